Background: an optimization exercise with open tools, aiming at small area and a short achievable clock period. Do not read the settings as production practice. Where RTL was checked, it was by simulation tests only, not by an equivalence proof against the original. Order is by start time. A run may have started before the one above it ended, and the first run may already hold edits. The series may have gaps, and a smaller design here may also do less where the tests do not look. For runs 2 to 6, 10 to 12, 21, 26, 27 and 40 to 42, only the layout was checked, not whether the RTL still works. The clock cells of runs 16 to 42 come from the design's own scripts or RTL, not from TritonCTS. No driver is modelled on the clock port, so clock power and skew are understated where the tree is cut down; a real chip needs a root buffer or a tree. No activity file was given, so power comes from the tool's default toggle rates.

**config.mk**
```make
export PLATFORM = sky130hd
export DESIGN_NAME = pipelined_multiplier
export DESIGN_NICKNAME = pipelined_multiplier
export VERILOG_FILES = /design/flow/design.v
export SDC_FILE = /design/flow/constraint.sdc
export NUM_CORES = 4
export LEC_CHECK = 0
export CAP_MARGIN = 20
export CORE_MARGIN = 2
export CORE_UTILIZATION = 40
export SLEW_MARGIN = 20
```
**constraint.sdc**
```tcl
create_clock -name core_clock -period 4.5 [get_ports {clk}]
set_input_delay 0.9000 -clock core_clock [delete_from_list [all_inputs] [get_ports {clk}]]
set_output_delay 0.9000 -clock core_clock [all_outputs]
set_load 0.01 [all_outputs]
```
**design.v**
```verilog
module pipelined_multiplier (
    input clk,                 
    input rst,                 
    input [10:0] n1,           
    input [7:0] n2,        
    output reg [18:0] product  
);
    reg [10:0] reg_n1_stage1;
    reg [7:0] reg_n2_stage1;
    reg [18:0] partial_product_stage2;
    reg [18:0] final_product_stage3;
    always @(posedge clk or posedge rst) begin
        if (rst) begin
            reg_n1_stage1 <= 11'b0;
            reg_n2_stage1 <= 8'b0;
        end else begin
            reg_n1_stage1 <= n1;
            reg_n2_stage1 <= n2;
        end
    end
    always @(posedge clk or posedge rst) begin
        if (rst) begin
            partial_product_stage2 <= 19'b0;
        end else begin
            partial_product_stage2 <= reg_n1_stage1 * reg_n2_stage1; 
        end
    end
    always @(posedge clk or posedge rst) begin
        if (rst) begin
            final_product_stage3 <= 19'b0;
        end else begin
            final_product_stage3 <= {3'b000, partial_product_stage2};     
        end
    end
    always @(posedge clk or posedge rst) begin
        if (rst) begin
            product <= 19'b0;
        end else begin
            product <= final_product_stage3;
        end
    end
endmodule
```
**run.sh**
```bash
#!/bin/bash
# synth_recipe.tcl (not shown) runs the flow's synth.tcl, then flattens the netlist and writes it again
# the make line also repeats each setting of config.mk as NAME=value (left out here)
make -C /OpenROAD-flow-scripts/flow DESIGN_CONFIG=/design/flow/config.mk WORK_HOME=/design/flow/orfs CLKGATE_MAP_FILE= SYNTH_SCRIPT=/design/flow/synth_recipe.tcl finish
```
==> key figures, run 1 <==
Worst setup path
  – Worst Path Max Fanout: 8
  – Crit path kind: flop to flop
  – Largest delay contributor family on the critical path: adder cells
  – Crit path required time: 4.73 ns
  – Critical Path End Type: flop
  – Maximum cell stage delay along the critical path: 0.53 ns
  – Crit-path most repeated cell: fa_1
  – Startpoint types: flop
  – Critical path's slowest cell: fa_1
  – Worst-path cell chain: and2_1, fa_1, fa_1, fa_1, inv_1, fa_1, inv_1, ha_1, a211oi_2, nor2_1, a311oi_2, o21bai_1, xnor2_1
  – Data arrival, critical path: 4.57 ns
  – CP bufs+invs: 2

Timing
  – Rel. slew slack: 47.96%
  – RSZ-0062 raised after global routing: false
  – Final hold viol count: 0
  – Fin crit share: 96.50%
  – F_max: 0.2303 GHz
  – Setup TNS: 0 ns
  – Setup Skew: 0.004940 ns
  – WHS: 0.3442 ns
  – Clock period minus worst slack: 4.343 ns
  – Final Max Tran Viols: 0
  – Pin slew with the least headroom to its limit: 0.7797 ns
  – Final setup violation count: 0

Drt
  – Initial DRT Pass Iterations: 4
  – Initial DRC Count: 132
  – Total number of vias: 3006
  – Routed wire per std cell: 13.49 um
  – Vias per cell: 4.864
  – Post-Route WL: 8335 um
  – DRT antenna net count: 0
  – DRC viols: 0

Cells and area
  – Ant diodes: 0
  – Area delta synth->final: 18.81%
  – Sequential Area: 1913 um2
  – Final Cell Area: 5786 um2
  – Final core utilization: 48.37%
  – Layout cells sized above 1: 9.342%
  – Multi-input gate area: 2645 um2
  – Final nets: 580
  – Filler cell count: 1076

Synthesis
  – Synth top area share: 39.05%
  – Post-synthesis sequential area ratio: 39.05%
  – Synth Instances: 422
  – Most area-consuming cells after synthesis: dfrtp_1 39%, fa_1 22%, ha_1 10%, and2_1 9.4%, inv_1 5.7%
  – Synth Warn #: 1
  – Net Count, Synth: 536
  – Post-synth cell types: 37
  – Syn Area/Cell: 11.54 um2
  – Synth Cell Area: 4870 um2
  – Synth area leader: dfrtp_1
  – Register bit count reported by yosys: 76

Floorplan
  – Full die area: 13070 um2
  – Row cnt: 40
  – Initial core utilization: 40.71%
  – Die Ht: 114.3 um
  – I/O pin cnt: 40
  – Core Box Area: 11960 um2
  – Die width: 114.3 um

Global routing
  – Initial antenna violation count: 0
  – Vias in the first global route: 3067
  – GRT overflow: 0
  – First-pass GRT wire length: 14280 um
  – Largest net degree at the start of global routing: 48
  – GR Util All Layers: 14.36%

Power and ir drop
  – PwrDens: 564.5 nW/um2
  – Maximum vdd drop: 0.0002862 V
  – Static leakage: 2.784 nW
  – Total Power: 3.266 mW

Clocking
  – Post-CTS Hold Buffers: 0
  – Num Clock Sinks: 76
  – Clk pin slew, worst setup/hold paths: 0.06 ns
  – Root Driver: clkbuf_16
  – CTS Buffer Depth: 2
  – Worst skew pair latency: 0.34 ns
  – H-tree levels: 3
  – CTS tree: built
  – Num CTS Buffers: 9

Run
  – Number of max-cap violations: 0

Place
  – Placed instance area: 5413 um2
  – HPWL after DPL: 6547 um
  – Final Wtd Congestion: 0.9016
  – IO buf count: 39

Hold path
  – Hold Crit Class: flop to flop

Status
  – Status: finished clean
-- final timing paths --
check,start,slack (ns),cells past startpoint,end
max in group asynchronous,rst,2.62,3,reg_n1_stage1[3]
hold reg to reg,partial_product_stage2[2],0.34,0,final_product_stage3[2]
setup reg to reg,reg_n1_stage1[9],0.16,13,partial_product_stage2[18]
setup / recovery,reg_n1_stage1[9],0.16,13,partial_product_stage2[18]
hold / removal,partial_product_stage2[2],0.34,0,final_product_stage3[2]
min in group asynchronous,rst,1.01,2,product[10]
-- kinds of logic after synthesis --
group	after synthesis	share of synthesized area, %
AOI/OAI and AO/OA	37	6.038
xor gates and xnor gates	14	2.518
adders and majority gates	93	32.22
buffers and inverters	86	6.835
DFF	76	39.05
muxes	1	0.2056
and+or+nand+nor	115	13.13
-- cells in the final DEF, fill, tap and decap left out, types with 2 or more instances in the layout --
master	n
clkdlybuf4s50_1	39
a21oi_1	7
a21o_1	2
bufinv_16	2
clkbuf_8	2
and2_1	73
clkbuf_1	2
o21ai_0	5
nand4_1	3
clkbuf_16	9
fa_1	54
a211oi_2	3
nand3b_1	2
dfrtp_1	67
xnor2_1	10
ha_1	38
nor2_1	5
o211ai_2	2
nand2_1	27
inv_1	73
a21oi_2	3
xor2_1	4
nand2b_1	2
dfrtp_2	9
buf_4	6
o21ai_1	3
-- power by group --
group	switching [mW]	total (mW)	internal [mW]
clock	0.264	0.781	0.517
sequential	0.0695	0.987	0.918
combinational	0.809	1.50	0.689
-- metal layers --
metal | routed length (um) | GRT usage, %
met1 | 3424 | 17.73
met2 | 4358 | 23.49
met3 | 366 | 4.182
met4 | 185 | 6.423
met5 | 0 | 0
-- Yosys cell counts, drive strengths merged --
cell    instances
a211oi          3
a21o            3
a21oi          11
a311oi          1
a31oi           1
a41o            1
and2           73
buf             3
clkbuf          9
dfrtp          76
fa             54
ha             39
inv            74
mux2i           1
nand2          27
nand2b          2
nand3           1
nand3b          2
nand4           3
nor2            5
nor2b           1
nor3            1
o211ai          3
o21a            1
o21ai           8
o21bai          2
o221a           1
o31a            1
o31ai           1
xnor2          10
xor2            4
-- state kept, by name, summed over array words and instances (netlist names) --
register and flops:
reg_n2_stage1 8, final_product_stage3 19, product 19, reg_n1_stage1 11
partial_product_stage2 19
-- cell type report --
cell class / instances / area share (%)
tap: 147 / 3.179
timing repair buffer: 45 / 7.526
sequential: 76 / 33.07
clock buffer: 13 / 4.498
clock inverter: 3 / 1.189
inverter: 74 / 4.823
multi-input combinational: 260 / 45.72
-- what timing repair did --
item / in CTS / in global routing
endpoints found under the hold margin: 0 / 0
endpoints found under the setup margin: 0 / 2
gates resized for setup: 0 / 11
buffers inserted: 0 / 3
-- per-stage QoR --
step	cells	setup WS, ns
floorplan	422	0.3771
global placement	599	0.1520
detailed placement	599	0.07908
CTS	615	0.04894
global route	618	0.0002562
finish	618	0.1573
-- worst reg2reg max path, delay by kind of cell (launching register included) --
| family | cells | cell delay (ns) |
|---|---|---|
| adder cells (fa/ha/maj) | 5 | 2.45 |
| AO/OA/AOI/OAI | 3 | 0.77 |
| flip-flops | 1 | 0.46 |
| AND/OR/NAND/NOR | 2 | 0.31 |
| XOR/XNOR | 1 | 0.14 |
| buffers and inverters | 2 | 0.09 |
==> inputs of run 2 (changes only) <==
==> design.v (replaced) <==
module pipelined_multiplier (
    input clk,
    input rst,
    input [10:0] n1,
    input [7:0] n2,
    output reg [18:0] product
);
    reg [10:0] a1, a2, a3;
    reg [7:0]  b1;
    reg [4:0]  b2;
    reg [1:0]  b3;
    reg [13:0] p2;
    reg [16:0] p3;
    reg        v1, v2, v3;
    always @(posedge clk) begin
        a1 <= n1; b1 <= n2;
        a2 <= a1; b2 <= b1[7:3]; p2 <= a1 * b1[2:0];
        a3 <= a2; b3 <= b2[4:3]; p3 <= p2 + ((a2 * b2[2:0]) << 3);
    end
    always @(posedge clk or posedge rst) begin
        if (rst) begin
            v1 <= 1'b0;
            v2 <= 1'b0;
            v3 <= 1'b0;
        end else begin
            v1 <= 1'b1;
            v2 <= v1;
            v3 <= v2;
        end
    end
    always @(posedge clk or posedge rst) begin
        if (rst)
            product <= 19'b0;
        else if (v3)
            product <= p3 + ((a3 * b3) << 6);
        else
            product <= 19'b0;
    end
endmodule
==> run 2 against run 1 <==
  * Die area rose by 15%
  * Count of clock-buffer cells in the layout shrank 3
  * Cell count is 33% higher
  * Power shrank 4.7%
  * Setup slack better by 0.32 ns
  * Clock power rose by 1%
  * Clock skew hardly changed
  * Cell area grew 13%
  * Area after synthesis up 16%
  * Sequential power grew 18%
  * Critical path type unchanged
==> key figures, run 2 <==
Timing
  – Fin crit share: 89.35%
  – Setup Skew: 0.005032 ns
  – Final Max Tran Viols: 0
  – F_max: 0.2487 GHz
  – Clock period minus worst slack: 4.021 ns
  – Setup TNS: 0 ns
  – Final setup violation count: 0
  – Final hold viol count: 0
  – Pin slew with the least headroom to its limit: 0.8309 ns
  – RSZ-0062 raised after global routing: false
  – Rel. slew slack: 44.54%

Worst setup path
  – Largest delay contributor family on the critical path: adder cells
  – Critical Path End Type: flop
  – Crit path kind: flop to flop
  – Crit path required time: 4.73 ns
  – CP bufs+invs: 1
  – Worst-path cell chain: nand2_1, fa_1, inv_1, ha_1, fa_1, a211oi_2, o21ai_0, a21oi_1, xnor2_1, ha_1, nand3_1, nor2_1, a21oi_1, a21oi_1, nand3_1, nand2b_1, o211ai_1
  – Critical path's slowest cell: fa_1
  – Worst Path Max Fanout: 11
  – Crit-path most repeated cell: a21oi_1
  – Startpoint types: flop
  – Maximum cell stage delay along the critical path: 0.56 ns
  – Data arrival, critical path: 4.25 ns

Clocking
  – Post-CTS setup buffers: 0
  – Worst skew pair latency: 0.35 ns
  – CTS Buffer Depth: 2
  – Post-cts sizing count: 0
  – Root Driver: clkbuf_16
  – H-tree levels: 3
  – Post-CTS Hold Buffers: 0
  – Num Clock Sinks: 101
  – CTS tree: built
  – Clk pin slew, worst setup/hold paths: 0.07 ns
  – Num CTS Buffers: 9

Synthesis
  – Synth Warn #: 1
  – Async SR Flop Fraction: 21.78%
  – Syn Area/Cell: 9.420 um2
  – Synth top area share: 28.08%
  – Synth Instances: 598
  – Synth area leader: dfxtp_1
  – Ys flop type: dfxtp_1
  – Most area-consuming cells after synthesis: dfxtp_1 28%, ha_1 14%, dfrtp_1 9.8%, fa_1 8.2%, nand2_1 4.8%
  – Top cells by count, synth: 79 x dfxtp_1, 72 x nand2_1, 61 x ha_1
  – Post-synth cell types: 53
  – Most frequent cell after synthesis: dfxtp_1
  – Post-synthesis sequential area ratio: 37.85%
  – Register bit count reported by yosys: 101
  – EDFF count, synth: 0
  – Net Count, Synth: 703
  – Synth Cell Area: 5633 um2

Power and ir drop
  – Maximum vdd drop: 0.0001917 V
  – Clock power frac: 25.4%
  – Static leakage: 3.076 nW
  – Flop pwr share: 37.2%
  – Power Internal: 2.082 mW
  – Sw Ratio: 33.12%
  – Gate power share: 37.5%
  – PwrDens: 477.5 nW/um2
  – Net Sw Power: 1.031 mW
  – Total Power: 3.113 mW

Cells and area
  – Final core utilization: 47.15%
  – Max reg flops: 19
  – Filler-free cell count of the finished design: 823
  – Final nets: 743
  – Biggest regs: product (19), p3 (17), p2 (14)
  – Largest Register: product
  – Ant diodes: 0
  – Final Cell Area: 6519 um2
  – Most frequent cells in the layout: 79 x dfxtp_1, 72 x nand2_1, 61 x ha_1, 51 x inv_1, 44 x nor2_1
  – Most common cell after layout, fill and taps aside: dfxtp_1
  – Area delta synth->final: 15.73%
  – Layout cells sized above 1: 3.888%

Drt
  – Post-Route WL: 10030 um
  – Initial DRC Count: 124
  – DRC viols: 0
  – Total number of vias: 4057
  – Routed wire per std cell: 12.19 um
  – Vias per cell: 4.930
  – Initial DRT Pass Iterations: 4
  – DRT antenna net count: 0

Floorplan
  – Row cnt: 43
  – Die width: 122.7 um
  – Die Ht: 122.7 um
  – Full die area: 15050 um2
  – I/O pin cnt: 40
  – Core Box Area: 13830 um2
  – Initial core utilization: 40.74%

Global routing
  – Vias in the first global route: 4066
  – First-pass GRT wire length: 17660 um
  – GR Util All Layers: 15.08%
  – GRT overflow: 0
  – Largest net degree at the start of global routing: 23
  – Initial antenna violation count: 0

Place
  – HPWL after DPL: 8233 um
  – Final Wtd Congestion: 0.8563
  – IO buf count: 39
  – Placed instance area: 6211 um2
  – Cell count after placement: 807

Hold path
  – Hold Crit Class: flop to flop

Run
  – Number of max-cap violations: 0

Status
  – Status: finished clean
[run 2: layout make-up]
cell class	count	area, um2
Clock buffer	10	229.0
Clock inverter	6	78.83
Fill cell	1312	7308
Inverter	52	195.2
Multi-Input combinational cell	435	3268
Sequential cell	101	2132
Tap cell	180	225.2
Timing Repair Buffer	39	390.4
[run 2: power by group through the flow]
stage          Sequential [mW]  Combinational, mW  Clock [mW]
2_1_floorplan             1.17              0.864           0
3_3_place_gp              1.18               1.14           0
3_5_place_dp              1.18               1.16           0
4_1_cts                   1.16               1.17       0.825
5_1_grt                   1.17               1.34       0.866
6_report                  1.16               1.17       0.789
[run 2: worst register-to-register path, cell delays in order, from the launching register on]
cell,delay (ns)
dfxtp_1,0.54
nand2_1,0.15
fa_1,0.56
inv_1,0.05
ha_1,0.22
fa_1,0.44
a211oi_2,0.23
o21ai_0,0.12
a21oi_1,0.23
xnor2_1,0.12
ha_1,0.36
nand3_1,0.08
nor2_1,0.10
a21oi_1,0.11
a21oi_1,0.26
nand3_1,0.13
nand2b_1,0.10
o211ai_1,0.09
[run 2: logic make-up (layout without fill, tap and decap cells)]
family / count (synthesis) / after routing / synth area share (%)
simple gates: 206 / 206 / 17.55
compound gates: 104 / 104 / 12.44
flops: 101 / 101 / 37.85
fa+ha+maj: 84 / 84 / 21.72
buf+inv: 62 / 107 / 4.131
xor+xnor: 39 / 39 / 6.064
other cells: 1 / 1 / 0.06657
mux: 1 / 1 / 0.1777
[run 2: path summary, 6_finish.rpt]
path / start / endpoint / slack [ns] / cells after the start
max in group asynchronous: rst / product[4] / 2.98 / 2
max reg2reg: b2[2] / p3[16] / 0.48 / 17
min reg2reg: b2[4] / b3[1] / 0.33 / 0
min in group asynchronous: rst / product[6] / 1.01 / 2
min: b2[4] / b3[1] / 0.33 / 0
max: b2[2] / p3[16] / 0.48 / 17
[run 2: through the flow]
stage                     setup slack [ns]  hold slack (ns)
after global placement              0.6237           0.3121
final                               0.4794           0.3266
after detailed placement            0.4971           0.3128
after CTS                           0.4691           0.3290
after floorplan                     0.8191           0.3096
after global routing                0.1174           0.3403
[run 2: metal layers]
layer  vias up  global-route usage [%]  part of all wire (%)
met5         -                       0                     0
met2        70                   26.35                    50
li1       2076                       -                     -
met1      1893                   17.23                    44
met3        18                   4.600                   4.0
met4         0                   5.675                   1.6
==> inputs of run 3 (changes only) <==
--- a/design.v
+++ b/design.v
@@ -8,7 +8,3 @@
     reg [10:0] a1, a2, a3;
-    reg [7:0]  b1;
-    reg [4:0]  b2;
-    reg [1:0]  b3;
-    reg [13:0] p2;
-    reg [16:0] p3;
+    reg [7:0]  b1, b2, b3;
     reg        v1, v2, v3;
@@ -16,4 +12,4 @@
         a1 <= n1; b1 <= n2;
-        a2 <= a1; b2 <= b1[7:3]; p2 <= a1 * b1[2:0];
-        a3 <= a2; b3 <= b2[4:3]; p3 <= p2 + ((a2 * b2[2:0]) << 3);
+        a2 <= a1; b2 <= b1;
+        a3 <= a2; b3 <= b2;
     end
@@ -30,2 +26,3 @@
     end
+    wire [7:0] b3g = b3 & {8{v3}};
     always @(posedge clk or posedge rst) begin
@@ -33,6 +30,4 @@
             product <= 19'b0;
-        else if (v3)
-            product <= p3 + ((a3 * b3) << 6);
         else
-            product <= 19'b0;
+            product <= a3 * b3g;
     end
==> run 3 against run 2 <==
  * Non-clock buffer count rose by 16
  * Setup slack got worse by 0.34 ns
  * Sequential power fell by 29%
  * Clock power fell by 8.7%
  * Combinational power fell by 28%
  * Global-route usage fell by 1.0 points
  * Still clean
  * Critical path type unchanged
  * Routed wire length fell by 15%
  * Synthesized cell count fell by 26%
  * Cell area fell by 11%
  * Critical endpoint is now product[17]
==> key figures, run 3 <==
Status
  – Status: finished clean

Timing
  – Rel. slew slack: 41.61%
  – Final setup violation count: 0
  – Final hold viol count: 0
  – Clock period minus worst slack: 4.357 ns
  – Setup Skew: 0.01205 ns
  – WHS: 0.3193 ns
  – Pin slew with the least headroom to its limit: 0.8749 ns
  – Final Max Tran Viols: 0
  – F_max: 0.2295 GHz
  – Fin crit share: 96.83%
  – PnR worst setup slack: 0.1427 ns

Floorplan
  – Initial core utilization: 41.30%
  – Die Ht: 112.8 um
  – Core Box Area: 11470 um2
  – Full die area: 12730 um2
  – Die width: 112.8 um
  – I/O pin cnt: 40
  – Row cnt: 39

Synthesis
  – Syn Area/Cell: 10.74 um2
  – Post-synth cell types: 39
  – Ys flop type: dfxtp_1
  – Post-synthesis sequential area ratio: 35.72%
  – Most area-consuming cells after synthesis: dfxtp_1 24%, fa_1 23%, dfrtp_1 12%, ha_1 10%, and3_1 9.6%
  – Synth area leader: dfxtp_1
  – Top cells by count, synth: 80 x inv_1, 73 x and3_1, 57 x dfxtp_1
  – Synth Cell Area: 4736 um2
  – Register bit count reported by yosys: 79
  – Net Count, Synth: 555
  – EDFF count, synth: 0
  – Synth Instances: 441
  – Synth Warn #: 1
  – Most frequent cell after synthesis: inv_1
  – Async SR Flop Fraction: 27.85%
  – Synth top area share: 24.10%

Clocking
  – H-tree levels: 3
  – Post-CTS Hold Buffers: 0
  – Num Clock Sinks: 79
  – Num CTS Buffers: 9
  – Worst skew pair latency: 0.34 ns
  – CTS Buffer Depth: 2
  – CTS tree: built
  – Root Driver: clkbuf_16
  – Clk pin slew, worst setup/hold paths: 0.08 ns

Place
  – Placed instance area: 5323 um2
  – Final Wtd Congestion: 0.8621
  – Cell count after placement: 613
  – HPWL after DPL: 6327 um
  – IO buf count: 39
  – Place WS: -0.001732 ns

Cells and area
  – Max reg flops: 19
  – Most frequent cells in the layout: 79 x inv_1, 73 x and3_1, 56 x dfxtp_1, 53 x fa_1, 39 x clkdlybuf4s50_1
  – Final Cell Area: 5801 um2
  – Layout cells sized above 1: 12.42%
  – Area delta synth->final: 22.48%
  – Final nets: 600
  – Largest Register: product
  – Ant diodes: 0
  – Filler-free cell count of the finished design: 634
  – Final core utilization: 50.58%
  – Most common cell after layout, fill and taps aside: inv_1

Worst setup path
  – Crit path kind: flop to flop
  – Critical Path End Type: flop
  – Worst Path Max Fanout: 23
  – Crit path required time: 4.76 ns
  – Setup crit start: v3
  – Data arrival, critical path: 4.62 ns
  – Startpoint types: flop
  – Critical R2R Launch: v3

Drt
  – Routed wire per std cell: 13.38 um
  – Total number of vias: 3059
  – Initial DRC Count: 182
  – Post-Route WL: 8483 um
  – DRC viols: 0
  – DRT antenna net count: 0
  – Vias per cell: 4.825
  – Initial DRT Pass Iterations: 4

Power and ir drop
  – PwrDens: 411.7 nW/um2
  – Maximum vdd drop: 0.0002280 V
  – Static leakage: 2.941 nW

Hold path
  – Hold path startpoint: b2[0]
  – Hold Crit Class: flop to flop

Global routing
  – Initial antenna violation count: 0
  – Largest net degree at the start of global routing: 47
  – GRT overflow: 0
  – GR Util All Layers: 14.09%
  – Vias in the first global route: 3077
  – First-pass GRT wire length: 14420 um

Run
  – Number of max-cap violations: 0
-- run 3: changes by cell type after synthesis, moves of 29 or more --
| cell | before | now |
|---|---|---|
| nand2_1 | 72 | 11 |
| inv_1 | 51 | 80 |
| and2_1 | 42 | 0 |
| and3_1 | 3 | 73 |
| fa_1 | 23 | 54 |
| nor2_1 | 44 | 5 |
-- run 3: repair_timing --
action,CTS,global route
endpoints found under the setup margin,1,7
gates cloned,0,1
gates resized for setup,1,21
pin swaps,0,19
setup buffers,0,4
-- run 3: cell families after synthesis --
group,after synthesis,synth area share [%]
flops,79,35.72
mux,1,0.2114
buf+inv,101,8.243
other cells,1,0.07918
simple gates,123,15.03
xor+xnor,13,2.404
fa+ha+maj,93,33.13
compound gates,30,5.178
-- run 3: path summary, 6_finish.rpt --
check	end	slack (ns)	depth (start not counted)
max	product[17]	0.14	16
min	b3[0]	0.32	0
max reg2reg	product[17]	0.14	16
min reg2reg	b3[0]	0.32	0
max in group asynchronous	v3	2.86	2
min in group asynchronous	product[6]	1.04	2
-- run 3: worst max-delay path: stages (launching register included) --
cell and delay (ns):
dfrtp_2 0.44, buf_6 0.15, buf_12 0.14, and3_1 0.16, fa_1 0.45, fa_1 0.53, fa_1 0.55, inv_1 0.05
fa_1 0.53, inv_1 0.07, ha_4 0.28, buf_4 0.13, o211ai_1 0.10, a31oi_2 0.28, o21ai_4 0.10, o221ai_2 0.17
xor2_1 0.15
-- run 3: metal layers --
layer / GRT usage, % / wire length, um / up-vias
met5: 0 / 0 / -
met4: 5.203 / 178 / 0
met3: 3.428 / 379 / 15
met2: 22.44 / 4068 / 69
met1: 18.78 / 3856 / 1464
li1: - / - / 1511
-- run 3: cell type report --
class                   count  area, um2
fillers                  1002       5667
flip-flops and latches     79       1694
multi-input cells         261       2771
clock buffers               9      225.2
inverters                  80      300.3
well taps                 143      178.9
clock inverters             7      73.82
repair buffers             55      556.8
-- run 3: through the flow --
step / TNS [ns] / total power [mW]
final: 0 / 2.388
after floorplan: 0 / 1.351
after detailed placement: -0.001732 / 1.607
after CTS: 0 / 2.338
after global placement: 0 / 1.593
after global routing: -0.03517 / 2.566
-- run 3: power by group --
part | internal, mW | total [mW] | leakage, nW | switching [mW]
Combinational | 0.425 | 0.843 | 2.05 | 0.419
Sequential | 0.788 | 0.825 | 0.751 | 0.0373
Clock | 0.392 | 0.720 | 0.141 | 0.328
==> inputs of run 4 (changes only) <==
==> design.v (replaced) <==
module pipelined_multiplier (
    input clk,
    input rst,
    input [10:0] n1,
    input [7:0] n2,
    output reg [18:0] product
);
    reg [10:0] a1;
    reg [7:0] b1;
    reg [18:0] x2, y2;
    reg [18:0] p3;
    reg v1, v2, v3;
    wire pp1;
    wire pp2;
    wire pp3;
    wire pp4;
    wire pp5;
    wire pp6;
    wire pp7;
    wire pp8;
    wire pp9;
    wire pp10;
    wire pp11;
    wire pp12;
    wire pp13;
    wire pp14;
    wire pp15;
    wire pp16;
    wire pp17;
    wire pp18;
    wire pp19;
    wire pp20;
    wire pp21;
    wire pp22;
    wire pp23;
    wire pp24;
    wire pp25;
    wire pp26;
    wire pp27;
    wire pp28;
    wire pp29;
    wire pp30;
    wire pp31;
    wire pp32;
    wire pp33;
    wire pp34;
    wire pp35;
    wire pp36;
    wire pp37;
    wire pp38;
    wire pp39;
    wire pp40;
    wire pp41;
    wire pp42;
    wire pp43;
    wire pp44;
    wire pp45;
    wire pp46;
    wire pp47;
    wire pp48;
    wire pp49;
    wire pp50;
    wire pp51;
    wire pp52;
    wire pp53;
    wire pp54;
    wire pp55;
    wire pp56;
    wire pp57;
    wire pp58;
    wire pp59;
    wire pp60;
    wire pp61;
    wire pp62;
    wire pp63;
    wire pp64;
    wire pp65;
    wire pp66;
    wire pp67;
    wire pp68;
    wire pp69;
    wire pp70;
    wire pp71;
    wire pp72;
    wire pp73;
    wire pp74;
    wire pp75;
    wire pp76;
    wire pp77;
    wire pp78;
    wire pp79;
    wire pp80;
    wire pp81;
    wire pp82;
    wire pp83;
    wire pp84;
    wire pp85;
    wire pp86;
    wire pp87;
    wire pp88;
    wire s89;
    wire c90;
    wire s91;
    wire c92;
    wire s93;
    wire c94;
    wire s95;
    wire c96;
    wire s97;
    wire c98;
    wire s99;
    wire c100;
    wire s101;
    wire c102;
    wire s103;
    wire c104;
    wire s105;
    wire c106;
    wire s107;
    wire c108;
    wire s109;
    wire c110;
    wire s111;
    wire c112;
    wire s113;
    wire c114;
    wire s115;
    wire c116;
    wire s117;
    wire c118;
    wire s119;
    wire c120;
    wire s121;
    wire c122;
    wire s123;
    wire c124;
    wire s125;
    wire c126;
    wire s127;
    wire c128;
    wire s129;
    wire c130;
    wire s131;
    wire c132;
    wire s133;
    wire c134;
    wire s135;
    wire c136;
    wire s137;
    wire c138;
    wire s139;
    wire c140;
    wire s141;
    wire c142;
    wire s143;
    wire c144;
    wire s145;
    wire c146;
    wire s147;
    wire c148;
    wire s149;
    wire c150;
    wire s151;
    wire c152;
    wire s153;
    wire c154;
    wire s155;
    wire c156;
    wire s157;
    wire c158;
    wire s159;
    wire c160;
    wire s161;
    wire c162;
    wire s163;
    wire c164;
    wire s165;
    wire c166;
    wire s167;
    wire c168;
    wire s169;
    wire c170;
    wire s171;
    wire c172;
    wire s173;
    wire c174;
    wire s175;
    wire c176;
    wire s177;
    wire c178;
    wire s179;
    wire c180;
    wire s181;
    wire c182;
    wire s183;
    wire c184;
    wire s185;
    wire c186;
    wire s187;
    wire c188;
    wire s189;
    wire c190;
    wire s191;
    wire c192;
    wire s193;
    wire c194;
    wire s195;
    wire c196;
    wire s197;
    wire c198;
    wire s199;
    wire c200;
    wire s201;
    wire c202;
    wire s203;
    wire c204;
    wire s205;
    wire c206;
    wire s207;
    wire c208;
    assign pp1 = a1[0] & b1[0];
    assign pp2 = a1[0] & b1[1];
    assign pp3 = a1[0] & b1[2];
    assign pp4 = a1[0] & b1[3];
    assign pp5 = a1[0] & b1[4];
    assign pp6 = a1[0] & b1[5];
    assign pp7 = a1[0] & b1[6];
    assign pp8 = a1[0] & b1[7];
    assign pp9 = a1[1] & b1[0];
    assign pp10 = a1[1] & b1[1];
    assign pp11 = a1[1] & b1[2];
    assign pp12 = a1[1] & b1[3];
    assign pp13 = a1[1] & b1[4];
    assign pp14 = a1[1] & b1[5];
    assign pp15 = a1[1] & b1[6];
    assign pp16 = a1[1] & b1[7];
    assign pp17 = a1[2] & b1[0];
    assign pp18 = a1[2] & b1[1];
    assign pp19 = a1[2] & b1[2];
    assign pp20 = a1[2] & b1[3];
    assign pp21 = a1[2] & b1[4];
    assign pp22 = a1[2] & b1[5];
    assign pp23 = a1[2] & b1[6];
    assign pp24 = a1[2] & b1[7];
    assign pp25 = a1[3] & b1[0];
    assign pp26 = a1[3] & b1[1];
    assign pp27 = a1[3] & b1[2];
    assign pp28 = a1[3] & b1[3];
    assign pp29 = a1[3] & b1[4];
    assign pp30 = a1[3] & b1[5];
    assign pp31 = a1[3] & b1[6];
    assign pp32 = a1[3] & b1[7];
    assign pp33 = a1[4] & b1[0];
    assign pp34 = a1[4] & b1[1];
    assign pp35 = a1[4] & b1[2];
    assign pp36 = a1[4] & b1[3];
    assign pp37 = a1[4] & b1[4];
    assign pp38 = a1[4] & b1[5];
    assign pp39 = a1[4] & b1[6];
    assign pp40 = a1[4] & b1[7];
    assign pp41 = a1[5] & b1[0];
    assign pp42 = a1[5] & b1[1];
    assign pp43 = a1[5] & b1[2];
    assign pp44 = a1[5] & b1[3];
    assign pp45 = a1[5] & b1[4];
    assign pp46 = a1[5] & b1[5];
    assign pp47 = a1[5] & b1[6];
    assign pp48 = a1[5] & b1[7];
    assign pp49 = a1[6] & b1[0];
    assign pp50 = a1[6] & b1[1];
    assign pp51 = a1[6] & b1[2];
    assign pp52 = a1[6] & b1[3];
    assign pp53 = a1[6] & b1[4];
    assign pp54 = a1[6] & b1[5];
    assign pp55 = a1[6] & b1[6];
    assign pp56 = a1[6] & b1[7];
    assign pp57 = a1[7] & b1[0];
    assign pp58 = a1[7] & b1[1];
    assign pp59 = a1[7] & b1[2];
    assign pp60 = a1[7] & b1[3];
    assign pp61 = a1[7] & b1[4];
    assign pp62 = a1[7] & b1[5];
    assign pp63 = a1[7] & b1[6];
    assign pp64 = a1[7] & b1[7];
    assign pp65 = a1[8] & b1[0];
    assign pp66 = a1[8] & b1[1];
    assign pp67 = a1[8] & b1[2];
    assign pp68 = a1[8] & b1[3];
    assign pp69 = a1[8] & b1[4];
    assign pp70 = a1[8] & b1[5];
    assign pp71 = a1[8] & b1[6];
    assign pp72 = a1[8] & b1[7];
    assign pp73 = a1[9] & b1[0];
    assign pp74 = a1[9] & b1[1];
    assign pp75 = a1[9] & b1[2];
    assign pp76 = a1[9] & b1[3];
    assign pp77 = a1[9] & b1[4];
    assign pp78 = a1[9] & b1[5];
    assign pp79 = a1[9] & b1[6];
    assign pp80 = a1[9] & b1[7];
    assign pp81 = a1[10] & b1[0];
    assign pp82 = a1[10] & b1[1];
    assign pp83 = a1[10] & b1[2];
    assign pp84 = a1[10] & b1[3];
    assign pp85 = a1[10] & b1[4];
    assign pp86 = a1[10] & b1[5];
    assign pp87 = a1[10] & b1[6];
    assign pp88 = a1[10] & b1[7];
    assign s89 = pp10 ^ pp17 ^ pp3;
    assign c90 = (pp10 & pp17) | (pp10 & pp3) | (pp17 & pp3);
    assign s91 = pp11 ^ pp18 ^ pp25;
    assign c92 = (pp11 & pp18) | (pp11 & pp25) | (pp18 & pp25);
    assign s93 = pp4 ^ c90 ^ s91;
    assign c94 = (pp4 & c90) | (pp4 & s91) | (c90 & s91);
    assign s95 = pp12 ^ pp19 ^ pp26;
    assign c96 = (pp12 & pp19) | (pp12 & pp26) | (pp19 & pp26);
    assign s97 = pp33 ^ pp5 ^ c92;
    assign c98 = (pp33 & pp5) | (pp33 & c92) | (pp5 & c92);
    assign s99 = s95 ^ c94 ^ s97;
    assign c100 = (s95 & c94) | (s95 & s97) | (c94 & s97);
    assign s101 = pp13 ^ pp20 ^ pp27;
    assign c102 = (pp13 & pp20) | (pp13 & pp27) | (pp20 & pp27);
    assign s103 = pp34 ^ pp41 ^ pp6;
    assign c104 = (pp34 & pp41) | (pp34 & pp6) | (pp41 & pp6);
    assign s105 = c96 ^ s101 ^ s103;
    assign c106 = (c96 & s101) | (c96 & s103) | (s101 & s103);
    assign s107 = c98 ^ s105 ^ c100;
    assign c108 = (c98 & s105) | (c98 & c100) | (s105 & c100);
    assign s109 = pp14 ^ pp21 ^ pp28;
    assign c110 = (pp14 & pp21) | (pp14 & pp28) | (pp21 & pp28);
    assign s111 = pp35 ^ pp42 ^ pp49;
    assign c112 = (pp35 & pp42) | (pp35 & pp49) | (pp42 & pp49);
    assign s113 = pp7 ^ c102 ^ c104;
    assign c114 = (pp7 & c102) | (pp7 & c104) | (c102 & c104);
    assign s115 = s109 ^ s111 ^ c106;
    assign c116 = (s109 & s111) | (s109 & c106) | (s111 & c106);
    assign s117 = s113 ^ s115 ^ c108;
    assign c118 = (s113 & s115) | (s113 & c108) | (s115 & c108);
    assign s119 = pp15 ^ pp22 ^ pp29;
    assign c120 = (pp15 & pp22) | (pp15 & pp29) | (pp22 & pp29);
    assign s121 = pp36 ^ pp43 ^ pp50;
    assign c122 = (pp36 & pp43) | (pp36 & pp50) | (pp43 & pp50);
    assign s123 = pp57 ^ pp8 ^ c110;
    assign c124 = (pp57 & pp8) | (pp57 & c110) | (pp8 & c110);
    assign s125 = c112 ^ s119 ^ s121;
    assign c126 = (c112 & s119) | (c112 & s121) | (s119 & s121);
    assign s127 = c114 ^ s123 ^ s125;
    assign c128 = (c114 & s123) | (c114 & s125) | (s123 & s125);
    assign s129 = c116 ^ s127 ^ c118;
    assign c130 = (c116 & s127) | (c116 & c118) | (s127 & c118);
    assign s131 = pp16 ^ pp23 ^ pp30;
    assign c132 = (pp16 & pp23) | (pp16 & pp30) | (pp23 & pp30);
    assign s133 = pp37 ^ pp44 ^ pp51;
    assign c134 = (pp37 & pp44) | (pp37 & pp51) | (pp44 & pp51);
    assign s135 = pp58 ^ pp65 ^ c120;
    assign c136 = (pp58 & pp65) | (pp58 & c120) | (pp65 & c120);
    assign s137 = c122 ^ s131 ^ s133;
    assign c138 = (c122 & s131) | (c122 & s133) | (s131 & s133);
    assign s139 = c124 ^ c126 ^ s135;
    assign c140 = (c124 & c126) | (c124 & s135) | (c126 & s135);
    assign s141 = s137 ^ c128 ^ s139;
    assign c142 = (s137 & c128) | (s137 & s139) | (c128 & s139);
    assign s143 = pp24 ^ pp31 ^ pp38;
    assign c144 = (pp24 & pp31) | (pp24 & pp38) | (pp31 & pp38);
    assign s145 = pp45 ^ pp52 ^ pp59;
    assign c146 = (pp45 & pp52) | (pp45 & pp59) | (pp52 & pp59);
    assign s147 = pp66 ^ pp73 ^ c132;
    assign c148 = (pp66 & pp73) | (pp66 & c132) | (pp73 & c132);
    assign s149 = c134 ^ s143 ^ s145;
    assign c150 = (c134 & s143) | (c134 & s145) | (s143 & s145);
    assign s151 = c136 ^ c138 ^ s147;
    assign c152 = (c136 & c138) | (c136 & s147) | (c138 & s147);
    assign s153 = s149 ^ c140 ^ s151;
    assign c154 = (s149 & c140) | (s149 & s151) | (c140 & s151);
    assign s155 = pp32 ^ pp39 ^ pp46;
    assign c156 = (pp32 & pp39) | (pp32 & pp46) | (pp39 & pp46);
    assign s157 = pp53 ^ pp60 ^ pp67;
    assign c158 = (pp53 & pp60) | (pp53 & pp67) | (pp60 & pp67);
    assign s159 = pp74 ^ pp81 ^ c144;
    assign c160 = (pp74 & pp81) | (pp74 & c144) | (pp81 & c144);
    assign s161 = c146 ^ s155 ^ s157;
    assign c162 = (c146 & s155) | (c146 & s157) | (s155 & s157);
    assign s163 = c148 ^ c150 ^ s159;
    assign c164 = (c148 & c150) | (c148 & s159) | (c150 & s159);
    assign s165 = s161 ^ c152 ^ s163;
    assign c166 = (s161 & c152) | (s161 & s163) | (c152 & s163);
    assign s167 = pp40 ^ pp47 ^ pp54;
    assign c168 = (pp40 & pp47) | (pp40 & pp54) | (pp47 & pp54);
    assign s169 = pp61 ^ pp68 ^ pp75;
    assign c170 = (pp61 & pp68) | (pp61 & pp75) | (pp68 & pp75);
    assign s171 = pp82 ^ c156 ^ c158;
    assign c172 = (pp82 & c156) | (pp82 & c158) | (c156 & c158);
    assign s173 = s167 ^ s169 ^ c160;
    assign c174 = (s167 & s169) | (s167 & c160) | (s169 & c160);
    assign s175 = c162 ^ s171 ^ c164;
    assign c176 = (c162 & s171) | (c162 & c164) | (s171 & c164);
    assign s177 = s173 ^ s175 ^ c166;
    assign c178 = (s173 & s175) | (s173 & c166) | (s175 & c166);
    assign s179 = pp48 ^ pp55 ^ pp62;
    assign c180 = (pp48 & pp55) | (pp48 & pp62) | (pp55 & pp62);
    assign s181 = pp69 ^ pp76 ^ pp83;
    assign c182 = (pp69 & pp76) | (pp69 & pp83) | (pp76 & pp83);
    assign s183 = c168 ^ c170 ^ s179;
    assign c184 = (c168 & c170) | (c168 & s179) | (c170 & s179);
    assign s185 = s181 ^ c172 ^ s183;
    assign c186 = (s181 & c172) | (s181 & s183) | (c172 & s183);
    assign s187 = c174 ^ s185 ^ c176;
    assign c188 = (c174 & s185) | (c174 & c176) | (s185 & c176);
    assign s189 = pp56 ^ pp63 ^ pp70;
    assign c190 = (pp56 & pp63) | (pp56 & pp70) | (pp63 & pp70);
    assign s191 = pp77 ^ pp84 ^ c180;
    assign c192 = (pp77 & pp84) | (pp77 & c180) | (pp84 & c180);
    assign s193 = c182 ^ s189 ^ c184;
    assign c194 = (c182 & s189) | (c182 & c184) | (s189 & c184);
    assign s195 = s191 ^ c186 ^ s193;
    assign c196 = (s191 & c186) | (s191 & s193) | (c186 & s193);
    assign s197 = pp64 ^ pp71 ^ pp78;
    assign c198 = (pp64 & pp71) | (pp64 & pp78) | (pp71 & pp78);
    assign s199 = pp85 ^ c190 ^ s197;
    assign c200 = (pp85 & c190) | (pp85 & s197) | (c190 & s197);
    assign s201 = c192 ^ s199 ^ c194;
    assign c202 = (c192 & s199) | (c192 & c194) | (s199 & c194);
    assign s203 = pp72 ^ pp79 ^ pp86;
    assign c204 = (pp72 & pp79) | (pp72 & pp86) | (pp79 & pp86);
    assign s205 = c198 ^ s203 ^ c200;
    assign c206 = (c198 & s203) | (c198 & c200) | (s203 & c200);
    assign s207 = pp80 ^ pp87 ^ c204;
    assign c208 = (pp80 & pp87) | (pp80 & c204) | (pp87 & c204);
    wire [18:0] xa = {1'b0, pp88, c206, c202, c196, c188, c178, s177, c154, c142, c130, s129, s117, s107, s99, s93, s89, pp2, pp1};
    wire [18:0] xb = {1'b0, c208, s207, s205, s201, s195, s187, 1'b0, s165, s153, s141, 1'b0, 1'b0, 1'b0, 1'b0, 1'b0, 1'b0, pp9, 1'b0};
    always @(posedge clk) begin
        a1 <= n1;
        b1 <= n2;
        x2 <= xa;
        y2 <= xb;
        p3 <= x2 + y2;
    end
    always @(posedge clk or posedge rst) begin
        if (rst) begin
            v1 <= 1'b0;
            v2 <= 1'b0;
            v3 <= 1'b0;
        end else begin
            v1 <= 1'b1;
            v2 <= v1;
            v3 <= v2;
        end
    end
    always @(posedge clk or posedge rst) begin
        if (rst)
            product <= 19'b0;
        else
            product <= p3 & {19{v3}};
    end
endmodule
==> run 4 against run 3 <==
  * Global-route usage fell by 0.076 points
  * Still clean
  * Critical endpoint is now x2[7]
  * Clock skew fell by 0.0054 ns
  * First-iteration DRC count fell by 64%
  * Count of clock-buffer cells in the layout did not move
  * Highest routed layer unchanged
==> key figures, run 4 <==
Cells and area
  – Filler cell count: 1042
  – Layout cells sized above 1: 4.167%
  – Final nets: 543
  – Filler-free cell count of the finished design: 599
  – Sequential Area: 1872 um2
  – Final core utilization: 47.92%
  – Most frequent cells in the layout: 82 x and2_1, 66 x dfxtp_1, 61 x inv_1, 60 x fa_1, 39 x clkdlybuf4s50_1
  – Final Cell Area: 5401 um2
  – Most common cell after layout, fill and taps aside: and2_1
  – Area delta synth->final: 18.05%
  – Multi-input gate area: 2430 um2
  – Biggest regs: p3 (19), product (19), x2 (18)
  – Ant diodes: 0

Floorplan
  – Die width: 111.0 um
  – Core Box Area: 11270 um2
  – Row cnt: 39
  – Full die area: 12310 um2
  – I/O pin cnt: 40
  – Die Ht: 111.0 um
  – Initial core utilization: 40.59%

Worst setup path
  – Critical Path End Type: flop
  – Startpoint types: flop
  – Worst Path Max Fanout: 11
  – Data arrival, critical path: 3.44 ns
  – Crit path required time: 4.72 ns
  – Crit path kind: flop to flop

Synthesis
  – Synth area leader: dfxtp_1
  – Net Count, Synth: 504
  – Most frequent cell after synthesis: and2_1
  – Post-synthesis sequential area ratio: 40.91%
  – EDFF count, synth: 0
  – Synth Warn #: 1
  – Post-synth cell types: 36
  – Ys flop type: dfxtp_1
  – Most area-consuming cells after synthesis: dfxtp_1 29%, fa_1 26%, dfrtp_1 12%, and2_1 11%, inv_1 5.0%
  – Synth Cell Area: 4576 um2
  – Syn Area/Cell: 11.11 um2
  – Register bit count reported by yosys: 88
  – Synth top area share: 28.88%
  – Top cells by count, synth: 82 x and2_1, 66 x dfxtp_1, 61 x inv_1
  – Async SR Flop Fraction: 25.00%
  – Synth Instances: 412

Drt
  – Post-Route WL: 7809 um
  – Total number of vias: 2658
  – Routed wire per std cell: 13.04 um
  – DRC viols: 0
  – Vias per cell: 4.437
  – Initial DRC Count: 66
  – DRT antenna net count: 0
  – Initial DRT Pass Iterations: 4

Power and ir drop
  – Static leakage: 2.465 nW
  – Total Power: 2.730 mW
  – Net Sw Power: 860.5 uW
  – PwrDens: 505.4 nW/um2
  – Gate power share: 32.5%
  – Power Internal: 1.869 mW
  – Flop pwr share: 39.9%
  – Clock power frac: 27.5%
  – Maximum vdd drop: 0.0001777 V
  – Sw Ratio: 31.52%

Status
  – Status: finished clean

Global routing
  – GRT overflow: 0
  – First-pass GRT wire length: 13530 um
  – Largest net degree at the start of global routing: 23
  – Vias in the first global route: 2783
  – Initial antenna violation count: 0
  – GR Util All Layers: 14.01%

Timing
  – F_max: 0.3105 GHz
  – Final Max Tran Viols: 0
  – Pin slew with the least headroom to its limit: 0.7780 ns
  – Final hold viol count: 0
  – WHS: 0.3390 ns
  – Setup Skew: 0.006674 ns
  – Fin crit share: 71.56%
  – Final setup violation count: 0
  – Clock period minus worst slack: 3.220 ns
  – Setup TNS: 0 ns
  – Rel. slew slack: 48.07%
  – RSZ-0062 raised after global routing: false
  – PnR worst setup slack: 1.280 ns

Place
  – IO buf count: 39
  – HPWL after DPL: 6068 um
  – Cell count after placement: 583
  – Placed instance area: 5100 um2
  – Place WS: 1.298 ns
  – Final Wtd Congestion: 0.8502

Clocking
  – Num Clock Sinks: 88
  – Post-CTS Hold Buffers: 0
  – Clk pin slew, worst setup/hold paths: 0.06 ns
  – Num CTS Buffers: 9
  – H-tree levels: 3
  – CTS Buffer Depth: 2
  – Post-cts sizing count: 0
  – Worst skew pair latency: 0.35 ns
  – CTS tree: built
  – Post-CTS setup buffers: 0
  – Root Driver: clkbuf_16

Run
  – Number of max-cap violations: 0

Hold path
  – Hold Crit Class: flop to flop
[run 4: changes by cell type in the layout (fill, tap and decap cells not counted), moves of 7 or more]
cell     previous run  this run
and2_1              0        82
inv_1              79        61
and3_1             73         1
ha_1               33        11
buf_4              12         0
nand3_1            18         9
nand2_1            10        32
dfxtp_1            56        66
fa_1               53        60
[run 4: cell families (layout without fill, tap and decap cells)]
group,after synthesis,in the layout,synth area share (%)
AND/OR/NAND/NOR,139,139,16.95
flip-flops,88,88,40.91
buffers and inverters,72,116,5.989
adder cells (fa/ha/maj),71,71,29.26
AO/OA/AOI/OAI,28,28,4.293
XOR/XNOR,12,12,2.297
other,1,1,0.08196
multiplexers,1,1,0.2188
[run 4: power groups by stage]
stage | Clock [mW] | Combinational, mW | Sequential (mW)
after floorplan | 0 | 0.645 | 1.10
after global placement | 0 | 0.863 | 1.10
after detailed placement | 0 | 0.896 | 1.11
after CTS | 0.777 | 0.902 | 1.09
after global routing | 0.819 | 1.01 | 1.12
final | 0.752 | 0.888 | 1.09
[run 4: worst paths after layout]
check	from	end	slack, ns	cells past startpoint
worst max register to register	b1[1]	x2[7]	1.28	9
worst min-delay path	x2[0]	p3[0]	0.34	0
worst max-delay path	b1[1]	x2[7]	1.28	9
max in group asynchronous	rst	product[16]	3.00	2
worst min register to register	x2[0]	p3[0]	0.34	0
min in group asynchronous	rst	product[7]	1.01	2
[run 4: critical path: stages (launching register included)]
cell	delay [ns]
dfxtp_1	0.52
and2_1	0.21
fa_1	0.45
fa_1	0.41
fa_1	0.41
inv_1	0.08
fa_1	0.16
inv_1	0.05
fa_1	0.38
fa_1	0.43
[run 4: layout make-up]
cell class	count	share of cell area, %
clock buffer	9	4.170
clock inverter	7	1.413
inverter	61	4.239
multi-input combinational	252	44.98
sequential	88	34.65
tap	143	3.312
timing repair buffer	39	7.227
[run 4: per-layer routing]
layer  global-route usage, %  wire length (um)
met4                   6.583               149
met5                       0                 0
met3                   3.116               263
met1                   18.09              3679
met2                   22.54              3717
==> inputs of run 5 (changes only) <==
--- a/design.v
+++ b/design.v
@@ -7,7 +7,6 @@
 );
-    reg [10:0] a1;
-    reg [7:0] b1;
-    reg [18:0] x2, y2;
-    reg [18:0] p3;
+    reg [10:0] a1, a2, a3;
+    reg [7:0] b1, b2, b3;
     reg v1, v2, v3;
+    wire [7:0] b3g = b3 & {8{v3}};
     wire pp1;
@@ -220,90 +219,90 @@
     wire c208;
-    assign pp1 = a1[0] & b1[0];
-    assign pp2 = a1[0] & b1[1];
-    assign pp3 = a1[0] & b1[2];
-    assign pp4 = a1[0] & b1[3];
-    assign pp5 = a1[0] & b1[4];
-    assign pp6 = a1[0] & b1[5];
-    assign pp7 = a1[0] & b1[6];
-    assign pp8 = a1[0] & b1[7];
-    assign pp9 = a1[1] & b1[0];
-    assign pp10 = a1[1] & b1[1];
-    assign pp11 = a1[1] & b1[2];
-    assign pp12 = a1[1] & b1[3];
-    assign pp13 = a1[1] & b1[4];
-    assign pp14 = a1[1] & b1[5];
-    assign pp15 = a1[1] & b1[6];
-    assign pp16 = a1[1] & b1[7];
-    assign pp17 = a1[2] & b1[0];
-    assign pp18 = a1[2] & b1[1];
-    assign pp19 = a1[2] & b1[2];
-    assign pp20 = a1[2] & b1[3];
-    assign pp21 = a1[2] & b1[4];
-    assign pp22 = a1[2] & b1[5];
-    assign pp23 = a1[2] & b1[6];
-    assign pp24 = a1[2] & b1[7];
-    assign pp25 = a1[3] & b1[0];
-    assign pp26 = a1[3] & b1[1];
-    assign pp27 = a1[3] & b1[2];
-    assign pp28 = a1[3] & b1[3];
-    assign pp29 = a1[3] & b1[4];
-    assign pp30 = a1[3] & b1[5];
-    assign pp31 = a1[3] & b1[6];
-    assign pp32 = a1[3] & b1[7];
-    assign pp33 = a1[4] & b1[0];
-    assign pp34 = a1[4] & b1[1];
-    assign pp35 = a1[4] & b1[2];
-    assign pp36 = a1[4] & b1[3];
-    assign pp37 = a1[4] & b1[4];
-    assign pp38 = a1[4] & b1[5];
-    assign pp39 = a1[4] & b1[6];
-    assign pp40 = a1[4] & b1[7];
-    assign pp41 = a1[5] & b1[0];
-    assign pp42 = a1[5] & b1[1];
-    assign pp43 = a1[5] & b1[2];
-    assign pp44 = a1[5] & b1[3];
-    assign pp45 = a1[5] & b1[4];
-    assign pp46 = a1[5] & b1[5];
-    assign pp47 = a1[5] & b1[6];
-    assign pp48 = a1[5] & b1[7];
-    assign pp49 = a1[6] & b1[0];
-    assign pp50 = a1[6] & b1[1];
-    assign pp51 = a1[6] & b1[2];
-    assign pp52 = a1[6] & b1[3];
-    assign pp53 = a1[6] & b1[4];
-    assign pp54 = a1[6] & b1[5];
-    assign pp55 = a1[6] & b1[6];
-    assign pp56 = a1[6] & b1[7];
-    assign pp57 = a1[7] & b1[0];
-    assign pp58 = a1[7] & b1[1];
-    assign pp59 = a1[7] & b1[2];
-    assign pp60 = a1[7] & b1[3];
-    assign pp61 = a1[7] & b1[4];
-    assign pp62 = a1[7] & b1[5];
-    assign pp63 = a1[7] & b1[6];
-    assign pp64 = a1[7] & b1[7];
-    assign pp65 = a1[8] & b1[0];
-    assign pp66 = a1[8] & b1[1];
-    assign pp67 = a1[8] & b1[2];
-    assign pp68 = a1[8] & b1[3];
-    assign pp69 = a1[8] & b1[4];
-    assign pp70 = a1[8] & b1[5];
-    assign pp71 = a1[8] & b1[6];
-    assign pp72 = a1[8] & b1[7];
-    assign pp73 = a1[9] & b1[0];
-    assign pp74 = a1[9] & b1[1];
-    assign pp75 = a1[9] & b1[2];
-    assign pp76 = a1[9] & b1[3];
-    assign pp77 = a1[9] & b1[4];
-    assign pp78 = a1[9] & b1[5];
-    assign pp79 = a1[9] & b1[6];
-    assign pp80 = a1[9] & b1[7];
-    assign pp81 = a1[10] & b1[0];
-    assign pp82 = a1[10] & b1[1];
-    assign pp83 = a1[10] & b1[2];
-    assign pp84 = a1[10] & b1[3];
-    assign pp85 = a1[10] & b1[4];
-    assign pp86 = a1[10] & b1[5];
-    assign pp87 = a1[10] & b1[6];
-    assign pp88 = a1[10] & b1[7];
+    assign pp1 = a3[0] & b3g[0];
+    assign pp2 = a3[0] & b3g[1];
+    assign pp3 = a3[0] & b3g[2];
+    assign pp4 = a3[0] & b3g[3];
+    assign pp5 = a3[0] & b3g[4];
+    assign pp6 = a3[0] & b3g[5];
+    assign pp7 = a3[0] & b3g[6];
+    assign pp8 = a3[0] & b3g[7];
+    assign pp9 = a3[1] & b3g[0];
+    assign pp10 = a3[1] & b3g[1];
+    assign pp11 = a3[1] & b3g[2];
+    assign pp12 = a3[1] & b3g[3];
+    assign pp13 = a3[1] & b3g[4];
+    assign pp14 = a3[1] & b3g[5];
+    assign pp15 = a3[1] & b3g[6];
+    assign pp16 = a3[1] & b3g[7];
+    assign pp17 = a3[2] & b3g[0];
+    assign pp18 = a3[2] & b3g[1];
+    assign pp19 = a3[2] & b3g[2];
+    assign pp20 = a3[2] & b3g[3];
+    assign pp21 = a3[2] & b3g[4];
+    assign pp22 = a3[2] & b3g[5];
+    assign pp23 = a3[2] & b3g[6];
+    assign pp24 = a3[2] & b3g[7];
+    assign pp25 = a3[3] & b3g[0];
+    assign pp26 = a3[3] & b3g[1];
+    assign pp27 = a3[3] & b3g[2];
+    assign pp28 = a3[3] & b3g[3];
+    assign pp29 = a3[3] & b3g[4];
+    assign pp30 = a3[3] & b3g[5];
+    assign pp31 = a3[3] & b3g[6];
+    assign pp32 = a3[3] & b3g[7];
+    assign pp33 = a3[4] & b3g[0];
+    assign pp34 = a3[4] & b3g[1];
+    assign pp35 = a3[4] & b3g[2];
+    assign pp36 = a3[4] & b3g[3];
+    assign pp37 = a3[4] & b3g[4];
+    assign pp38 = a3[4] & b3g[5];
+    assign pp39 = a3[4] & b3g[6];
+    assign pp40 = a3[4] & b3g[7];
+    assign pp41 = a3[5] & b3g[0];
+    assign pp42 = a3[5] & b3g[1];
+    assign pp43 = a3[5] & b3g[2];
+    assign pp44 = a3[5] & b3g[3];
+    assign pp45 = a3[5] & b3g[4];
+    assign pp46 = a3[5] & b3g[5];
+    assign pp47 = a3[5] & b3g[6];
+    assign pp48 = a3[5] & b3g[7];
+    assign pp49 = a3[6] & b3g[0];
+    assign pp50 = a3[6] & b3g[1];
+    assign pp51 = a3[6] & b3g[2];
+    assign pp52 = a3[6] & b3g[3];
+    assign pp53 = a3[6] & b3g[4];
+    assign pp54 = a3[6] & b3g[5];
+    assign pp55 = a3[6] & b3g[6];
+    assign pp56 = a3[6] & b3g[7];
+    assign pp57 = a3[7] & b3g[0];
+    assign pp58 = a3[7] & b3g[1];
+    assign pp59 = a3[7] & b3g[2];
+    assign pp60 = a3[7] & b3g[3];
+    assign pp61 = a3[7] & b3g[4];
+    assign pp62 = a3[7] & b3g[5];
+    assign pp63 = a3[7] & b3g[6];
+    assign pp64 = a3[7] & b3g[7];
+    assign pp65 = a3[8] & b3g[0];
+    assign pp66 = a3[8] & b3g[1];
+    assign pp67 = a3[8] & b3g[2];
+    assign pp68 = a3[8] & b3g[3];
+    assign pp69 = a3[8] & b3g[4];
+    assign pp70 = a3[8] & b3g[5];
+    assign pp71 = a3[8] & b3g[6];
+    assign pp72 = a3[8] & b3g[7];
+    assign pp73 = a3[9] & b3g[0];
+    assign pp74 = a3[9] & b3g[1];
+    assign pp75 = a3[9] & b3g[2];
+    assign pp76 = a3[9] & b3g[3];
+    assign pp77 = a3[9] & b3g[4];
+    assign pp78 = a3[9] & b3g[5];
+    assign pp79 = a3[9] & b3g[6];
+    assign pp80 = a3[9] & b3g[7];
+    assign pp81 = a3[10] & b3g[0];
+    assign pp82 = a3[10] & b3g[1];
+    assign pp83 = a3[10] & b3g[2];
+    assign pp84 = a3[10] & b3g[3];
+    assign pp85 = a3[10] & b3g[4];
+    assign pp86 = a3[10] & b3g[5];
+    assign pp87 = a3[10] & b3g[6];
+    assign pp88 = a3[10] & b3g[7];
     assign s89 = pp10 ^ pp17 ^ pp3;
@@ -431,7 +430,5 @@
     always @(posedge clk) begin
-        a1 <= n1;
-        b1 <= n2;
-        x2 <= xa;
-        y2 <= xb;
-        p3 <= x2 + y2;
+        a1 <= n1; b1 <= n2;
+        a2 <= a1; b2 <= b1;
+        a3 <= a2; b3 <= b2;
     end
@@ -452,3 +449,3 @@
         else
-            product <= p3 & {19{v3}};
+            product <= xa + xb;
     end
==> run 5 against run 4 <==
  * Largest power group unchanged
  * Still clean
  * Combinational power decreased by about 10%
  * Cell area increased by 3.9%
  * Sequential power fell by 24%
  * Power fell by 22%
  * Critical path type unchanged
  * Routed wire length is 13% higher
==> key figures, run 5 <==
Worst setup path
  – Data arrival, critical path: 4.69 ns
  – Critical R2R Capture: product[12]
  – Worst-path cell chain: buf_6, clkbuf_16, and3_4, fa_1, fa_2, inv_2, fa_1, fa_2, fa_1, or3b_4, or3_4, a311o_1, xnor2_1
  – Startpoint types: flop
  – Crit path kind: flop to flop
  – FF-to-FF setup slack: 0.08 ns
  – Critical path's slowest cell: dfrtp_2
  – Worst Path Max Fanout: 5
  – Critical path destination: product[12]
  – Critical Path End Type: flop
  – Setup crit start: v3
  – Critical R2R Launch: v3
  – Crit path required time: 4.77 ns
  – Maximum cell stage delay along the critical path: 0.49 ns
  – Worst r2r path cells: 13
  – Crit-path most repeated cell: fa_1

Synthesis
  – Post-synthesis sequential area ratio: 38.82%
  – Syn Area/Cell: 10.87 um2
  – Adder-cell share of the synthesized area: 30.72%
  – Async SR Flop Fraction: 27.85%
  – XOR/XNOR Fraction of Synth Area: 2.412%
  – Synth top area share: 27.56%
  – Post-synthesis mux area share: 0.4881%
  – Synth Warn #: 1
  – Simple-Gate Fraction of Synth Area: 16.51%
  – EDFF count, synth: 0
  – Most area-consuming cells after synthesis: fa_1 28%, dfxtp_1 26%, dfrtp_1 13%, and3_1 8.2%, inv_1 5.9%
  – Complex-gate fraction of the synthesized area: 3.618%
  – Largest family of logic cells by synthesized area: adder cells
  – Most frequent cell after synthesis: inv_1
  – Net Count, Synth: 493
  – Post-synth cell types: 39
  – Synth area leader: fa_1
  – Synth Instances: 401
  – Ys flop type: dfxtp_1
  – Top cells by count, synth: 69 x inv_1, 60 x fa_1, 57 x and3_1, 57 x dfxtp_1, 22 x dfrtp_1
  – Synth Cell Area: 4358 um2
  – Register bit count reported by yosys: 79

Cells and area
  – Layout cells sized above 1: 20.75%
  – Filler cell count: 985
  – Sequential Area: 1693 um2
  – Area delta synth->final: 28.77%
  – Multi-input gate area: 2492 um2
  – Final nets: 569
  – Ant diodes: 0
  – Most frequent cells in the layout: 63 x inv_1, 57 x dfxtp_1, 52 x and3_1, 45 x fa_1, 39 x clkdlybuf4s50_1
  – Largest Register: product
  – Max reg flops: 19
  – Most common cell after layout, fill and taps aside: inv_1

Drt
  – DRT antenna net count: 0
  – Routed wire per std cell: 14.17 um
  – DRC viols: 0
  – Initial DRC Count: 210
  – Vias per cell: 4.847
  – Total number of vias: 3015
  – Post-Route WL: 8812 um
  – Initial DRT Pass Iterations: 4

Clocking
  – CTS Buffer Depth: 2
  – Clk pin slew, worst setup/hold paths: 0.10 ns
  – H-tree levels: 3
  – CTS tree: built
  – Post-CTS Hold Buffers: 0
  – Num Clock Sinks: 79
  – Worst skew pair latency: 0.37 ns
  – Num CTS Buffers: 9
  – Root Driver: clkbuf_8

Timing
  – Final setup violation count: 0
  – WHS: 0.3157 ns
  – Final hold viol count: 0
  – Fin crit share: 98.19%
  – F_max: 0.2263 GHz
  – PnR worst setup slack: 0.08167 ns
  – RSZ-0062 raised after global routing: true
  – Final Max Tran Viols: 0
  – Rel. slew slack: 45.72%
  – Setup Skew: 0.01365 ns
  – Clock period minus worst slack: 4.418 ns
  – Pin slew with the least headroom to its limit: 0.8133 ns

Floorplan
  – Die width: 108.4 um
  – Die Ht: 108.4 um
  – Row cnt: 38
  – Initial core utilization: 40.56%
  – Core Box Area: 10750 um2
  – I/O pin cnt: 40
  – Full die area: 11750 um2

Global routing
  – First-pass GRT wire length: 13940 um
  – Initial antenna violation count: 0
  – Largest net degree at the start of global routing: 40
  – GRT overflow: 0
  – Vias in the first global route: 3027
  – GR Util All Layers: 15.70%

Place
  – Final Wtd Congestion: 0.9136
  – HPWL after DPL: 6293 um
  – Place WS: -0.1052 ns
  – IO buf count: 39

Hold path
  – Hold Crit Class: flop to flop

Status
  – Status: finished clean

Power and ir drop
  – Static leakage: 2.668 nW
  – Maximum vdd drop: 0.0001551 V
  – PwrDens: 377.7 nW/um2

Run
  – Number of max-cap violations: 0
==> run 5: cell count changes in the layout (fill, tap and decap cells not counted), sizes merged, moves of 4 or more <==
| cell | delta |
|---|---|
| and2 | -80 |
| and3 | +56 |
| buf | +38 |
| clkbuf | +4 |
| dfxtp | -9 |
| inv | +9 |
| nand2 | -13 |
| nand3 | +12 |
| nor2 | +5 |
==> run 5: cell families (layout without fill, tap and decap cells) <==
logic type	after synthesis	count (layout)
XOR/XNOR	12	12
adder cells (fa/ha/maj)	71	71
other	1	1
multiplexers	2	2
flip-flops	79	79
AND/OR/NAND/NOR	128	128
buffers and inverters	85	166
AO/OA/AOI/OAI	23	23
==> run 5: worst min path at each step <==
| stage | start | endpoint | slack, ns | cells after the start |
|---|---|---|---|---|
| 3_3_place_gp | a2[6] | a3[6] | 0.31 | 0 |
| 4_1_cts | b2[7] | b3[7] | 0.32 | 0 |
| 2_1_floorplan | a1[0] | a2[0] | 0.31 | 0 |
| 6_report | b2[7] | b3[7] | 0.32 | 0 |
| 3_5_place_dp | a1[8] | a2[8] | 0.31 | 0 |
| 5_1_grt | b2[7] | b3[7] | 0.33 | 0 |
==> run 5: timing repair <==
action,CTS,global route
cloned,0,5
resized for setup,3,45
pin swaps,0,30
setup endpoints to repair,1,7
buffers inserted,0,7
==> run 5: routing by layer <==
| layer | routed length [um] | vias to the layer above | GRT usage (%) | part of all wire [%] |
|---|---|---|---|---|
| li1 | - | 1441 | - | - |
| met4 | 204 | 0 | 7.509 | 2.3 |
| met1 | 3800 | 1453 | 19.82 | 43 |
| met2 | 4328 | 106 | 25.34 | 49 |
| met5 | 0 | - | 0 | 0 |
| met3 | 479 | 15 | 3.858 | 5.4 |
==> run 5: stage by stage <==
stage	std cells	utilization (%)	cell area [um2]	total power, mW	setup TNS, ns
5_1_grt	622	52.22	5612	2.275	-0.2111
3_5_place_dp	594	47.48	5102	1.538	-0.1052
6_report	622	52.22	5612	2.120	0
3_3_place_gp	594	47.48	5102	1.526	0
4_1_cts	610	49.21	5288	2.042	0
2_1_floorplan	401	-	4363	1.252	0
==> run 5: report_power, final <==
| part | switching [mW] | internal (mW) |
|---|---|---|
| clock | 0.288 | 0.207 |
| sequential | 0.0349 | 0.791 |
| combinational | 0.376 | 0.424 |
| total | 0.698 | 1.42 |
==> run 5: critical path, delay by kind of cell, from the launching register on <==
kind / cells / cell delay [ns]
AND/OR/NAND/NOR: 3 / 0.96
AO/OA/AOI/OAI: 1 / 0.28
flip-flops: 1 / 0.49
buffers and inverters: 3 / 0.35
adder cells (fa/ha/maj): 5 / 2.12
XOR/XNOR: 1 / 0.12
==> run 5: layout make-up <==
class / count / share of cell area [%]
sequential: 79 / 30.17
clock buffer: 9 / 2.207
multi-input combinational: 237 / 44.41
timing repair buffer: 81 / 14.54
tap: 140 / 3.122
inverter: 69 / 4.615
clock inverter: 7 / 0.9365
==> inputs of run 6 (changes only) <==
==> design.v (replaced) <==
module pipelined_multiplier (
    input clk,
    input rst,
    input [10:0] n1,
    input [7:0] n2,
    output reg [18:0] product
);
    reg [10:0] a1;
    reg [7:0] b1;
    reg [31:0] r2;
    reg [18:0] r3;
    reg v1, v2, v3;
    wire pp1;
    wire pp2;
    wire pp3;
    wire pp4;
    wire pp5;
    wire pp6;
    wire pp7;
    wire pp8;
    wire pp9;
    wire pp10;
    wire pp11;
    wire pp12;
    wire pp13;
    wire pp14;
    wire pp15;
    wire pp16;
    wire pp17;
    wire pp18;
    wire pp19;
    wire pp20;
    wire pp21;
    wire pp22;
    wire pp23;
    wire pp24;
    wire pp25;
    wire pp26;
    wire pp27;
    wire pp28;
    wire pp29;
    wire pp30;
    wire pp31;
    wire pp32;
    wire pp33;
    wire pp34;
    wire pp35;
    wire pp36;
    wire pp37;
    wire pp38;
    wire pp39;
    wire pp40;
    wire pp41;
    wire pp42;
    wire pp43;
    wire pp44;
    wire pp45;
    wire pp46;
    wire pp47;
    wire pp48;
    wire pp49;
    wire pp50;
    wire pp51;
    wire pp52;
    wire pp53;
    wire pp54;
    wire pp55;
    wire pp56;
    wire pp57;
    wire pp58;
    wire pp59;
    wire pp60;
    wire pp61;
    wire pp62;
    wire pp63;
    wire pp64;
    wire pp65;
    wire pp66;
    wire pp67;
    wire pp68;
    wire pp69;
    wire pp70;
    wire pp71;
    wire pp72;
    wire pp73;
    wire pp74;
    wire pp75;
    wire pp76;
    wire pp77;
    wire pp78;
    wire pp79;
    wire pp80;
    wire pp81;
    wire pp82;
    wire pp83;
    wire pp84;
    wire pp85;
    wire pp86;
    wire pp87;
    wire pp88;
    wire s89;
    wire c90;
    wire s91;
    wire c92;
    wire s93;
    wire c94;
    wire s95;
    wire c96;
    wire s97;
    wire c98;
    wire s99;
    wire c100;
    wire s101;
    wire c102;
    wire s103;
    wire c104;
    wire s105;
    wire c106;
    wire s107;
    wire c108;
    wire s109;
    wire c110;
    wire s111;
    wire c112;
    wire s113;
    wire c114;
    wire s115;
    wire c116;
    wire s117;
    wire c118;
    wire s119;
    wire c120;
    wire s121;
    wire c122;
    wire s123;
    wire c124;
    wire s125;
    wire c126;
    wire s127;
    wire c128;
    wire s129;
    wire c130;
    wire s131;
    wire c132;
    wire s133;
    wire c134;
    wire s135;
    wire c136;
    wire s137;
    wire c138;
    wire s139;
    wire c140;
    wire s141;
    wire c142;
    wire s143;
    wire c144;
    wire s145;
    wire c146;
    wire s147;
    wire c148;
    wire s149;
    wire c150;
    wire s151;
    wire c152;
    wire s153;
    wire c154;
    wire s155;
    wire c156;
    wire s157;
    wire c158;
    wire s159;
    wire c160;
    wire s161;
    wire c162;
    wire s163;
    wire c164;
    wire s165;
    wire c166;
    wire s167;
    wire c168;
    wire s169;
    wire c170;
    wire s171;
    wire c172;
    wire s173;
    wire c174;
    wire s175;
    wire c176;
    wire s177;
    wire c178;
    wire s179;
    wire c180;
    wire s181;
    wire c182;
    wire s183;
    wire c184;
    wire s185;
    wire c186;
    wire s187;
    wire c188;
    wire s189;
    wire c190;
    wire s191;
    wire c192;
    wire s193;
    wire c194;
    wire s195;
    wire c196;
    wire s197;
    wire c198;
    wire s199;
    wire c200;
    wire s201;
    wire c202;
    wire s203;
    wire c204;
    wire s205;
    wire c206;
    wire s207;
    wire c208;
    assign pp1 = a1[0] & b1[0];
    assign pp2 = a1[0] & b1[1];
    assign pp3 = a1[0] & b1[2];
    assign pp4 = a1[0] & b1[3];
    assign pp5 = a1[0] & b1[4];
    assign pp6 = a1[0] & b1[5];
    assign pp7 = a1[0] & b1[6];
    assign pp8 = a1[0] & b1[7];
    assign pp9 = a1[1] & b1[0];
    assign pp10 = a1[1] & b1[1];
    assign pp11 = a1[1] & b1[2];
    assign pp12 = a1[1] & b1[3];
    assign pp13 = a1[1] & b1[4];
    assign pp14 = a1[1] & b1[5];
    assign pp15 = a1[1] & b1[6];
    assign pp16 = a1[1] & b1[7];
    assign pp17 = a1[2] & b1[0];
    assign pp18 = a1[2] & b1[1];
    assign pp19 = a1[2] & b1[2];
    assign pp20 = a1[2] & b1[3];
    assign pp21 = a1[2] & b1[4];
    assign pp22 = a1[2] & b1[5];
    assign pp23 = a1[2] & b1[6];
    assign pp24 = a1[2] & b1[7];
    assign pp25 = a1[3] & b1[0];
    assign pp26 = a1[3] & b1[1];
    assign pp27 = a1[3] & b1[2];
    assign pp28 = a1[3] & b1[3];
    assign pp29 = a1[3] & b1[4];
    assign pp30 = a1[3] & b1[5];
    assign pp31 = a1[3] & b1[6];
    assign pp32 = a1[3] & b1[7];
    assign pp33 = a1[4] & b1[0];
    assign pp34 = a1[4] & b1[1];
    assign pp35 = a1[4] & b1[2];
    assign pp36 = a1[4] & b1[3];
    assign pp37 = a1[4] & b1[4];
    assign pp38 = a1[4] & b1[5];
    assign pp39 = a1[4] & b1[6];
    assign pp40 = a1[4] & b1[7];
    assign pp41 = a1[5] & b1[0];
    assign pp42 = a1[5] & b1[1];
    assign pp43 = a1[5] & b1[2];
    assign pp44 = a1[5] & b1[3];
    assign pp45 = a1[5] & b1[4];
    assign pp46 = a1[5] & b1[5];
    assign pp47 = a1[5] & b1[6];
    assign pp48 = a1[5] & b1[7];
    assign pp49 = a1[6] & b1[0];
    assign pp50 = a1[6] & b1[1];
    assign pp51 = a1[6] & b1[2];
    assign pp52 = a1[6] & b1[3];
    assign pp53 = a1[6] & b1[4];
    assign pp54 = a1[6] & b1[5];
    assign pp55 = a1[6] & b1[6];
    assign pp56 = a1[6] & b1[7];
    assign pp57 = a1[7] & b1[0];
    assign pp58 = a1[7] & b1[1];
    assign pp59 = a1[7] & b1[2];
    assign pp60 = a1[7] & b1[3];
    assign pp61 = a1[7] & b1[4];
    assign pp62 = a1[7] & b1[5];
    assign pp63 = a1[7] & b1[6];
    assign pp64 = a1[7] & b1[7];
    assign pp65 = a1[8] & b1[0];
    assign pp66 = a1[8] & b1[1];
    assign pp67 = a1[8] & b1[2];
    assign pp68 = a1[8] & b1[3];
    assign pp69 = a1[8] & b1[4];
    assign pp70 = a1[8] & b1[5];
    assign pp71 = a1[8] & b1[6];
    assign pp72 = a1[8] & b1[7];
    assign pp73 = a1[9] & b1[0];
    assign pp74 = a1[9] & b1[1];
    assign pp75 = a1[9] & b1[2];
    assign pp76 = a1[9] & b1[3];
    assign pp77 = a1[9] & b1[4];
    assign pp78 = a1[9] & b1[5];
    assign pp79 = a1[9] & b1[6];
    assign pp80 = a1[9] & b1[7];
    assign pp81 = a1[10] & b1[0];
    assign pp82 = a1[10] & b1[1];
    assign pp83 = a1[10] & b1[2];
    assign pp84 = a1[10] & b1[3];
    assign pp85 = a1[10] & b1[4];
    assign pp86 = a1[10] & b1[5];
    assign pp87 = a1[10] & b1[6];
    assign pp88 = a1[10] & b1[7];
    assign s89 = pp10 ^ pp17 ^ pp3;
    assign c90 = (pp10 & pp17) | (pp10 & pp3) | (pp17 & pp3);
    assign s91 = pp11 ^ pp18 ^ pp25;
    assign c92 = (pp11 & pp18) | (pp11 & pp25) | (pp18 & pp25);
    assign s93 = pp4 ^ c90 ^ s91;
    assign c94 = (pp4 & c90) | (pp4 & s91) | (c90 & s91);
    assign s95 = pp12 ^ pp19 ^ pp26;
    assign c96 = (pp12 & pp19) | (pp12 & pp26) | (pp19 & pp26);
    assign s97 = pp33 ^ pp5 ^ c92;
    assign c98 = (pp33 & pp5) | (pp33 & c92) | (pp5 & c92);
    assign s99 = s95 ^ c94 ^ s97;
    assign c100 = (s95 & c94) | (s95 & s97) | (c94 & s97);
    assign s101 = pp13 ^ pp20 ^ pp27;
    assign c102 = (pp13 & pp20) | (pp13 & pp27) | (pp20 & pp27);
    assign s103 = pp34 ^ pp41 ^ pp6;
    assign c104 = (pp34 & pp41) | (pp34 & pp6) | (pp41 & pp6);
    assign s105 = c96 ^ s101 ^ s103;
    assign c106 = (c96 & s101) | (c96 & s103) | (s101 & s103);
    assign s107 = c98 ^ s105 ^ c100;
    assign c108 = (c98 & s105) | (c98 & c100) | (s105 & c100);
    assign s109 = pp14 ^ pp21 ^ pp28;
    assign c110 = (pp14 & pp21) | (pp14 & pp28) | (pp21 & pp28);
    assign s111 = pp35 ^ pp42 ^ pp49;
    assign c112 = (pp35 & pp42) | (pp35 & pp49) | (pp42 & pp49);
    assign s113 = pp7 ^ c102 ^ c104;
    assign c114 = (pp7 & c102) | (pp7 & c104) | (c102 & c104);
    assign s115 = s109 ^ s111 ^ c106;
    assign c116 = (s109 & s111) | (s109 & c106) | (s111 & c106);
    assign s117 = pp15 ^ pp22 ^ pp29;
    assign c118 = (pp15 & pp22) | (pp15 & pp29) | (pp22 & pp29);
    assign s119 = pp36 ^ pp43 ^ pp50;
    assign c120 = (pp36 & pp43) | (pp36 & pp50) | (pp43 & pp50);
    assign s121 = pp57 ^ pp8 ^ c110;
    assign c122 = (pp57 & pp8) | (pp57 & c110) | (pp8 & c110);
    assign s123 = c112 ^ s117 ^ s119;
    assign c124 = (c112 & s117) | (c112 & s119) | (s117 & s119);
    assign s125 = c114 ^ s121 ^ s123;
    assign c126 = (c114 & s121) | (c114 & s123) | (s121 & s123);
    assign s127 = pp16 ^ pp23 ^ pp30;
    assign c128 = (pp16 & pp23) | (pp16 & pp30) | (pp23 & pp30);
    assign s129 = pp37 ^ pp44 ^ pp51;
    assign c130 = (pp37 & pp44) | (pp37 & pp51) | (pp44 & pp51);
    assign s131 = pp58 ^ pp65 ^ c118;
    assign c132 = (pp58 & pp65) | (pp58 & c118) | (pp65 & c118);
    assign s133 = c120 ^ s127 ^ s129;
    assign c134 = (c120 & s127) | (c120 & s129) | (s127 & s129);
    assign s135 = c122 ^ c124 ^ s131;
    assign c136 = (c122 & c124) | (c122 & s131) | (c124 & s131);
    assign s137 = s133 ^ c126 ^ s135;
    assign c138 = (s133 & c126) | (s133 & s135) | (c126 & s135);
    assign s139 = pp24 ^ pp31 ^ pp38;
    assign c140 = (pp24 & pp31) | (pp24 & pp38) | (pp31 & pp38);
    assign s141 = pp45 ^ pp52 ^ pp59;
    assign c142 = (pp45 & pp52) | (pp45 & pp59) | (pp52 & pp59);
    assign s143 = pp66 ^ pp73 ^ c128;
    assign c144 = (pp66 & pp73) | (pp66 & c128) | (pp73 & c128);
    assign s145 = c130 ^ s139 ^ s141;
    assign c146 = (c130 & s139) | (c130 & s141) | (s139 & s141);
    assign s147 = c132 ^ c134 ^ s143;
    assign c148 = (c132 & c134) | (c132 & s143) | (c134 & s143);
    assign s149 = s145 ^ c136 ^ s147;
    assign c150 = (s145 & c136) | (s145 & s147) | (c136 & s147);
    assign s151 = pp32 ^ pp39 ^ pp46;
    assign c152 = (pp32 & pp39) | (pp32 & pp46) | (pp39 & pp46);
    assign s153 = pp53 ^ pp60 ^ pp67;
    assign c154 = (pp53 & pp60) | (pp53 & pp67) | (pp60 & pp67);
    assign s155 = pp74 ^ pp81 ^ c140;
    assign c156 = (pp74 & pp81) | (pp74 & c140) | (pp81 & c140);
    assign s157 = c142 ^ s151 ^ s153;
    assign c158 = (c142 & s151) | (c142 & s153) | (s151 & s153);
    assign s159 = c144 ^ c146 ^ s155;
    assign c160 = (c144 & c146) | (c144 & s155) | (c146 & s155);
    assign s161 = s157 ^ c148 ^ s159;
    assign c162 = (s157 & c148) | (s157 & s159) | (c148 & s159);
    assign s163 = pp40 ^ pp47 ^ pp54;
    assign c164 = (pp40 & pp47) | (pp40 & pp54) | (pp47 & pp54);
    assign s165 = pp61 ^ pp68 ^ pp75;
    assign c166 = (pp61 & pp68) | (pp61 & pp75) | (pp68 & pp75);
    assign s167 = pp82 ^ c152 ^ c154;
    assign c168 = (pp82 & c152) | (pp82 & c154) | (c152 & c154);
    assign s169 = s163 ^ s165 ^ c156;
    assign c170 = (s163 & s165) | (s163 & c156) | (s165 & c156);
    assign s171 = c158 ^ s167 ^ c160;
    assign c172 = (c158 & s167) | (c158 & c160) | (s167 & c160);
    assign s173 = pp48 ^ pp55 ^ pp62;
    assign c174 = (pp48 & pp55) | (pp48 & pp62) | (pp55 & pp62);
    assign s175 = pp69 ^ pp76 ^ pp83;
    assign c176 = (pp69 & pp76) | (pp69 & pp83) | (pp76 & pp83);
    assign s177 = c164 ^ c166 ^ s173;
    assign c178 = (c164 & c166) | (c164 & s173) | (c166 & s173);
    assign s179 = s175 ^ c168 ^ s177;
    assign c180 = (s175 & c168) | (s175 & s177) | (c168 & s177);
    assign s181 = pp56 ^ pp63 ^ pp70;
    assign c182 = (pp56 & pp63) | (pp56 & pp70) | (pp63 & pp70);
    assign s183 = pp77 ^ pp84 ^ c174;
    assign c184 = (pp77 & pp84) | (pp77 & c174) | (pp84 & c174);
    assign s185 = c176 ^ s181 ^ c178;
    assign c186 = (c176 & s181) | (c176 & c178) | (s181 & c178);
    assign s187 = s183 ^ c180 ^ s185;
    assign c188 = (s183 & c180) | (s183 & s185) | (c180 & s185);
    assign s189 = pp64 ^ pp71 ^ pp78;
    assign c190 = (pp64 & pp71) | (pp64 & pp78) | (pp71 & pp78);
    assign s191 = pp85 ^ c182 ^ s189;
    assign c192 = (pp85 & c182) | (pp85 & s189) | (c182 & s189);
    assign s193 = c184 ^ s191 ^ c186;
    assign c194 = (c184 & s191) | (c184 & c186) | (s191 & c186);
    assign s195 = pp72 ^ pp79 ^ pp86;
    assign c196 = (pp72 & pp79) | (pp72 & pp86) | (pp79 & pp86);
    assign s197 = c190 ^ s195 ^ c192;
    assign c198 = (c190 & s195) | (c190 & c192) | (s195 & c192);
    assign s199 = pp80 ^ pp87 ^ c196;
    assign c200 = (pp80 & pp87) | (pp80 & c196) | (pp87 & c196);
    assign s201 = r2[7] ^ r2[8] ^ r2[9];
    assign c202 = (r2[7] & r2[8]) | (r2[7] & r2[9]) | (r2[8] & r2[9]);
    assign s203 = r2[10] ^ r2[11] ^ c202;
    assign c204 = (r2[10] & r2[11]) | (r2[10] & c202) | (r2[11] & c202);
    assign s205 = r2[17] ^ r2[18] ^ r2[19];
    assign c206 = (r2[17] & r2[18]) | (r2[17] & r2[19]) | (r2[18] & r2[19]);
    assign s207 = r2[20] ^ r2[21] ^ r2[22];
    assign c208 = (r2[20] & r2[21]) | (r2[20] & r2[22]) | (r2[21] & r2[22]);
    wire [18:0] sum2 = {1'b0, r2[30], r2[28], r2[26], r2[24], r2[23], c206, s205, r2[15], r2[13], r2[12], s203, s201, r2[6], r2[5], r2[4], r2[3], r2[1], r2[0]} + {1'b0, r2[31], r2[29], r2[27], r2[25], c208, s207, 1'b0, r2[16], r2[14], c204, 1'b0, 1'b0, 1'b0, 1'b0, 1'b0, 1'b0, r2[2], 1'b0};
    always @(posedge clk) begin
        a1 <= n1;
        b1 <= n2;
        r2[0] <= pp1;
        r2[1] <= pp2;
        r2[2] <= pp9;
        r2[3] <= s89;
        r2[4] <= s93;
        r2[5] <= s99;
        r2[6] <= s107;
        r2[7] <= s113;
        r2[8] <= s115;
        r2[9] <= c108;
        r2[10] <= c116;
        r2[11] <= s125;
        r2[12] <= s137;
        r2[13] <= c138;
        r2[14] <= s149;
        r2[15] <= c150;
        r2[16] <= s161;
        r2[17] <= s169;
        r2[18] <= s171;
        r2[19] <= c162;
        r2[20] <= c170;
        r2[21] <= s179;
        r2[22] <= c172;
        r2[23] <= s187;
        r2[24] <= c188;
        r2[25] <= s193;
        r2[26] <= c194;
        r2[27] <= s197;
        r2[28] <= c198;
        r2[29] <= s199;
        r2[30] <= pp88;
        r2[31] <= c200;
        r3 <= sum2;
    end
    always @(posedge clk or posedge rst) begin
        if (rst) begin
            v1 <= 1'b0;
            v2 <= 1'b0;
            v3 <= 1'b0;
        end else begin
            v1 <= 1'b1;
            v2 <= v1;
            v3 <= v2;
        end
    end
    always @(posedge clk or posedge rst) begin
        if (rst)
            product <= 19'b0;
        else
            product <= r3 & {19{v3}};
    end
endmodule
==> run 6 against run 5 <==
  * Still clean
  * Die area rose by 5.4%
  * Area after synthesis increased by 5.6%
  * Fmax increased by 60%
  * Register-to-register slack better by 1.7 ns
  * Routed wire length down 16%
  * Power increased by 30%
  * Worst hold slack improved by 0.024 ns
  * Combinational power is 18% higher
  * Cell area down 3.7%
==> key figures, run 6 <==
Cells and area
  – Max reg flops: 32
  – Filler cell count: 1100
  – Ant diodes: 0
  – Layout cells sized above 1: 4.846%
  – Most common cell after layout, fill and taps aside: dfxtp_1
  – Largest Register: r2
  – Filler-free cell count of the finished design: 597
  – Area delta synth->final: 17.43%
  – Biggest regs: r2 (32), product (19), r3 (19)
  – Final nets: 541
  – Final core utilization: 47.73%
  – Most frequent cells in the layout: 70 x dfxtp_1, 62 x inv_1, 62 x and2_1, 60 x fa_1, 49 x nand2_1

Timing
  – RSZ-0062 raised after global routing: false
  – Final hold viol count: 0
  – Pin slew with the least headroom to its limit: 0.7740 ns
  – Clock period minus worst slack: 2.765 ns
  – Setup TNS: 0 ns
  – Final Max Tran Viols: 0
  – Rel. slew slack: 48.34%
  – Fin crit share: 61.44%
  – Final setup violation count: 0
  – WHS: 0.3397 ns
  – Setup Skew: 0.006690 ns
  – F_max: 0.3617 GHz

Global routing
  – GRT overflow: 0
  – First-pass GRT wire length: 13190 um
  – Largest net degree at the start of global routing: 23
  – Initial antenna violation count: 0
  – GR Util All Layers: 13.37%
  – Vias in the first global route: 2776

Worst setup path
  – Startpoint types: flop
  – Data arrival, critical path: 2.97 ns
  – FF-to-FF setup slack: 1.74 ns
  – Crit path required time: 4.71 ns
  – Critical Path End Type: flop
  – Worst r2r path cells: 7
  – Critical R2R Launch: b1[6]
  – Critical R2R Capture: r2[12]
  – Critical path destination: r2[12]
  – Crit path kind: flop to flop
  – Worst Path Max Fanout: 11
  – Setup crit start: b1[6]

Drt
  – DRC viols: 0
  – Routed wire per std cell: 12.38 um
  – Total number of vias: 2685
  – Post-Route WL: 7393 um
  – Initial DRT Pass Iterations: 4
  – Initial DRC Count: 60
  – Vias per cell: 4.497
  – DRT antenna net count: 0

Synthesis
  – Largest family of logic cells by synthesized area: adder cells
  – Post-synthesis mux area share: 0.4622%
  – Post-synthesis sequential area ratio: 42.41%
  – Synth Cell Area: 4602 um2
  – Simple-Gate Fraction of Synth Area: 16.56%
  – Adder-cell share of the synthesized area: 29.09%
  – Most frequent cell after synthesis: dfxtp_1
  – Top cells by count, synth: 70 x dfxtp_1, 62 x and2_1, 62 x inv_1
  – Async SR Flop Fraction: 23.91%
  – Register bit count reported by yosys: 92
  – Synth Warn #: 1
  – Synth area leader: dfxtp_1
  – Most area-consuming cells after synthesis: dfxtp_1 30%, fa_1 26%, dfrtp_1 12%, and2_1 8.4%, inv_1 5.1%
  – EDFF count, synth: 0
  – Net Count, Synth: 503
  – Synth top area share: 30.45%
  – Syn Area/Cell: 11.20 um2
  – Synth Instances: 411
  – XOR/XNOR Fraction of Synth Area: 2.284%
  – Complex-gate fraction of the synthesized area: 3.072%
  – Post-synth cell types: 41
  – Ys flop type: dfxtp_1

Place
  – Final Wtd Congestion: 0.8421
  – Cell count after placement: 581
  – IO buf count: 39
  – HPWL after DPL: 5874 um

Clocking
  – Post-CTS Hold Buffers: 0
  – Post-cts sizing count: 0
  – CTS tree: built
  – Root Driver: clkbuf_16
  – Clk pin slew, worst setup/hold paths: 0.06 ns
  – Post-CTS setup buffers: 0
  – Num CTS Buffers: 9
  – H-tree levels: 3
  – Worst skew pair latency: 0.33 ns
  – Num Clock Sinks: 92
  – CTS Buffer Depth: 2

Power and ir drop
  – PwrDens: 511.7 nW/um2
  – Maximum vdd drop: 0.0002014 V
  – Total Power: 2.765 mW
  – Static leakage: 2.465 nW

Hold path
  – Hold Crit Class: flop to flop
  – Hold path startpoint: r2[0]
  – Hold Path Stages: 0

Floorplan
  – I/O pin cnt: 40
  – Initial core utilization: 40.65%
  – Full die area: 12380 um2
  – Row cnt: 39
  – Core Box Area: 11320 um2
  – Die width: 111.3 um
  – Die Ht: 111.3 um

Run
  – Number of max-cap violations: 0

Status
  – Status: finished clean
-- run 6: final cells by class --
type	instances	area, um2	share of cell area, %
multi-input cells	245	2372	43.90
flip-flops and latches	92	1952	36.12
repair buffers	39	390.4	7.224
clock buffers	11	242.7	4.492
inverters	62	232.7	4.307
well taps	143	178.9	3.311
clock inverters	5	35.03	0.6483
-- run 6: worst min-delay path by stage --
| stage | to |
|---|---|
| 2_1_floorplan | r3[0] |
| 3_3_place_gp | r3[0] |
| 3_5_place_dp | r3[0] |
| 4_1_cts | r3[0] |
| 5_1_grt | r3[0] |
| 6_report | r3[0] |
-- run 6: logic make-up after synthesis --
kind of cell,count (synthesis)
XOR/XNOR,12
multiplexers,2
AND/OR/NAND/NOR,139
other,1
buffers and inverters,74
adder cells (fa/ha/maj),71
flip-flops,92
AO/OA/AOI/OAI,20
-- run 6: metal layers --
layer	track usage (%)	share of wire, %
met4	5.185	0.64
met2	21.79	48
met1	17.23	47
met5	0	0
met3	3.335	4.5
-- run 6: power by group --
part | switching (mW) | total (mW) | internal, mW
Sequential | 0.0862 | 1.13 | 1.04
Combinational | 0.466 | 0.943 | 0.477
Clock | 0.301 | 0.692 | 0.391
Total | 0.854 | 2.77 | 1.91
-- run 6: per-stage QoR --
| step | setup WS, ns | instance area (um2) |
|---|---|---|
| detailed placement | 1.745 | 5126 |
| global placement | 1.768 | 5126 |
| CTS | 1.736 | 5404 |
| global route | 1.602 | 5404 |
| floorplan | 1.813 | 4602 |
| finish | 1.735 | 5404 |
-- run 6: critical path: stages (launching register included) --
cell and delay (ns):
dfxtp_1 0.40, and2_1 0.22, fa_1 0.53, inv_1 0.06
fa_1 0.43, fa_1 0.51, inv_1 0.05, fa_1 0.43
==> inputs of run 7 (changes only) <==
==> design.v (replaced) <==
module pipelined_multiplier (
    input clk,
    input rst,
    input [10:0] n1,
    input [7:0] n2,
    output reg [18:0] product
);
    reg [10:0] a1;
    reg [7:0] b1;
    reg [48:0] r2;
    reg [28:0] r3;
    reg v1, v2, v3;
    wire pp1;
    wire pp2;
    wire pp3;
    wire pp4;
    wire pp5;
    wire pp6;
    wire pp7;
    wire pp8;
    wire pp9;
    wire pp10;
    wire pp11;
    wire pp12;
    wire pp13;
    wire pp14;
    wire pp15;
    wire pp16;
    wire pp17;
    wire pp18;
    wire pp19;
    wire pp20;
    wire pp21;
    wire pp22;
    wire pp23;
    wire pp24;
    wire pp25;
    wire pp26;
    wire pp27;
    wire pp28;
    wire pp29;
    wire pp30;
    wire pp31;
    wire pp32;
    wire pp33;
    wire pp34;
    wire pp35;
    wire pp36;
    wire pp37;
    wire pp38;
    wire pp39;
    wire pp40;
    wire pp41;
    wire pp42;
    wire pp43;
    wire pp44;
    wire pp45;
    wire pp46;
    wire pp47;
    wire pp48;
    wire pp49;
    wire pp50;
    wire pp51;
    wire pp52;
    wire pp53;
    wire pp54;
    wire pp55;
    wire pp56;
    wire pp57;
    wire pp58;
    wire pp59;
    wire pp60;
    wire pp61;
    wire pp62;
    wire pp63;
    wire pp64;
    wire pp65;
    wire pp66;
    wire pp67;
    wire pp68;
    wire pp69;
    wire pp70;
    wire pp71;
    wire pp72;
    wire pp73;
    wire pp74;
    wire pp75;
    wire pp76;
    wire pp77;
    wire pp78;
    wire pp79;
    wire pp80;
    wire pp81;
    wire pp82;
    wire pp83;
    wire pp84;
    wire pp85;
    wire pp86;
    wire pp87;
    wire pp88;
    wire s89;
    wire c90;
    wire s91;
    wire c92;
    wire s93;
    wire c94;
    wire s95;
    wire c96;
    wire s97;
    wire c98;
    wire s99;
    wire c100;
    wire s101;
    wire c102;
    wire s103;
    wire c104;
    wire s105;
    wire c106;
    wire s107;
    wire c108;
    wire s109;
    wire c110;
    wire s111;
    wire c112;
    wire s113;
    wire c114;
    wire s115;
    wire c116;
    wire s117;
    wire c118;
    wire s119;
    wire c120;
    wire s121;
    wire c122;
    wire s123;
    wire c124;
    wire s125;
    wire c126;
    wire s127;
    wire c128;
    wire s129;
    wire c130;
    wire s131;
    wire c132;
    wire s133;
    wire c134;
    wire s135;
    wire c136;
    wire s137;
    wire c138;
    wire s139;
    wire c140;
    wire s141;
    wire c142;
    wire s143;
    wire c144;
    wire s145;
    wire c146;
    wire s147;
    wire c148;
    wire s149;
    wire c150;
    wire s151;
    wire c152;
    wire s153;
    wire c154;
    wire s155;
    wire c156;
    wire s157;
    wire c158;
    wire s159;
    wire c160;
    wire s161;
    wire c162;
    wire s163;
    wire c164;
    wire s165;
    wire c166;
    wire s167;
    wire c168;
    wire s169;
    wire c170;
    wire s171;
    wire c172;
    wire s173;
    wire c174;
    wire s175;
    wire c176;
    wire s177;
    wire c178;
    wire s179;
    wire c180;
    wire s181;
    wire c182;
    wire s183;
    wire c184;
    wire s185;
    wire c186;
    wire s187;
    wire c188;
    wire s189;
    wire c190;
    wire s191;
    wire c192;
    wire s193;
    wire c194;
    wire s195;
    wire c196;
    wire s197;
    wire c198;
    wire s199;
    wire c200;
    wire s201;
    wire c202;
    wire s203;
    wire c204;
    wire s205;
    wire c206;
    wire s207;
    wire c208;
    assign pp1 = a1[0] & b1[0];
    assign pp2 = a1[0] & b1[1];
    assign pp3 = a1[0] & b1[2];
    assign pp4 = a1[0] & b1[3];
    assign pp5 = a1[0] & b1[4];
    assign pp6 = a1[0] & b1[5];
    assign pp7 = a1[0] & b1[6];
    assign pp8 = a1[0] & b1[7];
    assign pp9 = a1[1] & b1[0];
    assign pp10 = a1[1] & b1[1];
    assign pp11 = a1[1] & b1[2];
    assign pp12 = a1[1] & b1[3];
    assign pp13 = a1[1] & b1[4];
    assign pp14 = a1[1] & b1[5];
    assign pp15 = a1[1] & b1[6];
    assign pp16 = a1[1] & b1[7];
    assign pp17 = a1[2] & b1[0];
    assign pp18 = a1[2] & b1[1];
    assign pp19 = a1[2] & b1[2];
    assign pp20 = a1[2] & b1[3];
    assign pp21 = a1[2] & b1[4];
    assign pp22 = a1[2] & b1[5];
    assign pp23 = a1[2] & b1[6];
    assign pp24 = a1[2] & b1[7];
    assign pp25 = a1[3] & b1[0];
    assign pp26 = a1[3] & b1[1];
    assign pp27 = a1[3] & b1[2];
    assign pp28 = a1[3] & b1[3];
    assign pp29 = a1[3] & b1[4];
    assign pp30 = a1[3] & b1[5];
    assign pp31 = a1[3] & b1[6];
    assign pp32 = a1[3] & b1[7];
    assign pp33 = a1[4] & b1[0];
    assign pp34 = a1[4] & b1[1];
    assign pp35 = a1[4] & b1[2];
    assign pp36 = a1[4] & b1[3];
    assign pp37 = a1[4] & b1[4];
    assign pp38 = a1[4] & b1[5];
    assign pp39 = a1[4] & b1[6];
    assign pp40 = a1[4] & b1[7];
    assign pp41 = a1[5] & b1[0];
    assign pp42 = a1[5] & b1[1];
    assign pp43 = a1[5] & b1[2];
    assign pp44 = a1[5] & b1[3];
    assign pp45 = a1[5] & b1[4];
    assign pp46 = a1[5] & b1[5];
    assign pp47 = a1[5] & b1[6];
    assign pp48 = a1[5] & b1[7];
    assign pp49 = a1[6] & b1[0];
    assign pp50 = a1[6] & b1[1];
    assign pp51 = a1[6] & b1[2];
    assign pp52 = a1[6] & b1[3];
    assign pp53 = a1[6] & b1[4];
    assign pp54 = a1[6] & b1[5];
    assign pp55 = a1[6] & b1[6];
    assign pp56 = a1[6] & b1[7];
    assign pp57 = a1[7] & b1[0];
    assign pp58 = a1[7] & b1[1];
    assign pp59 = a1[7] & b1[2];
    assign pp60 = a1[7] & b1[3];
    assign pp61 = a1[7] & b1[4];
    assign pp62 = a1[7] & b1[5];
    assign pp63 = a1[7] & b1[6];
    assign pp64 = a1[7] & b1[7];
    assign pp65 = a1[8] & b1[0];
    assign pp66 = a1[8] & b1[1];
    assign pp67 = a1[8] & b1[2];
    assign pp68 = a1[8] & b1[3];
    assign pp69 = a1[8] & b1[4];
    assign pp70 = a1[8] & b1[5];
    assign pp71 = a1[8] & b1[6];
    assign pp72 = a1[8] & b1[7];
    assign pp73 = a1[9] & b1[0];
    assign pp74 = a1[9] & b1[1];
    assign pp75 = a1[9] & b1[2];
    assign pp76 = a1[9] & b1[3];
    assign pp77 = a1[9] & b1[4];
    assign pp78 = a1[9] & b1[5];
    assign pp79 = a1[9] & b1[6];
    assign pp80 = a1[9] & b1[7];
    assign pp81 = a1[10] & b1[0];
    assign pp82 = a1[10] & b1[1];
    assign pp83 = a1[10] & b1[2];
    assign pp84 = a1[10] & b1[3];
    assign pp85 = a1[10] & b1[4];
    assign pp86 = a1[10] & b1[5];
    assign pp87 = a1[10] & b1[6];
    assign pp88 = a1[10] & b1[7];
    assign s89 = pp10 ^ pp17 ^ pp3;
    assign c90 = (pp10 & pp17) | (pp10 & pp3) | (pp17 & pp3);
    assign s91 = pp11 ^ pp18 ^ pp25;
    assign c92 = (pp11 & pp18) | (pp11 & pp25) | (pp18 & pp25);
    assign s93 = pp4 ^ c90 ^ s91;
    assign c94 = (pp4 & c90) | (pp4 & s91) | (c90 & s91);
    assign s95 = pp12 ^ pp19 ^ pp26;
    assign c96 = (pp12 & pp19) | (pp12 & pp26) | (pp19 & pp26);
    assign s97 = pp33 ^ pp5 ^ c92;
    assign c98 = (pp33 & pp5) | (pp33 & c92) | (pp5 & c92);
    assign s99 = pp13 ^ pp20 ^ pp27;
    assign c100 = (pp13 & pp20) | (pp13 & pp27) | (pp20 & pp27);
    assign s101 = pp34 ^ pp41 ^ pp6;
    assign c102 = (pp34 & pp41) | (pp34 & pp6) | (pp41 & pp6);
    assign s103 = c96 ^ s101 ^ s99;
    assign c104 = (c96 & s101) | (c96 & s99) | (s101 & s99);
    assign s105 = pp14 ^ pp21 ^ pp28;
    assign c106 = (pp14 & pp21) | (pp14 & pp28) | (pp21 & pp28);
    assign s107 = pp35 ^ pp42 ^ pp49;
    assign c108 = (pp35 & pp42) | (pp35 & pp49) | (pp42 & pp49);
    assign s109 = pp7 ^ c100 ^ c102;
    assign c110 = (pp7 & c100) | (pp7 & c102) | (c100 & c102);
    assign s111 = pp15 ^ pp22 ^ pp29;
    assign c112 = (pp15 & pp22) | (pp15 & pp29) | (pp22 & pp29);
    assign s113 = pp36 ^ pp43 ^ pp50;
    assign c114 = (pp36 & pp43) | (pp36 & pp50) | (pp43 & pp50);
    assign s115 = pp57 ^ pp8 ^ c106;
    assign c116 = (pp57 & pp8) | (pp57 & c106) | (pp8 & c106);
    assign s117 = c108 ^ s111 ^ s113;
    assign c118 = (c108 & s111) | (c108 & s113) | (s111 & s113);
    assign s119 = pp16 ^ pp23 ^ pp30;
    assign c120 = (pp16 & pp23) | (pp16 & pp30) | (pp23 & pp30);
    assign s121 = pp37 ^ pp44 ^ pp51;
    assign c122 = (pp37 & pp44) | (pp37 & pp51) | (pp44 & pp51);
    assign s123 = pp58 ^ pp65 ^ c112;
    assign c124 = (pp58 & pp65) | (pp58 & c112) | (pp65 & c112);
    assign s125 = c114 ^ s119 ^ s121;
    assign c126 = (c114 & s119) | (c114 & s121) | (s119 & s121);
    assign s127 = pp24 ^ pp31 ^ pp38;
    assign c128 = (pp24 & pp31) | (pp24 & pp38) | (pp31 & pp38);
    assign s129 = pp45 ^ pp52 ^ pp59;
    assign c130 = (pp45 & pp52) | (pp45 & pp59) | (pp52 & pp59);
    assign s131 = pp66 ^ pp73 ^ c120;
    assign c132 = (pp66 & pp73) | (pp66 & c120) | (pp73 & c120);
    assign s133 = c122 ^ s127 ^ s129;
    assign c134 = (c122 & s127) | (c122 & s129) | (s127 & s129);
    assign s135 = pp32 ^ pp39 ^ pp46;
    assign c136 = (pp32 & pp39) | (pp32 & pp46) | (pp39 & pp46);
    assign s137 = pp53 ^ pp60 ^ pp67;
    assign c138 = (pp53 & pp60) | (pp53 & pp67) | (pp60 & pp67);
    assign s139 = pp74 ^ pp81 ^ c128;
    assign c140 = (pp74 & pp81) | (pp74 & c128) | (pp81 & c128);
    assign s141 = c130 ^ s135 ^ s137;
    assign c142 = (c130 & s135) | (c130 & s137) | (s135 & s137);
    assign s143 = pp40 ^ pp47 ^ pp54;
    assign c144 = (pp40 & pp47) | (pp40 & pp54) | (pp47 & pp54);
    assign s145 = pp61 ^ pp68 ^ pp75;
    assign c146 = (pp61 & pp68) | (pp61 & pp75) | (pp68 & pp75);
    assign s147 = pp82 ^ c136 ^ c138;
    assign c148 = (pp82 & c136) | (pp82 & c138) | (c136 & c138);
    assign s149 = pp48 ^ pp55 ^ pp62;
    assign c150 = (pp48 & pp55) | (pp48 & pp62) | (pp55 & pp62);
    assign s151 = pp69 ^ pp76 ^ pp83;
    assign c152 = (pp69 & pp76) | (pp69 & pp83) | (pp76 & pp83);
    assign s153 = c144 ^ c146 ^ s149;
    assign c154 = (c144 & c146) | (c144 & s149) | (c146 & s149);
    assign s155 = pp56 ^ pp63 ^ pp70;
    assign c156 = (pp56 & pp63) | (pp56 & pp70) | (pp63 & pp70);
    assign s157 = pp77 ^ pp84 ^ c150;
    assign c158 = (pp77 & pp84) | (pp77 & c150) | (pp84 & c150);
    assign s159 = pp64 ^ pp71 ^ pp78;
    assign c160 = (pp64 & pp71) | (pp64 & pp78) | (pp71 & pp78);
    assign s161 = pp85 ^ c156 ^ s159;
    assign c162 = (pp85 & c156) | (pp85 & s159) | (c156 & s159);
    assign s163 = pp72 ^ pp79 ^ pp86;
    assign c164 = (pp72 & pp79) | (pp72 & pp86) | (pp79 & pp86);
    assign s165 = pp80 ^ pp87 ^ c164;
    assign c166 = (pp80 & pp87) | (pp80 & c164) | (pp87 & c164);
    assign s167 = r2[5] ^ r2[6] ^ r2[7];
    assign c168 = (r2[5] & r2[6]) | (r2[5] & r2[7]) | (r2[6] & r2[7]);
    assign s169 = r2[8] ^ r2[9] ^ c168;
    assign c170 = (r2[8] & r2[9]) | (r2[8] & c168) | (r2[9] & c168);
    assign s171 = r2[10] ^ r2[11] ^ r2[12];
    assign c172 = (r2[10] & r2[11]) | (r2[10] & r2[12]) | (r2[11] & r2[12]);
    assign s173 = r2[13] ^ s171 ^ c170;
    assign c174 = (r2[13] & s171) | (r2[13] & c170) | (s171 & c170);
    assign s175 = r2[14] ^ r2[15] ^ r2[16];
    assign c176 = (r2[14] & r2[15]) | (r2[14] & r2[16]) | (r2[15] & r2[16]);
    assign s177 = r2[17] ^ r2[18] ^ r2[19];
    assign c178 = (r2[17] & r2[18]) | (r2[17] & r2[19]) | (r2[18] & r2[19]);
    assign s179 = r2[20] ^ c176 ^ s177;
    assign c180 = (r2[20] & c176) | (r2[20] & s177) | (c176 & s177);
    assign s181 = r2[21] ^ r2[22] ^ r2[23];
    assign c182 = (r2[21] & r2[22]) | (r2[21] & r2[23]) | (r2[22] & r2[23]);
    assign s183 = r2[24] ^ c178 ^ s181;
    assign c184 = (r2[24] & c178) | (r2[24] & s181) | (c178 & s181);
    assign s185 = r2[25] ^ r2[26] ^ r2[27];
    assign c186 = (r2[25] & r2[26]) | (r2[25] & r2[27]) | (r2[26] & r2[27]);
    assign s187 = r2[28] ^ c182 ^ s185;
    assign c188 = (r2[28] & c182) | (r2[28] & s185) | (c182 & s185);
    assign s189 = r2[29] ^ r2[30] ^ r2[31];
    assign c190 = (r2[29] & r2[30]) | (r2[29] & r2[31]) | (r2[30] & r2[31]);
    assign s191 = r2[32] ^ r2[33] ^ c186;
    assign c192 = (r2[32] & r2[33]) | (r2[32] & c186) | (r2[33] & c186);
    assign s193 = s189 ^ c188 ^ s191;
    assign c194 = (s189 & c188) | (s189 & s191) | (c188 & s191);
    assign s195 = r2[34] ^ r2[35] ^ r2[36];
    assign c196 = (r2[34] & r2[35]) | (r2[34] & r2[36]) | (r2[35] & r2[36]);
    assign s197 = c190 ^ s195 ^ c192;
    assign c198 = (c190 & s195) | (c190 & c192) | (s195 & c192);
    assign s199 = r2[37] ^ r2[38] ^ r2[39];
    assign c200 = (r2[37] & r2[38]) | (r2[37] & r2[39]) | (r2[38] & r2[39]);
    assign s201 = r2[40] ^ c196 ^ s199;
    assign c202 = (r2[40] & c196) | (r2[40] & s199) | (c196 & s199);
    assign s203 = r2[41] ^ r2[42] ^ c200;
    assign c204 = (r2[41] & r2[42]) | (r2[41] & c200) | (r2[42] & c200);
    assign s205 = r2[43] ^ r2[44] ^ r2[45];
    assign c206 = (r2[43] & r2[44]) | (r2[43] & r2[45]) | (r2[44] & r2[45]);
    assign s207 = r3[10] ^ r3[8] ^ r3[9];
    assign c208 = (r3[10] & r3[8]) | (r3[10] & r3[9]) | (r3[8] & r3[9]);
    wire [18:0] sum3 = {1'b0, r3[27], r3[25], r3[23], r3[21], r3[19], r3[17], r3[16], r3[14], r3[12], r3[11], s207, r3[7], r3[6], r3[5], r3[4], r3[3], r3[1], r3[0]} + {1'b0, r3[28], r3[26], r3[24], r3[22], r3[20], r3[18], 1'b0, r3[15], r3[13], c208, 1'b0, 1'b0, 1'b0, 1'b0, 1'b0, 1'b0, r3[2], 1'b0};
    always @(posedge clk) begin
        a1 <= n1;
        b1 <= n2;
        r2[0] <= pp1;
        r2[1] <= pp2;
        r2[2] <= pp9;
        r2[3] <= s89;
        r2[4] <= s93;
        r2[5] <= s95;
        r2[6] <= c94;
        r2[7] <= s97;
        r2[8] <= c98;
        r2[9] <= s103;
        r2[10] <= s105;
        r2[11] <= s107;
        r2[12] <= c104;
        r2[13] <= s109;
        r2[14] <= c110;
        r2[15] <= s115;
        r2[16] <= s117;
        r2[17] <= c116;
        r2[18] <= c118;
        r2[19] <= s123;
        r2[20] <= s125;
        r2[21] <= c124;
        r2[22] <= c126;
        r2[23] <= s131;
        r2[24] <= s133;
        r2[25] <= c132;
        r2[26] <= c134;
        r2[27] <= s139;
        r2[28] <= s141;
        r2[29] <= s143;
        r2[30] <= s145;
        r2[31] <= c140;
        r2[32] <= c142;
        r2[33] <= s147;
        r2[34] <= s151;
        r2[35] <= c148;
        r2[36] <= s153;
        r2[37] <= c152;
        r2[38] <= s155;
        r2[39] <= c154;
        r2[40] <= s157;
        r2[41] <= c158;
        r2[42] <= s161;
        r2[43] <= c160;
        r2[44] <= s163;
        r2[45] <= c162;
        r2[46] <= s165;
        r2[47] <= pp88;
        r2[48] <= c166;
        r3[0] <= r2[0];
        r3[1] <= r2[1];
        r3[2] <= r2[2];
        r3[3] <= r2[3];
        r3[4] <= r2[4];
        r3[5] <= s167;
        r3[6] <= s169;
        r3[7] <= s173;
        r3[8] <= c172;
        r3[9] <= s175;
        r3[10] <= c174;
        r3[11] <= s179;
        r3[12] <= c180;
        r3[13] <= s183;
        r3[14] <= c184;
        r3[15] <= s187;
        r3[16] <= s193;
        r3[17] <= c194;
        r3[18] <= s197;
        r3[19] <= c198;
        r3[20] <= s201;
        r3[21] <= c202;
        r3[22] <= s203;
        r3[23] <= c204;
        r3[24] <= s205;
        r3[25] <= r2[46];
        r3[26] <= c206;
        r3[27] <= r2[47];
        r3[28] <= r2[48];
    end
    always @(posedge clk or posedge rst) begin
        if (rst) begin
            v1 <= 1'b0;
            v2 <= 1'b0;
            v3 <= 1'b0;
        end else begin
            v1 <= 1'b1;
            v2 <= v1;
            v3 <= v2;
        end
    end
    always @(posedge clk or posedge rst) begin
        if (rst)
            product <= 19'b0;
        else
            product <= sum3 & {19{v3}};
    end
endmodule
==> run 7 against run 6 <==
  * Still clean
  * Flip-flop and latch count rose by 27
  * Setup slack improved by 0.58 ns
  * Routed wire length rose by 17%
  * Combinational power fell by 4.6%
  * Clock skew rose by 0.0013 ns
  * Power rose by 29%
  * Die area rose by 12%
  * Sequential share of layout area rose by 3.5 points
  * Worst hold slack got worse by 0.020 ns
  * Register-to-register slack improved by 0.70 ns
  * Area after synthesis rose by 12%
  * Critical path type is now flop to output pin
  * Critical endpoint is now product[17]
  * Largest power group unchanged
==> key figures, run 7 <==
Clocking
  – Num Clock Sinks: 119
  – Worst skew pair latency: 0.41 ns
  – H-tree levels: 4
  – CTS tree: built
  – Post-cts sizing count: 0
  – CTS Buffer Depth: 2
  – Post-CTS setup buffers: 0
  – Post-CTS Hold Buffers: 0
  – Num CTS Buffers: 17
  – Root Driver: clkbuf_16
  – Clk pin slew, worst setup/hold paths: 0.05 ns

Timing
  – Rel. slew slack: 48.48%
  – PnR worst setup slack: 2.319 ns
  – F_max: 0.4585 GHz
  – Final setup violation count: 0
  – Fin crit share: 48.47%
  – RSZ-0062 raised after global routing: false
  – Clock period minus worst slack: 2.181 ns
  – Setup TNS: 0 ns
  – Final hold viol count: 0
  – Setup Skew: 0.008023 ns
  – Final Max Tran Viols: 0
  – Pin slew with the least headroom to its limit: 0.7719 ns

Worst setup path
  – CP bufs+invs: 1
  – Worst-path cell chain: clkdlybuf4s50_1
  – Setup crit start: product[17]
  – Crit path required time: 3.60 ns
  – Startpoint types: flop
  – Data arrival, critical path: 1.28 ns
  – Critical R2R Launch: r3[8]
  – Worst Path Max Fanout: 1
  – Maximum cell stage delay along the critical path: 0.53 ns
  – Critical path's slowest cell: clkdlybuf4s50_1
  – Critical R2R Capture: product[17]
  – FF-to-FF setup slack: 2.44 ns
  – Largest delay contributor family on the critical path: buffers and inverters
  – Worst r2r path cells: 6
  – Crit path kind: flop to output pin
  – Critical Path End Type: output pin

Synthesis
  – Ys flop type: dfxtp_1
  – Synth area leader: dfxtp_1
  – Post-synthesis sequential area ratio: 48.30%
  – Synth top area share: 37.63%
  – Top cells by count, synth: 97 x dfxtp_1, 70 x inv_1, 64 x and2_1
  – Async SR Flop Fraction: 18.49%
  – Most frequent cell after synthesis: dfxtp_1
  – Net Count, Synth: 538
  – Register bit count reported by yosys: 119
  – Largest family of logic cells by synthesized area: adder cells
  – Complex-gate fraction of the synthesized area: 3.395%
  – Post-synthesis mux area share: 0.5820%
  – XOR/XNOR Fraction of Synth Area: 1.697%
  – Post-synth cell types: 39
  – Syn Area/Cell: 11.57 um2
  – Adder-cell share of the synthesized area: 25.95%
  – Simple-Gate Fraction of Synth Area: 14.11%
  – Synth Instances: 446
  – Most area-consuming cells after synthesis: dfxtp_1 38%, fa_1 23%, dfrtp_1 11%, and2_1 7.8%, inv_1 5.1%
  – Synth Warn #: 1
  – EDFF count, synth: 0
  – Synth Cell Area: 5160 um2

Power and ir drop
  – PwrDens: 566.6 nW/um2
  – Total Power: 3.569 mW
  – Maximum vdd drop: 0.0002468 V
  – Static leakage: 2.869 nW

Cells and area
  – Most frequent cells in the layout: 97 x dfxtp_1, 70 x inv_1, 64 x and2_1, 60 x fa_1, 46 x nand2_1
  – Area delta synth->final: 22.07%
  – Biggest regs: r2 (49), r3 (29), product (19)
  – Final Cell Area: 6299 um2
  – Layout cells sized above 1: 6.917%
  – Ant diodes: 0
  – Filler cell count: 1142
  – Most common cell after layout, fill and taps aside: dfxtp_1
  – Max reg flops: 49
  – Final nets: 585
  – Largest Register: r2

Place
  – Placed instance area: 5724 um2
  – IO buf count: 39
  – Place WS: 2.438 ns
  – HPWL after DPL: 6471 um
  – Final Wtd Congestion: 0.8793

Hold path
  – Hold Crit Class: flop to flop
  – Hold path startpoint: r2[2]
  – Hold Path Stages: 0
  – Hold Crit Endpoint: r3[2]

Status
  – Status: finished clean

Global routing
  – Initial antenna violation count: 0
  – GR Util All Layers: 14.30%
  – GRT overflow: 0
  – First-pass GRT wire length: 15470 um
  – Vias in the first global route: 3270
  – Largest net degree at the start of global routing: 23

Drt
  – Initial DRT Pass Iterations: 4
  – Initial DRC Count: 120
  – DRT antenna net count: 0
  – Routed wire per std cell: 12.80 um
  – Post-Route WL: 8681 um
  – Vias per cell: 4.398
  – Total number of vias: 2982
  – DRC viols: 0

Run
  – Number of max-cap violations: 0

Floorplan
  – Core Box Area: 12620 um2
  – I/O pin cnt: 40
  – Initial core utilization: 40.89%
  – Full die area: 13820 um2
  – Die width: 117.6 um
  – Die Ht: 117.6 um
  – Row cnt: 41
[run 7: through the flow]
step	util, %	cells	hold slack, ns
2_1_floorplan	-	446	0.3096
3_5_place_dp	45.36	646	0.3121
3_3_place_gp	45.36	646	0.3169
5_1_grt	49.91	678	0.3318
4_1_cts	49.91	678	0.3210
6_report	49.91	678	0.3198
[run 7: cell families (layout without fill, tap and decap cells)]
| group | after synthesis | count (layout) |
|---|---|---|
| and+or+nand+nor | 136 | 136 |
| DFF | 119 | 119 |
| AOI/OAI and AO/OA | 25 | 25 |
| buffers and inverters | 81 | 141 |
| other | 1 | 1 |
| muxes | 3 | 3 |
| xor gates and xnor gates | 10 | 10 |
| adders and majority gates | 71 | 71 |
[run 7: power breakdown]
part / leakage (nW) / switching (mW) / internal, mW
combinational: 1.50 / 0.453 / 0.447
clock: 0.274 / 0.435 / 0.831
sequential: 1.10 / 0.120 / 1.28
[run 7: layout make-up]
class / instances / area [um2] / share of cell area, %
tap: 172 / 215.2 / 3.417
timing repair buffer: 39 / 390.4 / 6.198
sequential: 119 / 2492 / 39.57
inverter: 70 / 262.8 / 4.172
multi-input combinational: 246 / 2364 / 37.52
clock inverter: 7 / 67.56 / 1.073
clock buffer: 25 / 506.7 / 8.045
[run 7: worst register-to-register path: cells and delay by family, from the launching register on]
kind / cells / cell delay [ns]
adders and majority gates: 2 / 0.75
AOI/OAI and AO/OA: 2 / 0.62
DFF: 1 / 0.31
muxes: 1 / 0.21
and+or+nand+nor: 1 / 0.09
[run 7: worst max path at each step]
stage	end	cells past startpoint	slack (ns)
2_1_floorplan	product[17]	6	2.55
6_report	product[17]	1	2.32
5_1_grt	product[17]	1	2.25
3_3_place_gp	product[15]	7	2.49
3_5_place_dp	product[15]	7	2.44
4_1_cts	product[17]	1	2.28
[run 7: routing by layer]
layer | vias to the layer above | global-route usage (%) | part of all wire [%]
li1 | 1442 | - | -
met1 | 1452 | 17.23 | 45
met2 | 69 | 23.25 | 48
met3 | 19 | 4.264 | 4.7
met4 | 0 | 7.455 | 2.7
met5 | - | 0 | 0
==> inputs of run 8 (changes only) <==
==> flow/run.sh (new file) <==
#!/bin/bash
# Own layout flow: the standard ORFS flow (standard.sh) with two changes:
#  - synthesis: the same script as synth_recipe.tcl, except that the second
#    part of Yosys's synth (fine:) runs with -noabc, so the bit-level adders
#    of the design reach extract_fa as written and map onto full-adder cells
#    without inverters between them (the final ABC mapping still runs);
#  - port buffers: buffer_ports uses sky130_fd_sc_hd__buf_2 instead of the
#    cell it picks by itself (clkdlybuf4s50_1).
# Each tool's output goes to its own log file in the work folder.
set -euo pipefail
work=$(pwd)
first='proc synth {args} { yosys synth -nofsm -noshare {*}$args }'
if [[ "$(head -1 synth_recipe.tcl)" == "$first" ]]; then
  {
    echo 'proc synth {args} { if {[lsearch $args "fine:"] >= 0} { yosys synth -nofsm -noshare -noabc {*}$args } else { yosys synth -nofsm -noshare {*}$args } }'
    tail -n +2 synth_recipe.tcl
  } > "$work/own_synth.tcl"
else
  cp synth_recipe.tcl "$work/own_synth.tcl"
fi
extra=()
if [[ -f flow/extra.mk ]]; then
  while IFS= read -r line; do
    [[ -n "$line" && "$line" != \#* ]] && extra+=("$line")
  done < flow/extra.mk
fi
bash standard.sh SYNTH_SCRIPT="$work/own_synth.tcl" \
  "BUFFER_PORTS_ARGS=-buffer_cell sky130_fd_sc_hd__buf_2" ${extra[@]+"${extra[@]}"} finish \
  > "$work/orfs_make.log" 2>&1
==> standard.sh (new file) <==
#!/bin/bash
# synth_recipe.tcl (not shown) runs the flow's synth.tcl, then flattens the netlist and writes it again
# the make line also repeats each setting of config.mk as NAME=value (left out here)
make -C /OpenROAD-flow-scripts/flow DESIGN_CONFIG=/design/flow/config.mk WORK_HOME=/design/flow/orfs CLKGATE_MAP_FILE= SYNTH_SCRIPT=/design/flow/synth_recipe.tcl "${@:-finish}"
removed: run.sh
==> run 8 against run 7 <==
  * Global-route usage shrank 0.20 points
  * Still clean on timing, DRC and antenna
  * Cell area shrank 4.3%
  * Clock skew about the same
  * Via count down 8.7%
  * Register-to-register slack hardly changed
  * Power rose by 5.0%
  * First-iteration DRC count is 30% lower
  * Non-clock buffer count is the same
  * Critical path type is now flop to flop
  * Synthesized cell count is 15% lower
  * Flip-flop and latch count unchanged
  * Critical path depth rose by 6
==> key figures, run 8 <==
Status
  – Status: finished clean

Synthesis
  – Post-synth cell types: 33
  – Most area-consuming cells after synthesis: dfxtp_1 39%, fa_1 24%, and2_1 13%, dfrtp_1 11%, ha_1 2.7%
  – Top cells by count, synth: 105 x and2_1, 97 x dfxtp_1, 60 x fa_1
  – EDFF count, synth: 0
  – Synth Warn #: 1
  – Async SR Flop Fraction: 18.49%
  – Syn Area/Cell: 13.26 um2
  – Synth top area share: 38.65%
  – Net Count, Synth: 471
  – Synth Cell Area: 5025 um2
  – Post-synthesis sequential area ratio: 49.60%
  – Most frequent cell after synthesis: and2_1
  – Ys flop type: dfxtp_1
  – Synth area leader: dfxtp_1
  – Synth Instances: 379
  – Register bit count reported by yosys: 119

Worst setup path
  – Data arrival, critical path: 2.36 ns
  – Startpoint types: flop
  – CP Depth: 7
  – Critical Path End Type: flop
  – Largest delay contributor family on the critical path: adder cells
  – Critical path's slowest cell: fa_1
  – Maximum cell stage delay along the critical path: 0.42 ns
  – Worst-path cell chain: fa_1, ha_1, nand4_1, o21ai_1, a31oi_1, xnor2_1, and2_1
  – CP bufs+invs: 0
  – Worst Path Max Fanout: 4
  – Worst r2r path cells: 7
  – Crit path kind: flop to flop
  – Crit path required time: 4.79 ns

Timing
  – PnR worst setup slack: 2.435 ns
  – WHS: 0.3270 ns
  – Fin crit share: 45.90%
  – RSZ-0062 raised after global routing: false
  – Clock period minus worst slack: 2.065 ns
  – Setup Skew: 0.007897 ns
  – Final hold viol count: 0
  – Setup TNS: 0 ns
  – Rel. slew slack: 48.69%
  – Pin slew with the least headroom to its limit: 0.7689 ns
  – F_max: 0.4842 GHz
  – Final setup violation count: 0
  – Final Max Tran Viols: 0

Global routing
  – Largest net degree at the start of global routing: 23
  – Vias in the first global route: 2989
  – GR Util All Layers: 14.11%
  – Initial antenna violation count: 0
  – First-pass GRT wire length: 14300 um
  – GRT overflow: 0

Place
  – Place WS: 2.451 ns
  – Final Wtd Congestion: 0.8337
  – IO buf count: 39
  – Placed instance area: 5389 um2
  – HPWL after DPL: 5970 um
  – Cell count after placement: 575

Drt
  – Vias per cell: 4.488
  – DRT antenna net count: 0
  – Initial DRT Pass Iterations: 4
  – Initial DRC Count: 84
  – Routed wire per std cell: 13.69 um
  – Post-Route WL: 8311 um
  – Total number of vias: 2724
  – DRC viols: 0

Clocking
  – Post-cts sizing count: 0
  – Num Clock Sinks: 119
  – Post-CTS setup buffers: 0
  – Worst skew pair latency: 0.40 ns
  – H-tree levels: 4
  – CTS tree: built
  – Clk pin slew, worst setup/hold paths: 0.05 ns
  – Root Driver: clkbuf_16
  – Post-CTS Hold Buffers: 0
  – Num CTS Buffers: 17
  – CTS Buffer Depth: 2

Floorplan
  – Initial core utilization: 41.32%
  – I/O pin cnt: 40
  – Core Box Area: 12160 um2
  – Die width: 116.1 um
  – Full die area: 13470 um2
  – Row cnt: 40
  – Die Ht: 116.1 um

Cells and area
  – Filler-free cell count of the finished design: 607
  – Largest Register: r2
  – Biggest regs: r2 (49), r3 (29), product (19)
  – Ant diodes: 0
  – Most frequent cells in the layout: 105 x and2_1, 97 x dfxtp_1, 60 x fa_1, 39 x buf_2, 22 x dfrtp_1
  – Final core utilization: 49.58%
  – Max reg flops: 49
  – Layout cells sized above 1: 16.86%
  – Final nets: 518
  – Sequential Area: 2492 um2
  – Multi-input gate area: 2480 um2
  – Area delta synth->final: 19.99%
  – Most common cell after layout, fill and taps aside: and2_1
  – Final Cell Area: 6030 um2
  – Filler cell count: 1080

Power and ir drop
  – Static leakage: 2.673 nW
  – Sw Ratio: 27.99%
  – Gate power share: 24.3%
  – Clock power frac: 38.3%
  – Net Sw Power: 1.049 mW
  – PwrDens: 621.2 nW/um2
  – Total Power: 3.746 mW
  – Flop pwr share: 37.4%
  – Power Internal: 2.697 mW
  – Maximum vdd drop: 0.0002369 V

Run
  – Number of max-cap violations: 0

Hold path
  – Hold Crit Class: flop to flop
  – Hold Path Stages: 0
run 8: worst reg2reg max path: cells and delay by family, from the launching register on:
| family | cells | cell delay, ns |
|---|---|---|
| AND/OR/NAND/NOR | 2 | 0.28 |
| adder cells (fa/ha/maj) | 2 | 0.76 |
| XOR/XNOR | 1 | 0.14 |
| flip-flops | 1 | 0.31 |
| AO/OA/AOI/OAI | 2 | 0.47 |
run 8: logic make-up (layout without fill, tap and decap cells):
family / after synthesis / after routing / synth area share, %
AOI/OAI and AO/OA: 25 / 25 / 4.108
DFF: 119 / 119 / 49.60
adders and majority gates: 71 / 71 / 26.64
xor gates and xnor gates: 14 / 14 / 2.440
other: 1 / 1 / 0.07463
and+or+nand+nor: 135 / 135 / 16.09
buffers and inverters: 14 / 74 / 1.046
run 8: cell type report:
class,instances,share of cell area (%)
Timing Repair Buffer,39,3.237
Inverter,3,0.1868
Multi-Input combinational cell,246,41.13
Clock buffer,20,7.761
Clock inverter,12,2.864
Tap cell,168,3.486
Sequential cell,119,41.34
run 8: layer usage:
layer	track usage, %	wire [um]
met1	17.84	3921
met4	6.984	189
met5	0	0
met2	22.22	3863
met3	4.184	337
run 8: path summary, 6_finish.rpt:
| kind | end | start | slack [ns] |
|---|---|---|---|
| min | r3[2] | r2[2] | 0.33 |
| min reg2reg | r3[2] | r2[2] | 0.33 |
| max reg2reg | product[16] | r3[8] | 2.43 |
| min in group asynchronous | product[12] | rst | 0.64 |
| max | product[16] | r3[8] | 2.43 |
| max in group asynchronous | v1 | rst | 3.38 |
run 8: power groups by stage:
stage | combinational, mW | clock, mW | sequential [mW]
final | 0.910 | 1.43 | 1.40
after global routing | 1.04 | 1.52 | 1.43
after CTS | 0.918 | 1.46 | 1.40
after detailed placement | 0.904 | 0 | 1.42
after global placement | 0.878 | 0 | 1.42
after floorplan | 0.674 | 0 | 1.42
==> inputs of run 9 (changes only) <==
--- a/config.mk
+++ b/config.mk
@@ -9,3 +9,5 @@
 export CORE_MARGIN = 2
-export CORE_UTILIZATION = 40
+export CORE_UTILIZATION = 60
+export CTS_BUF_LIST = sky130_fd_sc_hd__clkbuf_8
+export CTS_CLUSTER_SIZE = 30
 export SLEW_MARGIN = 20
==> run 9 against run 8 <==
  * Area after synthesis is the same
  * Highest routed layer unchanged
  * Via count shrank 0.95%
  * First-iteration DRC count is the same
  * Clock skew grew 0.0018 ns
  * Critical path depth is the same
  * Sequential power is essentially flat
  * Routed wire length shrank 5.6%
  * Non-clock buffer count is the same
  * Critical path type unchanged
  * Largest cell class unchanged
  * Worst hold slack lost 0.0050 ns
  * Clock power shrank 27%
  * Core utilization grew 21 points
==> key figures, run 9 <==
Worst setup path
  – Startpoint types: flop
  – Critical R2R Launch: r3[8]
  – Largest delay contributor family on the critical path: adder cells
  – Crit path required time: 4.81 ns
  – CP Depth: 7
  – CP bufs+invs: 0
  – Maximum cell stage delay along the critical path: 0.42 ns
  – Critical R2R Capture: product[14]
  – Worst Path Max Fanout: 4
  – Critical path's slowest cell: fa_1
  – Crit path kind: flop to flop
  – Critical Path End Type: flop
  – Worst r2r path cells: 7
  – FF-to-FF setup slack: 2.43 ns
  – Data arrival, critical path: 2.38 ns
  – Worst-path cell chain: fa_1, ha_1, nand4_1, o21ai_1, a31oi_1, xnor2_1, and2_1

Synthesis
  – Synth Cell Area: 5025 um2
  – Syn Area/Cell: 13.26 um2
  – Synth top area share: 38.65%
  – Post-synthesis mux area share: 0%
  – Async SR Flop Fraction: 18.49%
  – Adder-cell share of the synthesized area: 26.64%
  – Largest family of logic cells by synthesized area: adder cells
  – Complex-gate fraction of the synthesized area: 4.109%
  – Top cells by count, synth: 105 x and2_1, 97 x dfxtp_1, 60 x fa_1
  – Net Count, Synth: 471
  – Post-synth cell types: 33
  – Ys flop type: dfxtp_1
  – Synth Warn #: 1
  – Synth area leader: dfxtp_1
  – EDFF count, synth: 0
  – Register bit count reported by yosys: 119
  – XOR/XNOR Fraction of Synth Area: 2.440%
  – Most area-consuming cells after synthesis: dfxtp_1 39%, fa_1 24%, and2_1 13%, dfrtp_1 11%, ha_1 2.7%
  – Synth Instances: 379
  – Simple-Gate Fraction of Synth Area: 16.09%
  – Most frequent cell after synthesis: and2_1
  – Post-synthesis sequential area ratio: 49.60%

Hold path
  – Hold Path Stages: 0
  – Hold path startpoint: r2[47]
  – Hold Crit Class: flop to flop
  – Hold Crit Endpoint: r3[27]

Power and ir drop
  – Clock power frac: 31.4%
  – PwrDens: 582.7 nW/um2
  – Power Internal: 2.345 mW
  – Flop pwr share: 41.8%
  – Maximum vdd drop: 0.0002399 V
  – Gate power share: 26.8%
  – Total Power: 3.351 mW
  – Static leakage: 2.584 nW
  – Net Sw Power: 1.006 mW
  – Sw Ratio: 30.03%

Clocking
  – Root Driver: clkbuf_8
  – Num CTS Buffers: 17
  – Num Clock Sinks: 119
  – Worst skew pair latency: 0.42 ns
  – Post-CTS setup buffers: 0
  – Clk pin slew, worst setup/hold paths: 0.07 ns
  – H-tree levels: 4
  – Post-CTS Hold Buffers: 0
  – CTS Buffer Depth: 2
  – Post-cts sizing count: 0
  – CTS tree: built

Floorplan
  – Core Box Area: 8175 um2
  – I/O pin cnt: 40
  – Row cnt: 33
  – Full die area: 9123 um2
  – Die Ht: 95.52 um
  – Initial core utilization: 61.46%
  – Die width: 95.52 um

Place
  – Placed instance area: 5310 um2
  – HPWL after DPL: 5740 um
  – Final Wtd Congestion: 0.8348
  – IO buf count: 39

Drt
  – Post-Route WL: 7848 um
  – Initial DRT Pass Iterations: 4
  – Initial DRC Count: 84
  – DRC viols: 0
  – DRT antenna net count: 0
  – Vias per cell: 4.960
  – Routed wire per std cell: 14.43 um
  – Total number of vias: 2698

Global routing
  – GRT overflow: 0
  – Vias in the first global route: 2854
  – Largest net degree at the start of global routing: 23
  – Initial antenna violation count: 0
  – GR Util All Layers: 20.25%
  – First-pass GRT wire length: 13570 um

Timing
  – Clock period minus worst slack: 2.066 ns
  – Final setup violation count: 0
  – Fin crit share: 45.92%
  – Setup Skew: 0.009659 ns
  – RSZ-0062 raised after global routing: false
  – Final hold viol count: 0
  – F_max: 0.4840 GHz
  – Rel. slew slack: 48.78%
  – Pin slew with the least headroom to its limit: 0.7675 ns
  – Setup TNS: 0 ns
  – Final Max Tran Viols: 0

Cells and area
  – Ant diodes: 0
  – Most common cell after layout, fill and taps aside: and2_1
  – Final Cell Area: 5752 um2
  – Final nets: 518
  – Biggest regs: r2 (49), r3 (29), product (19)
  – Area delta synth->final: 14.47%
  – Most frequent cells in the layout: 105 x and2_1, 97 x dfxtp_1, 60 x fa_1, 39 x buf_2, 22 x dfrtp_1
  – Max reg flops: 49
  – Largest Register: r2
  – Layout cells sized above 1: 16.86%

Run
  – Number of max-cap violations: 0

Status
  – Status: finished clean
[run 9: stage by stage]
step                util [%]  setup slack (ns)  instances  hold WS (ns)
floorplan                  -             2.621        379        0.3096
global placement       64.95             2.473        512        0.3142
detailed placement     64.95             2.450        512        0.3135
CTS                    70.36             2.439        544        0.3220
global route           70.36             2.329        544        0.3252
finish                 70.36             2.434        544        0.3220
[run 9: routing by layer]
metal  part of all wire (%)  vias up  track usage, %
met5                      0        -               0
met4                   0.97        0           7.024
met3                    4.7        8           6.640
met2                     46       68           30.63
met1                     48     1313           27.68
li1                       -     1309               -
[run 9: final cells by class]
| cell class | instances | area [um2] |
|---|---|---|
| Fill cell | 585 | 2424 |
| Timing Repair Buffer | 39 | 195.2 |
| Sequential cell | 119 | 2492 |
| Clock inverter | 14 | 193.9 |
| Multi-Input combinational cell | 246 | 2480 |
| Inverter | 3 | 11.26 |
| Tap cell | 105 | 131.4 |
| Clock buffer | 18 | 247.7 |
[run 9: cells by family after synthesis]
| logic type | Yosys count |
|---|---|
| flip-flops | 119 |
| buffers and inverters | 14 |
| AND/OR/NAND/NOR | 135 |
| other | 1 |
| adder cells (fa/ha/maj) | 71 |
| AO/OA/AOI/OAI | 25 |
| XOR/XNOR | 14 |
[run 9: worst max-delay path by stage]
stage                      from           to  slack, ns
final                     r3[8]  product[14]       2.43
after global routing      r3[8]  product[16]       2.33
after CTS                 r3[8]  product[14]       2.44
after detailed placement  r3[8]  product[16]       2.45
after global placement    r3[8]  product[14]       2.47
after floorplan           r3[8]  product[14]       2.62
[run 9: power by group through the flow]
| stage | logic (mW) | clock network, mW | registers (mW) |
|---|---|---|---|
| after floorplan | 0.674 | 0 | 1.42 |
| after global placement | 0.876 | 0 | 1.42 |
| after detailed placement | 0.899 | 0 | 1.43 |
| after CTS | 0.908 | 1.07 | 1.40 |
| after global routing | 1.02 | 1.12 | 1.43 |
| final | 0.899 | 1.05 | 1.40 |
==> inputs of run 10 (changes only) <==
==> design.v (replaced) <==
module pipelined_multiplier (
    input clk,
    input rst,
    input [10:0] n1,
    input [7:0] n2,
    output reg [18:0] product
);
    reg [10:0] a1;
    reg [7:0] b1;
    reg [48:0] r2;
    reg [32:0] r3;
    reg v1, v2, v3;
    wire pp1;
    wire pp2;
    wire pp3;
    wire pp4;
    wire pp5;
    wire pp6;
    wire pp7;
    wire pp8;
    wire pp9;
    wire pp10;
    wire pp11;
    wire pp12;
    wire pp13;
    wire pp14;
    wire pp15;
    wire pp16;
    wire pp17;
    wire pp18;
    wire pp19;
    wire pp20;
    wire pp21;
    wire pp22;
    wire pp23;
    wire pp24;
    wire pp25;
    wire pp26;
    wire pp27;
    wire pp28;
    wire pp29;
    wire pp30;
    wire pp31;
    wire pp32;
    wire pp33;
    wire pp34;
    wire pp35;
    wire pp36;
    wire pp37;
    wire pp38;
    wire pp39;
    wire pp40;
    wire pp41;
    wire pp42;
    wire pp43;
    wire pp44;
    wire pp45;
    wire pp46;
    wire pp47;
    wire pp48;
    wire pp49;
    wire pp50;
    wire pp51;
    wire pp52;
    wire pp53;
    wire pp54;
    wire pp55;
    wire pp56;
    wire pp57;
    wire pp58;
    wire pp59;
    wire pp60;
    wire pp61;
    wire pp62;
    wire pp63;
    wire pp64;
    wire pp65;
    wire pp66;
    wire pp67;
    wire pp68;
    wire pp69;
    wire pp70;
    wire pp71;
    wire pp72;
    wire pp73;
    wire pp74;
    wire pp75;
    wire pp76;
    wire pp77;
    wire pp78;
    wire pp79;
    wire pp80;
    wire pp81;
    wire pp82;
    wire pp83;
    wire pp84;
    wire pp85;
    wire pp86;
    wire pp87;
    wire pp88;
    wire s89;
    wire c90;
    wire s91;
    wire c92;
    wire s93;
    wire c94;
    wire s95;
    wire c96;
    wire s97;
    wire c98;
    wire s99;
    wire c100;
    wire s101;
    wire c102;
    wire s103;
    wire c104;
    wire s105;
    wire c106;
    wire s107;
    wire c108;
    wire s109;
    wire c110;
    wire s111;
    wire c112;
    wire s113;
    wire c114;
    wire s115;
    wire c116;
    wire s117;
    wire c118;
    wire s119;
    wire c120;
    wire s121;
    wire c122;
    wire s123;
    wire c124;
    wire s125;
    wire c126;
    wire s127;
    wire c128;
    wire s129;
    wire c130;
    wire s131;
    wire c132;
    wire s133;
    wire c134;
    wire s135;
    wire c136;
    wire s137;
    wire c138;
    wire s139;
    wire c140;
    wire s141;
    wire c142;
    wire s143;
    wire c144;
    wire s145;
    wire c146;
    wire s147;
    wire c148;
    wire s149;
    wire c150;
    wire s151;
    wire c152;
    wire s153;
    wire c154;
    wire s155;
    wire c156;
    wire s157;
    wire c158;
    wire s159;
    wire c160;
    wire s161;
    wire c162;
    wire s163;
    wire c164;
    wire s165;
    wire c166;
    wire s167;
    wire c168;
    wire s169;
    wire c170;
    wire s171;
    wire c172;
    wire s173;
    wire c174;
    wire s175;
    wire c176;
    wire s177;
    wire c178;
    wire s179;
    wire c180;
    wire s181;
    wire c182;
    wire s183;
    wire c184;
    wire s185;
    wire c186;
    wire s187;
    wire c188;
    wire s189;
    wire c190;
    wire s191;
    wire c192;
    wire s193;
    wire c194;
    wire s195;
    wire c196;
    wire s197;
    wire c198;
    wire s199;
    wire c200;
    wire s201;
    wire c202;
    wire s203;
    wire c204;
    wire s205;
    wire c206;
    wire s207;
    wire c208;
    assign pp1 = a1[0] & b1[0];
    assign pp2 = a1[0] & b1[1];
    assign pp3 = a1[0] & b1[2];
    assign pp4 = a1[0] & b1[3];
    assign pp5 = a1[0] & b1[4];
    assign pp6 = a1[0] & b1[5];
    assign pp7 = a1[0] & b1[6];
    assign pp8 = a1[0] & b1[7];
    assign pp9 = a1[1] & b1[0];
    assign pp10 = a1[1] & b1[1];
    assign pp11 = a1[1] & b1[2];
    assign pp12 = a1[1] & b1[3];
    assign pp13 = a1[1] & b1[4];
    assign pp14 = a1[1] & b1[5];
    assign pp15 = a1[1] & b1[6];
    assign pp16 = a1[1] & b1[7];
    assign pp17 = a1[2] & b1[0];
    assign pp18 = a1[2] & b1[1];
    assign pp19 = a1[2] & b1[2];
    assign pp20 = a1[2] & b1[3];
    assign pp21 = a1[2] & b1[4];
    assign pp22 = a1[2] & b1[5];
    assign pp23 = a1[2] & b1[6];
    assign pp24 = a1[2] & b1[7];
    assign pp25 = a1[3] & b1[0];
    assign pp26 = a1[3] & b1[1];
    assign pp27 = a1[3] & b1[2];
    assign pp28 = a1[3] & b1[3];
    assign pp29 = a1[3] & b1[4];
    assign pp30 = a1[3] & b1[5];
    assign pp31 = a1[3] & b1[6];
    assign pp32 = a1[3] & b1[7];
    assign pp33 = a1[4] & b1[0];
    assign pp34 = a1[4] & b1[1];
    assign pp35 = a1[4] & b1[2];
    assign pp36 = a1[4] & b1[3];
    assign pp37 = a1[4] & b1[4];
    assign pp38 = a1[4] & b1[5];
    assign pp39 = a1[4] & b1[6];
    assign pp40 = a1[4] & b1[7];
    assign pp41 = a1[5] & b1[0];
    assign pp42 = a1[5] & b1[1];
    assign pp43 = a1[5] & b1[2];
    assign pp44 = a1[5] & b1[3];
    assign pp45 = a1[5] & b1[4];
    assign pp46 = a1[5] & b1[5];
    assign pp47 = a1[5] & b1[6];
    assign pp48 = a1[5] & b1[7];
    assign pp49 = a1[6] & b1[0];
    assign pp50 = a1[6] & b1[1];
    assign pp51 = a1[6] & b1[2];
    assign pp52 = a1[6] & b1[3];
    assign pp53 = a1[6] & b1[4];
    assign pp54 = a1[6] & b1[5];
    assign pp55 = a1[6] & b1[6];
    assign pp56 = a1[6] & b1[7];
    assign pp57 = a1[7] & b1[0];
    assign pp58 = a1[7] & b1[1];
    assign pp59 = a1[7] & b1[2];
    assign pp60 = a1[7] & b1[3];
    assign pp61 = a1[7] & b1[4];
    assign pp62 = a1[7] & b1[5];
    assign pp63 = a1[7] & b1[6];
    assign pp64 = a1[7] & b1[7];
    assign pp65 = a1[8] & b1[0];
    assign pp66 = a1[8] & b1[1];
    assign pp67 = a1[8] & b1[2];
    assign pp68 = a1[8] & b1[3];
    assign pp69 = a1[8] & b1[4];
    assign pp70 = a1[8] & b1[5];
    assign pp71 = a1[8] & b1[6];
    assign pp72 = a1[8] & b1[7];
    assign pp73 = a1[9] & b1[0];
    assign pp74 = a1[9] & b1[1];
    assign pp75 = a1[9] & b1[2];
    assign pp76 = a1[9] & b1[3];
    assign pp77 = a1[9] & b1[4];
    assign pp78 = a1[9] & b1[5];
    assign pp79 = a1[9] & b1[6];
    assign pp80 = a1[9] & b1[7];
    assign pp81 = a1[10] & b1[0];
    assign pp82 = a1[10] & b1[1];
    assign pp83 = a1[10] & b1[2];
    assign pp84 = a1[10] & b1[3];
    assign pp85 = a1[10] & b1[4];
    assign pp86 = a1[10] & b1[5];
    assign pp87 = a1[10] & b1[6];
    assign pp88 = a1[10] & b1[7];
    assign s89 = pp3 ^ pp10 ^ pp17;
    assign c90 = (pp3 & pp10) | (pp3 & pp17) | (pp10 & pp17);
    assign s91 = pp4 ^ pp11 ^ pp18;
    assign c92 = (pp4 & pp11) | (pp4 & pp18) | (pp11 & pp18);
    assign s93 = pp5 ^ pp12 ^ pp19;
    assign c94 = (pp5 & pp12) | (pp5 & pp19) | (pp12 & pp19);
    assign s95 = pp6 ^ pp13 ^ pp20;
    assign c96 = (pp6 & pp13) | (pp6 & pp20) | (pp13 & pp20);
    assign s97 = pp27 ^ pp34 ^ pp41;
    assign c98 = (pp27 & pp34) | (pp27 & pp41) | (pp34 & pp41);
    assign s99 = pp7 ^ pp14 ^ pp21;
    assign c100 = (pp7 & pp14) | (pp7 & pp21) | (pp14 & pp21);
    assign s101 = pp28 ^ pp35 ^ pp42;
    assign c102 = (pp28 & pp35) | (pp28 & pp42) | (pp35 & pp42);
    assign s103 = pp8 ^ pp15 ^ pp22;
    assign c104 = (pp8 & pp15) | (pp8 & pp22) | (pp15 & pp22);
    assign s105 = pp29 ^ pp36 ^ pp43;
    assign c106 = (pp29 & pp36) | (pp29 & pp43) | (pp36 & pp43);
    assign s107 = pp16 ^ pp23 ^ pp30;
    assign c108 = (pp16 & pp23) | (pp16 & pp30) | (pp23 & pp30);
    assign s109 = pp37 ^ pp44 ^ pp51;
    assign c110 = (pp37 & pp44) | (pp37 & pp51) | (pp44 & pp51);
    assign s111 = pp24 ^ pp31 ^ pp38;
    assign c112 = (pp24 & pp31) | (pp24 & pp38) | (pp31 & pp38);
    assign s113 = pp45 ^ pp52 ^ pp59;
    assign c114 = (pp45 & pp52) | (pp45 & pp59) | (pp52 & pp59);
    assign s115 = pp32 ^ pp39 ^ pp46;
    assign c116 = (pp32 & pp39) | (pp32 & pp46) | (pp39 & pp46);
    assign s117 = pp53 ^ pp60 ^ pp67;
    assign c118 = (pp53 & pp60) | (pp53 & pp67) | (pp60 & pp67);
    assign s119 = pp40 ^ pp47 ^ pp54;
    assign c120 = (pp40 & pp47) | (pp40 & pp54) | (pp47 & pp54);
    assign s121 = pp61 ^ pp68 ^ pp75;
    assign c122 = (pp61 & pp68) | (pp61 & pp75) | (pp68 & pp75);
    assign s123 = pp48 ^ pp55 ^ pp62;
    assign c124 = (pp48 & pp55) | (pp48 & pp62) | (pp55 & pp62);
    assign s125 = pp69 ^ pp76 ^ pp83;
    assign c126 = (pp69 & pp76) | (pp69 & pp83) | (pp76 & pp83);
    assign s127 = pp56 ^ pp63 ^ pp70;
    assign c128 = (pp56 & pp63) | (pp56 & pp70) | (pp63 & pp70);
    assign s129 = pp64 ^ pp71 ^ pp78;
    assign c130 = (pp64 & pp71) | (pp64 & pp78) | (pp71 & pp78);
    assign s131 = pp72 ^ pp79 ^ pp86;
    assign c132 = (pp72 & pp79) | (pp72 & pp86) | (pp79 & pp86);
    assign s133 = pp25 ^ c90 ^ s91;
    assign c134 = (pp25 & c90) | (pp25 & s91) | (c90 & s91);
    assign s135 = pp26 ^ pp33 ^ c92;
    assign c136 = (pp26 & pp33) | (pp26 & c92) | (pp33 & c92);
    assign s137 = c94 ^ s95 ^ s97;
    assign c138 = (c94 & s95) | (c94 & s97) | (s95 & s97);
    assign s139 = pp49 ^ c96 ^ c98;
    assign c140 = (pp49 & c96) | (pp49 & c98) | (c96 & c98);
    assign s141 = pp50 ^ pp57 ^ c100;
    assign c142 = (pp50 & pp57) | (pp50 & c100) | (pp57 & c100);
    assign s143 = c102 ^ s103 ^ s105;
    assign c144 = (c102 & s103) | (c102 & s105) | (s103 & s105);
    assign s145 = pp58 ^ pp65 ^ c104;
    assign c146 = (pp58 & pp65) | (pp58 & c104) | (pp65 & c104);
    assign s147 = c106 ^ s107 ^ s109;
    assign c148 = (c106 & s107) | (c106 & s109) | (s107 & s109);
    assign s149 = pp66 ^ pp73 ^ c108;
    assign c150 = (pp66 & pp73) | (pp66 & c108) | (pp73 & c108);
    assign s151 = c110 ^ s111 ^ s113;
    assign c152 = (c110 & s111) | (c110 & s113) | (s111 & s113);
    assign s153 = pp74 ^ pp81 ^ c112;
    assign c154 = (pp74 & pp81) | (pp74 & c112) | (pp81 & c112);
    assign s155 = c114 ^ s115 ^ s117;
    assign c156 = (c114 & s115) | (c114 & s117) | (s115 & s117);
    assign s157 = pp82 ^ c116 ^ c118;
    assign c158 = (pp82 & c116) | (pp82 & c118) | (c116 & c118);
    assign s159 = c120 ^ c122 ^ s123;
    assign c160 = (c120 & c122) | (c120 & s123) | (c122 & s123);
    assign s161 = pp77 ^ pp84 ^ c124;
    assign c162 = (pp77 & pp84) | (pp77 & c124) | (pp84 & c124);
    assign s163 = pp85 ^ c128 ^ s129;
    assign c164 = (pp85 & c128) | (pp85 & s129) | (c128 & s129);
    assign s165 = pp80 ^ pp87 ^ c132;
    assign c166 = (pp80 & pp87) | (pp80 & c132) | (pp87 & c132);
    assign s167 = r2[29] ^ r2[30];
    assign c168 = r2[29] & r2[30];
    assign s169 = r2[10] ^ r2[11];
    assign c170 = r2[10] & r2[11];
    assign s171 = r2[14] ^ r2[15];
    assign c172 = r2[14] & r2[15];
    assign s173 = r2[17] ^ r2[18] ^ r2[19];
    assign c174 = (r2[17] & r2[18]) | (r2[17] & r2[19]) | (r2[18] & r2[19]);
    assign s175 = r2[21] ^ r2[22] ^ r2[23];
    assign c176 = (r2[21] & r2[22]) | (r2[21] & r2[23]) | (r2[22] & r2[23]);
    assign s177 = r2[25] ^ r2[26] ^ r2[27];
    assign c178 = (r2[25] & r2[26]) | (r2[25] & r2[27]) | (r2[26] & r2[27]);
    assign s179 = r2[31] ^ r2[32] ^ r2[33];
    assign c180 = (r2[31] & r2[32]) | (r2[31] & r2[33]) | (r2[32] & r2[33]);
    assign s181 = r2[34] ^ r2[35] ^ r2[36];
    assign c182 = (r2[34] & r2[35]) | (r2[34] & r2[36]) | (r2[35] & r2[36]);
    assign s183 = r2[37] ^ r2[38] ^ r2[39];
    assign c184 = (r2[37] & r2[38]) | (r2[37] & r2[39]) | (r2[38] & r2[39]);
    assign s185 = r2[5] ^ r2[6];
    assign c186 = r2[5] & r2[6];
    assign s187 = r2[8] ^ r2[9];
    assign c188 = r2[8] & r2[9];
    assign s189 = r2[12] ^ r2[13] ^ s169;
    assign c190 = (r2[12] & r2[13]) | (r2[12] & s169) | (r2[13] & s169);
    assign s191 = r2[16] ^ c170 ^ s171;
    assign c192 = (r2[16] & c170) | (r2[16] & s171) | (c170 & s171);
    assign s193 = r2[20] ^ c172 ^ s173;
    assign c194 = (r2[20] & c172) | (r2[20] & s173) | (c172 & s173);
    assign s195 = r2[24] ^ c174 ^ s175;
    assign c196 = (r2[24] & c174) | (r2[24] & s175) | (c174 & s175);
    assign s197 = r2[28] ^ c176 ^ s177;
    assign c198 = (r2[28] & c176) | (r2[28] & s177) | (c176 & s177);
    assign s199 = s167 ^ c178 ^ s179;
    assign c200 = (s167 & c178) | (s167 & s179) | (c178 & s179);
    assign s201 = c168 ^ c180 ^ s181;
    assign c202 = (c168 & c180) | (c168 & s181) | (c180 & s181);
    assign s203 = r2[40] ^ c182 ^ s183;
    assign c204 = (r2[40] & c182) | (r2[40] & s183) | (c182 & s183);
    assign s205 = r2[41] ^ r2[42] ^ c184;
    assign c206 = (r2[41] & r2[42]) | (r2[41] & c184) | (r2[42] & c184);
    assign s207 = r2[43] ^ r2[44] ^ r2[45];
    assign c208 = (r2[43] & r2[44]) | (r2[43] & r2[45]) | (r2[44] & r2[45]);
    wire [18:0] sum3 = {1'b0, r3[31], r3[29], r3[27], r3[25], r3[23], r3[21], r3[19], r3[17], r3[15], r3[13], r3[11], r3[9], r3[7], r3[5], r3[4], r3[3], r3[1], r3[0]}
                     + {1'b0, r3[32], r3[30], r3[28], r3[26], r3[24], r3[22], r3[20], r3[18], r3[16], r3[14], r3[12], r3[10], r3[8], r3[6], 1'b0, 1'b0, r3[2], 1'b0};
    always @(posedge clk) begin
        a1 <= n1;
        b1 <= n2;
        r2[0] <= pp1;
        r2[1] <= pp2;
        r2[2] <= pp9;
        r2[3] <= s89;
        r2[4] <= s133;
        r2[5] <= s93;
        r2[6] <= c134;
        r2[7] <= s135;
        r2[8] <= c136;
        r2[9] <= s137;
        r2[10] <= s99;
        r2[11] <= s101;
        r2[12] <= c138;
        r2[13] <= s139;
        r2[14] <= c140;
        r2[15] <= s141;
        r2[16] <= s143;
        r2[17] <= c142;
        r2[18] <= c144;
        r2[19] <= s145;
        r2[20] <= s147;
        r2[21] <= c146;
        r2[22] <= c148;
        r2[23] <= s149;
        r2[24] <= s151;
        r2[25] <= c150;
        r2[26] <= c152;
        r2[27] <= s153;
        r2[28] <= s155;
        r2[29] <= s119;
        r2[30] <= s121;
        r2[31] <= c154;
        r2[32] <= c156;
        r2[33] <= s157;
        r2[34] <= s125;
        r2[35] <= c158;
        r2[36] <= s159;
        r2[37] <= c126;
        r2[38] <= s127;
        r2[39] <= c160;
        r2[40] <= s161;
        r2[41] <= c162;
        r2[42] <= s163;
        r2[43] <= c130;
        r2[44] <= s131;
        r2[45] <= c164;
        r2[46] <= s165;
        r2[47] <= pp88;
        r2[48] <= c166;
        r3[0] <= r2[0];
        r3[1] <= r2[1];
        r3[2] <= r2[2];
        r3[3] <= r2[3];
        r3[4] <= r2[4];
        r3[5] <= r2[7];
        r3[6] <= s185;
        r3[7] <= c186;
        r3[8] <= s187;
        r3[9] <= c188;
        r3[10] <= s189;
        r3[11] <= c190;
        r3[12] <= s191;
        r3[13] <= c192;
        r3[14] <= s193;
        r3[15] <= c194;
        r3[16] <= s195;
        r3[17] <= c196;
        r3[18] <= s197;
        r3[19] <= c198;
        r3[20] <= s199;
        r3[21] <= c200;
        r3[22] <= s201;
        r3[23] <= c202;
        r3[24] <= s203;
        r3[25] <= c204;
        r3[26] <= s205;
        r3[27] <= c206;
        r3[28] <= s207;
        r3[29] <= r2[46];
        r3[30] <= c208;
        r3[31] <= r2[47];
        r3[32] <= r2[48];
    end
    always @(posedge clk or posedge rst) begin
        if (rst) begin
            v1 <= 1'b0;
            v2 <= 1'b0;
            v3 <= 1'b0;
        end else begin
            v1 <= 1'b1;
            v2 <= v1;
            v3 <= v2;
        end
    end
    always @(posedge clk or posedge rst) begin
        if (rst)
            product <= 19'b0;
        else
            product <= sum3 & {19{v3}};
    end
endmodule
==> run 10 against run 9 <==
  * Flip-flop and latch count grew 4
  * Register-to-register slack gained 0.13 ns
  * Via count grew 6.7%
  * Critical path depth shrank 1
  * Clock power is essentially flat
  * First-iteration DRC count is the same
  * Die area grew 3.8%
  * Fmax grew 7.0%
  * Critical endpoint is now product[17]
  * Highest routed layer unchanged
==> key figures, run 10 <==
Global routing
  – Vias in the first global route: 3192
  – First-pass GRT wire length: 15240 um
  – Largest net degree at the start of global routing: 23
  – GR Util All Layers: 20.57%
  – GRT overflow: 0
  – Initial antenna violation count: 0

Timing
  – F_max: 0.5176 GHz
  – Final hold viol count: 0
  – Fin crit share: 42.93%
  – Setup TNS: 0 ns
  – Setup Skew: 0.01196 ns
  – Final Max Tran Viols: 0
  – WHS: 0.3279 ns
  – Rel. slew slack: 47.51%
  – RSZ-0062 raised after global routing: false
  – Clock period minus worst slack: 1.932 ns
  – Final setup violation count: 0
  – Pin slew with the least headroom to its limit: 0.7865 ns

Cells and area
  – Filler cell count: 646
  – Final nets: 545
  – Biggest regs: r2 (49), r3 (33), product (19)
  – Sequential Area: 2572 um2
  – Largest Register: r2
  – Final Cell Area: 5953 um2
  – Max reg flops: 49
  – Ant diodes: 0
  – Most frequent cells in the layout: 101 x dfxtp_1, 91 x and2_1, 55 x fa_1, 39 x buf_2, 22 x dfrtp_1
  – Multi-input gate area: 2589 um2
  – Most common cell after layout, fill and taps aside: dfxtp_1
  – Layout cells sized above 1: 17.79%
  – Filler-free cell count of the finished design: 569
  – Area delta synth->final: 13.99%

Worst setup path
  – Critical R2R Launch: r3[21]
  – FF-to-FF setup slack: 2.57 ns
  – Startpoint types: flop
  – Worst r2r path cells: 6
  – Worst Path Max Fanout: 5
  – Crit path kind: flop to flop
  – Critical Path End Type: flop
  – Crit path required time: 4.85 ns
  – Data arrival, critical path: 2.29 ns
  – Critical R2R Capture: product[17]

Drt
  – Vias per cell: 5.062
  – Initial DRT Pass Iterations: 4
  – Total number of vias: 2880
  – DRT antenna net count: 0
  – Post-Route WL: 8603 um
  – DRC viols: 0
  – Initial DRC Count: 84
  – Routed wire per std cell: 15.12 um

Synthesis
  – Synth Cell Area: 5223 um2
  – Synth top area share: 38.72%
  – Most frequent cell after synthesis: dfxtp_1
  – Register bit count reported by yosys: 123
  – Async SR Flop Fraction: 17.89%
  – Synth Warn #: 1
  – EDFF count, synth: 0
  – Most area-consuming cells after synthesis: dfxtp_1 39%, fa_1 21%, and2_1 11%, dfrtp_1 11%, ha_1 5.0%
  – Synth area leader: dfxtp_1
  – Top cells by count, synth: 101 x dfxtp_1, 91 x and2_1, 55 x fa_1
  – Net Count, Synth: 498
  – Syn Area/Cell: 13.02 um2
  – Post-synth cell types: 43
  – Synth Instances: 401
  – Ys flop type: dfxtp_1
  – Post-synthesis sequential area ratio: 49.26%

Clocking
  – Num Clock Sinks: 123
  – Num CTS Buffers: 17
  – Post-CTS setup buffers: 0
  – Worst skew pair latency: 0.42 ns
  – CTS tree: built
  – Root Driver: clkbuf_8
  – Post-CTS Hold Buffers: 0
  – CTS Buffer Depth: 2
  – Clk pin slew, worst setup/hold paths: 0.08 ns
  – H-tree levels: 4
  – Post-cts sizing count: 0

Hold path
  – Hold Crit Endpoint: r3[2]
  – Hold path startpoint: r2[2]
  – Hold Path Stages: 0
  – Hold Crit Class: flop to flop

Power and ir drop
  – PwrDens: 583.0 nW/um2
  – Static leakage: 2.747 nW
  – Total Power: 3.471 mW
  – Maximum vdd drop: 0.0002858 V

Floorplan
  – Row cnt: 34
  – Core Box Area: 8593 um2
  – I/O pin cnt: 40
  – Die Ht: 97.30 um
  – Initial core utilization: 60.77%
  – Full die area: 9466 um2
  – Die width: 97.30 um

Run
  – Number of max-cap violations: 0

Place
  – Final Wtd Congestion: 0.8589
  – IO buf count: 39
  – Placed instance area: 5510 um2
  – HPWL after DPL: 6281 um
  – Cell count after placement: 537

Status
  – Status: finished clean
## run 10: cell types whose count changed after synthesis, sizes merged, moves of 8 or more
| cell | change |
|---|---|
| and2 | -14 |
| xnor2 | -9 |
| a21oi | +9 |
| ha | +10 |
| nor2 | +8 |
## run 10: worst max-delay path by stage
stage,start,to
3_5_place_dp,r3[11],product[15]
2_1_floorplan,r3[17],product[14]
6_report,r3[21],product[17]
4_1_cts,r3[21],product[17]
3_3_place_gp,r3[17],product[14]
5_1_grt,r3[21],product[17]
## run 10: layout make-up
class                   count  share of cell area, %
clock buffers              17                  3.930
clock inverters            15                  3.510
well taps                 108                  2.270
inverters                   5                 0.3153
repair buffers             39                  3.279
multi-input cells         262                  43.48
flip-flops and latches    123                  43.21
## run 10: cell families (layout without fill, tap and decap cells)
| group | after synthesis | after routing | share of synthesized area [%] |
|---|---|---|---|
| AND/OR/NAND/NOR | 129 | 129 | 14.28 |
| flip-flops | 123 | 123 | 49.26 |
| adder cells (fa/ha/maj) | 76 | 76 | 26.11 |
| AO/OA/AOI/OAI | 44 | 44 | 6.996 |
| buffers and inverters | 16 | 76 | 1.174 |
| XOR/XNOR | 8 | 8 | 1.342 |
| multiplexers | 4 | 4 | 0.7667 |
| other | 1 | 1 | 0.07180 |
## run 10: metrics by stage
step	setup slack (ns)	util, %
global route	2.420	69.28
global placement	2.685	64.12
finish	2.568	69.28
CTS	2.585	69.28
detailed placement	2.626	64.12
floorplan	2.762	-
## run 10: metal layers
layer  GRT usage, %  share of wire, %  vias to the layer above
li1               -                 -                     1403
met1          28.26                48                     1390
met2          31.57                46                       71
met3          4.964               4.1                       16
met4          9.081               1.9                        0
met5              0                 0                        -
## run 10: power breakdown
group          total (mW)  switching [mW]  internal, mW
Sequential           1.42          0.0963          1.32
Clock                1.07           0.454         0.614
Combinational       0.987           0.554         0.433
## run 10: critical path, stage by stage (launching register included)
cell     delay, ns
dfxtp_1       0.32
ha_1          0.37
a21oi_1       0.26
o21ai_0       0.21
a221o_1       0.35
a21oi_1       0.17
mux2i_1       0.19
==> inputs of run 11 (changes only) <==
--- a/config.mk
+++ b/config.mk
@@ -11,3 +11,5 @@
 export CTS_BUF_LIST = sky130_fd_sc_hd__clkbuf_8
-export CTS_CLUSTER_SIZE = 30
+export CTS_CLUSTER_DIAMETER = 150
+export CTS_CLUSTER_SIZE = 40
+export SETUP_SLACK_MARGIN = 2.8
 export SLEW_MARGIN = 20
==> run 11 against run 10 <==
  * Global-route usage down 0.076 points
  * Count of clock-buffer cells in the layout grew 1
  * Power increased by 3.5%
  * Highest routed layer unchanged
==> key figures, run 11 <==
Cells and area
  – Ant diodes: 0
  – Biggest regs: r2 (49), r3 (33), product (19)
  – Final core utilization: 74.17%
  – Most frequent cells in the layout: 81 x and2_1, 80 x dfxtp_1, 50 x fa_1, 40 x buf_2, 22 x dfrtp_1
  – Sequential Area: 2636 um2
  – Area delta synth->final: 22.04%
  – Layout cells sized above 1: 32.29%
  – Most common cell after layout, fill and taps aside: and2_1
  – Final nets: 564
  – Multi-input gate area: 2820 um2
  – Largest Register: r2
  – Final Cell Area: 6374 um2
  – Max reg flops: 49
  – Filler cell count: 575

Global routing
  – Largest net degree at the start of global routing: 23
  – Vias in the first global route: 3195
  – GRT overflow: 0
  – GR Util All Layers: 20.50%
  – First-pass GRT wire length: 15220 um
  – Initial antenna violation count: 0

Drt
  – Routed wire per std cell: 15.71 um
  – DRT antenna net count: 0
  – Initial DRC Count: 61
  – DRC viols: 0
  – Total number of vias: 2986
  – Initial DRT Pass Iterations: 4
  – Vias per cell: 5.078
  – Post-Route WL: 9237 um

Timing
  – Pin slew with the least headroom to its limit: 0.7900 ns
  – Setup Skew: 0.01695 ns
  – WHS: 0.3219 ns
  – Final hold viol count: 0
  – F_max: 0.5469 GHz
  – RSZ-0062 raised after global routing: true
  – Rel. slew slack: 47.27%
  – Clock period minus worst slack: 1.829 ns
  – Setup TNS: 0 ns
  – Fin crit share: 40.64%
  – Final Max Tran Viols: 0
  – Final setup violation count: 0

Place
  – HPWL after DPL: 6240 um
  – Placed instance area: 5560 um2
  – IO buf count: 39
  – Final Wtd Congestion: 0.8424

Synthesis
  – Async SR Flop Fraction: 17.89%
  – Synth Instances: 401
  – Synth top area share: 38.72%
  – Synth area leader: dfxtp_1
  – Post-synthesis sequential area ratio: 49.26%
  – Most frequent cell after synthesis: dfxtp_1
  – Syn Area/Cell: 13.02 um2
  – Post-synth cell types: 43
  – Net Count, Synth: 498
  – Most area-consuming cells after synthesis: dfxtp_1 39%, fa_1 21%, and2_1 11%, dfrtp_1 11%, ha_1 5.0%
  – EDFF count, synth: 0
  – Synth Warn #: 1
  – Synth Cell Area: 5223 um2
  – Register bit count reported by yosys: 123
  – Ys flop type: dfxtp_1
  – Top cells by count, synth: 101 x dfxtp_1, 91 x and2_1, 55 x fa_1

Clocking
  – Num CTS Buffers: 17
  – Worst skew pair latency: 0.41 ns
  – Clk pin slew, worst setup/hold paths: 0.08 ns
  – H-tree levels: 4
  – Root Driver: clkbuf_8
  – CTS tree: built
  – Num Clock Sinks: 123
  – CTS Buffer Depth: 2

Floorplan
  – Die width: 97.30 um
  – Die Ht: 97.30 um
  – I/O pin cnt: 40
  – Row cnt: 34
  – Core Box Area: 8593 um2
  – Initial core utilization: 60.77%
  – Full die area: 9466 um2

Worst setup path
  – Critical R2R Launch: r3[8]
  – Worst-path cell chain: buf_2
  – Crit path required time: 3.60 ns
  – Startpoint types: flop
  – Setup crit start: product[17]
  – Data arrival, critical path: 0.93 ns
  – Critical Path End Type: output pin
  – Critical path's slowest cell: dfrtp_1
  – CP Depth: 1
  – Maximum cell stage delay along the critical path: 0.38 ns
  – Critical R2R Capture: product[14]
  – Critical path destination: product[17]
  – Largest delay contributor family on the critical path: flip-flops
  – FF-to-FF setup slack: 2.74 ns
  – Worst Path Max Fanout: 1
  – Worst r2r path cells: 6
  – Crit path kind: flop to output pin
  – CP bufs+invs: 1

Run
  – Number of max-cap violations: 0

Power and ir drop
  – Maximum vdd drop: 0.0002505 V
  – Static leakage: 2.838 nW
  – PwrDens: 563.5 nW/um2

Status
  – Status: finished clean

Hold path
  – Hold Crit Class: flop to flop
## run 11: changes by cell type in the layout (fill, tap and decap cells not counted), sizes merged
| cell | previous run | this run |
|---|---|---|
| buf | 39 | 58 |
| bufinv | 4 | 2 |
| clkbuf | 17 | 18 |
| clkinv | 6 | 5 |
| clkinvlp | 0 | 3 |
| inv | 10 | 9 |
## run 11: final cells by class
| type | count | share of cell area, % |
|---|---|---|
| clock inverter | 14 | 2.277 |
| clock buffer | 18 | 3.887 |
| sequential | 123 | 41.36 |
| multi-input combinational | 262 | 44.25 |
| inverter | 5 | 0.2945 |
| timing repair buffer | 58 | 5.811 |
| tap | 108 | 2.120 |
## run 11: stage by stage
stage	worst slack [ns]	power, mW	cells
floorplan	2.807	2.211	401
global placement	2.711	2.442	537
detailed placement	2.666	2.459	537
CTS	2.652	3.496	573
global route	2.610	3.819	588
finish	2.671	3.591	588
## run 11: how the worst min path moves through the flow
stage | start | endpoint | slack (ns) | depth (start not counted)
6_report | r2[0] | r3[0] | 0.32 | 0
5_1_grt | r2[0] | r3[0] | 0.34 | 0
4_1_cts | r2[2] | r3[2] | 0.32 | 0
3_5_place_dp | r2[1] | r3[1] | 0.32 | 0
3_3_place_gp | r2[48] | r3[32] | 0.31 | 0
2_1_floorplan | r2[0] | r3[0] | 0.31 | 0
## run 11: power by group
group / internal, mW / total, mW / switching (mW)
logic: 0.577 / 1.21 / 0.637
clock network: 0.508 / 0.939 / 0.431
registers: 1.32 / 1.44 / 0.119
## run 11: kinds of logic after synthesis
| group | after synthesis | share of synthesized area (%) |
|---|---|---|
| muxes | 4 | 0.7667 |
| AOI/OAI and AO/OA | 44 | 6.996 |
| and+or+nand+nor | 129 | 14.28 |
| DFF | 123 | 49.26 |
| adders and majority gates | 76 | 26.11 |
| xor gates and xnor gates | 8 | 1.342 |
| other | 1 | 0.07180 |
| buffers and inverters | 16 | 1.174 |
## run 11: worst register-to-register path: cells and delay by family, from the launching register on
| family | cells | cell delay [ns] |
|---|---|---|
| mux | 1 | 0.11 |
| fa+ha+maj | 1 | 0.27 |
| compound gates | 4 | 0.94 |
| flops | 1 | 0.33 |
## run 11: routing by layer
metal | GRT usage, % | share of wire [%] | vias up
met2 | 33.44 | 49 | 75
met1 | 26.65 | 46 | 1459
li1 | - | - | 1436
met3 | 5.683 | 3.6 | 16
met5 | 0 | 0 | -
met4 | 7.158 | 1.6 | 0
## run 11: what timing repair did
item / CTS / global route
pin swaps: 9 / 31
setup buffers: 4 / 15
hold buffers: 0 / 0
endpoints found under the setup margin: 41 / 36
resized for setup: 35 / 58
==> inputs of run 12 (changes only) <==
--- a/config.mk
+++ b/config.mk
@@ -11,4 +11,3 @@
 export CTS_BUF_LIST = sky130_fd_sc_hd__clkbuf_8
-export CTS_CLUSTER_DIAMETER = 150
-export CTS_CLUSTER_SIZE = 40
+export CTS_CLUSTER_SIZE = 30
 export SETUP_SLACK_MARGIN = 2.8
==> run 12 against run 11 <==
  * Routed wire length did not move
  * Worst hold slack did not move
  * Combinational power about the same
  * Global-route usage unchanged
  * Flip-flop and latch count stayed put
  * Core utilization unchanged
  * Power unchanged
  * Fmax unchanged
  * Clock skew stayed put
  * Via count is the same
  * Cell area unchanged
  * Die area unchanged
==> key figures, run 12 <==
Clocking
  – Clk pin slew, worst setup/hold paths: 0.08 ns
  – Root Driver: clkbuf_8
  – CTS tree: built
  – H-tree levels: 4
  – Num Clock Sinks: 123
  – Num CTS Buffers: 17
  – Post-CTS Hold Buffers: 0
  – CTS Buffer Depth: 2
  – Worst skew pair latency: 0.41 ns

Synthesis
  – Simple-Gate Fraction of Synth Area: 14.28%
  – Async SR Flop Fraction: 17.89%
  – Adder-cell share of the synthesized area: 26.11%
  – Syn Area/Cell: 13.02 um2
  – Largest family of logic cells by synthesized area: adder cells
  – Synth area leader: dfxtp_1
  – Synth Cell Area: 5223 um2
  – Net Count, Synth: 498
  – Ys flop type: dfxtp_1
  – Complex-gate fraction of the synthesized area: 6.996%
  – EDFF count, synth: 0
  – Most area-consuming cells after synthesis: dfxtp_1 39%, fa_1 21%, and2_1 11%, dfrtp_1 11%, ha_1 5.0%
  – Post-synthesis sequential area ratio: 49.26%
  – Synth top area share: 38.72%
  – Top cells by count, synth: 101 x dfxtp_1, 91 x and2_1, 55 x fa_1
  – Most frequent cell after synthesis: dfxtp_1
  – Register bit count reported by yosys: 123
  – Synth Instances: 401
  – Post-synthesis mux area share: 0.7667%
  – XOR/XNOR Fraction of Synth Area: 1.342%
  – Post-synth cell types: 43
  – Synth Warn #: 1

Timing
  – Rel. slew slack: 47.27%
  – Final hold viol count: 0
  – Pin slew with the least headroom to its limit: 0.7900 ns
  – Fin crit share: 40.64%
  – F_max: 0.5469 GHz
  – Final setup violation count: 0
  – Setup TNS: 0 ns
  – RSZ-0062 raised after global routing: true
  – Clock period minus worst slack: 1.829 ns
  – Setup Skew: 0.01695 ns
  – Final Max Tran Viols: 0

Hold path
  – Hold path startpoint: r2[0]
  – Hold Crit Endpoint: r3[0]
  – Hold Crit Class: flop to flop
  – Hold Path Stages: 0

Status
  – Status: finished clean

Floorplan
  – Core Box Area: 8593 um2
  – I/O pin cnt: 40
  – Die width: 97.30 um
  – Initial core utilization: 60.77%
  – Die Ht: 97.30 um
  – Full die area: 9466 um2
  – Row cnt: 34

Cells and area
  – Final Cell Area: 6374 um2
  – Most frequent cells in the layout: 81 x and2_1, 80 x dfxtp_1, 50 x fa_1, 40 x buf_2, 22 x dfrtp_1
  – Final nets: 564
  – Most common cell after layout, fill and taps aside: and2_1
  – Largest Register: r2
  – Layout cells sized above 1: 32.29%
  – Filler cell count: 575
  – Multi-input gate area: 2820 um2
  – Biggest regs: r2 (49), r3 (33), product (19)
  – Sequential Area: 2636 um2
  – Max reg flops: 49
  – Ant diodes: 0
  – Area delta synth->final: 22.04%

Drt
  – DRT antenna net count: 0
  – Vias per cell: 5.078
  – Post-Route WL: 9237 um
  – Routed wire per std cell: 15.71 um
  – Initial DRC Count: 61
  – Total number of vias: 2986
  – DRC viols: 0
  – Initial DRT Pass Iterations: 4

Worst setup path
  – Data arrival, critical path: 0.93 ns
  – Maximum cell stage delay along the critical path: 0.38 ns
  – Crit path required time: 3.60 ns
  – Critical R2R Capture: product[14]
  – Crit path kind: flop to output pin
  – Critical Path End Type: output pin
  – Critical R2R Launch: r3[8]
  – Largest delay contributor family on the critical path: flip-flops
  – FF-to-FF setup slack: 2.74 ns
  – Worst-path cell chain: buf_2
  – Critical path's slowest cell: dfrtp_1
  – CP bufs+invs: 1
  – Worst r2r path cells: 6
  – Worst Path Max Fanout: 1
  – Startpoint types: flop

Place
  – Final Wtd Congestion: 0.8424
  – IO buf count: 39
  – HPWL after DPL: 6240 um
  – Placed instance area: 5560 um2

Power and ir drop
  – Flop pwr share: 40.0%
  – Net Sw Power: 1.188 mW
  – Gate power share: 33.8%
  – Total Power: 3.591 mW
  – Sw Ratio: 33.07%
  – Clock power frac: 26.1%
  – Power Internal: 2.404 mW
  – Maximum vdd drop: 0.0002505 V
  – PwrDens: 563.5 nW/um2
  – Static leakage: 2.838 nW

Global routing
  – First-pass GRT wire length: 15220 um
  – Initial antenna violation count: 0
  – Vias in the first global route: 3195
  – Largest net degree at the start of global routing: 23
  – GRT overflow: 0
  – GR Util All Layers: 20.50%

Run
  – Number of max-cap violations: 0
-- run 12: cell counts in the layout (fill, tap and decap cells not counted) --
No cell type changed its count.
-- run 12: what timing repair did --
action | 4_1_cts | 5_1_grt
buffers inserted | 4 | 15
hold endpoints to repair | 0 | 0
resized for setup | 35 | 58
pin swaps | 9 | 31
setup endpoints to repair | 41 | 36
cloned | 0 | 0
-- run 12: layout make-up --
type / count / area share, %
multi-input combinational: 262 / 44.25
clock inverter: 14 / 2.277
inverter: 5 / 0.2945
timing repair buffer: 58 / 5.811
sequential: 123 / 41.36
clock buffer: 18 / 3.887
tap: 108 / 2.120
-- run 12: worst max path at each step --
stage           startpoint          end  cells past startpoint
3_3_place_gp        r3[21]  product[17]                      6
5_1_grt              r3[1]  product[17]                      8
6_report       product[17]  product[17]                      1
3_5_place_dp        r3[21]  product[17]                      6
4_1_cts         product[2]   product[2]                      1
2_1_floorplan       r3[13]  product[14]                      6
-- run 12: through the flow --
step | util [%] | instances | hold slack [ns] | worst slack, ns
4_1_cts | 70.97 | 573 | 0.3243 | 2.652
3_5_place_dp | 64.71 | 537 | 0.3157 | 2.666
5_1_grt | 74.17 | 588 | 0.3390 | 2.610
3_3_place_gp | 64.71 | 537 | 0.3140 | 2.711
6_report | 74.17 | 588 | 0.3219 | 2.671
2_1_floorplan | - | 401 | 0.3096 | 2.807
-- run 12: power by group through the flow --
stage                     clock network (mW)  logic [mW]  registers, mW
after floorplan                            0       0.760           1.45
after global placement                     0       0.994           1.45
after detailed placement                   0        1.00           1.46
after CTS                              0.959        1.10           1.44
after global routing                    1.01        1.34           1.46
final                                  0.939        1.21           1.44
-- run 12: routing by layer --
metal  global-route usage, %  part of all wire (%)  vias to the layer above
met1                   26.65                    46                     1459
met5                       0                     0                        -
li1                        -                     -                     1436
met2                   33.44                    49                       75
met4                   7.158                   1.6                        0
met3                   5.683                   3.6                       16
-- run 12: cell families (layout without fill, tap and decap cells) --
logic type,count (synthesis),in the layout
xor gates and xnor gates,8,8
DFF,123,123
muxes,4,4
buffers and inverters,16,95
other,1,1
adders and majority gates,76,76
AOI/OAI and AO/OA,44,44
and+or+nand+nor,129,129
==> inputs of run 13 (changes only) <==
==> design.v: back to that of run 7 <==
==> run 13 against run 12 <==
  * Still clean on timing, DRC and antenna
  * First-iteration DRC count up 49%
  * Area after synthesis down 3.8%
  * Combinational power fell by 18%
  * Cell count shrank 6.5%
  * Synthesized cell count fell by 5.5%
  * Flip-flop and latch count is 4 lower
  * Routed wire length fell by 13%
  * Critical endpoint is now product[16]
  * Highest routed layer unchanged
==> key figures, run 13 <==
Worst setup path
  – Crit path required time: 4.80 ns
  – Worst-path cell chain: fa_2, ha_4, nand4_1, o21ai_2, a31oi_1, xnor2_1, and2_1
  – Critical R2R Launch: r3[10]
  – Critical path's slowest cell: fa_2
  – FF-to-FF setup slack: 2.59 ns
  – Critical R2R Capture: product[16]
  – Critical Path End Type: flop
  – Maximum cell stage delay along the critical path: 0.41 ns
  – Worst r2r path cells: 7
  – Largest delay contributor family on the critical path: adder cells
  – Worst Path Max Fanout: 4
  – Startpoint types: flop
  – Data arrival, critical path: 2.21 ns
  – CP bufs+invs: 0
  – Crit path kind: flop to flop

Timing
  – Final Max Tran Viols: 0
  – Final hold viol count: 0
  – RSZ-0062 raised after global routing: true
  – F_max: 0.5241 GHz
  – Final setup violation count: 0
  – Setup TNS: 0 ns
  – Rel. slew slack: 48.55%
  – Clock period minus worst slack: 1.908 ns
  – Setup Skew: 0.009015 ns
  – Pin slew with the least headroom to its limit: 0.7709 ns
  – Fin crit share: 42.40%

Floorplan
  – Row cnt: 33
  – I/O pin cnt: 40
  – Core Box Area: 8175 um2
  – Die width: 95.52 um
  – Full die area: 9123 um2
  – Initial core utilization: 61.46%
  – Die Ht: 95.52 um

Synthesis
  – Most frequent cell after synthesis: and2_1
  – Async SR Flop Fraction: 18.49%
  – EDFF count, synth: 0
  – Synth area leader: dfxtp_1
  – Ys flop type: dfxtp_1
  – Synth Warn #: 1
  – Synth top area share: 38.65%
  – Top cells by count, synth: 105 x and2_1, 97 x dfxtp_1, 60 x fa_1
  – Syn Area/Cell: 13.26 um2
  – Synth Instances: 379
  – Register bit count reported by yosys: 119
  – Post-synth cell types: 33
  – Synth Cell Area: 5025 um2
  – Most area-consuming cells after synthesis: dfxtp_1 39%, fa_1 24%, and2_1 13%, dfrtp_1 11%, ha_1 2.7%
  – Net Count, Synth: 471
  – Post-synthesis sequential area ratio: 49.60%

Drt
  – Total number of vias: 2742
  – Post-Route WL: 8066 um
  – Routed wire per std cell: 14.67 um
  – Vias per cell: 4.985
  – DRC viols: 0
  – DRT antenna net count: 0
  – Initial DRT Pass Iterations: 4
  – Initial DRC Count: 91

Clocking
  – Worst skew pair latency: 0.41 ns
  – Num CTS Buffers: 17
  – Clk pin slew, worst setup/hold paths: 0.08 ns
  – Post-CTS Hold Buffers: 0
  – CTS tree: built
  – H-tree levels: 4
  – Root Driver: clkbuf_8
  – CTS Buffer Depth: 2
  – Num Clock Sinks: 119

Global routing
  – First-pass GRT wire length: 13920 um
  – Vias in the first global route: 2941
  – GRT overflow: 0
  – GR Util All Layers: 20.73%
  – Initial antenna violation count: 0
  – Largest net degree at the start of global routing: 23

Place
  – HPWL after DPL: 5645 um
  – Final Wtd Congestion: 0.8220
  – Cell count after placement: 512
  – IO buf count: 39

Power and ir drop
  – PwrDens: 567.2 nW/um2
  – Maximum vdd drop: 0.0002706 V
  – Static leakage: 2.601 nW

Run
  – Number of max-cap violations: 0

Cells and area
  – Largest Register: r2
  – Most frequent cells in the layout: 102 x and2_1, 78 x dfxtp_1, 52 x fa_1, 36 x buf_2, 22 x dfrtp_1
  – Biggest regs: r2 (49), r3 (29), product (19)
  – Max reg flops: 49
  – Layout cells sized above 1: 26.29%
  – Most common cell after layout, fill and taps aside: and2_1
  – Filler-free cell count of the finished design: 550
  – Final nets: 524
  – Ant diodes: 0
  – Area delta synth->final: 17.28%

Hold path
  – Hold Crit Class: flop to flop
  – Hold Crit Endpoint: r3[4]
  – Hold Path Stages: 0
  – Hold path startpoint: r2[4]

Status
  – Status: finished clean
run 13: cell count changes in the layout (fill, tap and decap cells not counted), moves of 5 or more:
cell     change
and2_4       -7
buf_4        -7
ha_4         -8
nor2_1       -8
nand4_1      +5
and2_1      +21
xnor2_1      +9
run 13: where the power goes:
part	internal (mW)	switching, mW
logic	0.501	0.495
registers	1.28	0.125
clock network	0.510	0.429
run 13: per-layer routing:
| metal | part of all wire, % | global-route usage (%) |
|---|---|---|
| met5 | 0 | 0 |
| met4 | 2.6 | 7.857 |
| met3 | 3.8 | 6.403 |
| met2 | 46 | 31.75 |
| met1 | 47 | 27.98 |
run 13: worst max-delay path by stage:
stage,start,to,slack [ns],cells after the start
final,r3[10],product[16],2.59,7
after global routing,r3[10],product[16],2.50,7
after CTS,r3[10],product[16],2.58,7
after detailed placement,r3[10],product[16],2.59,7
after global placement,r3[10],product[16],2.65,7
after floorplan,r3[10],product[11],2.73,7
run 13: cells by family (layout without fill, tap and decap cells):
kind of cell	count (synthesis)	in the layout	share of synthesized area, %
AND/OR/NAND/NOR	135	135	16.09
flip-flops	119	119	49.60
adder cells (fa/ha/maj)	71	71	26.64
AO/OA/AOI/OAI	25	25	4.108
XOR/XNOR	14	14	2.440
buffers and inverters	14	80	1.046
other	1	1	0.07463
run 13: what timing repair did:
action / in CTS / in global routing
buffers inserted: 2 / 4
pin swaps: 5 / 10
endpoints found under the setup margin: 45 / 42
gates resized for setup: 18 / 30
run 13: metrics by stage:
stage	power (mW)	setup WS (ns)	hold slack [ns]	utilization (%)	cell area [um2]
CTS	3.339	2.578	0.3293	70.77	5786
global route	3.581	2.497	0.3366	72.08	5893
detailed placement	2.360	2.591	0.3164	65.37	5344
global placement	2.341	2.651	0.3136	65.37	5344
floorplan	2.131	2.734	0.3096	-	5059
finish	3.343	2.592	0.3243	72.08	5893
run 13: final cells by class:
cell class	count	area [um2]
Clock buffer	18	247.7
Multi-Input combinational cell	246	2549
Sequential cell	119	2546
Fill cell	567	2282
Clock inverter	14	147.6
Tap cell	105	131.4
Inverter	3	11.26
Timing Repair Buffer	45	260.3
--- run 14: outline of the changes from run 13 ---
design.v: 529 -> 811 lines; modules unchanged: 0
  pipelined_multiplier: edited, 529 -> 811 lines, shown in part
==> module pipelined_multiplier, changes in run 14, first 102 of 679 lines <==
@@ -10,3 +10,3 @@
     reg [48:0] r2;
-    reg [28:0] r3;
+    reg [32:0] r3;
     reg v1, v2, v3;
@@ -220,2 +220,141 @@
     wire c208;
+    wire g209;
+    wire p210;
+    wire g211;
+    wire p212;
+    wire g213;
+    wire p214;
+    wire g215;
+    wire p216;
+    wire g217;
+    wire p218;
+    wire g219;
+    wire p220;
+    wire g221;
+    wire p222;
+    wire g223;
+    wire p224;
+    wire g225;
+    wire p226;
+    wire g227;
+    wire p228;
+    wire g229;
+    wire p230;
+    wire g231;
+    wire p232;
+    wire g233;
+    wire p234;
+    wire g235;
+    wire p236;
+    wire g237;
+    wire p238;
+    wire G1_239;
+    wire P1_240;
+    wire P1_241;
+    wire P1_242;
+    wire G1_243;
+    wire P1_244;
+    wire G1_245;
+    wire P1_246;
+    wire G1_247;
+    wire P1_248;
+    wire G1_249;
+    wire P1_250;
+    wire G1_251;
+    wire P1_252;
+    wire G1_253;
+    wire P1_254;
+    wire G1_255;
+    wire P1_256;
+    wire G1_257;
+    wire P1_258;
+    wire G1_259;
+    wire P1_260;
+    wire G1_261;
+    wire P1_262;
+    wire G1_263;
+    wire P1_264;
+    wire G1_265;
+    wire P1_266;
+    wire G1_267;
+    wire P1_268;
+    wire G2_269;
+    wire G2_270;
+    wire P2_271;
+    wire P2_272;
+    wire G2_273;
+    wire P2_274;
+    wire G2_275;
+    wire P2_276;
+    wire G2_277;
+    wire P2_278;
+    wire G2_279;
+    wire P2_280;
+    wire G2_281;
+    wire P2_282;
+    wire G2_283;
+    wire P2_284;
+    wire G2_285;
+    wire P2_286;
+    wire G2_287;
+    wire P2_288;
+    wire G2_289;
+    wire P2_290;
+    wire G2_291;
+    wire P2_292;
+    wire G2_293;
+    wire P2_294;
+    wire G2_295;
+    wire P2_296;
+    wire G3_297;
+    wire G3_298;
+    wire G3_299;
+    wire G3_300;
+    wire P3_301;
+    wire G3_302;
+    wire P3_303;
--- a/config.mk
+++ b/config.mk
@@ -11,4 +11,2 @@
 export CTS_BUF_LIST = sky130_fd_sc_hd__clkbuf_8
-export CTS_CLUSTER_SIZE = 30
-export SETUP_SLACK_MARGIN = 2.8
 export SLEW_MARGIN = 20
==> run 14 against run 13 <==
  * Register-to-register slack better by 0.03 ns
  * Critical path depth decreased by 1
  * Via count grew 7.4%
  * Area after synthesis is 3.9% higher
  * Core utilization shrank 3.2 points
  * Flip-flop and latch count rose by 4
  * Global-route usage fell by 0.34 points
  * Count of clock-buffer cells in the layout shrank 1
==> key figures, run 14 <==
Drt
  – Vias per cell: 5.086
  – Total number of vias: 2945
  – Initial DRC Count: 52
  – Routed wire per std cell: 14.83 um
  – Post-Route WL: 8588 um
  – Initial DRT Pass Iterations: 4
  – DRT antenna net count: 0
  – DRC viols: 0

Synthesis
  – Register bit count reported by yosys: 123
  – Synth Cell Area: 5220 um2
  – Adder-cell share of the synthesized area: 26.13%
  – Complex-gate fraction of the synthesized area: 5.441%
  – Most area-consuming cells after synthesis: dfxtp_1 39%, fa_1 21%, and2_1 12%, dfrtp_1 11%, ha_1 5.0%
  – Post-synthesis sequential area ratio: 49.28%
  – Synth Warn #: 1
  – Post-synthesis mux area share: 0.1918%
  – Post-synth cell types: 43
  – Async SR Flop Fraction: 17.89%
  – Synth top area share: 38.73%
  – Synth Instances: 412
  – XOR/XNOR Fraction of Synth Area: 1.342%
  – Ys flop type: dfxtp_1
  – Net Count, Synth: 509
  – Synth area leader: dfxtp_1
  – Top cells by count, synth: 101 x dfxtp_1, 98 x and2_1, 55 x fa_1
  – Simple-Gate Fraction of Synth Area: 16.08%
  – EDFF count, synth: 0
  – Syn Area/Cell: 12.67 um2
  – Most frequent cell after synthesis: dfxtp_1
  – Largest family of logic cells by synthesized area: adder cells

Place
  – Place WS: 2.701 ns
  – Final Wtd Congestion: 0.8073
  – IO buf count: 39
  – HPWL after DPL: 6322 um

Global routing
  – GR Util All Layers: 20.39%
  – GRT overflow: 0
  – Vias in the first global route: 3146
  – Largest net degree at the start of global routing: 23
  – First-pass GRT wire length: 15030 um
  – Initial antenna violation count: 0

Cells and area
  – Area delta synth->final: 13.37%
  – Final nets: 555
  – Most frequent cells in the layout: 101 x dfxtp_1, 98 x and2_1, 55 x fa_1, 39 x buf_2, 22 x dfrtp_1
  – Ant diodes: 0
  – Biggest regs: r2 (49), r3 (33), product (19)
  – Largest Register: r2
  – Filler cell count: 625
  – Layout cells sized above 1: 15.71%
  – Most common cell after layout, fill and taps aside: dfxtp_1
  – Max reg flops: 49

Timing
  – PnR worst setup slack: 2.620 ns
  – Final hold viol count: 0
  – Fin crit share: 41.78%
  – Clock period minus worst slack: 1.880 ns
  – Setup TNS: 0 ns
  – Pin slew with the least headroom to its limit: 0.7670 ns
  – RSZ-0062 raised after global routing: false
  – F_max: 0.5319 GHz
  – Rel. slew slack: 48.81%
  – Final setup violation count: 0
  – Final Max Tran Viols: 0
  – Setup Skew: 0.01167 ns

Floorplan
  – Die Ht: 97.28 um
  – Initial core utilization: 60.75%
  – Core Box Area: 8593 um2
  – Die width: 97.28 um
  – I/O pin cnt: 40
  – Full die area: 9462 um2
  – Row cnt: 34

Clocking
  – CTS tree: built
  – Post-cts sizing count: 0
  – Worst skew pair latency: 0.42 ns
  – Post-CTS Hold Buffers: 0
  – Num Clock Sinks: 123
  – Clk pin slew, worst setup/hold paths: 0.08 ns
  – H-tree levels: 4
  – Num CTS Buffers: 17
  – Root Driver: clkbuf_8
  – CTS Buffer Depth: 2
  – Post-CTS setup buffers: 0

Power and ir drop
  – Flop pwr share: 46.8%
  – PwrDens: 550.3 nW/um2
  – Net Sw Power: 1.016 mW
  – Sw Ratio: 31.18%
  – Maximum vdd drop: 0.0002514 V
  – Power Internal: 2.241 mW
  – Clock power frac: 31.2%
  – Gate power share: 22.0%
  – Total Power: 3.257 mW
  – Static leakage: 2.697 nW

Run
  – Number of max-cap violations: 0

Worst setup path
  – Data arrival, critical path: 2.21 ns
  – FF-to-FF setup slack: 2.62 ns
  – Startpoint types: flop
  – Worst Path Max Fanout: 3
  – Crit path kind: flop to flop
  – Crit path required time: 4.83 ns
  – Critical Path End Type: flop

Status
  – Status: finished clean

Hold path
  – Hold Crit Class: flop to flop
==> run 14: path summary, 6_finish.rpt <==
path                       startpoint  cells past startpoint     endpoint
max                             r3[2]                      6  product[17]
min                             r2[3]                      0        r3[3]
max reg2reg                     r3[2]                      6  product[17]
min reg2reg                     r2[3]                      0        r3[3]
max in group asynchronous         rst                      2  product[16]
min in group asynchronous         rst                      2   product[1]
==> run 14: kinds of logic (layout without fill, tap and decap cells) <==
family / count (synthesis) / in the layout
multiplexers: 1 / 1
AO/OA/AOI/OAI: 43 / 43
other: 1 / 1
XOR/XNOR: 8 / 8
flip-flops: 123 / 123
AND/OR/NAND/NOR: 142 / 142
buffers and inverters: 18 / 77
adder cells (fa/ha/maj): 76 / 76
==> run 14: per-stage QoR <==
stage / std cells / hold WS (ns) / instance area [um2] / util (%)
4_1_cts: 579 / 0.3181 / 5918 / 68.87
6_report: 579 / 0.3162 / 5918 / 68.87
2_1_floorplan: 412 / 0.3096 / 5220 / -
3_3_place_gp: 547 / 0.3147 / 5497 / 63.96
3_5_place_dp: 547 / 0.3135 / 5497 / 63.96
5_1_grt: 579 / 0.3298 / 5918 / 68.87
==> run 14: worst max-delay path: stages, from the launching register on <==
cell and delay, ns:
dfxtp_1 0.32, ha_1 0.22, a31oi_1 0.35, a22oi_1 0.25
a221oi_1 0.35, a21oi_1 0.11, nor3b_1 0.18
==> run 14: area by class of cell <==
type	instances	area (um2)	share of cell area, %
sequential	123	2572	43.47
tap	108	135.1	2.283
timing repair buffer	39	195.2	3.298
clock inverter	15	187.7	3.171
clock buffer	17	234.0	3.953
inverter	6	22.52	0.3805
multi-input combinational	271	2571	43.45
==> run 14: power by group through the flow <==
stage	clock network (mW)	registers [mW]	logic, mW
after floorplan	0	1.50	0.538
after global placement	0	1.55	0.695
after detailed placement	0	1.55	0.714
after CTS	1.04	1.52	0.729
after global routing	1.09	1.55	0.841
final	1.02	1.52	0.718
==> run 14: metal layers <==
| metal | global-route usage, % | wire length (um) |
|---|---|---|
| met1 | 26.55 | 4126 |
| met2 | 33.17 | 3992 |
| met3 | 5.612 | 321 |
| met4 | 7.265 | 147 |
| met5 | 0 | 0 |
==> inputs of run 15 (changes only) <==
--- a/config.mk
+++ b/config.mk
@@ -11,2 +11,3 @@
 export CTS_BUF_LIST = sky130_fd_sc_hd__clkbuf_8
+export SETUP_SLACK_MARGIN = 2.65
 export SLEW_MARGIN = 20
==> run 15 against run 14 <==
  * Flip-flop and latch count unchanged
  * Cell count unchanged
  * Non-clock buffer count did not move
  * Combinational power is 1% higher
  * Via count is 0.14% higher
  * Power grew 0.35%
  * Worst hold slack barely moved
  * Clock power hardly changed
  * Critical path type is now flop to output pin
  * Largest cell class is now multi-input combinational cells
  * Largest power group unchanged
==> key figures, run 15 <==
Worst setup path
  – Critical Path End Type: output pin
  – Setup crit start: product[0]
  – Worst Path Max Fanout: 1
  – CP Depth: 1
  – Crit path kind: flop to output pin
  – FF-to-FF setup slack: 2.72 ns
  – Critical R2R Capture: r2[24]
  – Largest delay contributor family on the critical path: flip-flops
  – Critical path's slowest cell: dfrtp_1
  – Worst r2r path cells: 3
  – Crit path required time: 3.60 ns
  – Worst-path cell chain: buf_2
  – Critical R2R Launch: b1[3]
  – Maximum cell stage delay along the critical path: 0.37 ns
  – Data arrival, critical path: 0.93 ns
  – Critical path destination: product[0]
  – CP bufs+invs: 1
  – Startpoint types: flop

Drt
  – Post-Route WL: 8608 um
  – DRC viols: 0
  – Initial DRT Pass Iterations: 4
  – DRT antenna net count: 0
  – Total number of vias: 2949
  – Routed wire per std cell: 14.87 um
  – Vias per cell: 5.093
  – Initial DRC Count: 47

Timing
  – Setup TNS: 0 ns
  – Final Max Tran Viols: 0
  – Final setup violation count: 0
  – PnR worst setup slack: 2.673 ns
  – Rel. slew slack: 48.81%
  – Clock period minus worst slack: 1.827 ns
  – Fin crit share: 40.59%
  – Final hold viol count: 0
  – F_max: 0.5474 GHz
  – Pin slew with the least headroom to its limit: 0.7671 ns
  – RSZ-0062 raised after global routing: true
  – Setup Skew: 0.01204 ns

Cells and area
  – Final core utilization: 69.22%
  – Area delta synth->final: 13.95%
  – Max reg flops: 49
  – Most frequent cells in the layout: 99 x dfxtp_1, 98 x and2_1, 55 x fa_1, 39 x buf_2, 22 x dfrtp_1
  – Ant diodes: 0
  – Final Cell Area: 5948 um2
  – Layout cells sized above 1: 17.20%
  – Largest Register: r2
  – Most common cell after layout, fill and taps aside: dfxtp_1
  – Biggest regs: r2 (49), r3 (33), product (19)
  – Final nets: 555

Synthesis
  – Synth area leader: dfxtp_1
  – Synth Instances: 412
  – Syn Area/Cell: 12.67 um2
  – Synth Cell Area: 5220 um2
  – Post-synth cell types: 43
  – Ys flop type: dfxtp_1
  – Register bit count reported by yosys: 123
  – Most area-consuming cells after synthesis: dfxtp_1 39%, fa_1 21%, and2_1 12%, dfrtp_1 11%, ha_1 5.0%
  – Top cells by count, synth: 101 x dfxtp_1, 98 x and2_1, 55 x fa_1
  – Post-synthesis sequential area ratio: 49.28%
  – EDFF count, synth: 0
  – Async SR Flop Fraction: 17.89%
  – Synth Warn #: 1
  – Most frequent cell after synthesis: dfxtp_1
  – Synth top area share: 38.73%
  – Net Count, Synth: 509

Global routing
  – M2 GR Usage: 33.17%
  – Met1 usage: 26.55%
  – Met3 Usage GRT: 5.612%
  – Largest net degree at the start of global routing: 23
  – First-pass GRT wire length: 15030 um
  – Vias in the first global route: 3146
  – GRT overflow: 0
  – Busiest layer in global routing: met2
  – GR Util All Layers: 20.39%
  – Initial antenna violation count: 0

Clocking
  – H-tree levels: 4
  – Root Driver: clkbuf_8
  – Post-CTS Hold Buffers: 0
  – Clk pin slew, worst setup/hold paths: 0.08 ns
  – CTS tree: built
  – Num CTS Buffers: 17
  – Num Clock Sinks: 123
  – Worst skew pair latency: 0.42 ns
  – CTS Buffer Depth: 2

Floorplan
  – Die width: 97.28 um
  – Full die area: 9462 um2
  – Row cnt: 34
  – Core Box Area: 8593 um2
  – I/O pin cnt: 40
  – Die Ht: 97.28 um
  – Initial core utilization: 60.75%

Run
  – Number of max-cap violations: 0

Power and ir drop
  – Total Power: 3.269 mW
  – PwrDens: 549.5 nW/um2
  – Maximum vdd drop: 0.0002515 V
  – Static leakage: 2.698 nW

Place
  – Placed instance area: 5497 um2
  – IO buf count: 39
  – Final Wtd Congestion: 0.8073
  – Place WS: 2.701 ns
  – HPWL after DPL: 6322 um

Status
  – Status: finished clean

Hold path
  – Hold Crit Class: flop to flop
==> run 15: cell counts after synthesis <==
No cell type changed its count.
==> run 15: final cells by class <==
type                            instances  area (um2)
Clock buffer                           17       234.0
Inverter                                6       26.28
Multi-Input combinational cell        271        2595
Tap cell                              108       135.1
Fill cell                             626        2645
Timing Repair Buffer                   39       195.2
Sequential cell                       123        2575
Clock inverter                         15       187.7
==> run 15: where the power goes <==
part	internal [mW]	leakage, nW	total, mW	switching, mW
Clock	0.560	0.210	1.02	0.457
Combinational	0.355	1.36	0.726	0.371
Sequential	1.33	1.13	1.53	0.196
Total	2.24	2.70	3.27	1.02
==> run 15: repair_timing <==
action,CTS,global route
setup endpoints to repair,1,17
gates resized for setup,0,8
buffers inserted,0,0
==> run 15: per-stage QoR <==
step | std cells | hold slack, ns
2_1_floorplan | 412 | 0.3096
3_3_place_gp | 547 | 0.3147
3_5_place_dp | 547 | 0.3135
4_1_cts | 579 | 0.3181
5_1_grt | 579 | 0.3298
6_report | 579 | 0.3160
==> run 15: worst min path at each step <==
| stage | startpoint | depth (start not counted) | end |
|---|---|---|---|
| 6_report | r2[3] | 0 | r3[3] |
| 5_1_grt | r2[3] | 0 | r3[3] |
| 4_1_cts | r2[0] | 0 | r3[0] |
| 3_5_place_dp | r2[0] | 0 | r3[0] |
| 3_3_place_gp | r2[0] | 0 | r3[0] |
| 2_1_floorplan | r2[0] | 0 | r3[0] |
==> run 15: cell families after synthesis <==
group	after synthesis	synth area share, %
flops	123	49.28
fa+ha+maj	76	26.13
compound gates	43	5.441
buf+inv	18	1.462
other cells	1	0.07184
xor+xnor	8	1.342
simple gates	142	16.08
mux	1	0.1918
==> run 15: per-layer routing <==
layer  vias up  share of wire, %  routed length, um
met5         -                 0                  0
met4         0               1.7                147
met1      1434                48               4143
met2        66                47               4011
li1       1435                 -                  -
met3        14               3.5                305
==> inputs of run 16 (changes only) <==
--- a/flow/run.sh
+++ b/flow/run.sh
@@ -1,3 +1,3 @@
 #!/bin/bash
-# Own layout flow: the standard ORFS flow (standard.sh) with two changes:
+# Own layout flow: the standard ORFS flow (standard.sh) with three changes:
 #  - synthesis: the same script as synth_recipe.tcl, except that the second
@@ -7,3 +7,5 @@
 #  - port buffers: buffer_ports uses sky130_fd_sc_hd__buf_2 instead of the
-#    cell it picks by itself (clkdlybuf4s50_1).
+#    cell it picks by itself (clkdlybuf4s50_1);
+#  - clock tree: flow/mycts.tcl (sourced before CTS) replaces
+#    clock_tree_synthesis with a two-level tree (root and 9 leaf buffers).
 # Each tool's output goes to its own log file in the work folder.
@@ -27,3 +29,3 @@
 bash standard.sh SYNTH_SCRIPT="$work/own_synth.tcl" \
-  "BUFFER_PORTS_ARGS=-buffer_cell sky130_fd_sc_hd__buf_2" ${extra[@]+"${extra[@]}"} finish \
+  "BUFFER_PORTS_ARGS=-buffer_cell sky130_fd_sc_hd__buf_2" "PRE_CTS_TCL=$work/flow/mycts.tcl" ${extra[@]+"${extra[@]}"} finish \
   > "$work/orfs_make.log" 2>&1
==> flow/mycts.tcl (new file) <==
# Clock tree for a small design: the clock port drives one root buffer,
# which drives NLEAF leaf buffers, each driving one group of flip-flops
# (groups formed by position so each leaf is near its flip-flops).
# Replaces clock_tree_synthesis, whose H-tree makes 17 buffers here.
rename clock_tree_synthesis orig_clock_tree_synthesis
proc clock_tree_synthesis {args} {
  set leaf_cell sky130_fd_sc_hd__clkbuf_8
  set root_cell sky130_fd_sc_hd__clkbuf_16
  set nleaf 9
  if {[info exists ::env(OWN_CTS_LEAVES)]} { set nleaf $::env(OWN_CTS_LEAVES) }
  if {[info exists ::env(OWN_CTS_LEAF_CELL)]} { set leaf_cell $::env(OWN_CTS_LEAF_CELL) }
  if {[info exists ::env(OWN_CTS_ROOT_CELL)]} { set root_cell $::env(OWN_CTS_ROOT_CELL) }
  set block [ord::get_db_block]
  set clk_port [lindex [all_clocks] 0]
  set clk_net [[$block findBTerm clk] getNet]
  set sinks {}
  foreach pin [get_pins -of_objects [get_nets clk]] {
    if {[get_property $pin direction] ne "input"} { continue }
    set it [sta::sta_to_db_pin $pin]
    set bb [[$it getInst] getBBox]
    lappend sinks [list [expr {([$bb xMin] + [$bb xMax]) / 2}] [expr {([$bb yMin] + [$bb yMax]) / 2}] $pin]
  }
  set n [llength $sinks]
  puts "own cts: $n sinks, $nleaf leaf buffers"
  # split into nleaf groups: sort by y into rows of groups, then by x
  set ny [expr {int(sqrt($nleaf))}]
  if {$ny < 1} { set ny 1 }
  set nx [expr {($nleaf + $ny - 1) / $ny}]
  set groups {}
  set byy [lsort -integer -index 1 $sinks]
  set per_row [expr {($n + $ny - 1) / $ny}]
  for {set r 0} {$r < $ny} {incr r} {
    set row [lrange $byy [expr {$r * $per_row}] [expr {($r + 1) * $per_row - 1}]]
    set byx [lsort -integer -index 0 $row]
    set m [llength $byx]
    set per [expr {($m + $nx - 1) / $nx}]
    for {set c 0} {$c < $nx} {incr c} {
      set g [lrange $byx [expr {$c * $per}] [expr {($c + 1) * $per - 1}]]
      if {[llength $g]} { lappend groups $g }
    }
  }
  set dbu [$block getDbUnitsPerMicron]
  set leaves {}
  set k 0
  foreach g $groups {
    set sx 0; set sy 0; set pins {}
    foreach s $g { set sx [expr {$sx + [lindex $s 0]}]; set sy [expr {$sy + [lindex $s 1]}]; lappend pins [lindex $s 2] }
    set cx [expr {double($sx) / [llength $g] / $dbu}]
    set cy [expr {double($sy) / [llength $g] / $dbu}]
    set name "clkleaf_$k"
    set r [insert_buffer -buffer_cell $leaf_cell -net [get_nets clk] -load_pins $pins -location [list $cx $cy] -buffer_name $name -net_name "clknet_leaf_$k"]
    set name [get_full_name $r]
    lappend leaves $name
    incr k
  }
  # root buffer at the centre of the leaves
  set sx 0; set sy 0; set pins {}
  foreach l $leaves {
    set bb [[$block findInst $l] getBBox]
    set sx [expr {$sx + ([$bb xMin] + [$bb xMax]) / 2}]
    set sy [expr {$sy + ([$bb yMin] + [$bb yMax]) / 2}]
    lappend pins [get_pins $l/A]
  }
  set cx [expr {double($sx) / [llength $leaves] / $dbu}]
  set cy [expr {double($sy) / [llength $leaves] / $dbu}]
  insert_buffer -buffer_cell $root_cell -net [get_nets clk] -load_pins $pins -location [list $cx $cy] -buffer_name clkroot -net_name clknet_root
  foreach net [$block getNets] {
    set nm [$net getName]
    if {[string match clknet_* $nm] || $net eq $clk_net} { $net setSigType CLOCK }
  }
  set_propagated_clock [all_clocks]
}
--- a/config.mk
+++ b/config.mk
@@ -9,4 +9,3 @@
 export CORE_MARGIN = 2
-export CORE_UTILIZATION = 60
-export CTS_BUF_LIST = sky130_fd_sc_hd__clkbuf_8
+export CORE_UTILIZATION = 75
 export SETUP_SLACK_MARGIN = 2.65
==> run 16 against run 15 <==
  * Worst hold slack improved by 0.017 ns
  * Cell count down 8.6%
  * Largest power group unchanged
  * Register-to-register slack about the same
  * Flip-flop and latch count stayed put
  * Setup slack better by 0.038 ns
  * Combinational power rose by 3.3%
  * Critical path depth up 2
  * Clock skew increased by 0.0020 ns
==> key figures, run 16 <==
Worst setup path
  – Crit path required time: 4.71 ns
  – Maximum cell stage delay along the critical path: 0.56 ns
  – Critical path's slowest cell: fa_1
  – Crit-path most repeated cell: fa_1
  – CP bufs+invs: 0
  – Startpoint types: flop
  – Critical Path End Type: flop
  – Largest delay contributor family on the critical path: adder cells
  – Data arrival, critical path: 2.00 ns
  – Worst-path cell chain: and2_1, fa_1, fa_1
  – Worst Path Max Fanout: 11
  – Crit path kind: flop to flop

Power and ir drop
  – Gate power share: 26.8%
  – Static leakage: 2.565 nW
  – Flop pwr share: 54.6%
  – Maximum vdd drop: 0.0002838 V
  – Power Internal: 1.912 mW
  – Net Sw Power: 890.7 uW
  – Sw Ratio: 31.78%
  – PwrDens: 499.0 nW/um2
  – Total Power: 2.803 mW
  – Clock power frac: 18.7%

Synthesis
  – Post-synth cell types: 43
  – Synth Cell Area: 5220 um2
  – Register bit count reported by yosys: 123
  – Net Count, Synth: 509
  – Post-synthesis sequential area ratio: 49.28%
  – Most frequent cell after synthesis: dfxtp_1
  – Syn Area/Cell: 12.67 um2
  – Top cells by count, synth: 101 x dfxtp_1, 98 x and2_1, 55 x fa_1
  – Ys flop type: dfxtp_1
  – Synth area leader: dfxtp_1
  – Synth Instances: 412
  – EDFF count, synth: 0
  – Async SR Flop Fraction: 17.89%
  – Synth top area share: 38.73%
  – Most area-consuming cells after synthesis: dfxtp_1 39%, fa_1 21%, and2_1 12%, dfrtp_1 11%, ha_1 5.0%
  – Synth Warn #: 1

Timing
  – F_max: 0.5591 GHz
  – RSZ-0062 raised after global routing: true
  – Setup Skew: 0.01403 ns
  – Setup TNS: 0 ns
  – WHS: 0.3327 ns
  – Final hold viol count: 0
  – Final setup violation count: 0
  – Fin crit share: 39.75%
  – Final Max Tran Viols: 0
  – Clock period minus worst slack: 1.789 ns
  – Rel. slew slack: 49.92%
  – Pin slew with the least headroom to its limit: 0.7503 ns
  – PnR worst setup slack: 2.711 ns

Clocking
  – Post-CTS setup buffers: 0
  – Worst skew pair latency: 0.34 ns
  – Post-CTS Hold Buffers: 0
  – Clk pin slew, worst setup/hold paths: 0.09 ns

Drt
  – Initial DRT Pass Iterations: 4
  – Post-Route WL: 9117 um
  – Routed wire per std cell: 17.23 um
  – Initial DRC Count: 82
  – DRC viols: 0
  – DRT antenna net count: 0
  – Total number of vias: 2986
  – Vias per cell: 5.645

Floorplan
  – Row cnt: 30
  – Die width: 87.43 um
  – Full die area: 7643 um2
  – I/O pin cnt: 40
  – Initial core utilization: 77.26%
  – Core Box Area: 6756 um2
  – Die Ht: 87.43 um

Cells and area
  – Final core utilization: 83.13%
  – Final nets: 548
  – Max reg flops: 49
  – Area delta synth->final: 7.598%
  – Final Cell Area: 5617 um2
  – Filler-free cell count of the finished design: 529
  – Biggest regs: r2 (49), r3 (33), product (19)
  – Most frequent cells in the layout: 101 x dfxtp_1, 98 x and2_1, 55 x fa_1, 39 x buf_2, 22 x dfrtp_1
  – Most common cell after layout, fill and taps aside: dfxtp_1
  – Ant diodes: 0
  – Layout cells sized above 1: 11.80%
  – Largest Register: r2

Global routing
  – Initial antenna violation count: 0
  – Largest net degree at the start of global routing: 23
  – First-pass GRT wire length: 14810 um
  – Vias in the first global route: 3194
  – GR Util All Layers: 25.19%
  – GRT overflow: 0

Place
  – Cell count after placement: 519
  – IO buf count: 39
  – Placed instance area: 5461 um2
  – HPWL after DPL: 7004 um
  – Final Wtd Congestion: 0.8117
  – Place WS: 2.704 ns

Run
  – Number of max-cap violations: 0

Status
  – Status: finished clean

Hold path
  – Hold Crit Class: flop to flop
run 16: cell count changes in the layout (fill, tap and decap cells not counted), moves of 3 or more:
cell	delta
inv_6	-5
bufinv_16	-3
clkinvlp_4	-3
clkbuf_8	-8
run 16: cell families after synthesis:
family / Yosys count / synth area share, %
and+or+nand+nor: 142 / 16.08
DFF: 123 / 49.28
adders and majority gates: 76 / 26.13
AOI/OAI and AO/OA: 43 / 5.441
buffers and inverters: 18 / 1.462
xor gates and xnor gates: 8 / 1.342
other: 1 / 0.07184
muxes: 1 / 0.1918
run 16: power groups by stage:
| stage | clock, mW | sequential (mW) | combinational (mW) |
|---|---|---|---|
| floorplan | 0 | 1.50 | 0.538 |
| global placement | 0 | 1.54 | 0.679 |
| detailed placement | 0 | 1.55 | 0.738 |
| CTS | 0.542 | 1.53 | 0.758 |
| global route | 0.577 | 1.56 | 0.863 |
| finish | 0.523 | 1.53 | 0.750 |
run 16: area by class of cell, without the clock buffers:
cell class              instances  area (um2)
inverters                       6       22.52
fillers                       383        1140
multi-input cells             271        2577
repair buffers                 39       195.2
well taps                      80       100.1
flip-flops and latches        123        2572
run 16: timing repair:
item,4_1_cts,5_1_grt
hold endpoints to repair,0,0
gates resized for setup,0,1
setup endpoints to repair,0,3
run 16: path summary, 6_finish.rpt:
check / from / to / slack (ns) / depth (start not counted)
max in group asynchronous: rst / product[11] / 3.34 / 2
min in group asynchronous: rst / product[17] / 0.69 / 2
max: b1[2] / r2[9] / 2.71 / 3
min: r2[4] / r3[4] / 0.33 / 0
min reg2reg: r2[4] / r3[4] / 0.33 / 0
max reg2reg: b1[2] / r2[9] / 2.71 / 3
run 16: routing by layer:
metal | global-route usage, % | vias up | part of all wire, %
met2 | 46.90 | 92 | 52
met4 | 7.413 | 0 | 3.1
li1 | - | 1409 | -
met5 | 0 | - | 0
met1 | 30.51 | 1462 | 41
met3 | 3.033 | 23 | 4.3
==> inputs of run 17 (changes only) <==
--- a/config.mk
+++ b/config.mk
@@ -9,3 +9,3 @@
 export CORE_MARGIN = 2
-export CORE_UTILIZATION = 75
+export CORE_UTILIZATION = 60
 export SETUP_SLACK_MARGIN = 2.65
==> run 17 against run 16 <==
  * Still clean on timing, DRC and antenna
  * Cell count is 5.3% higher
  * Sequential power about the same
  * Critical path depth is the same
  * Area after synthesis is the same
  * Clock skew is 0.0013 ns lower
  * Global-route usage shrank 6.9 points
  * Fmax rose by 1.2%
  * Die area up 24%
  * Power decreased by 1.2%
  * Synthesized cell count did not move
  * Critical path type unchanged
  * Largest cell class unchanged
  * Largest power group unchanged
  * Highest routed layer unchanged
==> key figures, run 17 <==
Worst setup path
  – Crit path required time: 4.71 ns
  – Worst r2r path cells: 3
  – Data arrival, critical path: 1.98 ns
  – Crit path kind: flop to flop
  – Worst Path Max Fanout: 11
  – Critical R2R Capture: r2[20]
  – Setup crit start: b1[3]
  – Critical R2R Launch: b1[3]
  – Critical Path End Type: flop
  – FF-to-FF setup slack: 2.73 ns
  – Startpoint types: flop

Timing
  – Setup Skew: 0.01269 ns
  – Final setup violation count: 0
  – Final Max Tran Viols: 0
  – Setup TNS: 0 ns
  – Pin slew with the least headroom to its limit: 0.7647 ns
  – Clock period minus worst slack: 1.768 ns
  – Final hold viol count: 0
  – F_max: 0.5657 GHz
  – Fin crit share: 39.29%
  – RSZ-0062 raised after global routing: true
  – Rel. slew slack: 48.96%

Hold path
  – Hold Crit Endpoint: r3[4]
  – Hold Crit Class: flop to flop
  – Hold Path Stages: 0
  – Hold path startpoint: r2[4]

Run
  – Number of max-cap violations: 0

Synthesis
  – Most area-consuming cells after synthesis: dfxtp_1 39%, fa_1 21%, and2_1 12%, dfrtp_1 11%, ha_1 5.0%
  – Top cells by count, synth: 101 x dfxtp_1, 98 x and2_1, 55 x fa_1
  – Synth Instances: 412
  – Async SR Flop Fraction: 17.89%
  – Syn Area/Cell: 12.67 um2
  – Post-synthesis sequential area ratio: 49.28%
  – Most frequent cell after synthesis: dfxtp_1
  – Synth area leader: dfxtp_1
  – Synth Warn #: 1
  – Synth Cell Area: 5220 um2
  – Ys flop type: dfxtp_1
  – EDFF count, synth: 0
  – Post-synth cell types: 43
  – Register bit count reported by yosys: 123
  – Net Count, Synth: 509
  – Synth top area share: 38.73%

Cells and area
  – Max reg flops: 49
  – Final Cell Area: 5662 um2
  – Filler cell count: 646
  – Layout cells sized above 1: 12.69%
  – Final nets: 548
  – Multi-input gate area: 2584 um2
  – Biggest regs: r2 (49), r3 (33), product (19)
  – Most frequent cells in the layout: 98 x and2_1, 98 x dfxtp_1, 55 x fa_1, 39 x buf_2, 22 x dfrtp_1
  – Area delta synth->final: 8.461%
  – Largest Register: r2
  – Final core utilization: 65.89%
  – Sequential Area: 2576 um2
  – Ant diodes: 0

Drt
  – DRC viols: 0
  – DRT antenna net count: 0
  – Routed wire per std cell: 14.92 um
  – Initial DRC Count: 51
  – Initial DRT Pass Iterations: 4
  – Post-Route WL: 8309 um
  – Total number of vias: 2874
  – Vias per cell: 5.160

Floorplan
  – Initial core utilization: 60.75%
  – Full die area: 9462 um2
  – Die width: 97.28 um
  – Core Box Area: 8593 um2
  – Die Ht: 97.28 um
  – I/O pin cnt: 40
  – Row cnt: 34

Power and ir drop
  – Total Power: 2.768 mW
  – Maximum vdd drop: 0.0002220 V
  – Static leakage: 2.567 nW
  – PwrDens: 488.9 nW/um2

Place
  – Final Wtd Congestion: 0.8073
  – IO buf count: 39
  – Placed instance area: 5497 um2
  – HPWL after DPL: 6322 um

Global routing
  – Vias in the first global route: 3035
  – M2 GR Usage: 31.46%
  – Busiest layer in global routing: met2
  – First-pass GRT wire length: 14480 um
  – Met3 Usage GRT: 1.655%
  – Initial antenna violation count: 0
  – Largest net degree at the start of global routing: 23
  – GRT overflow: 0
  – Met1 usage: 25.81%
  – GR Util All Layers: 18.32%

Clocking
  – Post-CTS setup buffers: 0
  – Clk pin slew, worst setup/hold paths: 0.09 ns
  – Worst skew pair latency: 0.33 ns
  – Post-CTS Hold Buffers: 0

Status
  – Status: finished clean
run 17: worst max-delay path by stage:
stage / cells after the start / slack [ns] / endpoint
3_5_place_dp: 6 / 2.70 / product[17]
6_report: 3 / 2.73 / r2[20]
4_1_cts: 6 / 2.69 / product[17]
5_1_grt: 6 / 2.65 / product[17]
3_3_place_gp: 6 / 2.75 / product[17]
2_1_floorplan: 4 / 2.83 / r2[16]
run 17: metal layers:
layer / vias to the layer above / wire length, um
met2: 79 / 3742
met1: 1376 / 3990
met5: - / 0
met4: 0 / 212
met3: 16 / 364
li1: 1403 / -
run 17: cell type report, without the clock buffers:
cell class,count,share of cell area (%)
repair buffers,39,3.448
inverters,6,0.3978
well taps,108,2.387
flip-flops and latches,123,45.50
multi-input cells,271,45.64
run 17: worst max-delay path: stages (launching register included):
cell and delay [ns]:
dfxtp_1 0.53, and2_1 0.22, fa_1 0.44, fa_1 0.45
run 17: power by group:
part | internal (mW) | leakage [nW] | total [mW] | switching (mW)
Clock | 0.221 | 0.0770 | 0.530 | 0.310
Sequential | 1.33 | 1.13 | 1.52 | 0.194
Combinational | 0.352 | 1.36 | 0.714 | 0.363
run 17: cell families (layout without fill, tap and decap cells):
logic type      Yosys count  after routing  synth area share (%)
other cells               1              1               0.07184
fa+ha+maj                76             76                 26.13
mux                       1              1                0.1918
buf+inv                  18             55                 1.462
flops                   123            123                 49.28
compound gates           43             43                 5.441
simple gates            142            142                 16.08
xor+xnor                  8              8                 1.342
run 17: per-stage QoR:
step / hold slack [ns] / setup WS [ns] / cells
5_1_grt: 0.3517 / 2.649 / 557
3_5_place_dp: 0.3135 / 2.701 / 547
6_report: 0.3312 / 2.732 / 557
4_1_cts: 0.3331 / 2.688 / 557
3_3_place_gp: 0.3147 / 2.753 / 547
2_1_floorplan: 0.3096 / 2.830 / 412
run 17: what timing repair did:
item,in CTS,in global routing
endpoints found under the hold margin,0,0
resized for setup,0,6
setup endpoints to repair,0,6
==> inputs of run 18 (changes only) <==
--- a/config.mk
+++ b/config.mk
@@ -10,3 +10,3 @@
 export CORE_UTILIZATION = 60
-export SETUP_SLACK_MARGIN = 2.65
+export SETUP_SLACK_MARGIN = 2.75
 export SLEW_MARGIN = 20
==> run 18 against run 17 <==
  * Routed wire length increased by 0.45%
  * Largest power group unchanged
  * Global-route usage unchanged
  * Cell count unchanged
  * Cell area increased by 0.80%
  * Critical path type is now flop to output pin
  * Register-to-register slack improved by 0.08 ns
  * First-iteration DRC count increased by 12%
  * Flip-flop and latch count unchanged
  * Die area unchanged
==> key figures, run 18 <==
Status
  – Status: finished clean

Global routing
  – Vias in the first global route: 3043
  – Initial antenna violation count: 0
  – First-pass GRT wire length: 14500 um
  – GR Util All Layers: 18.32%
  – Largest net degree at the start of global routing: 23
  – GRT overflow: 0

Clocking
  – Clk pin slew, worst setup/hold paths: 0.08 ns
  – Worst skew pair latency: 0.33 ns

Synthesis
  – Post-synthesis sequential area ratio: 49.28%
  – Syn Area/Cell: 12.67 um2
  – Ys flop type: dfxtp_1
  – Most area-consuming cells after synthesis: dfxtp_1 39%, fa_1 21%, and2_1 12%, dfrtp_1 11%, ha_1 5.0%
  – Synth Cell Area: 5220 um2
  – EDFF count, synth: 0
  – Synth Instances: 412
  – Synth area leader: dfxtp_1
  – Async SR Flop Fraction: 17.89%
  – Net Count, Synth: 509
  – Register bit count reported by yosys: 123
  – Top cells by count, synth: 101 x dfxtp_1, 98 x and2_1, 55 x fa_1
  – Synth top area share: 38.73%
  – Post-synth cell types: 43
  – Synth Warn #: 1
  – Most frequent cell after synthesis: dfxtp_1

Worst setup path
  – Data arrival, critical path: 0.83 ns
  – Crit path required time: 3.60 ns
  – Worst Path Max Fanout: 1
  – Critical Path End Type: output pin
  – Critical path's slowest cell: dfrtp_1
  – Worst-path cell chain: buf_2
  – Startpoint types: flop
  – Maximum cell stage delay along the critical path: 0.37 ns
  – CP bufs+invs: 1
  – Critical R2R Capture: r2[24]
  – Crit path kind: flop to output pin
  – FF-to-FF setup slack: 2.81 ns
  – Worst r2r path cells: 3
  – Largest delay contributor family on the critical path: flip-flops
  – Critical R2R Launch: a1[6]

Cells and area
  – Max reg flops: 49
  – Most frequent cells in the layout: 98 x and2_1, 84 x dfxtp_1, 55 x fa_1, 39 x buf_2
  – Largest Register: r2
  – Biggest regs: r2 (49), r3 (33), product (19)
  – Layout cells sized above 1: 16.70%
  – Final nets: 548
  – Filler cell count: 646
  – Multi-input gate area: 2604 um2
  – Area delta synth->final: 9.324%
  – Ant diodes: 0
  – Filler-free cell count of the finished design: 557
  – Sequential Area: 2597 um2
  – Most common cell after layout, fill and taps aside: and2_1
  – Final core utilization: 66.41%

Timing
  – Setup Skew: 0.01363 ns
  – RSZ-0062 raised after global routing: true
  – F_max: 0.5784 GHz
  – Rel. slew slack: 48.85%
  – Setup TNS: 0 ns
  – Final hold viol count: 0
  – Clock period minus worst slack: 1.729 ns
  – Final setup violation count: 0
  – PnR worst setup slack: 2.771 ns
  – Fin crit share: 38.42%
  – Final Max Tran Viols: 0
  – Pin slew with the least headroom to its limit: 0.7665 ns

Floorplan
  – Initial core utilization: 60.75%
  – Full die area: 9462 um2
  – Die Ht: 97.28 um
  – Core Box Area: 8593 um2
  – Row cnt: 34
  – Die width: 97.28 um
  – I/O pin cnt: 40

Drt
  – Vias per cell: 5.156
  – Post-Route WL: 8346 um
  – DRC viols: 0
  – Initial DRT Pass Iterations: 4
  – Routed wire per std cell: 14.98 um
  – Total number of vias: 2872
  – DRT antenna net count: 0
  – Initial DRC Count: 57

Power and ir drop
  – Total Power: 2.781 mW
  – PwrDens: 487.3 nW/um2
  – Static leakage: 2.566 nW
  – Maximum vdd drop: 0.0002175 V

Place
  – Cell count after placement: 547
  – Final Wtd Congestion: 0.8073
  – IO buf count: 39
  – Place WS: 2.701 ns
  – HPWL after DPL: 6322 um

Hold path
  – Hold path startpoint: r2[4]
  – Hold Crit Endpoint: r3[4]
  – Hold Crit Class: flop to flop
  – Hold Path Stages: 0

Run
  – Number of max-cap violations: 0
## run 18: cell counts after synthesis
Identical to the previous run, type by type.
## run 18: worst max path at each step
| stage | start | end | slack, ns | cells after the start |
|---|---|---|---|---|
| final | product[18] | product[18] | 2.77 | 1 |
| after global routing | product[18] | product[18] | 2.73 | 1 |
| after CTS | product[18] | product[18] | 2.75 | 1 |
| after detailed placement | r3[2] | product[17] | 2.70 | 6 |
| after global placement | r3[2] | product[17] | 2.75 | 6 |
| after floorplan | b1[7] | r2[16] | 2.83 | 4 |
## run 18: area by class of cell, without the clock buffers
cell class,count,area share [%]
inverter,6,0.4604
sequential,123,45.52
timing repair buffer,39,3.420
multi-input combinational,271,45.63
tap,108,2.368
## run 18: where the power goes
group	switching (mW)	total, mW	internal, mW
clock network	0.308	0.529	0.221
logic	0.367	0.721	0.354
registers	0.198	1.53	1.33
## run 18: kinds of logic after synthesis
group	after synthesis	synth area share (%)
mux	1	0.1918
compound gates	43	5.441
other cells	1	0.07184
simple gates	142	16.08
buf+inv	18	1.462
flops	123	49.28
fa+ha+maj	76	26.13
xor+xnor	8	1.342
## run 18: stage by stage
step / area (um2) / hold WS [ns]
after global routing: 5707 / 0.3517
after floorplan: 5220 / 0.3096
after global placement: 5497 / 0.3147
final: 5707 / 0.3312
after detailed placement: 5497 / 0.3135
after CTS: 5655 / 0.3331
## run 18: repair_timing
item | in CTS | in global routing
gates cloned | 0 | 0
endpoints found under the setup margin | 5 | 32
gates resized for setup | 4 | 22
pin swaps | 0 | 1
endpoints found under the hold margin | 0 | 0
hold buffers | 0 | 0
buffers inserted | 0 | 0
## run 18: metal layers
metal	up-vias	track usage [%]	part of all wire, %
li1	1407	-	-
met1	1383	25.71	48
met3	16	1.655	3.9
met5	-	0	0
met2	66	31.57	46
met4	0	3.953	2.5
==> inputs of run 19 (changes only) <==
--- a/config.mk
+++ b/config.mk
@@ -10,3 +10,3 @@
 export CORE_UTILIZATION = 60
-export SETUP_SLACK_MARGIN = 2.75
+export SETUP_SLACK_MARGIN = 2.55
 export SLEW_MARGIN = 20
==> run 19 against run 18 <==
  * Critical path depth grew 2
  * Critical endpoint is now r2[20]
  * Still clean
  * Clock power is essentially flat
  * Flip-flop and latch count stayed put
==> key figures, run 19 <==
Timing
  – F_max: 0.5634 GHz
  – Setup Skew: 0.01279 ns
  – Final Max Tran Viols: 0
  – Fin crit share: 39.45%
  – Rel. slew slack: 48.96%
  – Final setup violation count: 0
  – Setup TNS: 0 ns
  – Pin slew with the least headroom to its limit: 0.7647 ns
  – Final hold viol count: 0
  – Clock period minus worst slack: 1.775 ns
  – RSZ-0062 raised after global routing: false

Cells and area
  – Layout cells sized above 1: 11.80%
  – Ant diodes: 0
  – Biggest regs: r2 (49), r3 (33), product (19)
  – Max reg flops: 49
  – Largest Register: r2
  – Most common cell after layout, fill and taps aside: dfxtp_1
  – Most frequent cells in the layout: 101 x dfxtp_1, 98 x and2_1, 55 x fa_1, 39 x buf_2, 22 x dfrtp_1
  – Final nets: 548
  – Area delta synth->final: 8.269%
  – Final Cell Area: 5652 um2

Synthesis
  – Most area-consuming cells after synthesis: dfxtp_1 39%, fa_1 21%, and2_1 12%, dfrtp_1 11%, ha_1 5.0%
  – Post-synthesis sequential area ratio: 49.28%
  – Net Count, Synth: 509
  – Post-synth cell types: 43
  – Register bit count reported by yosys: 123
  – Syn Area/Cell: 12.67 um2
  – EDFF count, synth: 0
  – Synth Warn #: 1
  – Most frequent cell after synthesis: dfxtp_1
  – Top cells by count, synth: 101 x dfxtp_1, 98 x and2_1, 55 x fa_1
  – Synth area leader: dfxtp_1
  – Synth Instances: 412
  – Synth top area share: 38.73%
  – Async SR Flop Fraction: 17.89%
  – Synth Cell Area: 5220 um2
  – Ys flop type: dfxtp_1

Worst setup path
  – FF-to-FF setup slack: 2.72 ns
  – Data arrival, critical path: 1.99 ns
  – Critical Path End Type: flop
  – Critical path destination: r2[20]
  – Setup crit start: b1[2]
  – Worst r2r path cells: 3
  – Startpoint types: flop
  – Worst Path Max Fanout: 11
  – Crit path required time: 4.71 ns
  – Critical R2R Capture: r2[20]
  – Critical R2R Launch: b1[2]
  – Crit path kind: flop to flop

Hold path
  – Hold Crit Class: flop to flop
  – Hold Path Stages: 0
  – Hold path startpoint: r2[4]

Clocking
  – Worst skew pair latency: 0.33 ns
  – Post-CTS setup buffers: 0
  – Post-CTS Hold Buffers: 0
  – Clk pin slew, worst setup/hold paths: 0.09 ns

Floorplan
  – Initial core utilization: 60.75%
  – Die Ht: 97.28 um
  – Die width: 97.28 um
  – Full die area: 9462 um2
  – I/O pin cnt: 40
  – Core Box Area: 8593 um2
  – Row cnt: 34

Place
  – Final Wtd Congestion: 0.8073
  – IO buf count: 39
  – HPWL after DPL: 6322 um
  – Placed instance area: 5497 um2

Global routing
  – Largest net degree at the start of global routing: 23
  – GR Util All Layers: 18.32%
  – Initial antenna violation count: 0
  – GRT overflow: 0
  – First-pass GRT wire length: 14480 um
  – Vias in the first global route: 3035

Drt
  – Initial DRT Pass Iterations: 4
  – Vias per cell: 5.145
  – DRC viols: 0
  – Post-Route WL: 8261 um
  – Total number of vias: 2866
  – Initial DRC Count: 56
  – Routed wire per std cell: 14.83 um
  – DRT antenna net count: 0

Power and ir drop
  – Static leakage: 2.565 nW
  – Maximum vdd drop: 0.0002221 V
  – PwrDens: 489.2 nW/um2

Status
  – Status: finished clean

Run
  – Number of max-cap violations: 0
==> run 19: changes by cell type in the layout (fill, tap and decap cells not counted), moves of 2 or more <==
cell / change
a221oi_2: -2
dfxtp_1: +17
a221oi_1: +2
dfxtp_2: -16
==> run 19: where the power goes <==
group / internal (mW) / leakage (nW) / switching (mW)
clock: 0.221 / 0.0770 / 0.311
sequential: 1.33 / 1.13 / 0.192
combinational: 0.351 / 1.36 / 0.361
==> run 19: cells by family (layout without fill, tap and decap cells) <==
| logic type | after synthesis | after routing | synth area share (%) |
|---|---|---|---|
| xor+xnor | 8 | 8 | 1.342 |
| flops | 123 | 123 | 49.28 |
| mux | 1 | 1 | 0.1918 |
| buf+inv | 18 | 55 | 1.462 |
| simple gates | 142 | 142 | 16.08 |
| other cells | 1 | 1 | 0.07184 |
| compound gates | 43 | 43 | 5.441 |
| fa+ha+maj | 76 | 76 | 26.13 |
==> run 19: layout make-up, without the clock buffers <==
cell class	instances	area, um2
Timing Repair Buffer	39	195.2
Inverter	6	22.52
Sequential cell	123	2572
Multi-Input combinational cell	271	2577
Tap cell	108	135.1
Fill cell	645	2942
==> run 19: worst min path at each step <==
stage	end	slack, ns
detailed placement	r3[0]	0.31
global placement	r3[0]	0.31
global route	r3[4]	0.35
finish	r3[4]	0.33
floorplan	r3[0]	0.31
CTS	r3[4]	0.33
==> run 19: per-layer routing <==
| layer | wire length (um) | global-route usage, % | vias to the layer above |
|---|---|---|---|
| met2 | 3708 | 31.46 | 72 |
| li1 | - | - | 1405 |
| met1 | 4002 | 25.81 | 1373 |
| met3 | 337 | 1.655 | 16 |
| met4 | 212 | 3.953 | 0 |
| met5 | 0 | 0 | - |
==> run 19: what timing repair did <==
item,in CTS,in global routing
resized for setup,0,1
setup endpoints to repair,0,1
hold endpoints to repair,0,0
==> run 19: critical path, cell delays in order (launching register included) <==
cell     delay [ns]
dfxtp_1        0.56
and2_1         0.21
fa_1           0.43
fa_1           0.45
==> run 19: metrics by stage <==
stage	hold WS (ns)	cells	total power, mW	util (%)	worst slack, ns
after detailed placement	0.3135	547	2.262	63.96	2.701
final	0.3312	557	2.765	65.77	2.725
after CTS	0.3331	557	2.801	65.70	2.688
after global routing	0.3517	557	2.980	65.77	2.575
after global placement	0.3147	547	2.243	63.96	2.753
after floorplan	0.3096	412	2.038	-	2.830
==> inputs of run 20 (changes only) <==
--- a/config.mk
+++ b/config.mk
@@ -10,3 +10,3 @@
 export CORE_UTILIZATION = 60
-export SETUP_SLACK_MARGIN = 2.55
+export SETUP_SLACK_MARGIN = 2.85
 export SLEW_MARGIN = 20
==> run 20 against run 19 <==
  * Routed wire length is 6.9% higher
  * Synthesized cell count did not move
  * Setup slack gained 0.038 ns
  * Fmax grew 2.2%
  * Global-route usage grew 0.41 points
  * Largest power group unchanged
  * Sequential power is essentially flat
  * Core utilization increased by 3.6 points
  * Combinational power grew 9.6%
  * Clock skew grew 0.0032 ns
  * Clock power about the same
  * Still clean on timing, DRC and antenna
==> key figures, run 20 <==
Drt
  – Routed wire per std cell: 15.46 um
  – Total number of vias: 3010
  – DRC viols: 0
  – DRT antenna net count: 0
  – Post-Route WL: 8827 um
  – Initial DRT Pass Iterations: 4
  – Initial DRC Count: 86
  – Vias per cell: 5.271

Place
  – Place WS: 2.723 ns
  – Placed instance area: 5502 um2
  – Final Wtd Congestion: 0.8021
  – IO buf count: 39
  – Cell count after placement: 547
  – HPWL after DPL: 6557 um

Worst setup path
  – Worst r2r path cells: 4
  – Worst-path cell chain: buf_6
  – Critical R2R Capture: r2[24]
  – Worst Path Max Fanout: 1
  – Critical R2R Launch: b1[4]
  – Critical Path End Type: output pin
  – Critical path destination: product[14]
  – Critical path's slowest cell: dfrtp_1
  – Setup crit start: product[14]
  – Largest delay contributor family on the critical path: flip-flops
  – FF-to-FF setup slack: 2.80 ns
  – CP bufs+invs: 1
  – Crit path kind: flop to output pin
  – Maximum cell stage delay along the critical path: 0.38 ns
  – CP Depth: 1
  – Startpoint types: flop
  – Data arrival, critical path: 0.84 ns
  – Crit path required time: 3.60 ns

Synthesis
  – Most frequent cell after synthesis: dfxtp_1
  – Top cells by count, synth: 101 x dfxtp_1, 98 x and2_1, 55 x fa_1
  – Complex-gate fraction of the synthesized area: 5.441%
  – XOR/XNOR Fraction of Synth Area: 1.342%
  – Most area-consuming cells after synthesis: dfxtp_1 39%, fa_1 21%, and2_1 12%, dfrtp_1 11%, ha_1 5.0%
  – Synth Instances: 412
  – Largest family of logic cells by synthesized area: adder cells
  – Post-synth cell types: 43
  – Simple-Gate Fraction of Synth Area: 16.08%
  – Ys flop type: dfxtp_1
  – Register bit count reported by yosys: 123
  – Synth Warn #: 1
  – Post-synthesis mux area share: 0.1918%
  – Syn Area/Cell: 12.67 um2
  – Adder-cell share of the synthesized area: 26.13%
  – Post-synthesis sequential area ratio: 49.28%
  – EDFF count, synth: 0
  – Synth top area share: 38.73%
  – Net Count, Synth: 509
  – Async SR Flop Fraction: 17.89%
  – Synth Cell Area: 5220 um2
  – Synth area leader: dfxtp_1

Floorplan
  – Full die area: 9462 um2
  – Die width: 97.28 um
  – Initial core utilization: 60.75%
  – Die Ht: 97.28 um
  – Core Box Area: 8593 um2
  – I/O pin cnt: 40
  – Row cnt: 34

Clocking
  – Worst skew pair latency: 0.34 ns
  – Clk pin slew, worst setup/hold paths: 0.09 ns

Cells and area
  – Most frequent cells in the layout: 88 x and2_1, 71 x dfxtp_1, 50 x fa_1, 37 x buf_2
  – Layout cells sized above 1: 26.35%
  – Biggest regs: r2 (49), r3 (33), product (19)
  – Area delta synth->final: 14.26%
  – Final Cell Area: 5964 um2
  – Max reg flops: 49
  – Most common cell after layout, fill and taps aside: and2_1
  – Filler-free cell count of the finished design: 571
  – Ant diodes: 0
  – Final nets: 562
  – Largest Register: r2

Status
  – Status: finished clean

Timing
  – Clock period minus worst slack: 1.737 ns
  – Final setup violation count: 0
  – Fin crit share: 38.60%
  – Final Max Tran Viols: 0
  – RSZ-0062 raised after global routing: true
  – PnR worst setup slack: 2.763 ns
  – F_max: 0.5757 GHz
  – Pin slew with the least headroom to its limit: 0.7633 ns
  – Setup TNS: 0 ns
  – Rel. slew slack: 49.06%
  – Final hold viol count: 0
  – Setup Skew: 0.01601 ns

Power and ir drop
  – Total Power: 2.857 mW
  – Maximum vdd drop: 0.0002689 V
  – Static leakage: 2.689 nW
  – PwrDens: 479.0 nW/um2

Global routing
  – Vias in the first global route: 3062
  – GRT overflow: 0
  – Largest net degree at the start of global routing: 23
  – Initial antenna violation count: 0
  – GR Util All Layers: 18.73%
  – First-pass GRT wire length: 14870 um

Hold path
  – Hold Crit Class: flop to flop
  – Hold path startpoint: r2[3]

Run
  – Number of max-cap violations: 0
-- run 20: through the flow --
stage | util [%] | hold WS, ns
after global placement | 64.02 | 0.3135
final | 69.41 | 0.3322
after global routing | 69.41 | 0.3404
after detailed placement | 64.02 | 0.3136
after CTS | 66.60 | 0.3327
after floorplan | - | 0.3096
-- run 20: layer usage --
metal	up-vias	GRT usage, %	wire (um)
met3	23	2.086	467
met2	90	32.00	4190
met4	0	3.632	229
met1	1454	26.46	3938
met5	-	0	0
li1	1443	-	-
-- run 20: how the worst min path moves through the flow --
stage,end,cells past startpoint
6_report,r3[3],0
5_1_grt,r3[3],0
4_1_cts,r3[3],0
3_5_place_dp,r3[3],0
3_3_place_gp,r3[0],0
2_1_floorplan,r3[0],0
-- run 20: cell families (layout without fill, tap and decap cells) --
kind of cell / count (synthesis) / count (layout)
muxes: 1 / 1
xor gates and xnor gates: 8 / 8
other: 1 / 1
buffers and inverters: 18 / 69
and+or+nand+nor: 142 / 142
adders and majority gates: 76 / 76
DFF: 123 / 123
AOI/OAI and AO/OA: 43 / 43
-- run 20: what timing repair did --
item,in CTS,in global routing
pin swaps,4,19
resized for setup,30,60
buffers inserted,2,12
hold buffers,0,0
endpoints found under the setup margin,47,47
endpoints found under the hold margin,0,0
gates cloned,0,0
-- run 20: power breakdown --
group / leakage, nW / switching [mW] / internal [mW] / total, mW
clock network: 0.0770 / 0.312 / 0.221 / 0.532
registers: 1.13 / 0.209 / 1.34 / 1.55
logic: 1.48 / 0.382 / 0.397 / 0.780
total: 2.69 / 0.903 / 1.95 / 2.86
-- run 20: worst reg2reg max path, stage by stage (launching register included) --
cell and delay [ns]:
dfxtp_4 0.38, buf_6 0.13, and2_1 0.14, fa_1 0.52, fa_2 0.43
-- run 20: area by class of cell, without the clock buffers --
cell class                 count  area (um2)
multi-input combinational    271        2678
inverter                       6       23.77
timing repair buffer          53       327.8
fill                         649        2629
sequential                   123        2651
tap                          108       135.1
==> inputs of run 21 (changes only) <==
--- a/design.v
+++ b/design.v
@@ -250,111 +250,69 @@
     wire p238;
-    wire G1_239;
-    wire P1_240;
+    wire P1_239;
+    wire G1_240;
     wire P1_241;
-    wire P1_242;
-    wire G1_243;
-    wire P1_244;
-    wire G1_245;
-    wire P1_246;
-    wire G1_247;
-    wire P1_248;
-    wire G1_249;
-    wire P1_250;
-    wire G1_251;
-    wire P1_252;
-    wire G1_253;
-    wire P1_254;
-    wire G1_255;
-    wire P1_256;
-    wire G1_257;
-    wire P1_258;
-    wire G1_259;
-    wire P1_260;
-    wire G1_261;
-    wire P1_262;
-    wire G1_263;
-    wire P1_264;
-    wire G1_265;
-    wire P1_266;
-    wire G1_267;
-    wire P1_268;
-    wire G2_269;
-    wire G2_270;
-    wire P2_271;
-    wire P2_272;
-    wire G2_273;
-    wire P2_274;
-    wire G2_275;
-    wire P2_276;
-    wire G2_277;
-    wire P2_278;
-    wire G2_279;
-    wire P2_280;
-    wire G2_281;
-    wire P2_282;
-    wire G2_283;
-    wire P2_284;
-    wire G2_285;
-    wire P2_286;
-    wire G2_287;
-    wire P2_288;
-    wire G2_289;
-    wire P2_290;
-    wire G2_291;
-    wire P2_292;
-    wire G2_293;
-    wire P2_294;
-    wire G2_295;
-    wire P2_296;
-    wire G3_297;
-    wire G3_298;
-    wire G3_299;
-    wire G3_300;
-    wire P3_301;
-    wire G3_302;
-    wire P3_303;
-    wire G3_304;
-    wire P3_305;
-    wire G3_306;
-    wire P3_307;
-    wire G3_308;
-    wire P3_309;
-    wire G3_310;
-    wire P3_311;
-    wire G3_312;
-    wire P3_313;
-    wire G3_314;
-    wire P3_315;
-    wire G3_316;
-    wire P3_317;
-    wire G3_318;
-    wire P3_319;
-    wire G4_320;
-    wire G4_321;
-    wire G4_322;
-    wire G4_323;
-    wire G4_324;
-    wire G4_325;
-    wire G4_326;
-    wire G4_327;
-    wire P4_328;
-    wire G4_329;
-    wire P4_330;
-    wire G5_331;
-    wire sum332;
-    wire sum333;
-    wire sum334;
-    wire sum335;
-    wire sum336;
-    wire sum337;
-    wire sum338;
-    wire sum339;
-    wire sum340;
-    wire sum341;
-    wire sum342;
-    wire sum343;
-    wire sum344;
-    wire sum345;
-    wire sum346;
-    wire sum347;
+    wire G1_242;
+    wire P1_243;
+    wire G1_244;
+    wire P1_245;
+    wire G1_246;
+    wire P1_247;
+    wire G1_248;
+    wire P1_249;
+    wire G1_250;
+    wire P1_251;
+    wire G1_252;
+    wire P1_253;
+    wire G2_254;
+    wire G2_255;
+    wire G2_256;
+    wire P2_257;
+    wire G2_258;
+    wire P2_259;
+    wire G2_260;
+    wire P2_261;
+    wire G2_262;
+    wire P2_263;
+    wire G2_264;
+    wire P2_265;
+    wire G2_266;
+    wire P2_267;
+    wire G3_268;
+    wire G3_269;
+    wire G3_270;
+    wire G3_271;
+    wire G3_272;
+    wire P3_273;
+    wire G3_274;
+    wire P3_275;
+    wire G3_276;
+    wire P3_277;
+    wire G3_278;
+    wire P3_279;
+    wire G4_280;
+    wire G4_281;
+    wire G4_282;
+    wire G4_283;
+    wire G4_284;
+    wire G4_285;
+    wire G4_286;
+    wire G4_287;
+    wire G5_288;
+    wire G5_289;
+    wire sum290;
+    wire sum291;
+    wire sum292;
+    wire sum293;
+    wire sum294;
+    wire sum295;
+    wire sum296;
+    wire sum297;
+    wire sum298;
+    wire sum299;
+    wire sum300;
+    wire sum301;
+    wire sum302;
+    wire sum303;
+    wire sum304;
+    wire sum305;
     assign pp1 = a1[0] & b1[0];
@@ -597,112 +555,70 @@
     assign g237 = r2[47] & r2[48];
-    assign G1_239 = r3[3] & r3[2];
-    assign P1_240 = r3[3] & r3[1];
-    assign P1_241 = r3[4] & r3[3];
-    assign P1_242 = r3[5] & r3[4];
-    assign G1_243 = r3[8] | (r3[7] & r3[6]);
-    assign P1_244 = r3[7] & r3[5];
-    assign G1_245 = r3[10] | (r3[9] & r3[8]);
-    assign P1_246 = r3[9] & r3[7];
-    assign G1_247 = r3[12] | (r3[11] & r3[10]);
-    assign P1_248 = r3[11] & r3[9];
-    assign G1_249 = r3[14] | (r3[13] & r3[12]);
-    assign P1_250 = r3[13] & r3[11];
-    assign G1_251 = r3[16] | (r3[15] & r3[14]);
-    assign P1_252 = r3[15] & r3[13];
-    assign G1_253 = r3[18] | (r3[17] & r3[16]);
-    assign P1_254 = r3[17] & r3[15];
-    assign G1_255 = r3[20] | (r3[19] & r3[18]);
-    assign P1_256 = r3[19] & r3[17];
-    assign G1_257 = r3[22] | (r3[21] & r3[20]);
-    assign P1_258 = r3[21] & r3[19];
-    assign G1_259 = r3[24] | (r3[23] & r3[22]);
-    assign P1_260 = r3[23] & r3[21];
-    assign G1_261 = r3[26] | (r3[25] & r3[24]);
-    assign P1_262 = r3[25] & r3[23];
-    assign G1_263 = r3[28] | (r3[27] & r3[26]);
-    assign P1_264 = r3[27] & r3[25];
-    assign G1_265 = r3[30] | (r3[29] & r3[28]);
-    assign P1_266 = r3[29] & r3[27];
-    assign G1_267 = r3[32] | (r3[31] & r3[30]);
-    assign P1_268 = r3[31] & r3[29];
-    assign G2_269 = P1_241 & r3[2];
-    assign G2_270 = r3[6] | (P1_242 & G1_239);
-    assign P2_271 = P1_242 & P1_240;
-    assign P2_272 = P1_244 & P1_241;
-    assign G2_273 = G1_245 | (P1_246 & r3[6]);
-    assign P2_274 = P1_246 & P1_242;
-    assign G2_275 = G1_247 | (P1_248 & G1_243);
-    assign P2_276 = P1_248 & P1_244;
-    assign G2_277 = G1_249 | (P1_250 & G1_245);
-    assign P2_278 = P1_250 & P1_246;
-    assign G2_279 = G1_251 | (P1_252 & G1_247);
-    assign P2_280 = P1_252 & P1_248;
-    assign G2_281 = G1_253 | (P1_254 & G1_249);
-    assign P2_282 = P1_254 & P1_250;
-    assign G2_283 = G1_255 | (P1_256 & G1_251);
-    assign P2_284 = P1_256 & P1_252;
-    assign G2_285 = G1_257 | (P1_258 & G1_253);
-    assign P2_286 = P1_258 & P1_254;
-    assign G2_287 = G1_259 | (P1_260 & G1_255);
-    assign P2_288 = P1_260 & P1_256;
-    assign G2_289 = G1_261 | (P1_262 & G1_257);
-    assign P2_290 = P1_262 & P1_258;
-    assign G2_291 = G1_263 | (P1_264 & G1_259);
-    assign P2_292 = P1_264 & P1_260;
-    assign G2_293 = G1_265 | (P1_266 & G1_261);
-    assign P2_294 = P1_266 & P1_262;
-    assign G2_295 = G1_267 | (P1_268 & G1_263);
-    assign P2_296 = P1_268 & P1_264;
-    assign G3_297 = G1_243 | (P2_272 & r3[2]);
-    assign G3_298 = G2_273 | (P2_274 & G1_239);
-    assign G3_299 = G2_275 | (P2_276 & G2_269);
-    assign G3_300 = G2_277 | (P2_278 & G2_270);
-    assign P3_301 = P2_278 & P2_271;
-    assign G3_302 = G2_279 | (P2_280 & G1_243);
-    assign P3_303 = P2_280 & P2_272;
-    assign G3_304 = G2_281 | (P2_282 & G2_273);
-    assign P3_305 = P2_282 & P2_274;
-    assign G3_306 = G2_283 | (P2_284 & G2_275);
-    assign P3_307 = P2_284 & P2_276;
-    assign G3_308 = G2_285 | (P2_286 & G2_277);
-    assign P3_309 = P2_286 & P2_278;
-    assign G3_310 = G2_287 | (P2_288 & G2_279);
-    assign P3_311 = P2_288 & P2_280;
-    assign G3_312 = G2_289 | (P2_290 & G2_281);
-    assign P3_313 = P2_290 & P2_282;
-    assign G3_314 = G2_291 | (P2_292 & G2_283);
-    assign P3_315 = P2_292 & P2_284;
-    assign G3_316 = G2_293 | (P2_294 & G2_285);
-    assign P3_317 = P2_294 & P2_286;
-    assign G3_318 = G2_295 | (P2_296 & G2_287);
-    assign P3_319 = P2_296 & P2_288;
-    assign G4_320 = G3_302 | (P3_303 & r3[2]);
-    assign G4_321 = G3_304 | (P3_305 & G1_239);
-    assign G4_322 = G3_306 | (P3_307 & G2_269);
-    assign G4_323 = G3_308 | (P3_309 & G2_270);
-    assign G4_324 = G3_310 | (P3_311 & G3_297);
-    assign G4_325 = G3_312 | (P3_313 & G3_298);
-    assign G4_326 = G3_314 | (P3_315 & G3_299);
-    assign G4_327 = G3_316 | (P3_317 & G3_300);
-    assign P4_328 = P3_317 & P3_301;
-    assign G4_329 = G3_318 | (P3_319 & G3_302);
-    assign P4_330 = P3_319 & P3_303;
-    assign G5_331 = G4_329 | (P4_330 & r3[2]);
-    assign sum332 = r3[3] ^ r3[2];
-    assign sum333 = r3[4] ^ G1_239;
-    assign sum334 = r3[5] ^ G2_269;
-    assign sum335 = r3[7] ^ G2_270;
-    assign sum336 = r3[9] ^ G3_297;
-    assign sum337 = r3[11] ^ G3_298;
-    assign sum338 = r3[13] ^ G3_299;
-    assign sum339 = r3[15] ^ G3_300;
-    assign sum340 = r3[17] ^ G4_320;
-    assign sum341 = r3[19] ^ G4_321;
-    assign sum342 = r3[21] ^ G4_322;
-    assign sum343 = r3[23] ^ G4_323;
-    assign sum344 = r3[25] ^ G4_324;
-    assign sum345 = r3[27] ^ G4_325;
-    assign sum346 = r3[29] ^ G4_326;
-    assign sum347 = r3[31] ^ G4_327;
-    wire [18:0] sum3 = {G5_331, sum347, sum346, sum345, sum344, sum343, sum342, sum341, sum340, sum339, sum338, sum337, sum336, sum335, sum334, sum333, sum332, r3[1], r3[0]};
+    assign P1_239 = r3[4] & r3[3];
+    assign G1_240 = r3[8] | (r3[7] & r3[6]);
+    assign P1_241 = r3[7] & r3[5];
+    assign G1_242 = r3[12] | (r3[11] & r3[10]);
+    assign P1_243 = r3[11] & r3[9];
+    assign G1_244 = r3[16] | (r3[15] & r3[14]);
+    assign P1_245 = r3[15] & r3[13];
+    assign G1_246 = r3[20] | (r3[19] & r3[18]);
+    assign P1_247 = r3[19] & r3[17];
+    assign G1_248 = r3[24] | (r3[23] & r3[22]);
+    assign P1_249 = r3[23] & r3[21];
+    assign G1_250 = r3[28] | (r3[27] & r3[26]);
+    assign P1_251 = r3[27] & r3[25];
+    assign G1_252 = r3[32] | (r3[31] & r3[30]);
+    assign P1_253 = r3[31] & r3[29];
+    assign G2_254 = r3[3] & r3[2];
+    assign G2_255 = P1_239 & r3[2];
+    assign G2_256 = r3[10] | (r3[9] & G1_240);
+    assign P2_257 = r3[9] & P1_241;
+    assign G2_258 = G1_242 | (P1_243 & G1_240);
+    assign P2_259 = P1_243 & P1_241;
+    assign G2_260 = r3[18] | (r3[17] & G1_244);
+    assign P2_261 = r3[17] & P1_245;
+    assign G2_262 = G1_246 | (P1_247 & G1_244);
+    assign P2_263 = P1_247 & P1_245;
+    assign G2_264 = r3[26] | (r3[25] & G1_248);
+    assign P2_265 = r3[25] & P1_249;
+    assign G2_266 = G1_250 | (P1_251 & G1_248);
+    assign P2_267 = P1_251 & P1_249;
+    assign G3_268 = r3[6] | (r3[5] & G2_255);
+    assign G3_269 = G1_240 | (P1_241 & G2_255);
+    assign G3_270 = G2_256 | (P2_257 & G2_255);
+    assign G3_271 = G2_258 | (P2_259 & G2_255);
+    assign G3_272 = r3[22] | (r3[21] & G2_262);
+    assign P3_273 = r3[21] & P2_263;
+    assign G3_274 = G1_248 | (P1_249 & G2_262);
+    assign P3_275 = P1_249 & P2_263;
+    assign G3_276 = G2_264 | (P2_265 & G2_262);
+    assign P3_277 = P2_265 & P2_263;
+    assign G3_278 = G2_266 | (P2_267 & G2_262);
+    assign P3_279 = P2_267 & P2_263;
+    assign G4_280 = r3[14] | (r3[13] & G3_271);
+    assign G4_281 = G1_244 | (P1_245 & G3_271);
+    assign G4_282 = G2_260 | (P2_261 & G3_271);
+    assign G4_283 = G2_262 | (P2_263 & G3_271);
+    assign G4_284 = G3_272 | (P3_273 & G3_271);
+    assign G4_285 = G3_274 | (P3_275 & G3_271);
+    assign G4_286 = G3_276 | (P3_277 & G3_271);
+    assign G4_287 = G3_278 | (P3_279 & G3_271);
+    assign G5_288 = r3[30] | (r3[29] & G4_287);
+    assign G5_289 = G1_252 | (P1_253 & G4_287);
+    assign sum290 = r3[3] ^ r3[2];
+    assign sum291 = r3[4] ^ G2_254;
+    assign sum292 = r3[5] ^ G2_255;
+    assign sum293 = r3[7] ^ G3_268;
+    assign sum294 = r3[9] ^ G3_269;
+    assign sum295 = r3[11] ^ G3_270;
+    assign sum296 = r3[13] ^ G3_271;
+    assign sum297 = r3[15] ^ G4_280;
+    assign sum298 = r3[17] ^ G4_281;
+    assign sum299 = r3[19] ^ G4_282;
+    assign sum300 = r3[21] ^ G4_283;
+    assign sum301 = r3[23] ^ G4_284;
+    assign sum302 = r3[25] ^ G4_285;
+    assign sum303 = r3[27] ^ G4_286;
+    assign sum304 = r3[29] ^ G4_287;
+    assign sum305 = r3[31] ^ G5_288;
+    wire [18:0] sum3 = {G5_289, sum305, sum304, sum303, sum302, sum301, sum300, sum299, sum298, sum297, sum296, sum295, sum294, sum293, sum292, sum291, sum290, r3[1], r3[0]};
     always @(posedge clk) begin
--- a/config.mk
+++ b/config.mk
@@ -10,3 +10,3 @@
 export CORE_UTILIZATION = 60
-export SETUP_SLACK_MARGIN = 2.85
+export SETUP_SLACK_MARGIN = 2.75
 export SLEW_MARGIN = 20
==> run 21 against run 20 <==
  * Largest power group unchanged
  * Routed wire length is 4.3% lower
  * Flip-flop and latch count stayed put
  * Die area is 1.8% lower
  * Largest cell class is now registers
  * Synthesized cell count is 8.0% lower
  * Highest routed layer unchanged
  * Critical path type is now flop to flop
  * Still clean
==> key figures, run 21 <==
Status
  – Status: finished clean

Timing
  – Final setup violation count: 0
  – F_max: 0.5212 GHz
  – Rel. slew slack: 49.04%
  – Setup TNS: 0 ns
  – Fin crit share: 42.64%
  – Clock period minus worst slack: 1.919 ns
  – Setup Skew: 0.01918 ns
  – Final hold viol count: 0
  – Final Max Tran Viols: 0
  – Pin slew with the least headroom to its limit: 0.7636 ns
  – RSZ-0062 raised after global routing: true

Worst setup path
  – Crit path kind: flop to flop
  – Critical Path End Type: flop
  – Critical R2R Launch: r3[14]
  – Largest delay contributor family on the critical path: simple AND/OR/NAND/NOR gates
  – CP Depth: 8
  – Startpoint types: flop
  – Worst Path Max Fanout: 3
  – Critical path destination: product[17]
  – Worst r2r path cells: 8
  – Worst-path cell chain: a21o_1, and3_4, nor3b_4, o221ai_2, a21o_1, ha_2, or3_1, and3_4
  – Setup crit start: r3[14]
  – Critical R2R Capture: product[17]
  – Critical path's slowest cell: dfxtp_2
  – Crit path required time: 4.74 ns
  – CP bufs+invs: 0
  – Maximum cell stage delay along the critical path: 0.33 ns
  – Data arrival, critical path: 2.16 ns
  – FF-to-FF setup slack: 2.58 ns

Floorplan
  – Full die area: 9288 um2
  – I/O pin cnt: 40
  – Core Box Area: 8258 um2
  – Row cnt: 33
  – Initial core utilization: 62.00%
  – Die width: 96.38 um
  – Die Ht: 96.38 um

Cells and area
  – Layout cells sized above 1: 25.17%
  – Filler-free cell count of the finished design: 538
  – Area delta synth->final: 13.47%
  – Most frequent cells in the layout: 98 x and2_1, 72 x dfxtp_1, 53 x fa_1, 32 x buf_2, 25 x dfxtp_2
  – Final Cell Area: 5809 um2
  – Final nets: 535
  – Most common cell after layout, fill and taps aside: and2_1
  – Biggest regs: r2 (49), r3 (33), product (19)
  – Max reg flops: 49
  – Filler cell count: 593
  – Ant diodes: 0
  – Largest Register: r2

Drt
  – Routed wire per std cell: 15.70 um
  – Initial DRC Count: 55
  – DRC viols: 0
  – DRT antenna net count: 0
  – Total number of vias: 2775
  – Vias per cell: 5.158
  – Post-Route WL: 8445 um
  – Initial DRT Pass Iterations: 4

Global routing
  – First-pass GRT wire length: 14790 um
  – GRT overflow: 0
  – Largest net degree at the start of global routing: 27
  – GR Util All Layers: 20.35%
  – Vias in the first global route: 2986
  – Initial antenna violation count: 0

Synthesis
  – Top cells by count, synth: 101 x dfxtp_1, 98 x and2_1, 55 x fa_1
  – Post-synthesis sequential area ratio: 50.24%
  – Synth top area share: 39.49%
  – Most frequent cell after synthesis: dfxtp_1
  – Ys flop type: dfxtp_1
  – Post-synth cell types: 41
  – Async SR Flop Fraction: 17.89%
  – Synth Warn #: 1
  – Syn Area/Cell: 13.51 um2
  – Register bit count reported by yosys: 123
  – EDFF count, synth: 0
  – Synth area leader: dfxtp_1
  – Synth Cell Area: 5120 um2
  – Synth Instances: 379
  – Most area-consuming cells after synthesis: dfxtp_1 39%, fa_1 22%, and2_1 12%, dfrtp_1 11%, ha_1 5.9%
  – Net Count, Synth: 479

Power and ir drop
  – Maximum vdd drop: 0.0002928 V
  – PwrDens: 492.8 nW/um2
  – Static leakage: 2.675 nW
  – Total Power: 2.863 mW

Run
  – Number of max-cap violations: 0

Place
  – Final Wtd Congestion: 0.8697
  – HPWL after DPL: 5831 um
  – Cell count after placement: 513
  – Placed instance area: 5445 um2
  – IO buf count: 39

Clocking
  – Post-CTS Hold Buffers: 0
  – Clk pin slew, worst setup/hold paths: 0.09 ns
  – Worst skew pair latency: 0.34 ns

Hold path
  – Hold path startpoint: r2[4]
  – Hold Crit Class: flop to flop
run 21: changes by cell type after synthesis, sizes merged, moves of 3 or more:
cell and change:
ha +3, a21boi -3, nand2 -8, a21oi -11, and3 +5, nand3 -6
nor2 -4
run 21: final cells by class, without the clock buffers:
cell class	count	area [um2]	area share, %
timing repair buffer	54	349.1	6.009
sequential	123	2619	45.08
multi-input combinational	240	2539	43.70
inverter	6	22.52	0.3877
tap	105	131.4	2.261
run 21: power breakdown:
group	switching [mW]	internal [mW]	total [mW]
logic	0.371	0.441	0.812
registers	0.168	1.34	1.51
clock network	0.322	0.221	0.542
total	0.861	2.00	2.86
run 21: worst min path at each step:
stage / to / slack (ns) / cells after the start
floorplan: r3[3] / 0.31 / 0
global placement: r3[3] / 0.32 / 0
detailed placement: r3[4] / 0.31 / 0
CTS: r3[4] / 0.33 / 0
global route: r3[3] / 0.34 / 0
finish: r3[4] / 0.33 / 0
run 21: repair_timing:
action | in CTS | in global routing
endpoints found under the setup margin | 18 | 32
gates cloned | 0 | 0
pin swaps | 8 | 7
gates resized for setup | 14 | 24
setup buffers | 10 | 5
run 21: cells by family after synthesis:
family | count (synthesis) | share of synthesized area, %
AOI/OAI and AO/OA | 25 | 4.277
xor gates and xnor gates | 4 | 0.6844
adders and majority gates | 79 | 27.37
buffers and inverters | 16 | 1.173
DFF | 123 | 50.24
muxes | 1 | 0.1955
other | 1 | 0.07324
and+or+nand+nor | 130 | 15.98
run 21: per-layer routing:
| metal | up-vias | GRT usage [%] | wire [um] |
|---|---|---|---|
| li1 | 1330 | - | - |
| met1 | 1354 | 29.14 | 3929 |
| met2 | 75 | 34.66 | 3980 |
| met3 | 16 | 1.707 | 347 |
| met4 | 0 | 3.756 | 188 |
| met5 | - | 0 | 0 |
run 21: per-stage QoR:
stage          util [%]  setup slack (ns)  hold slack [ns]
2_1_floorplan         -             2.646           0.3095
3_3_place_gp      65.94             2.575           0.3159
3_5_place_dp      65.94             2.501           0.3120
4_1_cts           68.95             2.524           0.3286
5_1_grt           70.35             2.516           0.3384
6_report          70.35             2.581           0.3286
run 21: worst register-to-register path, stage by stage (launching register included):
cell and delay [ns]:
dfxtp_2 0.33, a21o_1 0.19, and3_4 0.19, nor3b_4 0.18, o221ai_2 0.13, a21o_1 0.18, ha_2 0.16, or3_1 0.30
and3_4 0.17
==> inputs of run 22 (changes only) <==
==> design.v: back to that of run 14 <==
--- a/flow/run.sh
+++ b/flow/run.sh
@@ -9,3 +9,4 @@
 #  - clock tree: flow/mycts.tcl (sourced before CTS) replaces
-#    clock_tree_synthesis with a two-level tree (root and 9 leaf buffers).
+#    clock_tree_synthesis with a one-level tree (4 clkbuf_16 buffers fed by
+#    the clock port, each driving a quarter of the flip-flops).
 # Each tool's output goes to its own log file in the work folder.
--- a/flow/mycts.tcl
+++ b/flow/mycts.tcl
@@ -1,10 +1,6 @@
-# Clock tree for a small design: the clock port drives one root buffer,
-# which drives NLEAF leaf buffers, each driving one group of flip-flops
-# (groups formed by position so each leaf is near its flip-flops).
-# Replaces clock_tree_synthesis, whose H-tree makes 17 buffers here.
 rename clock_tree_synthesis orig_clock_tree_synthesis
 proc clock_tree_synthesis {args} {
-  set leaf_cell sky130_fd_sc_hd__clkbuf_8
-  set root_cell sky130_fd_sc_hd__clkbuf_16
-  set nleaf 9
+  set leaf_cell sky130_fd_sc_hd__clkbuf_16
+  set root_cell none
+  set nleaf 4
   if {[info exists ::env(OWN_CTS_LEAVES)]} { set nleaf $::env(OWN_CTS_LEAVES) }
@@ -55,2 +51,10 @@
   }
+  if {$root_cell eq "none"} {
+    foreach net [$block getNets] {
+      set nm [$net getName]
+      if {[string match clknet_* $nm] || $net eq $clk_net} { $net setSigType CLOCK }
+    }
+    set_propagated_clock [all_clocks]
+    return
+  }
   # root buffer at the centre of the leaves
--- a/config.mk
+++ b/config.mk
@@ -10,3 +10,3 @@
 export CORE_UTILIZATION = 60
-export SETUP_SLACK_MARGIN = 2.75
+export SETUP_SLACK_MARGIN = 2.85
 export SLEW_MARGIN = 20
==> run 22 against run 21 <==
  * Via count grew 5.4%
  * Routed wire length up 1.1%
  * Register-to-register slack gained 0.22 ns
  * Global-route usage down 1.8 points
  * Die area is 1.9% higher
  * Worst hold slack better by 0.0085 ns
  * Largest cell class unchanged
  * Clock skew down 0.0099 ns
==> key figures, run 22 <==
Drt
  – Total number of vias: 2926
  – DRT antenna net count: 0
  – Initial DRT Pass Iterations: 4
  – DRC viols: 0
  – Vias per cell: 5.216
  – Initial DRC Count: 66
  – Routed wire per std cell: 15.21 um
  – Post-Route WL: 8534 um

Cells and area
  – Most common cell after layout, fill and taps aside: and2_1
  – Ant diodes: 0
  – Final core utilization: 67.92%
  – Layout cells sized above 1: 23.62%
  – Filler-free cell count of the finished design: 561
  – Largest Register: r2
  – Final nets: 552
  – Most frequent cells in the layout: 92 x and2_1, 70 x dfxtp_1, 52 x fa_1, 39 x buf_2
  – Area delta synth->final: 11.82%
  – Max reg flops: 49
  – Biggest regs: r2 (49), r3 (33), product (19)

Worst setup path
  – Crit path kind: flop to flop
  – Worst r2r path cells: 4
  – Crit path required time: 4.56 ns
  – CP Depth: 4
  – Data arrival, critical path: 1.76 ns
  – Largest delay contributor family on the critical path: adder cells
  – Critical R2R Capture: r2[24]
  – Critical R2R Launch: b1[5]
  – CP bufs+invs: 1
  – Critical path's slowest cell: fa_1
  – Maximum cell stage delay along the critical path: 0.52 ns
  – Startpoint types: flop
  – Worst Path Max Fanout: 5
  – Critical Path End Type: flop
  – FF-to-FF setup slack: 2.80 ns
  – Worst-path cell chain: buf_4, and2_4, fa_1, fa_2

Floorplan
  – Die width: 97.28 um
  – I/O pin cnt: 40
  – Initial core utilization: 60.75%
  – Row cnt: 34
  – Die Ht: 97.28 um
  – Full die area: 9462 um2
  – Core Box Area: 8593 um2

Synthesis
  – Post-synthesis sequential area ratio: 49.28%
  – Synth Instances: 412
  – Syn Area/Cell: 12.67 um2
  – Synth area leader: dfxtp_1
  – Register bit count reported by yosys: 123
  – Post-synth cell types: 43
  – Top cells by count, synth: 101 x dfxtp_1, 98 x and2_1, 55 x fa_1
  – Async SR Flop Fraction: 17.89%
  – Synth top area share: 38.73%
  – EDFF count, synth: 0
  – Synth Cell Area: 5220 um2
  – Most area-consuming cells after synthesis: dfxtp_1 39%, fa_1 21%, and2_1 12%, dfrtp_1 11%, ha_1 5.0%
  – Synth Warn #: 1
  – Most frequent cell after synthesis: dfxtp_1
  – Net Count, Synth: 509
  – Ys flop type: dfxtp_1

Timing
  – Pin slew with the least headroom to its limit: 0.7630 ns
  – Setup Skew: 0.009328 ns
  – Fin crit share: 37.73%
  – Setup TNS: 0 ns
  – RSZ-0062 raised after global routing: true
  – Final Max Tran Viols: 0
  – WHS: 0.3372 ns
  – Final hold viol count: 0
  – Rel. slew slack: 49.08%
  – Clock period minus worst slack: 1.698 ns
  – Final setup violation count: 0
  – F_max: 0.5890 GHz

Hold path
  – Hold Crit Endpoint: r3[3]
  – Hold Path Stages: 0
  – Hold path startpoint: r2[3]
  – Hold Crit Class: flop to flop

Status
  – Status: finished clean

Power and ir drop
  – Static leakage: 2.616 nW
  – Total Power: 2.715 mW
  – PwrDens: 465.1 nW/um2
  – Maximum vdd drop: 0.0002220 V

Global routing
  – Vias in the first global route: 3014
  – Initial antenna violation count: 0
  – GR Util All Layers: 18.54%
  – GRT overflow: 0
  – First-pass GRT wire length: 14760 um
  – Largest net degree at the start of global routing: 32

Place
  – Cell count after placement: 547
  – IO buf count: 39
  – Final Wtd Congestion: 0.8021
  – HPWL after DPL: 6557 um

Clocking
  – Worst skew pair latency: 0.17 ns
  – Clk pin slew, worst setup/hold paths: 0.11 ns
  – Post-CTS Hold Buffers: 0

Run
  – Number of max-cap violations: 0
-- run 22: cell types whose count changed after synthesis, sizes merged, moves of 3 or more --
cell	change
ha	-3
nand3	+6
a21boi	+3
nor2	+4
a21oi	+11
nand2	+8
and3	-5
-- run 22: power breakdown --
part	switching [mW]	internal, mW	total, mW	leakage (nW)
combinational	0.371	0.383	0.754	1.43
sequential	0.212	1.34	1.55	1.13
clock	0.248	0.165	0.413	0.0493
-- run 22: what timing repair did --
item,in CTS,in global routing
setup buffers,4,6
setup endpoints to repair,29,28
cloned,0,0
pin swaps,9,14
gates resized for setup,34,38
-- run 22: how the worst max path moves through the flow --
stage / start / slack [ns] / to
after floorplan: b1[7] / 2.85 / r2[16]
after global placement: r3[2] / 2.75 / product[17]
after detailed placement: r3[2] / 2.72 / product[17]
after CTS: r3[2] / 2.80 / product[17]
after global routing: r3[2] / 2.78 / product[17]
final: b1[5] / 2.80 / r2[24]
-- run 22: worst register-to-register path, delay by kind of cell, from the launching register on --
| kind | cells | cell delay (ns) |
|---|---|---|
| simple gates | 1 | 0.13 |
| buf+inv | 1 | 0.14 |
| flops | 1 | 0.37 |
| fa+ha+maj | 2 | 0.95 |
-- run 22: routing by layer --
| metal | wire, um | global-route usage [%] | share of wire [%] |
|---|---|---|---|
| met1 | 4002 | 27.00 | 47 |
| met2 | 4072 | 31.89 | 48 |
| met3 | 279 | 0.9353 | 3.3 |
| met4 | 179 | 3.098 | 2.1 |
| met5 | 0 | 0 | 0 |
-- run 22: final cells by class, without the clock buffers --
cell class	instances	area (um2)
Multi-Input combinational cell	271	2651
Tap cell	108	135.1
Fill cell	663	2756
Inverter	6	23.77
Timing Repair Buffer	49	274.0
Sequential cell	123	2653
-- run 22: cells by family after synthesis --
kind of cell | share of synthesized area [%]
multiplexers | 0.1918
AND/OR/NAND/NOR | 16.08
XOR/XNOR | 1.342
flip-flops | 49.28
AO/OA/AOI/OAI | 5.441
other | 0.07184
buffers and inverters | 1.462
adder cells (fa/ha/maj) | 26.13
-- run 22: through the flow --
step | setup WS [ns] | cell area (um2)
6_report | 2.802 | 5837
5_1_grt | 2.775 | 5837
4_1_cts | 2.802 | 5698
3_5_place_dp | 2.723 | 5502
3_3_place_gp | 2.747 | 5502
2_1_floorplan | 2.846 | 5234
==> inputs of run 23 (changes only) <==
--- a/config.mk
+++ b/config.mk
@@ -10,3 +10,3 @@
 export CORE_UTILIZATION = 60
-export SETUP_SLACK_MARGIN = 2.85
+export SETUP_SLACK_MARGIN = 2.75
 export SLEW_MARGIN = 20
==> run 23 against run 22 <==
  * Clock skew about the same
  * Core utilization down 2.1 points
  * Flip-flop and latch count did not move
  * First-iteration DRC count shrank 27%
  * Combinational power is 4.4% lower
  * Worst hold slack lost 0.0030 ns
  * Critical path type unchanged
  * Largest cell class is now multi-input combinational cells
  * Largest power group unchanged
==> key figures, run 23 <==
Synthesis
  – Largest family of logic cells by synthesized area: adder cells
  – Async SR Flop Fraction: 17.89%
  – Most frequent cell after synthesis: dfxtp_1
  – Post-synthesis mux area share: 0.1918%
  – Synth Warn #: 1
  – Ys flop type: dfxtp_1
  – EDFF count, synth: 0
  – Synth Cell Area: 5220 um2
  – Post-synth cell types: 43
  – XOR/XNOR Fraction of Synth Area: 1.342%
  – Synth area leader: dfxtp_1
  – Synth top area share: 38.73%
  – Net Count, Synth: 509
  – Complex-gate fraction of the synthesized area: 5.441%
  – Most area-consuming cells after synthesis: dfxtp_1 39%, fa_1 21%, and2_1 12%, dfrtp_1 11%, ha_1 5.0%
  – Synth Instances: 412
  – Syn Area/Cell: 12.67 um2
  – Simple-Gate Fraction of Synth Area: 16.08%
  – Post-synthesis sequential area ratio: 49.28%
  – Top cells by count, synth: 101 x dfxtp_1, 98 x and2_1, 55 x fa_1
  – Register bit count reported by yosys: 123
  – Adder-cell share of the synthesized area: 26.13%

Cells and area
  – Ant diodes: 0
  – Most common cell after layout, fill and taps aside: and2_1
  – Biggest regs: r2 (49), r3 (33), product (19)
  – Final core utilization: 65.83%
  – Multi-input gate area: 2604 um2
  – Sequential Area: 2596 um2
  – Area delta synth->final: 8.365%
  – Layout cells sized above 1: 15.35%
  – Final Cell Area: 5657 um2
  – Max reg flops: 49
  – Filler cell count: 652
  – Final nets: 542
  – Largest Register: r2
  – Most frequent cells in the layout: 98 x and2_1, 85 x dfxtp_1, 55 x fa_1, 39 x buf_2
  – Filler-free cell count of the finished design: 551

Worst setup path
  – Critical Path End Type: flop
  – Crit path kind: flop to flop
  – Critical path destination: r2[24]
  – Startpoint types: flop
  – Data arrival, critical path: 1.75 ns
  – Critical R2R Capture: r2[24]
  – Setup crit start: a1[6]
  – FF-to-FF setup slack: 2.81 ns
  – Crit path required time: 4.55 ns
  – Critical R2R Launch: a1[6]
  – Worst Path Max Fanout: 8
  – Worst r2r path cells: 3

Timing
  – Pin slew with the least headroom to its limit: 0.7650 ns
  – Setup Skew: 0.008962 ns
  – RSZ-0062 raised after global routing: true
  – Final setup violation count: 0
  – F_max: 0.5900 GHz
  – Final hold viol count: 0
  – PnR worst setup slack: 2.805 ns
  – WHS: 0.3342 ns
  – Final Max Tran Viols: 0
  – Fin crit share: 37.66%
  – Rel. slew slack: 48.94%
  – Clock period minus worst slack: 1.695 ns
  – Setup TNS: 0 ns

Global routing
  – First-pass GRT wire length: 14280 um
  – GR Util All Layers: 18.00%
  – GRT overflow: 0
  – Vias in the first global route: 2990
  – Initial antenna violation count: 0
  – Largest net degree at the start of global routing: 32

Power and ir drop
  – PwrDens: 470.4 nW/um2
  – Clock power frac: 15.4%
  – Maximum vdd drop: 0.0002098 V
  – Gate power share: 27.1%
  – Sw Ratio: 30.52%
  – Total Power: 2.661 mW
  – Net Sw Power: 812.1 uW
  – Flop pwr share: 57.5%
  – Power Internal: 1.849 mW
  – Static leakage: 2.538 nW

Run
  – Number of max-cap violations: 0

Place
  – Placed instance area: 5497 um2
  – HPWL after DPL: 6322 um
  – Cell count after placement: 547
  – Place WS: 2.701 ns
  – IO buf count: 39
  – Final Wtd Congestion: 0.8073

Hold path
  – Hold Crit Class: flop to flop

Floorplan
  – Core Box Area: 8593 um2
  – Initial core utilization: 60.75%
  – Full die area: 9462 um2
  – Die width: 97.28 um
  – Die Ht: 97.28 um
  – I/O pin cnt: 40
  – Row cnt: 34

Drt
  – Initial DRC Count: 48
  – Initial DRT Pass Iterations: 4
  – Total number of vias: 2834
  – DRT antenna net count: 0
  – Vias per cell: 5.143
  – DRC viols: 0
  – Post-Route WL: 8235 um
  – Routed wire per std cell: 14.95 um

Clocking
  – Post-CTS Hold Buffers: 0
  – Clk pin slew, worst setup/hold paths: 0.11 ns
  – Worst skew pair latency: 0.17 ns

Status
  – Status: finished clean
==> run 23: cell counts after synthesis <==
Identical to the previous run, type by type.
==> run 23: kinds of logic (layout without fill, tap and decap cells) <==
kind of cell	count (synthesis)	after routing
other cells	1	1
simple gates	142	142
fa+ha+maj	76	76
mux	1	1
flops	123	123
buf+inv	18	49
xor+xnor	8	8
compound gates	43	43
==> run 23: area by class of cell, without the clock buffers <==
cell class | count | share of cell area [%]
Inverter | 6 | 0.4645
Tap cell | 108 | 2.389
Timing Repair Buffer | 39 | 3.451
Multi-Input combinational cell | 271 | 46.03
Sequential cell | 123 | 45.90
==> run 23: power groups by stage <==
stage,registers (mW),logic [mW],clock network (mW)
2_1_floorplan,1.50,0.538,0
3_3_place_gp,1.55,0.695,0
3_5_place_dp,1.55,0.714,0
4_1_cts,1.53,0.725,0.424
5_1_grt,1.56,0.843,0.470
6_report,1.53,0.721,0.411
==> run 23: layer usage <==
metal	global-route usage (%)	routed length, um	up-vias
li1	-	-	1391
met1	25.55	3959	1364
met2	31.84	3829	70
met3	1.367	319	9
met4	2.030	126	0
met5	0	0	-
==> run 23: critical path: stages, from the launching register on <==
cell	delay (ns)
dfxtp_1	0.49
and2_1	0.21
fa_1	0.44
fa_1	0.44
==> run 23: how the worst min path moves through the flow <==
stage	start	endpoint	slack [ns]	cells after the start
after detailed placement	r2[0]	r3[0]	0.31	0
after global placement	r2[0]	r3[0]	0.31	0
final	r2[4]	r3[4]	0.33	0
after floorplan	r2[0]	r3[0]	0.31	0
after global routing	r2[4]	r3[4]	0.35	0
after CTS	r2[0]	r3[0]	0.34	0
==> run 23: repair_timing <==
action	4_1_cts	5_1_grt
pin swaps	0	1
endpoints found under the hold margin	0	0
endpoints found under the setup margin	6	17
setup buffers	0	0
resized for setup	6	20
==> inputs of run 24 (changes only) <==
--- a/flow/run.sh
+++ b/flow/run.sh
@@ -6,3 +6,3 @@
 #    without inverters between them (the final ABC mapping still runs);
-#  - port buffers: buffer_ports uses sky130_fd_sc_hd__buf_2 instead of the
+#  - port buffers: buffer_ports uses sky130_fd_sc_hd__buf_1 instead of the
 #    cell it picks by itself (clkdlybuf4s50_1);
@@ -30,3 +30,3 @@
 bash standard.sh SYNTH_SCRIPT="$work/own_synth.tcl" \
-  "BUFFER_PORTS_ARGS=-buffer_cell sky130_fd_sc_hd__buf_2" "PRE_CTS_TCL=$work/flow/mycts.tcl" ${extra[@]+"${extra[@]}"} finish \
+  "BUFFER_PORTS_ARGS=-buffer_cell sky130_fd_sc_hd__buf_1" "PRE_CTS_TCL=$work/flow/mycts.tcl" ${extra[@]+"${extra[@]}"} finish \
   > "$work/orfs_make.log" 2>&1
==> run 24 against run 23 <==
  * Largest power group unchanged
  * Clock power up 2%
  * Sequential share of layout area increased by 0.53 points
  * Still clean
  * Clock skew barely moved
==> key figures, run 24 <==
Cells and area
  – Most frequent cells in the layout: 98 x and2_1, 87 x dfxtp_1, 55 x fa_1, 39 x buf_1, 22 x dfrtp_1
  – Most common cell after layout, fill and taps aside: and2_1
  – Area delta synth->final: 6.879%
  – Final nets: 542
  – Filler-free cell count of the finished design: 551
  – Ant diodes: 0
  – Biggest regs: r2 (49), r3 (33), product (19)
  – Largest Register: r2
  – Max reg flops: 49
  – Layout cells sized above 1: 5.418%

Timing
  – F_max: 0.5776 GHz
  – Final setup violation count: 0
  – Pin slew with the least headroom to its limit: 0.7627 ns
  – Fin crit share: 38.47%
  – Setup Skew: 0.009271 ns
  – Rel. slew slack: 49.10%
  – Final hold viol count: 0
  – Final Max Tran Viols: 0
  – RSZ-0062 raised after global routing: true
  – Setup TNS: 0 ns
  – Clock period minus worst slack: 1.731 ns

Worst setup path
  – Startpoint types: flop
  – Crit path required time: 4.58 ns
  – Critical Path End Type: flop
  – Critical path's slowest cell: dfxtp_1
  – Worst Path Max Fanout: 3
  – Crit path kind: flop to flop
  – Maximum cell stage delay along the critical path: 0.33 ns
  – Worst-path cell chain: ha_1, a31oi_2, a22oi_1, a221oi_2, a21oi_1, nor3b_1
  – Data arrival, critical path: 1.81 ns

Synthesis
  – Register bit count reported by yosys: 123
  – Synth Warn #: 1
  – Most frequent cell after synthesis: dfxtp_1
  – Ys flop type: dfxtp_1
  – EDFF count, synth: 0
  – Net Count, Synth: 509
  – Synth Instances: 412
  – Synth Cell Area: 5220 um2
  – Async SR Flop Fraction: 17.89%
  – Synth top area share: 38.73%
  – Most area-consuming cells after synthesis: dfxtp_1 39%, fa_1 21%, and2_1 12%, dfrtp_1 11%, ha_1 5.0%
  – Top cells by count, synth: 101 x dfxtp_1, 98 x and2_1, 55 x fa_1
  – Synth area leader: dfxtp_1
  – Post-synthesis sequential area ratio: 49.28%
  – Syn Area/Cell: 12.67 um2
  – Post-synth cell types: 43

Drt
  – Initial DRC Count: 60
  – DRT antenna net count: 0
  – Total number of vias: 2842
  – Initial DRT Pass Iterations: 4
  – DRC viols: 0
  – Vias per cell: 5.158
  – Post-Route WL: 8058 um
  – Routed wire per std cell: 14.62 um

Floorplan
  – Full die area: 9462 um2
  – Core Box Area: 8593 um2
  – I/O pin cnt: 40
  – Die Ht: 97.28 um
  – Initial core utilization: 60.75%
  – Die width: 97.28 um
  – Row cnt: 34

Place
  – IO buf count: 39
  – HPWL after DPL: 6345 um
  – Cell count after placement: 547
  – Final Wtd Congestion: 0.8178

Power and ir drop
  – PwrDens: 472.6 nW/um2
  – Static leakage: 2.417 nW
  – Maximum vdd drop: 0.0002280 V

Global routing
  – Initial antenna violation count: 0
  – Largest net degree at the start of global routing: 32
  – GR Util All Layers: 18.07%
  – Vias in the first global route: 2975
  – GRT overflow: 0
  – First-pass GRT wire length: 14440 um

Clocking
  – Post-CTS setup buffers: 0
  – Worst skew pair latency: 0.17 ns
  – Clk pin slew, worst setup/hold paths: 0.10 ns

Hold path
  – Hold Crit Class: flop to flop

Status
  – Status: finished clean

Run
  – Number of max-cap violations: 0
[run 24: metal layers]
layer	track usage, %	part of all wire, %
met1	26.35	49
met2	30.88	47
met3	1.655	3.5
met4	2.137	1.2
met5	0	0
[run 24: path summary, 6_finish.rpt]
check | startpoint | to | slack (ns) | cells after the start
max reg2reg | r3[2] | product[17] | 2.77 | 6
min in group asynchronous | rst | product[1] | 0.83 | 2
min reg2reg | r2[3] | r3[3] | 0.34 | 0
max | r3[2] | product[17] | 2.77 | 6
max in group asynchronous | rst | product[15] | 3.20 | 2
min | r2[3] | r3[3] | 0.34 | 0
[run 24: worst max-delay path: cells and delay by family, from the launching register on]
family	cells	cell delay, ns
AO/OA/AOI/OAI	4	0.90
adder cells (fa/ha/maj)	1	0.24
flip-flops	1	0.33
AND/OR/NAND/NOR	1	0.18
[run 24: kinds of logic after synthesis]
| family | share of synthesized area (%) |
|---|---|
| flops | 49.28 |
| mux | 0.1918 |
| compound gates | 5.441 |
| buf+inv | 1.462 |
| xor+xnor | 1.342 |
| other cells | 0.07184 |
| fa+ha+maj | 26.13 |
| simple gates | 16.08 |
[run 24: where the power goes]
| part | internal [mW] | leakage (nW) | switching, mW |
|---|---|---|---|
| sequential | 1.33 | 1.13 | 0.197 |
| clock | 0.165 | 0.0493 | 0.254 |
| combinational | 0.333 | 1.24 | 0.356 |
[run 24: timing repair]
item                                    4_1_cts  5_1_grt
hold buffers                                  0        0
endpoints found under the setup margin        4       17
pin swaps                                     0        0
gates resized for setup                       3       15
[run 24: final cells by class, without the clock buffers]
type | instances | area, um2
multi-input cells | 271 | 2584
well taps | 108 | 135.1
flip-flops and latches | 123 | 2590
inverters | 6 | 23.77
fillers | 683 | 3014
repair buffers | 39 | 146.4
[run 24: stage by stage]
stage / power, mW / hold WS (ns) / utilization (%) / worst slack, ns / cell area (um2)
global placement: 2.229 / 0.3177 / 63.40 / 2.747 / 5448
floorplan: 2.038 / 0.3096 / - / 2.830 / 5220
detailed placement: 2.243 / 0.3121 / 63.40 / 2.682 / 5448
CTS: 2.652 / 0.3368 / 64.66 / 2.754 / 5557
finish: 2.637 / 0.3382 / 64.92 / 2.769 / 5579
global route: 2.837 / 0.3454 / 64.92 / 2.636 / 5579
==> inputs of run 25 (changes only) <==
--- a/design.v
+++ b/design.v
@@ -359,90 +359,90 @@
     wire sum347;
-    assign pp1 = a1[0] & b1[0];
-    assign pp2 = a1[0] & b1[1];
-    assign pp3 = a1[0] & b1[2];
-    assign pp4 = a1[0] & b1[3];
-    assign pp5 = a1[0] & b1[4];
-    assign pp6 = a1[0] & b1[5];
-    assign pp7 = a1[0] & b1[6];
-    assign pp8 = a1[0] & b1[7];
-    assign pp9 = a1[1] & b1[0];
-    assign pp10 = a1[1] & b1[1];
-    assign pp11 = a1[1] & b1[2];
-    assign pp12 = a1[1] & b1[3];
-    assign pp13 = a1[1] & b1[4];
-    assign pp14 = a1[1] & b1[5];
-    assign pp15 = a1[1] & b1[6];
-    assign pp16 = a1[1] & b1[7];
-    assign pp17 = a1[2] & b1[0];
-    assign pp18 = a1[2] & b1[1];
-    assign pp19 = a1[2] & b1[2];
-    assign pp20 = a1[2] & b1[3];
-    assign pp21 = a1[2] & b1[4];
-    assign pp22 = a1[2] & b1[5];
-    assign pp23 = a1[2] & b1[6];
-    assign pp24 = a1[2] & b1[7];
-    assign pp25 = a1[3] & b1[0];
-    assign pp26 = a1[3] & b1[1];
-    assign pp27 = a1[3] & b1[2];
-    assign pp28 = a1[3] & b1[3];
-    assign pp29 = a1[3] & b1[4];
-    assign pp30 = a1[3] & b1[5];
-    assign pp31 = a1[3] & b1[6];
-    assign pp32 = a1[3] & b1[7];
-    assign pp33 = a1[4] & b1[0];
-    assign pp34 = a1[4] & b1[1];
-    assign pp35 = a1[4] & b1[2];
-    assign pp36 = a1[4] & b1[3];
-    assign pp37 = a1[4] & b1[4];
-    assign pp38 = a1[4] & b1[5];
-    assign pp39 = a1[4] & b1[6];
-    assign pp40 = a1[4] & b1[7];
-    assign pp41 = a1[5] & b1[0];
-    assign pp42 = a1[5] & b1[1];
-    assign pp43 = a1[5] & b1[2];
-    assign pp44 = a1[5] & b1[3];
-    assign pp45 = a1[5] & b1[4];
-    assign pp46 = a1[5] & b1[5];
-    assign pp47 = a1[5] & b1[6];
-    assign pp48 = a1[5] & b1[7];
-    assign pp49 = a1[6] & b1[0];
-    assign pp50 = a1[6] & b1[1];
-    assign pp51 = a1[6] & b1[2];
-    assign pp52 = a1[6] & b1[3];
-    assign pp53 = a1[6] & b1[4];
-    assign pp54 = a1[6] & b1[5];
-    assign pp55 = a1[6] & b1[6];
-    assign pp56 = a1[6] & b1[7];
-    assign pp57 = a1[7] & b1[0];
-    assign pp58 = a1[7] & b1[1];
-    assign pp59 = a1[7] & b1[2];
-    assign pp60 = a1[7] & b1[3];
-    assign pp61 = a1[7] & b1[4];
-    assign pp62 = a1[7] & b1[5];
-    assign pp63 = a1[7] & b1[6];
-    assign pp64 = a1[7] & b1[7];
-    assign pp65 = a1[8] & b1[0];
-    assign pp66 = a1[8] & b1[1];
-    assign pp67 = a1[8] & b1[2];
-    assign pp68 = a1[8] & b1[3];
-    assign pp69 = a1[8] & b1[4];
-    assign pp70 = a1[8] & b1[5];
-    assign pp71 = a1[8] & b1[6];
-    assign pp72 = a1[8] & b1[7];
-    assign pp73 = a1[9] & b1[0];
-    assign pp74 = a1[9] & b1[1];
-    assign pp75 = a1[9] & b1[2];
-    assign pp76 = a1[9] & b1[3];
-    assign pp77 = a1[9] & b1[4];
-    assign pp78 = a1[9] & b1[5];
-    assign pp79 = a1[9] & b1[6];
-    assign pp80 = a1[9] & b1[7];
-    assign pp81 = a1[10] & b1[0];
-    assign pp82 = a1[10] & b1[1];
-    assign pp83 = a1[10] & b1[2];
-    assign pp84 = a1[10] & b1[3];
-    assign pp85 = a1[10] & b1[4];
-    assign pp86 = a1[10] & b1[5];
-    assign pp87 = a1[10] & b1[6];
-    assign pp88 = a1[10] & b1[7];
+    assign pp1 = ~a1[0] & ~b1[0];
+    assign pp2 = ~a1[0] & ~b1[1];
+    assign pp3 = ~a1[0] & ~b1[2];
+    assign pp4 = ~a1[0] & ~b1[3];
+    assign pp5 = ~a1[0] & ~b1[4];
+    assign pp6 = ~a1[0] & ~b1[5];
+    assign pp7 = ~a1[0] & ~b1[6];
+    assign pp8 = ~a1[0] & ~b1[7];
+    assign pp9 = ~a1[1] & ~b1[0];
+    assign pp10 = ~a1[1] & ~b1[1];
+    assign pp11 = ~a1[1] & ~b1[2];
+    assign pp12 = ~a1[1] & ~b1[3];
+    assign pp13 = ~a1[1] & ~b1[4];
+    assign pp14 = ~a1[1] & ~b1[5];
+    assign pp15 = ~a1[1] & ~b1[6];
+    assign pp16 = ~a1[1] & ~b1[7];
+    assign pp17 = ~a1[2] & ~b1[0];
+    assign pp18 = ~a1[2] & ~b1[1];
+    assign pp19 = ~a1[2] & ~b1[2];
+    assign pp20 = ~a1[2] & ~b1[3];
+    assign pp21 = ~a1[2] & ~b1[4];
+    assign pp22 = ~a1[2] & ~b1[5];
+    assign pp23 = ~a1[2] & ~b1[6];
+    assign pp24 = ~a1[2] & ~b1[7];
+    assign pp25 = ~a1[3] & ~b1[0];
+    assign pp26 = ~a1[3] & ~b1[1];
+    assign pp27 = ~a1[3] & ~b1[2];
+    assign pp28 = ~a1[3] & ~b1[3];
+    assign pp29 = ~a1[3] & ~b1[4];
+    assign pp30 = ~a1[3] & ~b1[5];
+    assign pp31 = ~a1[3] & ~b1[6];
+    assign pp32 = ~a1[3] & ~b1[7];
+    assign pp33 = ~a1[4] & ~b1[0];
+    assign pp34 = ~a1[4] & ~b1[1];
+    assign pp35 = ~a1[4] & ~b1[2];
+    assign pp36 = ~a1[4] & ~b1[3];
+    assign pp37 = ~a1[4] & ~b1[4];
+    assign pp38 = ~a1[4] & ~b1[5];
+    assign pp39 = ~a1[4] & ~b1[6];
+    assign pp40 = ~a1[4] & ~b1[7];
+    assign pp41 = ~a1[5] & ~b1[0];
+    assign pp42 = ~a1[5] & ~b1[1];
+    assign pp43 = ~a1[5] & ~b1[2];
+    assign pp44 = ~a1[5] & ~b1[3];
+    assign pp45 = ~a1[5] & ~b1[4];
+    assign pp46 = ~a1[5] & ~b1[5];
+    assign pp47 = ~a1[5] & ~b1[6];
+    assign pp48 = ~a1[5] & ~b1[7];
+    assign pp49 = ~a1[6] & ~b1[0];
+    assign pp50 = ~a1[6] & ~b1[1];
+    assign pp51 = ~a1[6] & ~b1[2];
+    assign pp52 = ~a1[6] & ~b1[3];
+    assign pp53 = ~a1[6] & ~b1[4];
+    assign pp54 = ~a1[6] & ~b1[5];
+    assign pp55 = ~a1[6] & ~b1[6];
+    assign pp56 = ~a1[6] & ~b1[7];
+    assign pp57 = ~a1[7] & ~b1[0];
+    assign pp58 = ~a1[7] & ~b1[1];
+    assign pp59 = ~a1[7] & ~b1[2];
+    assign pp60 = ~a1[7] & ~b1[3];
+    assign pp61 = ~a1[7] & ~b1[4];
+    assign pp62 = ~a1[7] & ~b1[5];
+    assign pp63 = ~a1[7] & ~b1[6];
+    assign pp64 = ~a1[7] & ~b1[7];
+    assign pp65 = ~a1[8] & ~b1[0];
+    assign pp66 = ~a1[8] & ~b1[1];
+    assign pp67 = ~a1[8] & ~b1[2];
+    assign pp68 = ~a1[8] & ~b1[3];
+    assign pp69 = ~a1[8] & ~b1[4];
+    assign pp70 = ~a1[8] & ~b1[5];
+    assign pp71 = ~a1[8] & ~b1[6];
+    assign pp72 = ~a1[8] & ~b1[7];
+    assign pp73 = ~a1[9] & ~b1[0];
+    assign pp74 = ~a1[9] & ~b1[1];
+    assign pp75 = ~a1[9] & ~b1[2];
+    assign pp76 = ~a1[9] & ~b1[3];
+    assign pp77 = ~a1[9] & ~b1[4];
+    assign pp78 = ~a1[9] & ~b1[5];
+    assign pp79 = ~a1[9] & ~b1[6];
+    assign pp80 = ~a1[9] & ~b1[7];
+    assign pp81 = ~a1[10] & ~b1[0];
+    assign pp82 = ~a1[10] & ~b1[1];
+    assign pp83 = ~a1[10] & ~b1[2];
+    assign pp84 = ~a1[10] & ~b1[3];
+    assign pp85 = ~a1[10] & ~b1[4];
+    assign pp86 = ~a1[10] & ~b1[5];
+    assign pp87 = ~a1[10] & ~b1[6];
+    assign pp88 = ~a1[10] & ~b1[7];
     assign s89 = pp3 ^ pp10 ^ pp17;
@@ -708,4 +708,4 @@
     always @(posedge clk) begin
-        a1 <= n1;
-        b1 <= n2;
+        a1 <= ~n1;
+        b1 <= ~n2;
         r2[0] <= pp1;
==> run 25 against run 24 <==
  * First-iteration DRC count increased by 35%
  * Power is 0.90% higher
  * Routed wire length grew 6.2%
  * Combinational power grew 3%
  * Cell area is 2.2% lower
  * Via count grew 2.4%
  * Sequential power hardly changed
  * Worst hold slack improved by 0.0068 ns
  * Register-to-register slack improved by 0.03 ns
  * Highest routed layer unchanged
  * Critical path type unchanged
  * Clock skew grew 0.0031 ns
==> key figures, run 25 <==
Status
  – Status: finished clean

Global routing
  – Vias in the first global route: 2984
  – Initial antenna violation count: 0
  – GRT overflow: 0
  – First-pass GRT wire length: 14180 um
  – Largest net degree at the start of global routing: 32
  – GR Util All Layers: 19.44%

Worst setup path
  – Critical R2R Capture: r2[28]
  – Crit path required time: 4.55 ns
  – Critical path's slowest cell: fa_1
  – Crit path kind: flop to flop
  – Maximum cell stage delay along the critical path: 0.58 ns
  – Worst r2r path cells: 3
  – FF-to-FF setup slack: 2.79 ns
  – Crit-path most repeated cell: fa_1
  – Worst-path cell chain: nor2_1, fa_1, fa_1
  – Critical Path End Type: flop
  – Critical R2R Launch: b1[7]
  – Data arrival, critical path: 1.75 ns
  – Worst Path Max Fanout: 11
  – Startpoint types: flop

Cells and area
  – Filler cell count: 678
  – Biggest regs: r2 (49), r3 (33), product (19)
  – Ant diodes: 0
  – Layout cells sized above 1: 6.710%
  – Most common cell after layout, fill and taps aside: nor2_1
  – Most frequent cells in the layout: 97 x nor2_1, 84 x dfxtp_1, 55 x fa_1, 39 x buf_1, 24 x inv_1
  – Largest Register: r2
  – Final nets: 561
  – Max reg flops: 49
  – Area delta synth->final: 6.730%

Floorplan
  – I/O pin cnt: 40
  – Row cnt: 33
  – Initial core utilization: 61.91%
  – Full die area: 9275 um2
  – Core Box Area: 8258 um2
  – Die width: 96.31 um
  – Die Ht: 96.31 um

Timing
  – F_max: 0.5863 GHz
  – Pin slew with the least headroom to its limit: 0.7788 ns
  – Final hold viol count: 0
  – Rel. slew slack: 48.02%
  – Clock period minus worst slack: 1.705 ns
  – RSZ-0062 raised after global routing: true
  – Setup Skew: 0.01233 ns
  – Final Max Tran Viols: 0
  – Final setup violation count: 0
  – Fin crit share: 37.90%
  – Setup TNS: 0 ns

Synthesis
  – Async SR Flop Fraction: 17.89%
  – Net Count, Synth: 539
  – Post-synthesis sequential area ratio: 50.32%
  – Register bit count reported by yosys: 123
  – Ys flop type: dfxtp_1
  – Synth Warn #: 1
  – Synth top area share: 39.55%
  – Syn Area/Cell: 11.57 um2
  – Post-synth cell types: 43
  – Most area-consuming cells after synthesis: dfxtp_1 40%, fa_1 22%, dfrtp_1 11%, nor2_1 7.1%, ha_1 5.1%
  – Synth Instances: 442
  – Synth area leader: dfxtp_1
  – EDFF count, synth: 0
  – Top cells by count, synth: 101 x dfxtp_1, 97 x nor2_1, 55 x fa_1
  – Synth Cell Area: 5112 um2
  – Most frequent cell after synthesis: dfxtp_1

Hold path
  – Hold path startpoint: r2[3]
  – Hold Crit Class: flop to flop
  – Hold Crit Endpoint: r3[3]
  – Hold Path Stages: 0

Clocking
  – Post-CTS setup buffers: 0
  – Clk pin slew, worst setup/hold paths: 0.10 ns
  – Worst skew pair latency: 0.17 ns
  – Post-CTS Hold Buffers: 0
  – Post-cts sizing count: 14

Power and ir drop
  – Total Power: 2.660 mW
  – PwrDens: 487.6 nW/um2
  – Maximum vdd drop: 0.0003094 V
  – Static leakage: 2.454 nW

Drt
  – Total number of vias: 2911
  – DRT antenna net count: 0
  – Routed wire per std cell: 15.09 um
  – Post-Route WL: 8554 um
  – Initial DRC Count: 81
  – Vias per cell: 5.134
  – DRC viols: 0
  – Initial DRT Pass Iterations: 4

Run
  – Number of max-cap violations: 0

Place
  – Final Wtd Congestion: 0.8536
  – IO buf count: 39
  – HPWL after DPL: 6393 um
[run 25: cell count changes in the layout (fill, tap and decap cells not counted), moves of 3 or more]
cell     before  now
inv_1         5   24
and2_1       98   10
dfxtp_1      87   84
nor2_1        9   97
dfxtp_4       0    3
[run 25: how the worst max path moves through the flow]
stage	depth (start not counted)	slack (ns)	to	start
after floorplan	4	2.76	r2[16]	b1[4]
after global placement	6	2.73	product[17]	r3[2]
after detailed placement	3	2.65	r2[9]	b1[2]
after CTS	3	2.72	r2[9]	a1[0]
after global routing	6	2.67	product[17]	r3[2]
final	3	2.79	r2[28]	b1[7]
[run 25: cell type report, without the clock buffers]
class,count,area [um2],area share [%]
inverter,25,97.59,1.789
multi-input combinational,271,2379,43.59
sequential,123,2603,47.70
tap,105,131.4,2.408
timing repair buffer,39,146.4,2.683
[run 25: cells by family (layout without fill, tap and decap cells)]
kind of cell,count (synthesis),in the layout,synth area share (%)
AOI/OAI and AO/OA,43,43,5.556
xor gates and xnor gates,8,8,1.371
adders and majority gates,76,76,26.68
buffers and inverters,48,68,3.696
other,1,1,0.07335
muxes,1,1,0.1958
DFF,123,123,50.32
and+or+nand+nor,142,142,12.11
[run 25: critical path: cells and delay by family, from the launching register on]
kind / cells / cell delay (ns)
flip-flops: 1 / 0.46
AND/OR/NAND/NOR: 1 / 0.09
adder cells (fa/ha/maj): 2 / 1.03
[run 25: stage by stage]
| step | hold slack (ns) | cells | cell area [um2] | setup slack (ns) | util, % |
|---|---|---|---|---|---|
| detailed placement | 0.3199 | 563 | 5295 | 2.652 | 64.12 |
| global route | 0.3568 | 567 | 5456 | 2.666 | 66.08 |
| finish | 0.3451 | 567 | 5456 | 2.795 | 66.08 |
| global placement | 0.3167 | 563 | 5295 | 2.734 | 64.12 |
| floorplan | 0.3096 | 442 | 5115 | 2.760 | - |
| CTS | 0.3451 | 567 | 5423 | 2.721 | 65.67 |
[run 25: layer usage]
| layer | global-route usage [%] | vias up | share of wire (%) |
|---|---|---|---|
| met3 | 1.331 | 8 | 3.9 |
| met1 | 27.18 | 1396 | 47 |
| li1 | - | 1435 | - |
| met5 | 0 | - | 0 |
| met2 | 34.72 | 72 | 48 |
| met4 | 2.113 | 0 | 1.1 |
[run 25: where the power goes]
group / switching (mW) / internal (mW)
registers: 0.206 / 1.33
clock network: 0.251 / 0.165
logic: 0.376 / 0.332
==> inputs of run 26 (changes only) <==
--- a/design.v
+++ b/design.v
@@ -5,3 +5,3 @@
     input [7:0] n2,
-    output reg [18:0] product
+    output [18:0] product
 );
@@ -11,3 +11,4 @@
     reg [32:0] r3;
-    reg v1, v2, v3;
+    reg v1, v2, v3, vn4;
+    reg [18:0] qn4;
     wire pp1;
@@ -792,2 +793,3 @@
         r3[32] <= g237;
+        qn4 <= ~sum3;
     end
@@ -806,6 +808,7 @@
         if (rst)
-            product <= 19'b0;
+            vn4 <= 1'b1;
         else
-            product <= sum3 & {19{v3}};
+            vn4 <= ~v3;
     end
+    assign product = ~(qn4 | {19{vn4}});
 endmodule
==> run 26 against run 25 <==
  * Combinational power rose by 4.4%
  * Global-route usage decreased by 0.56 points
  * Clock skew decreased by 0.0049 ns
  * Sequential share of layout area down 1.2 points
  * Synthesized cell count is 0.23% lower
  * Cell area fell by 0.11%
  * Critical endpoint is now product[10]
  * Largest power group unchanged
  * Highest routed layer unchanged
==> key figures, run 26 <==
Synthesis
  – Synth area leader: dfxtp_1
  – EDFF count, synth: 0
  – Synth Instances: 441
  – Synth Warn #: 1
  – Top cells by count, synth: 120 x dfxtp_1, 114 x nor2_1, 55 x fa_1
  – Synth Cell Area: 5024 um2
  – Async SR Flop Fraction: 3.226%
  – Synth top area share: 47.82%
  – Most frequent cell after synthesis: dfxtp_1
  – Most area-consuming cells after synthesis: dfxtp_1 48%, fa_1 22%, nor2_1 8.5%, ha_1 5.2%, inv_1 2.1%
  – Net Count, Synth: 538
  – Post-synthesis sequential area ratio: 49.84%
  – Post-synth cell types: 39
  – Register bit count reported by yosys: 124
  – Ys flop type: dfxtp_1
  – Syn Area/Cell: 11.39 um2

Place
  – Final Wtd Congestion: 0.8181
  – HPWL after DPL: 5989 um
  – Placed instance area: 5200 um2
  – IO buf count: 39

Worst setup path
  – Critical Path End Type: output pin
  – Maximum cell stage delay along the critical path: 0.65 ns
  – CP bufs+invs: 2
  – Crit path kind: flop to output pin
  – Worst r2r path cells: 5
  – Worst Path Max Fanout: 7
  – CP Depth: 3
  – Critical path's slowest cell: dfstp_4
  – Startpoint types: flop
  – Crit path required time: 3.60 ns
  – Worst-path cell chain: buf_6, nor2_1, clkbuf_2
  – Largest delay contributor family on the critical path: flip-flops
  – Data arrival, critical path: 1.11 ns

Drt
  – Initial DRC Count: 67
  – Total number of vias: 2836
  – Vias per cell: 4.975
  – DRT antenna net count: 0
  – Initial DRT Pass Iterations: 4
  – Post-Route WL: 8104 um
  – DRC viols: 0
  – Routed wire per std cell: 14.22 um

Global routing
  – GRT overflow: 0
  – GR Util All Layers: 18.88%
  – First-pass GRT wire length: 13740 um
  – Largest net degree at the start of global routing: 32
  – Vias in the first global route: 2937
  – Initial antenna violation count: 0

Power and ir drop
  – PwrDens: 500.8 nW/um2
  – Maximum vdd drop: 0.0002808 V
  – Static leakage: 2.469 nW

Floorplan
  – I/O pin cnt: 40
  – Die width: 95.50 um
  – Initial core utilization: 61.45%
  – Die Ht: 95.50 um
  – Row cnt: 33
  – Full die area: 9120 um2
  – Core Box Area: 8175 um2

Cells and area
  – Final nets: 564
  – Max reg flops: 49
  – Largest Register: r2
  – Final core utilization: 66.67%
  – Most frequent cells in the layout: 110 x nor2_1, 101 x dfxtp_1, 55 x fa_1, 29 x buf_1, 28 x inv_1
  – Ant diodes: 0
  – Most common cell after layout, fill and taps aside: nor2_1
  – Area delta synth->final: 8.493%
  – Final Cell Area: 5450 um2
  – Biggest regs: r2 (49), r3 (33), qn4 (19)
  – Layout cells sized above 1: 11.61%

Timing
  – Final setup violation count: 0
  – Final Max Tran Viols: 0
  – Setup Skew: 0.007389 ns
  – Setup TNS: 0 ns
  – Clock period minus worst slack: 2.013 ns
  – F_max: 0.4967 GHz
  – Fin crit share: 44.74%
  – Final hold viol count: 0
  – RSZ-0062 raised after global routing: true

Hold path
  – Hold Path Stages: 0
  – Hold Crit Class: flop to flop

Clocking
  – Worst skew pair latency: 0.17 ns
  – Post-CTS Hold Buffers: 0
  – Clk pin slew, worst setup/hold paths: 0.11 ns

Run
  – Number of max-cap violations: 0

Status
  – Status: finished clean
-- run 26: power by group --
| part | total (mW) | internal (mW) | switching (mW) |
|---|---|---|---|
| combinational | 0.739 | 0.356 | 0.383 |
| sequential | 1.57 | 1.37 | 0.203 |
| clock | 0.421 | 0.165 | 0.256 |
-- run 26: logic make-up (layout without fill, tap and decap cells) --
kind of cell             count (synthesis)  in the layout  synth area share (%)
buffers and inverters                   52             76                 4.209
other                                    1              1               0.07465
flip-flops                             124            124                 49.84
adder cells (fa/ha/maj)                 76             76                 27.15
XOR/XNOR                                13             13                 2.267
AO/OA/AOI/OAI                           40             40                 5.753
AND/OR/NAND/NOR                        135            135                 10.71
-- run 26: final timing paths --
path                        from          end  slack [ns]
max                          vn4  product[10]        2.49
min                        r2[3]        r3[3]        0.34
max reg2reg                r3[7]      qn4[13]        2.76
min reg2reg                r2[3]        r3[3]        0.34
max in group asynchronous    rst          vn4        3.71
min in group asynchronous    rst           v3        0.56
-- run 26: stage by stage --
stage / std cells / total power [mW] / hold WS, ns / setup slack (ns)
finish: 570 / 2.730 / 0.3381 / 2.487
global route: 570 / 2.937 / 0.3528 / 2.424
CTS: 568 / 2.716 / 0.3412 / 2.488
detailed placement: 561 / 2.283 / 0.3150 / 2.637
global placement: 561 / 2.253 / 0.3131 / 2.658
floorplan: 441 / 2.087 / 0.3096 / 2.741
-- run 26: worst reg2reg max path, delay by kind of cell (launching register included) --
| family | cells | cell delay, ns |
|---|---|---|
| AO/OA/AOI/OAI | 4 | 1.19 |
| flip-flops | 1 | 0.37 |
| AND/OR/NAND/NOR | 1 | 0.08 |
-- run 26: final cells by class, without the clock buffers --
class | instances | area [um2]
fillers | 648 | 2725
inverters | 28 | 105.1
multi-input cells | 265 | 2370
flip-flops and latches | 124 | 2536
well taps | 105 | 131.4
repair buffers | 44 | 207.7
-- run 26: what timing repair did --
item,in CTS,in global routing
pin swaps,4,5
setup buffers,3,2
hold endpoints to repair,0,0
gates resized for setup,25,21
setup endpoints to repair,42,31
-- run 26: metal layers --
metal / share of wire, % / wire length [um] / global-route usage, % / vias to the layer above
li1: - / - / - / 1414
met1: 48 / 3877 / 26.18 / 1343
met2: 47 / 3810 / 33.98 / 73
met3: 4.2 / 340 / 1.502 / 6
met4: 0.94 / 76 / 1.667 / 0
met5: 0 / 0 / 0 / -
==> inputs of run 27 (changes only) <==
--- a/config.mk
+++ b/config.mk
@@ -10,3 +10,3 @@
 export CORE_UTILIZATION = 60
-export SETUP_SLACK_MARGIN = 2.75
+export SETUP_SLACK_MARGIN = 2.8
 export SLEW_MARGIN = 20
==> run 27 against run 26 <==
  * Still clean on timing, DRC and antenna
  * Clock skew rose by 0.0014 ns
  * Area after synthesis is the same
  * Synthesized cell count unchanged
  * Via count increased by 1.3%
  * Setup slack worse by 0.011 ns
  * Critical path type unchanged
  * Largest cell class unchanged
  * Highest routed layer unchanged
==> key figures, run 27 <==
Status
  – Status: finished clean

Place
  – HPWL after DPL: 5908 um
  – Placed instance area: 5195 um2
  – Final Wtd Congestion: 0.7867
  – IO buf count: 39
  – Cell count after placement: 561

Timing
  – Final setup violation count: 0
  – RSZ-0062 raised after global routing: true
  – Setup Skew: 0.008839 ns
  – Setup TNS: 0 ns
  – Final Max Tran Viols: 0
  – Clock period minus worst slack: 2.025 ns
  – Fin crit share: 44.99%
  – F_max: 0.4939 GHz
  – Final hold viol count: 0

Floorplan
  – Core Box Area: 8175 um2
  – Row cnt: 33
  – Initial core utilization: 61.45%
  – I/O pin cnt: 40
  – Full die area: 9120 um2
  – Die width: 95.50 um
  – Die Ht: 95.50 um

Hold path
  – Hold Crit Class: flop to flop

Synthesis
  – Synth Warn #: 1
  – Most area-consuming cells after synthesis: dfxtp_1 48%, fa_1 22%, nor2_1 8.5%, ha_1 5.2%, inv_1 2.1%
  – Most frequent cell after synthesis: dfxtp_1
  – Syn Area/Cell: 11.39 um2
  – EDFF count, synth: 0
  – Synth top area share: 47.82%
  – Post-synth cell types: 39
  – Post-synthesis sequential area ratio: 49.84%
  – Net Count, Synth: 538
  – Synth Instances: 441
  – Register bit count reported by yosys: 124
  – Top cells by count, synth: 120 x dfxtp_1, 114 x nor2_1, 55 x fa_1
  – Ys flop type: dfxtp_1
  – Async SR Flop Fraction: 3.226%
  – Synth Cell Area: 5024 um2
  – Synth area leader: dfxtp_1

Drt
  – DRT antenna net count: 0
  – Total number of vias: 2873
  – Initial DRT Pass Iterations: 4
  – DRC viols: 0
  – Initial DRC Count: 49
  – Routed wire per std cell: 14.22 um
  – Vias per cell: 5.040
  – Post-Route WL: 8105 um

Power and ir drop
  – PwrDens: 496.6 nW/um2
  – Static leakage: 2.459 nW
  – Maximum vdd drop: 0.0002469 V
  – Total Power: 2.719 mW

Global routing
  – First-pass GRT wire length: 13790 um
  – GR Util All Layers: 19.00%
  – Vias in the first global route: 2894
  – Largest net degree at the start of global routing: 32
  – Initial antenna violation count: 0
  – GRT overflow: 0

Worst setup path
  – Crit path required time: 3.60 ns
  – Worst-path cell chain: buf_6, nor2_1, buf_1
  – Critical Path End Type: output pin
  – Critical path's slowest cell: dfstp_4
  – FF-to-FF setup slack: 2.77 ns
  – Crit path kind: flop to output pin
  – Data arrival, critical path: 1.12 ns
  – Worst Path Max Fanout: 9
  – Startpoint types: flop
  – Maximum cell stage delay along the critical path: 0.64 ns

Cells and area
  – Area delta synth->final: 8.991%
  – Most frequent cells in the layout: 112 x nor2_1, 95 x dfxtp_1, 55 x fa_1, 33 x buf_1, 28 x inv_1
  – Filler-free cell count of the finished design: 570
  – Final Cell Area: 5475 um2
  – Most common cell after layout, fill and taps aside: nor2_1
  – Layout cells sized above 1: 12.04%
  – Filler cell count: 622
  – Final nets: 564
  – Largest Register: r2
  – Ant diodes: 0
  – Final core utilization: 66.97%
  – Max reg flops: 49
  – Biggest regs: r2 (49), r3 (33), qn4 (19)

Clocking
  – Post-CTS Hold Buffers: 0
  – Clk pin slew, worst setup/hold paths: 0.11 ns
  – Worst skew pair latency: 0.17 ns

Run
  – Number of max-cap violations: 0
## run 27: final cells by class, without the clock buffers
| class | instances | area, um2 | area share (%) |
|---|---|---|---|
| sequential | 124 | 2564 | 46.82 |
| inverter | 28 | 105.1 | 1.920 |
| multi-input combinational | 265 | 2374 | 43.35 |
| timing repair buffer | 44 | 201.4 | 3.679 |
| tap | 105 | 131.4 | 2.399 |
## run 27: critical path, delay by kind of cell, from the launching register on
kind                   cells  cell delay [ns]
flip-flops                 1             0.64
buffers and inverters      2             0.26
AND/OR/NAND/NOR            1             0.06
## run 27: report_power, final
group	total [mW]	internal, mW	switching [mW]
registers	1.57	1.36	0.206
clock network	0.414	0.165	0.249
logic	0.735	0.353	0.383
## run 27: repair_timing
item                       4_1_cts  5_1_grt
buffers inserted                 1        4
setup endpoints to repair       51       36
pin swaps                        4        1
gates resized for setup         32       28
hold endpoints to repair         0        0
cloned                           0        0
## run 27: cells by family (layout without fill, tap and decap cells)
| logic type | Yosys count | count (layout) | synth area share (%) |
|---|---|---|---|
| AND/OR/NAND/NOR | 135 | 135 | 10.71 |
| XOR/XNOR | 13 | 13 | 2.267 |
| other | 1 | 1 | 0.07465 |
| buffers and inverters | 52 | 76 | 4.209 |
| flip-flops | 124 | 124 | 49.84 |
| adder cells (fa/ha/maj) | 76 | 76 | 27.15 |
| AO/OA/AOI/OAI | 40 | 40 | 5.753 |
## run 27: stage by stage
step	hold slack, ns	worst slack (ns)
floorplan	0.3096	2.749
global placement	0.3139	2.656
detailed placement	0.3128	2.632
CTS	0.3338	2.487
global route	0.3496	2.427
finish	0.3329	2.475
## run 27: worst paths after layout
path                       start         end  depth (start not counted)
min                        r2[3]       r3[3]                          0
min reg2reg                r2[3]       r3[3]                          0
max reg2reg                r3[2]     qn4[17]                          6
min in group asynchronous    rst          v3                          2
max in group asynchronous    rst         vn4                          2
max                          vn4  product[3]                          3
## run 27: layer usage
layer | part of all wire [%] | global-route usage (%) | vias to the layer above
met2 | 46 | 32.45 | 90
met5 | 0 | 0 | -
met4 | 2.0 | 4.286 | 0
met3 | 3.9 | 1.423 | 13
met1 | 48 | 26.83 | 1351
li1 | - | - | 1419
==> inputs of run 28 (changes only) <==
--- a/design.v
+++ b/design.v
@@ -5,3 +5,3 @@
     input [7:0] n2,
-    output [18:0] product
+    output reg [18:0] product
 );
@@ -11,4 +11,3 @@
     reg [32:0] r3;
-    reg v1, v2, v3, vn4;
-    reg [18:0] qn4;
+    reg v1, v2, v3;
     wire pp1;
@@ -793,3 +792,2 @@
         r3[32] <= g237;
-        qn4 <= ~sum3;
     end
@@ -808,7 +806,6 @@
         if (rst)
-            vn4 <= 1'b1;
+            product <= 19'b0;
         else
-            vn4 <= ~v3;
+            product <= sum3 & {19{v3}};
     end
-    assign product = ~(qn4 | {19{vn4}});
 endmodule
==> run 28 against run 27 <==
  * Cell area grew 1.3%
  * Core utilization increased by 0.19 points
  * Critical path depth unchanged
  * Power down 0.91%
  * Cell count down 0.35%
  * Global-route usage rose by 0.82 points
  * Clock skew fell by 0.0039 ns
  * Area after synthesis grew 1.8%
  * Still clean
==> key figures, run 28 <==
Timing
  – Pin slew with the least headroom to its limit: 0.7667 ns
  – Final hold viol count: 0
  – Clock period minus worst slack: 1.683 ns
  – Setup Skew: 0.004976 ns
  – RSZ-0062 raised after global routing: true
  – Setup TNS: 0 ns
  – Rel. slew slack: 48.83%
  – Final Max Tran Viols: 0
  – Fin crit share: 37.41%
  – Final setup violation count: 0
  – F_max: 0.5941 GHz

Place
  – HPWL after DPL: 6353 um
  – Cell count after placement: 563
  – Final Wtd Congestion: 0.8394
  – IO buf count: 39

Synthesis
  – Post-synth cell types: 43
  – Synth Warn #: 1
  – Most area-consuming cells after synthesis: dfxtp_1 40%, fa_1 22%, dfrtp_1 11%, nor2_1 7.1%, ha_1 5.1%
  – Synth top area share: 39.55%
  – Register bit count reported by yosys: 123
  – Synth area leader: dfxtp_1
  – Net Count, Synth: 539
  – Post-synthesis sequential area ratio: 50.32%
  – Most frequent cell after synthesis: dfxtp_1
  – Ys flop type: dfxtp_1
  – Synth Cell Area: 5112 um2
  – EDFF count, synth: 0
  – Async SR Flop Fraction: 17.89%
  – Syn Area/Cell: 11.57 um2
  – Top cells by count, synth: 101 x dfxtp_1, 97 x nor2_1, 55 x fa_1
  – Synth Instances: 442

Worst setup path
  – Crit path required time: 4.56 ns
  – Critical Path End Type: flop
  – CP bufs+invs: 0
  – Startpoint types: flop
  – Worst-path cell chain: fa_1, fa_1, ha_1
  – Maximum cell stage delay along the critical path: 0.55 ns
  – Worst Path Max Fanout: 1
  – Largest delay contributor family on the critical path: adder cells
  – Data arrival, critical path: 1.75 ns
  – Critical path's slowest cell: fa_1
  – Crit path kind: flop to flop
  – Crit-path most repeated cell: fa_1

Global routing
  – GRT overflow: 0
  – First-pass GRT wire length: 14410 um
  – Vias in the first global route: 2995
  – Initial antenna violation count: 0
  – GR Util All Layers: 19.82%
  – Largest net degree at the start of global routing: 32

Floorplan
  – Row cnt: 33
  – Full die area: 9275 um2
  – Core Box Area: 8258 um2
  – I/O pin cnt: 40
  – Die Ht: 96.31 um
  – Initial core utilization: 61.91%
  – Die width: 96.31 um

Cells and area
  – Most common cell after layout, fill and taps aside: nor2_1
  – Ant diodes: 0
  – Filler-free cell count of the finished design: 568
  – Sequential Area: 2634 um2
  – Layout cells sized above 1: 10.37%
  – Area delta synth->final: 8.492%
  – Most frequent cells in the layout: 96 x nor2_1, 72 x dfxtp_1, 55 x fa_1, 39 x buf_1, 24 x inv_1
  – Largest Register: r2
  – Multi-input gate area: 2432 um2
  – Filler cell count: 635
  – Max reg flops: 49
  – Biggest regs: r2 (49), r3 (33), product (19)
  – Final nets: 562

Hold path
  – Hold Crit Class: flop to flop

Drt
  – Vias per cell: 5.178
  – Post-Route WL: 8455 um
  – DRT antenna net count: 0
  – Routed wire per std cell: 14.89 um
  – DRC viols: 0
  – Initial DRT Pass Iterations: 4
  – Total number of vias: 2941
  – Initial DRC Count: 65

Clocking
  – Post-CTS Hold Buffers: 0
  – Worst skew pair latency: 0.17 ns
  – Clk pin slew, worst setup/hold paths: 0.11 ns

Power and ir drop
  – Static leakage: 2.494 nW
  – Maximum vdd drop: 0.0002309 V
  – PwrDens: 485.8 nW/um2

Status
  – Status: finished clean

Run
  – Number of max-cap violations: 0
[run 28: cell count changes in the layout (fill, tap and decap cells not counted), moves of 4 or more]
cell	delta
a21oi_1	+5
dfxtp_1	-23
clkbuf_2	-6
dfxtp_2	+4
nor2_1	-16
buf_1	+6
and2_1	+9
inv_1	-4
dfrtp_1	+19
[run 28: metal layers]
| metal | up-vias | routed length, um | global-route usage [%] |
|---|---|---|---|
| li1 | 1440 | - | - |
| met1 | 1396 | 3978 | 28.36 |
| met2 | 96 | 3877 | 33.45 |
| met3 | 9 | 458 | 2.114 |
| met4 | 0 | 141 | 3.404 |
| met5 | - | 0 | 0 |
[run 28: cell type report, without the clock buffers]
type / instances / share of cell area (%)
Tap cell: 105 / 2.369
Timing Repair Buffer: 40 / 2.775
Inverter: 25 / 1.714
Sequential cell: 123 / 47.48
Multi-Input combinational cell: 271 / 43.85
[run 28: kinds of logic after synthesis]
kind of cell	synth area share, %
AO/OA/AOI/OAI	5.556
XOR/XNOR	1.371
adder cells (fa/ha/maj)	26.68
buffers and inverters	3.696
flip-flops	50.32
multiplexers	0.1958
other	0.07335
AND/OR/NAND/NOR	12.11
[run 28: worst paths after layout]
path | from | endpoint | slack, ns | cells past startpoint
worst max-delay path | r2[31] | r3[19] | 2.82 | 3
worst min-delay path | r2[0] | r3[0] | 0.34 | 0
worst max register to register | r2[31] | r3[19] | 2.82 | 3
worst min register to register | r2[0] | r3[0] | 0.34 | 0
max in group asynchronous | rst | product[17] | 3.19 | 2
min in group asynchronous | rst | v3 | 0.83 | 2
[run 28: repair_timing]
action	in CTS	in global routing
buffers inserted	0	1
gates resized for setup	21	35
pin swaps	0	8
endpoints found under the setup margin	33	21
[run 28: stage by stage]
step	utilization, %	hold slack (ns)	power (mW)	area, um2	setup slack, ns
final	67.17	0.3425	2.695	5547	2.817
after global routing	67.17	0.3601	2.922	5547	2.767
after CTS	65.83	0.3437	2.667	5436	2.773
after detailed placement	64.12	0.3185	2.241	5295	2.634
after global placement	64.12	0.3148	2.221	5295	2.731
after floorplan	-	0.3096	2.040	5121	2.807
[run 28: worst reg2reg max path: stages (launching register included)]
cell and delay (ns):
dfxtp_2 0.34, fa_1 0.55, fa_1 0.41, ha_1 0.28
[run 28: where the power goes]
part | internal, mW | switching (mW)
logic | 0.347 | 0.381
registers | 1.33 | 0.214
clock network | 0.165 | 0.254
==> inputs of run 29 (changes only) <==
--- a/config.mk
+++ b/config.mk
@@ -9,3 +9,3 @@
 export CORE_MARGIN = 2
-export CORE_UTILIZATION = 60
+export CORE_UTILIZATION = 45
 export SETUP_SLACK_MARGIN = 2.8
==> run 29 against run 28 <==
  * Combinational power decreased by 2%
  * Via count about the same
  * Fmax decreased by 1.5%
  * First-iteration DRC count rose by 7.7%
  * Routed wire length up 0.59%
  * Die area increased by 32%
  * Sequential share of layout area hardly changed
==> key figures, run 29 <==
Floorplan
  – Initial core utilization: 46.55%
  – Full die area: 12230 um2
  – Core Box Area: 10980 um2
  – I/O pin cnt: 40
  – Die Ht: 110.6 um
  – Die width: 110.6 um
  – Row cnt: 38

Synthesis
  – Top cells by count, synth: 101 x dfxtp_1, 97 x nor2_1, 55 x fa_1
  – Async SR Flop Fraction: 17.89%
  – Most frequent cell after synthesis: dfxtp_1
  – Register bit count reported by yosys: 123
  – Net Count, Synth: 539
  – Synth top area share: 39.55%
  – Most area-consuming cells after synthesis: dfxtp_1 40%, fa_1 22%, dfrtp_1 11%, nor2_1 7.1%, ha_1 5.1%
  – EDFF count, synth: 0
  – Synth Cell Area: 5112 um2
  – Ys flop type: dfxtp_1
  – Synth area leader: dfxtp_1
  – Post-synth cell types: 43
  – Post-synthesis sequential area ratio: 50.32%
  – Syn Area/Cell: 11.57 um2
  – Synth Instances: 442
  – Synth Warn #: 1

Cells and area
  – Final nets: 561
  – Largest Register: r2
  – Final core utilization: 50.44%
  – Layout cells sized above 1: 8.658%
  – Most common cell after layout, fill and taps aside: nor2_1
  – Area delta synth->final: 8.370%
  – Max reg flops: 49
  – Ant diodes: 0
  – Most frequent cells in the layout: 97 x nor2_1, 77 x dfxtp_1, 54 x fa_1, 39 x buf_1, 24 x inv_1
  – Biggest regs: r2 (49), r3 (33), product (19)

Worst setup path
  – Startpoint types: flop
  – CP bufs+invs: 0
  – Data arrival, critical path: 1.78 ns
  – Crit path required time: 4.57 ns
  – Crit path kind: flop to flop
  – Maximum cell stage delay along the critical path: 0.60 ns
  – Critical path's slowest cell: fa_2
  – Worst-path cell chain: fa_2, fa_1, ha_1
  – Critical Path End Type: flop
  – Largest delay contributor family on the critical path: adder cells
  – Worst Path Max Fanout: 1

Timing
  – Setup TNS: 0 ns
  – Final setup violation count: 0
  – Clock period minus worst slack: 1.709 ns
  – Final hold viol count: 0
  – RSZ-0062 raised after global routing: true
  – F_max: 0.5850 GHz
  – Pin slew with the least headroom to its limit: 0.7677 ns
  – Rel. slew slack: 48.76%
  – Setup Skew: 0.009435 ns
  – PnR worst setup slack: 2.791 ns
  – Final Max Tran Viols: 0
  – Fin crit share: 37.99%

Place
  – IO buf count: 39
  – Final Wtd Congestion: 0.8993
  – Place WS: 2.649 ns
  – HPWL after DPL: 6554 um

Clocking
  – Post-CTS setup buffers: 0
  – Clk pin slew, worst setup/hold paths: 0.11 ns
  – Worst skew pair latency: 0.17 ns
  – Post-CTS Hold Buffers: 0

Status
  – Status: finished clean

Run
  – Number of max-cap violations: 0

Drt
  – Vias per cell: 4.889
  – Post-Route WL: 8505 um
  – DRT antenna net count: 0
  – Routed wire per std cell: 14.13 um
  – DRC viols: 0
  – Initial DRT Pass Iterations: 4
  – Total number of vias: 2943
  – Initial DRC Count: 70

Global routing
  – GR Util All Layers: 14.08%
  – Largest net degree at the start of global routing: 32
  – First-pass GRT wire length: 14750 um
  – GRT overflow: 0
  – Vias in the first global route: 3078
  – Initial antenna violation count: 0

Power and ir drop
  – PwrDens: 480.8 nW/um2
  – Maximum vdd drop: 0.0002283 V
  – Static leakage: 2.469 nW

Hold path
  – Hold Crit Class: flop to flop
run 29: layout make-up, without the clock buffers:
type	instances	area [um2]
multi-input cells	271	2392
repair buffers	39	146.4
inverters	25	95.09
fillers	980	5443
well taps	140	175.2
flip-flops and latches	123	2631
run 29: power breakdown:
group | switching, mW | total, mW | internal, mW
Sequential | 0.203 | 1.53 | 1.33
Combinational | 0.379 | 0.715 | 0.336
Clock | 0.251 | 0.416 | 0.165
Total | 0.833 | 2.66 | 1.83
run 29: kinds of logic after synthesis:
family / synth area share (%)
buffers and inverters: 3.696
AO/OA/AOI/OAI: 5.556
XOR/XNOR: 1.371
other: 0.07335
flip-flops: 50.32
adder cells (fa/ha/maj): 26.68
AND/OR/NAND/NOR: 12.11
multiplexers: 0.1958
run 29: through the flow:
step / power, mW / hold slack, ns / cells / cell area, um2
final: 2.664 / 0.3451 / 602 / 5540
after global routing: 2.874 / 0.3581 / 602 / 5540
after CTS: 2.670 / 0.3453 / 602 / 5475
after detailed placement: 2.254 / 0.3199 / 598 / 5339
after global placement: 2.226 / 0.3150 / 598 / 5339
after floorplan: 2.040 / 0.3096 / 442 / 5121
run 29: timing repair:
item / in CTS / in global routing
endpoints found under the setup margin: 31 / 23
gates cloned: 0 / 0
gates resized for setup: 21 / 26
pin swaps: 1 / 7
run 29: per-layer routing:
layer	GRT usage [%]	wire (um)
met5	0	0
met2	23.68	3780
met3	1.482	365
met4	3.333	258
met1	19.76	4100
run 29: path summary, 6_finish.rpt:
check	startpoint	end	slack, ns	cells after the start
max reg2reg	r2[31]	r3[19]	2.79	3
min reg2reg	r2[3]	r3[3]	0.35	0
max	r2[31]	r3[19]	2.79	3
max in group asynchronous	rst	v3	3.15	2
min	r2[3]	r3[3]	0.35	0
min in group asynchronous	rst	product[0]	0.83	2
==> inputs of run 30 (changes only) <==
--- a/config.mk
+++ b/config.mk
@@ -9,3 +9,4 @@
 export CORE_MARGIN = 2
-export CORE_UTILIZATION = 45
+export CORE_UTILIZATION = 60
+export PLACE_DENSITY = 0.75
 export SETUP_SLACK_MARGIN = 2.8
==> run 30 against run 29 <==
  * Largest power group unchanged
  * Critical path depth did not move
  * Area after synthesis did not move
  * Routed wire length rose by 1.2%
  * Still clean
  * Setup slack got worse by 0.021 ns
  * Sequential share of layout area rose by 0.053 points
  * Clock power rose by 1%
  * Combinational power rose by 3%
  * Global-route usage rose by 5.9 points
  * Core utilization rose by 17 points
  * Flip-flop and latch count did not move
==> key figures, run 30 <==
Status
  – Status: finished clean

Timing
  – Fin crit share: 38.46%
  – Setup TNS: 0 ns
  – Rel. slew slack: 49.14%
  – RSZ-0062 raised after global routing: true
  – Clock period minus worst slack: 1.731 ns
  – Final hold viol count: 0
  – F_max: 0.5778 GHz
  – Final Max Tran Viols: 0
  – Pin slew with the least headroom to its limit: 0.7620 ns
  – Setup Skew: 0.008087 ns
  – Final setup violation count: 0

Worst setup path
  – Data arrival, critical path: 1.80 ns
  – Startpoint types: flop
  – Crit path kind: flop to flop
  – Maximum cell stage delay along the critical path: 0.60 ns
  – Critical path's slowest cell: fa_2
  – Critical Path End Type: flop
  – Crit path required time: 4.57 ns
  – Worst Path Max Fanout: 1
  – Worst-path cell chain: fa_2, fa_1, ha_1

Cells and area
  – Filler cell count: 656
  – Final core utilization: 66.98%
  – Most frequent cells in the layout: 94 x nor2_1, 74 x dfxtp_1, 54 x fa_1, 39 x buf_1, 24 x inv_1
  – Largest Register: r2
  – Biggest regs: r2 (49), r3 (33), product (19)
  – Ant diodes: 0
  – Area delta synth->final: 8.199%
  – Final nets: 563
  – Most common cell after layout, fill and taps aside: nor2_1
  – Final Cell Area: 5532 um2
  – Max reg flops: 49
  – Layout cells sized above 1: 10.99%

Floorplan
  – I/O pin cnt: 40
  – Core Box Area: 8258 um2
  – Die Ht: 96.31 um
  – Row cnt: 33
  – Full die area: 9275 um2
  – Initial core utilization: 61.91%
  – Die width: 96.31 um

Power and ir drop
  – Maximum vdd drop: 0.0002289 V
  – Total Power: 2.704 mW
  – Static leakage: 2.471 nW
  – PwrDens: 488.9 nW/um2

Drt
  – Vias per cell: 5.320
  – Total number of vias: 3027
  – Initial DRC Count: 117
  – Initial DRT Pass Iterations: 5
  – DRT antenna net count: 0
  – DRC viols: 0
  – Routed wire per std cell: 15.13 um
  – Post-Route WL: 8608 um

Clocking
  – Clk pin slew, worst setup/hold paths: 0.11 ns
  – Worst skew pair latency: 0.17 ns
  – Post-CTS Hold Buffers: 0

Place
  – Final Wtd Congestion: 0.8316
  – HPWL after DPL: 6543 um
  – IO buf count: 39
  – Placed instance area: 5295 um2

Hold path
  – Hold Crit Class: flop to flop

Synthesis
  – Register bit count reported by yosys: 123
  – Synth Instances: 442
  – Most frequent cell after synthesis: dfxtp_1
  – Net Count, Synth: 539
  – Async SR Flop Fraction: 17.89%
  – Synth area leader: dfxtp_1
  – EDFF count, synth: 0
  – Ys flop type: dfxtp_1
  – Synth top area share: 39.55%
  – Top cells by count, synth: 101 x dfxtp_1, 97 x nor2_1, 55 x fa_1
  – Post-synthesis sequential area ratio: 50.32%
  – Post-synth cell types: 43
  – Synth Warn #: 1
  – Syn Area/Cell: 11.57 um2
  – Most area-consuming cells after synthesis: dfxtp_1 40%, fa_1 22%, dfrtp_1 11%, nor2_1 7.1%, ha_1 5.1%
  – Synth Cell Area: 5112 um2

Run
  – Number of max-cap violations: 0

Global routing
  – First-pass GRT wire length: 14620 um
  – GRT overflow: 0
  – Largest net degree at the start of global routing: 32
  – GR Util All Layers: 19.99%
  – Vias in the first global route: 3039
  – Initial antenna violation count: 0
run 30: cell counts after synthesis:
Identical to the previous run, type by type.
run 30: path summary, 6_finish.rpt:
check	slack [ns]	startpoint	end	cells past startpoint
max in group asynchronous	3.15	rst	v3	2
hold reg to reg	0.33	r2[4]	r3[4]	0
hold / removal	0.33	r2[4]	r3[4]	0
setup reg to reg	2.77	r2[31]	r3[19]	3
min in group asynchronous	0.82	rst	product[11]	2
setup / recovery	2.77	r2[31]	r3[19]	3
run 30: worst max-delay path: cells and delay by family, from the launching register on:
kind / cells / cell delay, ns
flip-flops: 1 / 0.34
adder cells (fa/ha/maj): 3 / 1.29
run 30: cell families after synthesis:
group                      share of synthesized area, %
AOI/OAI and AO/OA                                 5.556
xor gates and xnor gates                          1.371
adders and majority gates                         26.68
buffers and inverters                             3.696
DFF                                               50.32
muxes                                            0.1958
other                                           0.07335
and+or+nand+nor                                   12.11
run 30: repair_timing:
action / 4_1_cts / 5_1_grt
pin swaps: 1 / 7
endpoints found under the hold margin: 0 / 0
gates resized for setup: 21 / 33
cloned: 0 / 0
setup endpoints to repair: 27 / 21
buffers inserted: 0 / 2
run 30: final cells by class, without the clock buffers:
type                    instances  area (um2)  share of cell area, %
repair buffers                 41       161.4                  2.918
well taps                     105       131.4                  2.375
inverters                      25       97.59                  1.764
multi-input cells             271        2411                  43.59
flip-flops and latches        123        2630                  47.55
run 30: through the flow:
step	std cells	hold slack [ns]	setup slack, ns
final	569	0.3317	2.769
after global routing	569	0.3417	2.736
after CTS	567	0.3394	2.756
after detailed placement	563	0.3135	2.665
after global placement	563	0.3163	2.743
after floorplan	442	0.3096	2.807
run 30: where the power goes:
part	total (mW)	switching, mW	internal [mW]
logic	0.733	0.384	0.350
registers	1.55	0.218	1.33
clock network	0.420	0.256	0.165
run 30: layer usage:
layer | track usage, % | share of wire, % | wire [um] | vias up
li1 | - | - | - | 1442
met1 | 27.53 | 44 | 3760 | 1467
met2 | 35.13 | 50 | 4283 | 110
met3 | 1.879 | 5.9 | 507 | 8
met4 | 3.521 | 0.65 | 56 | 0
met5 | 0 | 0 | 0 | -
==> inputs of run 31 (changes only) <==
--- a/config.mk
+++ b/config.mk
@@ -7,2 +7,3 @@
 export LEC_CHECK = 0
+export ABC_AREA = 1
 export CAP_MARGIN = 20
@@ -10,3 +11,2 @@
 export CORE_UTILIZATION = 60
-export PLACE_DENSITY = 0.75
 export SETUP_SLACK_MARGIN = 2.8
==> run 31 against run 30 <==
  * Critical endpoint unchanged
  * Flip-flop and latch count unchanged
  * Register-to-register slack improved by 0.02 ns
  * Global-route usage fell by 1.9 points
  * Setup slack better by 0.016 ns
  * Synthesized cell count grew 19%
  * Sequential share of layout area fell by 0.70 points
  * Die area is 2.6% higher
  * Sequential power fell by 3%
  * Routed wire length shrank 4.4%
  * Combinational power grew 2%
  * Still clean on timing, DRC and antenna
==> key figures, run 31 <==
Worst setup path
  – Data arrival, critical path: 1.77 ns
  – Critical Path End Type: flop
  – Setup crit start: r2[31]
  – Critical R2R Launch: r2[31]
  – Worst r2r path cells: 3
  – Crit path kind: flop to flop
  – Worst Path Max Fanout: 1
  – Crit path required time: 4.56 ns
  – Critical path destination: r3[19]
  – FF-to-FF setup slack: 2.79 ns
  – Startpoint types: flop
  – Critical R2R Capture: r3[19]

Drt
  – Total number of vias: 3159
  – Initial DRT Pass Iterations: 4
  – DRC viols: 0
  – Routed wire per std cell: 12.55 um
  – DRT antenna net count: 0
  – Initial DRC Count: 80
  – Vias per cell: 4.816
  – Post-Route WL: 8231 um

Timing
  – Final Max Tran Viols: 0
  – PnR worst setup slack: 2.785 ns
  – Setup TNS: 0 ns
  – Rel. slew slack: 49.18%
  – Pin slew with the least headroom to its limit: 0.7615 ns
  – Fin crit share: 38.11%
  – Setup Skew: 0.007473 ns
  – Final setup violation count: 0
  – Clock period minus worst slack: 1.715 ns
  – Final hold viol count: 0
  – RSZ-0062 raised after global routing: true
  – F_max: 0.5831 GHz

Place
  – IO buf count: 39
  – HPWL after DPL: 6550 um
  – Final Wtd Congestion: 0.8964
  – Place WS: 2.664 ns
  – Cell count after placement: 652

Hold path
  – Hold Crit Class: flop to flop

Synthesis
  – Ys flop type: dfxtp_1
  – Register bit count reported by yosys: 123
  – Most frequent cell after synthesis: nor2_1
  – Post-synth cell types: 22
  – Top cells by count, synth: 119 x nor2_1, 101 x dfxtp_1, 82 x nand2_1
  – Net Count, Synth: 623
  – Syn Area/Cell: 9.981 um2
  – Async SR Flop Fraction: 17.89%
  – Synth top area share: 38.51%
  – Most area-consuming cells after synthesis: dfxtp_1 39%, fa_1 21%, dfrtp_1 10%, nor2_1 8.5%, nand2_1 5.9%
  – EDFF count, synth: 0
  – Synth Warn #: 1
  – Synth Cell Area: 5250 um2
  – Synth area leader: dfxtp_1
  – Synth Instances: 526
  – Post-synthesis sequential area ratio: 49.00%

Cells and area
  – Largest Register: r2
  – Final core utilization: 65.00%
  – Most common cell after layout, fill and taps aside: nor2_1
  – Max reg flops: 49
  – Biggest regs: r2 (49), r3 (33), product (19)
  – Ant diodes: 0
  – Most frequent cells in the layout: 119 x nor2_1, 82 x nand2_1, 78 x dfxtp_1, 58 x inv_1, 55 x fa_1
  – Layout cells sized above 1: 6.752%
  – Filler cell count: 720
  – Filler-free cell count of the finished design: 656
  – Sequential Area: 2616 um2
  – Area delta synth->final: 6.387%
  – Multi-input gate area: 2362 um2
  – Final nets: 647

Power and ir drop
  – Static leakage: 2.753 nW
  – Total Power: 2.662 mW
  – Maximum vdd drop: 0.0002275 V
  – PwrDens: 476.5 nW/um2

Global routing
  – First-pass GRT wire length: 14430 um
  – GRT overflow: 0
  – Vias in the first global route: 3225
  – Initial antenna violation count: 0
  – Largest net degree at the start of global routing: 32
  – GR Util All Layers: 18.11%

Floorplan
  – I/O pin cnt: 40
  – Die width: 97.54 um
  – Row cnt: 34
  – Die Ht: 97.54 um
  – Full die area: 9514 um2
  – Initial core utilization: 61.09%
  – Core Box Area: 8593 um2

Clocking
  – Clk pin slew, worst setup/hold paths: 0.11 ns
  – Worst skew pair latency: 0.17 ns

Run
  – Number of max-cap violations: 0

Status
  – Status: finished clean
==> run 31: changes by cell type in the layout (fill, tap and decap cells not counted), sizes merged, moves of 3 or more <==
| cell | before | now |
|---|---|---|
| a211oi | 3 | 0 |
| a21o | 5 | 0 |
| a21oi | 14 | 17 |
| inv | 24 | 60 |
| xnor2 | 5 | 0 |
| nand2 | 11 | 86 |
| xor2 | 3 | 0 |
| nor3b | 3 | 0 |
| nor2 | 97 | 121 |
| and2 | 10 | 1 |
==> run 31: logic make-up after synthesis <==
logic type / share of synthesized area, %
and+or+nand+nor: 16.35
AOI/OAI and AO/OA: 2.598
other: 0.07143
buffers and inverters: 6.006
adders and majority gates: 25.98
DFF: 49.00
==> run 31: power by group <==
part	switching [mW]	total (mW)	internal (mW)	leakage [nW]
Combinational	0.449	0.747	0.298	1.57
Sequential	0.174	1.50	1.33	1.13
Clock	0.247	0.412	0.165	0.0493
==> run 31: through the flow <==
stage	hold slack, ns	area [um2]
floorplan	0.3096	5259
global placement	0.3143	5441
detailed placement	0.3135	5441
CTS	0.3381	5562
global route	0.3443	5585
finish	0.3377	5585
==> run 31: worst min-delay path by stage <==
stage | slack (ns) | to | start | depth (start not counted)
global route | 0.34 | r3[3] | r2[3] | 0
global placement | 0.31 | r3[3] | r2[3] | 0
CTS | 0.34 | r3[3] | r2[3] | 0
floorplan | 0.31 | r3[0] | r2[0] | 0
detailed placement | 0.31 | r3[3] | r2[3] | 0
finish | 0.34 | r3[3] | r2[3] | 0
==> run 31: cell type report, without the clock buffers <==
class / instances / share of cell area (%)
Sequential cell: 123 / 46.84
Inverter: 60 / 4.032
Multi-Input combinational cell: 322 / 42.29
Timing Repair Buffer: 39 / 2.621
Tap cell: 108 / 2.419
==> run 31: timing repair <==
item                       in CTS  in global routing
setup buffers                   0                  0
pin swaps                       0                  1
hold buffers                    0                  0
setup endpoints to repair      22                 15
resized for setup              16                 13
cloned                          0                  0
==> run 31: critical path: stages, from the launching register on <==
cell	delay, ns
dfxtp_2	0.34
fa_1	0.56
fa_1	0.42
ha_1	0.29
==> run 31: metal layers <==
layer	global-route usage, %	vias to the layer above	wire length [um]
met5	0	-	0
li1	-	1607	-
met2	33.10	68	3913
met3	1.655	8	342
met4	2.350	0	115
met1	24.25	1476	3859
==> inputs of run 32 (changes only) <==
--- a/design.v
+++ b/design.v
@@ -567,67 +567,67 @@
     assign c208 = (r2[43] & r2[44]) | (r2[43] & r2[45]) | (r2[44] & r2[45]);
-    assign p210 = r2[1] ^ r2[2];
-    assign g209 = r2[1] & r2[2];
-    assign p212 = r2[7] ^ s185;
-    assign g211 = r2[7] & s185;
-    assign p214 = c186 ^ s187;
-    assign g213 = c186 & s187;
-    assign p216 = c188 ^ s189;
-    assign g215 = c188 & s189;
-    assign p218 = c190 ^ s191;
-    assign g217 = c190 & s191;
-    assign p220 = c192 ^ s193;
-    assign g219 = c192 & s193;
-    assign p222 = c194 ^ s195;
-    assign g221 = c194 & s195;
-    assign p224 = c196 ^ s197;
-    assign g223 = c196 & s197;
-    assign p226 = c198 ^ s199;
-    assign g225 = c198 & s199;
-    assign p228 = c200 ^ s201;
-    assign g227 = c200 & s201;
-    assign p230 = c202 ^ s203;
-    assign g229 = c202 & s203;
-    assign p232 = c204 ^ s205;
-    assign g231 = c204 & s205;
-    assign p234 = c206 ^ s207;
-    assign g233 = c206 & s207;
-    assign p236 = r2[46] ^ c208;
-    assign g235 = r2[46] & c208;
-    assign p238 = r2[47] ^ r2[48];
-    assign g237 = r2[47] & r2[48];
-    assign G1_239 = r3[3] & r3[2];
-    assign P1_240 = r3[3] & r3[1];
+    assign p210 = r3[1] ^ r3[2];
+    assign g209 = r3[1] & r3[2];
+    assign p212 = r3[5] ^ r3[6];
+    assign g211 = r3[5] & r3[6];
+    assign p214 = r3[7] ^ r3[8];
+    assign g213 = r3[7] & r3[8];
+    assign p216 = r3[9] ^ r3[10];
+    assign g215 = r3[9] & r3[10];
+    assign p218 = r3[11] ^ r3[12];
+    assign g217 = r3[11] & r3[12];
+    assign p220 = r3[13] ^ r3[14];
+    assign g219 = r3[13] & r3[14];
+    assign p222 = r3[15] ^ r3[16];
+    assign g221 = r3[15] & r3[16];
+    assign p224 = r3[17] ^ r3[18];
+    assign g223 = r3[17] & r3[18];
+    assign p226 = r3[19] ^ r3[20];
+    assign g225 = r3[19] & r3[20];
+    assign p228 = r3[21] ^ r3[22];
+    assign g227 = r3[21] & r3[22];
+    assign p230 = r3[23] ^ r3[24];
+    assign g229 = r3[23] & r3[24];
+    assign p232 = r3[25] ^ r3[26];
+    assign g231 = r3[25] & r3[26];
+    assign p234 = r3[27] ^ r3[28];
+    assign g233 = r3[27] & r3[28];
+    assign p236 = r3[29] ^ r3[30];
+    assign g235 = r3[29] & r3[30];
+    assign p238 = r3[31] ^ r3[32];
+    assign g237 = r3[31] & r3[32];
+    assign G1_239 = r3[3] & g209;
+    assign P1_240 = r3[3] & p210;
     assign P1_241 = r3[4] & r3[3];
-    assign P1_242 = r3[5] & r3[4];
-    assign G1_243 = r3[8] | (r3[7] & r3[6]);
-    assign P1_244 = r3[7] & r3[5];
-    assign G1_245 = r3[10] | (r3[9] & r3[8]);
-    assign P1_246 = r3[9] & r3[7];
-    assign G1_247 = r3[12] | (r3[11] & r3[10]);
-    assign P1_248 = r3[11] & r3[9];
-    assign G1_249 = r3[14] | (r3[13] & r3[12]);
-    assign P1_250 = r3[13] & r3[11];
-    assign G1_251 = r3[16] | (r3[15] & r3[14]);
-    assign P1_252 = r3[15] & r3[13];
-    assign G1_253 = r3[18] | (r3[17] & r3[16]);
-    assign P1_254 = r3[17] & r3[15];
-    assign G1_255 = r3[20] | (r3[19] & r3[18]);
-    assign P1_256 = r3[19] & r3[17];
-    assign G1_257 = r3[22] | (r3[21] & r3[20]);
-    assign P1_258 = r3[21] & r3[19];
-    assign G1_259 = r3[24] | (r3[23] & r3[22]);
-    assign P1_260 = r3[23] & r3[21];
-    assign G1_261 = r3[26] | (r3[25] & r3[24]);
-    assign P1_262 = r3[25] & r3[23];
-    assign G1_263 = r3[28] | (r3[27] & r3[26]);
-    assign P1_264 = r3[27] & r3[25];
-    assign G1_265 = r3[30] | (r3[29] & r3[28]);
-    assign P1_266 = r3[29] & r3[27];
-    assign G1_267 = r3[32] | (r3[31] & r3[30]);
-    assign P1_268 = r3[31] & r3[29];
-    assign G2_269 = P1_241 & r3[2];
-    assign G2_270 = r3[6] | (P1_242 & G1_239);
+    assign P1_242 = p212 & r3[4];
+    assign G1_243 = g213 | (p214 & g211);
+    assign P1_244 = p214 & p212;
+    assign G1_245 = g215 | (p216 & g213);
+    assign P1_246 = p216 & p214;
+    assign G1_247 = g217 | (p218 & g215);
+    assign P1_248 = p218 & p216;
+    assign G1_249 = g219 | (p220 & g217);
+    assign P1_250 = p220 & p218;
+    assign G1_251 = g221 | (p222 & g219);
+    assign P1_252 = p222 & p220;
+    assign G1_253 = g223 | (p224 & g221);
+    assign P1_254 = p224 & p222;
+    assign G1_255 = g225 | (p226 & g223);
+    assign P1_256 = p226 & p224;
+    assign G1_257 = g227 | (p228 & g225);
+    assign P1_258 = p228 & p226;
+    assign G1_259 = g229 | (p230 & g227);
+    assign P1_260 = p230 & p228;
+    assign G1_261 = g231 | (p232 & g229);
+    assign P1_262 = p232 & p230;
+    assign G1_263 = g233 | (p234 & g231);
+    assign P1_264 = p234 & p232;
+    assign G1_265 = g235 | (p236 & g233);
+    assign P1_266 = p236 & p234;
+    assign G1_267 = g237 | (p238 & g235);
+    assign P1_268 = p238 & p236;
+    assign G2_269 = P1_241 & g209;
+    assign G2_270 = g211 | (P1_242 & G1_239);
     assign P2_271 = P1_242 & P1_240;
     assign P2_272 = P1_244 & P1_241;
-    assign G2_273 = G1_245 | (P1_246 & r3[6]);
+    assign G2_273 = G1_245 | (P1_246 & g211);
     assign P2_274 = P1_246 & P1_242;
@@ -655,3 +655,3 @@
     assign P2_296 = P1_268 & P1_264;
-    assign G3_297 = G1_243 | (P2_272 & r3[2]);
+    assign G3_297 = G1_243 | (P2_272 & g209);
     assign G3_298 = G2_273 | (P2_274 & G1_239);
@@ -678,3 +678,3 @@
     assign P3_319 = P2_296 & P2_288;
-    assign G4_320 = G3_302 | (P3_303 & r3[2]);
+    assign G4_320 = G3_302 | (P3_303 & g209);
     assign G4_321 = G3_304 | (P3_305 & G1_239);
@@ -689,20 +689,20 @@
     assign P4_330 = P3_319 & P3_303;
-    assign G5_331 = G4_329 | (P4_330 & r3[2]);
-    assign sum332 = r3[3] ^ r3[2];
+    assign G5_331 = G4_329 | (P4_330 & g209);
+    assign sum332 = r3[3] ^ g209;
     assign sum333 = r3[4] ^ G1_239;
-    assign sum334 = r3[5] ^ G2_269;
-    assign sum335 = r3[7] ^ G2_270;
-    assign sum336 = r3[9] ^ G3_297;
-    assign sum337 = r3[11] ^ G3_298;
-    assign sum338 = r3[13] ^ G3_299;
-    assign sum339 = r3[15] ^ G3_300;
-    assign sum340 = r3[17] ^ G4_320;
-    assign sum341 = r3[19] ^ G4_321;
-    assign sum342 = r3[21] ^ G4_322;
-    assign sum343 = r3[23] ^ G4_323;
-    assign sum344 = r3[25] ^ G4_324;
-    assign sum345 = r3[27] ^ G4_325;
-    assign sum346 = r3[29] ^ G4_326;
-    assign sum347 = r3[31] ^ G4_327;
-    wire [18:0] sum3 = {G5_331, sum347, sum346, sum345, sum344, sum343, sum342, sum341, sum340, sum339, sum338, sum337, sum336, sum335, sum334, sum333, sum332, r3[1], r3[0]};
+    assign sum334 = p212 ^ G2_269;
+    assign sum335 = p214 ^ G2_270;
+    assign sum336 = p216 ^ G3_297;
+    assign sum337 = p218 ^ G3_298;
+    assign sum338 = p220 ^ G3_299;
+    assign sum339 = p222 ^ G3_300;
+    assign sum340 = p224 ^ G4_320;
+    assign sum341 = p226 ^ G4_321;
+    assign sum342 = p228 ^ G4_322;
+    assign sum343 = p230 ^ G4_323;
+    assign sum344 = p232 ^ G4_324;
+    assign sum345 = p234 ^ G4_325;
+    assign sum346 = p236 ^ G4_326;
+    assign sum347 = p238 ^ G4_327;
+    wire [18:0] sum3 = {G5_331, sum347, sum346, sum345, sum344, sum343, sum342, sum341, sum340, sum339, sum338, sum337, sum336, sum335, sum334, sum333, sum332, p210, r3[0]};
     always @(posedge clk) begin
@@ -760,34 +760,34 @@
         r3[0] <= r2[0];
-        r3[1] <= p210;
-        r3[2] <= g209;
+        r3[1] <= r2[1];
+        r3[2] <= r2[2];
         r3[3] <= r2[3];
         r3[4] <= r2[4];
-        r3[5] <= p212;
-        r3[6] <= g211;
-        r3[7] <= p214;
-        r3[8] <= g213;
-        r3[9] <= p216;
-        r3[10] <= g215;
-        r3[11] <= p218;
-        r3[12] <= g217;
-        r3[13] <= p220;
-        r3[14] <= g219;
-        r3[15] <= p222;
-        r3[16] <= g221;
-        r3[17] <= p224;
-        r3[18] <= g223;
-        r3[19] <= p226;
-        r3[20] <= g225;
-        r3[21] <= p228;
-        r3[22] <= g227;
-        r3[23] <= p230;
-        r3[24] <= g229;
-        r3[25] <= p232;
-        r3[26] <= g231;
-        r3[27] <= p234;
-        r3[28] <= g233;
-        r3[29] <= p236;
-        r3[30] <= g235;
-        r3[31] <= p238;
-        r3[32] <= g237;
+        r3[5] <= r2[7];
+        r3[6] <= s185;
+        r3[7] <= c186;
+        r3[8] <= s187;
+        r3[9] <= c188;
+        r3[10] <= s189;
+        r3[11] <= c190;
+        r3[12] <= s191;
+        r3[13] <= c192;
+        r3[14] <= s193;
+        r3[15] <= c194;
+        r3[16] <= s195;
+        r3[17] <= c196;
+        r3[18] <= s197;
+        r3[19] <= c198;
+        r3[20] <= s199;
+        r3[21] <= c200;
+        r3[22] <= s201;
+        r3[23] <= c202;
+        r3[24] <= s203;
+        r3[25] <= c204;
+        r3[26] <= s205;
+        r3[27] <= c206;
+        r3[28] <= s207;
+        r3[29] <= r2[46];
+        r3[30] <= c208;
+        r3[31] <= r2[47];
+        r3[32] <= r2[48];
     end
--- a/config.mk
+++ b/config.mk
@@ -7,3 +7,2 @@
 export LEC_CHECK = 0
-export ABC_AREA = 1
 export CAP_MARGIN = 20
==> run 32 against run 31 <==
  * Clock skew is 0.0050 ns higher
  * Register-to-register slack about the same
  * Fmax down 0.11%
  * Critical path type unchanged
  * Still clean
  * Flip-flop and latch count stayed put
==> key figures, run 32 <==
Timing
  – Clock period minus worst slack: 1.717 ns
  – Pin slew with the least headroom to its limit: 0.7967 ns
  – RSZ-0062 raised after global routing: true
  – Final setup violation count: 0
  – Setup TNS: 0 ns
  – WHS: 0.3330 ns
  – Setup Skew: 0.01245 ns
  – Rel. slew slack: 46.83%
  – PnR worst setup slack: 2.783 ns
  – F_max: 0.5825 GHz
  – Final hold viol count: 0
  – Final Max Tran Viols: 0
  – Fin crit share: 38.15%

Cells and area
  – Biggest regs: r2 (49), r3 (33), product (19)
  – Final core utilization: 69.36%
  – Most frequent cells in the layout: 96 x nor2_1, 77 x dfxtp_1, 55 x fa_1, 39 x buf_1, 24 x inv_1
  – Max reg flops: 49
  – Final Cell Area: 5728 um2
  – Ant diodes: 0
  – Layout cells sized above 1: 14.50%
  – Area delta synth->final: 12.04%
  – Most common cell after layout, fill and taps aside: nor2_1
  – Largest Register: r2
  – Final nets: 568

Drt
  – Total number of vias: 2998
  – DRT antenna net count: 0
  – Post-Route WL: 8581 um
  – Routed wire per std cell: 14.95 um
  – Initial DRC Count: 77
  – Vias per cell: 5.223
  – Initial DRT Pass Iterations: 4
  – DRC viols: 0

Worst setup path
  – Critical R2R Launch: r3[7]
  – Setup crit start: r3[7]
  – Critical path destination: product[14]
  – Maximum cell stage delay along the critical path: 0.40 ns
  – CP Depth: 6
  – Worst Path Max Fanout: 4
  – Critical R2R Capture: product[14]
  – Crit path required time: 4.60 ns
  – Data arrival, critical path: 1.82 ns
  – CP bufs+invs: 0
  – Worst r2r path cells: 6
  – Critical Path End Type: flop
  – Worst-path cell chain: ha_4, a21oi_4, o211ai_2, a32o_2, or4_1, nand3_1
  – Largest delay contributor family on the critical path: compound AO/OA/AOI/OAI gates
  – Crit path kind: flop to flop
  – Startpoint types: flop
  – FF-to-FF setup slack: 2.78 ns
  – Critical path's slowest cell: or4_1

Hold path
  – Hold Crit Class: flop to flop
  – Hold Path Stages: 0
  – Hold path startpoint: r2[48]

Synthesis
  – Post-synthesis sequential area ratio: 50.32%
  – Synth Cell Area: 5112 um2
  – Post-synth cell types: 43
  – Synth area leader: dfxtp_1
  – Synth Instances: 442
  – Async SR Flop Fraction: 17.89%
  – Register bit count reported by yosys: 123
  – Syn Area/Cell: 11.57 um2
  – Top cells by count, synth: 101 x dfxtp_1, 97 x nor2_1, 55 x fa_1
  – Ys flop type: dfxtp_1
  – Most area-consuming cells after synthesis: dfxtp_1 40%, fa_1 22%, dfrtp_1 11%, nor2_1 7.1%, ha_1 5.1%
  – Most frequent cell after synthesis: dfxtp_1
  – Net Count, Synth: 539
  – Synth Warn #: 1
  – Synth top area share: 39.55%
  – EDFF count, synth: 0

Power and ir drop
  – Flop pwr share: 48.2%
  – Sw Ratio: 32.58%
  – Net Sw Power: 986.9 uW
  – Maximum vdd drop: 0.0002568 V
  – Clock power frac: 13.7%
  – Gate power share: 38.1%
  – PwrDens: 528.9 nW/um2
  – Static leakage: 2.499 nW
  – Power Internal: 2.043 mW

Clocking
  – Post-CTS Hold Buffers: 0
  – Clk pin slew, worst setup/hold paths: 0.11 ns
  – Worst skew pair latency: 0.17 ns

Global routing
  – GRT overflow: 0
  – Initial antenna violation count: 0
  – First-pass GRT wire length: 14660 um
  – Vias in the first global route: 3019
  – Largest net degree at the start of global routing: 32
  – GR Util All Layers: 20.05%

Floorplan
  – Core Box Area: 8258 um2
  – Die Ht: 96.31 um
  – Row cnt: 33
  – Initial core utilization: 61.91%
  – Die width: 96.31 um
  – I/O pin cnt: 40
  – Full die area: 9275 um2

Place
  – Placed instance area: 5350 um2
  – Place WS: 2.625 ns
  – Final Wtd Congestion: 0.8155
  – IO buf count: 39
  – HPWL after DPL: 6390 um

Status
  – Status: finished clean

Run
  – Number of max-cap violations: 0
[run 32: cells by family after synthesis]
group	count (synthesis)	synth area share, %
AO/OA/AOI/OAI	43	5.556
XOR/XNOR	8	1.371
adder cells (fa/ha/maj)	76	26.68
buffers and inverters	48	3.696
flip-flops	123	50.32
multiplexers	1	0.1958
other	1	0.07335
AND/OR/NAND/NOR	142	12.11
[run 32: through the flow]
step / power (mW) / std cells
3_5_place_dp: 2.410 / 563
2_1_floorplan: 2.179 / 442
3_3_place_gp: 2.388 / 563
6_report: 3.030 / 574
5_1_grt: 3.254 / 574
4_1_cts: 2.938 / 573
[run 32: layout make-up, without the clock buffers]
type	instances	area [um2]
well taps	105	131.4
inverters	25	97.59
repair buffers	46	198.9
flip-flops and latches	123	2620
multi-input cells	271	2580
fillers	630	2530
[run 32: worst min path at each step]
stage,end,slack (ns)
global placement,r3[2],0.31
detailed placement,r3[5],0.32
finish,r3[32],0.33
global route,r3[3],0.35
CTS,r3[5],0.34
floorplan,r3[0],0.31
[run 32: power by group through the flow]
stage / clock, mW / combinational, mW / sequential [mW]
floorplan: 0 / 0.734 / 1.45
global placement: 0 / 0.934 / 1.45
finish: 0.414 / 1.16 / 1.46
global route: 0.475 / 1.29 / 1.49
CTS: 0.425 / 1.06 / 1.45
detailed placement: 0 / 0.950 / 1.46
[run 32: what timing repair did]
action	in CTS	in global routing
resized for setup	43	23
endpoints found under the hold margin	0	0
pin swaps	9	7
endpoints found under the setup margin	32	16
gates cloned	0	0
buffers inserted	6	1
[run 32: per-layer routing]
layer	GRT usage [%]	routed length (um)	part of all wire (%)
met1	27.66	4023	47
met2	35.94	4113	48
met4	2.347	111	1.3
met3	1.644	333	3.9
met5	0	0	0
==> inputs of run 33 (changes only) <==
--- a/config.mk
+++ b/config.mk
@@ -7,2 +7,3 @@
 export LEC_CHECK = 0
+export ABC_AREA = 1
 export CAP_MARGIN = 20
==> run 33 against run 32 <==
  * Still clean on timing, DRC and antenna
  * Synthesized cell count increased by 19%
  * Critical path depth decreased by 3
  * Worst hold slack improved by 0.0038 ns
  * Flip-flop and latch count unchanged
  * Routed wire length decreased by 2.0%
  * Area after synthesis increased by 2.7%
  * Largest cell class unchanged
  * Highest routed layer unchanged
==> key figures, run 33 <==
Clocking
  – Worst skew pair latency: 0.16 ns
  – Clk pin slew, worst setup/hold paths: 0.10 ns
  – Post-CTS setup buffers: 0

Timing
  – Fin crit share: 36.93%
  – Setup Skew: 0.007667 ns
  – Final setup violation count: 0
  – RSZ-0062 raised after global routing: true
  – PnR worst setup slack: 2.838 ns
  – Clock period minus worst slack: 1.662 ns
  – Rel. slew slack: 49.01%
  – Setup TNS: 0 ns
  – F_max: 0.6018 GHz
  – Final hold viol count: 0
  – Pin slew with the least headroom to its limit: 0.7640 ns
  – Final Max Tran Viols: 0

Floorplan
  – I/O pin cnt: 40
  – Full die area: 9514 um2
  – Die width: 97.54 um
  – Initial core utilization: 61.09%
  – Core Box Area: 8593 um2
  – Row cnt: 34
  – Die Ht: 97.54 um

Place
  – HPWL after DPL: 6613 um
  – IO buf count: 39
  – Place WS: 2.693 ns
  – Final Wtd Congestion: 0.8694

Cells and area
  – Largest Register: r2
  – Layout cells sized above 1: 6.387%
  – Most frequent cells in the layout: 118 x nor2_1, 82 x nand2_1, 82 x dfxtp_1, 58 x inv_1, 55 x fa_1
  – Most common cell after layout, fill and taps aside: nor2_1
  – Final nets: 647
  – Ant diodes: 0
  – Area delta synth->final: 6.292%
  – Max reg flops: 49
  – Biggest regs: r2 (49), r3 (33), product (19)
  – Filler cell count: 711

Synthesis
  – Synth top area share: 38.51%
  – Synth Instances: 526
  – EDFF count, synth: 0
  – Top cells by count, synth: 119 x nor2_1, 101 x dfxtp_1, 82 x nand2_1
  – Syn Area/Cell: 9.981 um2
  – Async SR Flop Fraction: 17.89%
  – Ys flop type: dfxtp_1
  – Post-synth cell types: 22
  – Synth Warn #: 1
  – Net Count, Synth: 623
  – Register bit count reported by yosys: 123
  – Synth Cell Area: 5250 um2
  – Post-synthesis sequential area ratio: 49.00%
  – Most area-consuming cells after synthesis: dfxtp_1 39%, fa_1 21%, dfrtp_1 10%, nor2_1 8.5%, nand2_1 5.9%
  – Synth area leader: dfxtp_1
  – Most frequent cell after synthesis: nor2_1

Global routing
  – GRT overflow: 0
  – Initial antenna violation count: 0
  – GR Util All Layers: 18.72%
  – Vias in the first global route: 3297
  – Largest net degree at the start of global routing: 32
  – First-pass GRT wire length: 14970 um

Drt
  – DRC viols: 0
  – DRT antenna net count: 0
  – Post-Route WL: 8412 um
  – Initial DRT Pass Iterations: 4
  – Initial DRC Count: 73
  – Total number of vias: 3188
  – Routed wire per std cell: 12.82 um
  – Vias per cell: 4.860

Worst setup path
  – Crit path kind: flop to flop
  – Worst-path cell chain: nor2_1, fa_1, fa_1
  – Critical Path End Type: flop
  – Worst Path Max Fanout: 11
  – Crit path required time: 4.56 ns
  – FF-to-FF setup slack: 2.84 ns
  – Critical path's slowest cell: fa_1
  – Critical R2R Capture: r2[9]
  – Critical R2R Launch: b1[5]
  – Worst r2r path cells: 3
  – Startpoint types: flop
  – Data arrival, critical path: 1.72 ns
  – Crit-path most repeated cell: fa_1
  – Maximum cell stage delay along the critical path: 0.57 ns

Power and ir drop
  – Sw Ratio: 34.09%
  – Power Internal: 1.835 mW
  – Net Sw Power: 949.3 uW
  – PwrDens: 499.0 nW/um2
  – Maximum vdd drop: 0.0002434 V
  – Clock power frac: 14.8%
  – Flop pwr share: 51.0%
  – Gate power share: 34.2%
  – Static leakage: 2.750 nW

Hold path
  – Hold Crit Endpoint: r3[2]
  – Hold Path Stages: 0
  – Hold Crit Class: flop to flop
  – Hold path startpoint: r2[2]

Run
  – Number of max-cap violations: 0

Status
  – Status: finished clean
-- run 33: cell types whose count changed after synthesis, moves of 3 or more --
cell,before,now
a211oi_1,3,0
a21boi_0,3,0
a21o_1,5,0
a21oi_1,12,17
and2_1,10,1
inv_1,24,58
nand2_1,11,82
nand2_2,0,4
nor2_1,97,119
nor3b_1,3,0
xnor2_1,5,0
xor2_1,3,0
-- run 33: per-stage QoR --
step           utilization, %  std cells  instance area, um2  power, mW  hold slack [ns]
3_5_place_dp            63.32        652                5441      2.393           0.3121
4_1_cts                 64.72        656                5562      2.805           0.3370
5_1_grt                 64.94        656                5580      3.025           0.3442
2_1_floorplan               -        526                5259      2.146           0.3096
6_report                64.94        656                5580      2.784           0.3368
3_3_place_gp            63.32        652                5441      2.366           0.3138
-- run 33: power by group through the flow --
stage | logic [mW] | registers [mW] | clock network, mW
final | 0.951 | 1.42 | 0.412
after global routing | 1.11 | 1.45 | 0.464
after CTS | 0.948 | 1.43 | 0.430
after detailed placement | 0.942 | 1.45 | 0
after global placement | 0.920 | 1.45 | 0
after floorplan | 0.711 | 1.44 | 0
-- run 33: cell type report, without the clock buffers --
| cell class | instances | area (um2) | share of cell area, % |
|---|---|---|---|
| inverters | 60 | 225.2 | 4.036 |
| multi-input cells | 322 | 2367 | 42.42 |
| flip-flops and latches | 123 | 2606 | 46.70 |
| well taps | 108 | 135.1 | 2.422 |
| repair buffers | 39 | 146.4 | 2.623 |
-- run 33: worst max-delay path by stage --
stage / start / end / slack [ns] / cells past startpoint
6_report: b1[5] / r2[9] / 2.84 / 3
5_1_grt: b1[5] / r2[9] / 2.77 / 3
4_1_cts: b1[0] / r2[9] / 2.79 / 3
3_5_place_dp: b1[7] / r2[24] / 2.69 / 3
3_3_place_gp: b1[4] / r2[20] / 2.74 / 3
2_1_floorplan: a1[0] / r2[16] / 2.81 / 4
-- run 33: logic make-up after synthesis --
kind of cell | share of synthesized area, %
compound gates | 2.598
fa+ha+maj | 25.98
buf+inv | 6.006
flops | 49.00
other cells | 0.07143
simple gates | 16.35
-- run 33: layer usage --
layer  vias up  wire length (um)  track usage [%]
li1       1605                 -                -
met1      1491              3898            25.59
met2        81              4016            33.74
met3        11               370            1.799
met4         0               127            2.030
met5         -                 0                0
-- run 33: critical path: cells and delay by family (launching register included) --
| kind | cells | cell delay (ns) |
|---|---|---|
| flip-flops | 1 | 0.48 |
| AND/OR/NAND/NOR | 1 | 0.10 |
| adder cells (fa/ha/maj) | 2 | 0.98 |
-- run 33: what timing repair did --
action,CTS,global route
hold buffers,0,0
setup endpoints to repair,23,14
resized for setup,16,9
cloned,0,0
==> inputs of run 34 (changes only) <==
==> flow/mycts.tcl (replaced) <==
# Clock tree for a small design, replacing clock_tree_synthesis (whose
# H-tree makes 17 buffers here).  The clock port drives 4 clkbuf_16
# buffers.  Three of them drive the flip-flops outside the second pipeline
# register, in three groups formed by position.  The fourth drives DLEAF
# leaf buffers that drive the second pipeline register (r2): its clock
# arrives one buffer later, which gives the first stage (r1 -> r2) time
# that the second stage (r2 -> r3) does not need.  No register on a path
# from an input or to an output gets a different clock arrival.
rename clock_tree_synthesis orig_clock_tree_synthesis

proc own_cts_groups {sinks ngroups} {
  # split sinks ({x y pin}) into ngroups groups by position
  set n [llength $sinks]
  set ny [expr {int(sqrt($ngroups))}]
  if {$ny < 1} { set ny 1 }
  set nx [expr {($ngroups + $ny - 1) / $ny}]
  set groups {}
  set byy [lsort -integer -index 1 $sinks]
  set per_row [expr {($n + $ny - 1) / $ny}]
  for {set r 0} {$r < $ny} {incr r} {
    set row [lrange $byy [expr {$r * $per_row}] [expr {($r + 1) * $per_row - 1}]]
    set byx [lsort -integer -index 0 $row]
    set m [llength $byx]
    set per [expr {($m + $nx - 1) / $nx}]
    for {set c 0} {$c < $nx} {incr c} {
      set g [lrange $byx [expr {$c * $per}] [expr {($c + 1) * $per - 1}]]
      if {[llength $g]} { lappend groups $g }
    }
  }
  return $groups
}

proc own_cts_buffer {cell net group name netname} {
  # buffer driving the pins of group from net, placed at their centre
  set dbu [[ord::get_db_block] getDbUnitsPerMicron]
  set sx 0; set sy 0; set pins {}
  foreach s $group {
    set sx [expr {$sx + [lindex $s 0]}]
    set sy [expr {$sy + [lindex $s 1]}]
    lappend pins [lindex $s 2]
  }
  set cx [expr {double($sx) / [llength $group] / $dbu}]
  set cy [expr {double($sy) / [llength $group] / $dbu}]
  set r [insert_buffer -buffer_cell $cell -net $net -load_pins $pins -location [list $cx $cy] -buffer_name $name -net_name $netname]
  return [get_full_name $r]
}

proc clock_tree_synthesis {args} {
  set top_cell sky130_fd_sc_hd__clkbuf_16
  set leaf_cell sky130_fd_sc_hd__clkbuf_8
  set nleaf 3
  if {[info exists ::env(OWN_CTS_DLEAVES)]} { set nleaf $::env(OWN_CTS_DLEAVES) }
  if {[info exists ::env(OWN_CTS_DLEAF_CELL)]} { set leaf_cell $::env(OWN_CTS_DLEAF_CELL) }
  set block [ord::get_db_block]
  set normal {}
  set delayed {}
  foreach pin [get_pins -of_objects [get_nets clk]] {
    if {[get_property $pin direction] ne "input"} { continue }
    set it [sta::sta_to_db_pin $pin]
    set inst [$it getInst]
    set bb [$inst getBBox]
    set s [list [expr {([$bb xMin] + [$bb xMax]) / 2}] [expr {([$bb yMin] + [$bb yMax]) / 2}] $pin]
    if {[string match {r2*} [$inst getName]]} { lappend delayed $s } else { lappend normal $s }
  }
  puts "own cts: [llength $normal] flip-flops on the direct branches, [llength $delayed] on the delayed branch"
  set k 0
  foreach g [own_cts_groups $normal 3] {
    own_cts_buffer $top_cell [get_nets clk] $g "clkbuf_top_$k" "clknet_top_$k"
    incr k
  }
  set leaves {}
  set k 0
  foreach g [own_cts_groups $delayed $nleaf] {
    lappend leaves [own_cts_buffer $leaf_cell [get_nets clk] $g "clkbuf_dly_$k" "clknet_dly_$k"]
    incr k
  }
  # the fourth top buffer drives the delayed branch's leaf buffers
  set dbu [$block getDbUnitsPerMicron]
  set lg {}
  foreach l $leaves {
    set bb [[sta::sta_to_db_inst [get_cells $l]] getBBox]
    lappend lg [list [expr {([$bb xMin] + [$bb xMax]) / 2}] [expr {([$bb yMin] + [$bb yMax]) / 2}] [get_pins $l/A]]
  }
  own_cts_buffer $top_cell [get_nets clk] $lg "clkbuf_top_3" "clknet_top_3"
  foreach net [$block getNets] {
    if {[string match clknet_* [$net getName]] || [$net getName] eq "clk"} { $net setSigType CLOCK }
  }
  set_propagated_clock [all_clocks]
}
==> run 34 against run 33 <==
  * Clock skew increased by 0.13 ns
  * Power increased by 3.3%
  * Highest routed layer unchanged
  * Clock power increased by 21%
  * Still clean on timing, DRC and antenna
  * Die area unchanged
  * Critical path depth unchanged
==> key figures, run 34 <==
Place
  – Final Wtd Congestion: 0.8694
  – IO buf count: 39
  – Placed instance area: 5441 um2
  – HPWL after DPL: 6613 um

Drt
  – Total number of vias: 3216
  – Routed wire per std cell: 13.04 um
  – Vias per cell: 4.873
  – DRC viols: 0
  – Post-Route WL: 8606 um
  – Initial DRT Pass Iterations: 4
  – DRT antenna net count: 0
  – Initial DRC Count: 71

Floorplan
  – Full die area: 9514 um2
  – I/O pin cnt: 40
  – Initial core utilization: 61.09%
  – Row cnt: 34
  – Die Ht: 97.54 um
  – Die width: 97.54 um
  – Core Box Area: 8593 um2

Cells and area
  – Final nets: 651
  – Most frequent cells in the layout: 118 x nor2_1, 90 x dfxtp_1, 82 x nand2_1, 58 x inv_1, 55 x fa_1
  – Biggest regs: r2 (49), r3 (33), product (19)
  – Largest Register: r2
  – Max reg flops: 49
  – Ant diodes: 0
  – Final Cell Area: 5622 um2
  – Area delta synth->final: 7.078%
  – Most common cell after layout, fill and taps aside: nor2_1
  – Layout cells sized above 1: 5.797%

Power and ir drop
  – Static leakage: 2.775 nW
  – PwrDens: 511.8 nW/um2
  – Gate power share: 33.2%
  – Power Internal: 1.899 mW
  – Flop pwr share: 49.5%
  – Sw Ratio: 34.01%
  – Net Sw Power: 978.7 uW
  – Clock power frac: 17.3%
  – Maximum vdd drop: 0.0003353 V

Synthesis
  – Most frequent cell after synthesis: nor2_1
  – Largest family of logic cells by synthesized area: adder cells
  – Post-synthesis sequential area ratio: 49.00%
  – Net Count, Synth: 623
  – Top cells by count, synth: 119 x nor2_1, 101 x dfxtp_1, 82 x nand2_1
  – Synth top area share: 38.51%
  – XOR/XNOR Fraction of Synth Area: 0%
  – Post-synthesis mux area share: 0%
  – Syn Area/Cell: 9.981 um2
  – Adder-cell share of the synthesized area: 25.98%
  – Async SR Flop Fraction: 17.89%
  – Synth Instances: 526
  – Most area-consuming cells after synthesis: dfxtp_1 39%, fa_1 21%, dfrtp_1 10%, nor2_1 8.5%, nand2_1 5.9%
  – Synth Cell Area: 5250 um2
  – EDFF count, synth: 0
  – Post-synth cell types: 22
  – Ys flop type: dfxtp_1
  – Register bit count reported by yosys: 123
  – Complex-gate fraction of the synthesized area: 2.598%
  – Synth Warn #: 1
  – Synth area leader: dfxtp_1
  – Simple-Gate Fraction of Synth Area: 16.35%

Timing
  – Final setup violation count: 0
  – Fin crit share: 36.60%
  – Setup TNS: 0 ns
  – Final Max Tran Viols: 0
  – Rel. slew slack: 48.99%
  – RSZ-0062 raised after global routing: false
  – Clock period minus worst slack: 1.647 ns
  – F_max: 0.6072 GHz
  – Pin slew with the least headroom to its limit: 0.7643 ns
  – Final hold viol count: 0
  – Setup Skew: 0.1328 ns

Worst setup path
  – Critical Path End Type: flop
  – Worst r2r path cells: 3
  – Data arrival, critical path: 1.81 ns
  – Critical R2R Capture: r2[24]
  – Worst Path Max Fanout: 8
  – FF-to-FF setup slack: 2.85 ns
  – Crit path kind: flop to flop
  – Critical R2R Launch: a1[2]
  – Startpoint types: flop
  – Crit path required time: 4.66 ns

Global routing
  – Initial antenna violation count: 0
  – GRT overflow: 0
  – GR Util All Layers: 19.11%
  – Largest net degree at the start of global routing: 26
  – Vias in the first global route: 3323
  – First-pass GRT wire length: 15240 um

Clocking
  – Clk pin slew, worst setup/hold paths: 0.10 ns
  – Post-CTS Hold Buffers: 0
  – Worst skew pair latency: 0.29 ns

Status
  – Status: finished clean

Run
  – Number of max-cap violations: 0

Hold path
  – Hold path startpoint: v1
  – Hold Crit Endpoint: v2
  – Hold Path Stages: 0
  – Hold Crit Class: flop to flop
-- run 34: changes by cell type in the layout (fill, tap and decap cells not counted) --
cell      previous run  this run
clkbuf_8             0         3
buf_4                0         1
dfxtp_4              4         0
ha_4                 0         1
dfxtp_1             82        90
dfxtp_2             15        11
ha_1                20        19
-- run 34: power groups by stage --
stage	registers (mW)	clock network (mW)	logic, mW
after floorplan	1.44	0	0.711
after global placement	1.45	0	0.920
after detailed placement	1.45	0	0.942
after CTS	1.43	0.518	0.948
after global routing	1.45	0.555	1.12
final	1.43	0.498	0.954
-- run 34: cell type report, without the clock buffers --
class / count / area [um2]
fillers: 708 / 2972
inverters: 60 / 225.2
multi-input cells: 322 / 2380
flip-flops and latches: 123 / 2586
well taps: 108 / 135.1
repair buffers: 40 / 153.9
-- run 34: how the worst max path moves through the flow --
stage          start     endpoint  slack (ns)  cells past startpoint
5_1_grt        r3[9]  product[11]        2.80                     10
3_3_place_gp   b1[4]       r2[20]        2.74                      3
2_1_floorplan  a1[0]       r2[16]        2.81                      4
4_1_cts        b1[7]       r2[24]        2.80                      3
6_report       a1[2]       r2[24]        2.85                      3
3_5_place_dp   b1[7]       r2[24]        2.69                      3
-- run 34: what timing repair did --
item                                    4_1_cts  5_1_grt
endpoints found under the setup margin        0       21
buffers inserted                              0        1
resized for setup                             0       14
-- run 34: logic make-up (layout without fill, tap and decap cells) --
kind of cell    count (synthesis)  in the layout
other cells                     1              1
fa+ha+maj                      76             76
simple gates                  219            219
buf+inv                        81            107
flops                         123            123
compound gates                 26             26
-- run 34: through the flow --
stage / power [mW] / worst slack (ns) / util (%) / instances / hold WS (ns)
after global routing: 3.124 / 2.800 / 65.42 / 660 / 0.3735
after CTS: 2.891 / 2.802 / 64.97 / 659 / 0.3636
after detailed placement: 2.393 / 2.693 / 63.32 / 652 / 0.3121
final: 2.877 / 2.853 / 65.42 / 660 / 0.3606
after global placement: 2.366 / 2.744 / 63.32 / 652 / 0.3138
after floorplan: 2.146 / 2.807 / - / 526 / 0.3096
-- run 34: worst max-delay path, cell delays in order, from the launching register on --
cell and delay, ns:
dfxtp_1 0.51, nor2_1 0.13, fa_1 0.58, fa_1 0.43
-- run 34: per-layer routing --
metal	vias up	wire [um]	GRT usage [%]
met5	-	0	0
met3	10	390	1.583
met1	1506	3913	25.51
li1	1614	-	-
met2	86	4210	35.49
met4	0	91	1.709
==> inputs of run 35 (changes only) <==
--- a/config.mk
+++ b/config.mk
@@ -11,3 +11,3 @@
 export CORE_UTILIZATION = 60
-export SETUP_SLACK_MARGIN = 2.8
+export SETUP_SLACK_MARGIN = 2.9
 export SLEW_MARGIN = 20
==> run 35 against run 34 <==
  * Die area did not move
  * Worst hold slack improved by 0.0059 ns
  * Sequential power barely moved
  * Setup slack improved by 0.099 ns
  * Synthesized cell count did not move
  * Largest cell class unchanged
  * Sequential share of layout area fell by 0.66 points
==> key figures, run 35 <==
Status
  – Status: finished clean

Synthesis
  – Synth Instances: 526
  – Most frequent cell after synthesis: nor2_1
  – Post-synthesis sequential area ratio: 49.00%
  – Synth top area share: 38.51%
  – EDFF count, synth: 0
  – Synth area leader: dfxtp_1
  – Syn Area/Cell: 9.981 um2
  – Top cells by count, synth: 119 x nor2_1, 101 x dfxtp_1, 82 x nand2_1
  – Async SR Flop Fraction: 17.89%
  – Net Count, Synth: 623
  – Post-synth cell types: 22
  – Register bit count reported by yosys: 123
  – Most area-consuming cells after synthesis: dfxtp_1 39%, fa_1 21%, dfrtp_1 10%, nor2_1 8.5%, nand2_1 5.9%
  – Synth Cell Area: 5250 um2
  – Ys flop type: dfxtp_1
  – Synth Warn #: 1

Power and ir drop
  – Flop pwr share: 48.4%
  – Power Internal: 1.952 mW
  – Sw Ratio: 34.13%
  – Gate power share: 34.7%
  – Static leakage: 2.774 nW
  – Maximum vdd drop: 0.0003043 V
  – Clock power frac: 16.8%
  – Total Power: 2.964 mW
  – Net Sw Power: 1.011 mW
  – PwrDens: 514.4 nW/um2

Cells and area
  – Max reg flops: 49
  – Filler cell count: 689
  – Largest Register: r2
  – Biggest regs: r2 (49), r3 (33), product (19)
  – Ant diodes: 0
  – Layout cells sized above 1: 10.31%
  – Final nets: 652
  – Most frequent cells in the layout: 117 x nor2_1, 81 x nand2_1, 81 x dfxtp_1, 58 x inv_1, 55 x fa_1
  – Area delta synth->final: 9.747%
  – Most common cell after layout, fill and taps aside: nor2_1

Timing
  – Pin slew with the least headroom to its limit: 0.7657 ns
  – F_max: 0.6459 GHz
  – Clock period minus worst slack: 1.548 ns
  – RSZ-0062 raised after global routing: true
  – Fin crit share: 34.41%
  – Setup Skew: 0.1346 ns
  – Final setup violation count: 0
  – Final Max Tran Viols: 0
  – Final hold viol count: 0
  – PnR worst setup slack: 2.952 ns
  – Rel. slew slack: 48.90%
  – Setup TNS: 0 ns

Global routing
  – First-pass GRT wire length: 15090 um
  – Largest net degree at the start of global routing: 26
  – Vias in the first global route: 3294
  – Initial antenna violation count: 0
  – GRT overflow: 0
  – GR Util All Layers: 18.97%

Clocking
  – Clk pin slew, worst setup/hold paths: 0.09 ns
  – Post-CTS Hold Buffers: 0
  – Worst skew pair latency: 0.28 ns

Hold path
  – Hold path startpoint: v2
  – Hold Crit Class: flop to flop
  – Hold Crit Endpoint: v3
  – Hold Path Stages: 0

Drt
  – Total number of vias: 3187
  – DRT antenna net count: 0
  – Initial DRC Count: 71
  – Initial DRT Pass Iterations: 4
  – Post-Route WL: 8598 um
  – Vias per cell: 4.821
  – Routed wire per std cell: 13.01 um
  – DRC viols: 0

Worst setup path
  – Maximum cell stage delay along the critical path: 0.56 ns
  – Worst r2r path cells: 2
  – Critical Path End Type: flop
  – Critical R2R Launch: r2[34]
  – Data arrival, critical path: 1.58 ns
  – Critical path's slowest cell: fa_1
  – Critical R2R Capture: r3[22]
  – FF-to-FF setup slack: 2.95 ns
  – Crit path required time: 4.53 ns
  – Crit path kind: flop to flop
  – Worst-path cell chain: fa_1, fa_1
  – Crit-path most repeated cell: fa_1
  – Worst Path Max Fanout: 1
  – Startpoint types: flop

Floorplan
  – I/O pin cnt: 40
  – Full die area: 9514 um2
  – Row cnt: 34
  – Initial core utilization: 61.09%
  – Core Box Area: 8593 um2
  – Die Ht: 97.54 um
  – Die width: 97.54 um

Place
  – IO buf count: 39
  – Place WS: 2.675 ns
  – HPWL after DPL: 6538 um
  – Final Wtd Congestion: 0.8822

Run
  – Number of max-cap violations: 0
run 35: how the worst max path moves through the flow:
stage	startpoint	end	slack (ns)
2_1_floorplan	b1[7]	r2[16]	2.90
3_3_place_gp	b1[3]	r2[4]	2.73
3_5_place_dp	b1[4]	r2[16]	2.68
4_1_cts	r3[23]	product[14]	2.90
5_1_grt	r3[15]	product[14]	2.88
6_report	r2[34]	r3[22]	2.95
run 35: power by group through the flow:
stage,clock network (mW),registers [mW],logic (mW)
after floorplan,0,1.44,0.716
after global placement,0,1.45,0.922
after detailed placement,0,1.45,0.948
after CTS,0.519,1.42,0.955
after global routing,0.554,1.46,1.20
final,0.499,1.44,1.03
run 35: kinds of logic after synthesis:
family                     count (synthesis)  synth area share, %
AOI/OAI and AO/OA                         26                2.598
adders and majority gates                 76                25.98
buffers and inverters                     81                6.006
DFF                                      123                49.00
other                                      1              0.07143
and+or+nand+nor                          219                16.35
run 35: timing repair:
item | in CTS | in global routing
endpoints found under the setup margin | 21 | 21
buffers inserted | 0 | 2
gates cloned | 0 | 0
pin swaps | 0 | 5
gates resized for setup | 15 | 31
run 35: through the flow:
stage / area, um2 / utilization (%) / hold slack [ns] / cells
floorplan: 5323 / - / 0.3096 / 526
global placement: 5443 / 63.34 / 0.3122 / 652
detailed placement: 5443 / 63.34 / 0.3121 / 652
CTS: 5604 / 65.22 / 0.3716 / 659
global route: 5762 / 67.05 / 0.3780 / 661
finish: 5762 / 67.05 / 0.3665 / 661
run 35: layout make-up, without the clock buffers:
type                       instances  area [um2]  area share (%)
sequential                       123        2613           45.34
timing repair buffer              41       161.4           2.801
inverter                          60       225.2           3.909
tap                              108       135.1           2.345
multi-input combinational        322        2486           43.15
run 35: critical path: cells and delay by family (launching register included):
family	cells	cell delay, ns
flops	1	0.33
fa+ha+maj	2	0.98
run 35: routing by layer:
layer | track usage [%] | part of all wire (%) | wire [um] | up-vias
li1 | - | - | - | 1621
met1 | 25.46 | 47 | 4044 | 1495
met2 | 35.12 | 49 | 4219 | 65
met3 | 1.223 | 2.9 | 249 | 6
met4 | 2.244 | 0.99 | 85 | 0
met5 | 0 | 0 | 0 | -
==> inputs of run 36 (changes only) <==
--- a/flow/run.sh
+++ b/flow/run.sh
@@ -9,4 +9,6 @@
 #  - clock tree: flow/mycts.tcl (sourced before CTS) replaces
-#    clock_tree_synthesis with a one-level tree (4 clkbuf_16 buffers fed by
-#    the clock port, each driving a quarter of the flip-flops).
+#    clock_tree_synthesis with a small tree: the clock port drives four
+#    clkbuf_16 buffers; three drive the flip-flops outside r2 directly, the
+#    fourth drives three clkbuf_8 buffers that drive r2, so r2's clock
+#    arrives one buffer later (skew only between internal registers).
 # Each tool's output goes to its own log file in the work folder.
==> run 36 against run 35 <==
  * Still clean
  * Cell area unchanged
  * Clock power about the same
  * Worst hold slack unchanged
  * Register-to-register slack about the same
  * Flip-flop and latch count unchanged
  * Critical path type unchanged
==> key figures, run 36 <==
Timing
  – F_max: 0.6459 GHz
  – Final setup violation count: 0
  – Setup TNS: 0 ns
  – Pin slew with the least headroom to its limit: 0.7657 ns
  – Fin crit share: 34.41%
  – Final hold viol count: 0
  – Rel. slew slack: 48.90%
  – Setup Skew: 0.1346 ns
  – Final Max Tran Viols: 0
  – Clock period minus worst slack: 1.548 ns
  – RSZ-0062 raised after global routing: true

Floorplan
  – I/O pin cnt: 40
  – Die width: 97.54 um
  – Row cnt: 34
  – Core Box Area: 8593 um2
  – Die Ht: 97.54 um
  – Initial core utilization: 61.09%
  – Full die area: 9514 um2

Worst setup path
  – Maximum cell stage delay along the critical path: 0.56 ns
  – Critical Path End Type: flop
  – CP bufs+invs: 0
  – Critical path's slowest cell: fa_1
  – Data arrival, critical path: 1.58 ns
  – Crit path required time: 4.53 ns
  – Startpoint types: flop
  – Crit-path most repeated cell: fa_1
  – Largest delay contributor family on the critical path: adder cells
  – Worst-path cell chain: fa_1, fa_1
  – Worst Path Max Fanout: 1
  – Crit path kind: flop to flop

Cells and area
  – Max reg flops: 49
  – Final nets: 652
  – Layout cells sized above 1: 10.31%
  – Most frequent cells in the layout: 117 x nor2_1, 81 x nand2_1, 81 x dfxtp_1, 58 x inv_1, 55 x fa_1
  – Final Cell Area: 5762 um2
  – Area delta synth->final: 9.747%
  – Biggest regs: r2 (49), r3 (33), product (19)
  – Largest Register: r2
  – Ant diodes: 0
  – Most common cell after layout, fill and taps aside: nor2_1

Power and ir drop
  – Static leakage: 2.774 nW
  – PwrDens: 514.4 nW/um2
  – Maximum vdd drop: 0.0003043 V

Place
  – Final Wtd Congestion: 0.8822
  – Placed instance area: 5443 um2
  – HPWL after DPL: 6538 um
  – IO buf count: 39

Drt
  – Initial DRC Count: 71
  – Initial DRT Pass Iterations: 4
  – Routed wire per std cell: 13.01 um
  – Post-Route WL: 8598 um
  – Vias per cell: 4.821
  – Total number of vias: 3187
  – DRC viols: 0
  – DRT antenna net count: 0

Synthesis
  – Synth Cell Area: 5250 um2
  – Synth area leader: dfxtp_1
  – Post-synthesis sequential area ratio: 49.00%
  – Synth Warn #: 1
  – Async SR Flop Fraction: 17.89%
  – Ys flop type: dfxtp_1
  – Register bit count reported by yosys: 123
  – Top cells by count, synth: 119 x nor2_1, 101 x dfxtp_1, 82 x nand2_1
  – Net Count, Synth: 623
  – Post-synth cell types: 22
  – EDFF count, synth: 0
  – Most area-consuming cells after synthesis: dfxtp_1 39%, fa_1 21%, dfrtp_1 10%, nor2_1 8.5%, nand2_1 5.9%
  – Syn Area/Cell: 9.981 um2
  – Synth Instances: 526
  – Most frequent cell after synthesis: nor2_1
  – Synth top area share: 38.51%

Status
  – Status: finished clean

Clocking
  – Clk pin slew, worst setup/hold paths: 0.09 ns
  – Worst skew pair latency: 0.28 ns
  – Post-CTS Hold Buffers: 0

Global routing
  – GRT overflow: 0
  – Vias in the first global route: 3294
  – Largest net degree at the start of global routing: 26
  – First-pass GRT wire length: 15090 um
  – GR Util All Layers: 18.97%
  – Initial antenna violation count: 0

Hold path
  – Hold Crit Class: flop to flop

Run
  – Number of max-cap violations: 0
==> run 36: cells by family (layout without fill, tap and decap cells) <==
| family | count (synthesis) | after routing | share of synthesized area [%] |
|---|---|---|---|
| compound gates | 26 | 26 | 2.598 |
| fa+ha+maj | 76 | 76 | 25.98 |
| buf+inv | 81 | 108 | 6.006 |
| flops | 123 | 123 | 49.00 |
| other cells | 1 | 1 | 0.07143 |
| simple gates | 219 | 219 | 16.35 |
==> run 36: what timing repair did <==
action / 4_1_cts / 5_1_grt
buffers inserted: 0 / 2
setup endpoints to repair: 21 / 21
gates resized for setup: 15 / 31
pin swaps: 0 / 5
==> run 36: stage by stage <==
| stage | cells | util (%) | power (mW) | worst slack, ns | hold slack (ns) |
|---|---|---|---|---|---|
| floorplan | 526 | - | 2.152 | 2.896 | 0.3096 |
| global placement | 652 | 63.34 | 2.367 | 2.733 | 0.3122 |
| detailed placement | 652 | 63.34 | 2.394 | 2.675 | 0.3121 |
| CTS | 659 | 65.22 | 2.898 | 2.901 | 0.3716 |
| global route | 661 | 67.05 | 3.213 | 2.883 | 0.3780 |
| finish | 661 | 67.05 | 2.964 | 2.952 | 0.3665 |
==> run 36: area by class of cell, without the clock buffers <==
type	count	area, um2
well taps	108	135.1
inverters	60	225.2
multi-input cells	322	2486
fillers	689	2831
flip-flops and latches	123	2613
repair buffers	41	161.4
==> run 36: worst paths after layout <==
check | from | to | slack, ns | cells past startpoint
setup / recovery | r2[34] | r3[22] | 2.95 | 2
hold / removal | v2 | v3 | 0.37 | 0
setup reg to reg | r2[34] | r3[22] | 2.95 | 2
hold reg to reg | v2 | v3 | 0.37 | 0
max in group asynchronous | rst | product[15] | 3.17 | 2
min in group asynchronous | rst | v3 | 0.86 | 2
==> run 36: metal layers <==
layer | wire length [um] | share of wire (%) | vias up | global-route usage (%)
li1 | - | - | 1621 | -
met1 | 4044 | 47 | 1495 | 25.46
met2 | 4219 | 49 | 65 | 35.12
met3 | 249 | 2.9 | 6 | 1.223
met4 | 85 | 0.99 | 0 | 2.244
met5 | 0 | 0 | - | 0
==> run 36: where the power goes <==
group | internal (mW) | switching, mW | total, mW
combinational | 0.411 | 0.618 | 1.03
clock | 0.222 | 0.277 | 0.499
sequential | 1.32 | 0.117 | 1.44
total | 1.95 | 1.01 | 2.96
==> inputs of run 37 (changes only) <==
--- a/config.mk
+++ b/config.mk
@@ -11,3 +11,3 @@
 export CORE_UTILIZATION = 60
-export SETUP_SLACK_MARGIN = 2.9
+export SETUP_SLACK_MARGIN = 3.0
 export SLEW_MARGIN = 20
==> run 37 against run 36 <==
  * Still clean
  * Area after synthesis unchanged
  * Power increased by 7.1%
  * Flip-flop and latch count unchanged
  * First-iteration DRC count increased by 20%
  * Clock power increased by 3%
  * Sequential share of layout area decreased by 1.6 points
  * Setup slack got worse by 0.0012 ns
  * Largest power group unchanged
  * Highest routed layer unchanged
==> key figures, run 37 <==
Floorplan
  – I/O pin cnt: 40
  – Initial core utilization: 61.09%
  – Core Box Area: 8593 um2
  – Row cnt: 34
  – Die Ht: 97.54 um
  – Die width: 97.54 um
  – Full die area: 9514 um2

Drt
  – Vias per cell: 4.922
  – Total number of vias: 3278
  – Routed wire per std cell: 13.77 um
  – Initial DRT Pass Iterations: 4
  – Post-Route WL: 9174 um
  – Initial DRC Count: 85
  – DRT antenna net count: 0
  – DRC viols: 0

Synthesis
  – Most area-consuming cells after synthesis: dfxtp_1 39%, fa_1 21%, dfrtp_1 10%, nor2_1 8.5%, nand2_1 5.9%
  – Most frequent cell after synthesis: nor2_1
  – Synth top area share: 38.51%
  – Synth Instances: 526
  – Complex-gate fraction of the synthesized area: 2.598%
  – Async SR Flop Fraction: 17.89%
  – Synth area leader: dfxtp_1
  – Register bit count reported by yosys: 123
  – Post-synthesis sequential area ratio: 49.00%
  – Post-synthesis mux area share: 0%
  – Synth Warn #: 1
  – Net Count, Synth: 623
  – Ys flop type: dfxtp_1
  – Largest family of logic cells by synthesized area: adder cells
  – EDFF count, synth: 0
  – Adder-cell share of the synthesized area: 25.98%
  – XOR/XNOR Fraction of Synth Area: 0%
  – Synth Cell Area: 5250 um2
  – Post-synth cell types: 22
  – Simple-Gate Fraction of Synth Area: 16.35%
  – Top cells by count, synth: 119 x nor2_1, 101 x dfxtp_1, 82 x nand2_1
  – Syn Area/Cell: 9.981 um2

Timing
  – Final hold viol count: 0
  – Final Max Tran Viols: 0
  – PnR worst setup slack: 2.951 ns
  – Setup Skew: 0.1421 ns
  – Clock period minus worst slack: 1.549 ns
  – Setup TNS: 0 ns
  – RSZ-0062 raised after global routing: true
  – Final setup violation count: 0
  – Fin crit share: 34.43%
  – F_max: 0.6454 GHz
  – Rel. slew slack: 60.47%
  – Pin slew with the least headroom to its limit: 0.5929 ns
  – WHS: 0.3569 ns

Power and ir drop
  – Power Internal: 2.062 mW
  – PwrDens: 521.4 nW/um2
  – Sw Ratio: 35.06%
  – Static leakage: 2.879 nW
  – Total Power: 3.176 mW
  – Flop pwr share: 46.4%
  – Clock power frac: 16.1%
  – Maximum vdd drop: 0.0002963 V
  – Net Sw Power: 1.113 mW
  – Gate power share: 37.5%

Place
  – Place WS: 2.699 ns
  – Cell count after placement: 652
  – Final Wtd Congestion: 0.8493
  – HPWL after DPL: 6706 um
  – IO buf count: 39
  – Placed instance area: 5464 um2

Cells and area
  – Biggest regs: r2 (49), r3 (33), product (19)
  – Max reg flops: 49
  – Largest Register: r2
  – Final Cell Area: 6091 um2
  – Area delta synth->final: 16.02%
  – Most common cell after layout, fill and taps aside: nor2_1
  – Filler cell count: 633
  – Final nets: 657
  – Ant diodes: 0
  – Most frequent cells in the layout: 101 x nor2_1, 69 x nand2_1, 62 x dfxtp_1, 56 x inv_1, 50 x fa_1
  – Final core utilization: 70.88%
  – Layout cells sized above 1: 25.09%
  – Filler-free cell count of the finished design: 666

Global routing
  – Initial antenna violation count: 0
  – GRT overflow: 0
  – GR Util All Layers: 19.85%
  – Vias in the first global route: 3340
  – First-pass GRT wire length: 15730 um
  – Largest net degree at the start of global routing: 26

Worst setup path
  – CP bufs+invs: 1
  – CP Depth: 1
  – Critical R2R Capture: r3[18]
  – Critical path's slowest cell: dfrtp_1
  – Setup crit start: product[17]
  – Critical Path End Type: output pin
  – Critical R2R Launch: r2[27]
  – Worst-path cell chain: clkbuf_2
  – Startpoint types: flop
  – Worst Path Max Fanout: 1
  – Crit path required time: 3.60 ns
  – FF-to-FF setup slack: 2.96 ns
  – Worst r2r path cells: 2
  – Maximum cell stage delay along the critical path: 0.37 ns
  – Data arrival, critical path: 0.65 ns
  – Largest delay contributor family on the critical path: flip-flops
  – Critical path destination: product[17]
  – Crit path kind: flop to output pin

Status
  – Status: finished clean

Run
  – Number of max-cap violations: 0

Clocking
  – Worst skew pair latency: 0.29 ns
  – Post-CTS Hold Buffers: 0
  – Clk pin slew, worst setup/hold paths: 0.09 ns

Hold path
  – Hold Crit Class: flop to flop
run 37: cell families after synthesis:
| logic type | count (synthesis) |
|---|---|
| DFF | 123 |
| AOI/OAI and AO/OA | 26 |
| adders and majority gates | 76 |
| other | 1 |
| and+or+nand+nor | 219 |
| buffers and inverters | 81 |
run 37: routing by layer:
metal | vias up | global-route usage (%) | wire length, um
li1 | 1628 | - | -
met3 | 8 | 1.295 | 280
met4 | 0 | 2.350 | 87
met1 | 1564 | 26.73 | 4107
met5 | - | 0 | 0
met2 | 78 | 36.60 | 4699
run 37: layout make-up, without the clock buffers:
class                      count  area, um2  area share (%)
tap                          108      135.1           2.219
timing repair buffer          46      230.2           3.780
sequential                   123       2661           43.69
multi-input combinational    322       2694           44.23
inverter                      60      229.0           3.759
run 37: repair_timing:
action / CTS / global route
gates resized for setup: 50 / 87
setup buffers: 6 / 1
cloned: 0 / 0
pin swaps: 13 / 23
endpoints found under the setup margin: 59 / 72
run 37: worst min-delay path by stage:
| stage | start | end | cells after the start |
|---|---|---|---|
| 2_1_floorplan | r2[0] | r3[0] | 0 |
| 3_3_place_gp | r2[48] | r3[32] | 0 |
| 3_5_place_dp | r2[46] | r3[29] | 0 |
| 4_1_cts | v1 | v2 | 0 |
| 5_1_grt | v1 | v2 | 0 |
| 6_report | v1 | v2 | 0 |
run 37: power by group through the flow:
stage	Combinational (mW)	Sequential, mW	Clock, mW
finish	1.19	1.47	0.512
global route	1.36	1.50	0.565
CTS	1.01	1.45	0.530
detailed placement	0.940	1.45	0
global placement	0.921	1.45	0
floorplan	0.724	1.44	0
==> inputs of run 38 (changes only) <==
--- a/config.mk
+++ b/config.mk
@@ -11,3 +11,3 @@
 export CORE_UTILIZATION = 60
-export SETUP_SLACK_MARGIN = 3.0
+export SETUP_SLACK_MARGIN = 2.95
 export SLEW_MARGIN = 20
==> run 38 against run 37 <==
  * Sequential share of layout area rose by 0.75 points
  * Global-route usage fell by 0.40 points
  * Area after synthesis did not move
  * Still clean
  * Fmax barely moved
  * First-iteration DRC count fell by 25%
  * Clock power barely moved
  * Synthesized cell count did not move
  * Routed wire length fell by 0.70%
==> key figures, run 38 <==
Worst setup path
  – Worst-path cell chain: clkbuf_2
  – Startpoint types: flop
  – Data arrival, critical path: 0.65 ns
  – Maximum cell stage delay along the critical path: 0.37 ns
  – Worst Path Max Fanout: 1
  – Largest delay contributor family on the critical path: flip-flops
  – Critical path's slowest cell: dfrtp_1
  – Crit path kind: flop to output pin
  – Critical R2R Launch: r2[25]
  – CP bufs+invs: 1
  – Crit path required time: 3.60 ns
  – Critical Path End Type: output pin
  – Setup crit start: product[14]

Floorplan
  – Full die area: 9514 um2
  – Core Box Area: 8593 um2
  – Die width: 97.54 um
  – Initial core utilization: 61.09%
  – Row cnt: 34
  – I/O pin cnt: 40
  – Die Ht: 97.54 um

Cells and area
  – Most frequent cells in the layout: 108 x nor2_1, 75 x dfxtp_1, 74 x nand2_1, 57 x inv_1, 55 x fa_1
  – Biggest regs: r2 (49), r3 (33), product (19)
  – Final nets: 653
  – Largest Register: r2
  – Area delta synth->final: 13.04%
  – Layout cells sized above 1: 18.23%
  – Ant diodes: 0
  – Filler cell count: 665
  – Most common cell after layout, fill and taps aside: nor2_1
  – Final Cell Area: 5934 um2
  – Max reg flops: 49

Synthesis
  – Post-synthesis mux area share: 0%
  – Synth top area share: 38.51%
  – Synth Cell Area: 5250 um2
  – XOR/XNOR Fraction of Synth Area: 0%
  – Synth Instances: 526
  – Async SR Flop Fraction: 17.89%
  – Net Count, Synth: 623
  – Most area-consuming cells after synthesis: dfxtp_1 39%, fa_1 21%, dfrtp_1 10%, nor2_1 8.5%, nand2_1 5.9%
  – Simple-Gate Fraction of Synth Area: 16.35%
  – Most frequent cell after synthesis: nor2_1
  – Post-synthesis sequential area ratio: 49.00%
  – Top cells by count, synth: 119 x nor2_1, 101 x dfxtp_1, 82 x nand2_1
  – Complex-gate fraction of the synthesized area: 2.598%
  – Syn Area/Cell: 9.981 um2
  – Register bit count reported by yosys: 123
  – Synth area leader: dfxtp_1
  – Post-synth cell types: 22
  – Largest family of logic cells by synthesized area: adder cells
  – EDFF count, synth: 0
  – Adder-cell share of the synthesized area: 25.98%
  – Ys flop type: dfxtp_1
  – Synth Warn #: 1

Global routing
  – Vias in the first global route: 3285
  – Initial antenna violation count: 0
  – Largest net degree at the start of global routing: 26
  – GR Util All Layers: 19.45%
  – First-pass GRT wire length: 15460 um
  – GRT overflow: 0

Drt
  – DRC viols: 0
  – Total number of vias: 3254
  – Routed wire per std cell: 13.76 um
  – Post-Route WL: 9110 um
  – Initial DRC Count: 64
  – DRT antenna net count: 0
  – Initial DRT Pass Iterations: 4
  – Vias per cell: 4.915

Timing
  – RSZ-0062 raised after global routing: true
  – Clock period minus worst slack: 1.548 ns
  – Setup TNS: 0 ns
  – Fin crit share: 34.40%
  – Final Max Tran Viols: 0
  – Final hold viol count: 0
  – Final setup violation count: 0
  – Rel. slew slack: 60.03%
  – Setup Skew: 0.1451 ns
  – Pin slew with the least headroom to its limit: 0.5995 ns
  – F_max: 0.6459 GHz

Power and ir drop
  – Gate power share: 36.3%
  – Power Internal: 2.024 mW
  – Clock power frac: 16.5%
  – Sw Ratio: 34.69%
  – Maximum vdd drop: 0.0002920 V
  – PwrDens: 522.1 nW/um2
  – Net Sw Power: 1.075 mW
  – Flop pwr share: 47.2%
  – Static leakage: 2.842 nW

Hold path
  – Hold Crit Class: flop to flop
  – Hold path startpoint: v1

Clocking
  – Post-CTS Hold Buffers: 0
  – Worst skew pair latency: 0.30 ns
  – Clk pin slew, worst setup/hold paths: 0.09 ns

Place
  – HPWL after DPL: 6706 um
  – Final Wtd Congestion: 0.8493
  – IO buf count: 39
  – Placed instance area: 5464 um2

Status
  – Status: finished clean

Run
  – Number of max-cap violations: 0
[run 38: logic make-up (layout without fill, tap and decap cells)]
kind of cell	Yosys count	in the layout
and+or+nand+nor	219	219
DFF	123	123
buffers and inverters	81	109
adders and majority gates	76	76
AOI/OAI and AO/OA	26	26
other	1	1
[run 38: layer usage]
metal,vias up,part of all wire [%],track usage [%]
met1,1548,45,26.75
met2,84,51,35.60
met5,-,0,0
met4,0,0.59,1.816
li1,1616,-,-
met3,6,3.3,1.151
[run 38: power by group through the flow]
stage               Combinational (mW)  Clock [mW]  Sequential [mW]
floorplan                        0.724           0             1.44
global placement                 0.921           0             1.45
detailed placement               0.940           0             1.45
CTS                              0.966       0.530             1.43
global route                      1.29       0.565             1.48
finish                            1.13       0.512             1.46
[run 38: final timing paths]
| path | end | slack, ns | cells past startpoint |
|---|---|---|---|
| setup / recovery | product[14] | 2.95 | 1 |
| hold reg to reg | v2 | 0.36 | 0 |
| min in group asynchronous | product[0] | 0.74 | 2 |
| setup reg to reg | r3[18] | 2.96 | 2 |
| hold / removal | v2 | 0.36 | 0 |
| max in group asynchronous | product[17] | 3.49 | 2 |
[run 38: metrics by stage]
stage,setup WS (ns),utilization [%],hold slack [ns],power (mW),std cells
final,2.952,69.06,0.3555,3.098,662
after global routing,2.900,69.06,0.3587,3.341,662
after CTS,2.943,65.77,0.3571,2.929,659
after detailed placement,2.699,63.58,0.3121,2.394,652
after global placement,2.707,63.58,0.3118,2.369,652
after floorplan,2.915,-,0.3096,2.161,526
[run 38: cell type report, without the clock buffers]
cell class,count,area (um2),area share [%]
Sequential cell,123,2638,44.44
Tap cell,108,135.1,2.277
Timing Repair Buffer,42,188.9,3.184
Multi-Input combinational cell,322,2603,43.85
Inverter,60,229.0,3.858
[run 38: repair_timing]
action                     CTS  global route
gates cloned                 0             0
setup endpoints to repair   34            64
setup buffers                0             3
pin swaps                    0             8
gates resized for setup     20            70
==> inputs of run 39 (changes only) <==
--- a/config.mk
+++ b/config.mk
@@ -11,3 +11,3 @@
 export CORE_UTILIZATION = 60
-export SETUP_SLACK_MARGIN = 2.95
+export SETUP_SLACK_MARGIN = 2.85
 export SLEW_MARGIN = 20
==> run 39 against run 38 <==
  * Via count up 0.28%
  * Flip-flop and latch count unchanged
  * Global-route usage down 0.61 points
  * Worst hold slack better by 0.0023 ns
  * Die area unchanged
  * Sequential share of layout area up 1.2 points
  * Area after synthesis unchanged
  * Register-to-register slack worse by 0.08 ns
  * Cell area down 4.3%
  * Routed wire length down 3.7%
  * Clock power down 2%
  * Critical path type is now flop to flop
  * Critical endpoint is now r2[20]
  * Largest cell class unchanged
==> key figures, run 39 <==
Status
  – Status: finished clean

Timing
  – Rel. slew slack: 48.89%
  – Final setup violation count: 0
  – RSZ-0062 raised after global routing: true
  – Final hold viol count: 0
  – Pin slew with the least headroom to its limit: 0.7658 ns
  – Setup Skew: 0.1380 ns
  – Fin crit share: 36.04%
  – Clock period minus worst slack: 1.622 ns
  – Final Max Tran Viols: 0
  – Setup TNS: 0 ns
  – F_max: 0.6166 GHz

Clocking
  – Clk pin slew, worst setup/hold paths: 0.11 ns
  – Worst skew pair latency: 0.29 ns
  – Post-CTS Hold Buffers: 0

Power and ir drop
  – Total Power: 2.915 mW
  – PwrDens: 513.0 nW/um2
  – Static leakage: 2.768 nW
  – Maximum vdd drop: 0.0002829 V

Worst setup path
  – Critical R2R Capture: r2[20]
  – Worst r2r path cells: 3
  – Critical Path End Type: flop
  – Worst-path cell chain: nor2_1, fa_1, fa_1
  – Critical R2R Launch: a1[2]
  – Startpoint types: flop
  – Largest delay contributor family on the critical path: adder cells
  – CP bufs+invs: 0
  – Crit path required time: 4.67 ns
  – Worst Path Max Fanout: 8
  – Maximum cell stage delay along the critical path: 0.55 ns
  – Critical path's slowest cell: fa_1
  – Crit-path most repeated cell: fa_1
  – Crit path kind: flop to flop
  – FF-to-FF setup slack: 2.88 ns
  – Data arrival, critical path: 1.79 ns

Synthesis
  – Post-synthesis sequential area ratio: 49.00%
  – Ys flop type: dfxtp_1
  – Synth Warn #: 1
  – Synth top area share: 38.51%
  – Post-synth cell types: 22
  – Most area-consuming cells after synthesis: dfxtp_1 39%, fa_1 21%, dfrtp_1 10%, nor2_1 8.5%, nand2_1 5.9%
  – Top cells by count, synth: 119 x nor2_1, 101 x dfxtp_1, 82 x nand2_1
  – Async SR Flop Fraction: 17.89%
  – Syn Area/Cell: 9.981 um2
  – Most frequent cell after synthesis: nor2_1
  – Synth Cell Area: 5250 um2
  – Synth Instances: 526
  – EDFF count, synth: 0
  – Synth area leader: dfxtp_1
  – Register bit count reported by yosys: 123
  – Net Count, Synth: 623

Place
  – Final Wtd Congestion: 0.8685
  – IO buf count: 39
  – HPWL after DPL: 6602 um

Cells and area
  – Filler cell count: 683
  – Area delta synth->final: 8.222%
  – Largest Register: r2
  – Layout cells sized above 1: 8.680%
  – Biggest regs: r2 (49), r3 (33), product (19)
  – Sequential Area: 2594 um2
  – Multi-input gate area: 2425 um2
  – Most common cell after layout, fill and taps aside: nor2_1
  – Max reg flops: 49
  – Most frequent cells in the layout: 118 x nor2_1, 84 x dfxtp_1, 81 x nand2_1, 58 x inv_1, 55 x fa_1
  – Final nets: 652
  – Ant diodes: 0

Global routing
  – GRT overflow: 0
  – Initial antenna violation count: 0
  – Largest net degree at the start of global routing: 26
  – First-pass GRT wire length: 14970 um
  – Vias in the first global route: 3257
  – GR Util All Layers: 18.84%

Floorplan
  – Initial core utilization: 61.09%
  – Core Box Area: 8593 um2
  – I/O pin cnt: 40
  – Full die area: 9514 um2
  – Die Ht: 97.54 um
  – Row cnt: 34
  – Die width: 97.54 um

Hold path
  – Hold Crit Class: flop to flop
  – Hold Path Stages: 0
  – Hold Crit Endpoint: v2
  – Hold path startpoint: v1

Drt
  – DRT antenna net count: 0
  – DRC viols: 0
  – Initial DRC Count: 76
  – Vias per cell: 4.936
  – Total number of vias: 3263
  – Post-Route WL: 8771 um
  – Initial DRT Pass Iterations: 4
  – Routed wire per std cell: 13.27 um

Run
  – Number of max-cap violations: 0
==> run 39: cell counts after synthesis <==
No cell type changed its count.
==> run 39: report_power, final <==
part | internal (mW) | switching (mW)
Combinational | 0.378 | 0.603
Clock | 0.222 | 0.280
Sequential | 1.32 | 0.111
Total | 1.92 | 0.994
==> run 39: cell families after synthesis <==
logic type | after synthesis | synth area share, %
fa+ha+maj | 76 | 25.98
simple gates | 219 | 16.35
buf+inv | 81 | 6.006
other cells | 1 | 0.07143
compound gates | 26 | 2.598
flops | 123 | 49.00
==> run 39: what timing repair did <==
action	4_1_cts	5_1_grt
buffers inserted	0	2
gates resized for setup	10	20
pin swaps	0	4
setup endpoints to repair	11	16
==> run 39: worst max path at each step <==
stage                start     endpoint  slack, ns  depth (start not counted)
floorplan            b1[7]       r2[16]       2.86                          4
finish               a1[2]       r2[20]       2.88                          3
global placement     b1[4]       r2[16]       2.74                          3
global route        r3[23]  product[14]       2.84                          9
detailed placement   b1[5]        r2[9]       2.68                          3
CTS                  a1[4]       r2[20]       2.86                          3
==> run 39: area by class of cell, without the clock buffers <==
cell class | instances | share of cell area, %
flip-flops and latches | 123 | 45.65
multi-input cells | 322 | 42.68
inverters | 60 | 3.964
repair buffers | 41 | 2.841
well taps | 108 | 2.378
==> run 39: layer usage <==
metal | GRT usage, % | routed length, um | up-vias | part of all wire (%)
met5 | 0 | 0 | - | 0
met4 | 2.991 | 147 | 0 | 1.7
met3 | 2.014 | 370 | 16 | 4.2
met2 | 34.32 | 4223 | 90 | 48
met1 | 24.89 | 4029 | 1546 | 46
li1 | - | - | 1611 | -
==> run 39: per-stage QoR <==
step                hold slack [ns]  worst slack (ns)  utilization [%]  instance area [um2]  std cells
floorplan                    0.3096             2.855                -                 5270        526
CTS                          0.3628             2.856            65.13                 5597        659
detailed placement           0.3121             2.676            63.32                 5441        652
global placement             0.3137             2.742            63.32                 5441        652
finish                       0.3578             2.878            66.12                 5682        661
global route                 0.3743             2.835            66.12                 5682        661
==> run 40: too many edits to list; what changed since run 39 <==
design.v: 811 -> 792 lines; modules unchanged: 0
  pipelined_multiplier: edited, 811 -> 792 lines, shown in part
==> module pipelined_multiplier, changes in run 40, first 99 of 607 lines <==
@@ -9,4 +9,4 @@
     reg [7:0] b1;
-    reg [48:0] r2;
-    reg [32:0] r3;
+    reg [38:0] r2;
+    reg [31:0] r3;
     reg v1, v2, v3;
@@ -248,37 +248,37 @@
     wire p236;
-    wire g237;
-    wire p238;
-    wire G1_239;
+    wire G1_237;
+    wire P1_238;
+    wire P1_239;
     wire P1_240;
     wire P1_241;
-    wire P1_242;
-    wire G1_243;
-    wire P1_244;
-    wire G1_245;
-    wire P1_246;
-    wire G1_247;
-    wire P1_248;
-    wire G1_249;
-    wire P1_250;
-    wire G1_251;
-    wire P1_252;
-    wire G1_253;
-    wire P1_254;
-    wire G1_255;
-    wire P1_256;
-    wire G1_257;
-    wire P1_258;
-    wire G1_259;
-    wire P1_260;
-    wire G1_261;
-    wire P1_262;
-    wire G1_263;
-    wire P1_264;
-    wire G1_265;
-    wire P1_266;
-    wire G1_267;
-    wire P1_268;
-    wire G2_269;
-    wire G2_270;
-    wire P2_271;
+    wire G1_242;
+    wire P1_243;
+    wire G1_244;
+    wire P1_245;
+    wire G1_246;
+    wire P1_247;
+    wire G1_248;
+    wire P1_249;
+    wire G1_250;
+    wire P1_251;
+    wire G1_252;
+    wire P1_253;
+    wire G1_254;
+    wire P1_255;
+    wire G1_256;
+    wire P1_257;
+    wire G1_258;
+    wire P1_259;
+    wire G1_260;
+    wire P1_261;
+    wire G1_262;
+    wire P1_263;
+    wire G1_264;
+    wire P1_265;
+    wire G2_266;
+    wire G2_267;
+    wire P2_268;
+    wire P2_269;
+    wire P2_270;
+    wire G2_271;
     wire P2_272;
@@ -304,9 +304,9 @@
     wire P2_292;
-    wire G2_293;
-    wire P2_294;
-    wire G2_295;
-    wire P2_296;
-    wire G3_297;
+    wire G3_293;
+    wire G3_294;
+    wire G3_295;
+    wire G3_296;
+    wire P3_297;
     wire G3_298;
-    wire G3_299;
+    wire P3_299;
     wire G3_300;
@@ -327,6 +327,6 @@
     wire P3_315;
-    wire G3_316;
-    wire P3_317;
-    wire G3_318;
--- a/config.mk
+++ b/config.mk
@@ -11,3 +11,3 @@
 export CORE_UTILIZATION = 60
-export SETUP_SLACK_MARGIN = 2.85
+export SETUP_SLACK_MARGIN = 2.9
 export SLEW_MARGIN = 20
==> run 40 against run 39 <==
  * Still clean on timing, DRC and antenna
  * Power decreased by 1.9%
  * Clock skew decreased by 0.017 ns
  * Routed wire length increased by 1.2%
  * Sequential share of layout area decreased by 4.3 points
  * Critical path type unchanged
  * Largest cell class is now multi-input combinational cells
==> key figures, run 40 <==
Floorplan
  – Core Box Area: 8217 um2
  – Full die area: 9186 um2
  – Row cnt: 33
  – Die Ht: 95.85 um
  – Die width: 95.85 um
  – I/O pin cnt: 40
  – Initial core utilization: 61.60%

Cells and area
  – Largest Register: r2
  – Layout cells sized above 1: 19.46%
  – Sequential Area: 2415 um2
  – Area delta synth->final: 15.25%
  – Most common cell after layout, fill and taps aside: nor2_1
  – Most frequent cells in the layout: 91 x nor2_1, 74 x nand2_1, 70 x dfxtp_1, 65 x inv_1
  – Biggest regs: r2 (39), r3 (32), product (19)
  – Filler cell count: 611
  – Max reg flops: 39
  – Final nets: 653
  – Ant diodes: 0
  – Multi-input gate area: 2613 um2

Synthesis
  – Complex-gate fraction of the synthesized area: 2.794%
  – Async SR Flop Fraction: 19.64%
  – Syn Area/Cell: 9.847 um2
  – Net Count, Synth: 610
  – EDFF count, synth: 0
  – XOR/XNOR Fraction of Synth Area: 0%
  – Adder-cell share of the synthesized area: 26.85%
  – Most area-consuming cells after synthesis: dfxtp_1 36%, fa_1 22%, dfrtp_1 11%, nor2_1 8.5%, nand2_1 5.6%
  – Largest family of logic cells by synthesized area: adder cells
  – Register bit count reported by yosys: 112
  – Synth top area share: 35.60%
  – Synth Instances: 514
  – Simple-Gate Fraction of Synth Area: 17.23%
  – Most frequent cell after synthesis: nor2_1
  – Synth area leader: dfxtp_1
  – Post-synth cell types: 26
  – Ys flop type: dfxtp_1
  – Post-synthesis sequential area ratio: 46.48%
  – Post-synthesis mux area share: 0%
  – Synth Cell Area: 5061 um2
  – Synth Warn #: 1
  – Top cells by count, synth: 115 x nor2_1, 90 x dfxtp_1, 76 x nand2_1

Worst setup path
  – Crit path required time: 4.65 ns
  – Crit path kind: flop to flop
  – Worst-path cell chain: nor2_4, fa_1, fa_1, fa_1
  – Worst Path Max Fanout: 7
  – Startpoint types: flop
  – Crit-path most repeated cell: fa_1
  – Critical path's slowest cell: fa_1
  – Maximum cell stage delay along the critical path: 0.55 ns
  – Data arrival, critical path: 2.11 ns
  – Critical Path End Type: flop

Drt
  – Routed wire per std cell: 13.45 um
  – Vias per cell: 4.965
  – Initial DRC Count: 89
  – Post-Route WL: 8875 um
  – DRT antenna net count: 0
  – Initial DRT Pass Iterations: 4
  – DRC viols: 0
  – Total number of vias: 3277

Status
  – Status: finished clean

Global routing
  – GRT overflow: 0
  – Initial antenna violation count: 0
  – GR Util All Layers: 20.46%
  – Largest net degree at the start of global routing: 26
  – Vias in the first global route: 3269
  – First-pass GRT wire length: 15080 um

Timing
  – F_max: 0.5114 GHz
  – Clock period minus worst slack: 1.955 ns
  – Setup TNS: 0 ns
  – Final setup violation count: 0
  – Setup Skew: 0.1214 ns
  – PnR worst setup slack: 2.545 ns
  – Fin crit share: 43.45%
  – Final Max Tran Viols: 0
  – Rel. slew slack: 46.63%
  – RSZ-0062 raised after global routing: true
  – Pin slew with the least headroom to its limit: 0.7997 ns
  – Final hold viol count: 0

Power and ir drop
  – Static leakage: 2.754 nW
  – Maximum vdd drop: 0.0003215 V
  – PwrDens: 490.3 nW/um2

Hold path
  – Hold Crit Class: flop to flop

Place
  – HPWL after DPL: 6390 um
  – Final Wtd Congestion: 0.8313
  – Place WS: 2.240 ns
  – IO buf count: 39

Clocking
  – Clk pin slew, worst setup/hold paths: 0.10 ns
  – Worst skew pair latency: 0.27 ns

Run
  – Number of max-cap violations: 0
-- run 40: cell count changes after synthesis, moves of 3 or more --
cell and change:
inv_1 +7, dfxtp_1 -11, a21oi_1 -3, nor2_1 -4, nand4_1 +3, nand2_1 -6
-- run 40: logic make-up (layout without fill, tap and decap cells) --
kind of cell / count (synthesis) / in the layout
simple gates: 215 / 215
flops: 112 / 112
buf+inv: 86 / 127
fa+ha+maj: 75 / 75
compound gates: 25 / 25
other cells: 1 / 1
-- run 40: metrics by stage --
stage / utilization [%] / cells / cell area (um2) / power [mW] / hold slack [ns]
after global routing: 70.99 / 660 / 5833 / 3.125 / 0.3748
after floorplan: - / 514 / 5211 / 2.071 / 0.3096
after global placement: 64.50 / 637 / 5300 / 2.282 / 0.3131
after CTS: 68.72 / 655 / 5647 / 2.800 / 0.3588
final: 70.99 / 660 / 5833 / 2.860 / 0.3559
after detailed placement: 64.50 / 637 / 5300 / 2.310 / 0.3154
-- run 40: report_power, final --
group	leakage (nW)	internal [mW]	switching, mW
clock network	0.0709	0.221	0.250
logic	1.64	0.420	0.603
registers	1.04	1.24	0.129
-- run 40: worst max-delay path: cells and delay by family, from the launching register on --
kind / cells / cell delay, ns
flops: 1 / 0.44
simple gates: 1 / 0.06
fa+ha+maj: 3 / 1.45
-- run 40: routing by layer --
layer  GRT usage, %  up-vias  part of all wire, %
met2          38.58      101                   52
li1               -     1607                    -
met5              0        -                    0
met3          1.723       12                  5.1
met4          1.786        0                  1.3
met1          26.73     1557                   42
-- run 40: timing repair --
action | 4_1_cts | 5_1_grt
gates resized for setup | 55 | 36
endpoints found under the setup margin | 30 | 35
hold endpoints to repair | 0 | 0
hold buffers | 0 | 0
pin swaps | 7 | 6
setup buffers | 11 | 5
-- run 40: final cells by class, without the clock buffers --
| class | instances | share of cell area, % |
|---|---|---|
| timing repair buffer | 55 | 4.955 |
| inverter | 65 | 4.183 |
| multi-input combinational | 316 | 44.79 |
| sequential | 112 | 41.40 |
| tap | 105 | 2.252 |
-- run 40: final timing paths --
| check | startpoint | end | slack, ns | depth (start not counted) |
|---|---|---|---|---|
| min in group asynchronous | rst | v2 | 0.86 | 2 |
| worst min-delay path | v1 | v2 | 0.36 | 0 |
| worst max-delay path | a1[5] | r2[27] | 2.54 | 4 |
| worst min register to register | v1 | v2 | 0.36 | 0 |
| max in group asynchronous | rst | product[13] | 3.15 | 2 |
| worst max register to register | a1[5] | r2[27] | 2.54 | 4 |
==> inputs of run 41 (changes only) <==
==> flow/mycts.tcl (replaced) <==
rename clock_tree_synthesis orig_clock_tree_synthesis

proc own_cts_groups {sinks ngroups} {
  # split sinks ({x y pin}) into ngroups groups by position
  set n [llength $sinks]
  set ny [expr {int(sqrt($ngroups))}]
  if {$ny < 1} { set ny 1 }
  set nx [expr {($ngroups + $ny - 1) / $ny}]
  set groups {}
  set byy [lsort -integer -index 1 $sinks]
  set per_row [expr {($n + $ny - 1) / $ny}]
  for {set r 0} {$r < $ny} {incr r} {
    set row [lrange $byy [expr {$r * $per_row}] [expr {($r + 1) * $per_row - 1}]]
    set byx [lsort -integer -index 0 $row]
    set m [llength $byx]
    set per [expr {($m + $nx - 1) / $nx}]
    for {set c 0} {$c < $nx} {incr c} {
      set g [lrange $byx [expr {$c * $per}] [expr {($c + 1) * $per - 1}]]
      if {[llength $g]} { lappend groups $g }
    }
  }
  return $groups
}

proc own_cts_buffer {cell net group name netname} {
  # buffer driving the pins of group from net, placed at their centre
  set dbu [[ord::get_db_block] getDbUnitsPerMicron]
  set sx 0; set sy 0; set pins {}
  foreach s $group {
    set sx [expr {$sx + [lindex $s 0]}]
    set sy [expr {$sy + [lindex $s 1]}]
    lappend pins [lindex $s 2]
  }
  set cx [expr {double($sx) / [llength $group] / $dbu}]
  set cy [expr {double($sy) / [llength $group] / $dbu}]
  set r [insert_buffer -buffer_cell $cell -net $net -load_pins $pins -location [list $cx $cy] -buffer_name $name -net_name $netname]
  return [get_full_name $r]
}

proc own_cts_branch {top_name sinks nleaf leaf_cell chain top_cell tag} {
  # top buffer (fed by the clock port) -> chain of delay cells -> nleaf leaf
  # buffers -> sinks; with nleaf 0 the top buffer drives the sinks directly
  if {$nleaf == 0} {
    own_cts_buffer $top_cell [get_nets clk] $sinks $top_name "clknet_$top_name"
    return
  }
  set leaves {}
  set k 0
  foreach g [own_cts_groups $sinks $nleaf] {
    lappend leaves [own_cts_buffer $leaf_cell [get_nets clk] $g "clkbuf_${tag}_$k" "clknet_${tag}_$k"]
    incr k
  }
  set lg {}
  foreach l $leaves {
    set bb [[sta::sta_to_db_inst [get_cells $l]] getBBox]
    lappend lg [list [expr {([$bb xMin] + [$bb xMax]) / 2}] [expr {([$bb yMin] + [$bb yMax]) / 2}] [get_pins $l/A]]
  }
  set k 0
  foreach cell $chain {
    set r [own_cts_buffer $cell [get_nets clk] $lg "clkdly_${tag}_$k" "clknet_dly_${tag}_$k"]
    set bb [[sta::sta_to_db_inst [get_cells $r]] getBBox]
    set lg [list [list [expr {([$bb xMin] + [$bb xMax]) / 2}] [expr {([$bb yMin] + [$bb yMax]) / 2}] [get_pins $r/A]]]
    incr k
  }
  own_cts_buffer $top_cell [get_nets clk] $lg $top_name "clknet_$top_name"
}

proc clock_tree_synthesis {args} {
  set top_cell sky130_fd_sc_hd__clkbuf_16
  set leaf_cell sky130_fd_sc_hd__clkbuf_8
  # branch of r2 (second pipeline register) and of r3 (third): leaf count and
  # delay cells; the other flip-flops hang directly off two top buffers
  set r2_leaves 3
  set r2_chain {sky130_fd_sc_hd__clkdlybuf4s25_1}
  set r3_leaves 2
  set r3_chain {}
  foreach v {r2_leaves r2_chain r3_leaves r3_chain} {
    if {[info exists ::env(OWN_CTS_[string toupper $v])]} { set $v $::env(OWN_CTS_[string toupper $v]) }
  }
  set block [ord::get_db_block]
  set normal {}
  set s2 {}
  set s3 {}
  foreach pin [get_pins -of_objects [get_nets clk]] {
    if {[get_property $pin direction] ne "input"} { continue }
    set it [sta::sta_to_db_pin $pin]
    set inst [$it getInst]
    set bb [$inst getBBox]
    set s [list [expr {([$bb xMin] + [$bb xMax]) / 2}] [expr {([$bb yMin] + [$bb yMax]) / 2}] $pin]
    if {[string match {r2*} [$inst getName]]} {
      lappend s2 $s
    } elseif {[string match {r3*} [$inst getName]]} {
      lappend s3 $s
    } else {
      lappend normal $s
    }
  }
  puts "own cts: [llength $normal] flip-flops on direct branches, [llength $s2] r2, [llength $s3] r3"
  set k 0
  foreach g [own_cts_groups $normal 2] {
    own_cts_buffer $top_cell [get_nets clk] $g "clkbuf_top_$k" "clknet_top_$k"
    incr k
  }
  own_cts_branch clkbuf_top_2 $s2 $r2_leaves $leaf_cell $r2_chain $top_cell r2
  own_cts_branch clkbuf_top_3 $s3 $r3_leaves $leaf_cell $r3_chain $top_cell r3
  foreach net [$block getNets] {
    if {[string match clknet_* [$net getName]] || [$net getName] eq "clk"} { $net setSigType CLOCK }
  }
  set_propagated_clock [all_clocks]
}
==> run 41 against run 40 <==
  * Via count is essentially flat
  * Power grew 7.0%
  * Cell count shrank 0.91%
  * Area after synthesis is the same
  * Register-to-register slack gained 0.38 ns
  * Worst hold slack lost 0.35 ns
  * Routed wire length grew 0.37%
  * Largest power group unchanged
==> key figures, run 41 <==
Status
  – Status: finished clean

Worst setup path
  – Critical R2R Launch: b1[7]
  – Data arrival, critical path: 2.12 ns
  – Worst r2r path cells: 4
  – Startpoint types: flop
  – Maximum cell stage delay along the critical path: 0.55 ns
  – Critical R2R Capture: r2[27]
  – Critical path's slowest cell: fa_1
  – Crit path kind: flop to flop
  – Crit-path most repeated cell: fa_1
  – Worst Path Max Fanout: 11
  – FF-to-FF setup slack: 2.93 ns
  – Worst-path cell chain: nor2_2, fa_1, fa_1, fa_1
  – Critical Path End Type: flop
  – Crit path required time: 5.05 ns

Floorplan
  – Core Box Area: 8217 um2
  – I/O pin cnt: 40
  – Die width: 95.85 um
  – Full die area: 9186 um2
  – Die Ht: 95.85 um
  – Initial core utilization: 61.60%
  – Row cnt: 33

Cells and area
  – Filler cell count: 621
  – Biggest regs: r2 (39), r3 (32), product (19)
  – Ant diodes: 0
  – Final Cell Area: 5831 um2
  – Final nets: 647
  – Layout cells sized above 1: 18.76%
  – Max reg flops: 39
  – Largest Register: r2
  – Most common cell after layout, fill and taps aside: nor2_1
  – Most frequent cells in the layout: 97 x nor2_1, 67 x nand2_1, 65 x inv_1, 63 x dfxtp_1, 52 x fa_1
  – Area delta synth->final: 15.20%

Timing
  – Setup Skew: 0.5187 ns
  – Final setup violation count: 0
  – RSZ-0062 raised after global routing: true
  – Pin slew with the least headroom to its limit: 0.7982 ns
  – Setup TNS: 0 ns
  – Rel. slew slack: 46.73%
  – Clock period minus worst slack: 1.572 ns
  – F_max: 0.6362 GHz
  – PnR worst setup slack: 2.928 ns
  – Final Max Tran Viols: 0
  – Fin crit share: 34.93%
  – Final hold viol count: 0

Synthesis
  – Net Count, Synth: 610
  – Most area-consuming cells after synthesis: dfxtp_1 36%, fa_1 22%, dfrtp_1 11%, nor2_1 8.5%, nand2_1 5.6%
  – Register bit count reported by yosys: 112
  – Complex-gate fraction of the synthesized area: 2.794%
  – Top cells by count, synth: 115 x nor2_1, 90 x dfxtp_1, 76 x nand2_1
  – Simple-Gate Fraction of Synth Area: 17.23%
  – Ys flop type: dfxtp_1
  – Synth top area share: 35.60%
  – EDFF count, synth: 0
  – Synth Cell Area: 5061 um2
  – Synth area leader: dfxtp_1
  – Most frequent cell after synthesis: nor2_1
  – Synth Warn #: 1
  – Async SR Flop Fraction: 19.64%
  – Post-synthesis mux area share: 0%
  – XOR/XNOR Fraction of Synth Area: 0%
  – Largest family of logic cells by synthesized area: adder cells
  – Post-synthesis sequential area ratio: 46.48%
  – Syn Area/Cell: 9.847 um2
  – Synth Instances: 514
  – Post-synth cell types: 26
  – Adder-cell share of the synthesized area: 26.85%

Hold path
  – Hold path startpoint: b1[0]
  – Hold Crit Class: flop to flop
  – Hold Crit Endpoint: r2[0]
  – Hold Path Stages: 1

Clocking
  – Clk pin slew, worst setup/hold paths: 0.08 ns
  – Worst skew pair latency: 0.66 ns

Power and ir drop
  – Maximum vdd drop: 0.0003418 V
  – PwrDens: 524.7 nW/um2
  – Static leakage: 2.758 nW

Drt
  – Initial DRC Count: 51
  – DRC viols: 0
  – Total number of vias: 3279
  – Post-Route WL: 8908 um
  – Routed wire per std cell: 13.62 um
  – DRT antenna net count: 0
  – Vias per cell: 5.014
  – Initial DRT Pass Iterations: 5

Run
  – Number of max-cap violations: 0

Global routing
  – Largest net degree at the start of global routing: 23
  – Initial antenna violation count: 0
  – First-pass GRT wire length: 14970 um
  – GRT overflow: 0
  – GR Util All Layers: 20.36%
  – Vias in the first global route: 3232

Place
  – IO buf count: 39
  – Final Wtd Congestion: 0.8313
  – HPWL after DPL: 6390 um
  – Place WS: 2.240 ns
  – Placed instance area: 5300 um2
## run 41: cell count changes in the layout (fill, tap and decap cells not counted), moves of 4 or more
cell     previous run  this run
buf_4              11         5
buf_6               4         0
dfxtp_1            70        63
dfxtp_2             5        20
dfxtp_4            15         7
fa_1               39        52
fa_2               17         4
ha_1               11         5
ha_4                6        14
nand2_1            74        67
nand2_2             7        13
nor2_1             91        97
nor2_4             10         3
## run 41: how the worst max path moves through the flow
stage	startpoint	end
global placement	b1[6]	r2[12]
detailed placement	b1[6]	r2[12]
global route	r3[13]	product[13]
finish	b1[7]	r2[27]
CTS	r3[14]	product[14]
floorplan	b1[7]	r2[27]
## run 41: power by group
| part | internal (mW) | switching, mW |
|---|---|---|
| logic | 0.491 | 0.636 |
| registers | 1.25 | 0.155 |
| clock network | 0.268 | 0.265 |
| total | 2.00 | 1.05 |
## run 41: stage by stage
step | power (mW) | util [%] | cells | hold slack (ns)
after detailed placement | 2.310 | 64.50 | 637 | 0.3154
after global placement | 2.282 | 64.50 | 637 | 0.3131
after floorplan | 2.071 | - | 514 | 0.3096
final | 3.059 | 70.96 | 654 | 0.01043
after CTS | 2.919 | 68.36 | 652 | 0.01110
after global routing | 3.325 | 70.96 | 654 | 0.02793
## run 41: kinds of logic (layout without fill, tap and decap cells)
family,Yosys count,after routing
adder cells (fa/ha/maj),75,75
AND/OR/NAND/NOR,215,215
buffers and inverters,86,121
AO/OA/AOI/OAI,25,25
flip-flops,112,112
other,1,1
## run 41: what timing repair did
item	CTS	global route
setup buffers	3	2
endpoints found under the setup margin	21	23
gates cloned	0	0
hold endpoints to repair	2	0
hold buffers	2	0
resized for setup	25	47
pin swaps	2	12
## run 41: cell type report, without the clock buffers
type | instances | area [um2] | area share, %
Multi-Input combinational cell | 316 | 2669 | 45.77
Inverter | 65 | 244.0 | 4.185
Sequential cell | 112 | 2404 | 41.22
Tap cell | 105 | 131.4 | 2.253
Timing Repair Buffer | 46 | 203.9 | 3.498
## run 41: critical path: cells and delay by family, from the launching register on
kind                     cells  cell delay [ns]
AND/OR/NAND/NOR              1             0.06
adder cells (fa/ha/maj)      3             1.47
flip-flops                   1             0.44
## run 41: layer usage
metal | GRT usage (%) | up-vias | share of wire [%] | wire length [um]
met3 | 2.114 | 8 | 4.4 | 396
met5 | 0 | - | 0 | 0
li1 | - | 1587 | - | -
met1 | 26.45 | 1574 | 44 | 3905
met4 | 2.976 | 0 | 0.92 | 82
met2 | 37.65 | 110 | 51 | 4523
==> inputs of run 42 (changes only) <==
--- a/flow/mycts.tcl
+++ b/flow/mycts.tcl
@@ -74,3 +74,3 @@
   set r2_chain {sky130_fd_sc_hd__clkdlybuf4s25_1}
-  set r3_leaves 2
+  set r3_leaves 0
   set r3_chain {}
==> run 42 against run 41 <==
  * Largest power group unchanged
  * Still clean
  * Largest cell class unchanged
  * Critical endpoint is now r3[19]
  * Synthesized cell count is the same
  * Sequential share of layout area grew 1.0 points
  * Setup slack got worse by 0.071 ns
==> key figures, run 42 <==
Worst setup path
  – Crit path kind: flop to flop
  – Worst r2r path cells: 2
  – Startpoint types: flop
  – Critical Path End Type: flop
  – Data arrival, critical path: 1.69 ns
  – Largest delay contributor family on the critical path: adder cells
  – Worst-path cell chain: ha_4, fa_1
  – Worst Path Max Fanout: 1
  – FF-to-FF setup slack: 2.86 ns
  – Crit path required time: 4.55 ns
  – Critical path's slowest cell: fa_1
  – Critical R2R Capture: r3[19]
  – Critical R2R Launch: r2[22]
  – Maximum cell stage delay along the critical path: 0.43 ns
  – CP bufs+invs: 0

Global routing
  – Largest net degree at the start of global routing: 33
  – Vias in the first global route: 3154
  – Initial antenna violation count: 0
  – GRT overflow: 0
  – GR Util All Layers: 19.90%
  – First-pass GRT wire length: 14640 um

Timing
  – WHS: 0.01580 ns
  – Rel. slew slack: 46.36%
  – PnR worst setup slack: 2.857 ns
  – Final hold viol count: 0
  – Pin slew with the least headroom to its limit: 0.8037 ns
  – RSZ-0062 raised after global routing: true
  – Clock period minus worst slack: 1.643 ns
  – Final setup violation count: 0
  – Final Max Tran Viols: 0
  – Setup TNS: 0 ns
  – Fin crit share: 36.50%
  – Setup Skew: 0.5116 ns
  – F_max: 0.6088 GHz

Place
  – Final Wtd Congestion: 0.8313
  – HPWL after DPL: 6390 um
  – IO buf count: 39
  – Place WS: 2.240 ns

Power and ir drop
  – PwrDens: 512.8 nW/um2
  – Maximum vdd drop: 0.0003511 V
  – Static leakage: 2.693 nW
  – Total Power: 2.908 mW

Cells and area
  – Most frequent cells in the layout: 103 x nor2_1, 75 x nand2_1, 70 x dfxtp_1, 65 x inv_1, 52 x fa_1
  – Largest Register: r2
  – Layout cells sized above 1: 12.92%
  – Max reg flops: 39
  – Most common cell after layout, fill and taps aside: nor2_1
  – Final nets: 640
  – Area delta synth->final: 12.04%
  – Biggest regs: r2 (39), r3 (32), product (19)
  – Ant diodes: 0

Run
  – Number of max-cap violations: 0

Drt
  – DRT antenna net count: 0
  – Initial DRT Pass Iterations: 5
  – Routed wire per std cell: 13.51 um
  – DRC viols: 0
  – Vias per cell: 4.951
  – Total number of vias: 3203
  – Initial DRC Count: 93
  – Post-Route WL: 8742 um

Status
  – Status: finished clean

Synthesis
  – Synth Instances: 514
  – Top cells by count, synth: 115 x nor2_1, 90 x dfxtp_1, 76 x nand2_1
  – Post-synthesis sequential area ratio: 46.48%
  – EDFF count, synth: 0
  – Most frequent cell after synthesis: nor2_1
  – Most area-consuming cells after synthesis: dfxtp_1 36%, fa_1 22%, dfrtp_1 11%, nor2_1 8.5%, nand2_1 5.6%
  – Synth Warn #: 1
  – Synth area leader: dfxtp_1
  – Ys flop type: dfxtp_1
  – Syn Area/Cell: 9.847 um2
  – Synth top area share: 35.60%
  – Synth Cell Area: 5061 um2
  – Async SR Flop Fraction: 19.64%
  – Net Count, Synth: 610
  – Post-synth cell types: 26
  – Register bit count reported by yosys: 112

Hold path
  – Hold Path Stages: 1
  – Hold Crit Endpoint: r2[0]
  – Hold Crit Class: flop to flop
  – Hold path startpoint: b1[0]

Clocking
  – Worst skew pair latency: 0.66 ns
  – Post-CTS setup buffers: 0
  – Clk pin slew, worst setup/hold paths: 0.10 ns

Floorplan
  – Core Box Area: 8217 um2
  – Die width: 95.85 um
  – I/O pin cnt: 40
  – Full die area: 9186 um2
  – Row cnt: 33
  – Initial core utilization: 61.60%
  – Die Ht: 95.85 um
run 42: cell counts after synthesis:
No cell type changed its count.
run 42: final cells by class, without the clock buffers:
| type | instances | area, um2 |
|---|---|---|
| Multi-Input combinational cell | 316 | 2582 |
| Inverter | 65 | 244.0 |
| Sequential cell | 112 | 2395 |
| Timing Repair Buffer | 41 | 166.4 |
| Tap cell | 105 | 131.4 |
| Fill cell | 633 | 2546 |
run 42: through the flow:
step,instances,cell area (um2),utilization [%]
2_1_floorplan,514,5211,-
3_3_place_gp,637,5300,64.50
3_5_place_dp,637,5300,64.50
4_1_cts,647,5490,66.82
5_1_grt,647,5670,69.01
6_report,647,5670,69.01
run 42: per-layer routing:
layer | share of wire, % | global-route usage, % | up-vias
li1 | - | - | 1579
met1 | 45 | 26.23 | 1543
met2 | 51 | 36.95 | 77
met3 | 3.8 | 1.879 | 4
met4 | 0.57 | 2.024 | 0
met5 | 0 | 0 | -
run 42: worst max path at each step:
| stage | startpoint | endpoint | slack, ns | cells after the start |
|---|---|---|---|---|
| 2_1_floorplan | b1[7] | r2[27] | 2.47 | 5 |
| 3_3_place_gp | b1[6] | r2[12] | 2.28 | 4 |
| 3_5_place_dp | b1[6] | r2[12] | 2.24 | 4 |
| 4_1_cts | r2[23] | r3[19] | 2.83 | 2 |
| 5_1_grt | r2[22] | r3[19] | 2.81 | 2 |
| 6_report | r2[22] | r3[19] | 2.86 | 2 |
run 42: cells by family (layout without fill, tap and decap cells):
group | after synthesis | in the layout | synth area share, %
AOI/OAI and AO/OA | 25 | 25 | 2.794
buffers and inverters | 86 | 114 | 6.576
adders and majority gates | 75 | 75 | 26.85
other | 1 | 1 | 0.07409
and+or+nand+nor | 215 | 215 | 17.23
DFF | 112 | 112 | 46.48
run 42: timing repair:
item	in CTS	in global routing
setup endpoints to repair	18	24
resized for setup	14	32
pin swaps	1	0
hold buffers	2	0
endpoints found under the hold margin	2	0
run 42: report_power, final:
part           internal, mW  total [mW]  switching [mW]
Combinational         0.445        1.04           0.593
Clock                 0.230       0.481           0.250
Sequential             1.24        1.39           0.150
Total                  1.92        2.91           0.992

separate check: timing with driven ports:
The results above use ideal ports. As a check the final layouts listed here were re-extracted and re-timed, cells and wires unchanged.
Step 1, drivers: a clkbuf_16 drives clk and a buf_2 each remaining input, both assumed.
Step 2, shift: input delay + t, output delay - t, t = (earliest + latest rising clock arrival at the registers) / 2. This alone moves slack from input paths to output paths.
a / b / c = ideal ports / drivers / drivers and shift; a / b = the first two.
run | shift t [ns] | setup slack, ns | worst hold slack (ns) | worst setup path at the end | clock arrival spread, ns
run 1 | 0.381 | 0.157 / 0.157 / 0.157 | 0.344 / 0.344 / 0.344 | register to register | 0.007 / 0.007
run 2 | 0.389 | 0.479 / 0.479 / 0.479 | 0.327 / 0.327 / 0.327 | register to register | 0.005 / 0.005
run 3 | 0.371 | 0.143 / 0.143 / 0.143 | 0.319 / 0.319 / 0.319 | register to register | 0.013 / 0.013
run 4 | 0.376 | 1.280 / 1.280 / 1.280 | 0.339 / 0.339 / 0.339 | register to register | 0.008 / 0.008
run 5 | 0.399 | 0.082 / 0.082 / 0.082 | 0.316 / 0.316 / 0.316 | register to register | 0.014 / 0.014
run 6 | 0.363 | 1.735 / 1.735 / 1.735 | 0.340 / 0.340 / 0.340 | register to register | 0.007 / 0.006
run 7 | 0.440 | 2.319 / 2.284 / 2.435 | 0.320 / 0.320 / 0.320 | register to register | 0.010 / 0.009
run 8 | 0.438 | 2.435 / 2.435 / 2.435 | 0.327 / 0.327 / 0.327 | register to register | 0.008 / 0.008
run 9 | 0.444 | 2.434 / 2.434 / 2.434 | 0.322 / 0.322 / 0.322 | register to register | 0.014 / 0.013
run 10 | 0.449 | 2.568 / 2.568 / 2.568 | 0.328 / 0.328 / 0.328 | register to register | 0.014 / 0.014
run 11 | 0.436 | 2.671 / 2.639 / 2.742 | 0.322 / 0.322 / 0.322 | register to register | 0.019 / 0.019
run 12 | 0.436 | 2.671 / 2.639 / 2.742 | 0.322 / 0.322 / 0.322 | register to register | 0.019 / 0.019
run 13 | 0.442 | 2.592 / 2.592 / 2.592 | 0.324 / 0.324 / 0.324 | register to register | 0.012 / 0.012
run 14 | 0.448 | 2.620 / 2.620 / 2.620 | 0.316 / 0.316 / 0.316 | register to register | 0.012 / 0.013
run 15 | 0.448 | 2.673 / 2.641 / 2.723 | 0.316 / 0.316 / 0.316 | register to register | 0.012 / 0.013
run 16 | 0.365 | 2.711 / 2.711 / 2.711 | 0.333 / 0.333 / 0.333 | register to register | 0.016 / 0.016
run 17 | 0.364 | 2.732 / 2.732 / 2.732 | 0.331 / 0.331 / 0.331 | register to register | 0.015 / 0.015
run 18 | 0.364 | 2.771 / 2.734 / 2.806 | 0.331 / 0.331 / 0.331 | register to register | 0.016 / 0.016
run 19 | 0.364 | 2.725 / 2.725 / 2.725 | 0.331 / 0.331 / 0.331 | register to register | 0.016 / 0.016
run 20 | 0.370 | 2.763 / 2.726 / 2.801 | 0.332 / 0.332 / 0.332 | register to register | 0.017 / 0.017
run 21 | 0.373 | 2.581 / 2.581 / 2.581 | 0.329 / 0.329 / 0.329 | register to register | 0.020 / 0.021
run 22 | 0.244 | 2.802 / 2.802 / 2.802 | 0.337 / 0.337 / 0.337 | register to register | 0.010 / 0.010
run 23 | 0.243 | 2.805 / 2.805 / 2.805 | 0.334 / 0.334 / 0.334 | register to register | 0.012 / 0.011
run 24 | 0.244 | 2.769 / 2.769 / 2.769 | 0.338 / 0.338 / 0.338 | register to register | 0.012 / 0.012
run 25 | 0.242 | 2.794 / 2.794 / 2.794 | 0.345 / 0.345 / 0.345 | register to register | 0.012 / 0.013
run 26 | 0.242 | 2.487 / 2.408 / 2.650 | 0.338 / 0.338 / 0.338 | register to output | 0.011 / 0.010
run 27 | 0.242 | 2.475 / 2.397 / 2.639 | 0.333 / 0.333 / 0.333 | register to output | 0.009 / 0.009
run 28 | 0.243 | 2.817 / 2.817 / 2.817 | 0.343 / 0.343 / 0.343 | register to register | 0.006 / 0.006
run 29 | 0.241 | 2.791 / 2.791 / 2.791 | 0.345 / 0.345 / 0.345 | register to register | 0.010 / 0.010
run 30 | 0.241 | 2.769 / 2.769 / 2.769 | 0.332 / 0.332 / 0.332 | register to register | 0.008 / 0.008
run 31 | 0.242 | 2.785 / 2.785 / 2.785 | 0.338 / 0.338 / 0.338 | register to register | 0.010 / 0.011
run 32 | 0.242 | 2.783 / 2.783 / 2.783 | 0.333 / 0.333 / 0.333 | register to register | 0.013 / 0.013
run 33 | 0.238 | 2.838 / 2.838 / 2.838 | 0.337 / 0.337 / 0.337 | register to register | 0.009 / 0.009
run 34 | 0.290 | 2.853 / 2.853 / 2.853 | 0.361 / 0.361 / 0.361 | register to register | 0.135 / 0.134
run 35 | 0.284 | 2.952 / 2.887 / 2.923 | 0.366 / 0.366 / 0.366 | input, reset recovery | 0.136 / 0.135
run 36 | 0.284 | 2.952 / 2.887 / 2.923 | 0.366 / 0.366 / 0.366 | input, reset recovery | 0.136 / 0.135
run 37 | 0.293 | 2.951 / 2.879 / 2.961 | 0.357 / 0.357 / 0.357 | register to register | 0.142 / 0.142
run 38 | 0.293 | 2.952 / 2.881 / 2.955 | 0.356 / 0.356 / 0.356 | register to register | 0.145 / 0.145
run 39 | 0.292 | 2.878 / 2.878 / 2.878 | 0.358 / 0.358 / 0.358 | register to register | 0.139 / 0.139
run 40 | 0.278 | 2.545 / 2.545 / 2.545 | 0.356 / 0.356 / 0.356 | register to register | 0.122 / 0.122
run 41 | 0.475 | 2.928 / 2.887 / 2.715 | 0.010 / 0.010 / 0.010 | input, reset recovery | 0.522 / 0.521
run 42 | 0.471 | 2.857 / 2.857 / 2.713 | 0.016 / 0.016 / 0.016 | input, reset recovery | 0.515 / 0.515
Clock arrivals are far apart in run 41 and run 42, so t is only a midpoint there and step 2 fits no single register. For run 41, which loses most, drivers alone change the setup slack by -0.041 ns; drivers and shift together by -0.213 ns. Setup slack includes reset recovery checks.
